This is an optimization exercise on Yosys and OpenROAD, whose aim is small area and a short achievable clock period, not a production implementation.
RTL that was checked went through simulation tests only; none was proved equivalent to the original.
Order is by start time. A run may have started before the one above it ended, and the first run may already hold edits.
Not every run is shown, and edits may drop behaviour that the tests do not exercise.
No functional check of the RTL was part of runs 3, 5 to 10, 15 to 20, 32, 33, 36, 37 and 48 to 52.
The flow treats the clock pin as an ideal source, which a real chip does not have.
No activity file was given, so power comes from the tool's default toggle rates.

## flow/config.mk

```make
export PLATFORM = sky130hd
export DESIGN_NAME = pe
export DESIGN_NICKNAME = pe
export VERILOG_FILES = /design/flow/design.v
export SDC_FILE = /design/flow/constraint.sdc
export NUM_CORES = 4
export LEC_CHECK = 0
export CAP_MARGIN = 20
export CORE_MARGIN = 2
export CORE_UTILIZATION = 40
export SLEW_MARGIN = 20
```

## flow/constraint.sdc

```tcl
create_clock -name core_clock -period 10.5 [get_ports {clk}]
set_input_delay 2.1000 -clock core_clock [delete_from_list [all_inputs] [get_ports {clk}]]
set_output_delay 2.1000 -clock core_clock [all_outputs]
set_load 0.01 [all_outputs]
```

## flow/design.v

```verilog
module add #(
    parameter HALFWORD_WIDTH = 16  
) (
    input  signed [HALFWORD_WIDTH-1:0] A,   
    input  signed [HALFWORD_WIDTH-1:0] B,   
    output signed [HALFWORD_WIDTH-1:0] out  
);
  assign out = A + B;
endmodule
module signedm #(
    parameter DATA_SIZE      = 8,
    parameter HALFWORD_WIDTH = 16
) (
    input  signed [     DATA_SIZE-1:0] a,
                                       b,
    output signed [HALFWORD_WIDTH-1:0] data_out
);
  assign data_out = a * b;  
endmodule
`timescale 1ns / 1ps
module pe #(
    parameter PERIOD = 25  
) (
    input                               clk,         
    input                               rst,         
    input  signed [     8-1:0] weight,      
                                        inmap,       
    input                               inmap_vld,   
                                        weight_vld,  
    input  signed [     8-1:0] bias,        
    output signed [     8-1:0] outmap,      
    output                              outmap_vld,  
    output signed [16-1:0] outraw    
);
  wire                       in_vld;   
  reg  [               10:0] cnt;      
  wire [16-1:0] vldproduct;
  wire [16-1:0] biased;   
  wire [16-1:0] product;  
  wire [16-1:0] sum;      
  reg  [16-1:0] sum_reg;
  signedm #(
      .HALFWORD_WIDTH (16),
      .DATA_SIZE      (8)
  ) SIGNEDM (
      .a        (inmap),
      .b        (weight),
      .data_out (product)
  );   
  add #(
      .HALFWORD_WIDTH (16)
  ) ADD (
      .A   (vldproduct),
      .B   (sum),
      .out (biased)
  );
  assign in_vld     = inmap_vld & weight_vld;                                   
  assign sum        = (cnt == 0) ? {{5{bias[7]}}, bias, 3'b0} : sum_reg;      
  assign vldproduct = (in_vld == 1'b1) ? product : 16'b0;                       
  assign outraw  = (in_vld == 1'b1) ? biased : 16'b0;                        
  assign outmap_vld = cnt == (PERIOD - 1);
  assign outmap     = (outraw[15]) ? 8'b0 :                                  
                      (outraw[2]) ? {outraw[15], outraw[9:3] + 1'b1} :
                      {outraw[15], outraw[9:3]};   
  always @(posedge rst or posedge clk) begin
    if (rst) cnt <= 0;
    else begin
      if (in_vld) begin
        cnt <= cnt + 1;
        if (cnt == (PERIOD - 1)) begin
          cnt <= 0;
        end
      end
    end
  end
  always @(posedge rst or posedge clk) begin
    if (rst) begin
      sum_reg <= 0;
    end else begin
      if (in_vld) begin
        sum_reg <= outraw;
        if (cnt == (PERIOD - 1)) begin
          sum_reg <= 0;
        end
      end
    end
  end
endmodule
```

## flow/run.sh

```bash
#!/bin/bash
# synth_recipe.tcl (not shown) runs the flow's synth.tcl, then flattens the netlist and writes it again
# the make line also repeats each setting of config.mk as NAME=value (left out here)
make -C /OpenROAD-flow-scripts/flow DESIGN_CONFIG=/design/flow/config.mk WORK_HOME=/design/flow/orfs CLKGATE_MAP_FILE= SYNTH_SCRIPT=/design/flow/synth_recipe.tcl finish
```

==> notes.md, run 1 <==
first-pass GRT wire length: 19600 microns
top post-synthesis cells by area: fa_1 23%, dfrtp_1 14%, ha_1 12%
max incr delay on CP: 0.53 ns
Avg Synthesized Cell Area: 8.37 sq um
Worst EP required: 8.40 ns
initial core utilization: 40.5%
Max Clk Rate: 96.9 MHz
Setup CP Type: input pin to output port
post-DP HPWL: 9720 microns
I/O pins: 53
Hold Path Class: flip-flop to flip-flop
routability cong.: 0.875
number of global-route vias before repair: 4230
Post-synth EDFFs: 0
Synth Register Bits: 27
Synth area leader: fa_1
Synth top cells by count: 96 x inv_1, 77 x nand2_1, 56 x fa_1
final WL: 11700 microns
sequential share of the synthesized area: 14.0%
Tcrit/Tclk final: 98.3%
peak supply drop: 0.120 mV
via count: 4222
PwrDens: 284 nW/um^2
Leak Pwr: 0.00317 uW
status: complete, no violations
syn nets: 708
max reg flops: 16
slowest stage cell, crit path: fa_1
gr ovfl total: 0
register area: 676 sq um
DR WL/cell: 14.0 microns
WP buf/inv: 8
Worst setup EP type: output port
Post-synth top flop: dfrtp_1
FFs w/ async S/R, synth: 100%
Slew @ Worst Pin: 0.889 ns
Core Util, Final: 52.1%
Bufs on Longest Clock Path: 2
die area: 13000 sq um
CP most frequent cell: ha_1
final setup fails: 0
TritonCTS clock tree: done
maximum net fanout on the critical path: 7
post-DR vias/cell: 5.06
cell count after synthesis: 577
Routed Antenna Nets: 0
fin nets: 819
gr usage total: 18.5%
Die Wd: 114 microns
multi-input gate area in the final layout: 3850 sq um
Syn. warnings: 1
number of placement rows: 40
maximum number of pins on one net before global-route repair: 27
Area Growth Syn to Fin: 28.4%
Non-Filler Instances: 834
share of cells above drive strength 1: 14.8%
antenna violations before repair: 0
Clk pin slew, worst setup/hold paths: 0.07 ns
drt pass-1 iters: 4
I/O Buffers: 51
Post-CTS Hold Fix Bufs: 0
Starting DRT DRC Count: 187
Clock Sinks: 27
worst-skew pair later-pin latency: 0.28 ns
# DRC: 0
Core ar.: 11900 sq um
most common cell in the netlist: inv_1
max-slew violation count: 0
Critical Path Source Type: input pin
antenna cells: 0
Fin. Hold Viols: 0
CTS H-Tree Depth: 1
CP top delay family: adder cells
synthesized cell area: 4830 sq um
area share of the largest cell type after synthesis: 23.2%
RSZ-0062 raised after global routing: true
setup_tns: 0 ns
min cycle time layout: 10.32 ns
placed insts: 820
root buffer cell: clkbuf_16
Die Y: 114 microns
Num CTS Buffers: 3
Netlist cell types: 54
clock skew: 0.00591 ns
maximum capacitance violations: 0
Fillers: 1131
Slew HR: 40.8%
Arr. time, crit path: 8.22 ns
## per-layer routing
| layer | up-vias | wire, microns | track usage [%] |
|---|---|---|---|
| met5 | - | 0 | 0 |
| met4 | 0 | 65 | 2.76 |
| met3 | 6 | 420 | 2.76 |
| met2 | 68 | 5720 | 31.2 |
| met1 | 2060 | 5470 | 25.8 |
| li1 | 2088 | - | - |
## final cells by class
| cell class | instances | area share, % |
|---|---|---|
| repair buffers | 117 | 16.8 |
| clock inverters | 1 | 0.141 |
| well taps | 147 | 2.96 |
| inverters | 97 | 5.87 |
| clock buffers | 3 | 1.21 |
| flip-flops and latches | 27 | 10.9 |
| multi-input cells | 442 | 62.1 |
## layout by cell type, fill, tap and decap left out, types with 6 or more instances in the layout
cell / count
inv_1: 94
nand2_1: 77
buf_4: 63
fa_1: 54
and2_1: 45
ha_1: 45
clkdlybuf4s50_1: 38
nor2_1: 32
dfrtp_1: 27
xnor2_1: 24
a21oi_1: 18
o21ai_0: 18
xor2_1: 11
nand3_1: 10
a22o_1: 10
and3_1: 10
a21o_1: 8
dlymetal6s2s_1: 8
nand2b_1: 6
## logic make-up (layout without fill, tap and decap cells)
kind of cell	count (synthesis)	count (layout)	share of synthesized area, %
and+or+nand+nor	211	211	21.7
buffers and inverters	109	218	8.78
adders and majority gates	103	103	35.4
AOI/OAI and AO/OA	85	85	12.0
xor gates and xnor gates	37	38	7.02
DFF	27	27	14.0
muxes	4	4	1.11
other	1	1	0.0776
## worst register-to-register path, delay by kind of cell (launching register included)
kind                       cells  cell delay (ns)
AOI/OAI and AO/OA              6             1.43
xor gates and xnor gates       1             0.25
adders and majority gates      3             0.83
buffers and inverters          2             0.24
DFF                            1             0.43
and+or+nand+nor                4             1.33
## power breakdown
| group | internal [uW] | switching (uW) | leakage (uW) |
|---|---|---|---|
| Clock | 53.0 | 42.1 | 0.0000415 |
| Sequential | 140 | 25.7 | 0.000350 |
| Combinational | 759 | 743 | 0.00278 |
| Total | 952 | 810 | 0.00317 |
## through the flow
| stage | power [uW] | setup WS (ns) | cell area (sq um) | hold WS (ns) |
|---|---|---|---|---|
| finish | 1760 | 0.175 | 6200 | 0.478 |
| global route | 1930 | -0.112 | 6200 | 0.511 |
| floorplan | 1000 | 0.915 | 4830 | 0.447 |
| detailed placement | 1450 | -0.281 | 5910 | 0.467 |
| global placement | 1430 | -0.258 | 5880 | 0.464 |
| CTS | 1660 | 0.000354 | 6060 | 0.480 |
## worst paths after layout
path | start | endpoint | slack, ns | depth (start not counted)
setup reg to reg | cnt[0]$_DFFE_PP0P_ | sum_reg[14]$_DFFE_PP0P_ | 5.86 | 16
setup / recovery | inmap[3] | outraw[15] | 0.18 | 26
hold reg to reg | cnt[10]$_DFFE_PP0P_ | cnt[10]$_DFFE_PP0P_ | 0.48 | 1
max in group asynchronous | rst | cnt[2]$_DFFE_PP0P_ | 7.87 | 3
min in group asynchronous | rst | sum_reg[7]$_DFFE_PP0P_ | 2.15 | 2
hold / removal | cnt[10]$_DFFE_PP0P_ | cnt[10]$_DFFE_PP0P_ | 0.48 | 1
## repair_timing
action	in CTS	in global routing
gates cloned	1	0
gates resized for setup	11	31
endpoints found under the setup margin	8	11
pin swaps	4	14
buffers inserted	3	6
--- run 2: outline of the changes from run 1 ---
flow/design.v: 88 -> 179 lines; modules unchanged: 0
  add: edited, 9 -> 9 lines
  signedm: edited, 10 -> 10 lines
  pe: edited, 68 -> 159 lines, shown in part
==> module add as of run 2 <==
module add #(
    parameter HALFWORD_WIDTH = 16
) (
    input  signed [HALFWORD_WIDTH-1:0] A,
    input  signed [HALFWORD_WIDTH-1:0] B,
    output signed [HALFWORD_WIDTH-1:0] out
);
  assign out = A + B;
endmodule
==> module signedm, changes in run 2 <==
@@ -8,3 +8,3 @@
 );
-  assign data_out = a * b;  
+  assign data_out = a * b;
 endmodule
==> module pe, changes in run 2, first 19 of 224 lines <==
@@ -1,67 +1,158 @@
-module pe #(
-    parameter PERIOD = 25  
-) (
-    input                               clk,         
-    input                               rst,         
-    input  signed [     8-1:0] weight,      
-                                        inmap,       
-    input                               inmap_vld,   
-                                        weight_vld,  
-    input  signed [     8-1:0] bias,        
-    output signed [     8-1:0] outmap,      
-    output                              outmap_vld,  
-    output signed [16-1:0] outraw    
+module pe (
+    input               clk,
+    input               rst,
+    input  signed [7:0] weight,
+    input  signed [7:0] inmap,
==> run 2 against run 1 <==
  * Largest cell class unchanged
  * Highest routed layer unchanged
  * Critical endpoint is now outmap[3]
  * Global-route usage decreased by 0.95 points
  * Still clean on timing, DRC and antenna
  * Final cell count decreased by 41%
  * Register-to-register slack got worse by 0.77 ns
  * Clock power decreased by 45%
  * First-iteration DRC count decreased by 59%
==> notes.md, run 2 <==
gr ovfl total: 0 (unchanged)
Switching Fraction: 48.0% (+2.0 points)
hold path depth: 2 (+1)
Post-synth top flop: dfxtp_1
share of cells above drive strength 1: 6.12% (-8.7 points)
worst-skew pair later-pin latency: 0.25 ns (-0.03 ns)
Clock Sinks: 21 (-22%)
final instance area: 3670 sq um (-41%)
Synth Register Bits: 21 (-22%)
Fillers: 717 (-37%)
Combinational Power Share: 83.2% (-2.0 points)
Tcrit/Tclk final: 95.3% (-3.1 points)
most common cell in the netlist: inv_1
Max Clk Rate: 100 MHz (+3.2%)
Worst Hold Launch: acc[0]$_DFF_P_
min cycle time layout: 10.00 ns (-0.322 ns)
I/O Buffers: 51 (unchanged)
initial core utilization: 41.6% (+1.0 points)
Arr. time, crit path: 7.90 ns (-0.32 ns)
Fin. Hold Viols: 0 (unchanged)
top post-synthesis cells by area: fa_1 22%, dfxtp_1 11%, xnor2_1 9.5%
I/O pins: 53 (unchanged)
Worst EP required: 8.40 ns (about the same)
status: complete, no violations
Routed Antenna Nets: 0 (unchanged)
gr usage total: 17.5% (-0.95 points)
final WL: 6930 microns (-41%)
final setup fails: 0 (unchanged)
Reg2Reg Setup Slack: 5.09 ns (-0.77 ns)
Flop pwr share: 12.4% (+3.0 points)
Post-synth EDFFs: 0 (unchanged)
slowest stage cell, crit path: clkdlybuf4s50_1
peak supply drop: 0.162 mV (+35%)
RSZ-0062 raised after global routing: false
maximum number of pins on one net before global-route repair: 21 (-22%)
most frequent cells in the layout: 51 x clkdlybuf4s50_1, 48 x inv_1, 34 x fa_1, 33 x xnor2_1, 28 x nand2_1
Slew @ Worst Pin: 0.497 ns (-0.392 ns)
Setup CP Type: input pin to output port
Syn. warnings: 1 (unchanged)
routability cong.: 0.866 (-1.1%)
die area: 8340 sq um (-36%)
maximum capacitance violations: 0 (unchanged)
WP buf/inv: 3 (-5)
Slew HR: 66.8% (+26 points)
DR WL/cell: 14.1 microns (+0.82%)
postcts setup bufs: 0 (-3)
synthesized cell area: 3050 sq um (-37%)
drt pass-1 iters: 6 (+2)
Hold Path End: acc[0]$_DFF_P_
CP top delay family: adder cells
root buffer cell: clkbuf_8
sequential share of the synthesized area: 14.6% (+0.62 points)
pre-CTS setup slack: 0.337 ns (+0.618 ns)
area share of the largest cell type after synthesis: 22.3% (-0.89 points)
CTS H-Tree Depth: 1 (unchanged)
Die Wd: 91.3 microns (-20%)
antenna cells: 0 (unchanged)
post-DR vias/cell: 4.98 (-1.7%)
Die Y: 91.3 microns (-20%)
first-pass GRT wire length: 11800 microns (-40%)
clock skew: 0.00189 ns (-0.00402 ns)
maximum net fanout on the critical path: 14 (+7)
fin nets: 471 (-42%)
Worst setup EP type: output port
Core ar.: 7330 sq um (-38%)
cell count after synthesis: 355 (-38%)
Synth top cells by count: 48 x inv_1, 34 x fa_1, 33 x xnor2_1
max reg flops: 16 (unchanged)
capturing point of the worst reg2reg path: acc[14]$_DFF_P_
antenna violations before repair: 0 (unchanged)
via count: 2444 (-42%)
-- run 2: logic make-up after synthesis --
family / after synthesis / synth area share, %
DFF: 21 / 14.6
other: 1 / 0.123
buffers and inverters: 74 / 9.97
adders and majority gates: 50 / 28.9
muxes: 8 / 2.71
and+or+nand+nor: 97 / 17.7
xor gates and xnor gates: 42 / 12.1
AOI/OAI and AO/OA: 62 / 13.9
-- run 2: per-layer routing --
metal	vias to the layer above	GRT usage, %	share of wire [%]
li1	1239	-	-
met1	1124	26.4	52
met2	75	26.5	42
met3	6	2.24	4.7
met4	0	4.55	1.3
met5	-	0	0
-- run 2: cell type report --
type                    count  area (sq um)  area share, %
clock buffers               4          45.0           1.23
multi-input cells         260          2300           62.8
repair buffers             59           571           15.6
flip-flops and latches     21           445           12.1
inverters                  48           180           4.91
well taps                  99           124           3.38
-- run 2: through the flow --
| step | util (%) | instances |
|---|---|---|
| floorplan | - | 355 |
| global placement | 49.4 | 487 |
| detailed placement | 49.4 | 487 |
| CTS | 50.0 | 491 |
| global route | 50.0 | 491 |
| finish | 50.0 | 491 |
-- run 2: repair_timing --
item | CTS | global route
endpoints found under the setup margin | 0 | 1
resized for setup | 0 | 1
hold buffers | 0 | 0
-- run 2: power groups by stage --
| stage | Clock, uW | Combinational [uW] | Sequential, uW |
|---|---|---|---|
| detailed placement | 0 | 990 | 150 |
| global route | 57.9 | 1130 | 154 |
| finish | 52.5 | 996 | 149 |
| CTS | 54.9 | 998 | 149 |
| global placement | 0 | 984 | 150 |
| floorplan | 0 | 730 | 147 |
-- run 2: worst max path at each step --
stage	from	end	slack [ns]	depth (start not counted)
2_1_floorplan	inmap[1]	outraw[14]	1.32	24
3_3_place_gp	inmap_vld	outraw[14]	0.58	23
3_5_place_dp	weight_vld	outraw[14]	0.34	23
4_1_cts	weight_vld	outraw[14]	0.35	23
5_1_grt	inmap_vld	outmap[2]	0.11	17
6_report	weight_vld	outmap[3]	0.50	17
==> inputs of run 3 (changes only) <==
--- a/flow/design.v
+++ b/flow/design.v
@@ -38,5 +38,5 @@
   wire [7:0] xg = inmap & {8{v}};
-  wire one0 = xg[0] ^ 1'b0;
-  wire two0 = (xg[1] & ~xg[0] & ~1'b0) | (~xg[1] & xg[0] & 1'b0);
-  wire neg0 = xg[1] & ~(xg[0] & 1'b0);
+  wire one0 = inmap[0] ^ 1'b0;
+  wire two0 = (inmap[1] & ~inmap[0] & ~1'b0) | (~inmap[1] & inmap[0] & 1'b0);
+  wire neg0 = inmap[1] & ~(inmap[0] & 1'b0);
   wire w0 = ((one0 & weight[0]) | (two0 & 1'b0)) ^ neg0;
@@ -50,5 +50,5 @@
   wire w8 = ~(((one0 & weight[7]) | (two0 & weight[7])) ^ neg0);
-  wire one1 = xg[2] ^ xg[1];
-  wire two1 = (xg[3] & ~xg[2] & ~xg[1]) | (~xg[3] & xg[2] & xg[1]);
-  wire neg1 = xg[3] & ~(xg[2] & xg[1]);
+  wire one1 = inmap[2] ^ inmap[1];
+  wire two1 = (inmap[3] & ~inmap[2] & ~inmap[1]) | (~inmap[3] & inmap[2] & inmap[1]);
+  wire neg1 = inmap[3] & ~(inmap[2] & inmap[1]);
   wire w9 = ((one1 & weight[0]) | (two1 & 1'b0)) ^ neg1;
@@ -62,5 +62,5 @@
   wire w17 = ~(((one1 & weight[7]) | (two1 & weight[7])) ^ neg1);
-  wire one2 = xg[4] ^ xg[3];
-  wire two2 = (xg[5] & ~xg[4] & ~xg[3]) | (~xg[5] & xg[4] & xg[3]);
-  wire neg2 = xg[5] & ~(xg[4] & xg[3]);
+  wire one2 = inmap[4] ^ inmap[3];
+  wire two2 = (inmap[5] & ~inmap[4] & ~inmap[3]) | (~inmap[5] & inmap[4] & inmap[3]);
+  wire neg2 = inmap[5] & ~(inmap[4] & inmap[3]);
   wire w18 = ((one2 & weight[0]) | (two2 & 1'b0)) ^ neg2;
@@ -74,5 +74,5 @@
   wire w26 = ~(((one2 & weight[7]) | (two2 & weight[7])) ^ neg2);
-  wire one3 = xg[6] ^ xg[5];
-  wire two3 = (xg[7] & ~xg[6] & ~xg[5]) | (~xg[7] & xg[6] & xg[5]);
-  wire neg3 = xg[7] & ~(xg[6] & xg[5]);
+  wire one3 = inmap[6] ^ inmap[5];
+  wire two3 = (inmap[7] & ~inmap[6] & ~inmap[5]) | (~inmap[7] & inmap[6] & inmap[5]);
+  wire neg3 = inmap[7] & ~(inmap[6] & inmap[5]);
   wire w27 = ((one3 & weight[0]) | (two3 & 1'b0)) ^ neg3;
@@ -173,3 +173,3 @@
   assign outmap_vld = (n == 5'd24);
-  always @(posedge clk) acc <= t;
+  always @(posedge clk) if (v) acc <= t;
   always @(posedge clk or posedge rst) begin
==> run 3 against run 2 <==
  * Sequential cell count unchanged
  * Critical path type unchanged
  * Still clean
  * Critical path depth increased by 1
  * First-iteration DRC count up 87%
  * Core utilization decreased by 1.2 points
  * Clock skew about the same
  * Die area rose by 2.3%
  * Area after synthesis grew 2.4%
  * Setup slack improved by 0.13 ns
==> notes.md, run 3 <==
maximum net fanout on the critical path: 15 (+1)
Worst EP required: 8.40 ns (about the same)
setup_tns: 0 ns
Non-Filler Instances: 476 (-3.1%)
synthesized cell area: 3120 sq um (+2.4%)
I/O Buffers: 51 (unchanged)
first-pass GRT wire length: 11700 microns (-0.59%)
mux cell area share after synthesis: 4.85% (+2.1 points)
Routed Antenna Nets: 0 (unchanged)
gr ovfl total: 0 (unchanged)
post_cts resized: 0 (unchanged)
area share of the largest cell type after synthesis: 21.8% (-0.52 points)
min cycle time layout: 9.87 ns (-0.135 ns)
Synth Area in Compound Gates: 13.2% (-0.68 points)
Clk pin slew, worst setup/hold paths: 0.08 ns
routability cong.: 0.798 (-7.8%)
Slew @ Worst Pin: 0.608 ns (+0.111 ns)
XOR/XNOR Fraction of Synth Area: 10.1% (-2.0 points)
max reg flops: 16 (unchanged)
Post-Synth Simple-Gate Area: 14.6% (-3.1 points)
via count: 2452 (+0.33%)
CP top delay family: adder cells
maximum number of pins on one net before global-route repair: 19 (-9.5%)
fin nets: 453 (-3.8%)
Max Clk Rate: 101 MHz (+1.4%)
final setup fails: 0 (unchanged)
die area: 8530 sq um (+2.3%)
final instance area: 3730 sq um (+1.7%)
DR WL/cell: 15.1 microns (+7.0%)
most common cell in the netlist: inv_1
adder-cell share of the synthesized area: 28.2% (-0.67 points)
main combinational cell family by area after synthesis: adder cells
Synth top cells by count: 47 x inv_1, 34 x fa_1, 28 x xnor2_1
postcts setup bufs: 0 (unchanged)
top post-synthesis cells by area: fa_1 22%, edfxtp_1 15%, xnor2_1 7.9%
initial core utilization: 40.8% (-0.77 points)
Slew HR: 59.5% (-7.3 points)
Post-synth top flop: edfxtp_1
antenna cells: 0 (unchanged)
post-DR vias/cell: 5.15 (+3.5%)
Core Util, Final: 48.8% (-1.2 points)
Fin. Hold Viols: 0 (unchanged)
register area: 606 sq um (+36%)
Post-CTS Hold Fix Bufs: 0 (unchanged)
Post-synth EDFFs: 16 (+16)
status: complete, no violations
pre-CTS setup slack: 0.666 ns (+0.329 ns)
gr usage total: 17.2% (-0.36 points)
WP buf/inv: 5 (+2)
placed insts: 472 (-3.1%)
I/O pins: 53 (unchanged)
Worst setup EP type: output port
CP Launch Point: inmap[1]
drt pass-1 iters: 4 (-2)
Worst Hold Launch: n[1]$_DFFE_PP0P_
RSZ-0062 raised after global routing: false
Syn. warnings: 1 (unchanged)
Die Wd: 92.3 microns (+1.1%)
clock skew: 0.00213 ns (+0.000237 ns)
multi-input gate area in the final layout: 2220 sq um (-3.6%)
Fillers: 727 (+1.4%)
Setup CP Type: input pin to output port
most frequent cells in the layout: 51 x clkdlybuf4s50_1, 47 x inv_1, 34 x fa_1, 28 x xnor2_1, 26 x nand2_1
Synth Register Bits: 21 (unchanged)
worst-skew pair later-pin latency: 0.26 ns (about the same)
Die Y: 92.3 microns (+1.1%)
sequential share of the synthesized area: 19.4% (+4.8 points)
cell count after synthesis: 336 (-5.4%)
share of cells above drive strength 1: 4.55% (-1.6 points)
CTS H-Tree Depth: 1 (unchanged)
Clock Sinks: 21 (unchanged)
## run 3: worst register-to-register path: stages, from the launching register on
cell and delay (ns):
dfrtp_1 0.42, inv_1 0.09, ha_1 0.20, or4b_1 0.72, nand2_1 0.21, fa_1 0.47, fa_1 0.40, inv_1 0.07
fa_1 0.15, inv_1 0.05, fa_1 0.36, inv_1 0.09, fa_1 0.19, fa_1 0.17, inv_1 0.05, fa_1 0.35
inv_1 0.06, ha_1 0.16, nand3b_1 0.13, a211o_1 0.33, and3_1 0.28, or2_1 0.25
## run 3: layout make-up
cell class / instances / share of cell area (%)
inverters: 49 / 4.93
multi-input cells: 244 / 59.5
repair buffers: 56 / 14.7
well taps: 102 / 3.42
clock inverters: 1 / 0.134
flip-flops and latches: 21 / 16.2
clock buffers: 3 / 1.11
## run 3: layer usage
layer / vias to the layer above / track usage, % / wire length, microns
met4: 0 / 0.746 / 0
met5: - / 0 / 0
met1: 1197 / 23.5 / 3240
li1: 1198 / - / -
met2: 57 / 30.9 / 3690
met3: 0 / 2.03 / 262
## run 3: path summary, 6_finish.rpt
check,end,slack (ns),depth (start not counted)
setup / recovery,outmap[5],0.63,18
hold / removal,n[3]$_DFFE_PP0P_,0.59,2
setup reg to reg,acc[15]$_DFFE_PP_,5.06,21
hold reg to reg,n[3]$_DFFE_PP0P_,0.59,2
max in group asynchronous,n[1]$_DFFE_PP0P_,8.29,2
min in group asynchronous,n[4]$_DFFE_PP0P_,2.04,2
## run 3: kinds of logic (layout without fill, tap and decap cells)
family                     count (synthesis)  after routing
and+or+nand+nor                           83             83
buffers and inverters                     71            109
AOI/OAI and AO/OA                         59             59
adders and majority gates                 50             50
xor gates and xnor gates                  36             36
DFF                                       21             21
muxes                                     15             15
other                                      1              1
Power of run 3 is not shown: the default activity estimate is doubtful for this run.
==> inputs of run 4 (changes only) <==
--- a/flow/design.v
+++ b/flow/design.v
@@ -38,5 +38,5 @@
   wire [7:0] xg = inmap & {8{v}};
-  wire one0 = inmap[0] ^ 1'b0;
-  wire two0 = (inmap[1] & ~inmap[0] & ~1'b0) | (~inmap[1] & inmap[0] & 1'b0);
-  wire neg0 = inmap[1] & ~(inmap[0] & 1'b0);
+  wire one0 = xg[0] ^ 1'b0;
+  wire two0 = (xg[1] & ~xg[0] & ~1'b0) | (~xg[1] & xg[0] & 1'b0);
+  wire neg0 = xg[1] & ~(xg[0] & 1'b0);
   wire w0 = ((one0 & weight[0]) | (two0 & 1'b0)) ^ neg0;
@@ -50,5 +50,5 @@
   wire w8 = ~(((one0 & weight[7]) | (two0 & weight[7])) ^ neg0);
-  wire one1 = inmap[2] ^ inmap[1];
-  wire two1 = (inmap[3] & ~inmap[2] & ~inmap[1]) | (~inmap[3] & inmap[2] & inmap[1]);
-  wire neg1 = inmap[3] & ~(inmap[2] & inmap[1]);
+  wire one1 = xg[2] ^ xg[1];
+  wire two1 = (xg[3] & ~xg[2] & ~xg[1]) | (~xg[3] & xg[2] & xg[1]);
+  wire neg1 = xg[3] & ~(xg[2] & xg[1]);
   wire w9 = ((one1 & weight[0]) | (two1 & 1'b0)) ^ neg1;
@@ -62,5 +62,5 @@
   wire w17 = ~(((one1 & weight[7]) | (two1 & weight[7])) ^ neg1);
-  wire one2 = inmap[4] ^ inmap[3];
-  wire two2 = (inmap[5] & ~inmap[4] & ~inmap[3]) | (~inmap[5] & inmap[4] & inmap[3]);
-  wire neg2 = inmap[5] & ~(inmap[4] & inmap[3]);
+  wire one2 = xg[4] ^ xg[3];
+  wire two2 = (xg[5] & ~xg[4] & ~xg[3]) | (~xg[5] & xg[4] & xg[3]);
+  wire neg2 = xg[5] & ~(xg[4] & xg[3]);
   wire w18 = ((one2 & weight[0]) | (two2 & 1'b0)) ^ neg2;
@@ -74,5 +74,5 @@
   wire w26 = ~(((one2 & weight[7]) | (two2 & weight[7])) ^ neg2);
-  wire one3 = inmap[6] ^ inmap[5];
-  wire two3 = (inmap[7] & ~inmap[6] & ~inmap[5]) | (~inmap[7] & inmap[6] & inmap[5]);
-  wire neg3 = inmap[7] & ~(inmap[6] & inmap[5]);
+  wire one3 = xg[6] ^ xg[5];
+  wire two3 = (xg[7] & ~xg[6] & ~xg[5]) | (~xg[7] & xg[6] & xg[5]);
+  wire neg3 = xg[7] & ~(xg[6] & xg[5]);
   wire w27 = ((one3 & weight[0]) | (two3 & 1'b0)) ^ neg3;
@@ -173,3 +173,3 @@
   assign outmap_vld = (n == 5'd24);
-  always @(posedge clk) if (v) acc <= t;
+  always @(posedge clk) acc <= t;
   always @(posedge clk or posedge rst) begin
==> flow/flow/run.sh (new file) <==
#!/bin/bash
# Own layout flow: the standard ORFS layout, with port buffers of a small, fast buffer
# (buf_2) instead of the default the port buffering picks; every port still gets a buffer.
set -euo pipefail
export BUFFER_PORTS_ARGS="-buffer_cell sky130_fd_sc_hd__buf_2"
bash standard.sh > standard_flow.log 2>&1
==> flow/standard.sh (new file) <==
#!/bin/bash
# synth_recipe.tcl (not shown) runs the flow's synth.tcl, then flattens the netlist and writes it again
# the make line also repeats each setting of config.mk as NAME=value (left out here)
make -C /OpenROAD-flow-scripts/flow DESIGN_CONFIG=/design/flow/config.mk WORK_HOME=/design/flow/orfs CLKGATE_MAP_FILE= SYNTH_SCRIPT=/design/flow/synth_recipe.tcl "${@:-finish}"
removed: flow/run.sh
==> run 4 against run 3 <==
  * Sequential share of layout area shrank 3.0 points
  * Still clean on timing, DRC and antenna
  * Core utilization down 2.8 points
  * Setup slack improved by 0.57 ns
  * Global-route usage is essentially flat
  * Final cell count up 2.1%
==> notes.md, run 4 <==
WHS: 0.526 ns
post_cts resized: 0 (unchanged)
routability cong.: 0.831 (+4.1%)
I/O pins: 53 (unchanged)
final instance area: 3370 sq um (-9.6%)
met3 Usage GRT: 1.33% (-0.71 points)
Fillers: 729 (+0.28%)
placed insts: 482 (+2.1%)
capturing point of the worst reg2reg path: acc[14]$_DFF_P_
multi-input gate area in the final layout: 2300 sq um (+3.6%)
met2 GRT Util: 25.9% (-5.0 points)
top post-synthesis cells by area: fa_1 22%, dfxtp_1 11%, xnor2_1 9.5%
CP Launch Point: inmap[3]
drt pass-1 iters: 4 (unchanged)
busiest layer in global routing: met1
Setup CP Type: input pin to output port
Max Clk Rate: 108 MHz (+6.1%)
postcts setup bufs: 0 (unchanged)
hold path depth: 2 (unchanged)
Clock Sinks: 21 (unchanged)
setup_tns: 0 ns (unchanged)
pre-CTS setup slack: 1.23 ns (+0.568 ns)
DR WL/cell: 14.1 microns (-6.5%)
Syn. warnings: 1 (unchanged)
Non-Filler Instances: 486 (+2.1%)
I/O Buffers: 51 (unchanged)
R2R cell count: 21 (unchanged)
Fin. Hold Viols: 0 (unchanged)
share of cells above drive strength 1: 18.1% (+14 points)
register area: 445 sq um (-26%)
clock skew: 0.00161 ns (-0.000514 ns)
Clk pin slew, worst setup/hold paths: 0.08 ns (about the same)
initial core utilization: 41.6% (+0.77 points)
first-pass GRT wire length: 11600 microns (-1.3%)
Reg2Reg Setup Slack: 5.16 ns (+0.10 ns)
Core Util, Final: 46.0% (-2.8 points)
Slew @ Worst Pin: 0.651 ns (+0.0433 ns)
worst-skew pair later-pin latency: 0.26 ns (about the same)
FFs w/ async S/R, synth: 23.8%
via count: 2431 (-0.86%)
met2 wire length: 2870 microns (-22%)
maximum net fanout on the critical path: 9 (-6)
sequential share of the synthesized area: 14.6% (-4.8 points)
final setup fails: 0 (unchanged)
Met3 Wirelength: 302 microns (+15%)
most frequent cells in the layout: 51 x buf_2, 48 x inv_1, 34 x fa_1, 33 x xnor2_1, 28 x nand2_1
maximum number of pins on one net before global-route repair: 21 (+2)
antenna cells: 0 (unchanged)
Slew HR: 56.6% (-2.9 points)
cell count after synthesis: 355 (+5.7%)
DRT met1 WL: 3650 microns (+13%)
Max Used Layer: met4
Die Wd: 91.3 microns (-1.1%)
Post-synth top flop: dfxtp_1
RSZ-0062 raised after global routing: false
Synth top cells by count: 48 x inv_1, 34 x fa_1, 33 x xnor2_1
CTS H-Tree Depth: 1 (unchanged)
max reg flops: 16 (unchanged)
Post-CTS Hold Fix Bufs: 0 (unchanged)
synthesized cell area: 3050 sq um (-2.3%)
status: complete, no violations
area share of the largest cell type after synthesis: 22.3% (+0.52 points)
Die Y: 91.3 microns (-1.1%)
post-DR vias/cell: 5.00 (-2.9%)
Avg Synthesized Cell Area: 8.59 sq um
min cycle time layout: 9.30 ns (-0.568 ns)
Post-synth EDFFs: 0 (-16)
fin nets: 466 (+2.9%)
CP Capture Point: outmap[6]
Worst setup EP type: output port
gr usage total: 17.2% (+0.043 points)
-- run 4: changes by cell type after synthesis, moves of 3 or more --
cell | before | now
a21oi_1 | 9 | 15
a211o_1 | 1 | 4
dfxtp_1 | 0 | 16
or3b_2 | 0 | 3
mux2i_1 | 14 | 6
xnor2_1 | 28 | 33
o21ai_1 | 3 | 0
nor2b_1 | 7 | 4
and3_1 | 6 | 13
buf_2 | 0 | 3
a22oi_1 | 25 | 22
edfxtp_1 | 16 | 0
-- run 4: cell families (layout without fill, tap and decap cells) --
kind of cell,Yosys count,after routing,share of synthesized area [%]
buffers and inverters,74,106,9.97
adders and majority gates,50,50,28.9
and+or+nand+nor,97,97,17.7
other,1,1,0.123
muxes,8,8,2.71
DFF,21,21,14.6
AOI/OAI and AO/OA,62,62,13.9
xor gates and xnor gates,42,42,12.1
-- run 4: worst min path at each step --
stage | start | endpoint | slack (ns)
5_1_grt | acc[0]$_DFF_P_ | acc[0]$_DFF_P_ | 0.57
4_1_cts | acc[0]$_DFF_P_ | acc[0]$_DFF_P_ | 0.53
3_5_place_dp | acc[0]$_DFF_P_ | acc[0]$_DFF_P_ | 0.52
3_3_place_gp | acc[0]$_DFF_P_ | acc[0]$_DFF_P_ | 0.50
2_1_floorplan | acc[0]$_DFF_P_ | acc[0]$_DFF_P_ | 0.47
6_report | acc[0]$_DFF_P_ | acc[0]$_DFF_P_ | 0.53
-- run 4: critical path: stages --
cell and delay [ns]:
buf_2 0.12, or3b_2 0.45, a21oi_1 0.54, a22oi_1 0.17, xnor2_1 0.19, fa_1 0.53, inv_1 0.05, fa_1 0.38
fa_1 0.40, fa_1 0.40, fa_1 0.39, ha_1 0.36, a211oi_1 0.09, a211o_1 0.32, and3_1 0.25, nor4_1 0.27
buf_2 0.18
-- run 4: cell type report --
class,count,share of cell area [%]
Inverter,48,5.34
Timing Repair Buffer,54,8.23
Sequential cell,21,13.2
Multi-Input combinational cell,260,68.2
Clock inverter,1,0.148
Tap cell,99,3.67
Clock buffer,3,1.22
Power of run 4 is not shown: the default activity estimate is doubtful for this run.
--- run 5: outline of the changes from run 4 ---
flow/design.v: 179 -> 179 lines; modules unchanged: 2
  pe: edited, 159 -> 159 lines, not shown
==> run 5 against run 4 <==
  * Still clean
  * Sequential cell count unchanged
  * Global-route usage rose by 2.4 points
  * Synthesized cell count grew 31%
  * Die area is 18% higher
  * Maximum frequency shrank 3.7%
  * Non-clock buffer count is the same
  * Sequential share of layout area shrank 2.0 points
  * Setup slack got worse by 0.36 ns
  * Critical path type unchanged
  * Critical endpoint is now outmap[5]
==> notes.md, run 5 <==
Clk pin slew, worst setup/hold paths: 0.09 ns (about the same)
CTS H-Tree Depth: 1 (unchanged)
Routed Antenna Nets: 0
Die Wd: 99.4 microns (+8.8%)
slowest stage cell, crit path: fa_1
Max Clk Rate: 104 MHz (-3.7%)
maximum number of pins on one net before global-route repair: 22 (+4.8%)
status: complete, no violations
via count: 3309 (+36%)
CP most frequent cell: fa_1
FFs w/ async S/R, synth: 23.8% (unchanged)
busiest layer in global routing: met2
R2R cell count: 18 (-14%)
DRT met1 WL: 4790 microns (+31%)
met3 Usage GRT: 0.562% (-0.77 points)
register area: 445 sq um (unchanged)
top post-synthesis cells by area: fa_1 14%, ha_1 12%, dfxtp_1 8.8%
Slew HR: 60.7% (+4.1 points)
Post-CTS Hold Fix Bufs: 0 (unchanged)
clock skew: 0.00364 ns (+0.00203 ns)
maximum net fanout on the critical path: 17 (+8)
RSZ-0062 raised after global routing: false
Core Util, Final: 45.4% (-0.60 points)
postcts setup bufs: 0 (unchanged)
max incr delay on CP: 0.50 ns (-0.04 ns)
WP buf/inv: 3 (unchanged)
synthesized cell area: 3640 sq um (+19%)
CP Launch Point: inmap[5]
Avg Synthesized Cell Area: 7.82 sq um (-8.9%)
worst-skew pair later-pin latency: 0.28 ns (+0.02 ns)
max reg flops: 16 (unchanged)
share of cells above drive strength 1: 14.0% (-4.1 points)
Worst setup EP type: output port
Clock Sinks: 21 (unchanged)
Die Y: 99.4 microns (+8.8%)
final instance area: 3980 sq um (+18%)
most frequent cells in the layout: 58 x nand2_1, 51 x buf_2, 38 x inv_1, 35 x ha_1
gr usage total: 19.7% (+2.4 points)
CP top delay family: adder cells
initial core utilization: 41.5% (-0.075 points)
post_cts resized: 0 (unchanged)
Max Used Layer: met4
Reg2Reg Setup Slack: 5.21 ns (+0.05 ns)
pre-CTS setup slack: 0.916 ns (-0.318 ns)
fin nets: 583 (+25%)
cell count after synthesis: 465 (+31%)
Syn. warnings: 1 (unchanged)
capturing point of the worst reg2reg path: acc[15]$_DFF_P_
cell chain of the critical path: buf_2 -> and3_1 -> ha_1 -> a22oi_1 -> xnor2_1 -> fa_1 -> fa_1 -> fa_1 -> fa_1 -> inv_1 -> ha_1 -> a21o_1 -> o21bai_1 -> a221o_1 -> a221oi_2 -> nand4_1 -> a211oi_1 -> buf_2
first-pass GRT wire length: 15900 microns (+38%)
setup_tns: 0 ns (unchanged)
Post-synth EDFFs: 0 (unchanged)
Setup CP Type: input pin to output port
I/O pins: 53 (unchanged)
DR WL/cell: 15.7 microns (+11%)
Fillers: 880 (+21%)
Worst Hold Launch: n[1]$_DFFE_PP0N_
Post-synth top flop: dfxtp_1
final setup fails: 0 (unchanged)
met2 wire length: 4200 microns (+46%)
min cycle time layout: 9.66 ns (+0.357 ns)
post-DR vias/cell: 5.50 (+9.9%)
sequential share of the synthesized area: 12.2% (-2.4 points)
met2 GRT Util: 31.7% (+5.8 points)
Synth top cells by count: 58 x nand2_1, 38 x inv_1, 35 x ha_1
hold path depth: 2 (unchanged)
Fin. Hold Viols: 0 (unchanged)
Met3 Wirelength: 324 microns (+7.3%)
area share of the largest cell type after synthesis: 13.8% (-8.6 points)
I/O Buffers: 51 (unchanged)
drt pass-1 iters: 4 (unchanged)
==> run 5: cell count changes after synthesis, sizes merged, moves of 8 or more <==
cell and delta:
a22oi -13, o221ai +8, nor2 +21, and2 +9, ha +19, fa -9
a21oi +9, nand2 +30, inv -10, a21o +9, clkbuf +10
==> run 5: metrics by stage <==
step                std cells  hold slack [ns]
global route              602            0.623
detailed placement        598            0.590
global placement          598            0.576
finish                    602            0.607
floorplan                 465            0.522
CTS                       602            0.604
==> run 5: logic make-up after synthesis <==
| logic type | after synthesis | share of synthesized area (%) |
|---|---|---|
| AND/OR/NAND/NOR | 161 | 22.0 |
| other | 1 | 0.103 |
| buffers and inverters | 67 | 7.32 |
| AO/OA/AOI/OAI | 106 | 20.1 |
| XOR/XNOR | 38 | 9.35 |
| flip-flops | 21 | 12.2 |
| multiplexers | 11 | 3.06 |
| adder cells (fa/ha/maj) | 60 | 25.8 |
==> run 5: layout make-up <==
class	count	area share [%]
clock buffer	3	1.04
clock inverter	1	0.126
inverter	38	3.58
multi-input combinational	377	73.7
sequential	21	11.2
tap	108	3.40
timing repair buffer	54	6.98
==> run 5: worst reg2reg max path, cell delays in order, from the launching register on <==
cell and delay (ns):
dfrtp_1 0.42, inv_1 0.08, ha_1 0.21, or4b_1 0.69, nand2_1 0.15, nand2_1 0.08
fa_1 0.50, inv_1 0.05, fa_1 0.41, fa_1 0.40, fa_1 0.50, inv_1 0.04
ha_1 0.36, a21oi_1 0.19, o21bai_1 0.08, a221o_1 0.36, a221oi_2 0.38, nand3_1 0.13
nor2b_1 0.15
==> run 5: worst max-delay path by stage <==
stage	to	slack, ns	cells after the start
global route	outmap[5]	0.47	20
finish	outmap[5]	0.84	18
global placement	outmap[5]	1.07	18
detailed placement	outmap[5]	0.92	18
floorplan	outmap[5]	0.89	19
CTS	outmap[5]	0.85	18
Power of run 5 is not shown: the default activity estimate is doubtful for this run.
## Run 6: large edit since run 5, in outline
flow/design.v: 179 -> 251 lines; modules unchanged: 2
  pe: edited, 159 -> 231 lines, shown in part
==> module pe as of run 6, first 28 of 231 lines <==
module pe (
    input               clk,
    input               rst,
    input  signed [7:0] weight,
    input  signed [7:0] inmap,
    input               inmap_vld,
    input               weight_vld,
    input  signed [7:0] bias,
    output signed [7:0] outmap,
    output              outmap_vld,
    output signed [15:0] outraw
);
  wire v = inmap_vld & weight_vld;
  reg  [4:0]  n;     
  reg  [15:0] acc;   
  wire z = (n == 5'd0);
  wire [15:0] base = z ? {{5{bias[7]}}, bias, 3'b0} : acc;
  wire [7:0] xg = inmap & {8{v}};
  wire one0 = xg[0] ^ 1'b0;
  wire two0 = (xg[1] & ~xg[0] & ~1'b0) | (~xg[1] & xg[0] & 1'b0);
  wire neg0 = xg[1] & ~(xg[0] & 1'b0);
  wire w0 = ((one0 & weight[0]) | (two0 & 1'b0)) ^ neg0;
  wire w1 = ((one0 & weight[1]) | (two0 & weight[0])) ^ neg0;
  wire w2 = ((one0 & weight[2]) | (two0 & weight[1])) ^ neg0;
  wire w3 = ((one0 & weight[3]) | (two0 & weight[2])) ^ neg0;
  wire w4 = ((one0 & weight[4]) | (two0 & weight[3])) ^ neg0;
  wire w5 = ((one0 & weight[5]) | (two0 & weight[4])) ^ neg0;
  wire w6 = ((one0 & weight[6]) | (two0 & weight[5])) ^ neg0;
==> run 6 against run 5 <==
  * Final area fell by 11%
  * First-iteration DRC count fell by 24%
  * Routed wire length fell by 19%
  * Register-to-register slack got worse by 1.0 ns
  * Global-route usage fell by 0.46 points
  * Hold slack got worse by 0.092 ns
  * Sequential cell count did not move
  * Clock skew rose by 0.0010 ns
  * Non-clock buffer count rose by 9
  * Maximum frequency fell by 4.9%
  * Sequential share of layout area rose by 1.3 points
  * Core utilization rose by 1.0 points
  * Largest cell class unchanged
  * Highest routed layer unchanged
==> notes.md, run 6 <==
status: complete, no violations
top post-synthesis cells by area: fa_1 22%, ha_1 12%, dfxtp_1 10%
clock skew: 0.00465 ns (+0.00101 ns)
worst-skew pair later-pin latency: 0.28 ns (about the same)
most common cell in the netlist: inv_1
max-slew violation count: 0
Worst Hold Launch: acc[0]$_DFF_P_
routability cong.: 0.867
Syn. warnings: 1 (unchanged)
maximum net fanout on the critical path: 11 (-6)
CP Launch Point: inmap_vld
initial core utilization: 41.1% (-0.47 points)
root buffer cell: clkbuf_8
cell count after synthesis: 369 (-21%)
area share of the largest cell type after synthesis: 22.3% (+8.6 points)
post-DR vias/cell: 5.05 (-8.1%)
CP top delay family: adder cells
Max Clk Rate: 98.5 MHz (-4.9%)
Synth top cells by count: 54 x inv_1, 37 x nand2_1, 35 x fa_1
TritonCTS clock tree: done
Num CTS Buffers: 3
CTS H-Tree Depth: 1 (unchanged)
Die Wd: 92.6 microns (-6.8%)
# DRC: 0
Slew @ Worst Pin: 0.663 ns
Post-CTS Hold Fix Bufs: 0 (unchanged)
number of placement rows: 32
via count: 2592 (-22%)
Setup CP Type: input pin to output port
FFs w/ async S/R, synth: 23.8% (unchanged)
max reg flops: 16 (unchanged)
Avg Synthesized Cell Area: 8.51 sq um (+8.7%)
slowest stage cell, crit path: fa_1
Clock Sinks: 21 (unchanged)
sequential share of the synthesized area: 14.2% (+1.9 points)
antenna cells: 0
R2R cell count: 23 (+5)
first-pass GRT wire length: 13000 microns (-18%)
antenna violations before repair: 0
Die Y: 92.6 microns (-6.8%)
number of global-route vias before repair: 2633
Reg2Reg Setup Slack: 4.18 ns (-1.03 ns)
register area: 445 sq um (unchanged)
Synth area leader: fa_1
RSZ-0062 raised after global routing: false
synthesized cell area: 3140 sq um (-14%)
Area Growth Syn to Fin: 13.2%
most frequent cells in the layout: 54 x inv_1, 51 x buf_2, 37 x nand2_1, 35 x fa_1, 29 x ha_1
post-DP HPWL: 6140 microns
die area: 8570 sq um
capturing point of the worst reg2reg path: acc[15]$_DFF_P_
DR WL/cell: 14.8 microns (-5.3%)
Post-synth top flop: dfxtp_1
Netlist cell types: 42
CP most frequent cell: fa_1
max incr delay on CP: 0.48 ns (-0.02 ns)
Hold Path End: acc[0]$_DFF_P_
most common cell after layout, fill and taps aside: inv_1
setup_tns: 0 ns (unchanged)
min cycle time layout: 10.15 ns (+0.497 ns)
Post-synth EDFFs: 0 (unchanged)
Slew HR: 55.8% (-4.9 points)
final WL: 7620 microns
Routed Antenna Nets: 0 (unchanged)
WP buf/inv: 7 (+4)
Starting DRT DRC Count: 123
hold path depth: 2 (unchanged)
maximum number of pins on one net before global-route repair: 24 (+9.1%)
syn nets: 461
Tcrit/Tclk final: 96.7%
I/O pins: 53 (unchanged)
gr ovfl total: 0
Worst setup EP type: output port
RR Startpoint: n[0]$_DFFE_PP0N_
Core ar.: 7650 sq um
share of cells above drive strength 1: 18.5% (+4.5 points)
Arr. time, crit path: 8.05 ns
Synth Register Bits: 21
maximum capacitance violations: 0
WP depth: 26 (+8)
final setup fails: 0 (unchanged)
Bufs on Longest Clock Path: 2
multi-input gate area in the final layout: 2380 sq um
gr usage total: 19.2% (-0.46 points)
Fin. Hold Viols: 0 (unchanged)
Critical Path Source Type: input pin
Clk pin slew, worst setup/hold paths: 0.10 ns (about the same)
Fillers: 801 (-9.0%)
fin nets: 504 (-14%)
drt pass-1 iters: 4 (unchanged)
I/O Buffers: 51 (unchanged)
Worst EP required: 8.40 ns
Hold Path Class: flip-flop to flip-flop
run 6: changes by cell type after synthesis, moves of 9 or more:
cell,previous run,this run
a22oi_1,9,22
inv_1,38,54
a21o_1,10,1
nor2_1,31,18
a21oi_1,25,8
clkbuf_1,22,10
fa_1,25,35
xor2_1,6,17
and2_1,14,4
nand2_1,58,37
run 6: kinds of logic after synthesis:
family / synth area share, %
and+or+nand+nor: 15.5
buffers and inverters: 10.1
adders and majority gates: 33.9
AOI/OAI and AO/OA: 11.0
xor gates and xnor gates: 12.2
DFF: 14.2
muxes: 2.91
other: 0.119
run 6: cell type report:
cell class                 instances  area share [%]
tap                              102            3.59
timing repair buffer              63            9.72
clock inverter                     1           0.211
multi-input combinational        269            67.1
inverter                          54            5.70
sequential                        21            12.5
clock buffer                       3            1.16
run 6: worst max path at each step:
| stage | end |
|---|---|
| after global placement | outraw[15] |
| after detailed placement | outraw[15] |
| after floorplan | outmap[1] |
| after global routing | outmap[6] |
| final | outmap[1] |
| after CTS | outraw[15] |
run 6: through the flow:
step | instance area, sq um | instances | hold WS (ns) | worst slack, ns | utilization, %
finish | 3550 | 513 | 0.515 | 0.346 | 46.5
global route | 3550 | 513 | 0.563 | 0.00696 | 46.5
CTS | 3530 | 511 | 0.520 | 0.175 | 46.2
detailed placement | 3480 | 507 | 0.505 | 0.149 | 45.5
global placement | 3480 | 507 | 0.493 | 0.289 | 45.5
floorplan | 3140 | 369 | 0.475 | 0.430 | -
run 6: per-layer routing:
metal	up-vias	global-route usage, %	part of all wire, %
met5	-	0	0
met4	0	4.35	1.2
met3	6	1.95	3.0
met2	39	34.3	51
met1	1277	25.0	45
li1	1270	-	-
run 6: repair_timing:
| action | CTS | global route |
|---|---|---|
| gates resized for setup | 0 | 2 |
| endpoints found under the setup margin | 0 | 8 |
| setup buffers | 0 | 2 |
Power of run 6 is not shown: the default activity estimate is doubtful for this run.
==> inputs of run 7 (changes only) <==
--- a/flow/design.v
+++ b/flow/design.v
@@ -194,17 +194,27 @@
   wire cr8 = g7 | (p7 & cr7);
-  wire cr9 = g8 | (p8 & cr8);
-  wire cr10 = g9 | (p9 & cr9);
-  wire cr11 = g10 | (p10 & cr10);
-  wire w36 = g12 | (p12 & g11);
-  wire w37 = p12 & p11;
-  wire w38 = g14 | (p14 & g13);
-  wire w39 = p14 & p13;
-  wire w40 = g13 | (p13 & w36);
-  wire w41 = p13 & w37;
-  wire w42 = w38 | (w39 & w36);
-  wire w43 = w39 & w37;
-  wire cs12 = g11 | (p11 & cr11);
-  wire cs13 = w36 | (w37 & cr11);
-  wire cs14 = w40 | (w41 & cr11);
-  wire cs15 = w42 | (w43 & cr11);
+  wire w36 = g9 | (p9 & g8);
+  wire w37 = p9 & p8;
+  wire w38 = g11 | (p11 & g10);
+  wire w39 = p11 & p10;
+  wire w40 = g13 | (p13 & g12);
+  wire w41 = p13 & p12;
+  wire w42 = g10 | (p10 & w36);
+  wire w43 = p10 & w37;
+  wire w44 = w38 | (w39 & w36);
+  wire w45 = w39 & w37;
+  wire w46 = g14 | (p14 & w40);
+  wire w47 = p14 & w41;
+  wire w48 = g12 | (p12 & w44);
+  wire w49 = p12 & w45;
+  wire w50 = w40 | (w41 & w44);
+  wire w51 = w41 & w45;
+  wire w52 = w46 | (w47 & w44);
+  wire w53 = w47 & w45;
+  wire cs9 = g8 | (p8 & cr8);
+  wire cs10 = w36 | (w37 & cr8);
+  wire cs11 = w42 | (w43 & cr8);
+  wire cs12 = w44 | (w45 & cr8);
+  wire cs13 = w48 | (w49 & cr8);
+  wire cs14 = w50 | (w51 & cr8);
+  wire cs15 = w52 | (w53 & cr8);
   wire tt4 = p4 ^ g3;
@@ -214,5 +224,5 @@
   wire tt8 = p8 ^ cr8;
-  wire tt9 = p9 ^ cr9;
-  wire tt10 = p10 ^ cr10;
-  wire tt11 = p11 ^ cr11;
+  wire tt9 = p9 ^ cs9;
+  wire tt10 = p10 ^ cs10;
+  wire tt11 = p11 ^ cs11;
   wire tt12 = p12 ^ cs12;
@@ -238,3 +248,3 @@
   wire pa9 = p8 & pa8;
-  wire cu9 = cr9 | pa9;
+  wire cu9 = cs9 | pa9;
   wire u9 = p9 ^ cu9;
==> run 7 against run 6 <==
  * Largest cell class unchanged
  * Global-route usage up 0.40 points
  * Critical endpoint is now outraw[15]
  * Clock skew down 0.0023 ns
  * Maximum frequency rose by 6.5%
  * Still clean
  * Non-clock buffer count down 9
  * Routed wire length is 13% higher
  * Synthesized cell count rose by 18%
==> notes.md, run 7 <==
Slew @ Worst Pin: 0.702 ns (+0.0389 ns)
Tcrit/Tclk final: 90.8% (-5.9 points)
post-DP HPWL: 6880 microns (+12%)
antenna violations before repair: 0 (unchanged)
final setup fails: 0 (unchanged)
Setup CP Type: input pin to output port
Die Wd: 96.3 microns (+4.0%)
DR WL/cell: 15.1 microns (+1.6%)
RSZ-0062 raised after global routing: false
synthesized cell area: 3400 sq um (+8.4%)
mux cell area share after synthesis: 2.79% (-0.12 points)
setup_tns: 0 ns (unchanged)
Starting DRT DRC Count: 156 (+27%)
antenna cells: 0 (unchanged)
Non-Filler Instances: 572 (+12%)
status: complete, no violations
placed insts: 568 (+12%)
post-DR vias/cell: 5.17 (+2.3%)
drt pass-1 iters: 5 (+1)
Post-synth EDFFs: 0 (unchanged)
Die Y: 96.3 microns (+4.0%)
Bufs on Longest Clock Path: 2 (unchanged)
most frequent cells in the layout: 64 x nand2_1, 58 x inv_1, 51 x buf_2, 32 x nor2_1, 32 x fa_1
CP top delay family: adder cells
number of global-route vias before repair: 2880 (+9.4%)
Hold Path Class: flip-flop to flip-flop
maximum capacitance violations: 0 (unchanged)
met2 wire length: 4360 microns (+12%)
max reg flops: 16 (unchanged)
Synth top cells by count: 64 x nand2_1, 58 x inv_1, 32 x fa_1, 32 x nor2_1, 31 x xnor2_1
top post-synthesis cells by area: fa_1 19%, ha_1 10%, dfxtp_1 9.4%
Clk pin slew, worst setup/hold paths: 0.09 ns (about the same)
initial core utilization: 41.4% (+0.38 points)
Post-Synth Simple-Gate Area: 21.1% (+5.6 points)
# DRC: 0 (unchanged)
Core Util, Final: 45.5% (-0.92 points)
DRT met1 WL: 3800 microns (+11%)
maximum number of pins on one net before global-route repair: 36 (+50%)
most common cell after layout, fill and taps aside: nand2_1
Core ar.: 8220 sq um (+7.4%)
adder-cell share of the synthesized area: 29.1% (-4.8 points)
Routed Antenna Nets: 0 (unchanged)
root buffer cell: clkbuf_8
sequential share of the synthesized area: 13.1% (-1.1 points)
most common cell in the netlist: nand2_1
I/O Buffers: 51 (unchanged)
WHS: 0.510 ns (-0.00446 ns)
CTS H-Tree Depth: 1 (unchanged)
Worst EP required: 8.40 ns (about the same)
maximum net fanout on the critical path: 16 (+5)
Avg Synthesized Cell Area: 7.83 sq um (-8.0%)
die area: 9270 sq um (+8.1%)
Post-CTS Hold Fix Bufs: 0 (unchanged)
gr usage total: 19.6% (+0.40 points)
clock skew: 0.00240 ns (-0.00226 ns)
gr ovfl total: 0 (unchanged)
TritonCTS clock tree: done
Max Clk Rate: 105 MHz (+6.5%)
Slew HR: 53.0% (-2.8 points)
Num CTS Buffers: 3 (unchanged)
max incr delay on CP: 0.66 ns (+0.18 ns)
fin nets: 556 (+10%)
Met3 Wirelength: 314 microns (+38%)
via count: 2958 (+14%)
Critical Path Source Type: input pin
number of placement rows: 33 (+3.1%)
main combinational cell family by area after synthesis: adder cells
Max Used Layer: met4
XOR/XNOR Fraction of Synth Area: 9.74% (-2.5 points)
first-pass GRT wire length: 14000 microns (+7.7%)
routability cong.: 0.861 (-0.68%)
-- run 7: kinds of logic after synthesis --
kind of cell / after synthesis
DFF: 21
adders and majority gates: 60
buffers and inverters: 84
xor gates and xnor gates: 37
AOI/OAI and AO/OA: 72
other: 1
and+or+nand+nor: 151
muxes: 9
-- run 7: final cells by class --
class	instances	area, sq um	area share (%)
Multi-Input combinational cell	330	2620	70.1
Sequential cell	21	445	11.9
Timing Repair Buffer	54	278	7.42
Inverter	58	218	5.82
Tap cell	105	131	3.51
Clock buffer	3	41.3	1.10
Clock inverter	1	5.00	0.134
-- run 7: final timing paths --
check / slack (ns) / cells past startpoint / end / from
worst max-delay path: 0.96 / 20 / outraw[15] / inmap[5]
worst min-delay path: 0.51 / 2 / acc[0]$_DFF_P_ / acc[0]$_DFF_P_
worst max register to register: 4.95 / 20 / acc[15]$_DFF_P_ / n[0]$_DFFE_PP0N_
worst min register to register: 0.51 / 2 / acc[0]$_DFF_P_ / acc[0]$_DFF_P_
max in group asynchronous: 8.63 / 2 / n[1]$_DFFE_PP0N_ / rst
min in group asynchronous: 1.71 / 2 / n[2]$_DFFE_PP0N_ / rst
-- run 7: layer usage --
layer | vias to the layer above | global-route usage (%)
li1 | 1485 | -
met1 | 1408 | 25.9
met2 | 53 | 34.1
met3 | 12 | 2.51
met4 | 0 | 4.40
met5 | - | 0
-- run 7: through the flow --
step	instance area (sq um)	worst slack (ns)
2_1_floorplan	3400	1.38
3_3_place_gp	3700	1.09
3_5_place_dp	3700	1.01
4_1_cts	3740	0.982
5_1_grt	3740	0.627
6_report	3740	0.965
-- run 7: report_power, final --
group,internal [uW],switching [uW],total [uW],leakage [uW]
Clock,26.6,31.4,58.0,0.0000255
Sequential,133,22.9,156,0.000194
Combinational,424,559,983,0.00156
==> inputs of run 8 (changes only) <==
--- a/flow/design.v
+++ b/flow/design.v
@@ -194,27 +194,9 @@
   wire cr8 = g7 | (p7 & cr7);
-  wire w36 = g9 | (p9 & g8);
-  wire w37 = p9 & p8;
-  wire w38 = g11 | (p11 & g10);
-  wire w39 = p11 & p10;
-  wire w40 = g13 | (p13 & g12);
-  wire w41 = p13 & p12;
-  wire w42 = g10 | (p10 & w36);
-  wire w43 = p10 & w37;
-  wire w44 = w38 | (w39 & w36);
-  wire w45 = w39 & w37;
-  wire w46 = g14 | (p14 & w40);
-  wire w47 = p14 & w41;
-  wire w48 = g12 | (p12 & w44);
-  wire w49 = p12 & w45;
-  wire w50 = w40 | (w41 & w44);
-  wire w51 = w41 & w45;
-  wire w52 = w46 | (w47 & w44);
-  wire w53 = w47 & w45;
-  wire cs9 = g8 | (p8 & cr8);
-  wire cs10 = w36 | (w37 & cr8);
-  wire cs11 = w42 | (w43 & cr8);
-  wire cs12 = w44 | (w45 & cr8);
-  wire cs13 = w48 | (w49 & cr8);
-  wire cs14 = w50 | (w51 & cr8);
-  wire cs15 = w52 | (w53 & cr8);
+  wire cr9 = g8 | (p8 & cr8);
+  wire cr10 = g9 | (p9 & cr9);
+  wire cr11 = g10 | (p10 & cr10);
+  wire cr12 = g11 | (p11 & cr11);
+  wire cr13 = g12 | (p12 & cr12);
+  wire cr14 = g13 | (p13 & cr13);
+  wire cr15 = g14 | (p14 & cr14);
   wire tt4 = p4 ^ g3;
@@ -224,9 +206,9 @@
   wire tt8 = p8 ^ cr8;
-  wire tt9 = p9 ^ cs9;
-  wire tt10 = p10 ^ cs10;
-  wire tt11 = p11 ^ cs11;
-  wire tt12 = p12 ^ cs12;
-  wire tt13 = p13 ^ cs13;
-  wire tt14 = p14 ^ cs14;
-  wire tt15 = s31 ^ cs15;
+  wire tt9 = p9 ^ cr9;
+  wire tt10 = p10 ^ cr10;
+  wire tt11 = p11 ^ cr11;
+  wire tt12 = p12 ^ cr12;
+  wire tt13 = p13 ^ cr13;
+  wire tt14 = p14 ^ cr14;
+  wire tt15 = s31 ^ cr15;
   wire u3 = p3 ^ t[2];
@@ -248,3 +230,3 @@
   wire pa9 = p8 & pa8;
-  wire cu9 = cs9 | pa9;
+  wire cu9 = cr9 | pa9;
   wire u9 = p9 ^ cu9;
==> run 8 against run 7 <==
  * Now fails the layout checks on setup timing
  * Global-route usage decreased by 0.49 points
  * First-iteration DRC count is 42% lower
  * Setup slack got worse by 0.98 ns
  * Hold slack improved by 0.027 ns
  * Register-to-register slack worse by 1.4 ns
  * Sequential cell count is the same
  * Die area fell by 6.5%
  * Final area up 6.3%
  * Routed wire length shrank 8.9%
  * Critical endpoint is now outmap[1]
==> notes.md, run 8 <==
TritonCTS clock tree: done
CP most frequent cell: fa_2
max incr delay on CP: 0.51 ns (-0.15 ns)
via count: 2613 (-12%)
most common cell in the netlist: inv_1
Netlist cell types: 40
setup_tns: -0.0800 ns (-0.0800 ns)
gr usage total: 19.1% (-0.49 points)
Clk pin slew, worst setup/hold paths: 0.09 ns (about the same)
Synth Register Bits: 21
syn nets: 466
most frequent cells in the layout: 52 x inv_1, 49 x buf_2, 33 x nand2_1, 32 x buf_4, 27 x fa_1
drt pass-1 iters: 4 (-1)
Avg Synthesized Cell Area: 8.46 sq um (+8.2%)
Syn. warnings: 1
Non-Filler Instances: 541 (-5.4%)
SO Viols: setup timing
Synth top cells by count: 62 x inv_1, 38 x fa_1, 33 x nand2_1
Critical Path Source Type: input pin
Die Y: 93.1 microns (-3.3%)
share of cells above drive strength 1: 33.5%
cell count after synthesis: 375
Tcrit/Tclk final: 100% (+9.3 points)
min cycle time layout: 10.51 ns
number of global-route vias before repair: 2591 (-10%)
Post-Synth Simple-Gate Area: 16.2% (-4.9 points)
# DRC: 0 (unchanged)
Starting DRT DRC Count: 90 (-42%)
placed cell areas: 3800 sq um (+2.9%)
Worst setup EP type: output port
area share of the largest cell type after synthesis: 24.0%
routability cong.: 0.928 (+7.8%)
post-DR vias/cell: 4.83 (-6.6%)
WHS: 0.537 ns (+0.0268 ns)
Clock Sinks: 21
CTS H-Tree Depth: 1 (unchanged)
root buffer cell: clkbuf_8
die area: 8660 sq um (-6.5%)
worst-skew pair later-pin latency: 0.28 ns
max-slew violation count: 0
max reg flops: 16 (unchanged)
DR WL/cell: 14.5 microns (-3.7%)
Setup CP Type: input pin to output port
I/O pins: 53
Max Clk Rate: 95.1 MHz (-9.3%)
antenna cells: 0 (unchanged)
Area Growth Syn to Fin: 25.3%
RSZ-0062 raised after global routing: true
Die Wd: 93.1 microns (-3.3%)
first-pass GRT wire length: 12900 microns (-7.8%)
Arr. time, crit path: 8.41 ns
sequential share of the synthesized area: 14.0% (+0.95 points)
Reg2Reg Setup Slack: 3.58 ns (-1.37 ns)
Worst EP required: 8.40 ns (about the same)
Fin. Hold Viols: 0
gr ovfl total: 0 (unchanged)
Core ar.: 7730 sq um (-6.0%)
clock skew: 0.00806 ns (+0.00566 ns)
Hold Path Class: flip-flop to flip-flop
Synth area leader: fa_1
synthesized cell area: 3170 sq um (-6.8%)
fin nets: 531 (-4.5%)
adder-cell share of the synthesized area: 33.8% (+4.7 points)
antenna violations before repair: 0 (unchanged)
initial core utilization: 41.1% (-0.36 points)
placed insts: 534 (-6.0%)
Post-synth top flop: dfxtp_1
main combinational cell family by area after synthesis: adder cells
final WL: 7860 microns
pre-CTS setup slack: -0.300 ns (-1.31 ns)
maximum net fanout on the critical path: 7 (-9)
final instance area: 3980 sq um (+6.3%)
FFs w/ async S/R, synth: 23.8%
Post-synth EDFFs: 0 (unchanged)
most common cell after layout, fill and taps aside: inv_1
fin worst setup slack: -0.0140 ns (-0.979 ns)
mux cell area share after synthesis: 3.98% (+1.2 points)
slowest stage cell, crit path: fa_1
post-DP HPWL: 6460 microns (-6.1%)
I/O Buffers: 51 (unchanged)
number of placement rows: 32 (-3.0%)
Bufs on Longest Clock Path: 2 (unchanged)
maximum number of pins on one net before global-route repair: 17 (-53%)
Routed Antenna Nets: 0 (unchanged)
maximum capacitance violations: 0 (unchanged)
status: failed layout checks
XOR/XNOR Fraction of Synth Area: 10.2% (+0.47 points)
Core Util, Final: 51.5% (+5.9 points)
Num CTS Buffers: 3 (unchanged)
top post-synthesis cells by area: fa_1 24%, dfxtp_1 10%, ha_1 9.9%
final setup fails: 7 (+7)
Synth Area in Compound Gates: 10.5%
run 8: changes by cell type after synthesis, sizes merged, moves of 5 or more:
cell | before | now
nand2 | 64 | 34
a22oi | 7 | 18
o221ai | 11 | 0
nor2 | 32 | 22
fa | 32 | 38
nor4 | 6 | 0
nor2b | 5 | 0
xnor2 | 32 | 27
xor2 | 5 | 10
run 8: logic make-up after synthesis:
logic type / Yosys count
other cells: 1
buf+inv: 88
xor+xnor: 37
simple gates: 101
mux: 11
fa+ha+maj: 63
flops: 21
compound gates: 53
run 8: repair_timing:
item                                    4_1_cts  5_1_grt
pin swaps                                    11        6
buffers inserted                              1        2
gates resized for setup                      20        4
endpoints found under the setup margin        8        8
hold buffers                                  0        0
run 8: path summary, 6_finish.rpt:
check,startpoint,endpoint,cells past startpoint
max reg2reg,n[0]$_DFFE_PP0N_,acc[15]$_DFF_P_,29
min reg2reg,acc[0]$_DFF_P_,acc[0]$_DFF_P_,2
max in group asynchronous,rst,n[4]$_DFFE_PP0N_,2
min,acc[0]$_DFF_P_,acc[0]$_DFF_P_,2
min in group asynchronous,rst,n[2]$_DFFE_PP0N_,2
max,inmap[2],outmap[1],33
run 8: area by class of cell:
class / instances / area (sq um)
Clock buffer: 4 / 45.0
Fill cell: 750 / 3750
Inverter: 62 / 233
Multi-Input combinational cell: 266 / 2570
Sequential cell: 21 / 445
Tap cell: 102 / 128
Timing Repair Buffer: 86 / 551
run 8: worst max-delay path: cells and delay by family:
family	cells	cell delay [ns]
buf+inv	11	0.77
fa+ha+maj	14	4.25
compound gates	2	0.21
xor+xnor	2	0.31
simple gates	3	0.62
mux	1	0.16
run 8: routing by layer:
metal	part of all wire [%]	GRT usage, %	vias up	wire length (microns)
met2	49	34.0	48	3850
met5	0	0	-	0
met3	4.3	2.90	6	341
li1	-	-	1314	-
met1	46	25.2	1245	3600
met4	0.90	2.82	0	71
Power of run 8 is not shown: the default activity estimate is doubtful for this run.
==> inputs of run 9 (changes only) <==
--- a/flow/design.v
+++ b/flow/design.v
@@ -190,25 +190,59 @@
   wire g14 = hc7 & s30;
-  wire cr5 = g4 | (p4 & g3);
-  wire cr6 = g5 | (p5 & cr5);
-  wire cr7 = g6 | (p6 & cr6);
-  wire cr8 = g7 | (p7 & cr7);
-  wire cr9 = g8 | (p8 & cr8);
-  wire cr10 = g9 | (p9 & cr9);
-  wire cr11 = g10 | (p10 & cr10);
-  wire cr12 = g11 | (p11 & cr11);
-  wire cr13 = g12 | (p12 & cr12);
-  wire cr14 = g13 | (p13 & cr13);
-  wire cr15 = g14 | (p14 & cr14);
+  wire w36 = g5 | (p5 & g4);
+  wire w37 = p5 & p4;
+  wire w38 = g7 | (p7 & g6);
+  wire w39 = p7 & p6;
+  wire w40 = g9 | (p9 & g8);
+  wire w41 = p9 & p8;
+  wire w42 = g11 | (p11 & g10);
+  wire w43 = p11 & p10;
+  wire w44 = g13 | (p13 & g12);
+  wire w45 = p13 & p12;
+  wire w46 = g6 | (p6 & w36);
+  wire w47 = p6 & w37;
+  wire w48 = w38 | (w39 & w36);
+  wire w49 = w39 & w37;
+  wire w50 = g10 | (p10 & w40);
+  wire w51 = p10 & w41;
+  wire w52 = w42 | (w43 & w40);
+  wire w53 = w43 & w41;
+  wire w54 = g14 | (p14 & w44);
+  wire w55 = p14 & w45;
+  wire w56 = g8 | (p8 & w48);
+  wire w57 = p8 & w49;
+  wire w58 = w40 | (w41 & w48);
+  wire w59 = w41 & w49;
+  wire w60 = w50 | (w51 & w48);
+  wire w61 = w51 & w49;
+  wire w62 = w52 | (w53 & w48);
+  wire w63 = w53 & w49;
+  wire w64 = g12 | (p12 & w62);
+  wire w65 = p12 & w63;
+  wire w66 = w44 | (w45 & w62);
+  wire w67 = w45 & w63;
+  wire w68 = w54 | (w55 & w62);
+  wire w69 = w55 & w63;
+  wire cs5 = g4 | (p4 & g3);
+  wire cs6 = w36 | (w37 & g3);
+  wire cs7 = w46 | (w47 & g3);
+  wire cs8 = w48 | (w49 & g3);
+  wire cs9 = w56 | (w57 & g3);
+  wire cs10 = w58 | (w59 & g3);
+  wire cs11 = w60 | (w61 & g3);
+  wire cs12 = w62 | (w63 & g3);
+  wire cs13 = w64 | (w65 & g3);
+  wire cs14 = w66 | (w67 & g3);
+  wire cs15 = w68 | (w69 & g3);
   wire tt4 = p4 ^ g3;
-  wire tt5 = p5 ^ cr5;
-  wire tt6 = p6 ^ cr6;
-  wire tt7 = p7 ^ cr7;
-  wire tt8 = p8 ^ cr8;
-  wire tt9 = p9 ^ cr9;
-  wire tt10 = p10 ^ cr10;
-  wire tt11 = p11 ^ cr11;
-  wire tt12 = p12 ^ cr12;
-  wire tt13 = p13 ^ cr13;
-  wire tt14 = p14 ^ cr14;
-  wire tt15 = s31 ^ cr15;
+  wire tt5 = p5 ^ cs5;
+  wire tt6 = p6 ^ cs6;
+  wire tt7 = p7 ^ cs7;
+  wire tt8 = p8 ^ cs8;
+  wire tt9 = p9 ^ cs9;
+  wire tt10 = p10 ^ cs10;
+  wire tt11 = p11 ^ cs11;
+  wire tt12 = p12 ^ cs12;
+  wire tt13 = p13 ^ cs13;
+  wire tt14 = p14 ^ cs14;
+  wire tt15 = s31 ^ cs15;
   wire u3 = p3 ^ t[2];
@@ -218,15 +252,15 @@
   wire pa5 = p4 & pa4;
-  wire cu5 = cr5 | pa5;
+  wire cu5 = cs5 | pa5;
   wire u5 = p5 ^ cu5;
   wire pa6 = p5 & pa5;
-  wire cu6 = cr6 | pa6;
+  wire cu6 = cs6 | pa6;
   wire u6 = p6 ^ cu6;
   wire pa7 = p6 & pa6;
-  wire cu7 = cr7 | pa7;
+  wire cu7 = cs7 | pa7;
   wire u7 = p7 ^ cu7;
   wire pa8 = p7 & pa7;
-  wire cu8 = cr8 | pa8;
+  wire cu8 = cs8 | pa8;
   wire u8 = p8 ^ cu8;
   wire pa9 = p8 & pa8;
-  wire cu9 = cr9 | pa9;
+  wire cu9 = cs9 | pa9;
   wire u9 = p9 ^ cu9;
==> run 9 against run 8 <==
  * Now clean on timing, DRC and antenna
  * Via count grew 14%
  * Die area is 8.7% higher
  * Clock skew down 0.0056 ns
  * Final area shrank 4.5%
  * Critical endpoint is now outmap[0]
  * Largest cell class unchanged
  * Highest routed layer unchanged
==> notes.md, run 9 <==
antenna violations before repair: 0 (unchanged)
WP buf/inv: 3 (-8)
placed insts: 562 (+5.2%)
post_cts resized: 0 (-100%)
final WL: 8700 microns (+11%)
R2R cell count: 17 (-41%)
grt met1 use: 28.7% (+3.6 points)
number of global-route vias before repair: 2869 (+11%)
hold path depth: 2 (unchanged)
Routed Antenna Nets: 0 (unchanged)
top post-synthesis cells by area: fa_1 16%, ha_1 10%, dfxtp_1 9.2%
Reg2Reg Setup Slack: 5.43 ns (+1.85 ns)
drt pass-1 iters: 4 (unchanged)
met3 Usage GRT: 1.73% (-1.2 points)
first-pass GRT wire length: 14600 microns (+13%)
maximum number of pins on one net before global-route repair: 40 (+23)
Hold Path Class: flip-flop to flip-flop
most frequent cells in the layout: 62 x nand2_1, 51 x buf_2, 47 x inv_1, 31 x xnor2_1
Die Wd: 97.1 microns (+4.3%)
fin nets: 546 (+2.8%)
Clk pin slew, worst setup/hold paths: 0.10 ns (about the same)
number of placement rows: 33 (+3.1%)
CTS H-Tree Depth: 1 (unchanged)
Bufs on Longest Clock Path: 2 (unchanged)
via count: 2982 (+14%)
routability cong.: 0.858 (-7.5%)
status: complete, no violations
final instance area: 3800 sq um (-4.5%)
Netlist cell types: 56 (+40%)
gr usage total: 18.8% (-0.31 points)
maximum capacitance violations: 0 (unchanged)
final setup fails: 0 (-7)
post-DP HPWL: 6920 microns (+7.2%)
sequential share of the synthesized area: 12.9% (-1.2 points)
Setup CP Type: input pin to output port
CP top delay family: adder cells
most common cell in the netlist: nand2_1
Synth area leader: fa_1
Hold Path End: acc[0]$_DFF_P_
max reg flops: 16 (unchanged)
cell count after synthesis: 430 (+15%)
I/O pins: 53 (unchanged)
# DRC: 0 (unchanged)
pre-CTS setup slack: 1.29 ns (+1.59 ns)
met2 GRT Util: 29.3% (-4.7 points)
syn nets: 514 (+10%)
Critical Path Source Type: input pin
fin worst setup slack: 1.27 ns (+1.28 ns)
I/O Buffers: 51 (unchanged)
Synth Register Bits: 21 (unchanged)
Post-synth top flop: dfxtp_1
most common cell after layout, fill and taps aside: nand2_1
capturing point of the worst reg2reg path: acc[13]$_DFF_P_
Area Growth Syn to Fin: 9.68%
antenna cells: 0 (unchanged)
min cycle time layout: 9.23 ns (-1.28 ns)
clock skew: 0.00241 ns (-0.00565 ns)
setup_tns: 0 ns (+0.0800 ns)
maximum net fanout on the critical path: 16 (+9)
Worst EP required: 8.40 ns (about the same)
Die Y: 97.1 microns (+4.3%)
gr ovfl total: 0 (unchanged)
Avg Synthesized Cell Area: 8.05 sq um (-4.9%)
DR WL/cell: 15.4 microns (+5.8%)
Post-synth EDFFs: 0 (unchanged)
Syn. warnings: 1 (unchanged)
Num CTS Buffers: 3 (unchanged)
slowest stage cell, crit path: fa_1
Fin. Hold Viols: 0 (unchanged)
WHS: 0.518 ns (-0.0190 ns)
RR Startpoint: n[0]$_DFFE_PP0N_
run 9: cell count changes in the layout (fill, tap and decap cells not counted), sizes merged, moves of 5 or more:
cell	before	now
a21o	2	7
a21oi	15	23
a22oi	18	7
and2	4	10
buf	86	54
fa	38	28
inv	62	47
nand2	34	62
o221ai	0	12
xnor2	27	32
run 9: routing by layer:
layer	part of all wire [%]	vias up	wire length, microns
met1	50	1412	4340
met5	0	-	0
li1	-	1496	-
met3	3.6	5	313
met4	0.78	0	68
met2	46	69	3980
run 9: final cells by class:
class                      instances  area (sq um)
clock buffer                       3          41.3
clock inverter                     1          7.51
fill                             855          4500
inverter                          47           176
multi-input combinational        335          2720
sequential                        21           445
tap                              105           131
timing repair buffer              54           278
run 9: worst max-delay path by stage:
stage,start,end,slack (ns),cells past startpoint
5_1_grt,inmap[5],outmap[0],1.00,20
3_3_place_gp,inmap[5],outmap[0],1.37,17
2_1_floorplan,inmap[5],outmap[0],1.39,19
3_5_place_dp,inmap[5],outmap[0],1.29,17
6_report,inmap[5],outmap[0],1.27,17
4_1_cts,inmap[5],outmap[0],1.27,17
run 9: kinds of logic after synthesis:
| group | Yosys count | share of synthesized area (%) |
|---|---|---|
| flops | 21 | 12.9 |
| fa+ha+maj | 56 | 26.3 |
| simple gates | 134 | 18.6 |
| mux | 10 | 3.29 |
| buf+inv | 74 | 8.63 |
| compound gates | 88 | 18.0 |
| other cells | 1 | 0.108 |
| xor+xnor | 46 | 12.2 |
run 9: power by group:
| part | internal, uW | total [uW] | leakage, uW | switching (uW) |
|---|---|---|---|---|
| Sequential | 134 | 156 | 0.000194 | 22.6 |
| Combinational | 460 | 1050 | 0.00158 | 594 |
| Clock | 27.0 | 61.2 | 0.0000217 | 34.2 |
| Total | 620 | 1270 | 0.00180 | 650 |
## Run 10: large edit since run 9, in outline
flow/design.v: 277 -> 254 lines; modules unchanged: 2
  pe: edited, 257 -> 234 lines, shown in part
==> module pe as of run 10, first 28 of 234 lines <==
module pe (
    input               clk,
    input               rst,
    input  signed [7:0] weight,
    input  signed [7:0] inmap,
    input               inmap_vld,
    input               weight_vld,
    input  signed [7:0] bias,
    output signed [7:0] outmap,
    output              outmap_vld,
    output signed [15:0] outraw
);
  wire v = inmap_vld & weight_vld;
  reg  [4:0]  n;     
  reg  [15:0] acc;   
  wire z = (n == 5'd0);
  wire [15:0] base = z ? {{5{bias[7]}}, bias, 3'b0} : acc;
  wire [7:0] xg = inmap & {8{v}};
  wire one0 = xg[0] ^ 1'b0;
  wire two0 = (xg[1] & ~xg[0] & ~1'b0) | (~xg[1] & xg[0] & 1'b0);
  wire neg0 = xg[1] & ~(xg[0] & 1'b0);
  wire w0 = ((one0 & weight[0]) | (two0 & 1'b0)) ^ neg0;
  wire w1 = ((one0 & weight[1]) | (two0 & weight[0])) ^ neg0;
  wire w2 = ((one0 & weight[2]) | (two0 & weight[1])) ^ neg0;
  wire w3 = ((one0 & weight[3]) | (two0 & weight[2])) ^ neg0;
  wire w4 = ((one0 & weight[4]) | (two0 & weight[3])) ^ neg0;
  wire w5 = ((one0 & weight[5]) | (two0 & weight[4])) ^ neg0;
  wire w6 = ((one0 & weight[6]) | (two0 & weight[5])) ^ neg0;
==> run 10 against run 9 <==
  * Hold slack better by 0.078 ns
  * Final area decreased by 1.8%
  * Sequential cell count is the same
  * Clock power is 9.3% lower
  * Non-clock buffer count unchanged
  * Die area shrank 1.9%
  * Critical endpoint is now outmap[2]
  * Highest routed layer unchanged
==> notes.md, run 10 <==
status: complete, no violations
area share of the largest cell type after synthesis: 18.9%
Post-CTS Hold Fix Bufs: 0
multi-input gate area in the final layout: 2600 sq um (-4.4%)
Die Wd: 96.1 microns (-0.96%)
clock skew: 0.00789 ns (+0.00548 ns)
PwrDens: 312 nW/um^2
Num CTS Buffers: 3 (unchanged)
Slew @ Worst Pin: 0.586 ns
fin nets: 559 (+2.4%)
maximum capacitance violations: 0 (unchanged)
Die Y: 96.1 microns (-0.96%)
I/O Buffers: 51 (unchanged)
Avg Synthesized Cell Area: 7.73 sq um (-4.0%)
postcts setup bufs: 0
Slew HR: 60.8%
Post-Synth Simple-Gate Area: 21.3% (+2.7 points)
post_cts resized: 0 (unchanged)
FFs w/ async S/R, synth: 23.8%
max reg flops: 16 (unchanged)
# DRC: 0 (unchanged)
Arr. time, crit path: 7.23 ns
initial core utilization: 41.3%
Starting DRT DRC Count: 139
DR WL/cell: 14.1 microns (-8.5%)
share of cells above drive strength 1: 14.7%
maximum number of pins on one net before global-route repair: 24 (-40%)
Post-synth top flop: dfxtp_1
number of placement rows: 33 (unchanged)
synthesized cell area: 3390 sq um
syn nets: 527 (+2.5%)
die area: 9240 sq um
Synth Area in Compound Gates: 13.1% (-4.9 points)
Netlist cell types: 50 (-11%)
Synth top cells by count: 61 x inv_1, 61 x nand2_1, 36 x nor2_1
antenna cells: 0 (unchanged)
TritonCTS clock tree: done
gr usage total: 18.3% (-0.54 points)
Power Total: 1160 uW
register area: 445 sq um (unchanged)
root buffer cell: clkbuf_8
Clock Sinks: 21
Post-synth EDFFs: 0 (unchanged)
post-DP HPWL: 6630 microns (-4.2%)
peak supply drop: 0.101 mV
first-pass GRT wire length: 13200 microns (-10%)
XOR/XNOR Fraction of Synth Area: 9.51% (-2.7 points)
mux cell area share after synthesis: 3.39% (+0.10 points)
RSZ-0062 raised after global routing: false
Bufs on Longest Clock Path: 2 (unchanged)
Core ar.: 8220 sq um
Fillers: 853 (-0.23%)
Routed Antenna Nets: 0 (unchanged)
Clk pin slew, worst setup/hold paths: 0.09 ns (about the same)
placed insts: 571 (+1.6%)
Leak Pwr: 0.00177 uW
Non-Filler Instances: 575
via count: 2960 (-0.74%)
max-slew violation count: 0
Synth Register Bits: 21 (unchanged)
Synth area leader: fa_1
cell count after synthesis: 439 (+2.1%)
Setup CP Type: input pin to output port
adder-cell share of the synthesized area: 29.2% (+2.9 points)
Tcrit/Tclk final: 88.9%
main combinational cell family by area after synthesis: adder cells
placed cell areas: 3680 sq um
post-DR vias/cell: 5.15
Worst setup EP type: output port
drt pass-1 iters: 4 (unchanged)
Worst EP required: 8.40 ns (about the same)
final setup fails: 0 (unchanged)
antenna violations before repair: 0 (unchanged)
Hold Path Class: flip-flop to flip-flop
most frequent cells in the layout: 61 x inv_1, 61 x nand2_1, 51 x buf_2, 36 x nor2_1, 33 x xnor2_1
I/O pins: 53 (unchanged)
Area Growth Syn to Fin: 9.88%
sequential share of the synthesized area: 13.1% (+0.26 points)
CTS H-Tree Depth: 1 (unchanged)
top post-synthesis cells by area: fa_1 19%, ha_1 10%, dfxtp_1 9.4%
Critical Path Source Type: input pin
number of global-route vias before repair: 2631 (-8.3%)
gr ovfl total: 0 (unchanged)
Fin. Hold Viols: 0 (unchanged)
Max Clk Rate: 107 MHz
worst-skew pair later-pin latency: 0.27 ns
min cycle time layout: 9.33 ns (+0.0958 ns)
final WL: 8090 microns (-7.0%)
final instance area: 3730 sq um (-1.8%)
setup_tns: 0 ns (unchanged)
maximum net fanout on the critical path: 23 (+7)
routability cong.: 0.890 (+3.8%)
Syn. warnings: 1 (unchanged)
## run 10: path summary, 6_finish.rpt
path                                  start          endpoint  slack [ns]  depth (start not counted)
setup / recovery                  inmap_vld         outmap[2]        1.17                         17
hold / removal             n[1]$_DFFE_PP0N_  n[3]$_DFFE_PP0N_        0.60                          2
setup reg to reg           n[0]$_DFFE_PP0N_   acc[15]$_DFF_P_        4.31                         19
hold reg to reg            n[1]$_DFFE_PP0N_  n[3]$_DFFE_PP0N_        0.60                          2
max in group asynchronous               rst  n[2]$_DFFE_PP0N_        8.60                          2
min in group asynchronous               rst  n[3]$_DFFE_PP0N_        1.72                          2
## run 10: worst max-delay path, cell delays in order
cell,delay (ns)
buf_2,0.12
and2_1,0.40
buf_4,0.34
nand2_1,0.11
fa_1,0.46
fa_1,0.42
fa_1,0.40
fa_1,0.40
fa_1,0.41
fa_1,0.39
fa_1,0.42
nor2b_1,0.16
o31a_1,0.22
o211ai_1,0.16
nor3b_2,0.26
nor4_1,0.26
buf_2,0.18
## run 10: layout make-up
type                       count  area share, %
multi-input combinational    330           69.7
sequential                    21           11.9
timing repair buffer          54           7.45
inverter                      61           6.14
tap                          105           3.52
clock buffer                   3           1.11
clock inverter                 1          0.134
## run 10: metal layers
layer	part of all wire [%]	up-vias	global-route usage (%)
li1	-	1484	-
met1	51	1378	27.7
met2	42	92	27.9
met3	6.5	6	1.72
met4	0.98	0	4.17
met5	0	-	0
## run 10: metrics by stage
stage                     setup WS (ns)  utilization, %  hold slack (ns)
after floorplan                    1.35               -            0.537
after global placement             1.28            44.8            0.586
after detailed placement           1.19            44.8            0.589
after CTS                          1.18            45.4            0.602
after global routing              0.829            45.4            0.635
final                              1.17            45.4            0.596
## run 10: power by group
group	switching [uW]	internal, uW	total, uW
logic	542	413	954
clock network	29.0	26.5	55.5
registers	21.0	133	154
==> inputs of run 11 (changes only) <==
==> flow/design.v: back to that of run 2 <==
--- a/flow/config.mk
+++ b/flow/config.mk
@@ -9,3 +9,3 @@
 export CORE_MARGIN = 2
-export CORE_UTILIZATION = 40
+export CORE_UTILIZATION = 60
 export SLEW_MARGIN = 20
==> run 11 against run 10 <==
  * Still clean
  * Clock-buffer cell count is 1 higher
  * Area after synthesis fell by 10%
  * Global-route usage increased by 6.6 points
  * Highest routed layer unchanged
==> notes.md, run 11 <==
clock skew: 0.00520 ns (-0.00268 ns)
Worst Hold Launch: acc[0]$_DFF_P_
Reg2Reg Setup Slack: 5.13 ns (+0.82 ns)
maximum net fanout on the critical path: 14 (-39%)
most common cell in the netlist: inv_1
RSZ-0062 raised after global routing: false
Setup CP Type: input pin to output port
via count: 2442 (-18%)
Bufs on Longest Clock Path: 2 (unchanged)
Area Growth Syn to Fin: 9.03%
drt pass-1 iters: 5 (+1)
number of global-route vias before repair: 2318 (-12%)
most frequent cells in the layout: 51 x buf_2, 48 x inv_1, 34 x fa_1, 33 x xnor2_1, 28 x nand2_1
antenna violations before repair: 0 (unchanged)
share of cells above drive strength 1: 17.6% (+2.9 points)
initial core utilization: 63.3% (+22 points)
area share of the largest cell type after synthesis: 22.3% (+3.5 points)
Hold Path End: acc[0]$_DFF_P_
worst-skew pair later-pin latency: 0.26 ns (about the same)
number of placement rows: 25 (-24%)
hold path depth: 2 (unchanged)
antenna cells: 0 (unchanged)
Synth top cells by count: 48 x inv_1, 34 x fa_1, 33 x xnor2_1
cell count after synthesis: 355 (-19%)
Hold Path Class: flip-flop to flip-flop
setup_tns: 0 ns (unchanged)
RR Startpoint: n[0]$_DFFE_PP0N_
Arr. time, crit path: 7.42 ns (+0.19 ns)
Starting DRT DRC Count: 117 (-16%)
Worst setup EP type: output port
gr usage total: 24.9% (+6.6 points)
min cycle time layout: 9.52 ns (+0.187 ns)
Routed Antenna Nets: 0 (unchanged)
Syn. warnings: 1 (unchanged)
Avg Synthesized Cell Area: 8.59 sq um (+11%)
TritonCTS clock tree: done
I/O pins: 53 (unchanged)
Netlist cell types: 46 (-8.0%)
Die Wd: 75.3 microns (-22%)
postcts setup bufs: 0 (unchanged)
fin nets: 465 (-17%)
post-DP HPWL: 5420 microns (-18%)
final WL: 6590 microns (-19%)
Post-CTS Hold Fix Bufs: 0 (unchanged)
Met3 Wirelength: 308 microns (-41%)
max reg flops: 16 (unchanged)
maximum number of pins on one net before global-route repair: 23 (-4.2%)
Max Clk Rate: 105 MHz (-2.0%)
Tcrit/Tclk final: 90.6% (+1.8 points)
# DRC: 0 (unchanged)
I/O Buffers: 51 (unchanged)
routability cong.: 0.870 (-2.3%)
Fin. Hold Viols: 0 (unchanged)
DR WL/cell: 14.5 microns (+3.4%)
first-pass GRT wire length: 10800 microns (-18%)
CTS H-Tree Depth: 1 (unchanged)
DRT met1 WL: 3330 microns (-19%)
most common cell after layout, fill and taps aside: buf_2
synthesized cell area: 3050 sq um (-10%)
die area: 5670 sq um (-39%)
FFs w/ async S/R, synth: 23.8% (unchanged)
Clk pin slew, worst setup/hold paths: 0.07 ns (-0.02 ns)
Core ar.: 4820 sq um (-41%)
maximum capacitance violations: 0 (unchanged)
max-slew violation count: 0 (unchanged)
status: complete, no violations
final setup fails: 0 (unchanged)
Die Y: 75.3 microns (-22%)
Post-synth EDFFs: 0 (unchanged)
top post-synthesis cells by area: fa_1 22%, dfxtp_1 11%, xnor2_1 9.5%
root buffer cell: clkbuf_8
Max Used Layer: met4
post_cts resized: 0 (unchanged)
R2R cell count: 21 (+2)
Slew @ Worst Pin: 0.677 ns (+0.0910 ns)
Synth area leader: fa_1
met2 wire length: 2880 microns (-15%)
Synth Register Bits: 21 (unchanged)
Critical Path Source Type: input pin
Clock Sinks: 21 (unchanged)
post-DR vias/cell: 5.39 (+4.7%)
gr ovfl total: 0 (unchanged)
Num CTS Buffers: 3 (unchanged)
Worst EP required: 8.40 ns (about the same)
Slew HR: 54.9% (-5.9 points)
Post-synth top flop: dfxtp_1
capturing point of the worst reg2reg path: acc[14]$_DFF_P_
sequential share of the synthesized area: 14.6% (+1.5 points)
syn nets: 433 (-18%)
-- run 11: how the worst max path moves through the flow --
stage	slack, ns	start	endpoint	cells past startpoint
6_report	0.98	inmap_vld	outmap[5]	16
3_5_place_dp	1.06	inmap_vld	outmap[5]	16
4_1_cts	1.04	inmap_vld	outmap[5]	16
2_1_floorplan	1.32	inmap[1]	outraw[14]	24
3_3_place_gp	1.06	weight_vld	outmap[6]	16
5_1_grt	0.71	weight_vld	outmap[4]	16
-- run 11: cells by family (layout without fill, tap and decap cells) --
group                    Yosys count  after routing  synth area share (%)
AND/OR/NAND/NOR                   97             97                  17.7
buffers and inverters             74            105                  9.97
AO/OA/AOI/OAI                     62             62                  13.9
adder cells (fa/ha/maj)           50             50                  28.9
XOR/XNOR                          42             42                  12.1
flip-flops                        21             21                  14.6
multiplexers                       8              8                  2.71
other                              1              1                 0.123
-- run 11: layout make-up --
type                       instances  area [sq um]
multi-input combinational        260          2300
clock buffer                       4          45.0
inverter                          48           180
tap                               67          83.8
fill                             416          1490
sequential                        21           445
timing repair buffer              53           270
-- run 11: layer usage --
metal / vias to the layer above / GRT usage [%]
li1: 1227 / -
met4: 0 / 6.04
met1: 1124 / 37.8
met2: 83 / 39.4
met3: 8 / 1.20
met5: - / 0
-- run 11: metrics by stage --
stage	std cells	hold slack (ns)	area, sq um	setup slack, ns	util (%)
final	453	0.504	3320	0.983	69.0
after global routing	453	0.575	3320	0.710	69.0
after CTS	453	0.509	3320	1.04	69.0
after detailed placement	449	0.497	3280	1.06	68.1
after global placement	449	0.494	3280	1.06	68.1
after floorplan	355	0.475	3050	1.32	-
-- run 11: critical path, cell delays in order --
cell and delay (ns):
buf_2 0.22, and2_1 0.56, nand3b_1 0.59, xnor2_1 0.33, fa_1 0.50, inv_1 0.05
fa_1 0.38, fa_1 0.40, fa_1 0.39, fa_1 0.39, ha_1 0.39, a211oi_1 0.10
a211o_1 0.32, and3_1 0.25, nor4_1 0.26, buf_2 0.18
Power of run 11 is not shown: the default activity estimate is doubtful for this run.
==> inputs of run 12 (changes only) <==
--- a/flow/config.mk
+++ b/flow/config.mk
@@ -7,5 +7,6 @@
 export LEC_CHECK = 0
+export ABC_AREA = 1
 export CAP_MARGIN = 20
 export CORE_MARGIN = 2
-export CORE_UTILIZATION = 60
+export CORE_UTILIZATION = 40
 export SLEW_MARGIN = 20
==> run 12 against run 11 <==
  * Still clean on timing, DRC and antenna
  * Clock-buffer cell count shrank 1
  * First-iteration DRC count shrank 7.7%
  * Final cell count grew 32%
  * Hold slack gained 0.050 ns
  * Critical endpoint is now outraw[14]
  * Highest routed layer unchanged
==> notes.md, run 12 <==
Synth top cells by count: 113 x nand2_1, 90 x inv_1, 34 x fa_1
cell count after synthesis: 449 (+26%)
number of global-route vias before repair: 2625 (+13%)
Syn. warnings: 1 (unchanged)
main combinational cell family by area after synthesis: simple AND/OR/NAND/NOR gates
gr ovfl total: 0 (unchanged)
Post-Synth Simple-Gate Area: 27.3% (+9.5 points)
gr usage total: 18.9% (-6.0 points)
Worst setup EP type: output port
sequential share of the synthesized area: 13.8% (-0.84 points)
Num CTS Buffers: 3 (unchanged)
Post-synth EDFFs: 0 (unchanged)
met2 wire length: 3290 microns (+14%)
XOR/XNOR Fraction of Synth Area: 5.96% (-6.1 points)
Starting DRT DRC Count: 108 (-7.7%)
Clk pin slew, worst setup/hold paths: 0.08 ns (about the same)
antenna violations before repair: 0 (unchanged)
number of placement rows: 32 (+28%)
max reg flops: 16 (unchanged)
Synth area leader: fa_1
RSZ-0062 raised after global routing: false
area share of the largest cell type after synthesis: 21.0% (-1.3 points)
# DRC: 0 (unchanged)
fin nets: 574 (+23%)
Synth Register Bits: 21 (unchanged)
first-pass GRT wire length: 13000 microns (+21%)
TritonCTS clock tree: done
most frequent cells in the layout: 113 x nand2_1, 90 x inv_1, 51 x buf_2, 34 x fa_1, 33 x nor2_1
mux cell area share after synthesis: 1.86% (-0.85 points)
FFs w/ async S/R, synth: 23.8% (unchanged)
I/O pins: 53 (unchanged)
max incr delay on CP: 0.46 ns (-0.13 ns)
Fin. Hold Viols: 0 (unchanged)
Max Clk Rate: 109 MHz (+3.8%)
Worst EP required: 8.40 ns (about the same)
WP buf/inv: 7 (+4)
Core ar.: 7770 sq um (+61%)
die area: 8820 sq um (+56%)
I/O Buffers: 51 (unchanged)
max-slew violation count: 0 (unchanged)
post-DR vias/cell: 4.88 (-9.5%)
Die Y: 93.9 microns (+25%)
syn nets: 527 (+22%)
clock skew: 0.00221 ns (-0.00299 ns)
placed insts: 593 (+32%)
share of cells above drive strength 1: 16.2% (-1.5 points)
adder-cell share of the synthesized area: 27.2% (-1.7 points)
most common cell after layout, fill and taps aside: nand2_1
Non-Filler Instances: 597 (+32%)
status: complete, no violations
Clock Sinks: 21 (unchanged)
CP most frequent cell: fa_1
Arr. time, crit path: 7.07 ns (-0.35 ns)
Area Growth Syn to Fin: 11.8%
pre-CTS setup slack: 1.34 ns (+0.275 ns)
Met3 Wirelength: 445 microns (+44%)
final WL: 7910 microns (+20%)
fin worst setup slack: 1.33 ns (+0.350 ns)
Post-synth top flop: dfxtp_1
postcts setup bufs: 0 (unchanged)
synthesized cell area: 3230 sq um (+6.1%)
most common cell in the netlist: nand2_1
top post-synthesis cells by area: fa_1 21%, nand2_1 13%, inv_1 10%
DR WL/cell: 13.3 microns (-8.9%)
antenna cells: 0 (unchanged)
slowest stage cell, crit path: fa_1
maximum capacitance violations: 0 (unchanged)
routability cong.: 0.873 (+0.31%)
setup_tns: 0 ns (unchanged)
Routed Antenna Nets: 0 (unchanged)
Hold Path Class: flip-flop to flip-flop
Post-CTS Hold Fix Bufs: 0 (unchanged)
Bufs on Longest Clock Path: 2 (unchanged)
post-DP HPWL: 6530 microns (+20%)
Critical Path Source Type: input pin
initial core utilization: 41.6% (-22 points)
CP top delay family: adder cells
Setup CP Type: input pin to output port
CTS H-Tree Depth: 1 (unchanged)
min cycle time layout: 9.17 ns (-0.350 ns)
Max Used Layer: met4
root buffer cell: clkbuf_8
drt pass-1 iters: 4 (-1)
Fillers: 819 (+97%)
maximum number of pins on one net before global-route repair: 28 (+22%)
worst-skew pair later-pin latency: 0.26 ns (about the same)
Die Wd: 93.9 microns (+25%)
DRT met1 WL: 4090 microns (+23%)
Synth Area in Compound Gates: 11.1% (-2.8 points)
maximum net fanout on the critical path: 27 (+13)
via count: 2912 (+19%)
final setup fails: 0 (unchanged)
post_cts resized: 0 (unchanged)
Tcrit/Tclk final: 87.3% (-3.3 points)
Avg Synthesized Cell Area: 7.20 sq um (-16%)
Netlist cell types: 38 (-17%)
run 12: cell type report:
class / instances / area (sq um) / share of cell area [%]
clock buffer: 3 / 41.3 / 1.14
clock inverter: 1 / 5.00 / 0.138
inverter: 97 / 364 / 10.1
multi-input combinational: 322 / 2380 / 65.7
sequential: 21 / 445 / 12.3
tap: 102 / 128 / 3.53
timing repair buffer: 51 / 255 / 7.06
run 12: worst paths after layout:
check | from | to | slack (ns) | depth (start not counted)
hold / removal | acc[0]$_DFF_P_ | acc[0]$_DFF_P_ | 0.55 | 3
setup / recovery | inmap_vld | outraw[14] | 1.33 | 28
max in group asynchronous | rst | n[0]$_DFFE_PP0N_ | 8.61 | 2
min in group asynchronous | rst | n[3]$_DFFE_PP0N_ | 1.72 | 2
hold reg to reg | acc[0]$_DFF_P_ | acc[0]$_DFF_P_ | 0.55 | 3
setup reg to reg | n[0]$_DFFE_PP0N_ | acc[14]$_DFF_P_ | 5.50 | 27
run 12: through the flow:
stage | util [%] | cell area (sq um) | hold WS, ns
after floorplan | - | 3230 | 0.491
after global placement | 46.0 | 3570 | 0.533
after detailed placement | 46.0 | 3570 | 0.539
after CTS | 46.6 | 3620 | 0.559
after global routing | 46.6 | 3620 | 0.621
final | 46.6 | 3620 | 0.553
run 12: layer usage:
layer	vias to the layer above	global-route usage, %
met5	-	0
met4	0	3.74
met3	9	1.77
met2	66	28.8
met1	1357	29.2
li1	1480	-
run 12: cells by family (layout without fill, tap and decap cells):
family,after synthesis,after routing
flops,21,21
other cells,1,1
compound gates,58,58
simple gates,185,185
buf+inv,106,152
xor+xnor,22,22
fa+ha+maj,50,50
mux,6,6
run 12: worst min-delay path, delay by kind of cell, from the launching register on:
kind             cells  cell delay, ns
and+or+nand+nor      3            0.23
DFF                  1            0.30
Power of run 12 is not shown: the default activity estimate is doubtful for this run.
==> inputs of run 13 (changes only) <==
--- a/flow/config.mk
+++ b/flow/config.mk
@@ -7,3 +7,2 @@
 export LEC_CHECK = 0
-export ABC_AREA = 1
 export CAP_MARGIN = 20
@@ -11,2 +10,4 @@
 export CORE_UTILIZATION = 40
+export SETUP_SLACK_MARGIN = 2.0
 export SLEW_MARGIN = 20
+export TNS_END_PERCENT = 0
==> run 13 against run 12 <==
  * Still clean
  * Final cell count decreased by 16%
  * First-iteration DRC count decreased by 8.3%
  * Hold slack got worse by 0.022 ns
  * Sequential cell count unchanged
  * Die area decreased by 5.5%
  * Critical path depth decreased by 9
  * Register-to-register slack got worse by 0.32 ns
  * Sequential share of layout area decreased by 0.70 points
  * Clock-buffer cell count unchanged
  * Non-clock buffer count increased by 15
  * Synthesized cell count decreased by 21%
  * Core utilization increased by 5.7 points
  * Critical path type unchanged
  * Highest routed layer unchanged
==> notes.md, run 13 <==
CTS H-Tree Depth: 1 (unchanged)
Signal inverters: 48 (-51%)
Synth Register Bits: 21 (unchanged)
Hold Path Class: flip-flop to flip-flop
Setup CP Type: input pin to output port
I/O Buffers: 51 (unchanged)
syn nets: 433 (-18%)
Signal buf overhead: 10.8% (+3.8 points)
max-slew violation count: 0 (unchanged)
Synth top cells by count: 48 x inv_1, 34 x fa_1, 33 x xnor2_1
most frequent cells in the layout: 48 x buf_2, 43 x inv_1, 30 x xnor2_1, 27 x nand2_1, 21 x fa_1
routability cong.: 0.820 (-6.1%)
Multi-In Gates: 261 (-19%)
top post-synthesis cells by area: fa_1 22%, dfxtp_1 11%, xnor2_1 9.5%
share of cells above drive strength 1: 33.5% (+17 points)
Hold Path End: acc[0]$_DFF_P_
multi-input gate area in the final layout: 2620 sq um (+10%)
gr ovfl total: 0 (unchanged)
drt pass-1 iters: 4 (unchanged)
Netlist cell types: 46 (+21%)
max reg flops: 16 (unchanged)
maximum capacitance violations: 0 (unchanged)
Syn. warnings: 1 (unchanged)
RSZ-0062 raised after global routing: true
n_taps: 99 (-2.9%)
Tcrit/Tclk final: 82.1% (-5.2 points)
maximum number of pins on one net before global-route repair: 22 (-21%)
status: complete, no violations
Die Y: 91.3 microns (-2.8%)
Biggest Area Class: multi-input gates
via count: 2484 (-15%)
fraction of area in multi-input gates: 68.3% (+2.6 points)
most common cell after layout, fill and taps aside: buf_2
final WL: 7190 microns (-9.1%)
cell count after synthesis: 355 (-21%)
RR Startpoint: n[0]$_DFFE_PP0N_
area share of the largest cell type after synthesis: 22.3% (+1.3 points)
maximum net fanout on the critical path: 17 (-37%)
Core ar.: 7330 sq um (-5.6%)
die area: 8340 sq um (-5.5%)
hold path depth: 2 (-1)
sequential cell count: 21 (unchanged)
fin nets: 479 (-17%)
Max Clk Rate: 116 MHz (+6.4%)
worst-skew pair later-pin latency: 0.26 ns (about the same)
met3 Usage GRT: 1.24% (-0.52 points)
Arr. time, crit path: 6.52 ns (-0.55 ns)
DR WL/cell: 14.4 microns (+8.7%)
first-pass GRT wire length: 12400 microns (-5.2%)
clk tree area frac: 1.21% (-0.073 points)
gr usage total: 18.3% (-0.66 points)
Routed Antenna Nets: 0 (unchanged)
Num CTS Buffers: 3 (unchanged)
initial core utilization: 41.6% (-0.046 points)
grt met1 use: 27.3% (-1.9 points)
Clk pin slew, worst setup/hold paths: 0.08 ns (about the same)
clk_buf instances: 3 (unchanged)
clock skew: 0.00564 ns (+0.00343 ns)
bufs w/o clock: 66 (+29%)
antenna violations before repair: 0 (unchanged)
Worst EP required: 8.40 ns (about the same)
I/O pins: 53 (unchanged)
Post-synth EDFFs: 0 (unchanged)
Fin. Hold Viols: 0 (unchanged)
R2R cell count: 21 (-22%)
Starting DRT DRC Count: 99 (-8.3%)
number of placement rows: 31 (-3.1%)
Seq/total area: 11.6% (-0.70 points)
setup_tns: 0 ns (unchanged)
busiest layer in global routing: met2
Fillers: 690 (-16%)
[run 13: repair_timing]
action                                  4_1_cts  5_1_grt
cloned                                        1        0
endpoints found under the setup margin       15       12
buffers inserted                             12        1
hold buffers                                  0        0
pin swaps                                    23        4
gates resized for setup                      45        3
[run 13: per-layer routing]
layer	share of wire, %	vias to the layer above	wire length [microns]
met2	45	62	3210
li1	-	1261	-
met3	4.9	4	353
met5	0	-	0
met1	49	1157	3540
met4	1.3	0	90
[run 13: critical path: stages]
cell	delay, ns
buf_12	0.13
or3b_4	0.38
a21oi_4	0.24
buf_6	0.14
a22oi_2	0.07
xnor2_2	0.16
fa_1	0.54
inv_1	0.05
fa_2	0.34
fa_2	0.35
fa_2	0.34
fa_2	0.37
ha_4	0.26
a211oi_2	0.21
a211o_1	0.23
a21oi_4	0.06
buf_12	0.15
nor4_4	0.22
buf_2	0.16
[run 13: metrics by stage]
step / worst slack (ns) / instance area, sq um / cells / util, % / hold WS, ns
global route: 1.71 / 3830 / 499 / 52.3 / 0.552
CTS: 1.87 / 3820 / 498 / 52.1 / 0.525
global placement: 1.11 / 3490 / 481 / 47.6 / 0.501
floorplan: 2.01 / 3250 / 355 / - / 0.475
detailed placement: 1.04 / 3490 / 481 / 47.6 / 0.512
finish: 1.88 / 3830 / 499 / 52.3 / 0.531
[run 13: how the worst max path moves through the flow]
| stage | endpoint | from | cells after the start |
|---|---|---|---|
| 3_5_place_dp | outraw[15] | inmap_vld | 16 |
| 4_1_cts | outmap[2] | inmap[1] | 18 |
| 2_1_floorplan | outraw[15] | inmap[1] | 18 |
| 6_report | outmap[5] | inmap[1] | 19 |
| 5_1_grt | outmap[2] | inmap[2] | 19 |
| 3_3_place_gp | outraw[15] | inmap_vld | 16 |
[run 13: logic make-up after synthesis]
family / synth area share (%)
buffers and inverters: 9.97
adder cells (fa/ha/maj): 28.9
other: 0.123
XOR/XNOR: 12.1
AO/OA/AOI/OAI: 13.9
flip-flops: 14.6
AND/OR/NAND/NOR: 17.7
multiplexers: 2.71
Power of run 13 is not shown: the default activity estimate is doubtful for this run.
==> inputs of run 14 (changes only) <==
--- a/flow/config.mk
+++ b/flow/config.mk
@@ -10,3 +10,3 @@
 export CORE_UTILIZATION = 40
-export SETUP_SLACK_MARGIN = 2.0
+export SETUP_SLACK_MARGIN = 1.0
 export SLEW_MARGIN = 20
==> run 14 against run 13 <==
  * Maximum frequency fell by 7.4%
  * Clock skew fell by 0.0040 ns
  * Global-route usage fell by 1.1 points
  * Area after synthesis did not move
  * Highest routed layer unchanged
==> notes.md, run 14 <==
Worst EP required: 8.40 ns (about the same)
RSZ-0062 raised after global routing: true
cell count after synthesis: 355 (unchanged)
routability cong.: 0.831 (+1.4%)
via count: 2443 (-1.7%)
RR Startpoint: n[0]$_DFFE_PP0N_
Synth Register Bits: 21 (unchanged)
grt met1 use: 26.9% (-0.42 points)
Max Clk Rate: 107 MHz (-7.4%)
final instance area: 3380 sq um (-12%)
Netlist cell types: 46 (unchanged)
slowest stage cell, crit path: a21oi_1
Slew HR: 56.3%
placed insts: 482 (+0.21%)
antenna violations before repair: 0 (unchanged)
most frequent cells in the layout: 51 x buf_2, 48 x inv_1, 34 x fa_1, 33 x xnor2_1, 28 x nand2_1
setup_tns: 0 ns (unchanged)
Tcrit/Tclk final: 88.7% (+6.6 points)
worst-skew pair later-pin latency: 0.26 ns (about the same)
Post-synth EDFFs: 0 (unchanged)
number of placement rows: 31 (unchanged)
Core ar.: 7330 sq um (unchanged)
I/O pins: 53 (unchanged)
max reg flops: 16 (unchanged)
met3 Usage GRT: 1.33% (+0.083 points)
gr ovfl total: 0 (unchanged)
Area Growth Syn to Fin: 10.7%
Synth top cells by count: 48 x inv_1, 34 x fa_1, 33 x xnor2_1
DR WL/cell: 14.2 microns (-1.4%)
Post-CTS Hold Fix Bufs: 0 (unchanged)
I/O Buffers: 51 (unchanged)
first-pass GRT wire length: 11600 microns (-6.4%)
fin worst setup slack: 1.19 ns (-0.694 ns)
Core Util, Final: 46.0% (-6.2 points)
CP Launch Point: inmap[3]
maximum number of pins on one net before global-route repair: 21 (-4.5%)
CP most frequent cell: fa_1
Die Y: 91.3 microns (unchanged)
cell chain of the critical path: buf_2 -> or3b_2 -> a21oi_1 -> a22oi_1 -> xnor2_1 -> fa_1 -> inv_1 -> fa_1 -> fa_1 -> fa_1 -> fa_1 -> ha_1 -> a211oi_1 -> a211o_1 -> and3_1 -> nor4_1 -> buf_2
Non-Filler Instances: 486 (-2.6%)
Starting DRT DRC Count: 111 (+12%)
initial core utilization: 41.6% (unchanged)
postcts setup bufs: 0 (-12)
busiest layer in global routing: met1
Fin. Hold Viols: 0 (unchanged)
syn nets: 433 (unchanged)
maximum net fanout on the critical path: 9 (-8)
status: complete, no violations
CTS H-Tree Depth: 1 (unchanged)
max incr delay on CP: 0.55 ns (about the same)
most common cell after layout, fill and taps aside: buf_2
WP buf/inv: 3 (-2)
gr usage total: 17.2% (-1.1 points)
Syn. warnings: 1 (unchanged)
Num CTS Buffers: 3 (unchanged)
CP top delay family: adder cells
maximum capacitance violations: 0 (unchanged)
die area: 8340 sq um (unchanged)
top post-synthesis cells by area: fa_1 22%, dfxtp_1 11%, xnor2_1 9.5%
WHS: 0.526 ns (-0.00502 ns)
share of cells above drive strength 1: 18.3% (-15 points)
clock skew: 0.00161 ns (-0.00403 ns)
Hold Path Class: flip-flop to flip-flop
final WL: 6910 microns (-3.9%)
max-slew violation count: 0 (unchanged)
Routed Antenna Nets: 0 (unchanged)
drt pass-1 iters: 5 (+1)
area share of the largest cell type after synthesis: 22.3% (unchanged)
placed cell areas: 3330 sq um (-4.6%)
Post-synth top flop: dfxtp_1
fin nets: 466 (-2.7%)
run 14: metal layers:
layer	vias up	share of wire [%]
li1	1227	-
met4	0	0.83
met1	1135	53
met3	4	4.9
met2	77	41
met5	-	0
run 14: path summary, 6_finish.rpt:
check                                   end  slack (ns)  depth (start not counted)
max                               outmap[6]        1.19                         17
min                          acc[0]$_DFF_P_        0.53                          2
max reg2reg                 acc[14]$_DFF_P_        5.16                         21
min reg2reg                  acc[0]$_DFF_P_        0.53                          2
max in group asynchronous  n[2]$_DFFE_PP0N_        8.60                          2
min in group asynchronous  n[3]$_DFFE_PP0N_        1.72                          2
run 14: kinds of logic (layout without fill, tap and decap cells):
kind of cell | after synthesis | after routing | synth area share, %
AND/OR/NAND/NOR | 97 | 97 | 17.7
buffers and inverters | 74 | 106 | 9.97
AO/OA/AOI/OAI | 62 | 62 | 13.9
adder cells (fa/ha/maj) | 50 | 50 | 28.9
XOR/XNOR | 42 | 42 | 12.1
flip-flops | 21 | 21 | 14.6
multiplexers | 8 | 8 | 2.71
other | 1 | 1 | 0.123
run 14: layout make-up:
| cell class | instances | area [sq um] |
|---|---|---|
| Fill cell | 729 | 3960 |
| Multi-Input combinational cell | 260 | 2300 |
| Sequential cell | 21 | 445 |
| Timing Repair Buffer | 54 | 278 |
| Inverter | 48 | 180 |
| Tap cell | 99 | 124 |
| Clock buffer | 3 | 41.3 |
| Clock inverter | 1 | 5.00 |
run 14: worst register-to-register path: stages (launching register included):
cell and delay (ns):
dfrtp_1 0.40, inv_1 0.09, ha_1 0.19, or4b_1 0.70, and2_2 0.32, fa_1 0.48
fa_1 0.42, fa_1 0.37, inv_1 0.08, fa_1 0.15, inv_1 0.05, fa_1 0.37
fa_1 0.37, inv_1 0.07, fa_1 0.15, inv_1 0.04, ha_1 0.20, ha_1 0.21
a21o_1 0.18, a31oi_1 0.19, or3_1 0.14, nand2_1 0.05
Power of run 14 is not shown: the default activity estimate is doubtful for this run.
==> inputs of run 15 (changes only) <==
--- a/flow/design.v
+++ b/flow/design.v
@@ -116,57 +116,56 @@
   wire c14 = (c9 & s12) | (c9 & s13) | (s12 & s13);
-  wire s15 = c10 ^ s14 ^ c11;
-  wire c15 = (c10 & s14) | (c10 & c11) | (s14 & c11);
-  wire s16 = base[7] ^ w7 ^ w14;
-  wire c16 = (base[7] & w7) | (base[7] & w14) | (w7 & w14);
-  wire s17 = w21 ^ w28 ^ c12;
-  wire c17 = (w21 & w28) | (w21 & c12) | (w28 & c12);
-  wire s18 = c13 ^ s16 ^ c14;
-  wire c18 = (c13 & s16) | (c13 & c14) | (s16 & c14);
-  wire s19 = s17 ^ s18 ^ c15;
-  wire c19 = (s17 & s18) | (s17 & c15) | (s18 & c15);
-  wire s20 = 1'b1 ^ base[8] ^ w8;
-  wire c20 = (1'b1 & base[8]) | (1'b1 & w8) | (base[8] & w8);
-  wire s21 = w15 ^ w22 ^ w29;
-  wire c21 = (w15 & w22) | (w15 & w29) | (w22 & w29);
-  wire s22 = c16 ^ s20 ^ s21;
-  wire c22 = (c16 & s20) | (c16 & s21) | (s20 & s21);
-  wire s23 = c17 ^ s22 ^ c18;
-  wire c23 = (c17 & s22) | (c17 & c18) | (s22 & c18);
-  wire s24 = 1'b1 ^ base[9] ^ w16;
-  wire c24 = (1'b1 & base[9]) | (1'b1 & w16) | (base[9] & w16);
-  wire s25 = w23 ^ w30 ^ c20;
-  wire c25 = (w23 & w30) | (w23 & c20) | (w30 & c20);
-  wire s26 = c21 ^ s24 ^ c22;
-  wire c26 = (c21 & s24) | (c21 & c22) | (s24 & c22);
-  wire s27 = s25 ^ s26 ^ c23;
-  wire c27 = (s25 & s26) | (s25 & c23) | (s26 & c23);
-  wire s28 = base[10] ^ w17 ^ w24;
-  wire c28 = (base[10] & w17) | (base[10] & w24) | (w17 & w24);
-  wire s29 = w31 ^ c24 ^ s28;
-  wire c29 = (w31 & c24) | (w31 & s28) | (c24 & s28);
-  wire s30 = c25 ^ s29 ^ c26;
-  wire c30 = (c25 & s29) | (c25 & c26) | (s29 & c26);
-  wire s31 = 1'b1 ^ base[11] ^ w25;
-  wire c31 = (1'b1 & base[11]) | (1'b1 & w25) | (base[11] & w25);
-  wire s32 = w32 ^ c28 ^ s31;
-  wire c32 = (w32 & c28) | (w32 & s31) | (c28 & s31);
-  wire s33 = c29 ^ s32 ^ c30;
-  wire c33 = (c29 & s32) | (c29 & c30) | (s32 & c30);
-  wire s34 = base[12] ^ w26 ^ w33;
-  wire c34 = (base[12] & w26) | (base[12] & w33) | (w26 & w33);
-  wire s35 = c31 ^ s34 ^ c32;
-  wire c35 = (c31 & s34) | (c31 & c32) | (s34 & c32);
-  wire s36 = 1'b1 ^ base[13] ^ w34;
-  wire c36 = (1'b1 & base[13]) | (1'b1 & w34) | (base[13] & w34);
-  wire s37 = c34 ^ s36 ^ c35;
-  wire c37 = (c34 & s36) | (c34 & c35) | (s36 & c35);
-  wire s38 = base[14] ^ w35 ^ c36;
-  wire c38 = (base[14] & w35) | (base[14] & c36) | (w35 & c36);
-  wire s39 = 1'b1 ^ base[15] ^ c38;
-  wire c39 = (1'b1 & base[15]) | (1'b1 & c38) | (base[15] & c38);
-  wire [15:0] sx = {s39, s38, s37, s35, s33, s30, s27, s23, s19, s15, s11, s8, s5, s3, s1, s0};
-  wire [15:0] sy = {1'b0, c37, 1'b0, c33, 1'b0, c27, 1'b0, c19, 1'b0, 1'b0, 1'b0, 1'b0, 1'b0, 1'b0, 1'b0, 1'b0};
+  wire hs0 = c10 ^ s14;
+  wire hc0 = c10 & s14;
+  wire s15 = base[7] ^ w7 ^ w14;
+  wire c15 = (base[7] & w7) | (base[7] & w14) | (w7 & w14);
+  wire s16 = w21 ^ w28 ^ c12;
+  wire c16 = (w21 & w28) | (w21 & c12) | (w28 & c12);
+  wire s17 = c13 ^ s15 ^ c14;
+  wire c17 = (c13 & s15) | (c13 & c14) | (s15 & c14);
+  wire hs1 = s16 ^ hc0;
+  wire hc1 = s16 & hc0;
+  wire s18 = 1'b1 ^ base[8] ^ w8;
+  wire c18 = (1'b1 & base[8]) | (1'b1 & w8) | (base[8] & w8);
+  wire s19 = w15 ^ w22 ^ w29;
+  wire c19 = (w15 & w22) | (w15 & w29) | (w22 & w29);
+  wire s20 = c15 ^ s18 ^ s19;
+  wire c20 = (c15 & s18) | (c15 & s19) | (s18 & s19);
+  wire s21 = c16 ^ s20 ^ c17;
+  wire c21 = (c16 & s20) | (c16 & c17) | (s20 & c17);
+  wire s22 = 1'b1 ^ base[9] ^ w16;
+  wire c22 = (1'b1 & base[9]) | (1'b1 & w16) | (base[9] & w16);
+  wire s23 = w23 ^ w30 ^ c18;
+  wire c23 = (w23 & w30) | (w23 & c18) | (w30 & c18);
+  wire s24 = c19 ^ s22 ^ c20;
+  wire c24 = (c19 & s22) | (c19 & c20) | (s22 & c20);
+  wire hs2 = s23 ^ s24;
+  wire hc2 = s23 & s24;
+  wire s25 = base[10] ^ w17 ^ w24;
+  wire c25 = (base[10] & w17) | (base[10] & w24) | (w17 & w24);
+  wire s26 = w31 ^ c22 ^ s25;
+  wire c26 = (w31 & c22) | (w31 & s25) | (c22 & s25);
+  wire s27 = c23 ^ s26 ^ c24;
+  wire c27 = (c23 & s26) | (c23 & c24) | (s26 & c24);
+  wire s28 = 1'b1 ^ base[11] ^ w25;
+  wire c28 = (1'b1 & base[11]) | (1'b1 & w25) | (base[11] & w25);
+  wire s29 = w32 ^ c25 ^ s28;
+  wire c29 = (w32 & c25) | (w32 & s28) | (c25 & s28);
+  wire hs3 = c26 ^ s29;
+  wire hc3 = c26 & s29;
+  wire s30 = base[12] ^ w26 ^ w33;
+  wire c30 = (base[12] & w26) | (base[12] & w33) | (w26 & w33);
+  wire s31 = c28 ^ s30 ^ c29;
+  wire c31 = (c28 & s30) | (c28 & c29) | (s30 & c29);
+  wire s32 = 1'b1 ^ base[13] ^ w34;
+  wire c32 = (1'b1 & base[13]) | (1'b1 & w34) | (base[13] & w34);
+  wire hs4 = c30 ^ s32;
+  wire hc4 = c30 & s32;
+  wire s33 = base[14] ^ w35 ^ c32;
+  wire c33 = (base[14] & w35) | (base[14] & c32) | (w35 & c32);
+  wire top1 = 1'b1 ^ base[15];
+  wire [15:0] sx = {top1, hc4, hs4, hc3, hs3, hc2, c21, hc1, s17, hs0, s11, s8, s5, s3, s1, s0};
+  wire [15:0] sy = {c33, s33, c31, s31, c27, s27, hs2, s21, hs1, c11, 1'b0, 1'b0, 1'b0, 1'b0, 1'b0, 1'b0};
   wire [15:0] t = sx + sy;
+  wire [6:0] r = t[9:3] + t[2];
   assign outraw = t & {16{v}};
-  wire [6:0] r = t[9:3] + t[2];
   assign outmap = {1'b0, r & {7{v & ~t[15]}}};
--- a/flow/config.mk
+++ b/flow/config.mk
@@ -10,4 +10,2 @@
 export CORE_UTILIZATION = 40
-export SETUP_SLACK_MARGIN = 1.0
 export SLEW_MARGIN = 20
-export TNS_END_PERCENT = 0
==> run 15 against run 14 <==
  * Still clean
  * Sequential share of layout area shrank 0.54 points
  * Routed wire length grew 11%
  * Non-clock buffer count shrank 1
  * Maximum frequency shrank 0.84%
==> notes.md, run 15 <==
status: complete, no violations
CP top delay family: adder cells
gr ovfl total: 0 (unchanged)
die area: 8690 sq um (+4.2%)
Synth top cells by count: 44 x inv_1, 38 x nand2_1, 32 x xnor2_1
Tcrit/Tclk final: 89.4% (+0.75 points)
Non-Filler Instances: 518 (+6.6%)
fin nets: 500 (+7.3%)
Core Util, Final: 45.5% (-0.50 points)
Post-synth EDFFs: 0 (unchanged)
maximum capacitance violations: 0 (unchanged)
syn nets: 468 (+8.1%)
Syn. warnings: 1 (unchanged)
drt pass-1 iters: 4 (-1)
I/O Buffers: 51 (unchanged)
initial core utilization: 41.2% (-0.39 points)
main combinational cell family by area after synthesis: adder cells
most frequent cells in the layout: 51 x buf_2, 44 x inv_1, 38 x nand2_1, 32 x xnor2_1, 30 x fa_1
Core ar.: 7730 sq um (+5.4%)
RR Startpoint: n[0]$_DFFE_PP0N_
DR WL/cell: 14.8 microns (+4.3%)
cell count after synthesis: 385 (+8.5%)
worst-skew pair later-pin latency: 0.27 ns (about the same)
placed insts: 514 (+6.6%)
area share of the largest cell type after synthesis: 18.9% (-3.5 points)
top post-synthesis cells by area: fa_1 19%, dfxtp_1 10%, ha_1 9.8%
first-pass GRT wire length: 12200 microns (+5.6%)
setup_tns: 0 ns (unchanged)
WP buf/inv: 3 (unchanged)
mux cell area share after synthesis: 3.30% (+0.59 points)
WP depth: 16 (-1)
capturing point of the worst reg2reg path: acc[14]$_DFF_P_
Post-CTS Hold Fix Bufs: 0 (unchanged)
CP most frequent cell: fa_1
R2R cell count: 19 (-9.5%)
Post-synth top flop: dfxtp_1
gr usage total: 18.0% (+0.79 points)
adder-cell share of the synthesized area: 28.7% (-0.20 points)
slowest stage cell, crit path: or4_1
final WL: 7680 microns (+11%)
XOR/XNOR Fraction of Synth Area: 12.6% (+0.55 points)
Arr. time, crit path: 7.29 ns
most common cell after layout, fill and taps aside: buf_2
postcts setup bufs: 0 (unchanged)
share of cells above drive strength 1: 15.4% (-3.0 points)
clock skew: 0.00794 ns (+0.00633 ns)
maximum number of pins on one net before global-route repair: 19 (-9.5%)
synthesized cell area: 3180 sq um
CP Launch Point: inmap_vld
# DRC: 0
routability cong.: 0.907 (+9.1%)
cell chain of the critical path: buf_2 -> and2_1 -> nand3b_1 -> xnor2_1 -> fa_1 -> inv_1 -> fa_1 -> fa_1 -> fa_1 -> ha_1 -> a21o_1 -> a21oi_1 -> a211oi_1 -> or4_1 -> a21boi_1 -> buf_2
Synth Area in Compound Gates: 15.9% (+2.0 points)
Routed Antenna Nets: 0 (unchanged)
Starting DRT DRC Count: 149 (+34%)
Reg2Reg Setup Slack: 5.62 ns (+0.46 ns)
Worst EP required: 8.40 ns (about the same)
CP Capture Point: outmap[1]
Post-Synth Simple-Gate Area: 16.6% (-1.1 points)
Synth Register Bits: 21 (unchanged)
Area Growth Syn to Fin: 10.5%
via count: 2676 (+9.5%)
max-slew violation count: 0 (unchanged)
antenna violations before repair: 0 (unchanged)
Slew HR: 46.8% (-9.5 points)
maximum net fanout on the critical path: 18 (+9)
CTS H-Tree Depth: 1 (unchanged)
Num CTS Buffers: 3 (unchanged)
Netlist cell types: 48 (+4.3%)
max incr delay on CP: 0.65 ns (+0.10 ns)
number of placement rows: 32 (+3.2%)
-- run 15: cells by family after synthesis --
family	count (synthesis)
xor+xnor	45
buf+inv	70
mux	9
simple gates	105
other cells	1
flops	21
compound gates	79
fa+ha+maj	55
-- run 15: routing by layer --
| layer | vias up | GRT usage (%) | wire (microns) |
|---|---|---|---|
| li1 | 1338 | - | - |
| met1 | 1282 | 24.9 | 3540 |
| met2 | 52 | 31.5 | 3840 |
| met3 | 4 | 1.61 | 250 |
| met4 | 0 | 2.21 | 42 |
| met5 | - | 0 | 0 |
-- run 15: area by class of cell --
| type | count | area, sq um |
|---|---|---|
| clock buffers | 3 | 41.3 |
| inverters | 44 | 165 |
| fillers | 797 | 4210 |
| well taps | 102 | 128 |
| multi-input cells | 294 | 2460 |
| clock inverters | 1 | 5.00 |
| repair buffers | 53 | 270 |
| flip-flops and latches | 21 | 445 |
-- run 15: worst min-delay path, delay by kind of cell, from the launching register on --
kind / cells / cell delay (ns)
simple gates: 1 / 0.08
flops: 1 / 0.31
xor+xnor: 1 / 0.09
-- run 15: how the worst min path moves through the flow --
stage / to / slack [ns] / cells past startpoint
floorplan: acc[0]$_DFF_P_ / 0.47 / 2
global placement: acc[0]$_DFF_P_ / 0.50 / 2
detailed placement: acc[0]$_DFF_P_ / 0.50 / 2
CTS: acc[0]$_DFF_P_ / 0.52 / 2
global route: acc[0]$_DFF_P_ / 0.55 / 2
finish: acc[0]$_DFF_P_ / 0.52 / 2
-- run 15: stage by stage --
stage / cell area (sq um) / hold WS (ns) / setup slack, ns
floorplan: 3180 / 0.475 / 1.57
global placement: 3470 / 0.502 / 1.30
detailed placement: 3470 / 0.503 / 1.15
CTS: 3520 / 0.515 / 1.13
global route: 3520 / 0.550 / 0.880
finish: 3520 / 0.520 / 1.11
Power of run 15 is not shown: the default activity estimate is doubtful for this run.
==> inputs of run 16 (changes only) <==
--- a/flow/design.v
+++ b/flow/design.v
@@ -116,53 +116,54 @@
   wire c14 = (c9 & s12) | (c9 & s13) | (s12 & s13);
-  wire hs0 = c10 ^ s14;
-  wire hc0 = c10 & s14;
-  wire s15 = base[7] ^ w7 ^ w14;
-  wire c15 = (base[7] & w7) | (base[7] & w14) | (w7 & w14);
-  wire s16 = w21 ^ w28 ^ c12;
-  wire c16 = (w21 & w28) | (w21 & c12) | (w28 & c12);
-  wire s17 = c13 ^ s15 ^ c14;
-  wire c17 = (c13 & s15) | (c13 & c14) | (s15 & c14);
-  wire hs1 = s16 ^ hc0;
-  wire hc1 = s16 & hc0;
-  wire s18 = 1'b1 ^ base[8] ^ w8;
-  wire c18 = (1'b1 & base[8]) | (1'b1 & w8) | (base[8] & w8);
-  wire s19 = w15 ^ w22 ^ w29;
-  wire c19 = (w15 & w22) | (w15 & w29) | (w22 & w29);
-  wire s20 = c15 ^ s18 ^ s19;
-  wire c20 = (c15 & s18) | (c15 & s19) | (s18 & s19);
-  wire s21 = c16 ^ s20 ^ c17;
-  wire c21 = (c16 & s20) | (c16 & c17) | (s20 & c17);
-  wire s22 = 1'b1 ^ base[9] ^ w16;
-  wire c22 = (1'b1 & base[9]) | (1'b1 & w16) | (base[9] & w16);
-  wire s23 = w23 ^ w30 ^ c18;
-  wire c23 = (w23 & w30) | (w23 & c18) | (w30 & c18);
-  wire s24 = c19 ^ s22 ^ c20;
-  wire c24 = (c19 & s22) | (c19 & c20) | (s22 & c20);
-  wire hs2 = s23 ^ s24;
-  wire hc2 = s23 & s24;
-  wire s25 = base[10] ^ w17 ^ w24;
-  wire c25 = (base[10] & w17) | (base[10] & w24) | (w17 & w24);
-  wire s26 = w31 ^ c22 ^ s25;
-  wire c26 = (w31 & c22) | (w31 & s25) | (c22 & s25);
-  wire s27 = c23 ^ s26 ^ c24;
-  wire c27 = (c23 & s26) | (c23 & c24) | (s26 & c24);
-  wire s28 = 1'b1 ^ base[11] ^ w25;
-  wire c28 = (1'b1 & base[11]) | (1'b1 & w25) | (base[11] & w25);
-  wire s29 = w32 ^ c25 ^ s28;
-  wire c29 = (w32 & c25) | (w32 & s28) | (c25 & s28);
-  wire hs3 = c26 ^ s29;
-  wire hc3 = c26 & s29;
-  wire s30 = base[12] ^ w26 ^ w33;
-  wire c30 = (base[12] & w26) | (base[12] & w33) | (w26 & w33);
-  wire s31 = c28 ^ s30 ^ c29;
-  wire c31 = (c28 & s30) | (c28 & c29) | (s30 & c29);
-  wire s32 = 1'b1 ^ base[13] ^ w34;
-  wire c32 = (1'b1 & base[13]) | (1'b1 & w34) | (base[13] & w34);
-  wire hs4 = c30 ^ s32;
-  wire hc4 = c30 & s32;
-  wire s33 = base[14] ^ w35 ^ c32;
-  wire c33 = (base[14] & w35) | (base[14] & c32) | (w35 & c32);
-  wire top1 = 1'b1 ^ base[15];
-  wire [15:0] sx = {top1, hc4, hs4, hc3, hs3, hc2, c21, hc1, s17, hs0, s11, s8, s5, s3, s1, s0};
-  wire [15:0] sy = {c33, s33, c31, s31, c27, s27, hs2, s21, hs1, c11, 1'b0, 1'b0, 1'b0, 1'b0, 1'b0, 1'b0};
+  wire s15 = c10 ^ s14 ^ c11;
+  wire c15 = (c10 & s14) | (c10 & c11) | (s14 & c11);
+  wire s16 = base[7] ^ w7 ^ w14;
+  wire c16 = (base[7] & w7) | (base[7] & w14) | (w7 & w14);
+  wire s17 = w21 ^ w28 ^ c12;
+  wire c17 = (w21 & w28) | (w21 & c12) | (w28 & c12);
+  wire s18 = c13 ^ s16 ^ c14;
+  wire c18 = (c13 & s16) | (c13 & c14) | (s16 & c14);
+  wire s19 = s17 ^ s18 ^ c15;
+  wire c19 = (s17 & s18) | (s17 & c15) | (s18 & c15);
+  wire s20 = 1'b1 ^ base[8] ^ w8;
+  wire c20 = (1'b1 & base[8]) | (1'b1 & w8) | (base[8] & w8);
+  wire s21 = w15 ^ w22 ^ w29;
+  wire c21 = (w15 & w22) | (w15 & w29) | (w22 & w29);
+  wire s22 = c16 ^ s20 ^ s21;
+  wire c22 = (c16 & s20) | (c16 & s21) | (s20 & s21);
+  wire s23 = c17 ^ s22 ^ c18;
+  wire c23 = (c17 & s22) | (c17 & c18) | (s22 & c18);
+  wire s24 = 1'b1 ^ base[9] ^ w16;
+  wire c24 = (1'b1 & base[9]) | (1'b1 & w16) | (base[9] & w16);
+  wire s25 = w23 ^ w30 ^ c20;
+  wire c25 = (w23 & w30) | (w23 & c20) | (w30 & c20);
+  wire s26 = c21 ^ s24 ^ c22;
+  wire c26 = (c21 & s24) | (c21 & c22) | (s24 & c22);
+  wire hs0 = s25 ^ s26;
+  wire hc0 = s25 & s26;
+  wire s27 = base[10] ^ w17 ^ w24;
+  wire c27 = (base[10] & w17) | (base[10] & w24) | (w17 & w24);
+  wire s28 = w31 ^ c24 ^ s27;
+  wire c28 = (w31 & c24) | (w31 & s27) | (c24 & s27);
+  wire s29 = c25 ^ s28 ^ c26;
+  wire c29 = (c25 & s28) | (c25 & c26) | (s28 & c26);
+  wire s30 = 1'b1 ^ base[11] ^ w25;
+  wire c30 = (1'b1 & base[11]) | (1'b1 & w25) | (base[11] & w25);
+  wire s31 = w32 ^ c27 ^ s30;
+  wire c31 = (w32 & c27) | (w32 & s30) | (c27 & s30);
+  wire hs1 = c28 ^ s31;
+  wire hc1 = c28 & s31;
+  wire s32 = base[12] ^ w26 ^ w33;
+  wire c32 = (base[12] & w26) | (base[12] & w33) | (w26 & w33);
+  wire s33 = c30 ^ s32 ^ c31;
+  wire c33 = (c30 & s32) | (c30 & c31) | (s32 & c31);
+  wire s34 = 1'b1 ^ base[13] ^ w34;
+  wire c34 = (1'b1 & base[13]) | (1'b1 & w34) | (base[13] & w34);
+  wire hs2 = c32 ^ s34;
+  wire hc2 = c32 & s34;
+  wire s35 = base[14] ^ w35 ^ c34;
+  wire c35 = (base[14] & w35) | (base[14] & c34) | (w35 & c34);
+  wire s36 = 1'b1 ^ base[15] ^ c35;
+  wire c36 = (1'b1 & base[15]) | (1'b1 & c35) | (base[15] & c35);
+  wire [15:0] sx = {s36, hc2, hs2, hc1, hs1, hc0, c23, s23, s19, s15, s11, s8, s5, s3, s1, s0};
+  wire [15:0] sy = {1'b0, s35, c33, s33, c29, s29, hs0, c19, 1'b0, 1'b0, 1'b0, 1'b0, 1'b0, 1'b0, 1'b0, 1'b0};
   wire [15:0] t = sx + sy;
--- a/flow/config.mk
+++ b/flow/config.mk
@@ -7,2 +7,3 @@
 export LEC_CHECK = 0
+export ABC_AREA = 1
 export CAP_MARGIN = 20
==> run 16 against run 15 <==
  * Still clean on timing, DRC and antenna
  * Global-route usage rose by 1.5 points
  * Hold slack improved by 0.036 ns
  * Sequential cell count did not move
  * Final cell count rose by 20%
  * Via count rose by 13%
  * Core utilization barely moved
  * Final area rose by 5.3%
  * Critical endpoint is now outraw[12]
  * Largest cell class unchanged
  * Highest routed layer unchanged
==> notes.md, run 16 <==
status: complete, no violations
Die Wd: 95.1 microns
drt pass-1 iters: 5 (+1)
Die Y: 95.1 microns
post-DR vias/cell: 4.87
CP top delay family: adder cells
slowest stage cell, crit path: fa_1
top post-synthesis cells by area: fa_1 19%, nand2_1 12%, inv_1 11%
Netlist cell types: 36 (-25%)
Post-synth top flop: dfxtp_1
share of cells above drive strength 1: 15.1% (-0.27 points)
first-pass GRT wire length: 13700 microns (+12%)
TritonCTS clock tree: done
Post-synth EDFFs: 0 (unchanged)
Max Clk Rate: 108 MHz
Area Growth Syn to Fin: 11.6%
min cycle time layout: 9.26 ns
final WL: 8170 microns (+6.4%)
fin nets: 598 (+20%)
worst-skew pair later-pin latency: 0.27 ns (about the same)
setup_tns: 0 ns (unchanged)
Post-CTS Hold Fix Bufs: 0 (unchanged)
I/O pins: 53
number of placement rows: 33 (+3.1%)
fin worst setup slack: 1.24 ns (+0.123 ns)
clock skew: 0.00470 ns (-0.00324 ns)
R2R cell count: 26 (+7)
Synth top cells by count: 107 x nand2_1, 99 x inv_1, 33 x nor2_1
CP most frequent cell: fa_1
root buffer cell: clkbuf_8
Worst setup EP type: output port
Reg2Reg Setup Slack: 5.64 ns (+0.02 ns)
Clk pin slew, worst setup/hold paths: 0.08 ns
Starting DRT DRC Count: 182 (+22%)
Avg Synthesized Cell Area: 7.05 sq um
routability cong.: 0.907 (about the same)
most common cell in the netlist: nand2_1
final setup fails: 0
max reg flops: 16
I/O Buffers: 51 (unchanged)
# DRC: 0 (unchanged)
Syn. warnings: 1 (unchanged)
Tcrit/Tclk final: 88.2% (-1.2 points)
register area: 445 sq um (unchanged)
RR Startpoint: n[1]$_DFFE_PP0N_
CTS H-Tree Depth: 1 (unchanged)
Worst EP required: 8.40 ns (about the same)
Core Util, Final: 45.6% (about the same)
FFs w/ async S/R, synth: 23.8%
most common cell after layout, fill and taps aside: nand2_1
RSZ-0062 raised after global routing: false
post-DP HPWL: 6700 microns
maximum number of pins on one net before global-route repair: 29 (+10)
synthesized cell area: 3320 sq um (+4.3%)
syn nets: 552 (+18%)
gr ovfl total: 0 (unchanged)
Routed Antenna Nets: 0 (unchanged)
pre-CTS setup slack: 1.21 ns (+0.0643 ns)
Worst Hold Launch: acc[0]$_DFF_P_
Bufs on Longest Clock Path: 2
Fin. Hold Viols: 0
post_cts resized: 0
Synth Register Bits: 21 (unchanged)
maximum net fanout on the critical path: 28 (+10)
Num CTS Buffers: 3 (unchanged)
antenna violations before repair: 0 (unchanged)
Core ar.: 8130 sq um (+5.3%)
CP Capture Point: outraw[12]
Setup CP Type: input pin to output port
Hold Path Class: flip-flop to flip-flop
Clock Sinks: 21
Arr. time, crit path: 7.16 ns (-0.13 ns)
capturing point of the worst reg2reg path: acc[14]$_DFF_P_
WHS: 0.556 ns (+0.0363 ns)
maximum capacitance violations: 0 (unchanged)
CP Launch Point: inmap_vld
Critical Path Source Type: input pin
antenna cells: 0
number of global-route vias before repair: 3003
DR WL/cell: 13.2 microns (-11%)
area share of the largest cell type after synthesis: 19.3% (+0.42 points)
via count: 3027 (+13%)
die area: 9050 sq um (+4.1%)
cell count after synthesis: 471 (+22%)
gr usage total: 19.5% (+1.5 points)
postcts setup bufs: 0 (unchanged)
max-slew violation count: 0 (unchanged)
max incr delay on CP: 0.43 ns (-0.22 ns)
most frequent cells in the layout: 107 x nand2_1, 99 x inv_1, 51 x buf_2, 33 x nor2_1
initial core utilization: 40.8% (-0.37 points)
WP buf/inv: 8 (+5)
multi-input gate area in the final layout: 2440 sq um (-1.1%)
WP depth: 25 (+9)
sequential share of the synthesized area: 13.4%
Fillers: 843 (+5.8%)
Synth area leader: fa_1
run 16: worst reg2reg max path, delay by kind of cell, from the launching register on:
kind	cells	cell delay (ns)
buffers and inverters	10	0.73
XOR/XNOR	1	0.15
flip-flops	1	0.40
AND/OR/NAND/NOR	6	0.60
adder cells (fa/ha/maj)	9	2.86
run 16: cell type report:
type	instances	share of cell area, %
Clock buffer	4	1.22
Inverter	104	10.5
Multi-Input combinational cell	336	65.8
Sequential cell	21	12.0
Tap cell	105	3.54
Timing Repair Buffer	51	6.89
run 16: worst min-delay path by stage:
stage	to	cells past startpoint
final	acc[0]$_DFF_P_	3
after global routing	acc[0]$_DFF_P_	3
after global placement	acc[0]$_DFF_P_	3
after floorplan	acc[0]$_DFF_P_	3
after CTS	acc[0]$_DFF_P_	3
after detailed placement	acc[0]$_DFF_P_	3
run 16: kinds of logic after synthesis:
family / after synthesis / synth area share (%)
compound gates: 60 / 11.3
xor+xnor: 21 / 5.54
fa+ha+maj: 53 / 27.2
buf+inv: 114 / 13.2
flops: 21 / 13.4
mux: 5 / 1.51
other cells: 1 / 0.113
simple gates: 196 / 27.8
run 16: metrics by stage:
step | instances | instance area (sq um)
after detailed placement | 617 | 3660
after CTS | 621 | 3710
after floorplan | 471 | 3320
final | 621 | 3710
after global placement | 617 | 3660
after global routing | 621 | 3710
run 16: layer usage:
layer  vias to the layer above  routed length (microns)  track usage [%]  part of all wire (%)
met3                         7                      430             2.69                   5.3
met4                         0                       82             3.99                   1.0
li1                       1550                        -                -                     -
met2                        85                     4100             35.4                    50
met1                      1385                     3560             24.5                    44
met5                         -                        0                0                     0
Power of run 16 is not shown: the default activity estimate is doubtful for this run.
--- run 17: outline of the changes from run 16 ---
flow/design.v: 179 -> 223 lines; modules unchanged: 2
  fa: new, 10 lines, not shown
  ha: new, 9 lines
  invb: new, 6 lines
  gate8: new, 8 lines
  pe: edited, 159 -> 170 lines, shown in part
==> module ha as of run 17 <==
module ha (
    input  a,
    input  b,
    output s,
    output co
);
  assign s  = a ^ b;
  assign co = a & b;
endmodule
==> module invb as of run 17 <==
module invb (
    input  [7:0] a,
    output [7:0] y
);
  assign y = ~a;
endmodule
==> module gate8 as of run 17 <==
module gate8 (
    input  [7:0] a,
    input        e0,
    input        e1,
    output [7:0] y
);
  assign y = a & {8{e0 & e1}};
endmodule
==> module pe as of run 17, first 13 of 170 lines <==
module pe (
    input               clk,
    input               rst,
    input  signed [7:0] weight,
    input  signed [7:0] inmap,
    input               inmap_vld,
    input               weight_vld,
    input  signed [7:0] bias,
    output signed [7:0] outmap,
    output              outmap_vld,
    output signed [15:0] outraw
);
  wire v = inmap_vld & weight_vld;
--- a/flow/config.mk
+++ b/flow/config.mk
@@ -7,3 +7,2 @@
 export LEC_CHECK = 0
-export ABC_AREA = 1
 export CAP_MARGIN = 20
@@ -12 +11,3 @@
 export SLEW_MARGIN = 20
+export SYNTH_HIERARCHICAL = 1
+export SYNTH_MINIMUM_KEEP_SIZE = 0
==> run 17 against run 16 <==
  * Still clean
  * Clock-buffer cell count is 1 lower
  * Final cell count is 21% lower
  * Setup slack better by 0.14 ns
  * Critical endpoint unchanged
==> notes.md, run 17 <==
status: complete, no violations
Clock Sinks: 21 (unchanged)
sequential share of the synthesized area: 14.2% (+0.83 points)
top post-synthesis cells by area: fa_1 22%, xnor2_1 11%, dfxtp_1 10%
cell count after synthesis: 357 (-24%)
Clk pin slew, worst setup/hold paths: 0.08 ns (about the same)
Setup CP Type: input pin to output port
root buffer cell: clkbuf_8
met2 wire length: 3710 microns (-9.5%)
setup_tns: 0 ns (unchanged)
max incr delay on CP: 0.42 ns (about the same)
main combinational cell family by area after synthesis: adder cells
Max Clk Rate: 110 MHz (+1.6%)
maximum number of pins on one net before global-route repair: 21 (-28%)
Arr. time, crit path: 7.02 ns (-0.14 ns)
postcts setup bufs: 0 (unchanged)
I/O pins: 53 (unchanged)
Tcrit/Tclk final: 86.9% (-1.4 points)
Post-CTS Hold Fix Bufs: 0 (unchanged)
Critical Path Source Type: input pin
RSZ-0062 raised after global routing: false
maximum net fanout on the critical path: 18 (-36%)
final setup fails: 0 (unchanged)
DR WL/cell: 14.4 microns (+9.2%)
mux cell area share after synthesis: 1.64% (+0.13 points)
Routed Antenna Nets: 0 (unchanged)
Die Y: 92.5 microns (-2.8%)
die area: 8550 sq um (-5.6%)
WP buf/inv: 2 (-6)
most frequent cells in the layout: 51 x buf_2, 44 x nand2_1, 38 x xnor2_1, 34 x fa_1, 26 x a21oi_1
capturing point of the worst reg2reg path: acc[12]$_DFF_P_
Fin. Hold Viols: 0 (unchanged)
Starting DRT DRC Count: 132 (-27%)
Max Used Layer: met4
via count: 2525 (-17%)
Synth area leader: fa_1
Synth Register Bits: 21 (unchanged)
Fillers: 756 (-10%)
area share of the largest cell type after synthesis: 21.8% (+2.5 points)
Post-synth EDFFs: 0 (unchanged)
max-slew violation count: 0 (unchanged)
Synth Area in Compound Gates: 15.3% (+4.0 points)
CP Capture Point: outraw[12]
worst-skew pair later-pin latency: 0.27 ns (about the same)
# DRC: 0 (unchanged)
final WL: 7040 microns (-14%)
most common cell after layout, fill and taps aside: buf_2
drt pass-1 iters: 4 (-1)
max reg flops: 16 (unchanged)
Post-Synth Simple-Gate Area: 18.1% (-9.7 points)
CP most frequent cell: fa_1
post_cts resized: 0 (unchanged)
TritonCTS clock tree: done
WP depth: 18 (-28%)
XOR/XNOR Fraction of Synth Area: 13.2% (+7.6 points)
Worst EP required: 8.40 ns (about the same)
DRT met1 WL: 3070 microns (-14%)
clock skew: 0.00334 ns (-0.00136 ns)
WHS: 0.605 ns (+0.0488 ns)
CTS H-Tree Depth: 1 (unchanged)
Hold Path End: n[3]$_DFFE_PP0P_
Num CTS Buffers: 3 (unchanged)
maximum capacitance violations: 0 (unchanged)
Hold Path Class: flip-flop to flip-flop
Core ar.: 7650 sq um (-6.0%)
gr usage total: 16.6% (-2.9 points)
post-DR vias/cell: 5.15 (+5.7%)
CP top delay family: adder cells
hold path depth: 2 (-1)
FFs w/ async S/R, synth: 23.8% (unchanged)
Area Growth Syn to Fin: 10.2%
==> run 17: cell types whose count changed after synthesis, moves of 6 or more <==
cell,before,now
xor2_1,15,9
o211ai_1,18,1
nand2_1,107,44
inv_1,99,16
a22oi_1,0,21
nand3_1,32,5
nor2_1,33,3
o21ai_0,24,9
a21oi_1,8,26
and2_1,1,10
xnor2_1,6,38
and3_1,0,20
nand2b_1,0,6
clkbuf_1,3,15
==> run 17: per-module statistics from Yosys, one instance, submodules excluded <==
module / flops+latches / area, sq um
gate8: 0 / 50.0
fa: 0 / 20.0
pe: 21 / 2310
ha: 0 / 12.5
==> run 17: per-layer routing <==
| metal | vias to the layer above | GRT usage, % |
|---|---|---|
| met5 | - | 0 |
| met4 | 0 | 2.61 |
| met3 | 5 | 2.12 |
| met2 | 44 | 30.3 |
| met1 | 1200 | 21.2 |
| li1 | 1276 | - |
==> run 17: final cells by class <==
cell class	count	area [sq um]	share of cell area, %
clock buffers	3	41.3	1.20
clock inverters	1	5.00	0.145
well taps	102	128	3.70
inverters	19	71.3	2.07
multi-input cells	293	2500	72.6
repair buffers	51	255	7.40
flip-flops and latches	21	445	12.9
==> run 17: cells by family after synthesis <==
| kind of cell | Yosys count |
|---|---|
| compound gates | 76 |
| xor+xnor | 47 |
| fa+ha+maj | 59 |
| buf+inv | 43 |
| flops | 21 |
| mux | 5 |
| other cells | 1 |
| simple gates | 105 |
==> run 17: metrics by stage <==
step           worst slack [ns]  cell area (sq um)  cells
2_1_floorplan              1.72               3130    357
3_3_place_gp               1.50               3400    486
3_5_place_dp               1.41               3400    486
4_1_cts                    1.40               3450    490
5_1_grt                    1.07               3450    490
6_report                   1.38               3450    490
Power of run 17 is not shown: default switching activity piles up to over one toggle a cycle in this logic, so the estimate is an artifact.
==> inputs of run 18 (changes only) <==
--- a/flow/design.v
+++ b/flow/design.v
@@ -155,59 +155,59 @@
   fa u_fa14 (.a(c9), .b(s12), .ci(s13), .s(s14), .co(c14));
+  wire s15, c15;
+  fa u_fa15 (.a(c10), .b(s14), .ci(c11), .s(s15), .co(c15));
+  wire s16, c16;
+  fa u_fa16 (.a(base[7]), .b(pp0_7), .ci(pp1_5), .s(s16), .co(c16));
+  wire s17, c17;
+  fa u_fa17 (.a(pp2_3), .b(pp3_1), .ci(c12), .s(s17), .co(c17));
+  wire s18, c18;
+  fa u_fa18 (.a(c13), .b(s16), .ci(c14), .s(s18), .co(c18));
+  wire s19, c19;
+  fa u_fa19 (.a(s17), .b(s18), .ci(c15), .s(s19), .co(c19));
+  wire s20, c20;
+  fa u_fa20 (.a(basen8), .b(pp0_8), .ci(pp1_6), .s(s20), .co(c20));
+  wire s21, c21;
+  fa u_fa21 (.a(pp2_4), .b(pp3_2), .ci(c16), .s(s21), .co(c21));
+  wire s22, c22;
+  fa u_fa22 (.a(s20), .b(c17), .ci(s21), .s(s22), .co(c22));
   wire hs0, hc0;
-  ha u_ha0 (.a(c10), .b(s14), .s(hs0), .co(hc0));
-  wire s15, c15;
-  fa u_fa15 (.a(base[7]), .b(pp0_7), .ci(pp1_5), .s(s15), .co(c15));
-  wire s16, c16;
-  fa u_fa16 (.a(pp2_3), .b(pp3_1), .ci(c12), .s(s16), .co(c16));
-  wire s17, c17;
-  fa u_fa17 (.a(c13), .b(s15), .ci(c14), .s(s17), .co(c17));
+  ha u_ha0 (.a(c18), .b(s22), .s(hs0), .co(hc0));
+  wire s23, c23;
+  fa u_fa23 (.a(basen9), .b(base[8]), .ci(pp1_7), .s(s23), .co(c23));
+  wire s24, c24;
+  fa u_fa24 (.a(pp2_5), .b(pp3_3), .ci(c20), .s(s24), .co(c24));
+  wire s25, c25;
+  fa u_fa25 (.a(s23), .b(c21), .ci(s24), .s(s25), .co(c25));
   wire hs1, hc1;
-  ha u_ha1 (.a(s16), .b(hc0), .s(hs1), .co(hc1));
-  wire s18, c18;
-  fa u_fa18 (.a(basen8), .b(pp0_8), .ci(pp1_6), .s(s18), .co(c18));
-  wire s19, c19;
-  fa u_fa19 (.a(pp2_4), .b(pp3_2), .ci(c15), .s(s19), .co(c19));
-  wire s20, c20;
-  fa u_fa20 (.a(s18), .b(c16), .ci(s19), .s(s20), .co(c20));
+  ha u_ha1 (.a(c22), .b(s25), .s(hs1), .co(hc1));
+  wire s26, c26;
+  fa u_fa26 (.a(base[10]), .b(base[9]), .ci(pp1_8), .s(s26), .co(c26));
+  wire s27, c27;
+  fa u_fa27 (.a(pp2_6), .b(pp3_4), .ci(c23), .s(s27), .co(c27));
+  wire s28, c28;
+  fa u_fa28 (.a(s26), .b(c24), .ci(s27), .s(s28), .co(c28));
   wire hs2, hc2;
-  ha u_ha2 (.a(c17), .b(s20), .s(hs2), .co(hc2));
-  wire s21, c21;
-  fa u_fa21 (.a(basen9), .b(base[8]), .ci(pp1_7), .s(s21), .co(c21));
-  wire s22, c22;
-  fa u_fa22 (.a(pp2_5), .b(pp3_3), .ci(c18), .s(s22), .co(c22));
-  wire s23, c23;
-  fa u_fa23 (.a(s21), .b(c19), .ci(s22), .s(s23), .co(c23));
+  ha u_ha2 (.a(c25), .b(s28), .s(hs2), .co(hc2));
+  wire s29, c29;
+  fa u_fa29 (.a(basen11), .b(pp2_7), .ci(pp3_5), .s(s29), .co(c29));
+  wire s30, c30;
+  fa u_fa30 (.a(c26), .b(s29), .ci(c27), .s(s30), .co(c30));
   wire hs3, hc3;
-  ha u_ha3 (.a(c20), .b(s23), .s(hs3), .co(hc3));
-  wire s24, c24;
-  fa u_fa24 (.a(base[10]), .b(base[9]), .ci(pp1_8), .s(s24), .co(c24));
-  wire s25, c25;
-  fa u_fa25 (.a(pp2_6), .b(pp3_4), .ci(c21), .s(s25), .co(c25));
-  wire s26, c26;
-  fa u_fa26 (.a(s24), .b(c22), .ci(s25), .s(s26), .co(c26));
+  ha u_ha3 (.a(c28), .b(s30), .s(hs3), .co(hc3));
+  wire s31, c31;
+  fa u_fa31 (.a(base[12]), .b(base[11]), .ci(pp2_8), .s(s31), .co(c31));
+  wire s32, c32;
+  fa u_fa32 (.a(pp3_6), .b(c29), .ci(s31), .s(s32), .co(c32));
   wire hs4, hc4;
-  ha u_ha4 (.a(c23), .b(s26), .s(hs4), .co(hc4));
-  wire s27, c27;
-  fa u_fa27 (.a(basen11), .b(pp2_7), .ci(pp3_5), .s(s27), .co(c27));
-  wire s28, c28;
-  fa u_fa28 (.a(c24), .b(s27), .ci(c25), .s(s28), .co(c28));
+  ha u_ha4 (.a(s32), .b(c30), .s(hs4), .co(hc4));
+  wire s33, c33;
+  fa u_fa33 (.a(basen13), .b(pp3_7), .ci(c31), .s(s33), .co(c33));
   wire hs5, hc5;
-  ha u_ha5 (.a(c26), .b(s28), .s(hs5), .co(hc5));
-  wire s29, c29;
-  fa u_fa29 (.a(base[12]), .b(base[11]), .ci(pp2_8), .s(s29), .co(c29));
-  wire s30, c30;
-  fa u_fa30 (.a(pp3_6), .b(c27), .ci(s29), .s(s30), .co(c30));
+  ha u_ha5 (.a(c32), .b(s33), .s(hs5), .co(hc5));
+  wire s34, c34;
+  fa u_fa34 (.a(base[14]), .b(base[13]), .ci(pp3_8), .s(s34), .co(c34));
   wire hs6, hc6;
-  ha u_ha6 (.a(s30), .b(c28), .s(hs6), .co(hc6));
-  wire s31, c31;
-  fa u_fa31 (.a(basen13), .b(pp3_7), .ci(c29), .s(s31), .co(c31));
-  wire hs7, hc7;
-  ha u_ha7 (.a(c30), .b(s31), .s(hs7), .co(hc7));
-  wire s32, c32;
-  fa u_fa32 (.a(base[14]), .b(base[13]), .ci(pp3_8), .s(s32), .co(c32));
-  wire hs8, hc8;
-  ha u_ha8 (.a(s32), .b(c31), .s(hs8), .co(hc8));
-  wire w0 = basen15 ^ c32;
-  wire [15:0] sx = {w0, hs8, hs7, hs6, hs5, hc3, hc2, hc1, s17, hs0, s11, s8, s5, s3, s1, s0};
-  wire [15:0] sy = {hc8, hc7, hc6, hc5, hc4, hs4, hs3, hs2, hs1, c11, 1'b0, 1'b0, 1'b0, 1'b0, 1'b0, 1'b0};
+  ha u_ha6 (.a(s34), .b(c33), .s(hs6), .co(hc6));
+  wire w0 = basen15 ^ c34;
+  wire [15:0] sx = {w0, hs6, hs5, hs4, hs3, hc1, hc0, hs0, s19, s15, s11, s8, s5, s3, s1, s0};
+  wire [15:0] sy = {hc6, hc5, hc4, hc3, hc2, hs2, hs1, c19, 1'b0, 1'b0, 1'b0, 1'b0, 1'b0, 1'b0, 1'b0, 1'b0};
   wire [15:0] t = sx + sy;
==> run 18 against run 17 <==
  * Core utilization is 1.3 points higher
  * Synthesized cell count is 5.6% lower
  * Register-to-register slack worse by 0.62 ns
  * Largest cell class unchanged
==> notes.md, run 18 <==
status: complete, no violations
Worst Hold Launch: n[1]$_DFFE_PP0P_
DR WL/cell: 14.4 microns (+0.19%)
FFs w/ async S/R, synth: 23.8% (unchanged)
maximum capacitance violations: 0 (unchanged)
gr usage total: 17.1% (+0.56 points)
area share of the largest cell type after synthesis: 23.8% (+2.0 points)
RSZ-0062 raised after global routing: false
Hold Path End: n[1]$_DFFE_PP0P_
setup_tns: 0 ns (unchanged)
routability cong.: 0.949
Clk pin slew, worst setup/hold paths: 0.09 ns (about the same)
Syn. warnings: 7
worst-skew pair later-pin latency: 0.27 ns (about the same)
Critical Path Source Type: input pin
min cycle time layout: 9.57 ns
Tcrit/Tclk final: 91.1% (+4.3 points)
I/O pins: 53 (unchanged)
Bufs on Longest Clock Path: 2
Starting DRT DRC Count: 209 (+58%)
Routed Antenna Nets: 0 (unchanged)
most common cell in the netlist: nand2_1
max-slew violation count: 0 (unchanged)
Reg2Reg Setup Slack: 4.06 ns
Post-synth top flop: dfxtp_1
Netlist cell types: 47
number of global-route vias before repair: 2349
Worst EP required: 8.40 ns (about the same)
Die Wd: 91.0 microns
Die Y: 91.0 microns (-1.5%)
CP Launch Point: inmap_vld
Max Clk Rate: 104 MHz (-4.7%)
Num CTS Buffers: 3 (unchanged)
syn nets: 422
sequential share of the synthesized area: 14.7% (+0.46 points)
first-pass GRT wire length: 11300 microns
Post-CTS Hold Fix Bufs: 0 (unchanged)
fin nets: 459
top post-synthesis cells by area: fa_1 24%, xnor2_1 11%, dfxtp_1 11%
CP Capture Point: outraw[14]
post_cts resized: 0 (unchanged)
TritonCTS clock tree: done
R2R cell count: 19
final setup fails: 0 (unchanged)
Worst setup EP type: output port
most frequent cells in the layout: 51 x buf_2, 40 x nand2_1, 39 x xnor2_1, 36 x fa_1
final WL: 6800 microns (-3.5%)
die area: 8290 sq um (-3.0%)
initial core utilization: 41.6%
drt pass-1 iters: 4 (unchanged)
Synth area leader: fa_1
via count: 2447 (-3.1%)
hold path depth: 2 (unchanged)
max reg flops: 16 (unchanged)
postcts setup bufs: 0 (unchanged)
antenna cells: 0
root buffer cell: clkbuf_8
number of placement rows: 31
Arr. time, crit path: 7.47 ns (+0.45 ns)
clock skew: 0.0131 ns (+0.00980 ns)
Synth top cells by count: 40 x nand2_1, 39 x xnor2_1, 36 x fa_1
post-DP HPWL: 5740 microns
Avg Synthesized Cell Area: 8.99 sq um
# DRC: 0 (unchanged)
RR Startpoint: n[0]$_DFFE_PP0P_
synthesized cell area: 3030 sq um
Core ar.: 7290 sq um (-4.6%)
post-DR vias/cell: 5.18 (+0.61%)
Slew @ Worst Pin: 0.652 ns
antenna violations before repair: 0
most common cell after layout, fill and taps aside: buf_2
Post-synth EDFFs: 0 (unchanged)
Hold Path Class: flip-flop to flip-flop
gr ovfl total: 0
Slew HR: 56.4%
maximum net fanout on the critical path: 8 (-10)
Clock Sinks: 21 (unchanged)
Setup CP Type: input pin to output port
Area Growth Syn to Fin: 11.8%
CTS H-Tree Depth: 1 (unchanged)
Synth Register Bits: 21 (unchanged)
capturing point of the worst reg2reg path: acc[14]$_DFF_P_
share of cells above drive strength 1: 18.5%
maximum number of pins on one net before global-route repair: 21 (unchanged)
I/O Buffers: 51
Fin. Hold Viols: 0 (unchanged)
cell count after synthesis: 337 (-5.6%)
[run 18: area by class of cell]
type	count	area (sq um)
Fill cell	761	3910
Tap cell	99	124
Inverter	18	67.6
Clock buffer	3	41.3
Timing Repair Buffer	54	278
Multi-Input combinational cell	276	2420
Clock inverter	1	7.51
Sequential cell	21	445
[run 18: per-module statistics from Yosys, one instance, submodules excluded]
module  times used  cell area (sq um)  flip-flops and latches
fa              35               20.0                       0
gate8            1               50.0                       0
ha               7               12.5                       0
pe               1               2190                      21
[run 18: cell families after synthesis]
family          synth area share, %
compound gates                 13.7
xor+xnor                       14.1
fa+ha+maj                      32.5
buf+inv                        5.33
flops                          14.7
mux                            2.02
other cells                   0.124
simple gates                   17.6
[run 18: per-stage QoR]
stage / instance area [sq um] / worst slack (ns) / std cells / utilization (%) / hold WS, ns
floorplan: 3030 / 1.03 / 337 / - / 0.568
global placement: 3340 / 0.993 / 468 / 45.8 / 0.595
detailed placement: 3340 / 0.945 / 468 / 45.8 / 0.605
CTS: 3390 / 0.911 / 472 / 46.4 / 0.618
global route: 3390 / 0.579 / 472 / 46.4 / 0.643
finish: 3390 / 0.931 / 472 / 46.4 / 0.610
[run 18: worst max-delay path: stages]
cell and delay [ns]:
buf_2 0.08, and3_1 0.34, nand2_1 0.11, xnor2_1 0.14
fa_1 0.39, fa_1 0.40, fa_1 0.39, fa_1 0.39
fa_1 0.40, fa_1 0.39, fa_1 0.38, fa_1 0.37
ha_1 0.25, fa_1 0.41, a21o_1 0.17, a21oi_1 0.21
o21bai_1 0.11, mux2i_1 0.18, a21oi_1 0.09, buf_2 0.15
[run 18: routing by layer]
layer,vias to the layer above,GRT usage (%),share of wire (%),routed length [microns]
met5,-,0,0,0
met1,1171,24.2,46,3130
met4,0,4.29,1.0,71
li1,1204,-,-,-
met3,4,1.83,4.7,321
met2,68,28.1,48,3270
Power of run 18 is left out for the same reason.
==> inputs of run 19 (changes only) <==
--- a/flow/design.v
+++ b/flow/design.v
@@ -135,79 +135,79 @@
   fa u_fa4 (.a(base[3]), .b(pp0_3), .ci(pp1_1), .s(s4), .co(c4));
+  wire hs0, hc0;
+  ha u_ha0 (.a(c2), .b(s4), .s(hs0), .co(hc0));
   wire s5, c5;
-  fa u_fa5 (.a(c2), .b(s4), .ci(c3), .s(s5), .co(c5));
+  fa u_fa5 (.a(base[4]), .b(neg2), .ci(pp0_4), .s(s5), .co(c5));
   wire s6, c6;
-  fa u_fa6 (.a(base[4]), .b(neg2), .ci(pp0_4), .s(s6), .co(c6));
+  fa u_fa6 (.a(pp1_2), .b(pp2_0), .ci(c4), .s(s6), .co(c6));
+  wire hs1, hc1;
+  ha u_ha1 (.a(s5), .b(hc0), .s(hs1), .co(hc1));
   wire s7, c7;
-  fa u_fa7 (.a(pp1_2), .b(pp2_0), .ci(c4), .s(s7), .co(c7));
+  fa u_fa7 (.a(base[5]), .b(pp0_5), .ci(pp1_3), .s(s7), .co(c7));
   wire s8, c8;
-  fa u_fa8 (.a(s6), .b(s7), .ci(c5), .s(s8), .co(c8));
+  fa u_fa8 (.a(pp2_1), .b(c5), .ci(s7), .s(s8), .co(c8));
+  wire hs2, hc2;
+  ha u_ha2 (.a(c6), .b(hc1), .s(hs2), .co(hc2));
   wire s9, c9;
-  fa u_fa9 (.a(base[5]), .b(pp0_5), .ci(pp1_3), .s(s9), .co(c9));
+  fa u_fa9 (.a(base[6]), .b(neg3), .ci(pp0_6), .s(s9), .co(c9));
   wire s10, c10;
-  fa u_fa10 (.a(pp2_1), .b(c6), .ci(s9), .s(s10), .co(c10));
+  fa u_fa10 (.a(pp1_4), .b(pp2_2), .ci(pp3_0), .s(s10), .co(c10));
   wire s11, c11;
-  fa u_fa11 (.a(c7), .b(s10), .ci(c8), .s(s11), .co(c11));
+  fa u_fa11 (.a(c7), .b(s9), .ci(s10), .s(s11), .co(c11));
+  wire hs3, hc3;
+  ha u_ha3 (.a(c8), .b(s11), .s(hs3), .co(hc3));
   wire s12, c12;
-  fa u_fa12 (.a(base[6]), .b(neg3), .ci(pp0_6), .s(s12), .co(c12));
+  fa u_fa12 (.a(base[7]), .b(pp0_7), .ci(pp1_5), .s(s12), .co(c12));
   wire s13, c13;
-  fa u_fa13 (.a(pp1_4), .b(pp2_2), .ci(pp3_0), .s(s13), .co(c13));
+  fa u_fa13 (.a(pp2_3), .b(pp3_1), .ci(c9), .s(s13), .co(c13));
   wire s14, c14;
-  fa u_fa14 (.a(c9), .b(s12), .ci(s13), .s(s14), .co(c14));
+  fa u_fa14 (.a(c10), .b(s12), .ci(c11), .s(s14), .co(c14));
+  wire hs4, hc4;
+  ha u_ha4 (.a(s13), .b(hc3), .s(hs4), .co(hc4));
   wire s15, c15;
-  fa u_fa15 (.a(c10), .b(s14), .ci(c11), .s(s15), .co(c15));
+  fa u_fa15 (.a(basen8), .b(pp0_8), .ci(pp1_6), .s(s15), .co(c15));
   wire s16, c16;
-  fa u_fa16 (.a(base[7]), .b(pp0_7), .ci(pp1_5), .s(s16), .co(c16));
+  fa u_fa16 (.a(pp2_4), .b(pp3_2), .ci(c12), .s(s16), .co(c16));
   wire s17, c17;
-  fa u_fa17 (.a(pp2_3), .b(pp3_1), .ci(c12), .s(s17), .co(c17));
+  fa u_fa17 (.a(s15), .b(c13), .ci(s16), .s(s17), .co(c17));
+  wire hs5, hc5;
+  ha u_ha5 (.a(c14), .b(s17), .s(hs5), .co(hc5));
   wire s18, c18;
-  fa u_fa18 (.a(c13), .b(s16), .ci(c14), .s(s18), .co(c18));
+  fa u_fa18 (.a(basen9), .b(base[8]), .ci(pp1_7), .s(s18), .co(c18));
   wire s19, c19;
-  fa u_fa19 (.a(s17), .b(s18), .ci(c15), .s(s19), .co(c19));
+  fa u_fa19 (.a(pp2_5), .b(pp3_3), .ci(c15), .s(s19), .co(c19));
   wire s20, c20;
-  fa u_fa20 (.a(basen8), .b(pp0_8), .ci(pp1_6), .s(s20), .co(c20));
+  fa u_fa20 (.a(s18), .b(c16), .ci(s19), .s(s20), .co(c20));
+  wire hs6, hc6;
+  ha u_ha6 (.a(c17), .b(s20), .s(hs6), .co(hc6));
   wire s21, c21;
-  fa u_fa21 (.a(pp2_4), .b(pp3_2), .ci(c16), .s(s21), .co(c21));
+  fa u_fa21 (.a(base[10]), .b(base[9]), .ci(pp1_8), .s(s21), .co(c21));
   wire s22, c22;
-  fa u_fa22 (.a(s20), .b(c17), .ci(s21), .s(s22), .co(c22));
-  wire hs0, hc0;
-  ha u_ha0 (.a(c18), .b(s22), .s(hs0), .co(hc0));
+  fa u_fa22 (.a(pp2_6), .b(pp3_4), .ci(c18), .s(s22), .co(c22));
   wire s23, c23;
-  fa u_fa23 (.a(basen9), .b(base[8]), .ci(pp1_7), .s(s23), .co(c23));
+  fa u_fa23 (.a(s21), .b(c19), .ci(s22), .s(s23), .co(c23));
+  wire hs7, hc7;
+  ha u_ha7 (.a(c20), .b(s23), .s(hs7), .co(hc7));
   wire s24, c24;
-  fa u_fa24 (.a(pp2_5), .b(pp3_3), .ci(c20), .s(s24), .co(c24));
+  fa u_fa24 (.a(basen11), .b(pp2_7), .ci(pp3_5), .s(s24), .co(c24));
   wire s25, c25;
-  fa u_fa25 (.a(s23), .b(c21), .ci(s24), .s(s25), .co(c25));
-  wire hs1, hc1;
-  ha u_ha1 (.a(c22), .b(s25), .s(hs1), .co(hc1));
+  fa u_fa25 (.a(c21), .b(s24), .ci(c22), .s(s25), .co(c25));
+  wire hs8, hc8;
+  ha u_ha8 (.a(c23), .b(s25), .s(hs8), .co(hc8));
   wire s26, c26;
-  fa u_fa26 (.a(base[10]), .b(base[9]), .ci(pp1_8), .s(s26), .co(c26));
+  fa u_fa26 (.a(base[12]), .b(base[11]), .ci(pp2_8), .s(s26), .co(c26));
   wire s27, c27;
-  fa u_fa27 (.a(pp2_6), .b(pp3_4), .ci(c23), .s(s27), .co(c27));
+  fa u_fa27 (.a(pp3_6), .b(c24), .ci(s26), .s(s27), .co(c27));
+  wire hs9, hc9;
+  ha u_ha9 (.a(s27), .b(c25), .s(hs9), .co(hc9));
   wire s28, c28;
-  fa u_fa28 (.a(s26), .b(c24), .ci(s27), .s(s28), .co(c28));
-  wire hs2, hc2;
-  ha u_ha2 (.a(c25), .b(s28), .s(hs2), .co(hc2));
+  fa u_fa28 (.a(basen13), .b(pp3_7), .ci(c26), .s(s28), .co(c28));
+  wire hs10, hc10;
+  ha u_ha10 (.a(c27), .b(s28), .s(hs10), .co(hc10));
   wire s29, c29;
-  fa u_fa29 (.a(basen11), .b(pp2_7), .ci(pp3_5), .s(s29), .co(c29));
-  wire s30, c30;
-  fa u_fa30 (.a(c26), .b(s29), .ci(c27), .s(s30), .co(c30));
-  wire hs3, hc3;
-  ha u_ha3 (.a(c28), .b(s30), .s(hs3), .co(hc3));
-  wire s31, c31;
-  fa u_fa31 (.a(base[12]), .b(base[11]), .ci(pp2_8), .s(s31), .co(c31));
-  wire s32, c32;
-  fa u_fa32 (.a(pp3_6), .b(c29), .ci(s31), .s(s32), .co(c32));
-  wire hs4, hc4;
-  ha u_ha4 (.a(s32), .b(c30), .s(hs4), .co(hc4));
-  wire s33, c33;
-  fa u_fa33 (.a(basen13), .b(pp3_7), .ci(c31), .s(s33), .co(c33));
-  wire hs5, hc5;
-  ha u_ha5 (.a(c32), .b(s33), .s(hs5), .co(hc5));
-  wire s34, c34;
-  fa u_fa34 (.a(base[14]), .b(base[13]), .ci(pp3_8), .s(s34), .co(c34));
-  wire hs6, hc6;
-  ha u_ha6 (.a(s34), .b(c33), .s(hs6), .co(hc6));
-  wire w0 = basen15 ^ c34;
-  wire [15:0] sx = {w0, hs6, hs5, hs4, hs3, hc1, hc0, hs0, s19, s15, s11, s8, s5, s3, s1, s0};
-  wire [15:0] sy = {hc6, hc5, hc4, hc3, hc2, hs2, hs1, c19, 1'b0, 1'b0, 1'b0, 1'b0, 1'b0, 1'b0, 1'b0, 1'b0};
+  fa u_fa29 (.a(base[14]), .b(base[13]), .ci(pp3_8), .s(s29), .co(c29));
+  wire hs11, hc11;
+  ha u_ha11 (.a(s29), .b(c28), .s(hs11), .co(hc11));
+  wire w0 = basen15 ^ c29;
+  wire [15:0] sx = {w0, hs11, hs10, hs9, hs8, hc6, hc5, hc4, s14, hc2, s8, s6, hs0, s3, s1, s0};
+  wire [15:0] sy = {hc11, hc10, hc9, hc8, hc7, hs7, hs6, hs5, hs4, hs3, hs2, hs1, c3, 1'b0, 1'b0, 1'b0};
   wire [15:0] t = sx + sy;
==> run 19 against run 18 <==
  * Area after synthesis increased by 9.0%
  * Hold slack worse by 0.013 ns
  * Die area rose by 8.6%
  * Setup slack better by 0.81 ns
  * Routed wire length grew 15%
  * Sequential share of layout area fell by 0.90 points
  * Final area rose by 7.3%
  * Largest cell class unchanged
==> notes.md, run 19 <==
maximum number of pins on one net before global-route repair: 21 (unchanged)
grt met1 use: 25.1% (+0.88 points)
final WL: 7810 microns (+15%)
routability cong.: 0.921 (-3.0%)
area share of the largest cell type after synthesis: 18.8% (-5.0 points)
status: complete, no violations
most frequent cells in the layout: 51 x buf_2, 42 x xnor2_1, 40 x nand2_1, 31 x fa_1, 31 x ha_1
worst-skew pair later-pin latency: 0.26 ns (about the same)
Netlist cell types: 58 (+23%)
I/O Buffers: 51 (unchanged)
Max Clk Rate: 114 MHz (+9.2%)
Worst EP required: 8.40 ns (about the same)
min cycle time layout: 8.76 ns (-0.808 ns)
max incr delay on CP: 0.51 ns (+0.10 ns)
top post-synthesis cells by area: fa_1 19%, ha_1 12%, xnor2_1 11%
Post-synth top flop: dfxtp_1
max-slew violation count: 0 (unchanged)
antenna cells: 0 (unchanged)
fin worst setup slack: 1.74 ns (+0.808 ns)
max reg flops: 16 (unchanged)
postcts setup bufs: 0 (unchanged)
clock skew: 0.00532 ns (-0.00782 ns)
FFs w/ async S/R, synth: 23.8% (unchanged)
Routed Antenna Nets: 0 (unchanged)
Starting DRT DRC Count: 94 (-55%)
Tcrit/Tclk final: 83.4% (-7.7 points)
TritonCTS clock tree: done
die area: 9000 sq um (+8.6%)
Clk pin slew, worst setup/hold paths: 0.08 ns (about the same)
Core ar.: 8090 sq um (+11%)
Hold Path End: n[1]$_DFFE_PP0P_
Setup CP Type: input pin to output port
met2 GRT Util: 31.9% (+3.7 points)
share of cells above drive strength 1: 17.5% (-0.99 points)
WP buf/inv: 2 (unchanged)
Die Y: 94.9 microns (+4.2%)
antenna violations before repair: 0 (unchanged)
Post-synth EDFFs: 0 (unchanged)
cell chain of the critical path: buf_2 -> nand2_1 -> o21ai_1 -> a22oi_1 -> xnor2_1 -> fa_1 -> fa_1 -> fa_1 -> ha_1 -> ha_1 -> a21o_1 -> a311oi_1 -> nor2_1 -> a211o_2 -> mux2i_4 -> nor2_1 -> buf_2
Num CTS Buffers: 3 (unchanged)
Arr. time, crit path: 6.66 ns (-0.81 ns)
DR WL/cell: 15.0 microns (+3.9%)
Slew @ Worst Pin: 0.697 ns (+0.0450 ns)
synthesized cell area: 3300 sq um (+9.0%)
drt pass-1 iters: 4 (unchanged)
final setup fails: 0 (unchanged)
capturing point of the worst reg2reg path: acc[15]$_DFF_P_
first-pass GRT wire length: 13000 microns (+15%)
initial core utilization: 40.8% (-0.74 points)
via count: 2687 (+9.8%)
Clock Sinks: 21 (unchanged)
post-DP HPWL: 6410 microns (+12%)
post_cts resized: 0 (unchanged)
CP most frequent cell: fa_1
Die Wd: 94.9 microns (+4.2%)
met2 wire length: 3850 microns (+18%)
post-DR vias/cell: 5.15 (-0.71%)
number of placement rows: 33 (+6.5%)
RSZ-0062 raised after global routing: false
Fillers: 838 (+10%)
Reg2Reg Setup Slack: 5.46 ns (+1.40 ns)
fin nets: 508 (+11%)
Area Growth Syn to Fin: 10.0%
Worst setup EP type: output port
CTS H-Tree Depth: 1 (unchanged)
syn nets: 474 (+12%)
sequential share of the synthesized area: 13.5% (-1.2 points)
pre-CTS setup slack: 1.74 ns (+0.799 ns)
busiest layer in global routing: met2
Synth area leader: fa_1
cell count after synthesis: 384 (+14%)
run 19: cell types whose count changed after synthesis, sizes merged, moves of 2 or more:
cell,previous run,this run
and2,14,18
and3,19,14
fa,36,31
ha,21,31
inv,18,26
mux2i,5,3
nand2b,4,7
nor2,6,18
nor3,6,2
nor3b,0,2
o21ai,11,21
xnor2,40,43
run 19: cell families (layout without fill, tap and decap cells):
group	Yosys count	in the layout	share of synthesized area, %
AOI/OAI and AO/OA	81	81	15.8
adders and majority gates	62	62	30.5
muxes	4	4	1.63
buffers and inverters	48	81	6.02
and+or+nand+nor	116	116	18.7
DFF	21	21	13.5
xor gates and xnor gates	51	51	13.8
other	1	1	0.114
run 19: modules after synthesis (local to each module, per instance):
module  cells inside  area (sq um)
fa                 1          20.0
gate8              8          50.0
ha                 1          12.5
pe               334          2500
run 19: worst max path at each step:
stage                     startpoint         to  slack [ns]  cells past startpoint
after detailed placement    inmap[1]  outmap[0]        1.74                     17
after global placement      inmap[1]  outmap[0]        1.89                     17
after floorplan             inmap[1]  outmap[2]        2.18                     16
after CTS                   inmap[1]  outmap[0]        1.74                     17
after global routing        inmap[1]  outmap[0]        1.42                     17
final                       inmap[1]  outmap[0]        1.74                     17
run 19: final cells by class:
type | count | area (sq um) | share of cell area, %
multi-input combinational | 315 | 2660 | 73.1
inverter | 26 | 97.6 | 2.69
tap | 105 | 131 | 3.61
clock buffer | 3 | 41.3 | 1.14
clock inverter | 1 | 5.00 | 0.138
timing repair buffer | 51 | 255 | 7.02
sequential | 21 | 445 | 12.3
run 19: tightest hold or removal path, cell delays in order (launching register included):
cell     delay [ns]
dfrtp_1        0.40
inv_1          0.07
o21ai_0        0.08
run 19: stage by stage:
stage	area, sq um	instances	hold slack, ns
2_1_floorplan	3300	384	0.551
3_3_place_gp	3590	518	0.577
3_5_place_dp	3590	518	0.581
4_1_cts	3630	522	0.599
5_1_grt	3630	522	0.643
6_report	3630	522	0.597
Power of run 19 is left out for the same reason.
--- run 20: outline of the changes from run 19 ---
flow/design.v: 223 -> 223 lines; modules unchanged: 6
  pe: edited, 170 -> 170 lines, not shown
==> run 20 against run 19 <==
  * Still clean
  * Non-clock buffer count rose by 1
  * Clock skew rose by 0.00051 ns
  * First-iteration DRC count fell by 36%
  * Global-route usage fell by 0.15 points
  * Area after synthesis fell by 3.2%
  * Critical path depth fell by 1
  * Die area fell by 3.1%
  * Final cell count fell by 4.6%
  * Highest routed layer unchanged
  * Maximum frequency fell by 2.3%
  * Clock-buffer cell count did not move
  * Register-to-register slack got worse by 0.72 ns
  * Setup slack got worse by 0.20 ns
==> notes.md, run 20 <==
placed cell areas: 3460 sq um (-3.6%)
Starting DRT DRC Count: 60 (-36%)
final instance area: 3510 sq um (-3.5%)
# DRC: 0
Worst EP required: 8.40 ns (about the same)
number of placement rows: 32 (-3.0%)
antenna violations before repair: 0 (unchanged)
Slew @ Worst Pin: 0.829 ns (+0.132 ns)
Die Y: 93.4 microns (-1.5%)
Setup CP Type: input pin to output port
Hold Path End: acc[7]$_DFF_P_
syn nets: 456 (-3.8%)
worst-skew pair later-pin latency: 0.27 ns (about the same)
via count: 2675 (-0.45%)
met2 GRT Util: 32.9% (+1.1 points)
area share of the largest cell type after synthesis: 20.7% (+1.9 points)
clock skew: 0.00583 ns (+0.000514 ns)
post-DR vias/cell: 5.37 (+4.4%)
min cycle time layout: 8.96 ns (+0.202 ns)
Fillers: 772 (-7.9%)
post-DP HPWL: 6400 microns (-0.17%)
DR WL/cell: 15.5 microns (+3.4%)
Core Util, Final: 45.4%
routability cong.: 0.899 (-2.4%)
final setup fails: 0 (unchanged)
Tcrit/Tclk final: 85.4% (+1.9 points)
TritonCTS clock tree: done
most common cell in the netlist: nand2_1
share of cells above drive strength 1: 15.7% (-1.8 points)
grt met1 use: 23.7% (-1.4 points)
placed insts: 494 (-4.6%)
Synth area leader: fa_1
Arr. time, crit path: 6.86 ns (+0.20 ns)
capturing point of the worst reg2reg path: acc[15]$_DFF_P_
sequential share of the synthesized area: 13.9% (+0.44 points)
antenna cells: 0 (unchanged)
WHS: 0.448 ns (-0.150 ns)
final WL: 7710 microns (-1.4%)
most frequent cells in the layout: 51 x buf_2, 44 x nand2_1, 42 x xnor2_1, 33 x fa_1, 30 x a21oi_1
busiest layer in global routing: met2
I/O Buffers: 51 (unchanged)
initial core utilization: 41.4% (+0.57 points)
Max Clk Rate: 112 MHz (-2.3%)
Routed Antenna Nets: 0 (unchanged)
Netlist cell types: 44 (-24%)
Num CTS Buffers: 3 (unchanged)
Post-synth top flop: dfxtp_1
Die Wd: 93.4 microns (-1.5%)
Area Growth Syn to Fin: 9.62%
Core ar.: 7730 sq um (-4.5%)
Clock Sinks: 21 (unchanged)
max reg flops: 16 (unchanged)
maximum number of pins on one net before global-route repair: 24 (+14%)
cell count after synthesis: 368 (-4.2%)
drt pass-1 iters: 4 (unchanged)
status: complete, no violations
Worst setup EP type: output port
first-pass GRT wire length: 12600 microns (-3.3%)
Syn. warnings: 7
fin worst setup slack: 1.54 ns (-0.202 ns)
Non-Filler Instances: 498 (-4.6%)
pre-CTS setup slack: 1.48 ns (-0.269 ns)
number of global-route vias before repair: 2601
Reg2Reg Setup Slack: 4.74 ns (-0.72 ns)
postcts setup bufs: 0 (unchanged)
Post-synth EDFFs: 0 (unchanged)
fin nets: 485 (-4.5%)
max-slew violation count: 0 (unchanged)
Fin. Hold Viols: 0
FFs w/ async S/R, synth: 23.8% (unchanged)
met2 wire length: 3920 microns (+2.0%)
==> run 20: cell types whose count changed in the layout (fill, tap and decap cells not counted), moves of 4 or more <==
cell,before,now
nand2_1,40,44
inv_1,23,17
a21oi_1,21,30
and2_1,16,2
a21o_1,2,22
ha_1,31,27
o21ai_0,18,8
nor2_1,17,6
==> run 20: how the worst max path moves through the flow <==
stage | from | endpoint | depth (start not counted)
after floorplan | inmap[1] | outmap[2] | 15
after global placement | inmap_vld | outmap[2] | 16
after detailed placement | inmap_vld | outmap[2] | 16
after CTS | inmap_vld | outmap[2] | 16
after global routing | inmap_vld | outmap[2] | 17
final | inmap_vld | outmap[2] | 16
==> run 20: modules after synthesis (local to each module, per instance) <==
module | copies in the design | cells inside | flops+latches
gate8 | 1 | 8 | 0
pe | 1 | 318 | 21
fa | 32 | 1 | 0
ha | 10 | 1 | 0
==> run 20: cell type report <==
cell class | count | area [sq um] | share of cell area, %
timing repair buffer | 52 | 263 | 7.49
multi-input combinational | 299 | 2550 | 72.7
inverter | 20 | 75.1 | 2.14
sequential | 21 | 445 | 12.7
tap | 102 | 128 | 3.64
clock buffer | 3 | 41.3 | 1.18
clock inverter | 1 | 5.00 | 0.143
==> run 20: critical path: stages <==
cell and delay [ns]:
buf_2 0.15, and2_1 0.33, and3_1 0.27, fa_1 0.43, fa_1 0.39, fa_1 0.38
fa_1 0.39, fa_1 0.38, ha_1 0.24, fa_1 0.41, a21o_1 0.20, a22oi_1 0.15
a21oi_1 0.11, xnor2_1 0.64, nor2_1 0.11, buf_2 0.17
==> run 20: logic make-up (layout without fill, tap and decap cells) <==
group | count (synthesis) | in the layout | share of synthesized area [%]
compound gates | 97 | 97 | 19.6
simple gates | 87 | 87 | 13.7
fa+ha+maj | 60 | 60 | 31.2
xor+xnor | 49 | 49 | 13.4
buf+inv | 48 | 76 | 6.38
flops | 21 | 21 | 13.9
mux | 5 | 5 | 1.60
other cells | 1 | 1 | 0.117
Power of run 20 is not shown: the default activity estimate is doubtful for this run.
==> inputs of run 21 (changes only) <==
--- a/flow/design.v
+++ b/flow/design.v
@@ -135,79 +135,79 @@
   fa u_fa4 (.a(base[3]), .b(pp0_3), .ci(pp1_1), .s(s4), .co(c4));
+  wire hs0, hc0;
+  ha u_ha0 (.a(c2), .b(s4), .s(hs0), .co(hc0));
   wire s5, c5;
-  fa u_fa5 (.a(c2), .b(s4), .ci(c3), .s(s5), .co(c5));
+  fa u_fa5 (.a(base[4]), .b(neg2), .ci(pp0_4), .s(s5), .co(c5));
   wire s6, c6;
-  fa u_fa6 (.a(base[4]), .b(neg2), .ci(pp0_4), .s(s6), .co(c6));
+  fa u_fa6 (.a(pp1_2), .b(pp2_0), .ci(c4), .s(s6), .co(c6));
+  wire hs1, hc1;
+  ha u_ha1 (.a(s5), .b(hc0), .s(hs1), .co(hc1));
   wire s7, c7;
-  fa u_fa7 (.a(pp1_2), .b(pp2_0), .ci(c4), .s(s7), .co(c7));
+  fa u_fa7 (.a(base[5]), .b(pp0_5), .ci(pp1_3), .s(s7), .co(c7));
   wire s8, c8;
-  fa u_fa8 (.a(s6), .b(s7), .ci(c5), .s(s8), .co(c8));
+  fa u_fa8 (.a(pp2_1), .b(c5), .ci(s7), .s(s8), .co(c8));
+  wire hs2, hc2;
+  ha u_ha2 (.a(c6), .b(hc1), .s(hs2), .co(hc2));
   wire s9, c9;
-  fa u_fa9 (.a(base[5]), .b(pp0_5), .ci(pp1_3), .s(s9), .co(c9));
+  fa u_fa9 (.a(base[6]), .b(neg3), .ci(pp0_6), .s(s9), .co(c9));
   wire s10, c10;
-  fa u_fa10 (.a(pp2_1), .b(c6), .ci(s9), .s(s10), .co(c10));
-  wire hs0, hc0;
-  ha u_ha0 (.a(c7), .b(s10), .s(hs0), .co(hc0));
+  fa u_fa10 (.a(pp1_4), .b(pp2_2), .ci(pp3_0), .s(s10), .co(c10));
   wire s11, c11;
-  fa u_fa11 (.a(base[6]), .b(neg3), .ci(pp0_6), .s(s11), .co(c11));
+  fa u_fa11 (.a(c7), .b(s9), .ci(s10), .s(s11), .co(c11));
+  wire hs3, hc3;
+  ha u_ha3 (.a(c8), .b(s11), .s(hs3), .co(hc3));
   wire s12, c12;
-  fa u_fa12 (.a(pp1_4), .b(pp2_2), .ci(pp3_0), .s(s12), .co(c12));
+  fa u_fa12 (.a(base[7]), .b(pp0_7), .ci(pp1_5), .s(s12), .co(c12));
   wire s13, c13;
-  fa u_fa13 (.a(c9), .b(s11), .ci(s12), .s(s13), .co(c13));
-  wire hs1, hc1;
-  ha u_ha1 (.a(c10), .b(s13), .s(hs1), .co(hc1));
+  fa u_fa13 (.a(pp2_3), .b(pp3_1), .ci(c9), .s(s13), .co(c13));
   wire s14, c14;
-  fa u_fa14 (.a(base[7]), .b(pp0_7), .ci(pp1_5), .s(s14), .co(c14));
+  fa u_fa14 (.a(c10), .b(s12), .ci(c11), .s(s14), .co(c14));
+  wire hs4, hc4;
+  ha u_ha4 (.a(s13), .b(hc3), .s(hs4), .co(hc4));
   wire s15, c15;
-  fa u_fa15 (.a(pp2_3), .b(pp3_1), .ci(c11), .s(s15), .co(c15));
+  fa u_fa15 (.a(basen8), .b(pp0_8), .ci(pp1_6), .s(s15), .co(c15));
   wire s16, c16;
-  fa u_fa16 (.a(c12), .b(s14), .ci(c13), .s(s16), .co(c16));
-  wire hs2, hc2;
-  ha u_ha2 (.a(s15), .b(hc1), .s(hs2), .co(hc2));
+  fa u_fa16 (.a(pp2_4), .b(pp3_2), .ci(c12), .s(s16), .co(c16));
   wire s17, c17;
-  fa u_fa17 (.a(basen8), .b(pp0_8), .ci(pp1_6), .s(s17), .co(c17));
+  fa u_fa17 (.a(s15), .b(c13), .ci(s16), .s(s17), .co(c17));
+  wire hs5, hc5;
+  ha u_ha5 (.a(c14), .b(s17), .s(hs5), .co(hc5));
   wire s18, c18;
-  fa u_fa18 (.a(pp2_4), .b(pp3_2), .ci(c14), .s(s18), .co(c18));
+  fa u_fa18 (.a(basen9), .b(base[8]), .ci(pp1_7), .s(s18), .co(c18));
   wire s19, c19;
-  fa u_fa19 (.a(s17), .b(c15), .ci(s18), .s(s19), .co(c19));
-  wire hs3, hc3;
-  ha u_ha3 (.a(c16), .b(s19), .s(hs3), .co(hc3));
+  fa u_fa19 (.a(pp2_5), .b(pp3_3), .ci(c15), .s(s19), .co(c19));
   wire s20, c20;
-  fa u_fa20 (.a(basen9), .b(base[8]), .ci(pp1_7), .s(s20), .co(c20));
+  fa u_fa20 (.a(s18), .b(c16), .ci(s19), .s(s20), .co(c20));
+  wire hs6, hc6;
+  ha u_ha6 (.a(c17), .b(s20), .s(hs6), .co(hc6));
   wire s21, c21;
-  fa u_fa21 (.a(pp2_5), .b(pp3_3), .ci(c17), .s(s21), .co(c21));
+  fa u_fa21 (.a(base[10]), .b(base[9]), .ci(pp1_8), .s(s21), .co(c21));
   wire s22, c22;
-  fa u_fa22 (.a(s20), .b(c18), .ci(s21), .s(s22), .co(c22));
-  wire hs4, hc4;
-  ha u_ha4 (.a(c19), .b(s22), .s(hs4), .co(hc4));
+  fa u_fa22 (.a(pp2_6), .b(pp3_4), .ci(c18), .s(s22), .co(c22));
   wire s23, c23;
-  fa u_fa23 (.a(base[10]), .b(base[9]), .ci(pp1_8), .s(s23), .co(c23));
+  fa u_fa23 (.a(s21), .b(c19), .ci(s22), .s(s23), .co(c23));
+  wire hs7, hc7;
+  ha u_ha7 (.a(c20), .b(s23), .s(hs7), .co(hc7));
   wire s24, c24;
-  fa u_fa24 (.a(pp2_6), .b(pp3_4), .ci(c20), .s(s24), .co(c24));
+  fa u_fa24 (.a(basen11), .b(pp2_7), .ci(pp3_5), .s(s24), .co(c24));
   wire s25, c25;
-  fa u_fa25 (.a(s23), .b(c21), .ci(s24), .s(s25), .co(c25));
-  wire hs5, hc5;
-  ha u_ha5 (.a(c22), .b(s25), .s(hs5), .co(hc5));
+  fa u_fa25 (.a(c21), .b(s24), .ci(c22), .s(s25), .co(c25));
+  wire hs8, hc8;
+  ha u_ha8 (.a(c23), .b(s25), .s(hs8), .co(hc8));
   wire s26, c26;
-  fa u_fa26 (.a(basen11), .b(pp2_7), .ci(pp3_5), .s(s26), .co(c26));
+  fa u_fa26 (.a(base[12]), .b(base[11]), .ci(pp2_8), .s(s26), .co(c26));
   wire s27, c27;
-  fa u_fa27 (.a(c23), .b(s26), .ci(c24), .s(s27), .co(c27));
-  wire hs6, hc6;
-  ha u_ha6 (.a(c25), .b(s27), .s(hs6), .co(hc6));
+  fa u_fa27 (.a(pp3_6), .b(c24), .ci(s26), .s(s27), .co(c27));
+  wire hs9, hc9;
+  ha u_ha9 (.a(s27), .b(c25), .s(hs9), .co(hc9));
   wire s28, c28;
-  fa u_fa28 (.a(base[12]), .b(base[11]), .ci(pp2_8), .s(s28), .co(c28));
+  fa u_fa28 (.a(basen13), .b(pp3_7), .ci(c26), .s(s28), .co(c28));
+  wire hs10, hc10;
+  ha u_ha10 (.a(c27), .b(s28), .s(hs10), .co(hc10));
   wire s29, c29;
-  fa u_fa29 (.a(pp3_6), .b(c26), .ci(s28), .s(s29), .co(c29));
-  wire hs7, hc7;
-  ha u_ha7 (.a(s29), .b(c27), .s(hs7), .co(hc7));
-  wire s30, c30;
-  fa u_fa30 (.a(basen13), .b(pp3_7), .ci(c28), .s(s30), .co(c30));
-  wire hs8, hc8;
-  ha u_ha8 (.a(c29), .b(s30), .s(hs8), .co(hc8));
-  wire s31, c31;
-  fa u_fa31 (.a(base[14]), .b(base[13]), .ci(pp3_8), .s(s31), .co(c31));
-  wire hs9, hc9;
-  ha u_ha9 (.a(s31), .b(c30), .s(hs9), .co(hc9));
-  wire w0 = basen15 ^ c31;
-  wire [15:0] sx = {w0, hs9, hs8, hs7, hs6, hc4, hc3, hc2, s16, hc0, hs0, s8, s5, s3, s1, s0};
-  wire [15:0] sy = {hc9, hc8, hc7, hc6, hc5, hs5, hs4, hs3, hs2, hs1, c8, 1'b0, 1'b0, 1'b0, 1'b0, 1'b0};
+  fa u_fa29 (.a(base[14]), .b(base[13]), .ci(pp3_8), .s(s29), .co(c29));
+  wire hs11, hc11;
+  ha u_ha11 (.a(s29), .b(c28), .s(hs11), .co(hc11));
+  wire w0 = basen15 ^ c29;
+  wire [15:0] sx = {w0, hs11, hs10, hs9, hs8, hc6, hc5, hc4, s14, hc2, s8, s6, hs0, s3, s1, s0};
+  wire [15:0] sy = {hc11, hc10, hc9, hc8, hc7, hs7, hs6, hs5, hs4, hs3, hs2, hs1, c3, 1'b0, 1'b0, 1'b0};
   wire [15:0] t = sx + sy;
==> run 21 against run 20 <==
  * Critical path type unchanged
  * Clock skew down 0.0047 ns
  * Hold slack got worse by 0.0041 ns
  * Still clean on timing, DRC and antenna
  * Clock-buffer cell count is 1 higher
  * Final cell count decreased by 1.0%
  * Global-route usage is 0.47 points lower
  * Synthesized cell count is 2.4% lower
  * Critical path depth grew 1
  * Highest routed layer unchanged
==> notes.md, run 21 <==
status: complete, no violations
Clock Sinks: 21 (unchanged)
post-DP HPWL: 6030 microns (-5.7%)
number of placement rows: 32 (unchanged)
share of cells above drive strength 1: 16.9% (+1.2 points)
grt met1 use: 27.4% (+3.7 points)
worst-skew pair later-pin latency: 0.26 ns (about the same)
Slew @ Worst Pin: 0.636 ns (-0.192 ns)
Routed Antenna Nets: 0 (unchanged)
met2 GRT Util: 27.7% (-5.2 points)
Post-Synth Simple-Gate Area: 13.2% (-0.46 points)
clock skew: 0.00115 ns (-0.00468 ns)
via count: 2552 (-4.6%)
Setup CP Type: input pin to output port
Netlist cell types: 47 (+6.8%)
syn nets: 449 (-1.5%)
RSZ-0062 raised after global routing: false
number of global-route vias before repair: 2573 (-1.1%)
postcts setup bufs: 0 (unchanged)
placed insts: 489 (-1.0%)
Arr. time, crit path: 6.75 ns (-0.11 ns)
Synth Register Bits: 21
Die Y: 93.3 microns (-0.17%)
Post-synth EDFFs: 0 (unchanged)
mux cell area share after synthesis: 1.02% (-0.58 points)
adder-cell share of the synthesized area: 31.6% (+0.42 points)
Non-Filler Instances: 493 (-1.0%)
maximum number of pins on one net before global-route repair: 26 (+8.3%)
final WL: 7260 microns (-5.8%)
FFs w/ async S/R, synth: 23.8% (unchanged)
most frequent cells in the layout: 51 x buf_2, 41 x xnor2_1, 31 x fa_1, 31 x ha_1, 26 x nand2_1
TritonCTS clock tree: done
Area Growth Syn to Fin: 10.4%
Num CTS Buffers: 3 (unchanged)
area share of the largest cell type after synthesis: 19.5% (-1.2 points)
Worst setup EP type: output port
capturing point of the worst reg2reg path: acc[15]$_DFF_P_
drt pass-1 iters: 4 (unchanged)
max reg flops: 16 (unchanged)
fin nets: 482 (-0.62%)
most common cell in the netlist: xnor2_1
routability cong.: 0.869 (-3.4%)
Max Clk Rate: 113 MHz (+1.3%)
cell count after synthesis: 359 (-2.4%)
Tcrit/Tclk final: 84.3% (-1.1 points)
I/O Buffers: 51 (unchanged)
CP Launch Point: inmap_vld
Worst EP required: 8.40 ns (about the same)
antenna cells: 0 (unchanged)
main combinational cell family by area after synthesis: adder cells
Starting DRT DRC Count: 94 (+57%)
Post-synth top flop: dfxtp_1
max-slew violation count: 0 (unchanged)
placed cell areas: 3470 sq um (+0.33%)
Reg2Reg Setup Slack: 5.36 ns (+0.62 ns)
sequential share of the synthesized area: 14.0% (+0.049 points)
Fin. Hold Viols: 0 (unchanged)
post-DR vias/cell: 5.18 (-3.6%)
gr usage total: 18.0%
Die Wd: 93.3 microns (-0.17%)
busiest layer in global routing: met2
# DRC: 0 (unchanged)
antenna violations before repair: 0 (unchanged)
min cycle time layout: 8.85 ns (-0.111 ns)
initial core utilization: 41.2% (-0.15 points)
CP Capture Point: outmap[1]
final setup fails: 0 (unchanged)
XOR/XNOR Fraction of Synth Area: 14.3% (+0.83 points)
final instance area: 3520 sq um (+0.36%)
Core ar.: 7730 sq um (unchanged)
DR WL/cell: 14.7 microns (-4.9%)
run 21: area by class of cell:
| class | count | area (sq um) |
|---|---|---|
| inverter | 21 | 78.8 |
| tap | 102 | 128 |
| fill | 752 | 4210 |
| timing repair buffer | 52 | 263 |
| multi-input combinational | 293 | 2560 |
| sequential | 21 | 445 |
| clock buffer | 4 | 45.0 |
run 21: metal layers:
metal,share of wire [%],vias up
li1,-,1296
met1,52,1197
met2,44,53
met3,3.4,6
met4,1.2,0
met5,0,-
run 21: per-stage QoR:
stage | utilization [%] | setup slack [ns] | hold WS [ns]
global route | 45.5 | 1.19 | 0.458
CTS | 45.5 | 1.24 | 0.446
detailed placement | 44.9 | 1.27 | 0.432
global placement | 44.9 | 1.32 | 0.425
floorplan | - | 2.26 | 0.418
finish | 45.5 | 1.65 | 0.444
run 21: critical path: stages:
cell	delay [ns]
buf_2	0.16
nand2_1	0.07
buf_4	0.21
nor2b_2	0.54
a22oi_1	0.28
fa_1	0.51
fa_1	0.51
fa_1	0.43
ha_1	0.29
ha_1	0.39
a21oi_1	0.22
o21ai_0	0.15
nand3_1	0.10
o211ai_1	0.13
xnor2_2	0.39
nor2b_1	0.09
buf_2	0.15
run 21: worst min-delay path by stage:
stage	depth (start not counted)	start	endpoint	slack, ns
floorplan	1	acc[0]$_DFF_P_	acc[0]$_DFF_P_	0.42
global placement	1	acc[2]$_DFF_P_	acc[2]$_DFF_P_	0.42
detailed placement	1	acc[2]$_DFF_P_	acc[2]$_DFF_P_	0.43
CTS	2	acc[4]$_DFF_P_	acc[4]$_DFF_P_	0.45
global route	2	acc[4]$_DFF_P_	acc[4]$_DFF_P_	0.46
finish	2	acc[4]$_DFF_P_	acc[4]$_DFF_P_	0.44
run 21: Yosys stat by module, one instance, submodules excluded:
module / flip-flops and latches / times used / area (sq um) / cells
pe: 21 / 1 / 2390 / 309
gate8: 0 / 1 / 50.0 / 8
fa: 0 / 30 / 20.0 / 1
ha: 0 / 12 / 12.5 / 1
Power of run 21 is not shown: the default activity estimate is doubtful for this run.
==> inputs of run 22 (changes only) <==
--- a/flow/config.mk
+++ b/flow/config.mk
@@ -10,3 +10,3 @@
 export CORE_UTILIZATION = 40
-export SLEW_MARGIN = 20
+export SLEW_MARGIN = 60
 export SYNTH_HIERARCHICAL = 1
==> run 22 against run 21 <==
  * Setup slack improved by 0.12 ns
  * Sequential share of layout area barely moved
  * Non-clock buffer count did not move
  * Sequential cell count did not move
  * Area after synthesis did not move
  * Synthesized cell count did not move
  * Die area did not move
  * Largest cell class unchanged
  * Highest routed layer unchanged
==> notes.md, run 22 <==
TritonCTS clock tree: done
cell chain of the critical path: buf_2 -> nand2_1 -> o21ai_1 -> a22oi_1 -> xnor2_1 -> fa_1 -> fa_1 -> fa_1 -> ha_1 -> ha_1 -> a21o_1 -> a31oi_1 -> o211ai_1 -> xnor2_2 -> nor2b_1 -> buf_2
setup_tns: 0 ns
gr usage total: 17.8% (-0.19 points)
Slew HR: 62.0%
Bufs on Longest Clock Path: 2
number of global-route vias before repair: 2513 (-2.3%)
RSZ-0062 raised after global routing: false
max-slew violation count: 0 (unchanged)
pre-CTS setup slack: 1.75 ns (+0.475 ns)
worst-skew pair later-pin latency: 0.26 ns (about the same)
Tcrit/Tclk final: 83.1% (-1.2 points)
I/O Buffers: 51 (unchanged)
Synth area leader: fa_1
Die Y: 93.3 microns (unchanged)
Max Clk Rate: 115 MHz (+1.4%)
FFs w/ async S/R, synth: 23.8% (unchanged)
WHS: 0.444 ns (+0.000425 ns)
# DRC: 0 (unchanged)
Post-CTS Hold Fix Bufs: 0
WP buf/inv: 2 (-1)
Hold Path Class: flip-flop to flip-flop
top post-synthesis cells by area: fa_1 19%, ha_1 12%, xnor2_1 11%
I/O pins: 53
number of placement rows: 32 (unchanged)
status: complete, no violations
maximum capacitance violations: 0
Core Util, Final: 45.6% (+0.11 points)
Num CTS Buffers: 3 (unchanged)
min cycle time layout: 8.73 ns (-0.122 ns)
Post-synth EDFFs: 0 (unchanged)
post_cts resized: 0
most common cell after layout, fill and taps aside: buf_2
routability cong.: 0.869 (unchanged)
clock skew: 0.00297 ns (+0.00181 ns)
Critical Path Source Type: input pin
Netlist cell types: 47 (unchanged)
Worst setup EP type: output port
slowest stage cell, crit path: fa_1
cell count after synthesis: 359 (unchanged)
max reg flops: 16 (unchanged)
Core ar.: 7730 sq um (unchanged)
Die Wd: 93.3 microns (unchanged)
Worst EP required: 8.40 ns (about the same)
Setup CP Type: input pin to output port
drt pass-1 iters: 6 (+2)
maximum net fanout on the critical path: 20
Area Growth Syn to Fin: 10.7%
CP top delay family: adder cells
initial core utilization: 41.2% (unchanged)
Clock Sinks: 21 (unchanged)
maximum number of pins on one net before global-route repair: 26 (unchanged)
antenna cells: 0 (unchanged)
post-DP HPWL: 5990 microns (-0.73%)
Slew @ Worst Pin: 0.567 ns (-0.0692 ns)
share of cells above drive strength 1: 17.1% (+0.26 points)
gr ovfl total: 0
Starting DRT DRC Count: 83 (-12%)
fin nets: 482 (unchanged)
Fin. Hold Viols: 0 (unchanged)
Syn. warnings: 7
antenna violations before repair: 0 (unchanged)
most frequent cells in the layout: 51 x buf_2, 41 x xnor2_1, 31 x fa_1, 31 x ha_1, 26 x nand2_1
DR WL/cell: 14.7 microns (about the same)
area share of the largest cell type after synthesis: 19.5% (unchanged)
most common cell in the netlist: xnor2_1
root buffer cell: clkbuf_8
Routed Antenna Nets: 0 (unchanged)
fin worst setup slack: 1.77 ns (+0.122 ns)
postcts setup bufs: 0 (unchanged)
synthesized cell area: 3190 sq um
max incr delay on CP: 0.53 ns (about the same)
Arr. time, crit path: 6.63 ns (-0.12 ns)
Synth top cells by count: 41 x xnor2_1, 31 x fa_1, 31 x ha_1
Fillers: 753 (+0.13%)
syn nets: 449 (unchanged)
Avg Synthesized Cell Area: 8.88 sq um
Synth Register Bits: 21 (unchanged)
die area: 8700 sq um
Post-synth top flop: dfxtp_1
Clk pin slew, worst setup/hold paths: 0.07 ns
first-pass GRT wire length: 12500 microns
via count: 2573 (+0.82%)
sequential share of the synthesized area: 14.0% (unchanged)
CP most frequent cell: fa_1
post-DR vias/cell: 5.22 (+0.82%)
CTS H-Tree Depth: 1
final WL: 7260 microns (about the same)
final setup fails: 0 (unchanged)
run 22: cell counts after synthesis:
Identical to the previous run, type by type.
run 22: metrics by stage:
step | cell area (sq um) | instances
after floorplan | 3190 | 359
after global placement | 3470 | 489
after detailed placement | 3480 | 489
after CTS | 3530 | 493
after global routing | 3530 | 493
final | 3530 | 493
run 22: cell families (layout without fill, tap and decap cells):
family	Yosys count	in the layout	synth area share, %
buf+inv	45	77	5.81
mux	3	3	1.02
other cells	1	1	0.118
compound gates	95	95	19.9
flops	21	21	14.0
simple gates	81	81	13.2
fa+ha+maj	62	62	31.6
xor+xnor	51	51	14.3
run 22: per-module statistics from Yosys, one instance, submodules excluded:
| module | cells | area, sq um |
|---|---|---|
| pe | 309 | 2390 |
| fa | 1 | 20.0 |
| ha | 1 | 12.5 |
| gate8 | 8 | 50.0 |
run 22: final timing paths:
check | slack, ns | from | cells past startpoint | to
max in group asynchronous | 8.61 | rst | 2 | n[0]$_DFFE_PP0P_
min in group asynchronous | 1.72 | rst | 2 | n[4]$_DFFE_PP0P_
worst max-delay path | 1.77 | inmap[1] | 16 | outmap[1]
worst min-delay path | 0.44 | acc[4]$_DFF_P_ | 2 | acc[4]$_DFF_P_
worst min register to register | 0.44 | acc[4]$_DFF_P_ | 2 | acc[4]$_DFF_P_
worst max register to register | 5.43 | n[0]$_DFFE_PP0P_ | 17 | acc[15]$_DFF_P_
run 22: metal layers:
metal,vias to the layer above,part of all wire [%],track usage (%)
met5,-,0,0
met4,0,1.4,4.78
met3,7,3.7,1.69
met2,61,43,26.9
met1,1203,51,27.1
li1,1302,-,-
run 22: layout make-up:
cell class	count	area (sq um)	area share (%)
inverter	21	78.8	2.23
sequential	21	445	12.6
tap	102	128	3.62
multi-input combinational	293	2570	72.8
clock buffer	4	45.0	1.28
timing repair buffer	52	263	7.45
Power of run 22 is not shown: the default activity estimate is doubtful for this run.
==> inputs of run 23 (changes only) <==
--- a/flow/config.mk
+++ b/flow/config.mk
@@ -7,6 +7,6 @@
 export LEC_CHECK = 0
-export CAP_MARGIN = 20
+export CAP_MARGIN = 50
 export CORE_MARGIN = 2
 export CORE_UTILIZATION = 40
-export SLEW_MARGIN = 60
+export SLEW_MARGIN = 75
 export SYNTH_HIERARCHICAL = 1
==> run 23 against run 22 <==
  * First-iteration DRC count rose by 4.8%
  * Largest cell class unchanged
  * Hold slack improved by 0.0035 ns
  * Critical endpoint unchanged
  * Highest routed layer unchanged
  * Non-clock buffer count rose by 4
  * Via count fell by 0.43%
==> notes.md, run 23 <==
Post-CTS Hold Fix Bufs: 0 (unchanged)
Die Wd: 93.3 microns (unchanged)
maximum number of pins on one net before global-route repair: 26 (unchanged)
WP buf/inv: 6 (+4)
met3 Usage GRT: 0.886% (-0.81 points)
Setup CP Type: input pin to output port
Bufs on Longest Clock Path: 2 (unchanged)
Routed Antenna Nets: 0 (unchanged)
Clk pin slew, worst setup/hold paths: 0.07 ns (about the same)
drt pass-1 iters: 4 (-2)
maximum net fanout on the critical path: 25 (+25%)
Synth area leader: fa_1
most frequent cells in the layout: 50 x buf_2, 38 x xnor2_1, 31 x fa_1, 31 x ha_1, 26 x nand2_1
routability cong.: 0.869 (unchanged)
met2 GRT Util: 27.9% (+1.1 points)
Num CTS Buffers: 3 (unchanged)
I/O pins: 53 (unchanged)
initial core utilization: 41.2% (unchanged)
Critical Path Source Type: input pin
CP top delay family: adder cells
share of cells above drive strength 1: 20.5% (+3.4 points)
status: complete, no violations
Fillers: 744 (-1.2%)
XOR/XNOR Fraction of Synth Area: 14.3% (unchanged)
Tcrit/Tclk final: 82.8% (-0.33 points)
cell count after synthesis: 359 (unchanged)
met2 wire length: 3230 microns (+2.4%)
busiest layer in global routing: met2
Post-Synth Simple-Gate Area: 13.2% (unchanged)
antenna violations before repair: 0 (unchanged)
max incr delay on CP: 0.51 ns (-0.02 ns)
Netlist cell types: 47 (unchanged)
Core ar.: 7730 sq um (unchanged)
hold path depth: 1 (-1)
Die Y: 93.3 microns (unchanged)
R2R cell count: 19 (+2)
CP most frequent cell: fa_1
worst-skew pair later-pin latency: 0.26 ns (about the same)
post_cts resized: 0 (unchanged)
Post-synth EDFFs: 0 (unchanged)
post-DP HPWL: 6100 microns (+1.9%)
TritonCTS clock tree: done
Fin. Hold Viols: 0 (unchanged)
max-slew violation count: 0 (unchanged)
RR Startpoint: n[0]$_DFFE_PP0P_
Met3 Wirelength: 170 microns (-36%)
Clock Sinks: 21 (unchanged)
Arr. time, crit path: 6.60 ns (-0.03 ns)
synthesized cell area: 3190 sq um (unchanged)
setup_tns: 0 ns (unchanged)
Max Clk Rate: 115 MHz (+0.40%)
max reg flops: 16 (unchanged)
postcts setup bufs: 0 (unchanged)
syn nets: 449 (unchanged)
Worst EP required: 8.40 ns (about the same)
mux cell area share after synthesis: 1.02% (unchanged)
slowest stage cell, crit path: fa_1
main combinational cell family by area after synthesis: adder cells
maximum capacitance violations: 0 (unchanged)
Synth Area in Compound Gates: 19.9% (unchanged)
CP Launch Point: inmap_vld
clock skew: 0.00211 ns (-0.000858 ns)
final setup fails: 0 (unchanged)
min cycle time layout: 8.70 ns (-0.0345 ns)
Area Growth Syn to Fin: 13.9%
Hold Path Class: flip-flop to flip-flop
fin nets: 486 (+0.83%)
number of global-route vias before repair: 2535 (+0.88%)
sequential share of the synthesized area: 14.0% (unchanged)
Post-synth top flop: dfxtp_1
FFs w/ async S/R, synth: 23.8% (unchanged)
==> run 23: final cells by class <==
class	count	area (sq um)	area share [%]
Tap cell	102	128	3.51
Timing Repair Buffer	56	284	7.82
Inverter	21	78.8	2.17
Sequential cell	21	445	12.3
Clock buffer	4	45.0	1.24
Multi-Input combinational cell	293	2650	73.0
==> run 23: logic make-up after synthesis <==
family,after synthesis
muxes,3
adders and majority gates,62
other,1
and+or+nand+nor,81
AOI/OAI and AO/OA,95
DFF,21
xor gates and xnor gates,51
buffers and inverters,45
==> run 23: per-stage QoR <==
step	area (sq um)	setup WS, ns	util (%)	instances
floorplan	3190	2.26	-	359
global placement	3470	1.32	44.9	489
detailed placement	3570	1.82	46.2	493
CTS	3620	1.78	46.8	497
global route	3630	1.41	47.0	497
finish	3630	1.80	47.0	497
==> run 23: per-module statistics from Yosys, one instance, submodules excluded <==
module  cell area [sq um]  flip-flops and latches  cells inside
gate8                50.0                       0             8
pe                   2390                      21           309
fa                   20.0                       0             1
ha                   12.5                       0             1
==> run 23: final timing paths <==
kind,to,slack (ns)
max,outmap[1],1.80
min,acc[0]$_DFF_P_,0.45
max reg2reg,acc[15]$_DFF_P_,5.30
min reg2reg,acc[0]$_DFF_P_,0.45
max in group asynchronous,n[0]$_DFFE_PP0P_,8.61
min in group asynchronous,n[4]$_DFFE_PP0P_,1.72
==> run 23: worst reg2reg max path: stages, from the launching register on <==
cell and delay [ns]:
dfrtp_1 0.42, inv_1 0.08, ha_1 0.18, or4b_4 0.49, nor2b_4 0.18, buf_4 0.19
a22oi_1 0.25, inv_1 0.10, fa_1 0.43, fa_1 0.51, fa_1 0.43, ha_1 0.29
ha_1 0.44, a21oi_1 0.14, o21ai_0 0.25, nand3_1 0.11, o211ai_1 0.10, buf_1 0.21
xnor2_4 0.13, a21o_1 0.17
Power of run 23 is not shown: the default activity estimate is doubtful for this run.
==> inputs of run 24 (changes only) <==
==> flow/design.v: back to that of run 2 <==
--- a/flow/config.mk
+++ b/flow/config.mk
@@ -7,7 +7,5 @@
 export LEC_CHECK = 0
-export CAP_MARGIN = 50
+export CAP_MARGIN = 20
 export CORE_MARGIN = 2
 export CORE_UTILIZATION = 40
-export SLEW_MARGIN = 75
-export SYNTH_HIERARCHICAL = 1
-export SYNTH_MINIMUM_KEEP_SIZE = 0
+export SLEW_MARGIN = 60
==> run 24 against run 23 <==
  * Register-to-register slack worse by 0.14 ns
  * Final cell count decreased by 2.0%
  * Final area fell by 6.6%
  * Hold slack gained 0.077 ns
  * Non-clock buffer count fell by 1
  * First-iteration DRC count increased by 31%
  * Clock skew decreased by 0.00054 ns
  * Via count is 5.7% lower
  * Routed wire length shrank 4.2%
==> notes.md, run 24 <==
worst-skew pair later-pin latency: 0.26 ns (about the same)
Num CTS Buffers: 3 (unchanged)
Netlist cell types: 46 (-2.1%)
Post-synth EDFFs: 0 (unchanged)
XOR/XNOR Fraction of Synth Area: 12.1% (-2.2 points)
maximum net fanout on the critical path: 20 (-20%)
syn nets: 433 (-3.6%)
most frequent cells in the layout: 51 x buf_2, 48 x inv_1, 34 x fa_1, 33 x xnor2_1, 28 x nand2_1
Reg2Reg Setup Slack: 5.16 ns (-0.14 ns)
most common cell after layout, fill and taps aside: buf_2
drt pass-1 iters: 5 (+1)
max-slew violation count: 0 (unchanged)
Setup CP Type: input pin to output port
CP most frequent cell: fa_1
Area Growth Syn to Fin: 11.2%
DRT met1 WL: 3790 microns
gr ovfl total: 0
slowest stage cell, crit path: fa_1
setup_tns: 0 ns (unchanged)
status: complete, no violations
Die Y: 91.3 microns (-2.1%)
register area: 445 sq um (unchanged)
Critical Path Source Type: input pin
main combinational cell family by area after synthesis: adder cells
Hold Path Class: flip-flop to flip-flop
Arr. time, crit path: 7.19 ns (+0.59 ns)
Synth top cells by count: 48 x inv_1, 34 x fa_1, 33 x xnor2_1
Bufs on Longest Clock Path: 2 (unchanged)
maximum number of pins on one net before global-route repair: 21 (-19%)
Post-Synth Simple-Gate Area: 17.7% (+4.5 points)
antenna violations before repair: 0 (unchanged)
Post-synth top flop: dfxtp_1
final setup fails: 0 (unchanged)
Clock Sinks: 21 (unchanged)
FFs w/ async S/R, synth: 23.8% (unchanged)
Routed Antenna Nets: 0 (unchanged)
number of global-route vias before repair: 2312 (-8.8%)
postcts setup bufs: 0 (unchanged)
max incr delay on CP: 0.55 ns (+0.04 ns)
Core Util, Final: 46.3% (-0.73 points)
clock skew: 0.00157 ns (-0.000538 ns)
share of cells above drive strength 1: 19.1% (-1.4 points)
Tcrit/Tclk final: 88.4% (+5.6 points)
multi-input gate area in the final layout: 2310 sq um (-13%)
Worst EP required: 8.40 ns (about the same)
WP buf/inv: 4 (-2)
initial core utilization: 41.6% (+0.35 points)
root buffer cell: clkbuf_8
I/O pins: 53 (unchanged)
max reg flops: 16 (unchanged)
post_cts resized: 0 (unchanged)
Fillers: 762 (+2.4%)
mux cell area share after synthesis: 2.71% (+1.7 points)
Die Wd: 91.3 microns (-2.1%)
TritonCTS clock tree: done
post-DP HPWL: 5850 microns (-4.2%)
Met3 Wirelength: 293 microns (+72%)
Fin. Hold Viols: 0 (unchanged)
Max Clk Rate: 108 MHz (-6.4%)
Synth Area in Compound Gates: 13.9% (-6.0 points)
synthesized cell area: 3050 sq um (-4.3%)
Synth area leader: fa_1
Core ar.: 7330 sq um (-5.1%)
sequential share of the synthesized area: 14.6% (+0.63 points)
fin nets: 467 (-3.9%)
Clk pin slew, worst setup/hold paths: 0.08 ns (about the same)
CP top delay family: adder cells
met2 wire length: 2880 microns (-11%)
cell count after synthesis: 355 (-1.1%)
min cycle time layout: 9.29 ns (+0.590 ns)
maximum capacitance violations: 0 (unchanged)
run 24: cell types whose count changed in the layout (fill, tap and decap cells not counted), moves of 8 or more:
cell	delta
inv_1	+30
a21o_1	-18
ha_1	-15
and3_1	+8
a21oi_1	-11
run 24: final timing paths:
path	cells past startpoint	to	from
max	18	outmap[5]	inmap_vld
min	2	acc[0]$_DFF_P_	acc[0]$_DFF_P_
min in group asynchronous	2	n[3]$_DFFE_PP0N_	rst
min reg2reg	2	acc[0]$_DFF_P_	acc[0]$_DFF_P_
max in group asynchronous	2	n[2]$_DFFE_PP0N_	rst
max reg2reg	21	acc[14]$_DFF_P_	n[1]$_DFFE_PP0N_
run 24: per-stage QoR:
stage | worst slack, ns | instance area [sq um] | hold slack [ns] | cells
4_1_cts | 1.25 | 3390 | 0.532 | 487
2_1_floorplan | 1.32 | 3050 | 0.475 | 355
3_3_place_gp | 1.23 | 3330 | 0.505 | 482
5_1_grt | 0.913 | 3390 | 0.566 | 487
6_report | 1.21 | 3390 | 0.524 | 487
3_5_place_dp | 1.26 | 3340 | 0.518 | 483
run 24: tightest hold or removal path, stage by stage (launching register included):
cell	delay [ns]
dfxtp_1	0.31
nand2_1	0.08
xnor2_1	0.09
run 24: cell type report:
cell class	count	area share, %
inverters	48	5.31
clock inverters	1	0.148
repair buffers	55	8.41
flip-flops and latches	21	13.1
multi-input cells	260	68.1
well taps	99	3.65
clock buffers	3	1.22
run 24: cell families (layout without fill, tap and decap cells):
group / count (synthesis) / count (layout)
simple gates: 97 / 97
buf+inv: 74 / 107
compound gates: 62 / 62
fa+ha+maj: 50 / 50
xor+xnor: 42 / 42
flops: 21 / 21
mux: 8 / 8
other cells: 1 / 1
run 24: routing by layer:
layer / vias up / global-route usage [%]
li1: 1230 / -
met1: 1121 / 26.6
met2: 64 / 25.9
met3: 2 / 1.08
met4: 0 / 3.79
met5: - / 0
Power of run 24 is not shown: the default activity estimate is doubtful for this run.
==> inputs of run 25 (changes only) <==
--- a/flow/config.mk
+++ b/flow/config.mk
@@ -7,5 +7,5 @@
 export LEC_CHECK = 0
-export CAP_MARGIN = 20
+export CAP_MARGIN = 50
 export CORE_MARGIN = 2
 export CORE_UTILIZATION = 40
-export SLEW_MARGIN = 60
+export SLEW_MARGIN = 75
==> run 25 against run 24 <==
  * First-iteration DRC count decreased by 17%
  * Area after synthesis is the same
  * Critical path type unchanged
  * Critical endpoint is now outmap[4]
  * Synthesized cell count did not move
  * Clock skew rose by 0.0028 ns
  * Final cell count increased by 0.21%
  * Still clean
  * Highest routed layer unchanged
  * Hold slack lost 0.0013 ns
  * Maximum frequency rose by 1.3%
  * Non-clock buffer count grew 1
==> notes.md, run 25 <==
post-DR vias/cell: 5.00
maximum capacitance violations: 0 (unchanged)
area share of the largest cell type after synthesis: 22.3%
max-slew violation count: 0 (unchanged)
register area: 445 sq um (unchanged)
Netlist cell types: 46 (unchanged)
Worst setup EP type: output port
worst-skew pair later-pin latency: 0.26 ns (about the same)
Post-synth top flop: dfxtp_1
met2 wire length: 2930 microns (+1.8%)
post-DP HPWL: 5870 microns (+0.35%)
DR WL/cell: 14.4 microns
Syn. warnings: 1
Area Growth Syn to Fin: 12.2%
most common cell after layout, fill and taps aside: buf_2
antenna violations before repair: 0 (unchanged)
via count: 2441
met3 Usage GRT: 1.33% (+0.25 points)
Synth top cells by count: 48 x inv_1, 34 x fa_1, 33 x xnor2_1
maximum net fanout on the critical path: 17 (-15%)
grt met1 use: 26.9% (+0.26 points)
initial core utilization: 41.6% (unchanged)
fin nets: 468 (+0.21%)
Post-synth EDFFs: 0 (unchanged)
Critical Path Source Type: input pin
Clock Sinks: 21 (unchanged)
WHS: 0.523 ns (-0.00127 ns)
DRT met1 WL: 3710 microns (-2.3%)
Max Clk Rate: 109 MHz (+1.3%)
syn nets: 433 (unchanged)
final setup fails: 0 (unchanged)
FFs w/ async S/R, synth: 23.8% (unchanged)
Worst Hold Launch: acc[0]$_DFF_P_
Routed Antenna Nets: 0 (unchanged)
status: complete, no violations
Die Wd: 91.3 microns (unchanged)
top post-synthesis cells by area: fa_1 22%, dfxtp_1 11%, xnor2_1 9.5%
Max Used Layer: met4
Tcrit/Tclk final: 87.3% (-1.1 points)
Core ar.: 7330 sq um (unchanged)
RR Startpoint: n[1]$_DFFE_PP0N_
post_cts resized: 0 (unchanged)
Die Y: 91.3 microns (unchanged)
setup_tns: 0 ns (unchanged)
most common cell in the netlist: inv_1
met2 GRT Util: 26.6% (+0.68 points)
multi-input gate area in the final layout: 2340 sq um (+1.2%)
max reg flops: 16 (unchanged)
Post-CTS Hold Fix Bufs: 0
routability cong.: 0.831
Synth area leader: fa_1
share of cells above drive strength 1: 20.1% (+0.98 points)
gr usage total: 17.5%
maximum number of pins on one net before global-route repair: 21 (unchanged)
sequential share of the synthesized area: 14.6% (unchanged)
die area: 8340 sq um
# DRC: 0
Fin. Hold Viols: 0 (unchanged)
synthesized cell area: 3050 sq um (unchanged)
TritonCTS clock tree: done
antenna cells: 0
CTS H-Tree Depth: 1
most frequent cells in the layout: 53 x buf_2, 48 x inv_1, 34 x fa_1, 33 x xnor2_1, 27 x nand2_1
drt pass-1 iters: 4 (-1)
clock skew: 0.00434 ns (+0.00276 ns)
I/O Buffers: 51
CP Launch Point: inmap[1]
Fillers: 702 (-7.9%)
root buffer cell: clkbuf_8
Setup CP Type: input pin to output port
first-pass GRT wire length: 11800 microns
number of placement rows: 31
Synth Register Bits: 21
final WL: 7030 microns
Avg Synthesized Cell Area: 8.59 sq um
Hold Path Class: flip-flop to flip-flop
Num CTS Buffers: 3 (unchanged)
I/O pins: 53 (unchanged)
number of global-route vias before repair: 2399 (+3.8%)
busiest layer in global routing: met1
gr ovfl total: 0 (unchanged)
min cycle time layout: 9.17 ns (-0.117 ns)
RSZ-0062 raised after global routing: false
postcts setup bufs: 0 (unchanged)
Clk pin slew, worst setup/hold paths: 0.08 ns (about the same)
Bufs on Longest Clock Path: 2 (unchanged)
Starting DRT DRC Count: 95
Worst EP required: 8.40 ns (about the same)
cell count after synthesis: 355 (unchanged)
Met3 Wirelength: 322 microns (+9.9%)
Arr. time, crit path: 7.07 ns (-0.12 ns)
run 25: cell count changes in the layout (fill, tap and decap cells not counted), sizes merged:
| cell | before | now |
|---|---|---|
| buf | 55 | 56 |
run 25: worst paths after layout:
path,end,slack (ns),cells after the start
min,acc[0]$_DFF_P_,0.52,2
max reg2reg,acc[14]$_DFF_P_,5.07,21
min in group asynchronous,n[3]$_DFFE_PP0N_,1.72,2
max,outmap[4],1.33,17
max in group asynchronous,n[2]$_DFFE_PP0N_,8.60,2
min reg2reg,acc[0]$_DFF_P_,0.52,2
run 25: metrics by stage:
stage / utilization [%] / instances / area [sq um] / setup WS [ns]
3_5_place_dp: 45.8 / 484 / 3360 / 1.31
6_report: 46.7 / 488 / 3420 / 1.33
4_1_cts: 46.5 / 488 / 3410 / 1.28
2_1_floorplan: - / 355 / 3050 / 1.32
5_1_grt: 46.7 / 488 / 3420 / 1.09
3_3_place_gp: 45.4 / 482 / 3330 / 1.23
run 25: final cells by class:
cell class              count  area share (%)
clock buffers               3            1.21
flip-flops and latches     21            13.0
well taps                  99            3.62
repair buffers             56            8.41
inverters                  48            5.27
multi-input cells         260            68.3
clock inverters             1           0.146
run 25: logic make-up (layout without fill, tap and decap cells):
logic type / Yosys count / count (layout) / synth area share (%)
AO/OA/AOI/OAI: 62 / 62 / 13.9
XOR/XNOR: 42 / 42 / 12.1
adder cells (fa/ha/maj): 50 / 50 / 28.9
buffers and inverters: 74 / 108 / 9.97
flip-flops: 21 / 21 / 14.6
multiplexers: 8 / 8 / 2.71
other: 1 / 1 / 0.123
AND/OR/NAND/NOR: 97 / 97 / 17.7
run 25: worst max-delay path: stages:
cell      delay [ns]
buf_2           0.22
or3b_2          0.54
a21oi_4         0.27
a22oi_1         0.12
xnor2_1         0.17
fa_1            0.54
inv_1           0.05
fa_1            0.37
fa_1            0.42
fa_1            0.40
fa_1            0.38
ha_1            0.37
a211oi_1        0.10
a211o_1         0.32
and3_1          0.25
nor4_1          0.26
buf_2           0.18
Power of run 25 is not shown: the default activity estimate is doubtful for this run.
==> inputs of run 26 (changes only) <==
--- a/flow/config.mk
+++ b/flow/config.mk
@@ -7,5 +7,6 @@
 export LEC_CHECK = 0
-export CAP_MARGIN = 50
+export CAP_MARGIN = 20
 export CORE_MARGIN = 2
 export CORE_UTILIZATION = 40
-export SLEW_MARGIN = 75
+export GPL_TIMING_DRIVEN = 0
+export SLEW_MARGIN = 20
==> run 26 against run 25 <==
  * Setup slack worse by 0.61 ns
  * Still clean on timing, DRC and antenna
  * Largest cell class unchanged
  * Sequential share of layout area about the same
  * Critical path type unchanged
  * Maximum frequency down 6.2%
  * Highest routed layer unchanged
==> notes.md, run 26 <==
sequential share of the synthesized area: 14.6% (unchanged)
number of global-route vias before repair: 2482 (+3.5%)
Synth Register Bits: 21 (unchanged)
top post-synthesis cells by area: fa_1 22%, dfxtp_1 11%, xnor2_1 9.5%
post-DP HPWL: 5960 microns (+1.6%)
syn nets: 433 (unchanged)
max-slew violation count: 0 (unchanged)
Post-synth EDFFs: 0 (unchanged)
most frequent cells in the layout: 48 x inv_1, 45 x buf_2, 34 x fa_1, 33 x xnor2_1, 28 x nand2_1
Routed Antenna Nets: 0 (unchanged)
CP Launch Point: inmap[1]
I/O Buffers: 42 (-18%)
FFs w/ async S/R, synth: 23.8% (unchanged)
postcts setup bufs: 0 (unchanged)
R2R cell count: 22 (+4.8%)
final instance area: 3430 sq um (+0.22%)
share of cells above drive strength 1: 16.0% (-4.1 points)
cell count after synthesis: 355 (unchanged)
CP most frequent cell: fa_1
post_cts resized: 0 (unchanged)
status: complete, no violations
main combinational cell family by area after synthesis: adder cells
Bufs on Longest Clock Path: 2 (unchanged)
gr ovfl total: 0 (unchanged)
Setup CP Type: input pin to output port
maximum net fanout on the critical path: 10 (-7)
Die Y: 91.3 microns (unchanged)
root buffer cell: clkbuf_8
Worst EP required: 8.40 ns (about the same)
Avg Synthesized Cell Area: 8.59 sq um (unchanged)
first-pass GRT wire length: 12200 microns (+4.0%)
Tcrit/Tclk final: 93.1% (+5.8 points)
Netlist cell types: 46 (unchanged)
max reg flops: 16 (unchanged)
max incr delay on CP: 0.54 ns (about the same)
CP top delay family: adder cells
area share of the largest cell type after synthesis: 22.3% (unchanged)
Starting DRT DRC Count: 115 (+21%)
DR WL/cell: 14.5 microns (+0.39%)
CTS H-Tree Depth: 1 (unchanged)
Fin. Hold Viols: 0 (unchanged)
RSZ-0062 raised after global routing: false
clock skew: 0.00162 ns (-0.00272 ns)
maximum capacitance violations: 0 (unchanged)
setup_tns: 0 ns (unchanged)
most common cell after layout, fill and taps aside: inv_1
WP buf/inv: 9 (+6)
Clock Sinks: 21 (unchanged)
worst-skew pair later-pin latency: 0.25 ns (about the same)
drt pass-1 iters: 5 (+1)
Synth top cells by count: 48 x inv_1, 34 x fa_1, 33 x xnor2_1
Hold Path End: acc[0]$_DFF_P_
Worst Hold Launch: acc[0]$_DFF_P_
Max Clk Rate: 102 MHz (-6.2%)
TritonCTS clock tree: done
synthesized cell area: 3050 sq um (unchanged)
Die Wd: 91.3 microns (unchanged)
via count: 2525 (+3.4%)
Post-synth top flop: dfxtp_1
Area Growth Syn to Fin: 12.4%
Post-Synth Simple-Gate Area: 17.7% (unchanged)
capturing point of the worst reg2reg path: acc[14]$_DFF_P_
routability cong.: 0.845 (+1.6%)
Arr. time, crit path: 7.68 ns (+0.61 ns)
slowest stage cell, crit path: fa_1
antenna violations before repair: 0 (unchanged)
initial core utilization: 41.6% (unchanged)
Synth area leader: fa_1
number of placement rows: 31 (unchanged)
maximum number of pins on one net before global-route repair: 12 (-43%)
mux cell area share after synthesis: 2.71% (unchanged)
[run 26: per-stage QoR]
stage / hold slack (ns) / setup WS, ns / utilization [%] / cells
2_1_floorplan: 0.475 / 1.32 / - / 355
3_3_place_gp: 0.498 / 0.833 / 46.2 / 496
3_5_place_dp: 0.511 / 0.767 / 46.2 / 496
4_1_cts: 0.523 / 0.764 / 46.8 / 500
5_1_grt: 0.553 / 0.326 / 46.8 / 500
6_report: 0.526 / 0.724 / 46.8 / 500
[run 26: worst max path at each step]
stage / end / slack (ns) / cells past startpoint
2_1_floorplan: outraw[14] / 1.32 / 24
3_3_place_gp: outraw[14] / 0.83 / 25
3_5_place_dp: outraw[14] / 0.77 / 25
4_1_cts: outraw[14] / 0.76 / 25
5_1_grt: outraw[14] / 0.33 / 25
6_report: outraw[14] / 0.72 / 25
[run 26: tightest hold or removal path, cell delays in order, from the launching register on]
cell	delay, ns
dfxtp_1	0.30
nand2_1	0.09
xnor2_1	0.09
[run 26: layout make-up]
| cell class | count | area (sq um) |
|---|---|---|
| multi-input cells | 260 | 2300 |
| repair buffers | 42 | 210 |
| fillers | 726 | 3900 |
| clock buffers | 4 | 45.0 |
| well taps | 99 | 124 |
| inverters | 48 | 180 |
| plain buffers | 26 | 124 |
| flip-flops and latches | 21 | 445 |
[run 26: logic make-up after synthesis]
kind of cell	after synthesis
muxes	8
buffers and inverters	74
DFF	21
other	1
AOI/OAI and AO/OA	62
xor gates and xnor gates	42
and+or+nand+nor	97
adders and majority gates	50
[run 26: per-layer routing]
metal / global-route usage [%] / wire length [microns]
met2: 27.3 / 2980
met5: 0 / 0
met3: 0.913 / 506
met1: 28.5 / 3670
met4: 4.29 / 80
Power of run 26 is not shown: the default activity estimate is doubtful for this run.
==> inputs of run 27 (changes only) <==
==> flow/design.v: back to that of run 21 <==
--- a/flow/config.mk
+++ b/flow/config.mk
@@ -12 +12,3 @@
 export SLEW_MARGIN = 20
+export SYNTH_HIERARCHICAL = 1
+export SYNTH_MINIMUM_KEEP_SIZE = 0
==> run 27 against run 26 <==
  * Critical path depth is 6 lower
  * Still clean on timing, DRC and antenna
  * Highest routed layer unchanged
  * Register-to-register slack worse by 0.13 ns
  * Via count is 5.0% higher
  * Clock skew is 0.0023 ns higher
  * Final area is 5.3% higher
  * Area after synthesis is 4.5% higher
  * First-iteration DRC count is 42% lower
  * Routed wire length is 1.9% higher
  * Global-route usage hardly changed
  * Final cell count is 3.0% higher
  * Synthesized cell count is 1.1% higher
  * Core utilization is 0.053 points lower
==> notes.md, run 27 <==
multi-input gate area in the final layout: 2560 sq um (+11%)
share of cells above drive strength 1: 16.5% (+0.50 points)
number of placement rows: 32 (+3.2%)
drt pass-1 iters: 4 (-1)
Worst Hold Launch: acc[2]$_DFF_P_
final WL: 7370 microns
Die Y: 93.3 microns (+2.1%)
worst-skew pair later-pin latency: 0.26 ns (about the same)
post_cts resized: 0 (unchanged)
number of global-route vias before repair: 2636 (+6.2%)
Signal inverters: 21 (-56%)
Tcrit/Tclk final: 85.1% (-8.0 points)
initial core utilization: 41.2% (-0.35 points)
sequential cell count: 21 (unchanged)
CP most frequent cell: fa_1
synthesized cell area: 3190 sq um (+4.5%)
Starting DRT DRC Count: 67 (-42%)
Hold Path End: acc[2]$_DFF_P_
min cycle time layout: 8.94 ns
most frequent cells in the layout: 51 x buf_2, 41 x xnor2_1, 31 x fa_1, 31 x ha_1, 26 x nand2_1
maximum number of pins on one net before global-route repair: 12 (unchanged)
Max Clk Rate: 112 MHz (+9.4%)
postcts setup bufs: 0 (unchanged)
Clock Sinks: 21 (unchanged)
Arr. time, crit path: 6.84 ns (-0.84 ns)
root buffer cell: clkbuf_8
bufs w/o clock: 74 (+8.8%)
cell count after synthesis: 359 (+1.1%)
area share of the largest cell type after synthesis: 19.5% (-2.8 points)
Worst EP required: 8.40 ns (about the same)
Setup CP Type: input pin to output port
status: complete, no violations
clk_buf instances: 4 (unchanged)
slowest stage cell, crit path: fa_1
Netlist cell types: 47 (+2.2%)
I/O Buffers: 50 (+19%)
via count: 2652 (+5.0%)
DR WL/cell: 14.3 microns (-1.1%)
Synth top cells by count: 41 x xnor2_1, 31 x fa_1, 31 x ha_1
routability cong.: 0.866 (+2.5%)
max reg flops: 16 (unchanged)
clock skew: 0.00392 ns (+0.00230 ns)
top post-synthesis cells by area: fa_1 19%, ha_1 12%, xnor2_1 11%
post-DP HPWL: 6120 microns (+2.6%)
RSZ-0062 raised after global routing: false
max-slew violation count: 0 (unchanged)
fraction of area in multi-input gates: 70.8% (+3.7 points)
Multi-In Gates: 293 (+13%)
capturing point of the worst reg2reg path: acc[15]$_DFF_P_
maximum capacitance violations: 0 (unchanged)
FFs w/ async S/R, synth: 23.8% (unchanged)
Synth Register Bits: 21 (unchanged)
first-pass GRT wire length: 12800 microns (+4.6%)
Fin. Hold Viols: 0 (unchanged)
Post-synth top flop: dfxtp_1
n_taps: 102 (+3.0%)
I/O pins: 53
Avg Synthesized Cell Area: 8.88 sq um (+3.3%)
max incr delay on CP: 0.51 ns (-0.03 ns)
register area: 445 sq um (unchanged)
Slew @ Worst Pin: 0.607 ns
Signal buf overhead: 9.88% (+0.13 points)
antenna violations before repair: 0 (unchanged)
Biggest Area Class: multi-input gates
Fillers: 768 (+5.8%)
R2R cell count: 17 (-23%)
Post-synth EDFFs: 0 (unchanged)
Synth area leader: fa_1
Die Wd: 93.3 microns (+2.1%)
Routed Antenna Nets: 0 (unchanged)
Slew HR: 59.3%
## run 27: Yosys stat by module (local to each module, per instance)
module	flip-flops and latches	cells inside	times used
pe	21	309	1
gate8	0	8	1
fa	0	1	30
ha	0	1	12
## run 27: through the flow
stage               hold slack [ns]  worst slack (ns)  util, %  cells  area, sq um
finish                        0.447              1.56     46.7    515         3610
global placement              0.425              1.65     46.1    511         3560
detailed placement            0.431              1.57     46.1    511         3560
floorplan                     0.418              2.26        -    359         3190
CTS                           0.449              1.53     46.7    515         3610
global route                  0.465              1.19     46.7    515         3610
## run 27: how the worst max path moves through the flow
stage | start | cells after the start | to | slack, ns
finish | inmap[1] | 19 | outmap[3] | 1.56
global route | inmap[1] | 17 | outmap[2] | 1.19
CTS | inmap[1] | 19 | outmap[3] | 1.53
detailed placement | inmap[1] | 17 | outmap[3] | 1.57
global placement | inmap_vld | 17 | outmap[4] | 1.65
floorplan | inmap[1] | 15 | outmap[6] | 2.26
## run 27: cells by family (layout without fill, tap and decap cells)
family | after synthesis | in the layout | share of synthesized area (%)
mux | 3 | 3 | 1.02
buf+inv | 45 | 99 | 5.81
xor+xnor | 51 | 51 | 14.3
compound gates | 95 | 95 | 19.9
fa+ha+maj | 62 | 62 | 31.6
other cells | 1 | 1 | 0.118
simple gates | 81 | 81 | 13.2
flops | 21 | 21 | 14.0
## run 27: critical path, delay by kind of cell
| kind | cells | cell delay, ns |
|---|---|---|
| compound gates | 5 | 1.15 |
| xor+xnor | 2 | 0.44 |
| simple gates | 3 | 0.29 |
| fa+ha+maj | 5 | 1.90 |
| buf+inv | 4 | 0.96 |
## run 27: metal layers
| metal | share of wire [%] | up-vias | global-route usage [%] |
|---|---|---|---|
| met5 | 0 | - | 0 |
| met4 | 1.8 | 0 | 5.02 |
| met2 | 44 | 59 | 29.3 |
| li1 | - | 1341 | - |
| met3 | 3.3 | 9 | 1.29 |
| met1 | 51 | 1243 | 26.1 |
Power of run 27 is not shown: the default activity estimate is doubtful for this run.
==> inputs of run 28 (changes only) <==
==> flow/design.v: back to that of run 2 <==
==> flow/flow/run.sh (replaced) <==
#!/bin/bash
# Own layout flow: the standard ORFS layout (standard.sh) with two changes:
#  - port buffers use buf_2 instead of the buffer the port buffering picks by default
#    (every input and output port still gets its own buffer);
#  - before clock-tree synthesis, a timing-driven sizing pass (gate upsizing and pin
#    swaps only, no new buffers) aims at a worst slack somewhat above the placed one.
set -euo pipefail
here=$(cd "$(dirname "$0")" && pwd)
export BUFFER_PORTS_ARGS="-buffer_cell sky130_fd_sc_hd__buf_2"
export PRE_CTS_TCL="$here/pre_cts.tcl"
export SIZE_EXTRA_SLACK="${SIZE_EXTRA_SLACK:-0.35}"
bash standard.sh > standard_flow.log 2>&1
==> flow/flow/pre_cts.tcl (new file) <==
# Timing-driven gate sizing before CTS: upsize gates and swap pins (no buffering) on the
# worst paths until the worst slack is SIZE_EXTRA_SLACK ns above what placement left.
estimate_parasitics -placement
set ws [worst_slack -max]
puts "pre_cts sizing: worst slack $ws, target [expr {$ws + $::env(SIZE_EXTRA_SLACK)}]"
repair_timing -setup -setup_margin [expr {$ws + $::env(SIZE_EXTRA_SLACK)}] \
  -sequence "sizeup,swap" -repair_tns 0 -verbose
puts "pre_cts sizing: worst slack now [worst_slack -max]"
--- a/flow/config.mk
+++ b/flow/config.mk
@@ -10,5 +10,2 @@
 export CORE_UTILIZATION = 40
-export GPL_TIMING_DRIVEN = 0
 export SLEW_MARGIN = 20
-export SYNTH_HIERARCHICAL = 1
-export SYNTH_MINIMUM_KEEP_SIZE = 0
==> run 28 against run 27 <==
  * Clock-buffer cell count down 1
  * Non-clock buffer count down 20
  * Setup slack worse by 0.020 ns
  * Die area down 4.1%
  * Final cell count down 5.6%
  * Register-to-register slack worse by 0.02 ns
  * Critical endpoint is now outmap[4]
==> notes.md, run 28 <==
Post-CTS Hold Fix Bufs: 0
most common cell in the netlist: inv_1
Avg Synthesized Cell Area: 8.59 sq um (-3.2%)
# DRC: 0
final instance area: 3470 sq um (-4.0%)
number of placement rows: 31 (-3.1%)
first-pass GRT wire length: 11800 microns (-8.0%)
Starting DRT DRC Count: 111 (+66%)
maximum number of pins on one net before global-route repair: 21 (+9)
Worst EP required: 8.40 ns (about the same)
Synth top cells by count: 48 x inv_1, 34 x fa_1, 33 x xnor2_1
Non-Filler Instances: 486 (-5.6%)
Synth Register Bits: 21 (unchanged)
max reg flops: 16 (unchanged)
synthesized cell area: 3050 sq um (-4.3%)
Tcrit/Tclk final: 85.3% (+0.19 points)
initial core utilization: 41.6% (+0.35 points)
share of cells above drive strength 1: 22.0% (+5.5 points)
cell count after synthesis: 355 (-1.1%)
DR WL/cell: 14.4 microns (+0.41%)
Reg2Reg Setup Slack: 5.16 ns
placed insts: 482 (-5.7%)
most frequent cells in the layout: 49 x buf_2, 48 x inv_1, 33 x xnor2_1, 31 x fa_1, 27 x nand2_1
Netlist cell types: 46 (-2.1%)
sequential share of the synthesized area: 14.6%
I/O Buffers: 51 (+2.0%)
TritonCTS clock tree: done
adder-cell share of the synthesized area: 28.9% (-2.8 points)
Critical Path Source Type: input pin
fin worst setup slack: 1.54 ns (-0.0197 ns)
worst-skew pair later-pin latency: 0.26 ns (about the same)
final setup fails: 0
antenna cells: 0
post_cts resized: 20 (+20)
number of global-route vias before repair: 2356 (-11%)
drt pass-1 iters: 4 (unchanged)
Arr. time, crit path: 6.86 ns (+0.02 ns)
FFs w/ async S/R, synth: 23.8% (unchanged)
Core Util, Final: 47.3% (+0.58 points)
max-slew violation count: 0 (unchanged)
mux cell area share after synthesis: 2.71% (+1.7 points)
postcts setup bufs: 0 (unchanged)
Hold Path Class: flip-flop to flip-flop
I/O pins: 53 (unchanged)
setup_tns: 0 ns
Die Y: 91.3 microns (-2.1%)
antenna violations before repair: 0 (unchanged)
gr usage total: 17.5%
Post-Synth Simple-Gate Area: 17.7% (+4.5 points)
main combinational cell family by area after synthesis: adder cells
Synth area leader: fa_1
post-DR vias/cell: 5.04
clock skew: 0.00187 ns (-0.00206 ns)
Slew HR: 57.5% (-1.8 points)
XOR/XNOR Fraction of Synth Area: 12.1% (-2.2 points)
via count: 2448 (-7.7%)
final WL: 6980 microns (-5.2%)
min cycle time layout: 8.96 ns (+0.0197 ns)
Routed Antenna Nets: 0 (unchanged)
Worst setup EP type: output port
placed cell areas: 3330 sq um (-6.7%)
Area Growth Syn to Fin: 13.7%
Clk pin slew, worst setup/hold paths: 0.08 ns
Max Clk Rate: 112 MHz (-0.22%)
Fillers: 722 (-6.0%)
top post-synthesis cells by area: fa_1 22%, dfxtp_1 11%, xnor2_1 9.5%
Slew @ Worst Pin: 0.636 ns (+0.0292 ns)
syn nets: 433
Die Wd: 91.3 microns (-2.1%)
die area: 8340 sq um
fin nets: 466
Post-synth top flop: dfxtp_1
most common cell after layout, fill and taps aside: buf_2
post-DP HPWL: 5750 microns (-6.0%)
routability cong.: 0.831 (-4.0%)
area share of the largest cell type after synthesis: 22.3% (+2.8 points)
status: complete, no violations
Num CTS Buffers: 3
pre-CTS setup slack: 1.23 ns (-0.334 ns)
Clock Sinks: 21 (unchanged)
Core ar.: 7330 sq um
Synth Area in Compound Gates: 13.9% (-6.0 points)
gr ovfl total: 0
maximum net fanout on the critical path: 14
maximum capacitance violations: 0 (unchanged)
WHS: 0.526 ns (+0.0785 ns)
RSZ-0062 raised after global routing: false
Syn. warnings: 1
Fin. Hold Viols: 0 (unchanged)
Setup CP Type: input pin to output port
Post-synth EDFFs: 0 (unchanged)
## run 28: cell types whose count changed in the layout (fill, tap and decap cells not counted), moves of 4 or more
cell      delta
nand2b_1     -4
nand3b_1     +4
a21oi_1     -11
ha_1        -17
inv_1       +30
nand3_1      -5
a21o_1      -18
a211o_1      +4
mux2i_1      +5
buf_1        -7
clkbuf_1    -13
a22o_1       -5
xnor2_1      -8
## run 28: final cells by class
cell class                 count  area [sq um]  share of cell area (%)
inverter                      48           180                    5.20
multi-input combinational    260          2390                    68.9
sequential                    21           445                    12.8
timing repair buffer          54           283                    8.16
clock inverter                 1          5.00                   0.144
clock buffer                   3          41.3                    1.19
tap                           99           124                    3.57
## run 28: logic make-up after synthesis
kind of cell             count (synthesis)
AO/OA/AOI/OAI                           62
XOR/XNOR                                42
buffers and inverters                   74
AND/OR/NAND/NOR                         97
flip-flops                              21
other                                    1
multiplexers                             8
adder cells (fa/ha/maj)                 50
## run 28: final timing paths
path	to	from	cells after the start
setup / recovery	outmap[4]	inmap_vld	17
hold / removal	acc[0]$_DFF_P_	acc[0]$_DFF_P_	2
min in group asynchronous	n[3]$_DFFE_PP0N_	rst	2
hold reg to reg	acc[0]$_DFF_P_	acc[0]$_DFF_P_	2
max in group asynchronous	n[2]$_DFFE_PP0N_	rst	2
setup reg to reg	acc[14]$_DFF_P_	n[0]$_DFFE_PP0N_	21
## run 28: critical path, cell delays in order
cell	delay, ns
clkbuf_4	0.18
and3_1	0.21
ha_1	0.18
nand3b_1	0.52
xnor2_1	0.30
fa_1	0.51
inv_1	0.06
fa_1	0.39
fa_2	0.36
fa_1	0.36
inv_1	0.08
fa_1	0.43
nand3b_1	0.22
a211o_1	0.37
and3_4	0.20
nor4_2	0.22
buf_2	0.17
## run 28: metal layers
metal	share of wire (%)	global-route usage (%)	vias to the layer above
met5	0	0	-
met4	0.60	3.79	0
met3	5.0	1.41	2
met2	42	26.2	70
met1	52	27.3	1148
li1	-	-	1228
Power of run 28 is not shown: the default activity estimate is doubtful for this run.
==> inputs of run 29 (changes only) <==
==> flow/design.v: back to that of run 21 <==
--- a/flow/config.mk
+++ b/flow/config.mk
@@ -10,2 +10,4 @@
 export CORE_UTILIZATION = 40
-export SLEW_MARGIN = 20
+export SLEW_MARGIN = 60
+export SYNTH_HIERARCHICAL = 1
+export SYNTH_MINIMUM_KEEP_SIZE = 0
==> run 29 against run 28 <==
  * Still clean
  * First-iteration DRC count fell by 30%
  * Register-to-register slack better by 0.43 ns
  * Global-route usage rose by 0.38 points
  * Sequential cell count unchanged
  * Area after synthesis rose by 4.5%
  * Sequential share of layout area is 0.41 points lower
  * Clock-buffer cell count grew 1
  * Maximum frequency up 6.6%
  * Core utilization decreased by 0.95 points
  * Critical path type unchanged
==> notes.md, run 29 <==
status: complete, no violations
most common cell after layout, fill and taps aside: buf_2
capturing point of the worst reg2reg path: acc[15]$_DFF_P_
Critical Path Source Type: input pin
Synth Area in Compound Gates: 19.9% (+6.0 points)
post-DP HPWL: 5990 microns (+4.1%)
Syn. warnings: 7 (+6)
Routed Antenna Nets: 0 (unchanged)
most common cell in the netlist: xnor2_1
Post-synth EDFFs: 0 (unchanged)
Clock Sinks: 21 (unchanged)
main combinational cell family by area after synthesis: adder cells
Post-CTS Hold Fix Bufs: 0 (unchanged)
Post-synth top flop: dfxtp_1
adder-cell share of the synthesized area: 31.6% (+2.8 points)
FFs w/ async S/R, synth: 23.8% (unchanged)
synthesized cell area: 3190 sq um (+4.5%)
post_cts resized: 14 (-30%)
Slew HR: 61.6% (+4.1 points)
cell chain of the critical path: buf_2 -> nand2_1 -> buf_6 -> nor2_4 -> a22o_1 -> fa_1 -> fa_1 -> fa_1 -> ha_1 -> ha_1 -> a21o_1 -> a31oi_2 -> o211ai_1 -> xnor2_2 -> nor2b_1 -> buf_2
mux cell area share after synthesis: 1.02% (-1.7 points)
Num CTS Buffers: 3 (unchanged)
final WL: 7300 microns (+4.6%)
syn nets: 449 (+3.7%)
WP buf/inv: 3 (-1)
Starting DRT DRC Count: 78 (-30%)
Tcrit/Tclk final: 80.0% (-5.3 points)
first-pass GRT wire length: 12600 microns (+7.2%)
number of global-route vias before repair: 2530 (+7.4%)
Worst EP required: 8.40 ns (about the same)
RR Startpoint: n[0]$_DFFE_PP0P_
Max Clk Rate: 119 MHz (+6.6%)
maximum number of pins on one net before global-route repair: 26 (+24%)
Die Wd: 93.3 microns (+2.1%)
maximum capacitance violations: 0 (unchanged)
drt pass-1 iters: 4 (unchanged)
min cycle time layout: 8.40 ns (-0.552 ns)
Worst setup EP type: output port
Synth Register Bits: 21 (unchanged)
Core ar.: 7730 sq um (+5.4%)
max reg flops: 16 (unchanged)
XOR/XNOR Fraction of Synth Area: 14.3% (+2.2 points)
via count: 2593 (+5.9%)
Hold Path Class: flip-flop to flip-flop
CP Capture Point: outmap[1]
post-DR vias/cell: 5.26 (+4.4%)
Arr. time, crit path: 6.30 ns (-0.56 ns)
Non-Filler Instances: 493 (+1.4%)
DR WL/cell: 14.8 microns (+3.1%)
slowest stage cell, crit path: fa_1
Clk pin slew, worst setup/hold paths: 0.08 ns (about the same)
antenna cells: 0 (unchanged)
Netlist cell types: 47 (+2.2%)
CP Launch Point: inmap_vld
gr ovfl total: 0 (unchanged)
Reg2Reg Setup Slack: 5.59 ns (+0.43 ns)
cell count after synthesis: 359 (+1.1%)
Slew @ Worst Pin: 0.572 ns (-0.0634 ns)
share of cells above drive strength 1: 19.4% (-2.5 points)
top post-synthesis cells by area: fa_1 19%, ha_1 12%, xnor2_1 11%
Fillers: 749 (+3.7%)
area share of the largest cell type after synthesis: 19.5% (-2.8 points)
initial core utilization: 41.2% (-0.35 points)
postcts setup bufs: 0 (unchanged)
number of placement rows: 32 (+3.2%)
maximum net fanout on the critical path: 25 (+11)
clock skew: 0.00283 ns (+0.000965 ns)
Fin. Hold Viols: 0 (unchanged)
placed insts: 489 (+1.5%)
max-slew violation count: 0 (unchanged)
Synth top cells by count: 41 x xnor2_1, 31 x fa_1, 31 x ha_1
==> run 29: cell families after synthesis <==
logic type,count (synthesis)
mux,3
other cells,1
simple gates,81
buf+inv,45
compound gates,95
flops,21
fa+ha+maj,62
xor+xnor,51
==> run 29: worst min-delay path by stage <==
| stage | startpoint | endpoint | slack [ns] | cells after the start |
|---|---|---|---|---|
| finish | acc[4]$_DFF_P_ | acc[4]$_DFF_P_ | 0.44 | 2 |
| global route | acc[4]$_DFF_P_ | acc[4]$_DFF_P_ | 0.46 | 2 |
| CTS | acc[4]$_DFF_P_ | acc[4]$_DFF_P_ | 0.45 | 2 |
| detailed placement | acc[2]$_DFF_P_ | acc[2]$_DFF_P_ | 0.43 | 1 |
| global placement | acc[2]$_DFF_P_ | acc[2]$_DFF_P_ | 0.42 | 1 |
| floorplan | acc[0]$_DFF_P_ | acc[0]$_DFF_P_ | 0.42 | 1 |
==> run 29: per-module statistics from Yosys (local to each module, per instance) <==
module,cells inside,flops+latches,times used
fa,1,0,30
gate8,8,0,1
pe,309,21,1
ha,1,0,12
==> run 29: per-stage QoR <==
step                hold slack (ns)  setup slack [ns]  instance area, sq um  utilization [%]
global placement              0.425              1.32                  3470             44.9
detailed placement            0.432              1.75                  3480             45.1
floorplan                     0.418              2.26                  3190                -
global route                  0.456              1.76                  3580             46.3
CTS                           0.446              2.07                  3580             46.3
finish                        0.443              2.10                  3580             46.3
==> run 29: layout make-up <==
cell class	count	area [sq um]	share of cell area, %
well taps	102	128	3.56
multi-input cells	293	2610	72.9
inverters	21	78.8	2.20
flip-flops and latches	21	445	12.4
repair buffers	52	273	7.62
clock buffers	4	45.0	1.26
==> run 29: per-layer routing <==
| layer | up-vias | wire [microns] | track usage, % |
|---|---|---|---|
| met5 | - | 0 | 0 |
| li1 | 1304 | - | - |
| met4 | 0 | 95 | 4.04 |
| met3 | 6 | 301 | 2.10 |
| met1 | 1217 | 3750 | 27.3 |
| met2 | 66 | 3160 | 26.9 |
Power of run 29 is not shown: the default activity estimate is doubtful for this run.
==> inputs of run 30 (changes only) <==
--- a/flow/flow/run.sh
+++ b/flow/flow/run.sh
@@ -10,3 +10,3 @@
 export PRE_CTS_TCL="$here/pre_cts.tcl"
-export SIZE_EXTRA_SLACK="${SIZE_EXTRA_SLACK:-0.35}"
+export SIZE_EXTRA_SLACK="${SIZE_EXTRA_SLACK:-0.25}"
 bash standard.sh > standard_flow.log 2>&1
==> run 30 against run 29 <==
  * Via count down 0.77%
  * Still clean on timing, DRC and antenna
  * Area after synthesis unchanged
  * Final area down 0.59%
  * Sequential share of layout area up 0.074 points
  * Critical path type unchanged
  * Synthesized cell count unchanged
==> notes.md, run 30 <==
Hold Path Class: flip-flop to flip-flop
die area: 8700 sq um
most common cell in the netlist: xnor2_1
Die Wd: 93.3 microns (unchanged)
fin nets: 482
WP depth: 18
share of cells above drive strength 1: 18.7% (-0.77 points)
Non-Filler Instances: 493 (unchanged)
initial core utilization: 41.2% (unchanged)
Worst setup EP type: output port
max-slew violation count: 0 (unchanged)
maximum capacitance violations: 0 (unchanged)
Fillers: 745 (-0.53%)
top post-synthesis cells by area: fa_1 19%, ha_1 12%, xnor2_1 11%
CP Launch Point: inmap_vld
Slew @ Worst Pin: 0.559 ns (-0.0129 ns)
Core ar.: 7730 sq um (unchanged)
max reg flops: 16 (unchanged)
antenna violations before repair: 0
Clock Sinks: 21 (unchanged)
Arr. time, crit path: 6.38 ns (+0.08 ns)
Num CTS Buffers: 3 (unchanged)
slowest stage cell, crit path: fa_1
Fin. Hold Viols: 0 (unchanged)
first-pass GRT wire length: 12600 microns (-0.11%)
maximum number of pins on one net before global-route repair: 26 (unchanged)
number of placement rows: 32 (unchanged)
placed insts: 489 (unchanged)
min cycle time layout: 8.48 ns (+0.0722 ns)
Post-synth top flop: dfxtp_1
CP most frequent cell: fa_1
Routed Antenna Nets: 0 (unchanged)
R2R cell count: 17
Slew HR: 62.5% (+0.86 points)
gr ovfl total: 0 (unchanged)
Clk pin slew, worst setup/hold paths: 0.08 ns (about the same)
clock skew: 0.00305 ns (+0.000222 ns)
Worst EP required: 8.40 ns (about the same)
Syn. warnings: 7 (unchanged)
DR WL/cell: 14.9 microns (+0.26%)
CP top delay family: adder cells
Post-synth EDFFs: 0 (unchanged)
most common cell after layout, fill and taps aside: buf_2
Synth area leader: fa_1
Avg Synthesized Cell Area: 8.88 sq um
cell count after synthesis: 359 (unchanged)
TritonCTS clock tree: done
status: complete, no violations
setup_tns: 0 ns
RSZ-0062 raised after global routing: false
worst-skew pair later-pin latency: 0.25 ns
cell chain of the critical path: buf_2 -> nand2_1 -> buf_4 -> nor2_4 -> a22oi_2 -> inv_1 -> fa_1 -> fa_1 -> fa_1 -> ha_1 -> ha_2 -> a21oi_1 -> o21ai_0 -> nand3_1 -> o211ai_1 -> xnor2_2 -> nor2b_1 -> buf_2
Synth Register Bits: 21 (unchanged)
drt pass-1 iters: 4 (unchanged)
post-DP HPWL: 5990 microns (unchanged)
final setup fails: 0
most frequent cells in the layout: 50 x buf_2, 41 x xnor2_1, 31 x fa_1, 29 x ha_1, 26 x nand2_1
max incr delay on CP: 0.51 ns
post-DR vias/cell: 5.22 (-0.77%)
routability cong.: 0.869
Synth top cells by count: 41 x xnor2_1, 31 x fa_1, 31 x ha_1
RR Startpoint: n[0]$_DFFE_PP0P_
syn nets: 449 (unchanged)
FFs w/ async S/R, synth: 23.8% (unchanged)
I/O pins: 53
# DRC: 0
synthesized cell area: 3190 sq um (unchanged)
Critical Path Source Type: input pin
hold path depth: 2 (unchanged)
maximum net fanout on the critical path: 25 (unchanged)
Starting DRT DRC Count: 80 (+2.6%)
final WL: 7320 microns (+0.26%)
Netlist cell types: 47 (unchanged)
Setup CP Type: input pin to output port
Max Clk Rate: 118 MHz (-0.85%)
via count: 2573 (-0.77%)
Worst Hold Launch: acc[4]$_DFF_P_
Die Y: 93.3 microns
WP buf/inv: 4 (+1)
number of global-route vias before repair: 2529 (-0.040%)
sequential share of the synthesized area: 14.0%
antenna cells: 0 (unchanged)
area share of the largest cell type after synthesis: 19.5% (unchanged)
I/O Buffers: 51
gr usage total: 17.8%
Tcrit/Tclk final: 80.7% (+0.69 points)
Post-CTS Hold Fix Bufs: 0 (unchanged)
Area Growth Syn to Fin: 11.7%
==> run 30: cell count changes in the layout (fill, tap and decap cells not counted), sizes merged <==
| cell | before | now |
|---|---|---|
| clkbuf | 4 | 5 |
| buf | 52 | 51 |
==> run 30: per-layer routing <==
metal  up-vias  wire, microns  global-route usage [%]
met2        57           3130                    26.7
li1       1303              -                       -
met3         6            285                    2.10
met4         0             90                    4.04
met1      1207           3820                    27.3
met5         -              0                       0
==> run 30: layout make-up <==
cell class / count / area, sq um / share of cell area [%]
clock buffer: 4 / 45.0 / 1.27
inverter: 21 / 78.8 / 2.21
multi-input combinational: 293 / 2600 / 73.0
sequential: 21 / 445 / 12.5
tap: 102 / 128 / 3.59
timing repair buffer: 52 / 265 / 7.45
==> run 30: metrics by stage <==
step | hold WS [ns] | setup WS [ns] | utilization (%) | area, sq um
after floorplan | 0.418 | 2.26 | - | 3190
after global placement | 0.425 | 1.32 | 44.9 | 3470
after detailed placement | 0.432 | 1.75 | 45.1 | 3480
after CTS | 0.446 | 1.99 | 46.1 | 3560
after global routing | 0.456 | 1.65 | 46.1 | 3560
final | 0.443 | 2.02 | 46.1 | 3560
==> run 30: logic make-up after synthesis <==
kind of cell,synth area share [%]
buffers and inverters,5.81
XOR/XNOR,14.3
adder cells (fa/ha/maj),31.6
multiplexers,1.02
flip-flops,14.0
AO/OA/AOI/OAI,19.9
AND/OR/NAND/NOR,13.2
other,0.118
==> run 30: worst paths after layout <==
kind	to	slack (ns)
max in group asynchronous	n[0]$_DFFE_PP0P_	8.61
min reg2reg	acc[4]$_DFF_P_	0.44
max	outmap[1]	2.02
min	acc[4]$_DFF_P_	0.44
max reg2reg	acc[15]$_DFF_P_	5.58
min in group asynchronous	n[4]$_DFFE_PP0P_	1.73
==> run 30: per-module statistics from Yosys (local to each module, per instance) <==
module,copies in the design,flip-flops and latches
pe,1,21
fa,30,0
ha,12,0
gate8,1,0
==> run 30: timing repair <==
item,4_1_cts,5_1_grt
endpoints found under the setup margin,9,0
resized for setup,8,0
setup buffers,0,0
Power of run 30 is not shown: the default activity estimate is doubtful for this run.
==> inputs of run 31 (changes only) <==
--- a/flow/flow/run.sh
+++ b/flow/flow/run.sh
@@ -10,3 +10,3 @@
 export PRE_CTS_TCL="$here/pre_cts.tcl"
-export SIZE_EXTRA_SLACK="${SIZE_EXTRA_SLACK:-0.25}"
+export SIZE_EXTRA_SLACK="${SIZE_EXTRA_SLACK:-0.5}"
 bash standard.sh > standard_flow.log 2>&1
==> run 31 against run 30 <==
  * The flow now stops in final report
  * First-iteration DRC count decreased by 5.0%
  * Global-route usage grew 0.079 points
  * Routed wire length grew 0.14%
  * Area after synthesis is the same
==> notes.md, run 31 <==
status: aborted with a tool error
Failed at: final report
First Err: [ERROR PSM-0069] Check connectivity failed on VDD.
Avg Synthesized Cell Area: 8.88 sq um (unchanged)
gr usage total: 17.9% (+0.079 points)
drt pass-1 iters: 4 (unchanged)
Routed Antenna Nets: 0 (unchanged)
Die Y: 93.3 microns (unchanged)
Post-synth EDFFs: 0 (unchanged)
top post-synthesis cells by area: fa_1 19%, ha_1 12%, xnor2_1 11%
cell count after synthesis: 359 (unchanged)
area share of the largest cell type after synthesis: 19.5% (unchanged)
syn nets: 449 (unchanged)
maximum number of pins on one net before global-route repair: 26 (unchanged)
routability cong.: 0.869 (unchanged)
post-DP HPWL: 5990 microns (unchanged)
number of placement rows: 32 (unchanged)
gr ovfl total: 0 (unchanged)
Post-CTS Hold Fix Bufs: 0 (unchanged)
Num CTS Buffers: 3 (unchanged)
Syn. warnings: 7 (unchanged)
via count: 2577 (+0.16%)
most common cell in the netlist: xnor2_1
Starting DRT DRC Count: 76 (-5.0%)
I/O pins: 53 (unchanged)
first-pass GRT wire length: 12600 microns (+0.44%)
final WL: 7330 microns (+0.14%)
antenna violations before repair: 0 (unchanged)
Post-synth top flop: dfxtp_1
number of global-route vias before repair: 2541 (+0.47%)
Clock Sinks: 21 (unchanged)
initial core utilization: 41.2% (unchanged)
post_cts resized: 25 (+17)
Synth area leader: fa_1
sequential share of the synthesized area: 14.0% (unchanged)
pre-CTS setup slack: 1.75 ns (unchanged)
synthesized cell area: 3190 sq um (unchanged)
Synth top cells by count: 41 x xnor2_1, 31 x fa_1, 31 x ha_1
Netlist cell types: 47 (unchanged)
postcts setup bufs: 0 (unchanged)
Die Wd: 93.3 microns (unchanged)
Synth Register Bits: 21 (unchanged)
FFs w/ async S/R, synth: 23.8% (unchanged)
I/O Buffers: 51 (unchanged)
[run 31: kinds of logic after synthesis]
| kind of cell | synth area share (%) |
|---|---|
| xor+xnor | 14.3 |
| fa+ha+maj | 31.6 |
| other cells | 0.118 |
| mux | 1.02 |
| flops | 14.0 |
| buf+inv | 5.81 |
| compound gates | 19.9 |
| simple gates | 13.2 |
[run 31: per-stage QoR]
stage / hold slack (ns) / instances / area [sq um] / utilization (%)
detailed placement: 0.432 / 489 / 3480 / 45.1
floorplan: 0.418 / 359 / 3190 / -
global placement: 0.425 / 489 / 3470 / 44.9
CTS: 0.446 / 493 / 3650 / 47.2
global route: 0.456 / 493 / 3650 / 47.2
[run 31: per-module statistics from Yosys, one instance, submodules excluded]
module,copies in the design,cell area [sq um],flip-flops and latches
fa,30,20.0,0
ha,12,12.5,0
pe,1,2390,21
gate8,1,50.0,0
[run 31: worst max-delay path by stage]
stage | depth (start not counted) | end | slack, ns | startpoint
after global placement | 17 | outmap[5] | 1.32 | inmap_vld
after CTS | 17 | outmap[6] | 2.21 | inmap_vld
after global routing | 17 | outmap[5] | 1.93 | inmap_vld
after detailed placement | 16 | outmap[1] | 1.75 | inmap[1]
after floorplan | 15 | outmap[6] | 2.26 | inmap[1]
[run 31: metal layers]
| layer | GRT usage [%] | wire [microns] | vias up |
|---|---|---|---|
| li1 | - | - | 1304 |
| met3 | 2.10 | 263 | 7 |
| met2 | 27.0 | 3170 | 57 |
| met5 | 0 | 0 | - |
| met1 | 27.3 | 3800 | 1209 |
| met4 | 4.06 | 96 | 0 |
==> inputs of run 32 (changes only) <==
--- a/flow/design.v
+++ b/flow/design.v
@@ -135,79 +135,79 @@
   fa u_fa4 (.a(base[3]), .b(pp0_3), .ci(pp1_1), .s(s4), .co(c4));
+  wire s5, c5;
+  fa u_fa5 (.a(c2), .b(s4), .ci(c3), .s(s5), .co(c5));
+  wire s6, c6;
+  fa u_fa6 (.a(base[4]), .b(neg2), .ci(pp0_4), .s(s6), .co(c6));
+  wire s7, c7;
+  fa u_fa7 (.a(pp1_2), .b(pp2_0), .ci(c4), .s(s7), .co(c7));
   wire hs0, hc0;
-  ha u_ha0 (.a(c2), .b(s4), .s(hs0), .co(hc0));
-  wire s5, c5;
-  fa u_fa5 (.a(base[4]), .b(neg2), .ci(pp0_4), .s(s5), .co(c5));
-  wire s6, c6;
-  fa u_fa6 (.a(pp1_2), .b(pp2_0), .ci(c4), .s(s6), .co(c6));
+  ha u_ha0 (.a(s6), .b(s7), .s(hs0), .co(hc0));
+  wire s8, c8;
+  fa u_fa8 (.a(base[5]), .b(pp0_5), .ci(pp1_3), .s(s8), .co(c8));
+  wire s9, c9;
+  fa u_fa9 (.a(pp2_1), .b(c6), .ci(s8), .s(s9), .co(c9));
   wire hs1, hc1;
-  ha u_ha1 (.a(s5), .b(hc0), .s(hs1), .co(hc1));
-  wire s7, c7;
-  fa u_fa7 (.a(base[5]), .b(pp0_5), .ci(pp1_3), .s(s7), .co(c7));
-  wire s8, c8;
-  fa u_fa8 (.a(pp2_1), .b(c5), .ci(s7), .s(s8), .co(c8));
+  ha u_ha1 (.a(c7), .b(s9), .s(hs1), .co(hc1));
+  wire s10, c10;
+  fa u_fa10 (.a(base[6]), .b(neg3), .ci(pp0_6), .s(s10), .co(c10));
+  wire s11, c11;
+  fa u_fa11 (.a(pp1_4), .b(pp2_2), .ci(pp3_0), .s(s11), .co(c11));
+  wire s12, c12;
+  fa u_fa12 (.a(c8), .b(s10), .ci(s11), .s(s12), .co(c12));
   wire hs2, hc2;
-  ha u_ha2 (.a(c6), .b(hc1), .s(hs2), .co(hc2));
-  wire s9, c9;
-  fa u_fa9 (.a(base[6]), .b(neg3), .ci(pp0_6), .s(s9), .co(c9));
-  wire s10, c10;
-  fa u_fa10 (.a(pp1_4), .b(pp2_2), .ci(pp3_0), .s(s10), .co(c10));
-  wire s11, c11;
-  fa u_fa11 (.a(c7), .b(s9), .ci(s10), .s(s11), .co(c11));
+  ha u_ha2 (.a(c9), .b(s12), .s(hs2), .co(hc2));
+  wire s13, c13;
+  fa u_fa13 (.a(base[7]), .b(pp0_7), .ci(pp1_5), .s(s13), .co(c13));
+  wire s14, c14;
+  fa u_fa14 (.a(pp2_3), .b(pp3_1), .ci(c10), .s(s14), .co(c14));
+  wire s15, c15;
+  fa u_fa15 (.a(c11), .b(s13), .ci(c12), .s(s15), .co(c15));
   wire hs3, hc3;
-  ha u_ha3 (.a(c8), .b(s11), .s(hs3), .co(hc3));
-  wire s12, c12;
-  fa u_fa12 (.a(base[7]), .b(pp0_7), .ci(pp1_5), .s(s12), .co(c12));
-  wire s13, c13;
-  fa u_fa13 (.a(pp2_3), .b(pp3_1), .ci(c9), .s(s13), .co(c13));
-  wire s14, c14;
-  fa u_fa14 (.a(c10), .b(s12), .ci(c11), .s(s14), .co(c14));
+  ha u_ha3 (.a(s14), .b(hc2), .s(hs3), .co(hc3));
+  wire s16, c16;
+  fa u_fa16 (.a(basen8), .b(pp0_8), .ci(pp1_6), .s(s16), .co(c16));
+  wire s17, c17;
+  fa u_fa17 (.a(pp2_4), .b(pp3_2), .ci(c13), .s(s17), .co(c17));
+  wire s18, c18;
+  fa u_fa18 (.a(s16), .b(c14), .ci(s17), .s(s18), .co(c18));
   wire hs4, hc4;
-  ha u_ha4 (.a(s13), .b(hc3), .s(hs4), .co(hc4));
-  wire s15, c15;
-  fa u_fa15 (.a(basen8), .b(pp0_8), .ci(pp1_6), .s(s15), .co(c15));
-  wire s16, c16;
-  fa u_fa16 (.a(pp2_4), .b(pp3_2), .ci(c12), .s(s16), .co(c16));
-  wire s17, c17;
-  fa u_fa17 (.a(s15), .b(c13), .ci(s16), .s(s17), .co(c17));
+  ha u_ha4 (.a(c15), .b(s18), .s(hs4), .co(hc4));
+  wire s19, c19;
+  fa u_fa19 (.a(basen9), .b(base[8]), .ci(pp1_7), .s(s19), .co(c19));
+  wire s20, c20;
+  fa u_fa20 (.a(pp2_5), .b(pp3_3), .ci(c16), .s(s20), .co(c20));
+  wire s21, c21;
+  fa u_fa21 (.a(s19), .b(c17), .ci(s20), .s(s21), .co(c21));
   wire hs5, hc5;
-  ha u_ha5 (.a(c14), .b(s17), .s(hs5), .co(hc5));
-  wire s18, c18;
-  fa u_fa18 (.a(basen9), .b(base[8]), .ci(pp1_7), .s(s18), .co(c18));
-  wire s19, c19;
-  fa u_fa19 (.a(pp2_5), .b(pp3_3), .ci(c15), .s(s19), .co(c19));
-  wire s20, c20;
-  fa u_fa20 (.a(s18), .b(c16), .ci(s19), .s(s20), .co(c20));
+  ha u_ha5 (.a(c18), .b(s21), .s(hs5), .co(hc5));
+  wire s22, c22;
+  fa u_fa22 (.a(base[10]), .b(base[9]), .ci(pp1_8), .s(s22), .co(c22));
+  wire s23, c23;
+  fa u_fa23 (.a(pp2_6), .b(pp3_4), .ci(c19), .s(s23), .co(c23));
+  wire s24, c24;
+  fa u_fa24 (.a(s22), .b(c20), .ci(s23), .s(s24), .co(c24));
   wire hs6, hc6;
-  ha u_ha6 (.a(c17), .b(s20), .s(hs6), .co(hc6));
-  wire s21, c21;
-  fa u_fa21 (.a(base[10]), .b(base[9]), .ci(pp1_8), .s(s21), .co(c21));
-  wire s22, c22;
-  fa u_fa22 (.a(pp2_6), .b(pp3_4), .ci(c18), .s(s22), .co(c22));
-  wire s23, c23;
-  fa u_fa23 (.a(s21), .b(c19), .ci(s22), .s(s23), .co(c23));
+  ha u_ha6 (.a(c21), .b(s24), .s(hs6), .co(hc6));
+  wire s25, c25;
+  fa u_fa25 (.a(basen11), .b(pp2_7), .ci(pp3_5), .s(s25), .co(c25));
+  wire s26, c26;
+  fa u_fa26 (.a(c22), .b(s25), .ci(c23), .s(s26), .co(c26));
   wire hs7, hc7;
-  ha u_ha7 (.a(c20), .b(s23), .s(hs7), .co(hc7));
-  wire s24, c24;
-  fa u_fa24 (.a(basen11), .b(pp2_7), .ci(pp3_5), .s(s24), .co(c24));
-  wire s25, c25;
-  fa u_fa25 (.a(c21), .b(s24), .ci(c22), .s(s25), .co(c25));
+  ha u_ha7 (.a(c24), .b(s26), .s(hs7), .co(hc7));
+  wire s27, c27;
+  fa u_fa27 (.a(base[12]), .b(base[11]), .ci(pp2_8), .s(s27), .co(c27));
+  wire s28, c28;
+  fa u_fa28 (.a(pp3_6), .b(c25), .ci(s27), .s(s28), .co(c28));
   wire hs8, hc8;
-  ha u_ha8 (.a(c23), .b(s25), .s(hs8), .co(hc8));
-  wire s26, c26;
-  fa u_fa26 (.a(base[12]), .b(base[11]), .ci(pp2_8), .s(s26), .co(c26));
-  wire s27, c27;
-  fa u_fa27 (.a(pp3_6), .b(c24), .ci(s26), .s(s27), .co(c27));
+  ha u_ha8 (.a(s28), .b(c26), .s(hs8), .co(hc8));
+  wire s29, c29;
+  fa u_fa29 (.a(basen13), .b(pp3_7), .ci(c27), .s(s29), .co(c29));
   wire hs9, hc9;
-  ha u_ha9 (.a(s27), .b(c25), .s(hs9), .co(hc9));
-  wire s28, c28;
-  fa u_fa28 (.a(basen13), .b(pp3_7), .ci(c26), .s(s28), .co(c28));
+  ha u_ha9 (.a(c28), .b(s29), .s(hs9), .co(hc9));
+  wire s30, c30;
+  fa u_fa30 (.a(base[14]), .b(base[13]), .ci(pp3_8), .s(s30), .co(c30));
   wire hs10, hc10;
-  ha u_ha10 (.a(c27), .b(s28), .s(hs10), .co(hc10));
-  wire s29, c29;
-  fa u_fa29 (.a(base[14]), .b(base[13]), .ci(pp3_8), .s(s29), .co(c29));
-  wire hs11, hc11;
-  ha u_ha11 (.a(s29), .b(c28), .s(hs11), .co(hc11));
-  wire w0 = basen15 ^ c29;
-  wire [15:0] sx = {w0, hs11, hs10, hs9, hs8, hc6, hc5, hc4, s14, hc2, s8, s6, hs0, s3, s1, s0};
-  wire [15:0] sy = {hc11, hc10, hc9, hc8, hc7, hs7, hs6, hs5, hs4, hs3, hs2, hs1, c3, 1'b0, 1'b0, 1'b0};
+  ha u_ha10 (.a(s30), .b(c29), .s(hs10), .co(hc10));
+  wire w0 = basen15 ^ c30;
+  wire [15:0] sx = {w0, hs10, hs9, hs8, hs7, hc5, hc4, hc3, s15, hc1, hc0, hs0, s5, s3, s1, s0};
+  wire [15:0] sy = {hc10, hc9, hc8, hc7, hc6, hs6, hs5, hs4, hs3, hs2, hs1, c5, 1'b0, 1'b0, 1'b0, 1'b0};
   wire [15:0] t = sx + sy;
--- a/flow/flow/run.sh
+++ b/flow/flow/run.sh
@@ -10,3 +10,3 @@
 export PRE_CTS_TCL="$here/pre_cts.tcl"
-export SIZE_EXTRA_SLACK="${SIZE_EXTRA_SLACK:-0.5}"
+export SIZE_EXTRA_SLACK="${SIZE_EXTRA_SLACK:-0.35}"
 bash standard.sh > standard_flow.log 2>&1
==> run 32 against run 31 <==
  * The run now finishes clean
  * Routed wire length shrank 5.3%
  * Synthesized cell count down 4.7%
  * Global-route usage down 0.88 points
  * Area after synthesis is 1.4% lower
==> notes.md, run 32 <==
Area Growth Syn to Fin: 11.4%
Avg Synthesized Cell Area: 9.19 sq um (+3.5%)
grt met1 use: 24.2% (-3.1 points)
status: complete, no violations
maximum number of pins on one net before global-route repair: 25 (-3.8%)
Syn. warnings: 7 (unchanged)
post_cts resized: 5 (-80%)
Met3 Wirelength: 353 microns (+34%)
R2R cell count: 16
Post-Synth Simple-Gate Area: 12.6% (-0.65 points)
area share of the largest cell type after synthesis: 20.4% (+0.91 points)
initial core utilization: 40.9% (-0.35 points)
cell count after synthesis: 342 (-4.7%)
Synth area leader: fa_1
first-pass GRT wire length: 11900 microns (-6.2%)
DR WL/cell: 14.6 microns
min cycle time layout: 8.67 ns
post-DP HPWL: 5880 microns (-1.7%)
mux cell area share after synthesis: 1.04% (+0.014 points)
via count: 2539 (-1.5%)
most common cell in the netlist: xnor2_1
adder-cell share of the synthesized area: 31.9% (+0.28 points)
maximum net fanout on the critical path: 20
most common cell after layout, fill and taps aside: buf_2
gr usage total: 17.0% (-0.88 points)
drt pass-1 iters: 4 (unchanged)
Die Y: 92.6 microns (-0.66%)
maximum capacitance violations: 0
Max Used Layer: met4
Routed Antenna Nets: 0 (unchanged)
Post-CTS Hold Fix Bufs: 0 (unchanged)
Post-synth EDFFs: 0 (unchanged)
synthesized cell area: 3140 sq um (-1.4%)
Starting DRT DRC Count: 113 (+49%)
Netlist cell types: 42 (-11%)
share of cells above drive strength 1: 19.5%
Synth Area in Compound Gates: 20.0% (+0.039 points)
Clock Sinks: 21 (unchanged)
FFs w/ async S/R, synth: 23.8% (unchanged)
Hold Path End: acc[1]$_DFF_P_
Slew HR: 66.8%
met2 GRT Util: 27.7% (+0.74 points)
Synth top cells by count: 41 x xnor2_1, 32 x fa_1, 29 x ha_1
busiest layer in global routing: met2
syn nets: 431 (-4.0%)
antenna violations before repair: 0 (unchanged)
main combinational cell family by area after synthesis: adder cells
postcts setup bufs: 0 (unchanged)
met2 wire length: 3490 microns (+10%)
sequential share of the synthesized area: 14.2% (+0.19 points)
number of placement rows: 32 (unchanged)
final WL: 6940 microns (-5.3%)
Num CTS Buffers: 3 (unchanged)
gr ovfl total: 0 (unchanged)
DRT met1 WL: 3050 microns (-20%)
Post-synth top flop: dfxtp_1
met3 Usage GRT: 2.85% (+0.75 points)
Synth Register Bits: 21 (unchanged)
setup_tns: 0 ns
top post-synthesis cells by area: fa_1 20%, ha_1 12%, xnor2_1 11%
routability cong.: 0.920 (+5.9%)
worst-skew pair later-pin latency: 0.26 ns
Die Wd: 92.6 microns (-0.66%)
max reg flops: 16
Fin. Hold Viols: 0
Worst setup EP type: output port
I/O Buffers: 51 (unchanged)
I/O pins: 53 (unchanged)
XOR/XNOR Fraction of Synth Area: 14.7% (+0.44 points)
number of global-route vias before repair: 2460 (-3.2%)
RSZ-0062 raised after global routing: false
[run 32: changes by cell type after synthesis, sizes merged, moves of 2 or more]
cell / previous run / this run
ha: 31 / 29
a211oi: 0 / 2
clkbuf: 12 / 10
nand2: 26 / 22
inv: 21 / 18
a21o: 19 / 21
and3: 9 / 11
a21oi: 24 / 17
and4: 2 / 0
o21a: 2 / 0
[run 32: cell families (layout without fill, tap and decap cells)]
| logic type | after synthesis | after routing |
|---|---|---|
| compound gates | 90 | 90 |
| xor+xnor | 51 | 51 |
| fa+ha+maj | 61 | 61 |
| buf+inv | 41 | 74 |
| flops | 21 | 21 |
| mux | 3 | 3 |
| other cells | 1 | 1 |
| simple gates | 74 | 74 |
[run 32: per-stage QoR]
step           setup WS (ns)  hold WS (ns)  std cells  util (%)  area, sq um
2_1_floorplan           2.13         0.418        342         -         3140
3_3_place_gp            1.59         0.429        472      44.5         3420
3_5_place_dp            1.45         0.435        472      44.5         3420
4_1_cts                 1.82         0.454        476      45.4         3490
5_1_grt                 1.59         0.476        477      45.6         3500
6_report                1.83         0.449        477      45.6         3500
[run 32: cell type report]
| class | instances | area, sq um |
|---|---|---|
| Fill cell | 799 | 4190 |
| Multi-Input combinational cell | 280 | 2560 |
| Sequential cell | 21 | 445 |
| Timing Repair Buffer | 52 | 260 |
| Tap cell | 102 | 128 |
| Inverter | 18 | 67.6 |
| Clock buffer | 4 | 45.0 |
[run 32: per-module statistics from Yosys (local to each module, per instance)]
module | cells | times used | flip-flops and latches | area, sq um
pe | 292 | 1 | 21 | 2330
gate8 | 8 | 1 | 0 | 50.0
fa | 1 | 31 | 0 | 20.0
ha | 1 | 11 | 0 | 12.5
[run 32: critical path, delay by kind of cell]
| kind | cells | cell delay [ns] |
|---|---|---|
| compound gates | 4 | 0.96 |
| simple gates | 2 | 0.40 |
| xor+xnor | 2 | 0.27 |
| fa+ha+maj | 6 | 2.36 |
| buf+inv | 2 | 0.50 |
Power of run 32 is not shown: the default activity estimate is doubtful for this run.
==> inputs of run 33 (changes only) <==
==> flow/design.v: back to that of run 19 <==
==> run 33 against run 32 <==
  * Still clean
  * Global-route usage grew 1.4 points
  * Clock skew is 0.0016 ns lower
  * First-iteration DRC count grew 4.4%
  * Sequential cell count unchanged
  * Die area increased by 4.9%
  * Via count up 6.4%
  * Hold slack better by 0.15 ns
  * Clock-buffer cell count shrank 1
  * Critical path depth did not move
  * Critical endpoint is now outmap[0]
  * Largest cell class unchanged
==> notes.md, run 33 <==
number of placement rows: 33 (+3.1%)
DR WL/cell: 15.0 microns (+3.1%)
top post-synthesis cells by area: fa_1 19%, ha_1 12%, xnor2_1 11%
I/O pins: 53 (unchanged)
Clock Sinks: 21 (unchanged)
setup_tns: 0 ns (unchanged)
Netlist cell types: 58 (+38%)
adder-cell share of the synthesized area: 30.5% (-1.4 points)
maximum net fanout on the critical path: 20 (unchanged)
grt met1 use: 24.9% (+0.68 points)
synthesized cell area: 3300 sq um (+5.1%)
most common cell after layout, fill and taps aside: buf_2
die area: 9000 sq um
gr usage total: 18.5% (+1.4 points)
Non-Filler Instances: 523 (+9.6%)
maximum capacitance violations: 0 (unchanged)
R2R cell count: 16 (unchanged)
via count: 2702 (+6.4%)
busiest layer in global routing: met2
Area Growth Syn to Fin: 11.2%
main combinational cell family by area after synthesis: adder cells
Clk pin slew, worst setup/hold paths: 0.08 ns
Synth area leader: fa_1
Worst setup EP type: output port
FFs w/ async S/R, synth: 23.8% (unchanged)
most common cell in the netlist: xnor2_1
routability cong.: 0.921 (about the same)
Post-synth top flop: dfxtp_1
Post-synth EDFFs: 0 (unchanged)
max reg flops: 16 (unchanged)
Fin. Hold Viols: 0 (unchanged)
Slew HR: 66.2% (-0.60 points)
number of global-route vias before repair: 2635 (+7.1%)
sequential share of the synthesized area: 13.5% (-0.69 points)
cell count after synthesis: 384 (+12%)
Fillers: 847 (+6.0%)
DRT met1 WL: 3610 microns (+18%)
Met3 Wirelength: 213 microns (-40%)
met3 Usage GRT: 2.00% (-0.85 points)
placed insts: 519 (+10%)
Synth top cells by count: 42 x xnor2_1, 40 x nand2_1, 31 x fa_1, 31 x ha_1, 23 x inv_1
Synth Area in Compound Gates: 15.8% (-4.2 points)
I/O Buffers: 51 (unchanged)
final WL: 7840 microns (+13%)
Post-Synth Simple-Gate Area: 18.7% (+6.1 points)
min cycle time layout: 8.42 ns (-0.253 ns)
hold path depth: 2
drt pass-1 iters: 5 (+1)
initial core utilization: 40.8% (-0.069 points)
Reg2Reg Setup Slack: 5.45 ns
met2 wire length: 3930 microns (+13%)
capturing point of the worst reg2reg path: acc[15]$_DFF_P_
Die Wd: 94.9 microns (+2.4%)
Max Used Layer: met4
post-DP HPWL: 6380 microns (+8.4%)
Syn. warnings: 7 (unchanged)
worst-skew pair later-pin latency: 0.26 ns (about the same)
maximum number of pins on one net before global-route repair: 21 (-16%)
antenna violations before repair: 0 (unchanged)
Starting DRT DRC Count: 118 (+4.4%)
XOR/XNOR Fraction of Synth Area: 13.8% (-0.94 points)
Avg Synthesized Cell Area: 8.60 sq um (-6.4%)
RSZ-0062 raised after global routing: false
Num CTS Buffers: 3 (unchanged)
met2 GRT Util: 32.1% (+4.4 points)
status: complete, no violations
mux cell area share after synthesis: 1.63% (+0.59 points)
postcts setup bufs: 0 (unchanged)
Hold Path End: n[1]$_DFFE_PP0P_
first-pass GRT wire length: 12800 microns (+8.1%)
syn nets: 474 (+10%)
-- run 33: changes by cell type after synthesis, moves of 6 or more --
cell	delta
nor2_1	+6
inv_1	+8
o21ai_0	+8
nand2_1	+19
and2_1	+9
a21o_1	-19
-- run 33: how the worst max path moves through the flow --
stage	start	endpoint	slack [ns]	depth (start not counted)
floorplan	inmap[1]	outmap[2]	2.18	16
global placement	inmap[1]	outmap[0]	1.89	17
detailed placement	inmap[1]	outmap[0]	1.75	17
CTS	inmap[1]	outmap[0]	2.09	16
global route	weight_vld	outmap[0]	1.83	16
finish	inmap[1]	outmap[0]	2.08	16
-- run 33: metrics by stage --
| step | area [sq um] | hold slack (ns) | utilization (%) | worst slack (ns) |
|---|---|---|---|---|
| 3_3_place_gp | 3590 | 0.577 | 44.3 | 1.89 |
| 2_1_floorplan | 3300 | 0.551 | - | 2.18 |
| 3_5_place_dp | 3590 | 0.581 | 44.4 | 1.75 |
| 4_1_cts | 3670 | 0.599 | 45.4 | 2.09 |
| 6_report | 3670 | 0.596 | 45.4 | 2.08 |
| 5_1_grt | 3670 | 0.643 | 45.4 | 1.83 |
-- run 33: area by class of cell --
type | instances | area, sq um | share of cell area (%)
flip-flops and latches | 21 | 445 | 12.1
clock buffers | 3 | 41.3 | 1.12
well taps | 105 | 131 | 3.58
inverters | 26 | 100 | 2.72
clock inverters | 1 | 5.00 | 0.136
repair buffers | 52 | 267 | 7.25
multi-input cells | 315 | 2690 | 73.1
-- run 33: critical path: stages --
cell and delay, ns:
buf_6 0.18, ha_2 0.36, a22oi_2 0.22, xnor2_1 0.11
fa_1 0.38, fa_1 0.51, fa_1 0.42, ha_1 0.29
ha_1 0.36, a21o_1 0.18, a311oi_1 0.27, nor2_1 0.08
a211o_2 0.31, mux2i_4 0.30, nor2_1 0.08, buf_2 0.15
-- run 33: repair_timing --
| action | 4_1_cts | 5_1_grt |
|---|---|---|
| endpoints found under the setup margin | 12 | 0 |
| resized for setup | 11 | 0 |
| hold buffers | 0 | 0 |
Power of run 33 is left out: the tool's default activity adds up to more than one toggle a clock period on the data nets, which glitch-free logic cannot reach.
==> inputs of run 34 (changes only) <==
--- a/flow/design.v
+++ b/flow/design.v
@@ -69,3 +69,3 @@
   wire z = (n == 5'd0);
-  wire [15:0] base = z ? {{5{bias[7]}}, bias, 3'b0} : acc;
+  wire [15:0] base = (v & z) ? {{5{bias[7]}}, bias, 3'b0} : (v ? acc : 16'd0);
   wire [7:0] wg;
@@ -214,6 +214,6 @@
   wire [6:0] r = t[9:3] + t[2];
-  assign outraw = t & {16{v}};
-  assign outmap = {1'b0, r & {7{v & ~t[15]}}};
+  assign outraw = t;
+  assign outmap = {1'b0, r & {7{~t[15]}}};
   assign outmap_vld = (n == 5'd24);
-  always @(posedge clk) acc <= t;
+  always @(posedge clk) acc <= t | (acc & {16{~v}});
   always @(posedge clk or posedge rst) begin
--- a/flow/config.mk
+++ b/flow/config.mk
@@ -9,3 +9,3 @@
 export CORE_MARGIN = 2
-export CORE_UTILIZATION = 40
+export CORE_UTILIZATION = 55
 export SLEW_MARGIN = 60
==> run 34 against run 33 <==
  * Area after synthesis shrank 3.5%
  * Critical path depth is the same
  * Final cell count shrank 11%
  * Final area shrank 3.9%
  * Global-route usage grew 5.7 points
  * Clock-buffer cell count is the same
  * Sequential share of layout area grew 0.50 points
  * Maximum frequency grew 0.11%
  * Routed wire length shrank 8.5%
  * Still clean
  * Largest cell class unchanged
  * Register-to-register slack gained 0.16 ns
  * Clock skew grew 0.0020 ns
  * Setup slack gained 0.0093 ns
==> notes.md, run 34 <==
met2 GRT Util: 37.4% (+5.3 points)
cell chain of the critical path: buf_4 -> nand2_1 -> o21ai_2 -> a22oi_1 -> xnor2_1 -> fa_1 -> fa_1 -> fa_1 -> ha_1 -> ha_1 -> a21o_1 -> a31oi_2 -> o211ai_1 -> xnor2_2 -> nor2_1 -> buf_2
die area: 6420 sq um (-29%)
FFs w/ async S/R, synth: 23.8% (unchanged)
I/O pins: 53 (unchanged)
Die Wd: 80.1 microns (-16%)
min cycle time layout: 8.41 ns (-0.00931 ns)
maximum capacitance violations: 0 (unchanged)
Post-synth EDFFs: 0 (unchanged)
Max Used Layer: met4
Area Growth Syn to Fin: 10.8%
setup_tns: 0 ns (unchanged)
met2 wire length: 3110 microns (-21%)
slowest stage cell, crit path: fa_1
first-pass GRT wire length: 12100 microns (-5.4%)
syn nets: 449 (-5.3%)
Clk pin slew, worst setup/hold paths: 0.08 ns (about the same)
Syn. warnings: 7 (unchanged)
Worst setup EP type: output port
routability cong.: 0.860 (-6.6%)
Tcrit/Tclk final: 80.1%
Avg Synthesized Cell Area: 8.88 sq um (+3.2%)
Synth area leader: fa_1
worst-skew pair later-pin latency: 0.26 ns (about the same)
maximum net fanout on the critical path: 20 (unchanged)
adder-cell share of the synthesized area: 31.6% (+1.1 points)
drt pass-1 iters: 4 (-1)
antenna violations before repair: 0 (unchanged)
final WL: 7180 microns (-8.5%)
most common cell after layout, fill and taps aside: buf_2
number of placement rows: 27 (-18%)
CP most frequent cell: fa_1
maximum number of pins on one net before global-route repair: 26 (+24%)
Post-Synth Simple-Gate Area: 13.2% (-5.5 points)
sequential share of the synthesized area: 14.0% (+0.49 points)
main combinational cell family by area after synthesis: adder cells
Starting DRT DRC Count: 81 (-31%)
I/O Buffers: 51 (unchanged)
number of global-route vias before repair: 2506 (-4.9%)
Netlist cell types: 47 (-19%)
Slew HR: 64.8% (-1.5 points)
Clock Sinks: 21 (unchanged)
Critical Path Source Type: input pin
Fin. Hold Viols: 0 (unchanged)
via count: 2566 (-5.0%)
mux cell area share after synthesis: 1.02% (-0.61 points)
Num CTS Buffers: 3 (unchanged)
Met3 Wirelength: 297 microns (+39%)
max reg flops: 16 (unchanged)
busiest layer in global routing: met2
max incr delay on CP: 0.52 ns (about the same)
top post-synthesis cells by area: fa_1 19%, ha_1 12%, xnor2_1 11%
DRT met1 WL: 3710 microns (+2.9%)
antenna cells: 0
Setup CP Type: input pin to output port
RSZ-0062 raised after global routing: false
status: complete, no violations
synthesized cell area: 3190 sq um (-3.5%)
cell count after synthesis: 359 (-6.5%)
DR WL/cell: 15.5 microns (+3.4%)
Synth Area in Compound Gates: 19.9% (+4.2 points)
post-DP HPWL: 5970 microns (-6.4%)
postcts setup bufs: 0 (unchanged)
initial core utilization: 57.5% (+17 points)
grt met1 use: 36.7% (+12 points)
XOR/XNOR Fraction of Synth Area: 14.3% (+0.50 points)
most common cell in the netlist: xnor2_1
Synth top cells by count: 41 x xnor2_1, 31 x fa_1, 31 x ha_1
Post-synth top flop: dfxtp_1
gr usage total: 24.1% (+5.7 points)
met3 Usage GRT: 2.36% (+0.36 points)
-- run 34: layout make-up --
class / instances / area [sq um]
clock inverter: 1 / 7.51
fill: 488 / 2010
tap: 72 / 90.1
multi-input combinational: 293 / 2600
clock buffer: 3 / 41.3
timing repair buffer: 52 / 269
sequential: 21 / 445
inverter: 21 / 78.8
-- run 34: final timing paths --
kind                                       start               end  slack [ns]  cells past startpoint
worst min register to register    acc[4]$_DFF_P_    acc[4]$_DFF_P_        0.45                      2
worst max register to register  n[0]$_DFFE_PP0P_   acc[15]$_DFF_P_        5.61                     17
worst min-delay path              acc[4]$_DFF_P_    acc[4]$_DFF_P_        0.45                      2
worst max-delay path                    inmap[1]         outmap[3]        2.09                     16
min in group asynchronous                    rst  n[0]$_DFFE_PP0P_        1.72                      2
max in group asynchronous                    rst  n[3]$_DFFE_PP0P_        8.61                      2
-- run 34: metrics by stage --
step           area [sq um]  std cells  worst slack [ns]  hold slack, ns  util, %
2_1_floorplan          3190        359              2.26           0.418        -
3_3_place_gp           3430        459              1.50           0.427     62.0
3_5_place_dp           3440        459              1.73           0.433     62.0
4_1_cts                3530        463              2.08           0.448     63.7
5_1_grt                3530        463              1.79           0.465     63.7
6_report               3530        463              2.09           0.450     63.7
-- run 34: cell families after synthesis --
family / after synthesis
AO/OA/AOI/OAI: 95
AND/OR/NAND/NOR: 81
flip-flops: 21
buffers and inverters: 45
other: 1
multiplexers: 3
XOR/XNOR: 51
adder cells (fa/ha/maj): 62
-- run 34: worst max-delay path: cells and delay by family --
kind | cells | cell delay [ns]
AOI/OAI and AO/OA | 5 | 1.04
xor gates and xnor gates | 2 | 0.57
adders and majority gates | 5 | 1.97
buffers and inverters | 2 | 0.40
and+or+nand+nor | 2 | 0.20
-- run 34: what timing repair did --
action	CTS	global route
gates resized for setup	12	0
hold buffers	0	0
endpoints found under the setup margin	12	0
Power of run 34 is not shown: the default activity estimate is doubtful for this run.
==> inputs of run 35 (changes only) <==
--- a/flow/config.mk
+++ b/flow/config.mk
@@ -9,3 +9,4 @@
 export CORE_MARGIN = 2
-export CORE_UTILIZATION = 55
+export CORE_UTILIZATION = 40
+export CTS_BUF_LIST = sky130_fd_sc_hd__clkbuf_4
 export SLEW_MARGIN = 60
==> run 35 against run 34 <==
  * Synthesized cell count did not move
  * Clock-buffer cell count is 1 higher
  * Global-route usage down 6.4 points
  * Area after synthesis is the same
  * Sequential share of layout area decreased by 0.13 points
  * First-iteration DRC count is 1.2% lower
  * Hold slack worse by 0.00065 ns
  * Clock skew increased by 0.0030 ns
  * Final area up 1.0%
  * Sequential cell count stayed put
  * Register-to-register slack lost 0.03 ns
  * Core utilization shrank 18 points
==> notes.md, run 35 <==
RSZ-0062 raised after global routing: false
sequential share of the synthesized area: 14.0% (unchanged)
capturing point of the worst reg2reg path: acc[15]$_DFF_P_
CP Launch Point: inmap_vld
FFs w/ async S/R, synth: 23.8% (unchanged)
Post-synth top flop: dfxtp_1
placed cell areas: 3480 sq um (+1.3%)
top post-synthesis cells by area: fa_1 19%, ha_1 12%, xnor2_1 11%
worst-skew pair later-pin latency: 0.30 ns (+0.04 ns)
RR Startpoint: n[0]$_DFFE_PP0P_
drt pass-1 iters: 4 (unchanged)
Worst setup EP type: output port
status: complete, no violations
post_cts resized: 14 (+2)
pre-CTS setup slack: 1.75 ns (+0.0134 ns)
I/O Buffers: 51 (unchanged)
final instance area: 3570 sq um (+1.0%)
number of placement rows: 32 (+19%)
most common cell after layout, fill and taps aside: buf_2
Fillers: 751 (+54%)
met2 GRT Util: 26.9% (-11 points)
Post-CTS Hold Fix Bufs: 0 (unchanged)
busiest layer in global routing: met1
CP Capture Point: outmap[1]
Clock Sinks: 21 (unchanged)
hold path depth: 2 (unchanged)
placed insts: 489 (+6.5%)
antenna cells: 0 (unchanged)
min cycle time layout: 8.40 ns (-0.00964 ns)
final WL: 7290 microns (+1.6%)
fin worst setup slack: 2.10 ns (+0.00964 ns)
cell chain of the critical path: buf_2 -> nand2_1 -> buf_6 -> nor2_4 -> a22o_1 -> fa_1 -> fa_1 -> fa_1 -> ha_1 -> ha_1 -> a21o_1 -> a31oi_2 -> o211ai_1 -> xnor2_2 -> nor2b_1 -> buf_2
max reg flops: 16 (unchanged)
postcts setup bufs: 0 (unchanged)
Syn. warnings: 7 (unchanged)
first-pass GRT wire length: 12600 microns (+3.7%)
routability cong.: 0.869 (+0.99%)
grt met1 use: 27.3% (-9.4 points)
Non-Filler Instances: 493 (+6.5%)
I/O pins: 53 (unchanged)
Netlist cell types: 47 (unchanged)
maximum number of pins on one net before global-route repair: 26 (unchanged)
WP buf/inv: 3 (+1)
Fin. Hold Viols: 0 (unchanged)
max incr delay on CP: 0.53 ns (about the same)
setup_tns: 0 ns (unchanged)
CP most frequent cell: fa_1
Starting DRT DRC Count: 80 (-1.2%)
CP top delay family: adder cells
Avg Synthesized Cell Area: 8.88 sq um (unchanged)
via count: 2570 (+0.16%)
met3 Usage GRT: 1.85% (-0.51 points)
Area Growth Syn to Fin: 11.9%
Num CTS Buffers: 3 (unchanged)
Reg2Reg Setup Slack: 5.58 ns (-0.03 ns)
initial core utilization: 41.2% (-16 points)
Core Util, Final: 46.1% (-18 points)
Critical Path Source Type: input pin
DR WL/cell: 14.8 microns (-4.6%)
R2R cell count: 17 (unchanged)
Die Wd: 93.3 microns (+16%)
Tcrit/Tclk final: 80.0% (-0.092 points)
cell count after synthesis: 359 (unchanged)
Clk pin slew, worst setup/hold paths: 0.12 ns (+0.04 ns)
WHS: 0.449 ns (-0.000646 ns)
post-DP HPWL: 5990 microns (+0.30%)
maximum net fanout on the critical path: 25 (+25%)
Synth area leader: fa_1
synthesized cell area: 3190 sq um (unchanged)
syn nets: 449 (unchanged)
Post-synth EDFFs: 0 (unchanged)
run 35: cells by family after synthesis:
logic type                 count (synthesis)  synth area share, %
DFF                                       21                 14.0
buffers and inverters                     45                 5.81
AOI/OAI and AO/OA                         95                 19.9
xor gates and xnor gates                  51                 14.3
other                                      1                0.118
adders and majority gates                 62                 31.6
and+or+nand+nor                           81                 13.2
muxes                                      3                 1.02
run 35: routing by layer:
metal	wire, microns	vias up
met5	0	-
met3	289	6
li1	-	1304
met2	3140	62
met4	95	0
met1	3770	1198
run 35: per-module statistics from Yosys (local to each module, per instance):
module / cells / copies in the design / cell area, sq um / flip-flops and latches
fa: 1 / 30 / 20.0 / 0
gate8: 8 / 1 / 50.0 / 0
ha: 1 / 12 / 12.5 / 0
pe: 309 / 1 / 2390 / 21
run 35: layout make-up:
cell class / instances / area, sq um / share of cell area (%)
Timing Repair Buffer: 52 / 273 / 7.65
Tap cell: 102 / 128 / 3.58
Clock buffer: 4 / 30.0 / 0.842
Sequential cell: 21 / 445 / 12.5
Inverter: 21 / 78.8 / 2.21
Multi-Input combinational cell: 293 / 2610 / 73.2
run 35: worst register-to-register path, delay by kind of cell, from the launching register on:
kind	cells	cell delay, ns
buffers and inverters	2	0.18
adder cells (fa/ha/maj)	6	2.26
AO/OA/AOI/OAI	3	0.73
XOR/XNOR	1	0.21
flip-flops	1	0.44
AND/OR/NAND/NOR	5	1.00
run 35: how the worst min path moves through the flow:
| stage | startpoint | to |
|---|---|---|
| floorplan | acc[0]$_DFF_P_ | acc[0]$_DFF_P_ |
| global placement | acc[2]$_DFF_P_ | acc[2]$_DFF_P_ |
| detailed placement | acc[2]$_DFF_P_ | acc[2]$_DFF_P_ |
| CTS | acc[4]$_DFF_P_ | acc[4]$_DFF_P_ |
| global route | acc[4]$_DFF_P_ | acc[4]$_DFF_P_ |
| finish | acc[4]$_DFF_P_ | acc[4]$_DFF_P_ |
Power of run 35 is not shown: the default activity estimate is doubtful for this run.
==> inputs of run 36 (changes only) <==
--- a/flow/design.v
+++ b/flow/design.v
@@ -126,3 +126,3 @@
   wire s0, c0;
-  fa u_fa0 (.a(base[0]), .b(neg0), .ci(pp0_0), .s(s0), .co(c0));
+  fa u_fa0 (.a(neg0), .b(base[0]), .ci(pp0_0), .s(s0), .co(c0));
   wire s1, c1;
@@ -130,3 +130,3 @@
   wire s2, c2;
-  fa u_fa2 (.a(base[2]), .b(neg1), .ci(pp0_2), .s(s2), .co(c2));
+  fa u_fa2 (.a(neg1), .b(base[2]), .ci(pp0_2), .s(s2), .co(c2));
   wire s3, c3;
@@ -138,3 +138,3 @@
   wire s5, c5;
-  fa u_fa5 (.a(base[4]), .b(neg2), .ci(pp0_4), .s(s5), .co(c5));
+  fa u_fa5 (.a(neg2), .b(base[4]), .ci(pp0_4), .s(s5), .co(c5));
   wire s6, c6;
@@ -150,3 +150,3 @@
   wire s9, c9;
-  fa u_fa9 (.a(base[6]), .b(neg3), .ci(pp0_6), .s(s9), .co(c9));
+  fa u_fa9 (.a(neg3), .b(base[6]), .ci(pp0_6), .s(s9), .co(c9));
   wire s10, c10;
--- a/flow/config.mk
+++ b/flow/config.mk
@@ -10,3 +10,2 @@
 export CORE_UTILIZATION = 40
-export CTS_BUF_LIST = sky130_fd_sc_hd__clkbuf_4
 export SLEW_MARGIN = 60
==> run 36 against run 35 <==
  * Core utilization grew 0.18 points
  * Highest routed layer unchanged
  * Critical path type unchanged
  * Die area unchanged
  * Sequential cell count stayed put
  * Maximum frequency shrank 0.85%
  * Non-clock buffer count grew 1
  * Area after synthesis unchanged
  * Setup slack worse by 0.072 ns
  * Still clean
==> notes.md, run 36 <==
status: complete, no violations
number of global-route vias before repair: 2665
Arr. time, crit path: 6.37 ns
first-pass GRT wire length: 12900 microns (+2.7%)
fin nets: 483
Fin. Hold Viols: 0 (unchanged)
maximum net fanout on the critical path: 25 (unchanged)
Core ar.: 7730 sq um
FFs w/ async S/R, synth: 23.8% (unchanged)
max-slew violation count: 0
Non-Filler Instances: 494 (+0.20%)
Starting DRT DRC Count: 97 (+21%)
Slew HR: 66.2%
Worst setup EP type: output port
TritonCTS clock tree: done
most common cell in the netlist: xnor2_1
area share of the largest cell type after synthesis: 19.5%
Syn. warnings: 7 (unchanged)
antenna cells: 0 (unchanged)
Met3 Wirelength: 297 microns (+2.8%)
antenna violations before repair: 0
Post-synth EDFFs: 0 (unchanged)
Die Y: 93.3 microns
gr usage total: 18.6%
via count: 2598 (+1.1%)
fin worst setup slack: 2.03 ns (-0.0717 ns)
sequential share of the synthesized area: 14.0% (unchanged)
Area Growth Syn to Fin: 12.3%
most frequent cells in the layout: 50 x buf_2, 40 x xnor2_1, 31 x fa_1, 29 x ha_1, 26 x nand2_1
Post-synth top flop: dfxtp_1
syn nets: 449 (unchanged)
initial core utilization: 41.2% (unchanged)
# DRC: 0
placed insts: 490 (+0.20%)
I/O pins: 53 (unchanged)
final instance area: 3580 sq um (+0.39%)
final WL: 7360 microns (+0.89%)
maximum capacitance violations: 0
Netlist cell types: 47 (unchanged)
CP Launch Point: inmap_vld
cell count after synthesis: 359 (unchanged)
min cycle time layout: 8.47 ns (+0.0717 ns)
post-DR vias/cell: 5.26
Routed Antenna Nets: 0
Clock Sinks: 21 (unchanged)
DR WL/cell: 14.9 microns (+0.69%)
Setup CP Type: input pin to output port
synthesized cell area: 3190 sq um (unchanged)
I/O Buffers: 51 (unchanged)
clock skew: 0.00128 ns
maximum number of pins on one net before global-route repair: 26 (unchanged)
post-DP HPWL: 6040 microns (+0.88%)
DRT met1 WL: 3860 microns (+2.5%)
final setup fails: 0
RR Startpoint: n[0]$_DFFE_PP0P_
most common cell after layout, fill and taps aside: buf_2
Synth top cells by count: 41 x xnor2_1, 31 x fa_1, 31 x ha_1
top post-synthesis cells by area: fa_1 19%, ha_1 12%, xnor2_1 11%
die area: 8700 sq um
Worst Hold Launch: acc[4]$_DFF_P_
Max Used Layer: met4
max reg flops: 16 (unchanged)
Core Util, Final: 46.3% (+0.18 points)
Clk pin slew, worst setup/hold paths: 0.08 ns (-0.04 ns)
pre-CTS setup slack: 1.68 ns (-0.0618 ns)
RSZ-0062 raised after global routing: false
Synth Register Bits: 21
Synth area leader: fa_1
Tcrit/Tclk final: 80.6% (+0.68 points)
drt pass-1 iters: 4 (unchanged)
share of cells above drive strength 1: 19.1%
Avg Synthesized Cell Area: 8.88 sq um (unchanged)
setup_tns: 0 ns (unchanged)
Die Wd: 93.3 microns (unchanged)
number of placement rows: 32 (unchanged)
met2 wire length: 3080 microns (-2.0%)
Max Clk Rate: 118 MHz
placed cell areas: 3480 sq um (unchanged)
Slew @ Worst Pin: 0.503 ns
worst-skew pair later-pin latency: 0.26 ns (-0.04 ns)
Critical Path Source Type: input pin
Num CTS Buffers: 3 (unchanged)
Worst EP required: 8.40 ns
post_cts resized: 11 (-3)
Post-CTS Hold Fix Bufs: 0 (unchanged)
routability cong.: 0.860 (-0.98%)
WHS: 0.446 ns (-0.00362 ns)
postcts setup bufs: 0 (unchanged)
Hold Path Class: flip-flop to flip-flop
gr ovfl total: 0
## run 36: logic make-up after synthesis
kind of cell / count (synthesis) / share of synthesized area [%]
flops: 21 / 14.0
other cells: 1 / 0.118
mux: 3 / 1.02
simple gates: 81 / 13.2
buf+inv: 45 / 5.81
fa+ha+maj: 62 / 31.6
compound gates: 95 / 19.9
xor+xnor: 51 / 14.3
## run 36: final cells by class
cell class	count	area [sq um]
timing repair buffer	53	277
fill	768	4150
inverter	21	81.3
multi-input combinational	293	2600
tap	102	128
clock buffer	4	45.0
sequential	21	445
## run 36: final timing paths
kind / endpoint / slack [ns] / cells after the start
setup / recovery: outmap[5] / 2.03 / 19
hold / removal: acc[4]$_DFF_P_ / 0.45 / 2
setup reg to reg: acc[15]$_DFF_P_ / 5.46 / 18
hold reg to reg: acc[4]$_DFF_P_ / 0.45 / 2
max in group asynchronous: n[3]$_DFFE_PP0P_ / 8.61 / 2
min in group asynchronous: n[1]$_DFFE_PP0P_ / 1.72 / 2
## run 36: per-module statistics from Yosys, one instance, submodules excluded
module	times used	cell area, sq um	flops+latches	cells inside
ha	12	12.5	0	1
pe	1	2390	21	309
fa	30	20.0	0	1
gate8	1	50.0	0	8
## run 36: layer usage
layer / vias up / GRT usage, %
met4: 0 / 5.88
met2: 64 / 27.7
met5: - / 0
met3: 12 / 1.85
met1: 1222 / 28.3
li1: 1300 / -
## run 36: critical path, stage by stage
cell and delay (ns):
buf_2 0.15, nand2_1 0.09, buf_6 0.22, nor2b_4 0.09, buf_4 0.18, a22oi_2 0.21
inv_1 0.09, fa_1 0.43, fa_1 0.52, fa_1 0.42, ha_1 0.29, ha_2 0.34
a21oi_1 0.18, o21ai_0 0.13, nand3_1 0.10, o211ai_1 0.14, xnor2_2 0.43, nor2_1 0.09
buf_2 0.15
Power of run 36 is not shown: the default activity estimate is doubtful for this run.
==> inputs of run 37 (changes only) <==
--- a/flow/design.v
+++ b/flow/design.v
@@ -120,17 +120,17 @@
   wire pp3_8 = ~(((one3 & wg[7]) | (two3 & wg[7])) ^ neg3);
-  wire basen8 = ~base[8];
-  wire basen9 = ~base[9];
-  wire basen11 = ~base[11];
-  wire basen13 = ~base[13];
+  wire basen8 = ~pp0_8;
+  wire basen9 = ~pp1_7;
+  wire basen11 = ~pp2_7;
+  wire basen13 = ~pp3_7;
   wire basen15 = ~base[15];
   wire s0, c0;
-  fa u_fa0 (.a(neg0), .b(base[0]), .ci(pp0_0), .s(s0), .co(c0));
+  fa u_fa0 (.a(neg0), .b(pp0_0), .ci(base[0]), .s(s0), .co(c0));
   wire s1, c1;
-  fa u_fa1 (.a(base[1]), .b(pp0_1), .ci(c0), .s(s1), .co(c1));
+  fa u_fa1 (.a(pp0_1), .b(base[1]), .ci(c0), .s(s1), .co(c1));
   wire s2, c2;
-  fa u_fa2 (.a(neg1), .b(base[2]), .ci(pp0_2), .s(s2), .co(c2));
+  fa u_fa2 (.a(neg1), .b(pp0_2), .ci(pp1_0), .s(s2), .co(c2));
   wire s3, c3;
-  fa u_fa3 (.a(pp1_0), .b(s2), .ci(c1), .s(s3), .co(c3));
+  fa u_fa3 (.a(base[2]), .b(s2), .ci(c1), .s(s3), .co(c3));
   wire s4, c4;
-  fa u_fa4 (.a(base[3]), .b(pp0_3), .ci(pp1_1), .s(s4), .co(c4));
+  fa u_fa4 (.a(pp0_3), .b(pp1_1), .ci(base[3]), .s(s4), .co(c4));
   wire hs0, hc0;
@@ -138,17 +138,17 @@
   wire s5, c5;
-  fa u_fa5 (.a(neg2), .b(base[4]), .ci(pp0_4), .s(s5), .co(c5));
+  fa u_fa5 (.a(neg2), .b(pp0_4), .ci(pp1_2), .s(s5), .co(c5));
   wire s6, c6;
-  fa u_fa6 (.a(pp1_2), .b(pp2_0), .ci(c4), .s(s6), .co(c6));
+  fa u_fa6 (.a(pp2_0), .b(base[4]), .ci(s5), .s(s6), .co(c6));
   wire hs1, hc1;
-  ha u_ha1 (.a(s5), .b(hc0), .s(hs1), .co(hc1));
+  ha u_ha1 (.a(c4), .b(hc0), .s(hs1), .co(hc1));
   wire s7, c7;
-  fa u_fa7 (.a(base[5]), .b(pp0_5), .ci(pp1_3), .s(s7), .co(c7));
+  fa u_fa7 (.a(pp0_5), .b(pp1_3), .ci(pp2_1), .s(s7), .co(c7));
   wire s8, c8;
-  fa u_fa8 (.a(pp2_1), .b(c5), .ci(s7), .s(s8), .co(c8));
+  fa u_fa8 (.a(base[5]), .b(c5), .ci(s7), .s(s8), .co(c8));
   wire hs2, hc2;
-  ha u_ha2 (.a(c6), .b(hc1), .s(hs2), .co(hc2));
+  ha u_ha2 (.a(c6), .b(s8), .s(hs2), .co(hc2));
   wire s9, c9;
-  fa u_fa9 (.a(neg3), .b(base[6]), .ci(pp0_6), .s(s9), .co(c9));
+  fa u_fa9 (.a(neg3), .b(pp0_6), .ci(pp1_4), .s(s9), .co(c9));
   wire s10, c10;
-  fa u_fa10 (.a(pp1_4), .b(pp2_2), .ci(pp3_0), .s(s10), .co(c10));
+  fa u_fa10 (.a(pp2_2), .b(pp3_0), .ci(base[6]), .s(s10), .co(c10));
   wire s11, c11;
@@ -158,13 +158,13 @@
   wire s12, c12;
-  fa u_fa12 (.a(base[7]), .b(pp0_7), .ci(pp1_5), .s(s12), .co(c12));
+  fa u_fa12 (.a(pp0_7), .b(pp1_5), .ci(pp2_3), .s(s12), .co(c12));
   wire s13, c13;
-  fa u_fa13 (.a(pp2_3), .b(pp3_1), .ci(c9), .s(s13), .co(c13));
+  fa u_fa13 (.a(pp3_1), .b(base[7]), .ci(c9), .s(s13), .co(c13));
   wire s14, c14;
-  fa u_fa14 (.a(c10), .b(s12), .ci(c11), .s(s14), .co(c14));
+  fa u_fa14 (.a(s12), .b(c10), .ci(s13), .s(s14), .co(c14));
   wire hs4, hc4;
-  ha u_ha4 (.a(s13), .b(hc3), .s(hs4), .co(hc4));
+  ha u_ha4 (.a(c11), .b(s14), .s(hs4), .co(hc4));
   wire s15, c15;
-  fa u_fa15 (.a(basen8), .b(pp0_8), .ci(pp1_6), .s(s15), .co(c15));
+  fa u_fa15 (.a(basen8), .b(pp1_6), .ci(pp2_4), .s(s15), .co(c15));
   wire s16, c16;
-  fa u_fa16 (.a(pp2_4), .b(pp3_2), .ci(c12), .s(s16), .co(c16));
+  fa u_fa16 (.a(pp3_2), .b(base[8]), .ci(c12), .s(s16), .co(c16));
   wire s17, c17;
@@ -174,5 +174,5 @@
   wire s18, c18;
-  fa u_fa18 (.a(basen9), .b(base[8]), .ci(pp1_7), .s(s18), .co(c18));
+  fa u_fa18 (.a(basen9), .b(pp2_5), .ci(pp3_3), .s(s18), .co(c18));
   wire s19, c19;
-  fa u_fa19 (.a(pp2_5), .b(pp3_3), .ci(c15), .s(s19), .co(c19));
+  fa u_fa19 (.a(pp0_8), .b(base[9]), .ci(c15), .s(s19), .co(c19));
   wire s20, c20;
@@ -182,5 +182,5 @@
   wire s21, c21;
-  fa u_fa21 (.a(base[10]), .b(base[9]), .ci(pp1_8), .s(s21), .co(c21));
+  fa u_fa21 (.a(pp1_8), .b(pp2_6), .ci(pp3_4), .s(s21), .co(c21));
   wire s22, c22;
-  fa u_fa22 (.a(pp2_6), .b(pp3_4), .ci(c18), .s(s22), .co(c22));
+  fa u_fa22 (.a(pp1_7), .b(base[10]), .ci(c18), .s(s22), .co(c22));
   wire s23, c23;
@@ -190,3 +190,3 @@
   wire s24, c24;
-  fa u_fa24 (.a(basen11), .b(pp2_7), .ci(pp3_5), .s(s24), .co(c24));
+  fa u_fa24 (.a(basen11), .b(pp3_5), .ci(base[11]), .s(s24), .co(c24));
   wire s25, c25;
@@ -196,5 +196,5 @@
   wire s26, c26;
-  fa u_fa26 (.a(base[12]), .b(base[11]), .ci(pp2_8), .s(s26), .co(c26));
+  fa u_fa26 (.a(pp2_8), .b(pp3_6), .ci(pp2_7), .s(s26), .co(c26));
   wire s27, c27;
-  fa u_fa27 (.a(pp3_6), .b(c24), .ci(s26), .s(s27), .co(c27));
+  fa u_fa27 (.a(base[12]), .b(s26), .ci(c24), .s(s27), .co(c27));
   wire hs9, hc9;
@@ -202,7 +202,7 @@
   wire s28, c28;
-  fa u_fa28 (.a(basen13), .b(pp3_7), .ci(c26), .s(s28), .co(c28));
+  fa u_fa28 (.a(basen13), .b(base[13]), .ci(c26), .s(s28), .co(c28));
   wire hs10, hc10;
-  ha u_ha10 (.a(c27), .b(s28), .s(hs10), .co(hc10));
+  ha u_ha10 (.a(s28), .b(c27), .s(hs10), .co(hc10));
   wire s29, c29;
-  fa u_fa29 (.a(base[14]), .b(base[13]), .ci(pp3_8), .s(s29), .co(c29));
+  fa u_fa29 (.a(pp3_8), .b(pp3_7), .ci(base[14]), .s(s29), .co(c29));
   wire hs11, hc11;
@@ -210,3 +210,3 @@
   wire w0 = basen15 ^ c29;
-  wire [15:0] sx = {w0, hs11, hs10, hs9, hs8, hc6, hc5, hc4, s14, hc2, s8, s6, hs0, s3, s1, s0};
+  wire [15:0] sx = {w0, hs11, hs10, hs9, hs8, hc6, hc5, hc4, hc3, hc2, hc1, s6, hs0, s3, s1, s0};
   wire [15:0] sy = {hc11, hc10, hc9, hc8, hc7, hs7, hs6, hs5, hs4, hs3, hs2, hs1, c3, 1'b0, 1'b0, 1'b0};
==> run 37 against run 36 <==
  * Global-route usage shrank 0.86 points
  * Non-clock buffer count shrank 1
  * Clock-buffer cell count is the same
  * Core utilization shrank 0.43 points
  * Sequential cell count is the same
  * Critical path type unchanged
  * Still clean on timing, DRC and antenna
==> notes.md, run 37 <==
status: complete, no violations
fin nets: 481 (-0.41%)
RSZ-0062 raised after global routing: false
DR WL/cell: 14.6 microns (-2.2%)
Area Growth Syn to Fin: 11.3%
Die Wd: 93.0 microns (-0.27%)
synthesized cell area: 3170 sq um (-0.55%)
min cycle time layout: 8.53 ns (+0.0668 ns)
share of cells above drive strength 1: 17.9% (-1.2 points)
antenna cells: 0 (unchanged)
Worst setup EP type: output port
Post-synth top flop: dfxtp_1
Routed Antenna Nets: 0 (unchanged)
slowest stage cell, crit path: fa_1
Synth area leader: fa_1
CP most frequent cell: fa_1
maximum capacitance violations: 0 (unchanged)
Worst Hold Launch: acc[0]$_DFF_P_
first-pass GRT wire length: 12400 microns (-4.1%)
setup_tns: 0 ns (unchanged)
routability cong.: 0.862 (+0.17%)
antenna violations before repair: 0 (unchanged)
maximum number of pins on one net before global-route repair: 26 (unchanged)
FFs w/ async S/R, synth: 23.8% (unchanged)
cell chain of the critical path: buf_6 -> ha_2 -> a22o_1 -> xnor2_2 -> inv_1 -> fa_1 -> fa_1 -> fa_1 -> ha_1 -> ha_2 -> a21oi_2 -> o21ai_0 -> nand3_1 -> o211ai_1 -> xnor2_2 -> nor2_1 -> buf_2
CP top delay family: adder cells
# DRC: 0 (unchanged)
Clk pin slew, worst setup/hold paths: 0.08 ns (about the same)
via count: 2618 (+0.77%)
most common cell after layout, fill and taps aside: buf_2
final WL: 7170 microns (-2.6%)
Post-synth EDFFs: 0 (unchanged)
Core Util, Final: 45.9% (-0.43 points)
Hold Path Class: flip-flop to flip-flop
number of global-route vias before repair: 2561 (-3.9%)
die area: 8650 sq um (-0.54%)
Max Clk Rate: 117 MHz (-0.78%)
most frequent cells in the layout: 50 x buf_2, 34 x nand2_1, 33 x xnor2_1, 31 x fa_1, 29 x ha_1
Setup CP Type: input pin to output port
gr usage total: 17.7% (-0.86 points)
max reg flops: 16 (unchanged)
Clock Sinks: 21 (unchanged)
Slew HR: 64.6% (-1.6 points)
Critical Path Source Type: input pin
WHS: 0.447 ns (+0.000790 ns)
Synth top cells by count: 34 x nand2_1, 34 x xnor2_1, 31 x fa_1, 31 x ha_1
Syn. warnings: 7 (unchanged)
maximum net fanout on the critical path: 20 (-20%)
syn nets: 449 (unchanged)
top post-synthesis cells by area: fa_1 20%, ha_1 12%, dfxtp_1 10%
sequential share of the synthesized area: 14.1% (+0.077 points)
Tcrit/Tclk final: 81.3% (+0.64 points)
cell count after synthesis: 359 (unchanged)
initial core utilization: 41.2% (about the same)
I/O Buffers: 51 (unchanged)
post-DP HPWL: 5890 microns (-2.5%)
Fin. Hold Viols: 0 (unchanged)
Arr. time, crit path: 6.43 ns (+0.06 ns)
clock skew: 0.00243 ns (+0.00116 ns)
Core ar.: 7690 sq um (-0.52%)
RR Startpoint: n[0]$_DFFE_PP0P_
Worst EP required: 8.40 ns (about the same)
max-slew violation count: 0 (unchanged)
max incr delay on CP: 0.52 ns (about the same)
Avg Synthesized Cell Area: 8.83 sq um (-0.55%)
gr ovfl total: 0 (unchanged)
area share of the largest cell type after synthesis: 19.6% (+0.11 points)
CP Launch Point: inmap[1]
WP buf/inv: 3 (-2)
final setup fails: 0 (unchanged)
TritonCTS clock tree: done
number of placement rows: 32 (unchanged)
Synth Register Bits: 21 (unchanged)
Die Y: 93.0 microns (-0.27%)
drt pass-1 iters: 5 (+1)
I/O pins: 53 (unchanged)
Starting DRT DRC Count: 78 (-20%)
Num CTS Buffers: 3 (unchanged)
post-DR vias/cell: 5.32 (+1.2%)
Post-CTS Hold Fix Bufs: 0 (unchanged)
Slew @ Worst Pin: 0.527 ns (+0.0240 ns)
Netlist cell types: 47 (unchanged)
worst-skew pair later-pin latency: 0.26 ns (about the same)
==> run 37: kinds of logic after synthesis <==
kind of cell	count (synthesis)	synth area share [%]
compound gates	88	19.1
xor+xnor	44	12.4
fa+ha+maj	62	31.8
buf+inv	39	5.13
flops	21	14.1
mux	3	0.987
other cells	1	0.118
simple gates	101	16.3
==> run 37: layout make-up <==
class / count / area, sq um
sequential: 21 / 445
timing repair buffer: 52 / 269
fill: 793 / 4160
clock buffer: 4 / 45.0
multi-input combinational: 299 / 2590
tap: 102 / 128
inverter: 14 / 52.6
==> run 37: modules after synthesis, one instance, submodules excluded <==
module | cells | flops+latches | times used | cell area [sq um]
fa | 1 | 0 | 30 | 20.0
gate8 | 8 | 0 | 1 | 50.0
ha | 1 | 0 | 12 | 12.5
pe | 309 | 21 | 1 | 2370
==> run 37: what timing repair did <==
item,CTS,global route
buffers inserted,0,0
setup endpoints to repair,10,0
resized for setup,8,0
==> run 37: layer usage <==
layer | GRT usage (%) | up-vias | wire [microns]
met5 | 0 | - | 0
met4 | 5.64 | 0 | 111
met3 | 1.21 | 8 | 421
met2 | 27.8 | 87 | 3120
met1 | 26.1 | 1223 | 3510
li1 | - | 1300 | -
==> run 37: worst paths after layout <==
check	end	slack [ns]	cells after the start
max in group asynchronous	n[3]$_DFFE_PP0P_	8.59	2
worst min register to register	acc[0]$_DFF_P_	0.45	1
worst min-delay path	acc[0]$_DFF_P_	0.45	1
worst max register to register	acc[15]$_DFF_P_	5.90	16
worst max-delay path	outmap[5]	1.97	17
min in group asynchronous	n[0]$_DFFE_PP0P_	1.73	2
==> run 37: metrics by stage <==
step	setup WS [ns]	cells	cell area [sq um]
detailed placement	1.67	488	3460
global route	1.68	492	3530
CTS	1.96	492	3530
floorplan	2.13	359	3170
global placement	1.71	488	3450
finish	1.97	492	3530
Power of run 37 is not shown: the default activity estimate is doubtful for this run.
==> inputs of run 38 (changes only) <==
==> flow/design.v: back to that of run 21 <==
--- a/flow/flow/pre_cts.tcl
+++ b/flow/flow/pre_cts.tcl
@@ -6,3 +6,3 @@
 repair_timing -setup -setup_margin [expr {$ws + $::env(SIZE_EXTRA_SLACK)}] \
-  -sequence "sizeup,swap" -repair_tns 0 -verbose
+  -sequence "sizeup,swap,clone" -repair_tns 0 -verbose
 puts "pre_cts sizing: worst slack now [worst_slack -max]"
==> run 38 against run 37 <==
  * Sequential cell count unchanged
  * Area after synthesis up 0.55%
  * Largest cell class unchanged
  * Critical path type unchanged
  * Still clean on timing, DRC and antenna
  * Final cell count up 0.81%
==> notes.md, run 38 <==
status: complete, no violations
drt pass-1 iters: 4 (-1)
Hold Path End: acc[4]$_DFF_P_
clock skew: 0.00219 ns (-0.000246 ns)
Clk pin slew, worst setup/hold paths: 0.07 ns (about the same)
antenna violations before repair: 0 (unchanged)
Arr. time, crit path: 6.27 ns (-0.16 ns)
post-DR vias/cell: 5.26 (-1.2%)
Synth Register Bits: 21 (unchanged)
CP Capture Point: outmap[1]
first-pass GRT wire length: 12900 microns (+4.2%)
area share of the largest cell type after synthesis: 19.5% (-0.11 points)
maximum number of pins on one net before global-route repair: 28 (+7.7%)
Slew HR: 62.3% (-2.4 points)
Die Y: 93.3 microns (+0.27%)
Critical Path Source Type: input pin
Post-synth EDFFs: 0 (unchanged)
gr usage total: 18.4% (+0.64 points)
CP Launch Point: inmap[1]
FFs w/ async S/R, synth: 23.8% (unchanged)
I/O Buffers: 51 (unchanged)
Syn. warnings: 7 (unchanged)
fin nets: 485 (+0.83%)
WHS: 0.443 ns (-0.00318 ns)
final setup fails: 0 (unchanged)
Clock Sinks: 21 (unchanged)
# DRC: 0 (unchanged)
RR Startpoint: n[0]$_DFFE_PP0P_
max-slew violation count: 0 (unchanged)
capturing point of the worst reg2reg path: acc[15]$_DFF_P_
Netlist cell types: 47 (unchanged)
initial core utilization: 41.2% (about the same)
Num CTS Buffers: 3 (unchanged)
worst-skew pair later-pin latency: 0.25 ns (about the same)
cell count after synthesis: 359 (unchanged)
Avg Synthesized Cell Area: 8.88 sq um (+0.55%)
Reg2Reg Setup Slack: 5.55 ns (-0.35 ns)
sequential share of the synthesized area: 14.0% (-0.077 points)
synthesized cell area: 3190 sq um (+0.55%)
post-DP HPWL: 5990 microns (+1.7%)
Setup CP Type: input pin to output port
most common cell in the netlist: xnor2_1
die area: 8700 sq um (+0.54%)
Worst EP required: 8.40 ns (about the same)
most common cell after layout, fill and taps aside: buf_2
via count: 2608 (-0.38%)
Synth area leader: fa_1
Slew @ Worst Pin: 0.562 ns (+0.0355 ns)
Worst setup EP type: output port
setup_tns: 0 ns (unchanged)
hold path depth: 2 (+1)
TritonCTS clock tree: done
maximum net fanout on the critical path: 20 (unchanged)
Starting DRT DRC Count: 92 (+18%)
Die Wd: 93.3 microns (+0.27%)
share of cells above drive strength 1: 21.1% (+3.1 points)
Post-synth top flop: dfxtp_1
Synth top cells by count: 41 x xnor2_1, 31 x fa_1, 31 x ha_1
top post-synthesis cells by area: fa_1 19%, ha_1 12%, xnor2_1 11%
Core ar.: 7730 sq um (+0.52%)
max reg flops: 16 (unchanged)
routability cong.: 0.869 (+0.81%)
DR WL/cell: 15.3 microns (+4.8%)
gr ovfl total: 0 (unchanged)
most frequent cells in the layout: 50 x buf_2, 40 x xnor2_1, 31 x fa_1, 28 x ha_1, 26 x nand2_1
maximum capacitance violations: 0 (unchanged)
I/O pins: 53 (unchanged)
number of placement rows: 32 (unchanged)
Fillers: 746 (-5.9%)
Max Clk Rate: 119 MHz (+1.9%)
Area Growth Syn to Fin: 14.1%
Routed Antenna Nets: 0 (unchanged)
antenna cells: 0 (unchanged)
Fin. Hold Viols: 0 (unchanged)
min cycle time layout: 8.37 ns (-0.161 ns)
syn nets: 449 (unchanged)
R2R cell count: 17 (+1)
Worst Hold Launch: acc[4]$_DFF_P_
number of global-route vias before repair: 2569 (+0.31%)
postcts setup bufs: 0 (unchanged)
Hold Path Class: flip-flop to flip-flop
RSZ-0062 raised after global routing: false
Tcrit/Tclk final: 79.8% (-1.5 points)
final WL: 7570 microns (+5.7%)
## run 38: cell type report
cell class	count	area [sq um]	share of cell area, %
Timing Repair Buffer	52	282	7.74
Tap cell	102	128	3.51
Inverter	21	78.8	2.17
Clock buffer	4	45.0	1.24
Multi-Input combinational cell	296	2660	73.1
Sequential cell	21	445	12.2
## run 38: per-layer routing
metal / wire length, microns / share of wire, % / vias up / track usage (%)
li1: - / - / 1311 / -
met1: 3820 / 50 / 1222 / 27.5
met2: 3340 / 44 / 69 / 28.3
met3: 318 / 4.2 / 6 / 2.26
met4: 95 / 1.3 / 0 / 4.17
met5: 0 / 0 / - / 0
## run 38: what timing repair did
action	4_1_cts	5_1_grt
gates resized for setup	24	0
endpoints found under the setup margin	12	0
hold buffers	0	0
endpoints found under the hold margin	0	0
## run 38: critical path, stage by stage
cell and delay, ns:
buf_6 0.15, ha_2 0.18, nand2b_1 0.20, inv_2 0.23
xnor2_1 0.15, fa_1 0.39, fa_1 0.52, fa_1 0.43
ha_1 0.29, ha_1 0.40, nand2_1 0.10, nor2_1 0.12
nand3_1 0.09, o211ai_1 0.42, xnor2_2 0.21, nor2b_1 0.14
buf_2 0.14
## run 38: cell families after synthesis
logic type | synth area share (%)
buffers and inverters | 5.81
flip-flops | 14.0
AO/OA/AOI/OAI | 19.9
adder cells (fa/ha/maj) | 31.6
other | 0.118
XOR/XNOR | 14.3
multiplexers | 1.02
AND/OR/NAND/NOR | 13.2
## run 38: per-module statistics from Yosys (local to each module, per instance)
module,flip-flops and latches,copies in the design
gate8,0,1
ha,0,12
pe,21,1
fa,0,30
## run 38: metrics by stage
step                cell area, sq um  util [%]  cells  setup WS [ns]
detailed placement              3480      45.1    489           1.75
global placement                3470      44.9    489           1.32
global route                    3640      47.1    496           1.84
finish                          3640      47.1    496           2.13
floorplan                       3190         -    359           2.26
CTS                             3640      47.1    496           2.08
Power of run 38 is not shown: the default activity estimate is doubtful for this run.
==> inputs of run 39 (changes only) <==
--- a/flow/flow/run.sh
+++ b/flow/flow/run.sh
@@ -8,3 +8,3 @@
 here=$(cd "$(dirname "$0")" && pwd)
-export BUFFER_PORTS_ARGS="-buffer_cell sky130_fd_sc_hd__buf_2"
+export BUFFER_PORTS_ARGS="-buffer_cell sky130_fd_sc_hd__buf_1"
 export PRE_CTS_TCL="$here/pre_cts.tcl"
--- a/flow/flow/pre_cts.tcl
+++ b/flow/flow/pre_cts.tcl
@@ -6,3 +6,3 @@
 repair_timing -setup -setup_margin [expr {$ws + $::env(SIZE_EXTRA_SLACK)}] \
-  -sequence "sizeup,swap,clone" -repair_tns 0 -verbose
+  -sequence "sizeup,swap" -repair_tns 0 -verbose
 puts "pre_cts sizing: worst slack now [worst_slack -max]"
==> run 39 against run 38 <==
  * Via count shrank 1.3%
  * Non-clock buffer count unchanged
  * First-iteration DRC count shrank 1.1%
  * Final area is 3.4% lower
  * Critical endpoint is now outmap[4]
  * Routed wire length is 4.6% lower
  * Area after synthesis unchanged
  * Clock-buffer cell count is the same
  * Sequential share of layout area rose by 0.44 points
  * Global-route usage shrank 0.65 points
  * Clock skew increased by 0.0028 ns
==> notes.md, run 39 <==
final setup fails: 0 (unchanged)
Hold Path Class: flip-flop to flip-flop
most common cell in the netlist: xnor2_1
cell chain of the critical path: clkbuf_2 -> and3_1 -> a22oi_1 -> xnor2_1 -> fa_1 -> fa_1 -> fa_1 -> ha_1 -> ha_1 -> a21o_1 -> a31oi_2 -> o211ai_1 -> xnor2_2 -> nor2_1 -> buf_1
Netlist cell types: 47 (unchanged)
Synth Area in Compound Gates: 19.9% (unchanged)
DR WL/cell: 14.7 microns (-4.0%)
maximum net fanout on the critical path: 10 (-50%)
Worst EP required: 8.40 ns (about the same)
R2R cell count: 18 (+1)
Clock Sinks: 21 (unchanged)
Die Y: 93.3 microns (unchanged)
# DRC: 0 (unchanged)
status: complete, no violations
slowest stage cell, crit path: fa_1
max-slew violation count: 0 (unchanged)
Fin. Hold Viols: 0 (unchanged)
drt pass-1 iters: 4 (unchanged)
main combinational cell family by area after synthesis: adder cells
Post-CTS Hold Fix Bufs: 0 (unchanged)
most frequent cells in the layout: 47 x buf_1, 40 x xnor2_1, 31 x fa_1, 30 x ha_1, 25 x nand2_1
min cycle time layout: 8.45 ns (+0.0741 ns)
first-pass GRT wire length: 12400 microns (-3.9%)
mux cell area share after synthesis: 1.02% (unchanged)
Max Clk Rate: 118 MHz (-0.88%)
Post-Synth Simple-Gate Area: 13.2% (unchanged)
clock skew: 0.00502 ns (+0.00283 ns)
syn nets: 449 (unchanged)
synthesized cell area: 3190 sq um (unchanged)
postcts setup bufs: 0 (unchanged)
CP most frequent cell: fa_1
WP depth: 15 (-2)
number of placement rows: 32 (unchanged)
antenna cells: 0 (unchanged)
routability cong.: 0.858 (-1.2%)
sequential share of the synthesized area: 14.0% (unchanged)
Arr. time, crit path: 6.35 ns (+0.08 ns)
Synth Register Bits: 21 (unchanged)
TritonCTS clock tree: done
capturing point of the worst reg2reg path: acc[15]$_DFF_P_
RR Startpoint: n[0]$_DFFE_PP0P_
Routed Antenna Nets: 0 (unchanged)
share of cells above drive strength 1: 6.39% (-15 points)
Core ar.: 7730 sq um (unchanged)
Avg Synthesized Cell Area: 8.88 sq um (unchanged)
max incr delay on CP: 0.52 ns (about the same)
Die Wd: 93.3 microns (unchanged)
die area: 8700 sq um (unchanged)
Syn. warnings: 7 (unchanged)
CP Capture Point: outmap[4]
RSZ-0062 raised after global routing: false
final WL: 7230 microns (-4.6%)
Synth top cells by count: 41 x xnor2_1, 31 x fa_1, 31 x ha_1
adder-cell share of the synthesized area: 31.6% (unchanged)
fin nets: 482 (-0.62%)
FFs w/ async S/R, synth: 23.8% (unchanged)
initial core utilization: 41.2% (unchanged)
Starting DRT DRC Count: 91 (-1.1%)
antenna violations before repair: 0 (unchanged)
DRT met1 WL: 3830 microns (+0.26%)
Num CTS Buffers: 3 (unchanged)
Post-synth EDFFs: 0 (unchanged)
maximum number of pins on one net before global-route repair: 26 (-7.1%)
met2 wire length: 3100 microns (-7.1%)
Clk pin slew, worst setup/hold paths: 0.07 ns (about the same)
XOR/XNOR Fraction of Synth Area: 14.3% (unchanged)
CP Launch Point: inmap_vld
Core Util, Final: 45.5% (-1.6 points)
Met3 Wirelength: 235 microns (-26%)
Max Used Layer: met4
Tcrit/Tclk final: 80.5% (+0.71 points)
[run 39: area by class of cell]
| cell class | instances | area, sq um |
|---|---|---|
| fillers | 759 | 4220 |
| multi-input cells | 293 | 2610 |
| flip-flops and latches | 21 | 445 |
| repair buffers | 52 | 206 |
| well taps | 102 | 128 |
| inverters | 21 | 81.3 |
| clock buffers | 4 | 45.0 |
[run 39: worst min-delay path by stage]
stage / from / endpoint / slack, ns / cells after the start
floorplan: acc[0]$_DFF_P_ / acc[0]$_DFF_P_ / 0.42 / 1
global placement: acc[2]$_DFF_P_ / acc[2]$_DFF_P_ / 0.42 / 1
detailed placement: acc[2]$_DFF_P_ / acc[2]$_DFF_P_ / 0.43 / 1
CTS: acc[4]$_DFF_P_ / acc[4]$_DFF_P_ / 0.45 / 2
global route: acc[4]$_DFF_P_ / acc[4]$_DFF_P_ / 0.47 / 2
finish: acc[2]$_DFF_P_ / acc[2]$_DFF_P_ / 0.45 / 1
[run 39: metrics by stage]
step | hold slack, ns | setup slack (ns) | instances | cell area [sq um]
3_3_place_gp | 0.424 | 1.42 | 489 | 3410
4_1_cts | 0.448 | 2.00 | 493 | 3500
5_1_grt | 0.471 | 1.72 | 493 | 3510
2_1_floorplan | 0.418 | 2.26 | 359 | 3190
6_report | 0.446 | 2.05 | 493 | 3510
3_5_place_dp | 0.434 | 1.64 | 489 | 3410
[run 39: routing by layer]
metal,vias up,track usage [%]
met5,-,0
met4,0,4.53
met3,4,1.05
met2,53,26.2
met1,1218,28.0
li1,1299,-
[run 39: cells by family after synthesis]
group,after synthesis
adder cells (fa/ha/maj),62
AO/OA/AOI/OAI,95
flip-flops,21
AND/OR/NAND/NOR,81
multiplexers,3
XOR/XNOR,51
other,1
buffers and inverters,45
[run 39: what timing repair did]
| item | 4_1_cts | 5_1_grt |
|---|---|---|
| resized for setup | 12 | 0 |
| endpoints found under the setup margin | 11 | 0 |
| hold endpoints to repair | 0 | 0 |
Power of run 39 is not shown: the default activity estimate is doubtful for this run.
==> inputs of run 40 (changes only) <==
--- a/flow/flow/run.sh
+++ b/flow/flow/run.sh
@@ -10,3 +10,3 @@
 export PRE_CTS_TCL="$here/pre_cts.tcl"
-export SIZE_EXTRA_SLACK="${SIZE_EXTRA_SLACK:-0.35}"
+export SIZE_EXTRA_SLACK="${SIZE_EXTRA_SLACK:-0.45}"
 bash standard.sh > standard_flow.log 2>&1
==> run 40 against run 39 <==
  * Global-route usage about the same
  * Critical endpoint is now outmap[6]
  * Critical path depth is 3 higher
  * Area after synthesis stayed put
  * Final area grew 0.61%
  * Sequential cell count unchanged
  * Clock-buffer cell count is the same
  * Final cell count unchanged
  * Setup slack gained 0.073 ns
  * Synthesized cell count unchanged
  * Via count shrank 0.89%
  * Die area did not move
  * Clock skew barely moved
  * Still clean
==> notes.md, run 40 <==
status: complete, no violations
WHS: 0.446 ns (+0.0000250 ns)
max-slew violation count: 0 (unchanged)
hold path depth: 1 (unchanged)
clock skew: 0.00490 ns (-0.000119 ns)
Synth top cells by count: 41 x xnor2_1, 31 x fa_1, 31 x ha_1
first-pass GRT wire length: 12400 microns (+0.11%)
synthesized cell area: 3190 sq um (unchanged)
Max Used Layer: met4
RR Startpoint: n[0]$_DFFE_PP0P_
Die Wd: 93.3 microns (unchanged)
routability cong.: 0.858 (unchanged)
Avg Synthesized Cell Area: 8.88 sq um (unchanged)
Worst EP required: 8.40 ns (about the same)
Worst Hold Launch: acc[2]$_DFF_P_
sequential share of the synthesized area: 14.0% (unchanged)
DR WL/cell: 14.6 microns (-0.46%)
RSZ-0062 raised after global routing: false
Fin. Hold Viols: 0 (unchanged)
die area: 8700 sq um (unchanged)
Starting DRT DRC Count: 77 (-15%)
Hold Path Class: flip-flop to flip-flop
Clk pin slew, worst setup/hold paths: 0.07 ns (about the same)
initial core utilization: 41.2% (unchanged)
Post-synth EDFFs: 0 (unchanged)
Synth Register Bits: 21 (unchanged)
Die Y: 93.3 microns (unchanged)
Core Util, Final: 45.7% (+0.28 points)
Syn. warnings: 7 (unchanged)
Clock Sinks: 21 (unchanged)
Core ar.: 7730 sq um (unchanged)
maximum net fanout on the critical path: 25 (+15)
met2 wire length: 3090 microns (-0.26%)
drt pass-1 iters: 4 (unchanged)
# DRC: 0 (unchanged)
min cycle time layout: 8.38 ns (-0.0733 ns)
Max Clk Rate: 119 MHz (+0.88%)
TritonCTS clock tree: done
Met3 Wirelength: 255 microns (+8.5%)
most common cell in the netlist: xnor2_1
max reg flops: 16
fin nets: 482 (unchanged)
cell chain of the critical path: clkbuf_2 -> nand2_8 -> nor2b_1 -> buf_4 -> a22oi_2 -> inv_1 -> fa_1 -> fa_1 -> fa_1 -> ha_1 -> ha_2 -> a21oi_1 -> o21ai_0 -> nand3_1 -> o211ai_1 -> xnor2_2 -> a21oi_1 -> buf_1
top post-synthesis cells by area: fa_1 19%, ha_1 12%, xnor2_1 11%
slowest stage cell, crit path: fa_1
maximum number of pins on one net before global-route repair: 26 (unchanged)
final setup fails: 0 (unchanged)
max incr delay on CP: 0.51 ns (about the same)
antenna cells: 0 (unchanged)
Tcrit/Tclk final: 79.8% (-0.70 points)
antenna violations before repair: 0 (unchanged)
met3 Usage GRT: 1.05% (unchanged)
final WL: 7200 microns (-0.46%)
CP most frequent cell: fa_1
DRT met1 WL: 3790 microns (-1.2%)
post_cts resized: 24 (+12)
grt met1 use: 28.0% (unchanged)
placed cell areas: 3410 sq um (unchanged)
Arr. time, crit path: 6.28 ns (-0.07 ns)
Netlist cell types: 47 (unchanged)
met2 GRT Util: 26.3% (+0.060 points)
share of cells above drive strength 1: 9.21% (+2.8 points)
Hold Path End: acc[2]$_DFF_P_
final instance area: 3530 sq um (+0.61%)
FFs w/ async S/R, synth: 23.8% (unchanged)
busiest layer in global routing: met1
Num CTS Buffers: 3 (unchanged)
capturing point of the worst reg2reg path: acc[15]$_DFF_P_
R2R cell count: 18 (unchanged)
syn nets: 449 (unchanged)
Routed Antenna Nets: 0 (unchanged)
==> run 40: cell types whose count changed in the layout (fill, tap and decap cells not counted) <==
| cell | before | now |
|---|---|---|
| buf_4 | 2 | 1 |
| clkbuf_2 | 3 | 4 |
| and3_1 | 9 | 2 |
| ha_2 | 1 | 3 |
| nand2b_2 | 0 | 1 |
| buf_6 | 0 | 1 |
| and3_2 | 0 | 7 |
| ha_1 | 30 | 28 |
| nand2b_1 | 5 | 4 |
| buf_1 | 47 | 46 |
==> run 40: through the flow <==
stage,setup WS (ns),cells
after floorplan,2.26,359
after global placement,1.42,489
after detailed placement,1.64,489
after CTS,2.07,493
after global routing,1.78,493
final,2.12,493
==> run 40: kinds of logic (layout without fill, tap and decap cells) <==
group	count (synthesis)	count (layout)	synth area share [%]
muxes	3	3	1.02
adders and majority gates	62	62	31.6
AOI/OAI and AO/OA	95	95	19.9
and+or+nand+nor	81	81	13.2
other	1	1	0.118
xor gates and xnor gates	51	51	14.3
buffers and inverters	45	77	5.81
DFF	21	21	14.0
==> run 40: how the worst max path moves through the flow <==
stage / startpoint / endpoint / slack [ns] / cells after the start
6_report: inmap_vld / outmap[6] / 2.12 / 18
5_1_grt: weight_vld / outmap[6] / 1.78 / 18
4_1_cts: weight_vld / outmap[4] / 2.07 / 16
2_1_floorplan: inmap[1] / outmap[6] / 2.26 / 15
3_5_place_dp: inmap_vld / outmap[4] / 1.64 / 15
3_3_place_gp: inmap[1] / outmap[2] / 1.42 / 16
==> run 40: cell type report <==
cell class | instances | area, sq um
inverter | 21 | 81.3
tap | 102 | 128
timing repair buffer | 52 | 211
sequential | 21 | 445
multi-input combinational | 293 | 2620
fill | 762 | 4190
clock buffer | 4 | 45.0
==> run 40: modules after synthesis, one instance, submodules excluded <==
module | area [sq um] | cells inside | times used
fa | 20.0 | 1 | 30
gate8 | 50.0 | 8 | 1
ha | 12.5 | 1 | 12
pe | 2390 | 309 | 1
Power of run 40 is not shown: the default activity estimate is doubtful for this run.
==> inputs of run 41 (changes only) <==
--- a/flow/config.mk
+++ b/flow/config.mk
@@ -10,3 +10,3 @@
 export CORE_UTILIZATION = 40
-export SLEW_MARGIN = 60
+export SLEW_MARGIN = 40
 export SYNTH_HIERARCHICAL = 1
==> run 41 against run 40 <==
  * Synthesized cell count unchanged
  * Highest routed layer unchanged
  * Die area unchanged
  * Setup slack worse by 0.28 ns
  * Register-to-register slack worse by 0.16 ns
  * Critical path depth down 2
==> notes.md, run 41 <==
Clock Sinks: 21 (unchanged)
Die Wd: 93.3 microns (unchanged)
Routed Antenna Nets: 0 (unchanged)
Fillers: 759 (-0.39%)
number of global-route vias before repair: 2538
Post-synth top flop: dfxtp_1
busiest layer in global routing: met1
Die Y: 93.3 microns (unchanged)
met2 GRT Util: 26.1% (-0.18 points)
cell count after synthesis: 359
Hold Path End: acc[2]$_DFF_P_
Worst setup EP type: output port
post-DP HPWL: 5900 microns
min cycle time layout: 8.65 ns (+0.279 ns)
die area: 8700 sq um (unchanged)
Synth top cells by count: 41 x xnor2_1, 31 x fa_1, 31 x ha_1
worst-skew pair later-pin latency: 0.26 ns
Num CTS Buffers: 3 (unchanged)
maximum capacitance violations: 0
Critical Path Source Type: input pin
most frequent cells in the layout: 50 x buf_1, 41 x xnor2_1, 31 x fa_1, 31 x ha_1, 25 x nand2_1
RSZ-0062 raised after global routing: false
Post-synth EDFFs: 0 (unchanged)
gr ovfl total: 0
Core ar.: 7730 sq um (unchanged)
Setup CP Type: input pin to output port
setup_tns: 0 ns
Synth Register Bits: 21 (unchanged)
capturing point of the worst reg2reg path: acc[15]$_DFF_P_
area share of the largest cell type after synthesis: 19.5%
antenna violations before repair: 0 (unchanged)
Tcrit/Tclk final: 82.4% (+2.7 points)
placed insts: 489 (unchanged)
maximum number of pins on one net before global-route repair: 26 (unchanged)
Worst EP required: 8.40 ns (about the same)
final setup fails: 0 (unchanged)
Reg2Reg Setup Slack: 5.38 ns
gr usage total: 17.5%
antenna cells: 0 (unchanged)
clock skew: 0.00127 ns (-0.00363 ns)
hold path depth: 1 (unchanged)
RR Startpoint: n[0]$_DFFE_PP0P_
I/O pins: 53
Syn. warnings: 7 (unchanged)
max-slew violation count: 0 (unchanged)
FFs w/ async S/R, synth: 23.8% (unchanged)
Hold Path Class: flip-flop to flip-flop
Fin. Hold Viols: 0 (unchanged)
routability cong.: 0.858 (unchanged)
grt met1 use: 27.2% (-0.75 points)
most common cell in the netlist: xnor2_1
status: complete, no violations
final WL: 7130 microns (-0.96%)
top post-synthesis cells by area: fa_1 19%, ha_1 12%, xnor2_1 11%
Non-Filler Instances: 493 (unchanged)
Netlist cell types: 47 (unchanged)
maximum net fanout on the critical path: 20 (-20%)
# DRC: 0 (unchanged)
post-DR vias/cell: 5.21
I/O Buffers: 51
sequential share of the synthesized area: 14.0% (unchanged)
postcts setup bufs: 0
R2R cell count: 18 (unchanged)
initial core utilization: 41.2% (unchanged)
Starting DRT DRC Count: 84 (+9.1%)
share of cells above drive strength 1: 4.35% (-4.9 points)
first-pass GRT wire length: 12200 microns (-1.6%)
via count: 2567
Max Clk Rate: 116 MHz (-3.2%)
CP Capture Point: outmap[3]
CP Launch Point: inmap[1]
most common cell after layout, fill and taps aside: buf_1
Core Util, Final: 44.9% (-0.83 points)
drt pass-1 iters: 4 (unchanged)
fin nets: 482 (unchanged)
Synth area leader: fa_1
met3 Usage GRT: 1.53% (+0.48 points)
number of placement rows: 32
Arr. time, crit path: 6.55 ns (+0.27 ns)
Slew HR: 58.8%
syn nets: 449 (unchanged)
Worst Hold Launch: acc[2]$_DFF_P_
Area Growth Syn to Fin: 8.87%
TritonCTS clock tree: done
Clk pin slew, worst setup/hold paths: 0.08 ns (about the same)
DR WL/cell: 14.5 microns (-0.96%)
max reg flops: 16 (unchanged)
Slew @ Worst Pin: 0.614 ns
synthesized cell area: 3190 sq um (unchanged)
Avg Synthesized Cell Area: 8.88 sq um (unchanged)
[run 41: cell type report]
class / instances / area (sq um) / share of cell area, %
multi-input combinational: 293 / 2570 / 74.1
tap: 102 / 128 / 3.68
clock buffer: 4 / 45.0 / 1.30
inverter: 21 / 78.8 / 2.27
timing repair buffer: 52 / 200 / 5.77
sequential: 21 / 445 / 12.8
[run 41: worst max-delay path, stage by stage]
cell      delay [ns]
buf_2           0.36
ha_1            0.21
nand2b_1        0.21
inv_2           0.16
xnor2_1         0.26
fa_1            0.46
fa_1            0.39
fa_1            0.40
ha_1            0.31
ha_1            0.32
a21o_1          0.17
a31oi_1         0.37
o211ai_1        0.21
xnor2_2         0.39
nor2_1          0.09
buf_1           0.14
[run 41: metrics by stage]
stage	hold slack, ns	instance area, sq um	worst slack [ns]
floorplan	0.418	3190	2.26
global placement	0.424	3410	1.42
detailed placement	0.431	3410	1.35
CTS	0.448	3470	1.80
global route	0.472	3470	1.38
finish	0.447	3470	1.85
[run 41: layer usage]
metal	vias up	part of all wire (%)	wire length, microns
met4	0	0.90	64
met2	72	43	3050
met3	6	4.7	332
li1	1297	-	-
met1	1192	52	3680
met5	-	0	0
[run 41: cell families (layout without fill, tap and decap cells)]
logic type               after synthesis  in the layout  synth area share, %
AO/OA/AOI/OAI                         95             95                 19.9
buffers and inverters                 45             77                 5.81
AND/OR/NAND/NOR                       81             81                 13.2
adder cells (fa/ha/maj)               62             62                 31.6
multiplexers                           3              3                 1.02
flip-flops                            21             21                 14.0
other                                  1              1                0.118
XOR/XNOR                              51             51                 14.3
[run 41: modules after synthesis (local to each module, per instance)]
module,copies in the design,area (sq um)
pe,1,2390
gate8,1,50.0
fa,30,20.0
ha,12,12.5
[run 41: repair_timing]
| action | CTS | global route |
|---|---|---|
| gates resized for setup | 4 | 0 |
| endpoints found under the setup margin | 14 | 0 |
| hold buffers | 0 | 0 |
Power of run 41 is not shown: the default activity estimate is doubtful for this run.
==> inputs of run 42 (changes only) <==
--- a/flow/flow/run.sh
+++ b/flow/flow/run.sh
@@ -10,3 +10,3 @@
 export PRE_CTS_TCL="$here/pre_cts.tcl"
-export SIZE_EXTRA_SLACK="${SIZE_EXTRA_SLACK:-0.45}"
+export SIZE_EXTRA_SLACK="${SIZE_EXTRA_SLACK:-0.55}"
 bash standard.sh > standard_flow.log 2>&1
--- a/flow/config.mk
+++ b/flow/config.mk
@@ -10,3 +10,3 @@
 export CORE_UTILIZATION = 40
-export SLEW_MARGIN = 40
+export SLEW_MARGIN = 60
 export SYNTH_HIERARCHICAL = 1
==> run 42 against run 41 <==
  * The run now fails in final report
  * First-iteration DRC count up 15%
  * Global-route usage rose by 0.30 points
  * Routed wire length rose by 0.90%
  * Synthesized cell count stayed put
==> notes.md, run 42 <==
routability cong.: 0.858 (unchanged)
top post-synthesis cells by area: fa_1 19%, ha_1 12%, xnor2_1 11%
Synth top cells by count: 41 x xnor2_1, 31 x fa_1, 31 x ha_1
syn nets: 449 (unchanged)
grt met1 use: 28.0% (+0.75 points)
Failed at: final report
first-pass GRT wire length: 12400 microns (+1.5%)
Avg Synthesized Cell Area: 8.88 sq um (unchanged)
initial core utilization: 41.2% (unchanged)
most common cell in the netlist: xnor2_1
Num CTS Buffers: 3 (unchanged)
number of placement rows: 32 (unchanged)
postcts setup bufs: 0 (unchanged)
Synth Register Bits: 21 (unchanged)
drt pass-1 iters: 4 (unchanged)
Syn. warnings: 7 (unchanged)
met3 Usage GRT: 1.05% (-0.48 points)
busiest layer in global routing: met1
final WL: 7190 microns (+0.90%)
I/O pins: 53 (unchanged)
gr ovfl total: 0 (unchanged)
Post-synth EDFFs: 0 (unchanged)
FFs w/ async S/R, synth: 23.8% (unchanged)
Clock Sinks: 21 (unchanged)
area share of the largest cell type after synthesis: 19.5% (unchanged)
met2 GRT Util: 26.3% (+0.26 points)
antenna violations before repair: 0 (unchanged)
Netlist cell types: 47 (unchanged)
Routed Antenna Nets: 0 (unchanged)
Die Wd: 93.3 microns (unchanged)
via count: 2566 (-0.039%)
post-DP HPWL: 6000 microns (+1.7%)
cell count after synthesis: 359 (unchanged)
First Err: [ERROR PSM-0069] Check connectivity failed on VDD.
Post-synth top flop: dfxtp_1
number of global-route vias before repair: 2524 (-0.55%)
gr usage total: 17.8% (+0.30 points)
Starting DRT DRC Count: 97 (+15%)
I/O Buffers: 51 (unchanged)
Synth area leader: fa_1
synthesized cell area: 3190 sq um (unchanged)
status: aborted with a tool error
sequential share of the synthesized area: 14.0% (unchanged)
Die Y: 93.3 microns (unchanged)
maximum number of pins on one net before global-route repair: 26 (unchanged)
run 42: cell counts after synthesis:
Identical to the previous run, type by type.
run 42: per-stage QoR:
step                      cell area [sq um]  hold WS, ns  cells  setup slack, ns  utilization (%)
after floorplan                        3190        0.418    359             2.26                -
after global placement                 3410        0.424    489             1.42             44.1
after detailed placement               3410        0.434    489             1.64             44.2
after CTS                              3590        0.448    493             2.20             46.5
after global routing                   3600        0.471    493             1.91             46.6
run 42: how the worst min path moves through the flow:
| stage | start | endpoint | depth (start not counted) |
|---|---|---|---|
| 5_1_grt | acc[4]$_DFF_P_ | acc[4]$_DFF_P_ | 2 |
| 3_5_place_dp | acc[2]$_DFF_P_ | acc[2]$_DFF_P_ | 1 |
| 4_1_cts | acc[4]$_DFF_P_ | acc[4]$_DFF_P_ | 2 |
| 2_1_floorplan | acc[0]$_DFF_P_ | acc[0]$_DFF_P_ | 1 |
| 3_3_place_gp | acc[2]$_DFF_P_ | acc[2]$_DFF_P_ | 1 |
run 42: per-module statistics from Yosys, one instance, submodules excluded:
module	flops+latches	copies in the design	area, sq um	cells
ha	0	12	12.5	1
gate8	0	1	50.0	8
pe	21	1	2390	309
fa	0	30	20.0	1
run 42: repair_timing:
item                       in CTS  in global routing
gates resized for setup        39                  0
setup endpoints to repair      15                  0
hold buffers                    0                  0
run 42: logic make-up after synthesis:
| group | share of synthesized area [%] |
|---|---|
| AO/OA/AOI/OAI | 19.9 |
| XOR/XNOR | 14.3 |
| adder cells (fa/ha/maj) | 31.6 |
| buffers and inverters | 5.81 |
| flip-flops | 14.0 |
| multiplexers | 1.02 |
| other | 0.118 |
| AND/OR/NAND/NOR | 13.2 |
run 42: per-layer routing:
layer	part of all wire, %	wire (microns)
met5	0	0
met4	0.89	64
met3	3.4	247
met2	43	3070
met1	53	3800
==> inputs of run 43 (changes only) <==
==> flow/flow/run.sh (replaced) <==
#!/bin/bash
# Own layout flow: the standard ORFS layout (standard.sh, which also runs the standard
# synthesis) with two changes:
#  - port buffers are buf_1 instead of the buffer the port buffering picks by default
#    (every input and output port still gets its own buffer; the sizing may upsize it);
#  - before clock-tree synthesis, pre_cts.tcl runs a timing-driven sizing pass (gate
#    upsizing and pin swaps only) aiming at a worst slack SIZE_EXTRA_SLACK ns above the
#    placed one.
# The final report's power-grid check has failed now and then on a placement; if the run
# fails, it is redone from scratch with a slightly smaller sizing target. Each attempt's
# output is in standard_flow_<target>.log; ORFS's own logs are under orfs/logs.
set -uo pipefail
here=$(cd "$(dirname "$0")" && pwd)
export BUFFER_PORTS_ARGS="-buffer_cell sky130_fd_sc_hd__buf_1"
export PRE_CTS_TCL="$here/pre_cts.tcl"
for x in 0.45 0.40 0.35 0.30; do
  rm -rf orfs out/final.def
  if SIZE_EXTRA_SLACK=$x bash standard.sh > "standard_flow_$x.log" 2>&1 && [[ -f out/final.def ]]; then
    echo "layout done with sizing target +$x ns"
    exit 0
  fi
  echo "layout with sizing target +$x ns failed; see standard_flow_$x.log"
done
exit 1
==> run 43 against run 42 <==
  * Now clean on timing, DRC and antenna
  * Via count down 0.58%
  * Routed wire length hardly changed
  * Global-route usage about the same
==> notes.md, run 43 <==
maximum net fanout on the critical path: 25
Netlist cell types: 47 (unchanged)
Synth area leader: fa_1
Worst setup EP type: output port
WHS: 0.446 ns
routability cong.: 0.858 (unchanged)
Arr. time, crit path: 6.28 ns
met2 wire length: 3090 microns (+0.62%)
max incr delay on CP: 0.51 ns
top post-synthesis cells by area: fa_1 19%, ha_1 12%, xnor2_1 11%
Synth top cells by count: 41 x xnor2_1, 31 x fa_1, 31 x ha_1
most common cell in the netlist: xnor2_1
DRT met1 WL: 3790 microns (-0.45%)
I/O pins: 53 (unchanged)
Syn. warnings: 7 (unchanged)
worst-skew pair later-pin latency: 0.26 ns
Num CTS Buffers: 3 (unchanged)
min cycle time layout: 8.38 ns
Tcrit/Tclk final: 79.8%
fin worst setup slack: 2.12 ns
Fin. Hold Viols: 0
final WL: 7200 microns (about the same)
slowest stage cell, crit path: fa_1
number of global-route vias before repair: 2515 (-0.36%)
number of placement rows: 32 (unchanged)
Max Clk Rate: 119 MHz
cell count after synthesis: 359 (unchanged)
most frequent cells in the layout: 46 x buf_1, 40 x xnor2_1, 31 x fa_1, 28 x ha_1, 25 x nand2_1
DR WL/cell: 14.6 microns
max-slew violation count: 0
FFs w/ async S/R, synth: 23.8% (unchanged)
Critical Path Source Type: input pin
Clock Sinks: 21 (unchanged)
Worst EP required: 8.40 ns
CP top delay family: adder cells
gr usage total: 17.8% (-0.045 points)
share of cells above drive strength 1: 9.21%
TritonCTS clock tree: done
Starting DRT DRC Count: 77 (-21%)
maximum number of pins on one net before global-route repair: 26 (unchanged)
Core Util, Final: 45.7%
post-DR vias/cell: 5.17
most common cell after layout, fill and taps aside: buf_1
syn nets: 449 (unchanged)
Die Wd: 93.3 microns (unchanged)
met2 GRT Util: 26.3% (-0.076 points)
Die Y: 93.3 microns (unchanged)
initial core utilization: 41.2% (unchanged)
antenna violations before repair: 0 (unchanged)
Post-synth top flop: dfxtp_1
met3 Usage GRT: 1.05% (-0.0017 points)
Fillers: 762
Slew @ Worst Pin: 0.521 ns
gr ovfl total: 0 (unchanged)
Met3 Wirelength: 255 microns (+3.2%)
Routed Antenna Nets: 0 (unchanged)
# DRC: 0
CP most frequent cell: fa_1
area share of the largest cell type after synthesis: 19.5% (unchanged)
Post-synth EDFFs: 0 (unchanged)
die area: 8700 sq um
cell chain of the critical path: clkbuf_2 -> nand2_8 -> nor2b_1 -> buf_4 -> a22oi_2 -> inv_1 -> fa_1 -> fa_1 -> fa_1 -> ha_1 -> ha_2 -> a21oi_1 -> o21ai_0 -> nand3_1 -> o211ai_1 -> xnor2_2 -> a21oi_1 -> buf_1
sequential share of the synthesized area: 14.0% (unchanged)
synthesized cell area: 3190 sq um (unchanged)
status: complete, no violations
final instance area: 3530 sq um
drt pass-1 iters: 4 (unchanged)
pre-CTS setup slack: 1.64 ns (unchanged)
final setup fails: 0
clock skew: 0.00490 ns
post-DP HPWL: 6000 microns (unchanged)
maximum capacitance violations: 0
setup_tns: 0 ns
Setup CP Type: input pin to output port
RSZ-0062 raised after global routing: false
fin nets: 482
antenna cells: 0
Post-CTS Hold Fix Bufs: 0 (unchanged)
Hold Path Class: flip-flop to flip-flop
Core ar.: 7730 sq um
Non-Filler Instances: 493
Area Growth Syn to Fin: 10.9%
Synth Register Bits: 21 (unchanged)
Max Used Layer: met4
placed cell areas: 3410 sq um (unchanged)
grt met1 use: 28.0% (unchanged)
Avg Synthesized Cell Area: 8.88 sq um (unchanged)
Slew HR: 65.0%
placed insts: 489 (unchanged)
max reg flops: 16
I/O Buffers: 51 (unchanged)
Clk pin slew, worst setup/hold paths: 0.07 ns
first-pass GRT wire length: 12400 microns (about the same)
busiest layer in global routing: met1
via count: 2551 (-0.58%)
WP buf/inv: 4
run 43: cell counts after synthesis:
Identical to the previous run, type by type.
run 43: repair_timing:
| action | CTS | global route |
|---|---|---|
| setup endpoints to repair | 14 | 0 |
| gates resized for setup | 24 | 0 |
| buffers inserted | 0 | 0 |
run 43: path summary, 6_finish.rpt:
kind,from,endpoint,slack [ns],depth (start not counted)
max,inmap_vld,outmap[6],2.12,18
min,acc[2]$_DFF_P_,acc[2]$_DFF_P_,0.45,1
max reg2reg,n[0]$_DFFE_PP0P_,acc[15]$_DFF_P_,5.54,18
min reg2reg,acc[2]$_DFF_P_,acc[2]$_DFF_P_,0.45,1
max in group asynchronous,rst,n[0]$_DFFE_PP0P_,8.62,2
min in group asynchronous,rst,n[2]$_DFFE_PP0P_,1.70,2
run 43: layout make-up:
cell class / instances / area [sq um] / area share [%]
inverters: 21 / 81.3 / 2.30
flip-flops and latches: 21 / 445 / 12.6
multi-input cells: 293 / 2620 / 74.2
well taps: 102 / 128 / 3.61
clock buffers: 4 / 45.0 / 1.27
repair buffers: 52 / 211 / 5.98
run 43: worst reg2reg max path, cell delays in order, from the launching register on:
cell and delay (ns):
dfrtp_1 0.42, inv_1 0.07, ha_1 0.17, or4b_4 0.48, nor2b_1 0.15, buf_4 0.19, a22oi_2 0.22, inv_1 0.09
fa_1 0.41, fa_1 0.51, fa_1 0.42, ha_1 0.29, ha_2 0.41, a21oi_1 0.10, o21ai_0 0.25, nand3_1 0.11
o211ai_1 0.17, xnor2_2 0.21, a21o_1 0.19
run 43: kinds of logic (layout without fill, tap and decap cells):
kind of cell / Yosys count / after routing / share of synthesized area, %
adder cells (fa/ha/maj): 62 / 62 / 31.6
XOR/XNOR: 51 / 51 / 14.3
AND/OR/NAND/NOR: 81 / 81 / 13.2
multiplexers: 3 / 3 / 1.02
other: 1 / 1 / 0.118
buffers and inverters: 45 / 77 / 5.81
AO/OA/AOI/OAI: 95 / 95 / 19.9
flip-flops: 21 / 21 / 14.0
Power of run 43 is not shown: the default activity estimate is doubtful for this run.
==> inputs of run 44 (changes only) <==
--- a/flow/config.mk
+++ b/flow/config.mk
@@ -7,2 +7,3 @@
 export LEC_CHECK = 0
+export ABC_AREA = 1
 export CAP_MARGIN = 20
==> run 44 against run 43 <==
  * Non-clock buffer count shrank 1
  * Global-route usage is 0.13 points higher
  * Die area up 9.8%
  * Still clean
==> notes.md, run 44 <==
status: complete, no violations
antenna cells: 0 (unchanged)
syn nets: 558 (+24%)
Tcrit/Tclk final: 78.4% (-1.4 points)
Setup CP Type: input pin to output port
I/O Buffers: 51 (unchanged)
antenna violations before repair: 0 (unchanged)
capturing point of the worst reg2reg path: acc[10]$_DFF_P_
hold path depth: 2 (+1)
Clock Sinks: 21 (unchanged)
most common cell in the netlist: inv_1
Core ar.: 8640 sq um (+12%)
Post-synth top flop: dfxtp_1
Worst EP required: 8.40 ns (about the same)
max reg flops: 16 (unchanged)
final WL: 8280 microns (+15%)
top post-synthesis cells by area: fa_1 18%, ha_1 11%, dfxtp_1 9.1%
Die Wd: 97.7 microns (+4.8%)
sequential share of the synthesized area: 12.7% (-1.3 points)
DRT met1 WL: 4180 microns (+10%)
Worst Hold Launch: acc[0]$_DFF_P_
setup_tns: 0 ns (unchanged)
Netlist cell types: 36 (-23%)
post-DP HPWL: 7050 microns (+17%)
first-pass GRT wire length: 14300 microns (+15%)
Arr. time, crit path: 6.13 ns (-0.15 ns)
Starting DRT DRC Count: 123 (+60%)
area share of the largest cell type after synthesis: 17.7% (-1.8 points)
multi-input gate area in the final layout: 2710 sq um (+3.4%)
Synth top cells by count: 82 x inv_1, 74 x nand2_1, 34 x nor2_1
min cycle time layout: 8.23 ns (-0.145 ns)
post_cts resized: 9 (-63%)
Avg Synthesized Cell Area: 7.51 sq um (-15%)
TritonCTS clock tree: done
# DRC: 0 (unchanged)
synthesized cell area: 3510 sq um (+10%)
Met3 Wirelength: 330 microns (+29%)
Critical Path Source Type: input pin
met2 GRT Util: 28.9% (+2.7 points)
drt pass-1 iters: 4 (unchanged)
Synth Register Bits: 21 (unchanged)
gr ovfl total: 0 (unchanged)
most frequent cells in the layout: 80 x inv_1, 73 x nand2_1, 50 x buf_1, 34 x nor2_1, 32 x xor2_1
Die Y: 97.7 microns (+4.8%)
die area: 9550 sq um (+9.8%)
max-slew violation count: 0 (unchanged)
DR WL/cell: 13.3 microns (-8.8%)
cell count after synthesis: 468 (+30%)
Num CTS Buffers: 3 (unchanged)
Hold Path End: acc[0]$_DFF_P_
Worst setup EP type: output port
via count: 3061 (+20%)
Fillers: 927 (+22%)
I/O pins: 53 (unchanged)
fin nets: 605 (+26%)
CP Capture Point: outmap[6]
RR Startpoint: n[0]$_DFFE_PP0P_
Hold Path Class: flip-flop to flip-flop
worst-skew pair later-pin latency: 0.27 ns (about the same)
FFs w/ async S/R, synth: 23.8% (unchanged)
most common cell after layout, fill and taps aside: inv_1
number of global-route vias before repair: 3009 (+20%)
Routed Antenna Nets: 0 (unchanged)
CP Launch Point: inmap[1]
routability cong.: 0.935 (+9.0%)
initial core utilization: 40.7% (-0.54 points)
met3 Usage GRT: 1.79% (+0.74 points)
met2 wire length: 3680 microns (+19%)
Max Clk Rate: 122 MHz (+1.8%)
Clk pin slew, worst setup/hold paths: 0.09 ns (+0.02 ns)
maximum net fanout on the critical path: 12 (-52%)
postcts setup bufs: 0 (unchanged)
Reg2Reg Setup Slack: 6.12 ns (+0.58 ns)
number of placement rows: 34 (+6.3%)
gr usage total: 17.9% (+0.13 points)
Area Growth Syn to Fin: 9.93%
RSZ-0062 raised after global routing: false
busiest layer in global routing: met2
maximum capacitance violations: 0 (unchanged)
maximum number of pins on one net before global-route repair: 26 (unchanged)
clock skew: 0.00396 ns (-0.000943 ns)
Fin. Hold Viols: 0 (unchanged)
register area: 445 sq um (unchanged)
Synth area leader: fa_1
Post-synth EDFFs: 0 (unchanged)
Max Used Layer: met4
Post-CTS Hold Fix Bufs: 0 (unchanged)
grt met1 use: 26.4% (-1.6 points)
post-DR vias/cell: 4.92 (-4.9%)
share of cells above drive strength 1: 9.53% (+0.33 points)
Syn. warnings: 7 (unchanged)
final setup fails: 0 (unchanged)
R2R cell count: 19 (+1)
## run 44: changes by cell type after synthesis, moves of 9 or more
cell,before,now
a21o_1,19,1
inv_1,18,82
clkbuf_1,12,2
nand3_1,7,20
nor2_1,11,34
xnor2_1,41,8
nand2_1,26,74
o22ai_1,0,29
o21ai_0,10,23
a21oi_1,24,12
a22oi_1,23,0
and3_1,9,0
xor2_1,9,32
## run 44: modules after synthesis (local to each module, per instance)
module  cells inside  area, sq um  times used
pe               409         2700           1
gate8             17         66.3           1
ha                 1         12.5          12
fa                 1         20.0          30
## run 44: kinds of logic (layout without fill, tap and decap cells)
group	Yosys count	after routing	share of synthesized area, %
AOI/OAI and AO/OA	81	81	13.5
xor gates and xnor gates	40	40	9.97
adders and majority gates	62	62	28.7
buffers and inverters	96	142	10.9
DFF	21	21	12.7
other	1	1	0.107
and+or+nand+nor	167	167	24.1
## run 44: final cells by class
class | instances | share of cell area (%)
Clock buffer | 3 | 1.07
Clock inverter | 1 | 0.130
Inverter | 87 | 8.58
Multi-Input combinational cell | 351 | 70.2
Sequential cell | 21 | 11.5
Tap cell | 108 | 3.50
Timing Repair Buffer | 51 | 4.99
## run 44: worst max-delay path, stage by stage
cell	delay, ns
buf_2	0.26
ha_1	0.31
inv_2	0.14
o22ai_1	0.12
xor2_1	0.18
fa_1	0.54
fa_1	0.41
fa_1	0.39
ha_1	0.31
ha_1	0.36
nand2_1	0.12
nor2_1	0.16
nand2_1	0.09
nand3_1	0.07
nand2_1	0.05
nand2_1	0.12
inv_2	0.05
nand2_1	0.06
nand2_1	0.07
nor2_4	0.07
buf_1	0.15
## run 44: through the flow
step	cells	worst slack, ns	instance area [sq um]	hold WS (ns)	util (%)
floorplan	468	2.83	3510	0.440	-
finish	622	2.27	3860	0.472	44.7
global placement	618	1.67	3780	0.450	43.8
detailed placement	618	1.78	3780	0.459	43.8
CTS	622	2.20	3860	0.472	44.7
global route	622	1.82	3860	0.512	44.7
Power of run 44 is not shown: the default activity estimate is doubtful for this run.
==> inputs of run 45 (changes only) <==
--- a/flow/config.mk
+++ b/flow/config.mk
@@ -7,6 +7,5 @@
 export LEC_CHECK = 0
-export ABC_AREA = 1
 export CAP_MARGIN = 20
 export CORE_MARGIN = 2
-export CORE_UTILIZATION = 40
+export CORE_UTILIZATION = 50
 export SLEW_MARGIN = 60
==> run 45 against run 44 <==
  * Still clean
  * Non-clock buffer count is 2 higher
  * Area after synthesis shrank 9.3%
  * Register-to-register slack worse by 0.47 ns
  * Hold slack worse by 0.026 ns
  * Critical path depth is 3 lower
  * Sequential cell count unchanged
  * Sequential share of layout area up 1.0 points
  * Final cell count down 25%
  * Final area down 8.0%
  * Critical endpoint unchanged
  * Highest routed layer unchanged
==> notes.md, run 45 <==
Post-synth EDFFs: 0 (unchanged)
WP depth: 18 (-14%)
Worst setup EP type: output port
RR Startpoint: n[0]$_DFFE_PP0P_
max incr delay on CP: 0.44 ns (-0.10 ns)
register area: 445 sq um (unchanged)
fin worst setup slack: 2.21 ns (-0.0592 ns)
Area Growth Syn to Fin: 11.6%
maximum net fanout on the critical path: 25 (+13)
pre-CTS setup slack: 1.78 ns (+0.00898 ns)
placed insts: 465 (-25%)
CP Launch Point: inmap_vld
worst-skew pair later-pin latency: 0.27 ns (about the same)
number of placement rows: 29 (-15%)
WP buf/inv: 5 (+1)
I/O Buffers: 51 (unchanged)
capturing point of the worst reg2reg path: acc[15]$_DFF_P_
Die Wd: 83.8 microns (-14%)
Num CTS Buffers: 3 (unchanged)
syn nets: 449 (-20%)
routability cong.: 0.778 (-17%)
min cycle time layout: 8.29 ns (+0.0592 ns)
adder-cell share of the synthesized area: 31.6% (+3.0 points)
cell count after synthesis: 359 (-23%)
Synth area leader: fa_1
Fin. Hold Viols: 0 (unchanged)
postcts setup bufs: 0 (unchanged)
clock skew: 0.00677 ns (+0.00281 ns)
Worst EP required: 8.40 ns (about the same)
multi-input gate area in the final layout: 2650 sq um (-2.4%)
TritonCTS clock tree: done
Synth Area in Compound Gates: 19.9% (+6.4 points)
maximum capacitance violations: 0 (unchanged)
# DRC: 0 (unchanged)
I/O pins: 53 (unchanged)
R2R cell count: 17 (-2)
most frequent cells in the layout: 46 x buf_1, 39 x xnor2_1, 30 x fa_1, 27 x ha_1, 25 x nand2_1
post-DR vias/cell: 5.48 (+11%)
placed cell areas: 3390 sq um (-10%)
final WL: 7400 microns (-11%)
CP Capture Point: outmap[6]
number of global-route vias before repair: 2381 (-21%)
Fillers: 603 (-35%)
Netlist cell types: 47 (+31%)
Reg2Reg Setup Slack: 5.65 ns (-0.47 ns)
maximum number of pins on one net before global-route repair: 26 (unchanged)
mux cell area share after synthesis: 1.02% (+1.0 points)
share of cells above drive strength 1: 9.69% (+0.16 points)
setup_tns: 0 ns (unchanged)
status: complete, no violations
area share of the largest cell type after synthesis: 19.5% (+1.8 points)
initial core utilization: 51.1% (+10 points)
Post-synth top flop: dfxtp_1
Setup CP Type: input pin to output port
gr usage total: 21.5% (+3.6 points)
XOR/XNOR Fraction of Synth Area: 14.3% (+4.3 points)
CP top delay family: adder cells
Synth Register Bits: 21 (unchanged)
first-pass GRT wire length: 12200 microns (-15%)
Starting DRT DRC Count: 78 (-37%)
max-slew violation count: 0 (unchanged)
via count: 2571 (-16%)
Syn. warnings: 7 (unchanged)
Avg Synthesized Cell Area: 8.88 sq um (+18%)
gr ovfl total: 0 (unchanged)
FFs w/ async S/R, synth: 23.8% (unchanged)
Post-CTS Hold Fix Bufs: 0 (unchanged)
slowest stage cell, crit path: fa_1
fin nets: 483 (-20%)
Critical Path Source Type: input pin
Arr. time, crit path: 6.19 ns (+0.06 ns)
run 45: changes by cell type in the layout (fill, tap and decap cells not counted), sizes merged, moves of 9 or more:
cell | previous run | this run
nand2 | 86 | 26
xnor2 | 8 | 42
o21ai | 28 | 13
nand3 | 25 | 7
inv | 87 | 21
and3 | 0 | 9
nor2 | 47 | 12
a21o | 1 | 19
a22oi | 0 | 24
o22ai | 29 | 0
xor2 | 32 | 9
a21oi | 12 | 24
run 45: layout make-up:
cell class                      instances  share of cell area [%]
Tap cell                               77                    2.71
Timing Repair Buffer                   53                    6.62
Clock buffer                            3                    1.16
Sequential cell                        21                    12.5
Clock inverter                          1                   0.211
Inverter                               21                    2.29
Multi-Input combinational cell        293                    74.5
run 45: layer usage:
layer	up-vias	GRT usage [%]	share of wire, %
li1	1297	-	-
met1	1215	34.7	53
met2	52	31.6	43
met3	7	1.19	3.1
met4	0	4.55	1.2
met5	-	0	0
run 45: worst min-delay path: cells and delay by family, from the launching register on:
family           cells  cell delay, ns
DFF                  1            0.32
and+or+nand+nor      2            0.09
run 45: kinds of logic after synthesis:
kind of cell	count (synthesis)
buffers and inverters	45
multiplexers	3
other	1
XOR/XNOR	51
AO/OA/AOI/OAI	95
flip-flops	21
adder cells (fa/ha/maj)	62
AND/OR/NAND/NOR	81
run 45: per-module statistics from Yosys, one instance, submodules excluded:
module	copies in the design	cells inside	area [sq um]
ha	12	1	12.5
gate8	1	8	50.0
pe	1	309	2390
fa	30	1	20.0
run 45: worst min path at each step:
stage                     endpoint  slack [ns]  cells past startpoint
floorplan           acc[0]$_DFF_P_        0.42                      1
global placement    acc[2]$_DFF_P_        0.43                      1
detailed placement  acc[4]$_DFF_P_        0.44                      2
CTS                 acc[4]$_DFF_P_        0.45                      2
global route        acc[0]$_DFF_P_        0.47                      1
finish              acc[4]$_DFF_P_        0.45                      2
Power of run 45 is not shown: the default activity estimate is doubtful for this run.
==> inputs of run 46 (changes only) <==
--- a/flow/flow/run.sh
+++ b/flow/flow/run.sh
@@ -15,3 +15,3 @@
 export PRE_CTS_TCL="$here/pre_cts.tcl"
-for x in 0.45 0.40 0.35 0.30; do
+for x in 0.55 0.45 0.40 0.35; do
   rm -rf orfs out/final.def
--- a/flow/config.mk
+++ b/flow/config.mk
@@ -9,3 +9,3 @@
 export CORE_MARGIN = 2
-export CORE_UTILIZATION = 50
+export CORE_UTILIZATION = 40
 export SLEW_MARGIN = 60
==> run 46 against run 45 <==
  * Still clean on timing, DRC and antenna
  * First-iteration DRC count down 1.3%
  * Hold slack worse by 0.0010 ns
  * Sequential cell count unchanged
  * Sequential share of layout area up 0.080 points
  * Register-to-register slack worse by 0.11 ns
  * Die area up 24%
  * Non-clock buffer count down 1
==> notes.md, run 46 <==
status: complete, no violations
most common cell after layout, fill and taps aside: buf_1
I/O Buffers: 51 (unchanged)
RSZ-0062 raised after global routing: false
via count: 2551 (-0.78%)
antenna cells: 0
Tcrit/Tclk final: 79.8%
Post-CTS Hold Fix Bufs: 0 (unchanged)
post-DR vias/cell: 5.17 (-5.6%)
most common cell in the netlist: xnor2_1
syn nets: 449 (unchanged)
Reg2Reg Setup Slack: 5.54 ns (-0.11 ns)
Post-synth top flop: dfxtp_1
maximum number of pins on one net before global-route repair: 26 (unchanged)
routability cong.: 0.858 (+10%)
Die Y: 93.3 microns
Netlist cell types: 47 (unchanged)
Synth Register Bits: 21 (unchanged)
die area: 8700 sq um
maximum net fanout on the critical path: 25 (unchanged)
hold path depth: 1 (-1)
CP most frequent cell: fa_1
R2R cell count: 18 (+1)
gr ovfl total: 0 (unchanged)
Fin. Hold Viols: 0 (unchanged)
share of cells above drive strength 1: 9.21% (-0.49 points)
maximum capacitance violations: 0 (unchanged)
I/O pins: 53 (unchanged)
RR Startpoint: n[0]$_DFFE_PP0P_
slowest stage cell, crit path: fa_1
sequential share of the synthesized area: 14.0%
cell count after synthesis: 359 (unchanged)
drt pass-1 iters: 4
gr usage total: 17.8% (-3.7 points)
area share of the largest cell type after synthesis: 19.5% (unchanged)
Worst setup EP type: output port
most frequent cells in the layout: 46 x buf_1, 40 x xnor2_1, 31 x fa_1, 28 x ha_1, 25 x nand2_1
DR WL/cell: 14.6 microns
Worst Hold Launch: acc[2]$_DFF_P_
Avg Synthesized Cell Area: 8.88 sq um (unchanged)
post-DP HPWL: 6000 microns
top post-synthesis cells by area: fa_1 19%, ha_1 12%, xnor2_1 11%
Arr. time, crit path: 6.28 ns (+0.09 ns)
Clk pin slew, worst setup/hold paths: 0.07 ns
Setup CP Type: input pin to output port
clock skew: 0.00490 ns (-0.00187 ns)
Synth top cells by count: 41 x xnor2_1, 31 x fa_1, 31 x ha_1
Fillers: 762 (+26%)
post_cts resized: 24
antenna violations before repair: 0
Starting DRT DRC Count: 77 (-1.3%)
number of placement rows: 32 (+10%)
max-slew violation count: 0 (unchanged)
Worst EP required: 8.40 ns (about the same)
final WL: 7200 microns (-2.7%)
initial core utilization: 41.2% (-9.8 points)
worst-skew pair later-pin latency: 0.26 ns (about the same)
Hold Path Class: flip-flop to flip-flop
synthesized cell area: 3190 sq um
Num CTS Buffers: 3 (unchanged)
Slew HR: 65.0%
Syn. warnings: 7 (unchanged)
Max Clk Rate: 119 MHz
Synth area leader: fa_1
FFs w/ async S/R, synth: 23.8% (unchanged)
Clock Sinks: 21
TritonCTS clock tree: done
Routed Antenna Nets: 0
Die Wd: 93.3 microns (+11%)
Area Growth Syn to Fin: 10.9%
number of global-route vias before repair: 2515 (+5.6%)
Core ar.: 7730 sq um
Slew @ Worst Pin: 0.521 ns
postcts setup bufs: 0 (unchanged)
Hold Path End: acc[2]$_DFF_P_
setup_tns: 0 ns (unchanged)
Critical Path Source Type: input pin
Post-synth EDFFs: 0 (unchanged)
CP top delay family: adder cells
min cycle time layout: 8.38 ns (+0.0854 ns)
fin nets: 482 (-0.21%)
# DRC: 0 (unchanged)
max reg flops: 16
cell chain of the critical path: clkbuf_2 -> nand2_8 -> nor2b_1 -> buf_4 -> a22oi_2 -> inv_1 -> fa_1 -> fa_1 -> fa_1 -> ha_1 -> ha_2 -> a21oi_1 -> o21ai_0 -> nand3_1 -> o211ai_1 -> xnor2_2 -> a21oi_1 -> buf_1
first-pass GRT wire length: 12400 microns (+1.4%)
max incr delay on CP: 0.51 ns (+0.07 ns)
WP buf/inv: 4 (-1)
final setup fails: 0
capturing point of the worst reg2reg path: acc[15]$_DFF_P_
## run 46: cells by family after synthesis
kind of cell	after synthesis	share of synthesized area, %
AOI/OAI and AO/OA	95	19.9
and+or+nand+nor	81	13.2
adders and majority gates	62	31.6
xor gates and xnor gates	51	14.3
buffers and inverters	45	5.81
DFF	21	14.0
muxes	3	1.02
other	1	0.118
## run 46: final cells by class
type                       count  area (sq um)  area share [%]
sequential                    21           445            12.6
multi-input combinational    293          2620            74.2
inverter                      21          81.3            2.30
tap                          102           128            3.61
timing repair buffer          52           211            5.98
clock buffer                   4          45.0            1.27
## run 46: how the worst max path moves through the flow
| stage | end | start | slack (ns) | depth (start not counted) |
|---|---|---|---|---|
| floorplan | outmap[6] | inmap[1] | 2.26 | 15 |
| global placement | outmap[2] | inmap[1] | 1.42 | 16 |
| detailed placement | outmap[4] | inmap_vld | 1.64 | 15 |
| CTS | outmap[4] | weight_vld | 2.07 | 16 |
| global route | outmap[6] | weight_vld | 1.78 | 18 |
| finish | outmap[6] | inmap_vld | 2.12 | 18 |
## run 46: per-layer routing
metal	global-route usage (%)	routed length, microns	up-vias	share of wire (%)
li1	-	-	1300	-
met3	1.05	255	4	3.5
met1	28.0	3790	1194	53
met2	26.3	3090	53	43
met4	4.53	60	0	0.83
met5	0	0	-	0
## run 46: worst reg2reg max path: cells and delay by family (launching register included)
family,cells,cell delay [ns]
flops,1,0.42
buf+inv,3,0.35
compound gates,5,0.93
xor+xnor,1,0.21
simple gates,3,0.74
fa+ha+maj,6,2.21
## run 46: modules after synthesis, one instance, submodules excluded
module / flip-flops and latches / cells
pe: 21 / 309
fa: 0 / 1
gate8: 0 / 8
ha: 0 / 1
## run 46: through the flow
step	setup slack (ns)	area (sq um)	hold WS (ns)	util, %	instances
after floorplan	2.26	3190	0.418	-	359
after CTS	2.07	3520	0.448	45.6	493
after global routing	1.78	3530	0.471	45.7	493
after detailed placement	1.64	3410	0.434	44.2	489
after global placement	1.42	3410	0.424	44.1	489
final	2.12	3530	0.446	45.7	493
Power of run 46 is not shown: the default activity estimate is doubtful for this run.
==> inputs of run 47 (changes only) <==
--- a/flow/flow/run.sh
+++ b/flow/flow/run.sh
@@ -15,3 +15,3 @@
 export PRE_CTS_TCL="$here/pre_cts.tcl"
-for x in 0.55 0.45 0.40 0.35; do
+for x in 0.65 0.45 0.40 0.35; do
   rm -rf orfs out/final.def
==> run 47 against run 46 <==
  * Still clean on timing, DRC and antenna
  * Final area unchanged
  * Area after synthesis unchanged
  * Register-to-register slack about the same
  * Critical path depth unchanged
  * Final cell count is the same
  * Global-route usage unchanged
  * Non-clock buffer count unchanged
  * Routed wire length unchanged
  * Clock skew is the same
  * First-iteration DRC count unchanged
  * Die area unchanged
==> notes.md, run 47 <==
Setup CP Type: input pin to output port
max incr delay on CP: 0.51 ns (about the same)
maximum number of pins on one net before global-route repair: 26 (unchanged)
Die Y: 93.3 microns (unchanged)
Post-CTS Hold Fix Bufs: 0 (unchanged)
antenna cells: 0 (unchanged)
clock skew: 0.00490 ns (unchanged)
post-DP HPWL: 6000 microns (unchanged)
slowest stage cell, crit path: fa_1
Die Wd: 93.3 microns (unchanged)
Netlist cell types: 47 (unchanged)
worst-skew pair later-pin latency: 0.26 ns (about the same)
I/O pins: 53 (unchanged)
Slew HR: 65.0% (unchanged)
max-slew violation count: 0 (unchanged)
fin worst setup slack: 2.12 ns (unchanged)
cell count after synthesis: 359 (unchanged)
Slew @ Worst Pin: 0.521 ns (unchanged)
Arr. time, crit path: 6.28 ns (about the same)
Area Growth Syn to Fin: 10.9% (unchanged)
top post-synthesis cells by area: fa_1 19%, ha_1 12%, xnor2_1 11%
drt pass-1 iters: 4 (unchanged)
max reg flops: 16 (unchanged)
gr ovfl total: 0 (unchanged)
sequential share of the synthesized area: 14.0% (unchanged)
most common cell after layout, fill and taps aside: buf_1
placed insts: 489 (unchanged)
Num CTS Buffers: 3 (unchanged)
initial core utilization: 41.2% (unchanged)
Avg Synthesized Cell Area: 8.88 sq um (unchanged)
Tcrit/Tclk final: 79.8% (unchanged)
DR WL/cell: 14.6 microns (unchanged)
cell chain of the critical path: clkbuf_2 -> nand2_8 -> nor2b_1 -> buf_4 -> a22oi_2 -> inv_1 -> fa_1 -> fa_1 -> fa_1 -> ha_1 -> ha_2 -> a21oi_1 -> o21ai_0 -> nand3_1 -> o211ai_1 -> xnor2_2 -> a21oi_1 -> buf_1
Critical Path Source Type: input pin
gr usage total: 17.8% (unchanged)
CP most frequent cell: fa_1
Synth top cells by count: 41 x xnor2_1, 31 x fa_1, 31 x ha_1
Starting DRT DRC Count: 77 (unchanged)
number of placement rows: 32 (unchanged)
placed cell areas: 3410 sq um (unchanged)
setup_tns: 0 ns (unchanged)
Non-Filler Instances: 493 (unchanged)
WHS: 0.446 ns (unchanged)
TritonCTS clock tree: done
RSZ-0062 raised after global routing: false
Worst setup EP type: output port
syn nets: 449 (unchanged)
Core ar.: 7730 sq um (unchanged)
Max Used Layer: met4
status: complete, no violations
final WL: 7200 microns (unchanged)
fin nets: 482 (unchanged)
first-pass GRT wire length: 12400 microns (unchanged)
via count: 2551 (unchanged)
Hold Path Class: flip-flop to flip-flop
Synth Register Bits: 21 (unchanged)
met2 wire length: 3090 microns (unchanged)
Worst EP required: 8.40 ns (about the same)
maximum net fanout on the critical path: 25 (unchanged)
Clock Sinks: 21 (unchanged)
Core Util, Final: 45.7% (unchanged)
synthesized cell area: 3190 sq um (unchanged)
pre-CTS setup slack: 1.64 ns (unchanged)
antenna violations before repair: 0 (unchanged)
Post-synth EDFFs: 0 (unchanged)
Routed Antenna Nets: 0 (unchanged)
final instance area: 3530 sq um (unchanged)
Syn. warnings: 7 (unchanged)
Met3 Wirelength: 255 microns (unchanged)
I/O Buffers: 51 (unchanged)
min cycle time layout: 8.38 ns (unchanged)
Post-synth top flop: dfxtp_1
most common cell in the netlist: xnor2_1
share of cells above drive strength 1: 9.21% (unchanged)
FFs w/ async S/R, synth: 23.8% (unchanged)
area share of the largest cell type after synthesis: 19.5% (unchanged)
routability cong.: 0.858 (unchanged)
Max Clk Rate: 119 MHz (unchanged)
# DRC: 0 (unchanged)
Clk pin slew, worst setup/hold paths: 0.07 ns (about the same)
maximum capacitance violations: 0 (unchanged)
most frequent cells in the layout: 46 x buf_1, 40 x xnor2_1, 31 x fa_1, 28 x ha_1, 25 x nand2_1
Synth area leader: fa_1
Fin. Hold Viols: 0 (unchanged)
DRT met1 WL: 3790 microns (unchanged)
post-DR vias/cell: 5.17 (unchanged)
die area: 8700 sq um (unchanged)
number of global-route vias before repair: 2515 (unchanged)
final setup fails: 0 (unchanged)
run 47: layout make-up:
| cell class | instances | area (sq um) |
|---|---|---|
| Timing Repair Buffer | 52 | 211 |
| Clock buffer | 4 | 45.0 |
| Fill cell | 762 | 4190 |
| Tap cell | 102 | 128 |
| Multi-Input combinational cell | 293 | 2620 |
| Sequential cell | 21 | 445 |
| Inverter | 21 | 81.3 |
run 47: worst paths after layout:
check	slack, ns	cells after the start	end	startpoint
max reg2reg	5.54	18	acc[15]$_DFF_P_	n[0]$_DFFE_PP0P_
min in group asynchronous	1.70	2	n[2]$_DFFE_PP0P_	rst
min reg2reg	0.45	1	acc[2]$_DFF_P_	acc[2]$_DFF_P_
min	0.45	1	acc[2]$_DFF_P_	acc[2]$_DFF_P_
max in group asynchronous	8.62	2	n[0]$_DFFE_PP0P_	rst
max	2.12	18	outmap[6]	inmap_vld
run 47: kinds of logic after synthesis:
group | share of synthesized area [%]
simple gates | 13.2
fa+ha+maj | 31.6
compound gates | 19.9
other cells | 0.118
buf+inv | 5.81
mux | 1.02
xor+xnor | 14.3
flops | 14.0
run 47: critical path: cells and delay by family:
kind | cells | cell delay, ns
fa+ha+maj | 5 | 2.04
compound gates | 5 | 0.90
buf+inv | 4 | 0.63
simple gates | 3 | 0.38
xor+xnor | 1 | 0.21
run 47: repair_timing:
action / 4_1_cts / 5_1_grt
buffers inserted: 0 / 0
setup endpoints to repair: 14 / 0
resized for setup: 24 / 0
run 47: metal layers:
layer	track usage [%]	vias to the layer above
li1	-	1300
met1	28.0	1194
met2	26.3	53
met3	1.05	4
met4	4.53	0
met5	0	-
run 47: Yosys stat by module (local to each module, per instance):
module / flops+latches / area (sq um)
ha: 0 / 12.5
gate8: 0 / 50.0
pe: 21 / 2390
fa: 0 / 20.0
Power of run 47 is not shown: the default activity estimate is doubtful for this run.
--- run 48: outline of the changes from run 47 ---
flow/design.v: 223 -> 241 lines; modules unchanged: 6
  nandg8: new, 8 lines
  bsel4: new, 10 lines
  pe: edited, 170 -> 170 lines, not shown
==> module nandg8 as of run 48 <==
module nandg8 (
    input  [7:0] a,
    input        e0,
    input        e1,
    output [7:0] y
);
  assign y = ~(a & {8{e0 & e1}});
endmodule
==> module bsel4 as of run 48 <==
module bsel4 (
    input        e0,
    input        e1,
    input        z,
    input  [3:0] b,
    input  [3:0] a,
    output [3:0] y
);
  assign y = (e0 & e1) ? (z ? b : a) : 4'd0;
endmodule
--- a/flow/flow/run.sh
+++ b/flow/flow/run.sh
@@ -15,3 +15,3 @@
 export PRE_CTS_TCL="$here/pre_cts.tcl"
-for x in 0.65 0.45 0.40 0.35; do
+for x in 0.45 0.40 0.35 0.30; do
   rm -rf orfs out/final.def
==> run 48 against run 47 <==
  * Still clean on timing, DRC and antenna
  * Setup slack worse by 0.22 ns
  * Register-to-register slack worse by 0.10 ns
  * Non-clock buffer count rose by 1
  * Synthesized cell count is 2.5% higher
  * Maximum frequency is 2.5% lower
==> notes.md, run 48 <==
status: complete, no violations
Avg Synthesized Cell Area: 8.96 sq um (+0.89%)
Die Y: 94.8 microns (+1.6%)
synthesized cell area: 3300 sq um (+3.4%)
cell count after synthesis: 368 (+2.5%)
final instance area: 3660 sq um (+3.5%)
WP buf/inv: 3 (-1)
Arr. time, crit path: 6.49 ns (+0.21 ns)
Post-synth top flop: dfxtp_1
DR WL/cell: 14.8 microns (+1.6%)
most common cell after layout, fill and taps aside: buf_1
Critical Path Source Type: input pin
first-pass GRT wire length: 12800 microns (+3.2%)
I/O Buffers: 51 (unchanged)
Tcrit/Tclk final: 81.8% (+2.1 points)
via count: 2711 (+6.3%)
max incr delay on CP: 0.54 ns (+0.03 ns)
post-DP HPWL: 6150 microns (+2.4%)
antenna violations before repair: 0 (unchanged)
Starting DRT DRC Count: 94 (+22%)
Slew HR: 64.5% (-0.56 points)
Slew @ Worst Pin: 0.529 ns (+0.00841 ns)
sequential share of the synthesized area: 13.5% (-0.46 points)
placed cell areas: 3540 sq um (+3.7%)
Die Wd: 94.8 microns (+1.6%)
die area: 8980 sq um (+3.3%)
min cycle time layout: 8.59 ns (+0.218 ns)
Synth Register Bits: 21 (unchanged)
Clock Sinks: 21 (unchanged)
Core ar.: 8090 sq um (+4.7%)
maximum net fanout on the critical path: 11 (-56%)
Netlist cell types: 52 (+11%)
share of cells above drive strength 1: 8.93% (-0.27 points)
post-DR vias/cell: 5.34 (+3.1%)
Clk pin slew, worst setup/hold paths: 0.09 ns (+0.02 ns)
area share of the largest cell type after synthesis: 18.2% (-1.3 points)
cell chain of the critical path: buf_2 -> nand2_1 -> nor4_4 -> a22oi_2 -> fa_1 -> fa_1 -> fa_1 -> ha_1 -> ha_2 -> inv_1 -> nor3_1 -> a311oi_2 -> o311ai_2 -> or4b_1 -> a21oi_1 -> clkbuf_2
antenna cells: 0 (unchanged)
worst-skew pair later-pin latency: 0.27 ns (about the same)
placed insts: 504 (+3.1%)
max-slew violation count: 0 (unchanged)
number of placement rows: 33 (+3.1%)
Post-synth EDFFs: 0 (unchanged)
drt pass-1 iters: 5 (+1)
Syn. warnings: 7 (unchanged)
clock skew: 0.00777 ns (+0.00287 ns)
# DRC: 0 (unchanged)
pre-CTS setup slack: 1.47 ns (-0.172 ns)
Worst EP required: 8.40 ns (about the same)
number of global-route vias before repair: 2640 (+5.0%)
gr usage total: 18.1% (+0.30 points)
Hold Path Class: flip-flop to flip-flop
fin nets: 495 (+2.7%)
most frequent cells in the layout: 46 x buf_1, 41 x xnor2_1, 30 x fa_1, 30 x ha_1, 25 x a21oi_1
Worst setup EP type: output port
Non-Filler Instances: 508 (+3.0%)
syn nets: 459 (+2.2%)
Fin. Hold Viols: 0 (unchanged)
most common cell in the netlist: xnor2_1
RSZ-0062 raised after global routing: false
gr ovfl total: 0 (unchanged)
fin worst setup slack: 1.91 ns (-0.218 ns)
Synth area leader: fa_1
slowest stage cell, crit path: or4b_1
initial core utilization: 40.7% (-0.52 points)
Setup CP Type: input pin to output port
CP most frequent cell: fa_1
max reg flops: 16 (unchanged)
Area Growth Syn to Fin: 10.9% (about the same)
final setup fails: 0 (unchanged)
Num CTS Buffers: 3 (unchanged)
==> run 48: metrics by stage <==
| stage | util [%] | hold WS [ns] |
|---|---|---|
| 5_1_grt | 45.2 | 0.479 |
| 4_1_cts | 45.2 | 0.452 |
| 3_5_place_dp | 43.7 | 0.431 |
| 2_1_floorplan | - | 0.418 |
| 6_report | 45.2 | 0.447 |
| 3_3_place_gp | 43.6 | 0.425 |
==> run 48: per-layer routing <==
layer / wire [microns] / global-route usage [%] / vias to the layer above
met1: 3780 / 26.7 / 1282
met2: 3360 / 28.6 / 53
met3: 278 / 1.60 / 9
met5: 0 / 0 / -
li1: - / - / 1367
met4: 119 / 3.99 / 0
==> run 48: kinds of logic after synthesis <==
| family | share of synthesized area (%) |
|---|---|
| buffers and inverters | 5.24 |
| flip-flops | 13.5 |
| AO/OA/AOI/OAI | 22.2 |
| other | 0.114 |
| adder cells (fa/ha/maj) | 30.8 |
| multiplexers | 0.683 |
| AND/OR/NAND/NOR | 13.8 |
| XOR/XNOR | 13.7 |
==> run 48: layout make-up <==
| cell class | instances | area (sq um) |
|---|---|---|
| flip-flops and latches | 21 | 445 |
| clock inverters | 1 | 5.00 |
| clock buffers | 3 | 41.3 |
| fillers | 817 | 4440 |
| repair buffers | 53 | 215 |
| well taps | 105 | 131 |
| inverters | 21 | 81.3 |
| multi-input cells | 304 | 2740 |
==> run 48: worst paths after layout <==
check | slack [ns] | from | endpoint | cells after the start
setup / recovery | 1.91 | inmap_vld | outmap[6] | 16
hold / removal | 0.45 | acc[0]$_DFF_P_ | acc[0]$_DFF_P_ | 1
setup reg to reg | 5.44 | n[0]$_DFFE_PP0P_ | acc[15]$_DFF_P_ | 17
hold reg to reg | 0.45 | acc[0]$_DFF_P_ | acc[0]$_DFF_P_ | 1
max in group asynchronous | 8.63 | rst | n[3]$_DFFE_PP0P_ | 2
min in group asynchronous | 1.69 | rst | n[2]$_DFFE_PP0P_ | 2
==> run 48: timing repair <==
item	in CTS	in global routing
hold buffers	0	0
setup endpoints to repair	11	0
resized for setup	21	0
Power of run 48 is not shown: the default activity estimate is doubtful for this run.
--- run 49: outline of the changes from run 48 ---
flow/design.v: 241 -> 241 lines; modules unchanged: 8
  pe: edited, 170 -> 170 lines, not shown
==> run 49 against run 48 <==
  * Still clean on timing, DRC and antenna
  * Synthesized cell count fell by 7.3%
  * Final cell count fell by 6.3%
  * Core utilization fell by 0.63 points
  * Clock-buffer cell count did not move
  * Final area fell by 6.3%
  * Global-route usage fell by 1.2 points
  * Clock skew rose by 0.0034 ns
  * First-iteration DRC count rose by 12%
  * Highest routed layer unchanged
==> notes.md, run 49 <==
Slew @ Worst Pin: 0.551 ns (+0.0220 ns)
antenna cells: 0 (unchanged)
RSZ-0062 raised after global routing: false
Clock Sinks: 21 (unchanged)
WP buf/inv: 2 (-1)
max reg flops: 16 (unchanged)
DRT met1 WL: 3240 microns (-14%)
syn nets: 430 (-6.3%)
WHS: 0.452 ns (+0.00487 ns)
most common cell in the netlist: xnor2_1
via count: 2530 (-6.7%)
Clk pin slew, worst setup/hold paths: 0.08 ns (about the same)
fin nets: 464 (-6.3%)
max incr delay on CP: 0.52 ns (-0.02 ns)
max-slew violation count: 0 (unchanged)
Arr. time, crit path: 6.74 ns (+0.25 ns)
adder-cell share of the synthesized area: 31.9% (+1.1 points)
most common cell after layout, fill and taps aside: buf_1
mux cell area share after synthesis: 1.03% (+0.35 points)
XOR/XNOR Fraction of Synth Area: 14.7% (+0.93 points)
Starting DRT DRC Count: 105 (+12%)
Die Wd: 92.7 microns (-2.2%)
Worst EP required: 8.40 ns (about the same)
cell count after synthesis: 341 (-7.3%)
post-DP HPWL: 5970 microns (-3.0%)
number of global-route vias before repair: 2346 (-11%)
met2 wire length: 3500 microns (+4.2%)
CP Launch Point: inmap[1]
initial core utilization: 40.9% (+0.19 points)
DR WL/cell: 14.9 microns (+0.40%)
antenna violations before repair: 0 (unchanged)
Slew HR: 63.0% (-1.5 points)
Hold Path Class: flip-flop to flip-flop
main combinational cell family by area after synthesis: adder cells
Fin. Hold Viols: 0 (unchanged)
Worst setup EP type: output port
first-pass GRT wire length: 11600 microns (-9.4%)
area share of the largest cell type after synthesis: 20.4% (+2.1 points)
status: complete, no violations
# DRC: 0 (unchanged)
synthesized cell area: 3150 sq um (-4.6%)
placed cell areas: 3360 sq um (-5.1%)
number of placement rows: 32 (-3.0%)
Post-synth EDFFs: 0 (unchanged)
Max Clk Rate: 113 MHz
share of cells above drive strength 1: 5.88% (-3.1 points)
final instance area: 3420 sq um (-6.3%)
Synth Register Bits: 21 (unchanged)
Met3 Wirelength: 316 microns (+14%)
final setup fails: 0 (unchanged)
Critical Path Source Type: input pin
Area Growth Syn to Fin: 8.87%
drt pass-1 iters: 4 (-1)
Post-synth top flop: dfxtp_1
I/O Buffers: 51 (unchanged)
Avg Synthesized Cell Area: 9.22 sq um (+3.0%)
Netlist cell types: 42 (-19%)
Tcrit/Tclk final: 84.2% (+2.4 points)
Post-Synth Simple-Gate Area: 12.6% (-1.1 points)
Max Used Layer: met4
cell chain of the critical path: buf_2 -> ha_1 -> a22oi_1 -> xnor2_1 -> fa_1 -> fa_1 -> fa_1 -> ha_1 -> ha_1 -> and2_1 -> a221oi_1 -> a211oi_1 -> nor3_1 -> xnor2_2 -> nor2b_1 -> buf_1
clock skew: 0.0111 ns (+0.00335 ns)
slowest stage cell, crit path: fa_1
maximum net fanout on the critical path: 20 (+9)
most frequent cells in the layout: 47 x buf_1, 41 x xnor2_1, 32 x fa_1, 29 x ha_1, 23 x a22oi_1
post-DR vias/cell: 5.32 (-0.40%)
Worst Hold Launch: acc[0]$_DFF_P_
worst-skew pair later-pin latency: 0.27 ns (about the same)
Synth Area in Compound Gates: 20.0% (-2.2 points)
Core ar.: 7690 sq um (-5.0%)
Setup CP Type: input pin to output port
## run 49: cell count changes in the layout (fill, tap and decap cells not counted), moves of 3 or more
| cell | change |
|---|---|
| a21oi_1 | -8 |
| nand2_1 | -5 |
| o21a_1 | -4 |
| buf_4 | -3 |
| inv_1 | -3 |
| nand4_1 | -3 |
| o21ai_0 | +3 |
## run 49: path summary, 6_finish.rpt
kind	endpoint	slack (ns)	depth (start not counted)
max reg2reg	acc[15]$_DFF_P_	5.55	17
max	outmap[0]	1.66	16
max in group asynchronous	n[0]$_DFFE_PP0N_	8.64	2
min in group asynchronous	n[3]$_DFFE_PP0N_	1.69	2
min reg2reg	acc[0]$_DFF_P_	0.45	1
min	acc[0]$_DFF_P_	0.45	1
## run 49: Yosys stat by module, one instance, submodules excluded
module,cells,area (sq um),flops+latches
fa,1,20.0,0
pe,291,2340,21
ha,1,12.5,0
gate8,8,50.0,0
## run 49: area by class of cell
type | instances | area [sq um]
Inverter | 18 | 67.6
Tap cell | 102 | 128
Clock inverter | 1 | 5.00
Timing Repair Buffer | 52 | 201
Fill cell | 796 | 4260
Clock buffer | 3 | 41.3
Multi-Input combinational cell | 279 | 2540
Sequential cell | 21 | 445
## run 49: metal layers
metal  up-vias  global-route usage, %
met1      1234                   23.6
met5         -                      0
met3         5                   2.44
met2        48                   28.8
li1       1243                      -
met4         0                   1.47
## run 49: timing repair
| item | in CTS | in global routing |
|---|---|---|
| gates resized for setup | 4 | 0 |
| setup endpoints to repair | 12 | 0 |
| hold buffers | 0 | 0 |
## run 49: metrics by stage
step | std cells | utilization, % | setup slack [ns]
after floorplan | 341 | - | 2.14
after global placement | 471 | 43.7 | 1.20
after detailed placement | 471 | 43.7 | 1.20
after CTS | 475 | 44.5 | 1.65
after global routing | 476 | 44.5 | 1.34
final | 476 | 44.5 | 1.66
Power of run 49 is not shown: the default activity estimate is doubtful for this run.
==> inputs of run 50 (changes only) <==
--- a/flow/design.v
+++ b/flow/design.v
@@ -87,3 +87,3 @@
   wire z = (n == 5'd0);
-  wire [15:0] base = (v & z) ? {{5{bias[7]}}, bias, 3'b0} : (v ? acc : 16'd0);
+  wire [15:0] base = z ? {{5{bias[7]}}, bias, 3'b0} : acc;
   wire [7:0] wg;
@@ -153,85 +153,85 @@
   fa u_fa4 (.a(base[3]), .b(pp0_3), .ci(pp1_1), .s(s4), .co(c4));
+  wire hs0, hc0;
+  ha u_ha0 (.a(c2), .b(s4), .s(hs0), .co(hc0));
   wire s5, c5;
-  fa u_fa5 (.a(c2), .b(s4), .ci(c3), .s(s5), .co(c5));
+  fa u_fa5 (.a(base[4]), .b(neg2), .ci(pp0_4), .s(s5), .co(c5));
   wire s6, c6;
-  fa u_fa6 (.a(base[4]), .b(neg2), .ci(pp0_4), .s(s6), .co(c6));
+  fa u_fa6 (.a(pp1_2), .b(pp2_0), .ci(c4), .s(s6), .co(c6));
+  wire hs1, hc1;
+  ha u_ha1 (.a(s5), .b(hc0), .s(hs1), .co(hc1));
   wire s7, c7;
-  fa u_fa7 (.a(pp1_2), .b(pp2_0), .ci(c4), .s(s7), .co(c7));
-  wire hs0, hc0;
-  ha u_ha0 (.a(s6), .b(s7), .s(hs0), .co(hc0));
+  fa u_fa7 (.a(base[5]), .b(pp0_5), .ci(pp1_3), .s(s7), .co(c7));
   wire s8, c8;
-  fa u_fa8 (.a(base[5]), .b(pp0_5), .ci(pp1_3), .s(s8), .co(c8));
+  fa u_fa8 (.a(pp2_1), .b(c5), .ci(s7), .s(s8), .co(c8));
+  wire hs2, hc2;
+  ha u_ha2 (.a(c6), .b(hc1), .s(hs2), .co(hc2));
   wire s9, c9;
-  fa u_fa9 (.a(pp2_1), .b(c6), .ci(s8), .s(s9), .co(c9));
-  wire hs1, hc1;
-  ha u_ha1 (.a(c7), .b(s9), .s(hs1), .co(hc1));
+  fa u_fa9 (.a(base[6]), .b(neg3), .ci(pp0_6), .s(s9), .co(c9));
   wire s10, c10;
-  fa u_fa10 (.a(base[6]), .b(neg3), .ci(pp0_6), .s(s10), .co(c10));
+  fa u_fa10 (.a(pp1_4), .b(pp2_2), .ci(pp3_0), .s(s10), .co(c10));
   wire s11, c11;
-  fa u_fa11 (.a(pp1_4), .b(pp2_2), .ci(pp3_0), .s(s11), .co(c11));
+  fa u_fa11 (.a(c7), .b(s9), .ci(s10), .s(s11), .co(c11));
+  wire hs3, hc3;
+  ha u_ha3 (.a(c8), .b(s11), .s(hs3), .co(hc3));
   wire s12, c12;
-  fa u_fa12 (.a(c8), .b(s10), .ci(s11), .s(s12), .co(c12));
-  wire hs2, hc2;
-  ha u_ha2 (.a(c9), .b(s12), .s(hs2), .co(hc2));
+  fa u_fa12 (.a(base[7]), .b(pp0_7), .ci(pp1_5), .s(s12), .co(c12));
   wire s13, c13;
-  fa u_fa13 (.a(base[7]), .b(pp0_7), .ci(pp1_5), .s(s13), .co(c13));
+  fa u_fa13 (.a(pp2_3), .b(pp3_1), .ci(c9), .s(s13), .co(c13));
   wire s14, c14;
-  fa u_fa14 (.a(pp2_3), .b(pp3_1), .ci(c10), .s(s14), .co(c14));
+  fa u_fa14 (.a(c10), .b(s12), .ci(c11), .s(s14), .co(c14));
+  wire hs4, hc4;
+  ha u_ha4 (.a(s13), .b(hc3), .s(hs4), .co(hc4));
   wire s15, c15;
-  fa u_fa15 (.a(c11), .b(s13), .ci(c12), .s(s15), .co(c15));
-  wire hs3, hc3;
-  ha u_ha3 (.a(s14), .b(hc2), .s(hs3), .co(hc3));
+  fa u_fa15 (.a(basen8), .b(pp0_8), .ci(pp1_6), .s(s15), .co(c15));
   wire s16, c16;
-  fa u_fa16 (.a(basen8), .b(pp0_8), .ci(pp1_6), .s(s16), .co(c16));
+  fa u_fa16 (.a(pp2_4), .b(pp3_2), .ci(c12), .s(s16), .co(c16));
   wire s17, c17;
-  fa u_fa17 (.a(pp2_4), .b(pp3_2), .ci(c13), .s(s17), .co(c17));
+  fa u_fa17 (.a(s15), .b(c13), .ci(s16), .s(s17), .co(c17));
+  wire hs5, hc5;
+  ha u_ha5 (.a(c14), .b(s17), .s(hs5), .co(hc5));
   wire s18, c18;
-  fa u_fa18 (.a(s16), .b(c14), .ci(s17), .s(s18), .co(c18));
-  wire hs4, hc4;
-  ha u_ha4 (.a(c15), .b(s18), .s(hs4), .co(hc4));
+  fa u_fa18 (.a(basen9), .b(base[8]), .ci(pp1_7), .s(s18), .co(c18));
   wire s19, c19;
-  fa u_fa19 (.a(basen9), .b(base[8]), .ci(pp1_7), .s(s19), .co(c19));
+  fa u_fa19 (.a(pp2_5), .b(pp3_3), .ci(c15), .s(s19), .co(c19));
   wire s20, c20;
-  fa u_fa20 (.a(pp2_5), .b(pp3_3), .ci(c16), .s(s20), .co(c20));
+  fa u_fa20 (.a(s18), .b(c16), .ci(s19), .s(s20), .co(c20));
+  wire hs6, hc6;
+  ha u_ha6 (.a(c17), .b(s20), .s(hs6), .co(hc6));
   wire s21, c21;
-  fa u_fa21 (.a(s19), .b(c17), .ci(s20), .s(s21), .co(c21));
-  wire hs5, hc5;
-  ha u_ha5 (.a(c18), .b(s21), .s(hs5), .co(hc5));
+  fa u_fa21 (.a(base[10]), .b(base[9]), .ci(pp1_8), .s(s21), .co(c21));
   wire s22, c22;
-  fa u_fa22 (.a(base[10]), .b(base[9]), .ci(pp1_8), .s(s22), .co(c22));
+  fa u_fa22 (.a(pp2_6), .b(pp3_4), .ci(c18), .s(s22), .co(c22));
   wire s23, c23;
-  fa u_fa23 (.a(pp2_6), .b(pp3_4), .ci(c19), .s(s23), .co(c23));
+  fa u_fa23 (.a(s21), .b(c19), .ci(s22), .s(s23), .co(c23));
+  wire hs7, hc7;
+  ha u_ha7 (.a(c20), .b(s23), .s(hs7), .co(hc7));
   wire s24, c24;
-  fa u_fa24 (.a(s22), .b(c20), .ci(s23), .s(s24), .co(c24));
-  wire hs6, hc6;
-  ha u_ha6 (.a(c21), .b(s24), .s(hs6), .co(hc6));
+  fa u_fa24 (.a(basen11), .b(pp2_7), .ci(pp3_5), .s(s24), .co(c24));
   wire s25, c25;
-  fa u_fa25 (.a(basen11), .b(pp2_7), .ci(pp3_5), .s(s25), .co(c25));
+  fa u_fa25 (.a(c21), .b(s24), .ci(c22), .s(s25), .co(c25));
+  wire hs8, hc8;
+  ha u_ha8 (.a(c23), .b(s25), .s(hs8), .co(hc8));
   wire s26, c26;
-  fa u_fa26 (.a(c22), .b(s25), .ci(c23), .s(s26), .co(c26));
-  wire hs7, hc7;
-  ha u_ha7 (.a(c24), .b(s26), .s(hs7), .co(hc7));
+  fa u_fa26 (.a(base[12]), .b(base[11]), .ci(pp2_8), .s(s26), .co(c26));
   wire s27, c27;
-  fa u_fa27 (.a(base[12]), .b(base[11]), .ci(pp2_8), .s(s27), .co(c27));
+  fa u_fa27 (.a(pp3_6), .b(c24), .ci(s26), .s(s27), .co(c27));
+  wire hs9, hc9;
+  ha u_ha9 (.a(s27), .b(c25), .s(hs9), .co(hc9));
   wire s28, c28;
-  fa u_fa28 (.a(pp3_6), .b(c25), .ci(s27), .s(s28), .co(c28));
-  wire hs8, hc8;
-  ha u_ha8 (.a(s28), .b(c26), .s(hs8), .co(hc8));
+  fa u_fa28 (.a(basen13), .b(pp3_7), .ci(c26), .s(s28), .co(c28));
+  wire hs10, hc10;
+  ha u_ha10 (.a(c27), .b(s28), .s(hs10), .co(hc10));
   wire s29, c29;
-  fa u_fa29 (.a(basen13), .b(pp3_7), .ci(c27), .s(s29), .co(c29));
-  wire hs9, hc9;
-  ha u_ha9 (.a(c28), .b(s29), .s(hs9), .co(hc9));
-  wire s30, c30;
-  fa u_fa30 (.a(base[14]), .b(base[13]), .ci(pp3_8), .s(s30), .co(c30));
-  wire hs10, hc10;
-  ha u_ha10 (.a(s30), .b(c29), .s(hs10), .co(hc10));
-  wire w0 = basen15 ^ c30;
-  wire [15:0] sx = {w0, hs10, hs9, hs8, hs7, hc5, hc4, hc3, s15, hc1, hc0, hs0, s5, s3, s1, s0};
-  wire [15:0] sy = {hc10, hc9, hc8, hc7, hc6, hs6, hs5, hs4, hs3, hs2, hs1, c5, 1'b0, 1'b0, 1'b0, 1'b0};
+  fa u_fa29 (.a(base[14]), .b(base[13]), .ci(pp3_8), .s(s29), .co(c29));
+  wire hs11, hc11;
+  ha u_ha11 (.a(s29), .b(c28), .s(hs11), .co(hc11));
+  wire w0 = basen15 ^ c29;
+  wire [15:0] sx = {w0, hs11, hs10, hs9, hs8, hc6, hc5, hc4, s14, hc2, s8, s6, hs0, s3, s1, s0};
+  wire [15:0] sy = {hc11, hc10, hc9, hc8, hc7, hs7, hs6, hs5, hs4, hs3, hs2, hs1, c3, 1'b0, 1'b0, 1'b0};
   wire [15:0] t = sx + sy;
   wire [6:0] r = t[9:3] + t[2];
-  assign outraw = t;
-  assign outmap = {1'b0, r & {7{~t[15]}}};
+  assign outraw = t & {16{v}};
+  assign outmap = {1'b0, r & {7{v & ~t[15]}}};
   assign outmap_vld = (n == 5'd24);
-  always @(posedge clk) acc <= t | (acc & {16{~v}});
+  always @(posedge clk) acc <= t;
   always @(posedge clk or posedge rst) begin
==> run 50 against run 49 <==
  * Still clean
  * Global-route usage grew 1.9 points
  * Sequential share of layout area shrank 1.0 points
  * Via count grew 7.4%
  * Register-to-register slack gained 0.03 ns
  * Maximum frequency grew 7.1%
  * Hold slack gained 0.14 ns
==> notes.md, run 50 <==
Die Wd: 94.9 microns (+2.4%)
Post-Synth Simple-Gate Area: 18.8% (+6.1 points)
most common cell after layout, fill and taps aside: buf_1
I/O Buffers: 51 (unchanged)
area share of the largest cell type after synthesis: 18.8% (-1.6 points)
Avg Synthesized Cell Area: 8.63 sq um (-6.4%)
Synth Area in Compound Gates: 15.7% (-4.2 points)
antenna cells: 0 (unchanged)
most common cell in the netlist: xnor2_1
Slew HR: 61.6% (-1.4 points)
cell count after synthesis: 383 (+12%)
die area: 9010 sq um
fin nets: 508 (+9.5%)
Starting DRT DRC Count: 107 (+1.9%)
drt pass-1 iters: 4 (unchanged)
number of global-route vias before repair: 2635 (+12%)
Synth area leader: fa_1
syn nets: 473 (+10%)
Area Growth Syn to Fin: 12.3%
final setup fails: 0 (unchanged)
Critical Path Source Type: input pin
Fin. Hold Viols: 0 (unchanged)
Core Util, Final: 45.9% (+1.3 points)
main combinational cell family by area after synthesis: adder cells
Setup CP Type: input pin to output port
CP most frequent cell: fa_1
max reg flops: 16 (unchanged)
Clock Sinks: 21 (unchanged)
cell chain of the critical path: clkbuf_4 -> and3_4 -> nand2_1 -> mux2_2 -> fa_1 -> fa_1 -> fa_1 -> ha_1 -> ha_1 -> a21o_1 -> a311oi_1 -> nor2_1 -> a211o_2 -> mux2i_4 -> nor2_1 -> buf_1
Clk pin slew, worst setup/hold paths: 0.09 ns (about the same)
Max Clk Rate: 121 MHz (+7.1%)
CP top delay family: adder cells
number of placement rows: 33 (+3.1%)
antenna violations before repair: 0 (unchanged)
post-DR vias/cell: 5.21 (-2.0%)
mux cell area share after synthesis: 1.63% (+0.59 points)
Tcrit/Tclk final: 78.6% (-5.6 points)
final WL: 7900 microns
final instance area: 3710 sq um (+8.4%)
synthesized cell area: 3310 sq um (+5.1%)
Netlist cell types: 58 (+38%)
RSZ-0062 raised after global routing: false
post-DP HPWL: 6460 microns (+8.2%)
Worst EP required: 8.40 ns (about the same)
worst-skew pair later-pin latency: 0.27 ns (about the same)
maximum net fanout on the critical path: 14 (-30%)
adder-cell share of the synthesized area: 30.5% (-1.4 points)
slowest stage cell, crit path: fa_1
Synth Register Bits: 21 (unchanged)
max-slew violation count: 0 (unchanged)
Hold Path Class: flip-flop to flip-flop
max incr delay on CP: 0.51 ns (about the same)
Fillers: 821 (+3.1%)
Core ar.: 8090 sq um (+5.3%)
via count: 2718 (+7.4%)
WP buf/inv: 2 (unchanged)
first-pass GRT wire length: 13200 microns (+13%)
DR WL/cell: 15.1 microns (+1.6%)
clock skew: 0.00444 ns (-0.00668 ns)
status: complete, no violations
share of cells above drive strength 1: 11.8% (+5.9 points)
Slew @ Worst Pin: 0.571 ns (+0.0202 ns)
Worst setup EP type: output port
# DRC: 0 (unchanged)
Routed Antenna Nets: 0
initial core utilization: 40.8% (-0.071 points)
Post-CTS Hold Fix Bufs: 0 (unchanged)
XOR/XNOR Fraction of Synth Area: 13.7% (-0.94 points)
placed cell areas: 3540 sq um (+5.2%)
Post-synth top flop: dfxtp_1
most frequent cells in the layout: 46 x buf_1, 41 x xnor2_1, 38 x nand2_1, 31 x fa_1, 26 x ha_1
## run 50: routing by layer
| layer | track usage (%) | wire length [microns] | vias to the layer above |
|---|---|---|---|
| met5 | 0 | 0 | - |
| met4 | 2.29 | 63 | 0 |
| met3 | 2.23 | 286 | 6 |
| met2 | 31.6 | 3920 | 52 |
| met1 | 26.5 | 3620 | 1291 |
| li1 | - | - | 1369 |
## run 50: cell families after synthesis
group           Yosys count
simple gates            115
fa+ha+maj                62
buf+inv                  48
compound gates           81
flops                    21
other cells               1
mux                       4
xor+xnor                 51
## run 50: tightest hold or removal path, cell delays in order (launching register included)
cell	delay, ns
dfrtp_1	0.40
inv_1	0.08
o21ai_0	0.08
## run 50: area by class of cell
class | count | area [sq um] | area share, %
Multi-Input combinational cell | 314 | 2770 | 74.6
Sequential cell | 21 | 445 | 12.0
Timing Repair Buffer | 52 | 216 | 5.83
Tap cell | 105 | 131 | 3.54
Inverter | 26 | 103 | 2.76
Clock buffer | 3 | 41.3 | 1.11
Clock inverter | 1 | 5.00 | 0.135
## run 50: worst paths after layout
path                       slack [ns]  depth (start not counted)        startpoint                to
max                              2.25                         16         inmap_vld         outmap[3]
min                              0.60                          2  n[1]$_DFFE_PP0P_  n[1]$_DFFE_PP0P_
max reg2reg                      5.58                         16  n[0]$_DFFE_PP0P_   acc[15]$_DFF_P_
min reg2reg                      0.60                          2  n[1]$_DFFE_PP0P_  n[1]$_DFFE_PP0P_
max in group asynchronous        8.62                          2               rst  n[4]$_DFFE_PP0P_
min in group asynchronous        1.69                          2               rst  n[0]$_DFFE_PP0P_
## run 50: metrics by stage
stage                     setup WS (ns)  instances  hold WS, ns
after floorplan                    2.18        383        0.551
after CTS                          2.22        522        0.594
after detailed placement           1.77        518        0.580
after global placement             1.50        517        0.575
after global routing               1.99        522        0.650
final                              2.25        522        0.595
## run 50: timing repair
action | in CTS | in global routing
setup endpoints to repair | 14 | 0
gates resized for setup | 38 | 0
setup buffers | 0 | 0
hold endpoints to repair | 0 | 0
Power of run 50 is left out: the tool's default activity adds up to more than one toggle a clock period on the data nets, which glitch-free logic cannot reach.
==> inputs of run 51 (changes only) <==
==> flow/design.v: back to that of run 37 <==
==> run 51 against run 50 <==
  * Final area shrank 3.4%
  * Critical endpoint is now outmap[1]
  * First-iteration DRC count down 36%
  * Synthesized cell count down 6.3%
==> notes.md, run 51 <==
status: complete, no violations
antenna violations before repair: 0 (unchanged)
cell count after synthesis: 359 (-6.3%)
Max Clk Rate: 120 MHz (-1.0%)
most frequent cells in the layout: 46 x buf_1, 33 x nand2_1, 32 x xnor2_1, 31 x fa_1, 26 x ha_1
clock skew: 0.00931 ns (+0.00487 ns)
slowest stage cell, crit path: fa_1
fin worst setup slack: 2.16 ns (-0.0863 ns)
Post-Synth Simple-Gate Area: 16.3% (-2.4 points)
mux cell area share after synthesis: 0.987% (-0.64 points)
Routed Antenna Nets: 0 (unchanged)
share of cells above drive strength 1: 10.0% (-1.8 points)
most common cell after layout, fill and taps aside: buf_1
worst-skew pair later-pin latency: 0.26 ns (about the same)
Setup CP Type: input pin to output port
via count: 2566 (-5.6%)
number of global-route vias before repair: 2580 (-2.1%)
I/O Buffers: 51 (unchanged)
Worst setup EP type: output port
max incr delay on CP: 0.51 ns (about the same)
final instance area: 3590 sq um (-3.4%)
Fin. Hold Viols: 0 (unchanged)
Die Wd: 93.0 microns (-2.0%)
post-DP HPWL: 5790 microns (-10%)
Synth area leader: fa_1
DR WL/cell: 14.4 microns (-4.8%)
post-DR vias/cell: 5.22 (+0.16%)
initial core utilization: 41.2% (+0.38 points)
max-slew violation count: 0 (unchanged)
max reg flops: 16 (unchanged)
Avg Synthesized Cell Area: 8.83 sq um (+2.3%)
# DRC: 0 (unchanged)
synthesized cell area: 3170 sq um (-4.1%)
capturing point of the worst reg2reg path: acc[15]$_DFF_P_
pre-CTS setup slack: 1.77 ns (-0.00238 ns)
cell chain of the critical path: buf_1 -> nand2_1 -> o21ai_2 -> a22o_1 -> xnor2_2 -> inv_1 -> fa_1 -> fa_1 -> fa_1 -> ha_1 -> ha_4 -> nand2_1 -> nor2_1 -> nand3_1 -> o211ai_1 -> xnor2_2 -> nor2b_1 -> buf_1
maximum net fanout on the critical path: 9 (-5)
final setup fails: 0 (unchanged)
placed cell areas: 3390 sq um (-4.2%)
Reg2Reg Setup Slack: 5.84 ns (+0.26 ns)
drt pass-1 iters: 4 (unchanged)
XOR/XNOR Fraction of Synth Area: 12.4% (-1.3 points)
Tcrit/Tclk final: 79.4% (+0.82 points)
Post-synth top flop: dfxtp_1
Area Growth Syn to Fin: 13.1%
CP most frequent cell: fa_1
Clock Sinks: 21 (unchanged)
first-pass GRT wire length: 12500 microns (-4.8%)
Core ar.: 7690 sq um (-5.0%)
postcts setup bufs: 0 (unchanged)
area share of the largest cell type after synthesis: 19.6% (+0.81 points)
syn nets: 449 (-5.1%)
Worst Hold Launch: acc[1]$_DFF_P_
Critical Path Source Type: input pin
Clk pin slew, worst setup/hold paths: 0.08 ns (about the same)
number of placement rows: 32 (-3.0%)
main combinational cell family by area after synthesis: adder cells
Worst EP required: 8.40 ns (about the same)
Starting DRT DRC Count: 69 (-36%)
Slew @ Worst Pin: 0.514 ns (-0.0577 ns)
Synth Area in Compound Gates: 19.1% (+3.4 points)
placed insts: 488 (-5.8%)
Netlist cell types: 47 (-19%)
antenna cells: 0 (unchanged)
die area: 8650 sq um (-4.0%)
Synth Register Bits: 21 (unchanged)
RR Startpoint: n[0]$_DFFE_PP0P_
adder-cell share of the synthesized area: 31.8% (+1.3 points)
Non-Filler Instances: 492 (-5.7%)
final WL: 7080 microns (-10%)
RSZ-0062 raised after global routing: false
-- run 51: cell types whose count changed after synthesis, moves of 5 or more --
| cell | change |
|---|---|
| nor2_1 | -5 |
| inv_1 | -12 |
| a22o_1 | +9 |
| a21oi_1 | -11 |
| clkbuf_1 | +5 |
| and2_1 | -12 |
| nand3_1 | +11 |
| a21o_1 | +17 |
| xnor2_1 | -8 |
-- run 51: worst max-delay path, delay by kind of cell --
family	cells	cell delay, ns
AO/OA/AOI/OAI	3	0.82
XOR/XNOR	2	0.35
adder cells (fa/ha/maj)	5	2.01
buffers and inverters	3	0.42
AND/OR/NAND/NOR	5	0.53
-- run 51: worst max path at each step --
stage,endpoint,cells after the start,startpoint
final,outmap[1],18,inmap[2]
after global routing,outmap[0],18,inmap[2]
after CTS,outmap[6],18,inmap[2]
after detailed placement,outmap[5],17,inmap[1]
after global placement,outmap[2],17,inmap[1]
after floorplan,outmap[6],18,inmap[1]
-- run 51: what timing repair did --
item | in CTS | in global routing
hold buffers | 0 | 0
gates resized for setup | 38 | 0
setup endpoints to repair | 15 | 0
-- run 51: per-layer routing --
metal  share of wire [%]  track usage (%)
met1                  52             26.4
met2                  43             28.7
met3                 3.7             1.61
met4                0.92             4.66
met5                   0                0
-- run 51: Yosys stat by module (local to each module, per instance) --
module | cells | flip-flops and latches | copies in the design | cell area (sq um)
fa | 1 | 0 | 30 | 20.0
gate8 | 8 | 0 | 1 | 50.0
pe | 309 | 21 | 1 | 2370
ha | 1 | 0 | 12 | 12.5
-- run 51: through the flow --
step                      util, %  hold slack, ns
final                        46.6           0.449
after global routing         46.6           0.474
after CTS                    46.5           0.452
after detailed placement     44.1           0.431
after global placement       44.0           0.425
after floorplan                 -           0.418
-- run 51: layout make-up --
cell class              count  area [sq um]  area share (%)
multi-input cells         299          2690            75.1
flip-flops and latches     21           445            12.4
repair buffers             52           216            6.04
well taps                 102           128            3.56
inverters                  14          57.6            1.61
clock buffers               3          41.3            1.15
clock inverters             1          5.00           0.140
Power of run 51 is not shown: the default activity estimate is doubtful for this run.
--- run 52: outline of the changes from run 51 ---
flow/design.v: 223 -> 241 lines; modules unchanged: 6
  nandg8: new, 8 lines
  bsel4: new, 10 lines
  pe: edited, 170 -> 170 lines, not shown
==> module nandg8 as of run 52 <==
module nandg8 (
    input  [7:0] a,
    input        e0,
    input        e1,
    output [7:0] y
);
  assign y = ~(a & {8{e0 & e1}});
endmodule
==> module bsel4 as of run 52 <==
module bsel4 (
    input        e0,
    input        e1,
    input        z,
    input  [3:0] b,
    input  [3:0] a,
    output [3:0] y
);
  assign y = (e0 & e1) ? (z ? b : a) : 4'd0;
endmodule
==> run 52 against run 51 <==
  * Non-clock buffer count is 1 higher
  * Largest cell class unchanged
  * Final area is 1.5% lower
  * Hold slack gained 0.0042 ns
  * Critical path depth down 2
  * Setup slack worse by 0.058 ns
  * Area after synthesis rose by 0.63%
  * First-iteration DRC count rose by 26%
  * Sequential share of layout area is 0.19 points higher
  * Core utilization shrank 0.94 points
  * Synthesized cell count shrank 0.28%
  * Highest routed layer unchanged
  * Routed wire length up 5.0%
==> notes.md, run 52 <==
most common cell after layout, fill and taps aside: buf_1
Worst EP required: 8.40 ns (about the same)
status: complete, no violations
area share of the largest cell type after synthesis: 19.5% (-0.12 points)
Fin. Hold Viols: 0 (unchanged)
antenna cells: 0 (unchanged)
clock skew: 0.00291 ns (-0.00641 ns)
met2 GRT Util: 26.7% (-2.0 points)
RSZ-0062 raised after global routing: false
die area: 8700 sq um (+0.61%)
Synth area leader: fa_1
first-pass GRT wire length: 12700 microns (+1.4%)
busiest layer in global routing: met1
final setup fails: 0 (unchanged)
Reg2Reg Setup Slack: 5.49 ns (-0.35 ns)
antenna violations before repair: 0 (unchanged)
I/O Buffers: 51 (unchanged)
grt met1 use: 28.5% (+2.1 points)
Clock Sinks: 21 (unchanged)
# DRC: 0 (unchanged)
Met3 Wirelength: 298 microns (+13%)
Worst setup EP type: output port
met2 wire length: 3110 microns (+2.2%)
Die Wd: 93.3 microns (+0.31%)
post-DP HPWL: 6100 microns (+5.4%)
max-slew violation count: 0 (unchanged)
Critical Path Source Type: input pin
Avg Synthesized Cell Area: 8.91 sq um (+0.91%)
Netlist cell types: 47 (unchanged)
capturing point of the worst reg2reg path: acc[15]$_DFF_P_
Slew @ Worst Pin: 0.550 ns (+0.0365 ns)
RR Startpoint: n[0]$_DFFE_PP0P_
via count: 2590 (+0.94%)
number of placement rows: 32 (unchanged)
syn nets: 448 (-0.22%)
synthesized cell area: 3190 sq um (+0.63%)
Max Clk Rate: 119 MHz (-0.69%)
CP Launch Point: weight[3]
Clk pin slew, worst setup/hold paths: 0.08 ns (about the same)
met3 Usage GRT: 1.69% (+0.081 points)
Starting DRT DRC Count: 87 (+26%)
DRT met1 WL: 3910 microns (+5.5%)
final WL: 7440 microns (+5.0%)
maximum net fanout on the critical path: 9 (unchanged)
share of cells above drive strength 1: 7.93% (-2.1 points)
initial core utilization: 41.3% (+0.045 points)
Setup CP Type: input pin to output port
slowest stage cell, crit path: fa_1
CP Capture Point: outmap[3]
WP buf/inv: 3 (unchanged)
Core ar.: 7730 sq um (+0.52%)
cell count after synthesis: 358 (-0.28%)
worst-skew pair later-pin latency: 0.27 ns (about the same)
number of global-route vias before repair: 2540 (-1.6%)
CP top delay family: adder cells
WP depth: 16 (-2)
DR WL/cell: 15.1 microns (+4.8%)
post-DR vias/cell: 5.25 (+0.73%)
cell chain of the critical path: clkbuf_2 -> ha_1 -> nand2b_1 -> inv_2 -> xnor2_1 -> fa_1 -> fa_1 -> fa_1 -> ha_1 -> ha_1 -> a21o_1 -> a31oi_2 -> o211ai_1 -> xnor2_2 -> nor2_1 -> buf_1
Synth Register Bits: 21 (unchanged)
Area Growth Syn to Fin: 10.7%
Post-CTS Hold Fix Bufs: 0 (unchanged)
max incr delay on CP: 0.49 ns (-0.02 ns)
Post-synth top flop: dfxtp_1
postcts setup bufs: 0 (unchanged)
Tcrit/Tclk final: 80.0% (+0.55 points)
max reg flops: 16 (unchanged)
drt pass-1 iters: 4 (unchanged)
gr ovfl total: 0
most frequent cells in the layout: 46 x buf_1, 41 x xnor2_1, 31 x fa_1, 29 x ha_1, 24 x a21oi_1
Max Used Layer: met4
## run 52: changes by cell type after synthesis, moves of 7 or more
cell / delta
inv_1: +7
o21ai_0: -7
xnor2_1: +7
clkbuf_1: -7
nand2_1: -10
a21oi_1: +14
nand3_1: -7
## run 52: area by class of cell
type / count / area, sq um
flip-flops and latches: 21 / 445
clock buffers: 3 / 41.3
clock inverters: 1 / 5.00
inverters: 21 / 81.3
well taps: 102 / 128
repair buffers: 53 / 228
multi-input cells: 292 / 2600
fillers: 783 / 4200
## run 52: worst min-delay path by stage
stage | from | end | slack [ns]
finish | acc[1]$_DFF_P_ | acc[1]$_DFF_P_ | 0.45
global route | acc[1]$_DFF_P_ | acc[1]$_DFF_P_ | 0.48
CTS | acc[2]$_DFF_P_ | acc[2]$_DFF_P_ | 0.46
detailed placement | acc[2]$_DFF_P_ | acc[2]$_DFF_P_ | 0.44
global placement | acc[2]$_DFF_P_ | acc[2]$_DFF_P_ | 0.44
floorplan | acc[0]$_DFF_P_ | acc[0]$_DFF_P_ | 0.42
## run 52: cells by family after synthesis
family	count (synthesis)	synth area share, %
buffers and inverters	45	5.81
AOI/OAI and AO/OA	95	19.9
adders and majority gates	62	31.6
DFF	21	14.0
other	1	0.118
xor gates and xnor gates	51	14.2
muxes	3	1.02
and+or+nand+nor	80	13.3
## run 52: what timing repair did
item / CTS / global route
resized for setup: 22 / 0
hold endpoints to repair: 0 / 0
endpoints found under the setup margin: 13 / 0
## run 52: per-stage QoR
stage / hold WS (ns) / utilization, % / worst slack (ns) / instances / cell area, sq um
3_5_place_dp: 0.435 / 44.3 / 1.72 / 489 / 3420
6_report: 0.453 / 45.7 / 2.10 / 493 / 3530
5_1_grt: 0.475 / 45.7 / 1.76 / 493 / 3530
2_1_floorplan: 0.418 / - / 2.26 / 358 / 3190
4_1_cts: 0.456 / 45.7 / 2.09 / 493 / 3530
3_3_place_gp: 0.436 / 44.2 / 1.57 / 489 / 3420
Power of run 52 is not shown: the default activity estimate is doubtful for this run.
==> inputs of run 53 (changes only) <==
--- a/flow/design.v
+++ b/flow/design.v
@@ -41,20 +41,2 @@
   assign y = a & {8{e0 & e1}};
-endmodule
-module nandg8 (
-    input  [7:0] a,
-    input        e0,
-    input        e1,
-    output [7:0] y
-);
-  assign y = ~(a & {8{e0 & e1}});
-endmodule
-module bsel4 (
-    input        e0,
-    input        e1,
-    input        z,
-    input  [3:0] b,
-    input  [3:0] a,
-    output [3:0] y
-);
-  assign y = (e0 & e1) ? (z ? b : a) : 4'd0;
 endmodule
@@ -89,6 +71,6 @@
   wire [7:0] wg;
-  gate8 u_gw (.a(inmap), .e0(inmap_vld), .e1(weight_vld), .y(wg));
-  wire one0 = weight[0] ^ 1'b0;
-  wire two0 = (weight[1] & ~weight[0] & ~1'b0) | (~weight[1] & weight[0] & 1'b0);
-  wire neg0 = weight[1] & ~(weight[0] & 1'b0);
+  gate8 u_gw (.a(weight), .e0(inmap_vld), .e1(weight_vld), .y(wg));
+  wire one0 = inmap[0] ^ 1'b0;
+  wire two0 = (inmap[1] & ~inmap[0] & ~1'b0) | (~inmap[1] & inmap[0] & 1'b0);
+  wire neg0 = inmap[1] & ~(inmap[0] & 1'b0);
   wire pp0_0 = ((one0 & wg[0]) | (two0 & 1'b0)) ^ neg0;
@@ -102,5 +84,5 @@
   wire pp0_8 = ~(((one0 & wg[7]) | (two0 & wg[7])) ^ neg0);
-  wire one1 = weight[2] ^ weight[1];
-  wire two1 = (weight[3] & ~weight[2] & ~weight[1]) | (~weight[3] & weight[2] & weight[1]);
-  wire neg1 = weight[3] & ~(weight[2] & weight[1]);
+  wire one1 = inmap[2] ^ inmap[1];
+  wire two1 = (inmap[3] & ~inmap[2] & ~inmap[1]) | (~inmap[3] & inmap[2] & inmap[1]);
+  wire neg1 = inmap[3] & ~(inmap[2] & inmap[1]);
   wire pp1_0 = ((one1 & wg[0]) | (two1 & 1'b0)) ^ neg1;
@@ -114,5 +96,5 @@
   wire pp1_8 = ~(((one1 & wg[7]) | (two1 & wg[7])) ^ neg1);
-  wire one2 = weight[4] ^ weight[3];
-  wire two2 = (weight[5] & ~weight[4] & ~weight[3]) | (~weight[5] & weight[4] & weight[3]);
-  wire neg2 = weight[5] & ~(weight[4] & weight[3]);
+  wire one2 = inmap[4] ^ inmap[3];
+  wire two2 = (inmap[5] & ~inmap[4] & ~inmap[3]) | (~inmap[5] & inmap[4] & inmap[3]);
+  wire neg2 = inmap[5] & ~(inmap[4] & inmap[3]);
   wire pp2_0 = ((one2 & wg[0]) | (two2 & 1'b0)) ^ neg2;
@@ -126,5 +108,5 @@
   wire pp2_8 = ~(((one2 & wg[7]) | (two2 & wg[7])) ^ neg2);
-  wire one3 = weight[6] ^ weight[5];
-  wire two3 = (weight[7] & ~weight[6] & ~weight[5]) | (~weight[7] & weight[6] & weight[5]);
-  wire neg3 = weight[7] & ~(weight[6] & weight[5]);
+  wire one3 = inmap[6] ^ inmap[5];
+  wire two3 = (inmap[7] & ~inmap[6] & ~inmap[5]) | (~inmap[7] & inmap[6] & inmap[5]);
+  wire neg3 = inmap[7] & ~(inmap[6] & inmap[5]);
   wire pp3_0 = ((one3 & wg[0]) | (two3 & 1'b0)) ^ neg3;
--- a/flow/config.mk
+++ b/flow/config.mk
@@ -10,2 +10,3 @@
 export CORE_UTILIZATION = 40
+export PLACE_DENSITY = 0.8
 export SLEW_MARGIN = 60
==> run 53 against run 52 <==
  * Synthesized cell count up 0.28%
  * Area after synthesis barely moved
  * Sequential share of layout area is 0.13 points higher
  * First-iteration DRC count rose by 150%
  * Clock-buffer cell count unchanged
  * Final area is 1.0% lower
  * Global-route usage fell by 0.16 points
==> notes.md, run 53 <==
status: complete, no violations
number of global-route vias before repair: 2695 (+6.1%)
Avg Synthesized Cell Area: 8.88 sq um (-0.36%)
I/O Buffers: 51 (unchanged)
max incr delay on CP: 0.52 ns (+0.03 ns)
slowest stage cell, crit path: fa_1
gr ovfl total: 0 (unchanged)
Fin. Hold Viols: 0 (unchanged)
R2R cell count: 16
fin nets: 483
Num CTS Buffers: 3
WP buf/inv: 4 (+1)
Hold Path End: acc[2]$_DFF_P_
Starting DRT DRC Count: 215 (+150%)
TritonCTS clock tree: done
most frequent cells in the layout: 49 x buf_1, 41 x xnor2_1, 31 x fa_1, 31 x ha_1, 25 x nand2_1
max reg flops: 16 (unchanged)
drt pass-1 iters: 4 (unchanged)
multi-input gate area in the final layout: 2590 sq um (-0.58%)
share of cells above drive strength 1: 6.12% (-1.8 points)
RR Startpoint: n[0]$_DFFE_PP0P_
synthesized cell area: 3190 sq um (about the same)
most common cell in the netlist: xnor2_1
Worst EP required: 8.40 ns (about the same)
maximum capacitance violations: 0
Synth Register Bits: 21 (unchanged)
# DRC: 0 (unchanged)
postcts setup bufs: 0 (unchanged)
clock skew: 0.00748 ns (+0.00457 ns)
final WL: 7420 microns (-0.20%)
cell chain of the critical path: buf_1 -> nand2_2 -> buf_4 -> nor2b_4 -> buf_4 -> a22o_1 -> fa_1 -> fa_1 -> fa_1 -> ha_1 -> ha_1 -> a21o_1 -> a31oi_2 -> o211ai_1 -> xnor2_2 -> nor2_1 -> buf_1
max-slew violation count: 0 (unchanged)
Area Growth Syn to Fin: 9.70%
Reg2Reg Setup Slack: 5.42 ns (-0.07 ns)
most common cell after layout, fill and taps aside: buf_1
Die Wd: 93.3 microns (about the same)
initial core utilization: 41.2% (about the same)
Clk pin slew, worst setup/hold paths: 0.08 ns (about the same)
min cycle time layout: 8.77 ns
antenna violations before repair: 0 (unchanged)
Post-synth top flop: dfxtp_1
Synth top cells by count: 41 x xnor2_1, 31 x fa_1, 31 x ha_1
Worst Hold Launch: acc[2]$_DFF_P_
Worst setup EP type: output port
capturing point of the worst reg2reg path: acc[15]$_DFF_P_
DR WL/cell: 15.0 microns (-0.40%)
Netlist cell types: 47 (unchanged)
number of placement rows: 32 (unchanged)
CP top delay family: adder cells
Setup CP Type: input pin to output port
antenna cells: 0 (unchanged)
Critical Path Source Type: input pin
Synth area leader: fa_1
CP most frequent cell: fa_1
first-pass GRT wire length: 12800 microns (+0.98%)
Syn. warnings: 7
area share of the largest cell type after synthesis: 19.5% (about the same)
final setup fails: 0 (unchanged)
worst-skew pair later-pin latency: 0.27 ns (about the same)
sequential share of the synthesized area: 14.0%
post-DR vias/cell: 5.49 (+4.5%)
cell count after synthesis: 359 (+0.28%)
Tcrit/Tclk final: 83.5% (+3.6 points)
I/O pins: 53
Arr. time, crit path: 6.67 ns
Routed Antenna Nets: 0
via count: 2712 (+4.7%)
Slew @ Worst Pin: 0.516 ns (-0.0345 ns)
gr usage total: 18.2%
hold path depth: 1
post-DP HPWL: 6110 microns (+0.13%)
CP Launch Point: inmap_vld
register area: 445 sq um (unchanged)
Hold Path Class: flip-flop to flip-flop
maximum net fanout on the critical path: 15 (+6)
top post-synthesis cells by area: fa_1 19%, ha_1 12%, xnor2_1 11%
FFs w/ async S/R, synth: 23.8%
Clock Sinks: 21 (unchanged)
Max Clk Rate: 114 MHz (-4.3%)
Die Y: 93.3 microns
RSZ-0062 raised after global routing: false
setup_tns: 0 ns
Slew HR: 65.4%
die area: 8700 sq um (about the same)
syn nets: 449 (+0.22%)
Post-synth EDFFs: 0
Core ar.: 7730 sq um (unchanged)
maximum number of pins on one net before global-route repair: 21
Fillers: 743 (-5.1%)
routability cong.: 0.865
[run 53: cell count changes after synthesis]
| cell | before | now |
|---|---|---|
| nor2_1 | 10 | 11 |
| nand3b_1 | 3 | 2 |
| nand2_1 | 24 | 26 |
| nand2b_1 | 6 | 5 |
[run 53: timing repair]
action                     4_1_cts  5_1_grt
gates resized for setup          6        0
setup endpoints to repair       13        0
hold buffers                     0        0
[run 53: metal layers]
layer  global-route usage, %  wire length, microns
met5                       0                     0
met4                    5.15                   121
met1                    25.5                  3460
met3                   0.886                   374
met2                    30.5                  3470
[run 53: layout make-up]
class | count | share of cell area (%)
multi-input cells | 293 | 74.1
flip-flops and latches | 21 | 12.7
clock buffers | 3 | 1.18
repair buffers | 53 | 5.98
clock inverters | 1 | 0.143
well taps | 102 | 3.65
inverters | 21 | 2.25
[run 53: metrics by stage]
step | instances | hold slack (ns) | utilization, % | area, sq um | setup WS (ns)
final | 494 | 0.447 | 45.2 | 3500 | 1.73
after global routing | 494 | 0.463 | 45.2 | 3500 | 1.40
after CTS | 494 | 0.452 | 45.1 | 3490 | 1.72
after detailed placement | 490 | 0.433 | 44.2 | 3420 | 1.29
after global placement | 490 | 0.425 | 44.2 | 3410 | 1.49
after floorplan | 359 | 0.418 | - | 3190 | 2.26
[run 53: how the worst max path moves through the flow]
stage                            to  slack (ns)  depth (start not counted)
after detailed placement  outmap[2]        1.29                         17
after floorplan           outmap[6]        2.26                         15
after CTS                 outmap[2]        1.72                         17
after global placement    outmap[5]        1.49                         16
final                     outmap[2]        1.73                         17
after global routing      outmap[2]        1.40                         17
[run 53: cells by family after synthesis]
family / after synthesis / share of synthesized area (%)
AND/OR/NAND/NOR: 81 / 13.2
buffers and inverters: 45 / 5.81
other: 1 / 0.118
multiplexers: 3 / 1.02
AO/OA/AOI/OAI: 95 / 19.9
XOR/XNOR: 51 / 14.3
adder cells (fa/ha/maj): 62 / 31.6
flip-flops: 21 / 14.0
Power of run 53 is not shown: the default activity estimate is doubtful for this run.
==> inputs of run 54 (changes only) <==
--- a/flow/config.mk
+++ b/flow/config.mk
@@ -10,3 +10,3 @@
 export CORE_UTILIZATION = 40
-export PLACE_DENSITY = 0.8
+export PLACE_DENSITY = 0.9
 export SLEW_MARGIN = 60
==> run 54 against run 53 <==
  * Setup slack gained 0.39 ns
  * Clock-buffer cell count is the same
  * Sequential share of layout area shrank 0.21 points
  * Routed wire length grew 2.7%
  * Core utilization grew 0.76 points
  * Critical endpoint is now outmap[5]
  * First-iteration DRC count grew 3.3%
  * Critical path type unchanged
  * Final cell count shrank 0.20%
  * Non-clock buffer count shrank 1
  * Area after synthesis is the same
  * Register-to-register slack gained 0.10 ns
  * Maximum frequency grew 4.7%
  * Die area is the same
==> notes.md, run 54 <==
XOR/XNOR Fraction of Synth Area: 14.3% (unchanged)
final setup fails: 0 (unchanged)
Worst Hold Launch: acc[0]$_DFF_P_
mux cell area share after synthesis: 1.02% (unchanged)
Worst setup EP type: output port
Num CTS Buffers: 3 (unchanged)
status: complete, no violations
Post-Synth Simple-Gate Area: 13.2% (unchanged)
WHS: 0.449 ns (+0.00183 ns)
Area Growth Syn to Fin: 11.5%
# DRC: 0 (unchanged)
Synth top cells by count: 41 x xnor2_1, 31 x fa_1, 31 x ha_1
post-DP HPWL: 6180 microns (+1.2%)
cell count after synthesis: 359 (unchanged)
Synth Register Bits: 21 (unchanged)
max-slew violation count: 0 (unchanged)
FFs w/ async S/R, synth: 23.8% (unchanged)
RR Startpoint: n[0]$_DFFE_PP0P_
Clock Sinks: 21 (unchanged)
placed insts: 489 (-0.20%)
postcts setup bufs: 0 (unchanged)
antenna cells: 0 (unchanged)
final WL: 7620 microns (+2.7%)
routability cong.: 0.945 (+9.3%)
Non-Filler Instances: 493 (-0.20%)
number of global-route vias before repair: 2702 (+0.26%)
sequential share of the synthesized area: 14.0% (unchanged)
Tcrit/Tclk final: 79.8% (-3.7 points)
Synth Area in Compound Gates: 19.9% (unchanged)
gr usage total: 18.2% (+0.056 points)
Starting DRT DRC Count: 222 (+3.3%)
Core ar.: 7730 sq um (unchanged)
Setup CP Type: input pin to output port
post-DR vias/cell: 5.45 (-0.68%)
Arr. time, crit path: 6.28 ns (-0.39 ns)
max reg flops: 16 (unchanged)
Avg Synthesized Cell Area: 8.88 sq um (unchanged)
capturing point of the worst reg2reg path: acc[15]$_DFF_P_
Worst EP required: 8.40 ns (about the same)
maximum net fanout on the critical path: 25 (+10)
Post-synth EDFFs: 0 (unchanged)
fin nets: 482 (-0.21%)
most frequent cells in the layout: 46 x buf_1, 40 x xnor2_1, 31 x fa_1, 28 x ha_1, 25 x nand2_1
hold path depth: 1 (unchanged)
main combinational cell family by area after synthesis: adder cells
share of cells above drive strength 1: 8.95% (+2.8 points)
min cycle time layout: 8.38 ns (-0.394 ns)
antenna violations before repair: 0 (unchanged)
Max Clk Rate: 119 MHz (+4.7%)
Fin. Hold Viols: 0 (unchanged)
via count: 2688 (-0.88%)
DR WL/cell: 15.5 microns (+2.9%)
initial core utilization: 41.2% (unchanged)
maximum number of pins on one net before global-route repair: 26 (+24%)
Post-CTS Hold Fix Bufs: 0 (unchanged)
die area: 8700 sq um (unchanged)
Fillers: 707 (-4.8%)
Hold Path End: acc[0]$_DFF_P_
Core Util, Final: 46.0% (+0.76 points)
worst-skew pair later-pin latency: 0.27 ns (about the same)
placed cell areas: 3410 sq um (-0.15%)
number of placement rows: 32 (unchanged)
drt pass-1 iters: 4 (unchanged)
most common cell after layout, fill and taps aside: buf_1
Netlist cell types: 47 (unchanged)
syn nets: 449 (unchanged)
Hold Path Class: flip-flop to flip-flop
top post-synthesis cells by area: fa_1 19%, ha_1 12%, xnor2_1 11%
Clk pin slew, worst setup/hold paths: 0.08 ns (about the same)
final instance area: 3550 sq um (+1.7%)
Slew HR: 65.0% (-0.32 points)
[run 54: cell counts after synthesis]
Identical to the previous run, type by type.
[run 54: what timing repair did]
action | in CTS | in global routing
setup endpoints to repair | 14 | 0
hold endpoints to repair | 0 | 0
resized for setup | 28 | 0
[run 54: cell type report]
class / instances / area, sq um / area share [%]
Clock buffer: 3 / 41.3 / 1.16
Clock inverter: 1 / 5.00 / 0.141
Inverter: 21 / 83.8 / 2.36
Multi-Input combinational cell: 293 / 2640 / 74.2
Sequential cell: 21 / 445 / 12.5
Tap cell: 102 / 128 / 3.59
Timing Repair Buffer: 52 / 215 / 6.05
[run 54: critical path: stages]
cell and delay, ns:
clkbuf_2 0.17, nand2_8 0.20, nor2b_1 0.08, buf_6 0.16, a22o_1 0.23, fa_1 0.47
fa_1 0.52, fa_1 0.43, ha_1 0.29, ha_1 0.36, a21o_1 0.22, a31oi_4 0.22
o211ai_1 0.16, xnor2_2 0.41, nor2_1 0.11, buf_1 0.14
[run 54: worst max-delay path by stage]
| stage | startpoint | end | cells after the start |
|---|---|---|---|
| CTS | weight_vld | outmap[5] | 16 |
| global placement | inmap[1] | outmap[5] | 16 |
| global route | weight_vld | outmap[5] | 15 |
| detailed placement | inmap_vld | outmap[5] | 15 |
| floorplan | inmap[1] | outmap[6] | 15 |
| finish | weight_vld | outmap[5] | 16 |
[run 54: cell families (layout without fill, tap and decap cells)]
group                      after synthesis  in the layout
AOI/OAI and AO/OA                       95             95
xor gates and xnor gates                51             51
adders and majority gates               62             62
buffers and inverters                   45             77
DFF                                     21             21
muxes                                    3              3
other                                    1              1
and+or+nand+nor                         81             81
[run 54: metal layers]
metal | up-vias | GRT usage, % | wire length, microns
li1 | 1308 | - | -
met4 | 0 | 5.64 | 129
met5 | - | 0 | 0
met3 | 12 | 1.13 | 309
met1 | 1278 | 24.0 | 3380
met2 | 90 | 32.0 | 3800
Power of run 54 is not shown: the default activity estimate is doubtful for this run.
==> inputs of run 55 (changes only) <==
--- a/flow/config.mk
+++ b/flow/config.mk
@@ -10,4 +10,3 @@
 export CORE_UTILIZATION = 40
-export PLACE_DENSITY = 0.9
-export SLEW_MARGIN = 60
+export SLEW_MARGIN = 70
 export SYNTH_HIERARCHICAL = 1
==> run 55 against run 54 <==
  * Sequential cell count unchanged
  * Final cell count grew 0.20%
  * Final area up 1.5%
  * Still clean
  * Sequential share of layout area decreased by 0.19 points
  * Non-clock buffer count rose by 1
  * Global-route usage is 0.42 points lower
  * Largest cell class unchanged
==> notes.md, run 55 <==
status: complete, no violations
number of placement rows: 32 (unchanged)
Fin. Hold Viols: 0 (unchanged)
max reg flops: 16 (unchanged)
Die Wd: 93.3 microns
synthesized cell area: 3190 sq um
Arr. time, crit path: 6.27 ns (about the same)
worst-skew pair later-pin latency: 0.26 ns (about the same)
clock skew: 0.00338 ns
Die Y: 93.3 microns
R2R cell count: 19
Worst Hold Launch: acc[2]$_DFF_P_
Post-synth EDFFs: 0 (unchanged)
I/O Buffers: 51
drt pass-1 iters: 4 (unchanged)
post-DR vias/cell: 5.23 (-4.1%)
Avg Synthesized Cell Area: 8.88 sq um (unchanged)
Synth Register Bits: 21 (unchanged)
Clock Sinks: 21 (unchanged)
top post-synthesis cells by area: fa_1 19%, ha_1 12%, xnor2_1 11%
share of cells above drive strength 1: 10.7% (+1.8 points)
multi-input gate area in the final layout: 2680 sq um (+1.7%)
Worst EP required: 8.40 ns (about the same)
Tcrit/Tclk final: 79.7% (about the same)
Core ar.: 7730 sq um (unchanged)
most common cell after layout, fill and taps aside: buf_1
Post-synth top flop: dfxtp_1
Synth Area in Compound Gates: 19.9% (unchanged)
antenna cells: 0 (unchanged)
maximum net fanout on the critical path: 20 (-20%)
max-slew violation count: 0 (unchanged)
area share of the largest cell type after synthesis: 19.5%
Reg2Reg Setup Slack: 5.52 ns
first-pass GRT wire length: 12400 microns
final WL: 7240 microns (-5.0%)
antenna violations before repair: 0 (unchanged)
routability cong.: 0.858 (-9.2%)
I/O pins: 53
# DRC: 0 (unchanged)
Post-Synth Simple-Gate Area: 13.2% (unchanged)
final setup fails: 0 (unchanged)
post-DP HPWL: 5930 microns (-4.1%)
Netlist cell types: 47 (unchanged)
maximum capacitance violations: 0
Fillers: 739 (+4.5%)
setup_tns: 0 ns
initial core utilization: 41.2% (unchanged)
number of global-route vias before repair: 2534 (-6.2%)
fin nets: 483 (+0.21%)
Hold Path End: acc[2]$_DFF_P_
Area Growth Syn to Fin: 13.3%
Num CTS Buffers: 3 (unchanged)
maximum number of pins on one net before global-route repair: 26 (unchanged)
Setup CP Type: input pin to output port
Syn. warnings: 7
gr usage total: 17.8% (-0.42 points)
most frequent cells in the layout: 45 x buf_1, 39 x xnor2_1, 31 x fa_1, 28 x ha_1, 25 x nand2_1
Critical Path Source Type: input pin
Max Clk Rate: 119 MHz (about the same)
gr ovfl total: 0
Clk pin slew, worst setup/hold paths: 0.08 ns (about the same)
syn nets: 449 (unchanged)
Hold Path Class: flip-flop to flip-flop
Starting DRT DRC Count: 114 (-49%)
TritonCTS clock tree: done
RSZ-0062 raised after global routing: false
die area: 8700 sq um (unchanged)
Synth area leader: fa_1
FFs w/ async S/R, synth: 23.8% (unchanged)
XOR/XNOR Fraction of Synth Area: 14.3% (unchanged)
via count: 2582 (-3.9%)
main combinational cell family by area after synthesis: adder cells
RR Startpoint: n[0]$_DFFE_PP0P_
DR WL/cell: 14.7 microns (-5.2%)
register area: 445 sq um (unchanged)
sequential share of the synthesized area: 14.0% (unchanged)
cell count after synthesis: 359 (unchanged)
min cycle time layout: 8.37 ns (-0.00495 ns)
adder-cell share of the synthesized area: 31.6%
mux cell area share after synthesis: 1.02% (unchanged)
hold path depth: 1 (unchanged)
Worst setup EP type: output port
most common cell in the netlist: xnor2_1
capturing point of the worst reg2reg path: acc[15]$_DFF_P_
Synth top cells by count: 41 x xnor2_1, 31 x fa_1, 31 x ha_1
Routed Antenna Nets: 0
-- run 55: cell counts after synthesis --
No cell type changed its count.
-- run 55: how the worst max path moves through the flow --
stage,start,to,slack (ns),cells after the start
after floorplan,inmap[1],outmap[6],2.26,15
after global placement,inmap[1],outmap[2],1.42,16
after detailed placement,inmap_vld,outmap[0],1.85,18
after CTS,inmap[1],outmap[6],2.16,16
after global routing,weight_vld,outmap[6],1.85,19
final,inmap[1],outmap[6],2.13,17
-- run 55: stage by stage --
stage / hold slack [ns] / setup slack, ns / area (sq um) / cells / utilization, %
3_3_place_gp: 0.424 / 1.42 / 3410 / 489 / 44.1
3_5_place_dp: 0.434 / 1.85 / 3450 / 489 / 44.6
4_1_cts: 0.448 / 2.16 / 3590 / 493 / 46.4
6_report: 0.448 / 2.13 / 3610 / 494 / 46.7
2_1_floorplan: 0.418 / 2.26 / 3190 / 359 / -
5_1_grt: 0.472 / 1.85 / 3610 / 494 / 46.7
-- run 55: critical path: stages --
cell      delay, ns
buf_6          0.18
ha_2           0.36
a22oi_1        0.25
xnor2_1        0.14
fa_1           0.42
fa_1           0.51
fa_1           0.42
ha_1           0.29
ha_2           0.42
a21oi_1        0.11
o21ai_0        0.24
nand3_1        0.10
o211ai_1       0.10
clkbuf_2       0.19
xnor2_4        0.12
a21oi_1        0.14
buf_1          0.16
-- run 55: modules after synthesis (local to each module, per instance) --
module | flops+latches | cells inside
gate8 | 0 | 8
ha | 0 | 1
fa | 0 | 1
pe | 21 | 309
-- run 55: layout make-up --
type	instances	area share, %
multi-input combinational	293	74.3
sequential	21	12.3
timing repair buffer	53	6.27
tap	102	3.54
inverter	21	2.32
clock buffer	4	1.25
-- run 55: per-layer routing --
layer / part of all wire [%] / GRT usage (%)
met4: 0.83 / 4.53
met3: 4.7 / 1.69
met5: 0 / 0
met1: 51 / 27.5
met2: 44 / 26.6
-- run 55: repair_timing --
item	CTS	global route
hold buffers	0	0
resized for setup	32	0
endpoints found under the setup margin	13	0
buffers inserted	0	0
Power of run 55 is not shown: the default activity estimate is doubtful for this run.
==> inputs of run 56 (changes only) <==
--- a/flow/config.mk
+++ b/flow/config.mk
@@ -10,3 +10,3 @@
 export CORE_UTILIZATION = 40
-export SLEW_MARGIN = 70
+export SLEW_MARGIN = 80
 export SYNTH_HIERARCHICAL = 1
==> run 56 against run 55 <==
  * Synthesized cell count stayed put
  * Routed wire length is 3.5% higher
  * Non-clock buffer count is 7 higher
  * First-iteration DRC count is 11% lower
  * Clock skew is 0.00064 ns lower
  * Maximum frequency is 1.7% lower
  * Final cell count is 1.4% higher
  * Sequential share of layout area is 0.56 points lower
  * Sequential cell count stayed put
==> notes.md, run 56 <==
status: complete, no violations
Worst setup EP type: output port
Synth area leader: fa_1
placed cell areas: 3580 sq um (+3.9%)
final setup fails: 0 (unchanged)
# DRC: 0 (unchanged)
synthesized cell area: 3190 sq um (unchanged)
maximum net fanout on the critical path: 25 (+25%)
I/O pins: 53 (unchanged)
antenna violations before repair: 0 (unchanged)
number of global-route vias before repair: 2577 (+1.7%)
maximum number of pins on one net before global-route repair: 26 (unchanged)
clock skew: 0.00275 ns (-0.000638 ns)
most common cell in the netlist: xnor2_1
number of placement rows: 32 (unchanged)
Critical Path Source Type: input pin
Avg Synthesized Cell Area: 8.88 sq um (unchanged)
Post-synth EDFFs: 0 (unchanged)
syn nets: 449 (unchanged)
TritonCTS clock tree: done
Setup CP Type: input pin to output port
final WL: 7490 microns (+3.5%)
CP top delay family: adder cells
Starting DRT DRC Count: 102 (-11%)
Hold Path Class: flip-flop to flip-flop
RR Startpoint: n[0]$_DFFE_PP0P_
Num CTS Buffers: 3 (unchanged)
I/O Buffers: 51 (unchanged)
WP buf/inv: 6 (+3)
top post-synthesis cells by area: fa_1 19%, ha_1 12%, xnor2_1 11%
routability cong.: 0.858 (unchanged)
first-pass GRT wire length: 12700 microns (+2.3%)
Worst EP required: 8.40 ns (about the same)
setup_tns: 0 ns (unchanged)
Worst Hold Launch: acc[2]$_DFF_P_
fin nets: 490 (+1.4%)
max-slew violation count: 0 (unchanged)
pre-CTS setup slack: 1.73 ns (-0.124 ns)
die area: 8700 sq um (unchanged)
WHS: 0.449 ns (+0.00132 ns)
placed insts: 495 (+1.2%)
Fillers: 739 (unchanged)
Die Wd: 93.3 microns (unchanged)
Arr. time, crit path: 6.42 ns (+0.15 ns)
CP Launch Point: inmap_vld
Routed Antenna Nets: 0 (unchanged)
Post-synth top flop: dfxtp_1
CP most frequent cell: fa_1
Syn. warnings: 7 (unchanged)
DR WL/cell: 15.0 microns (+2.0%)
sequential share of the synthesized area: 14.0% (unchanged)
most frequent cells in the layout: 47 x buf_1, 33 x xnor2_1, 31 x fa_1, 26 x ha_1, 25 x nand2_1
Fin. Hold Viols: 0 (unchanged)
area share of the largest cell type after synthesis: 19.5% (unchanged)
cell chain of the critical path: clkbuf_4 -> nand2_8 -> nor2b_2 -> buf_6 -> a22oi_1 -> clkdlybuf4s25_1 -> fa_1 -> fa_1 -> fa_1 -> ha_1 -> ha_4 -> nand2_1 -> nor2_1 -> nand3_1 -> o211ai_1 -> buf_2 -> xnor2_4 -> buf_2 -> a21oi_1 -> clkbuf_2
Netlist cell types: 47 (unchanged)
cell count after synthesis: 359 (unchanged)
min cycle time layout: 8.52 ns (+0.147 ns)
Max Clk Rate: 117 MHz (-1.7%)
Core ar.: 7730 sq um (unchanged)
Core Util, Final: 48.9% (+2.2 points)
Non-Filler Instances: 501 (+1.4%)
Die Y: 93.3 microns (unchanged)
Clock Sinks: 21 (unchanged)
initial core utilization: 41.2% (unchanged)
gr ovfl total: 0 (unchanged)
multi-input gate area in the final layout: 2810 sq um (+4.7%)
most common cell after layout, fill and taps aside: buf_1
gr usage total: 18.2% (+0.39 points)
fin worst setup slack: 1.98 ns (-0.147 ns)
drt pass-1 iters: 4 (unchanged)
==> run 56: cell counts after synthesis <==
Identical to the previous run, type by type.
==> run 56: final cells by class <==
cell class              count  area share [%]
well taps                 102            3.38
inverters                  21            2.25
repair buffers             60            7.12
clock buffers               3            1.09
multi-input cells         293            74.2
clock inverters             1           0.132
flip-flops and latches     21            11.8
==> run 56: final timing paths <==
path	to	cells after the start
setup / recovery	outmap[6]	20
setup reg to reg	acc[14]$_DFF_P_	17
min in group asynchronous	n[2]$_DFFE_PP0P_	2
hold / removal	acc[2]$_DFF_P_	1
max in group asynchronous	n[3]$_DFFE_PP0P_	2
hold reg to reg	acc[2]$_DFF_P_	1
==> run 56: kinds of logic (layout without fill, tap and decap cells) <==
family          after synthesis  count (layout)  share of synthesized area, %
compound gates               95              95                          19.9
xor+xnor                     51              51                          14.3
fa+ha+maj                    62              62                          31.6
buf+inv                      45              85                          5.81
flops                        21              21                          14.0
mux                           3               3                          1.02
other cells                   1               1                         0.118
simple gates                 81              81                          13.2
==> run 56: worst register-to-register path, cell delays in order, from the launching register on <==
cell	delay (ns)
dfrtp_1	0.42
inv_1	0.07
ha_1	0.17
or4b_4	0.49
nor2_4	0.20
a22oi_1	0.15
clkdlybuf4s25_1	0.30
fa_1	0.45
fa_1	0.52
fa_1	0.42
ha_1	0.32
ha_4	0.26
a21oi_1	0.13
o21ai_1	0.09
a21o_1	0.18
a221oi_1	0.29
xnor2_1	0.13
a21o_1	0.16
==> run 56: timing repair <==
item	CTS	global route
setup endpoints to repair	12	0
setup buffers	0	0
gates resized for setup	22	0
==> run 56: per-module statistics from Yosys, one instance, submodules excluded <==
module,cells,flip-flops and latches
pe,309,21
gate8,8,0
fa,1,0
ha,1,0
==> run 56: routing by layer <==
layer	track usage [%]	share of wire, %	vias up
li1	-	-	1315
met1	27.9	51	1267
met2	28.2	44	70
met3	0.886	3.6	9
met4	4.17	1.3	0
met5	0	0	-
Power of run 56 is not shown: the default activity estimate is doubtful for this run.
==> inputs of run 57 (changes only) <==
--- a/flow/config.mk
+++ b/flow/config.mk
@@ -7,6 +7,6 @@
 export LEC_CHECK = 0
-export CAP_MARGIN = 20
+export CAP_MARGIN = 0
 export CORE_MARGIN = 2
 export CORE_UTILIZATION = 40
-export SLEW_MARGIN = 80
+export SLEW_MARGIN = 60
 export SYNTH_HIERARCHICAL = 1
==> run 57 against run 56 <==
  * Still clean
  * Sequential share of layout area grew 0.82 points
  * Synthesized cell count is the same
  * Clock-buffer cell count grew 1
  * Area after synthesis is the same
  * Hold slack lost 0.0032 ns
  * Setup slack gained 0.14 ns
  * Critical path depth shrank 2
  * Maximum frequency grew 1.7%
  * Critical endpoint unchanged
  * Largest cell class unchanged
==> notes.md, run 57 <==
initial core utilization: 41.2% (unchanged)
Starting DRT DRC Count: 77 (-25%)
DRT met1 WL: 3790 microns (-1.4%)
first-pass GRT wire length: 12400 microns (-2.3%)
final WL: 7200 microns (-4.0%)
Worst setup EP type: output port
Synth Area in Compound Gates: 19.9% (unchanged)
Hold Path Class: flip-flop to flip-flop
gr ovfl total: 0 (unchanged)
Multi-In Gates: 293 (unchanged)
Syn. warnings: 7 (unchanged)
clock skew: 0.00490 ns (+0.00215 ns)
I/O Buffers: 51 (unchanged)
min cycle time layout: 8.38 ns (-0.145 ns)
maximum number of pins on one net before global-route repair: 26 (unchanged)
fraction of area in multi-input gates: 74.2% (about the same)
busiest layer in global routing: met1
mux cell area share after synthesis: 1.02% (unchanged)
Post-synth top flop: dfxtp_1
number of global-route vias before repair: 2515 (-2.4%)
max-slew violation count: 0 (unchanged)
adder-cell share of the synthesized area: 31.6% (unchanged)
# DRC: 0 (unchanged)
Die Wd: 93.3 microns (unchanged)
met2 wire length: 3090 microns (-5.8%)
antenna violations before repair: 0 (unchanged)
fin nets: 482 (-1.6%)
n_taps: 102 (unchanged)
Signal inverters: 21 (unchanged)
Fillers: 762 (+3.1%)
cell count after synthesis: 359 (unchanged)
Worst EP required: 8.40 ns (about the same)
top post-synthesis cells by area: fa_1 19%, ha_1 12%, xnor2_1 11%
Netlist cell types: 47 (unchanged)
Avg Synthesized Cell Area: 8.88 sq um (unchanged)
drt pass-1 iters: 4 (unchanged)
Seq/total area: 12.6% (+0.82 points)
DR WL/cell: 14.6 microns (-2.4%)
routability cong.: 0.858 (unchanged)
sequential share of the synthesized area: 14.0% (unchanged)
Post-Synth Simple-Gate Area: 13.2% (unchanged)
Setup CP Type: input pin to output port
setup_tns: 0 ns (unchanged)
Critical Path Source Type: input pin
Met3 Wirelength: 255 microns (-6.3%)
maximum net fanout on the critical path: 25 (unchanged)
Num CTS Buffers: 3 (unchanged)
status: complete, no violations
sequential cell count: 21 (unchanged)
met2 GRT Util: 26.3% (-2.0 points)
bufs w/o clock: 52 (-13%)
most common cell after layout, fill and taps aside: buf_1
main combinational cell family by area after synthesis: adder cells
met3 Usage GRT: 1.05% (+0.16 points)
Max Clk Rate: 119 MHz (+1.7%)
syn nets: 449 (unchanged)
Max Used Layer: met4
Die Y: 93.3 microns (unchanged)
Routed Antenna Nets: 0 (unchanged)
Fin. Hold Viols: 0 (unchanged)
multi-input gate area in the final layout: 2620 sq um (-6.6%)
most common cell in the netlist: xnor2_1
most frequent cells in the layout: 46 x buf_1, 40 x xnor2_1, 31 x fa_1, 28 x ha_1, 25 x nand2_1
Signal buf overhead: 5.98% (-1.1 points)
number of placement rows: 32 (unchanged)
Synth area leader: fa_1
Biggest Area Class: multi-input gates
die area: 8700 sq um (unchanged)
Post-synth EDFFs: 0 (unchanged)
synthesized cell area: 3190 sq um (unchanged)
Core ar.: 7730 sq um (unchanged)
run 57: cell types whose count changed in the layout (fill, tap and decap cells not counted), sizes merged:
cell	change
clkdlybuf4s25	-1
clkbuf	+1
inv	+1
clkinv	-2
buf	-7
run 57: path summary, 6_finish.rpt:
| check | end | from | cells after the start | slack (ns) |
|---|---|---|---|---|
| max | outmap[6] | inmap_vld | 18 | 2.12 |
| min in group asynchronous | n[2]$_DFFE_PP0P_ | rst | 2 | 1.70 |
| min reg2reg | acc[2]$_DFF_P_ | acc[2]$_DFF_P_ | 1 | 0.45 |
| max in group asynchronous | n[0]$_DFFE_PP0P_ | rst | 2 | 8.62 |
| max reg2reg | acc[15]$_DFF_P_ | n[0]$_DFFE_PP0P_ | 18 | 5.54 |
| min | acc[2]$_DFF_P_ | acc[2]$_DFF_P_ | 1 | 0.45 |
run 57: metrics by stage:
step	setup slack [ns]	cells	area, sq um	util (%)
3_3_place_gp	1.42	489	3410	44.1
4_1_cts	2.07	493	3520	45.6
2_1_floorplan	2.26	359	3190	-
6_report	2.12	493	3530	45.7
3_5_place_dp	1.64	489	3410	44.2
5_1_grt	1.78	493	3530	45.7
run 57: repair_timing:
item,in CTS,in global routing
setup buffers,0,0
resized for setup,24,0
endpoints found under the setup margin,14,0
run 57: worst max-delay path, stage by stage:
cell and delay (ns):
clkbuf_2 0.19, nand2_8 0.20, nor2b_1 0.07, buf_4 0.19
a22oi_2 0.22, inv_1 0.09, fa_1 0.41, fa_1 0.51
fa_1 0.42, ha_1 0.29, ha_2 0.41, a21oi_1 0.10
o21ai_0 0.25, nand3_1 0.11, o211ai_1 0.17, xnor2_2 0.21
a21oi_1 0.16, buf_1 0.16
run 57: cells by family after synthesis:
group,Yosys count
AO/OA/AOI/OAI,95
XOR/XNOR,51
other,1
adder cells (fa/ha/maj),62
flip-flops,21
buffers and inverters,45
AND/OR/NAND/NOR,81
multiplexers,3
Power of run 57 is not shown: the default activity estimate is doubtful for this run.
==> inputs of run 58 (changes only) <==
--- a/flow/config.mk
+++ b/flow/config.mk
@@ -7,3 +7,3 @@
 export LEC_CHECK = 0
-export CAP_MARGIN = 0
+export CAP_MARGIN = 40
 export CORE_MARGIN = 2
==> run 58 against run 57 <==
  * Still clean
  * Routed wire length stayed put
  * First-iteration DRC count stayed put
  * Maximum frequency stayed put
  * Critical path type unchanged
==> notes.md, run 58 <==
status: complete, no violations
gr ovfl total: 0 (unchanged)
first-pass GRT wire length: 12400 microns (unchanged)
Syn. warnings: 7 (unchanged)
Fin. Hold Viols: 0 (unchanged)
DR WL/cell: 14.6 microns (unchanged)
Post-CTS Hold Fix Bufs: 0
maximum net fanout on the critical path: 25 (unchanged)
Area Growth Syn to Fin: 10.9%
Critical Path Source Type: input pin
Synth Register Bits: 21
max-slew violation count: 0 (unchanged)
antenna cells: 0
Netlist cell types: 47 (unchanged)
fin nets: 482 (unchanged)
post-DP HPWL: 6000 microns
max reg flops: 16
synthesized cell area: 3190 sq um (unchanged)
# DRC: 0 (unchanged)
min cycle time layout: 8.38 ns (unchanged)
Synth area leader: fa_1
adder-cell share of the synthesized area: 31.6% (unchanged)
final setup fails: 0
syn nets: 449 (unchanged)
post_cts resized: 24 (unchanged)
Clock Sinks: 21
cell count after synthesis: 359 (unchanged)
FFs w/ async S/R, synth: 23.8%
main combinational cell family by area after synthesis: adder cells
die area: 8700 sq um (unchanged)
sequential share of the synthesized area: 14.0% (unchanged)
register area: 445 sq um
Post-synth top flop: dfxtp_1
top post-synthesis cells by area: fa_1 19%, ha_1 12%, xnor2_1 11%
most common cell after layout, fill and taps aside: buf_1
mux cell area share after synthesis: 1.02% (unchanged)
Die Wd: 93.3 microns (unchanged)
Worst EP required: 8.40 ns (about the same)
most common cell in the netlist: xnor2_1
drt pass-1 iters: 4 (unchanged)
maximum number of pins on one net before global-route repair: 26 (unchanged)
Routed Antenna Nets: 0 (unchanged)
maximum capacitance violations: 0
number of placement rows: 32 (unchanged)
RSZ-0062 raised after global routing: false
clock skew: 0.00490 ns (unchanged)
Slew HR: 65.0%
Tcrit/Tclk final: 79.8%
area share of the largest cell type after synthesis: 19.5%
I/O Buffers: 51 (unchanged)
most frequent cells in the layout: 46 x buf_1, 40 x xnor2_1, 31 x fa_1, 28 x ha_1, 25 x nand2_1
Max Clk Rate: 119 MHz (unchanged)
Num CTS Buffers: 3 (unchanged)
Avg Synthesized Cell Area: 8.88 sq um (unchanged)
I/O pins: 53
Clk pin slew, worst setup/hold paths: 0.07 ns
Setup CP Type: input pin to output port
multi-input gate area in the final layout: 2620 sq um (unchanged)
TritonCTS clock tree: done
Fillers: 762 (unchanged)
antenna violations before repair: 0 (unchanged)
Post-Synth Simple-Gate Area: 13.2% (unchanged)
gr usage total: 17.8%
Hold Path Class: flip-flop to flip-flop
postcts setup bufs: 0 (unchanged)
initial core utilization: 41.2% (unchanged)
XOR/XNOR Fraction of Synth Area: 14.3%
Starting DRT DRC Count: 77 (unchanged)
Worst setup EP type: output port
Synth Area in Compound Gates: 19.9% (unchanged)
via count: 2551
number of global-route vias before repair: 2515 (unchanged)
Post-synth EDFFs: 0 (unchanged)
share of cells above drive strength 1: 9.21%
Synth top cells by count: 41 x xnor2_1, 31 x fa_1, 31 x ha_1
final WL: 7200 microns (unchanged)
Die Y: 93.3 microns (unchanged)
worst-skew pair later-pin latency: 0.26 ns
routability cong.: 0.858 (unchanged)
setup_tns: 0 ns (unchanged)
Core ar.: 7730 sq um (unchanged)
post-DR vias/cell: 5.17
Slew @ Worst Pin: 0.521 ns
Arr. time, crit path: 6.28 ns
## run 58: cell counts in the layout (fill, tap and decap cells not counted)
Identical to the previous run, type by type.
## run 58: cell type report
| cell class | count | share of cell area, % |
|---|---|---|
| well taps | 102 | 3.61 |
| inverters | 21 | 2.30 |
| repair buffers | 52 | 5.98 |
| clock buffers | 4 | 1.27 |
| flip-flops and latches | 21 | 12.6 |
| multi-input cells | 293 | 74.2 |
## run 58: Yosys stat by module (local to each module, per instance)
module,cell area (sq um),cells,flops+latches
pe,2390,309,21
gate8,50.0,8,0
fa,20.0,1,0
ha,12.5,1,0
## run 58: stage by stage
step                      worst slack (ns)  hold WS, ns  std cells  util [%]  cell area (sq um)
after floorplan                       2.26        0.418        359         -               3190
after global placement                1.42        0.424        489      44.1               3410
after detailed placement              1.64        0.434        489      44.2               3410
after CTS                             2.07        0.448        493      45.6               3520
after global routing                  1.78        0.471        493      45.7               3530
final                                 2.12        0.446        493      45.7               3530
## run 58: final timing paths
check,start,end,slack (ns),cells after the start
min reg2reg,acc[2]$_DFF_P_,acc[2]$_DFF_P_,0.45,1
min,acc[2]$_DFF_P_,acc[2]$_DFF_P_,0.45,1
min in group asynchronous,rst,n[2]$_DFFE_PP0P_,1.70,2
max reg2reg,n[0]$_DFFE_PP0P_,acc[15]$_DFF_P_,5.54,18
max in group asynchronous,rst,n[0]$_DFFE_PP0P_,8.62,2
max,inmap_vld,outmap[6],2.12,18
## run 58: critical path, cell delays in order
cell,delay [ns]
clkbuf_2,0.19
nand2_8,0.20
nor2b_1,0.07
buf_4,0.19
a22oi_2,0.22
inv_1,0.09
fa_1,0.41
fa_1,0.51
fa_1,0.42
ha_1,0.29
ha_2,0.41
a21oi_1,0.10
o21ai_0,0.25
nand3_1,0.11
o211ai_1,0.17
xnor2_2,0.21
a21oi_1,0.16
buf_1,0.16
## run 58: per-layer routing
layer  GRT usage (%)  wire length, microns
met4            4.53                    60
met2            26.3                  3090
met5               0                     0
met1            28.0                  3790
met3            1.05                   255
Power of run 58 is not shown: the default activity estimate is doubtful for this run.
==> inputs of run 59 (changes only) <==
--- a/flow/config.mk
+++ b/flow/config.mk
@@ -7,5 +7,8 @@
 export LEC_CHECK = 0
-export CAP_MARGIN = 40
+export CAP_MARGIN = 20
 export CORE_MARGIN = 2
 export CORE_UTILIZATION = 40
+export CTS_BUF_LIST = sky130_fd_sc_hd__clkbuf_8 sky130_fd_sc_hd__clkbuf_4
+export CTS_CLUSTER_DIAMETER = 200
+export CTS_CLUSTER_SIZE = 30
 export SLEW_MARGIN = 60
==> run 59 against run 58 <==
  * Still clean on timing, DRC and antenna
  * Hold slack about the same
  * Routed wire length about the same
  * Maximum frequency about the same
  * Global-route usage about the same
  * Setup slack better by 0.0019 ns
  * Synthesized cell count unchanged
  * Final cell count unchanged
  * Sequential share of layout area about the same
  * Area after synthesis unchanged
  * Register-to-register slack about the same
  * First-iteration DRC count up 3.9%
  * Final area up 0.11%
  * Critical path type unchanged
==> notes.md, run 59 <==
Starting DRT DRC Count: 80 (+3.9%)
RR Startpoint: n[0]$_DFFE_PP0P_
final setup fails: 0 (unchanged)
number of global-route vias before repair: 2519 (+0.16%)
gr ovfl total: 0 (unchanged)
antenna cells: 0 (unchanged)
busiest layer in global routing: met1
Worst Hold Launch: acc[2]$_DFF_P_
I/O Buffers: 51 (unchanged)
# DRC: 0 (unchanged)
TritonCTS clock tree: done
most common cell in the netlist: xnor2_1
CP most frequent cell: fa_1
Avg Synthesized Cell Area: 8.88 sq um (unchanged)
Non-Filler Instances: 493 (unchanged)
adder-cell share of the synthesized area: 31.6% (unchanged)
die area: 8700 sq um (unchanged)
sequential share of the synthesized area: 14.0% (unchanged)
I/O pins: 53 (unchanged)
max reg flops: 16 (unchanged)
Routed Antenna Nets: 0 (unchanged)
Syn. warnings: 7 (unchanged)
mux cell area share after synthesis: 1.02% (unchanged)
Critical Path Source Type: input pin
post-DP HPWL: 6000 microns (unchanged)
clock skew: 0.00614 ns (+0.00124 ns)
Synth top cells by count: 41 x xnor2_1, 31 x fa_1, 31 x ha_1
Reg2Reg Setup Slack: 5.55 ns (about the same)
Setup CP Type: input pin to output port
status: complete, no violations
Slew HR: 65.1% (+0.092 points)
Post-synth EDFFs: 0 (unchanged)
drt pass-1 iters: 4 (unchanged)
Synth Register Bits: 21 (unchanged)
top post-synthesis cells by area: fa_1 19%, ha_1 12%, xnor2_1 11%
number of placement rows: 32 (unchanged)
Netlist cell types: 47 (unchanged)
Worst setup EP type: output port
Tcrit/Tclk final: 79.7% (about the same)
synthesized cell area: 3190 sq um (unchanged)
Synth area leader: fa_1
fin nets: 482 (unchanged)
main combinational cell family by area after synthesis: adder cells
most frequent cells in the layout: 46 x buf_1, 40 x xnor2_1, 31 x fa_1, 28 x ha_1, 25 x nand2_1
Post-synth top flop: dfxtp_1
Core ar.: 7730 sq um (unchanged)
RSZ-0062 raised after global routing: false
maximum number of pins on one net before global-route repair: 26 (unchanged)
Fin. Hold Viols: 0 (unchanged)
placed insts: 489 (unchanged)
min cycle time layout: 8.37 ns (-0.00191 ns)
initial core utilization: 41.2% (unchanged)
final instance area: 3540 sq um (+0.11%)
Max Clk Rate: 119 MHz (about the same)
maximum net fanout on the critical path: 25 (unchanged)
cell chain of the critical path: clkbuf_2 -> nand2_8 -> nor2b_1 -> buf_4 -> a22oi_2 -> inv_1 -> fa_1 -> fa_1 -> fa_1 -> ha_1 -> ha_2 -> a21oi_1 -> o21ai_0 -> nand3_1 -> o211ai_1 -> xnor2_2 -> a21oi_1 -> buf_1
first-pass GRT wire length: 12400 microns (+0.16%)
Die Y: 93.3 microns (unchanged)
share of cells above drive strength 1: 9.46% (+0.26 points)
met2 GRT Util: 26.3% (unchanged)
Synth Area in Compound Gates: 19.9% (unchanged)
max incr delay on CP: 0.51 ns (about the same)
Clk pin slew, worst setup/hold paths: 0.07 ns (about the same)
area share of the largest cell type after synthesis: 19.5% (unchanged)
XOR/XNOR Fraction of Synth Area: 14.3% (unchanged)
Slew @ Worst Pin: 0.520 ns (-0.00137 ns)
Area Growth Syn to Fin: 11.0%
DR WL/cell: 14.6 microns (about the same)
Worst EP required: 8.40 ns (about the same)
syn nets: 449 (unchanged)
postcts setup bufs: 0 (unchanged)
==> run 59: cell counts after synthesis <==
No cell type changed its count.
==> run 59: worst max-delay path: cells and delay by family <==
| family | cells | cell delay [ns] |
|---|---|---|
| adder cells (fa/ha/maj) | 5 | 2.04 |
| AND/OR/NAND/NOR | 3 | 0.38 |
| AO/OA/AOI/OAI | 5 | 0.89 |
| XOR/XNOR | 1 | 0.20 |
| buffers and inverters | 4 | 0.63 |
==> run 59: per-stage QoR <==
stage	utilization [%]	hold slack [ns]	setup slack (ns)
2_1_floorplan	-	0.418	2.26
3_3_place_gp	44.1	0.424	1.42
3_5_place_dp	44.2	0.434	1.64
4_1_cts	45.7	0.448	2.07
5_1_grt	45.8	0.471	1.78
6_report	45.8	0.446	2.13
==> run 59: what timing repair did <==
item                       in CTS  in global routing
hold buffers                    0                  0
setup endpoints to repair      14                  0
resized for setup              24                  0
==> run 59: layout make-up <==
type / count / area, sq um
clock buffer: 4 / 48.8
timing repair buffer: 52 / 211
inverter: 21 / 81.3
tap: 102 / 128
sequential: 21 / 445
multi-input combinational: 293 / 2620
fill: 762 / 4190
==> run 59: final timing paths <==
kind / endpoint / cells past startpoint
hold / removal: acc[2]$_DFF_P_ / 1
min in group asynchronous: n[2]$_DFFE_PP0P_ / 2
setup reg to reg: acc[15]$_DFF_P_ / 18
max in group asynchronous: n[0]$_DFFE_PP0P_ / 2
setup / recovery: outmap[6] / 18
hold reg to reg: acc[2]$_DFF_P_ / 1
==> run 59: cell families (layout without fill, tap and decap cells) <==
logic type,Yosys count,in the layout
AOI/OAI and AO/OA,95,95
DFF,21,21
muxes,3,3
other,1,1
and+or+nand+nor,81,81
adders and majority gates,62,62
buffers and inverters,45,77
xor gates and xnor gates,51,51
==> run 59: metal layers <==
metal,share of wire [%],up-vias
li1,-,1300
met1,53,1194
met2,43,55
met3,3.6,4
met4,0.83,0
met5,0,-
Power of run 59 is not shown: the default activity estimate is doubtful for this run.
==> inputs of run 60 (changes only) <==
--- a/flow/config.mk
+++ b/flow/config.mk
@@ -10,3 +10,2 @@
 export CORE_UTILIZATION = 40
-export CTS_BUF_LIST = sky130_fd_sc_hd__clkbuf_8 sky130_fd_sc_hd__clkbuf_4
 export CTS_CLUSTER_DIAMETER = 200
==> run 60 against run 59 <==
  * Clock-buffer cell count did not move
  * Final cell count unchanged
  * Area after synthesis stayed put
  * Via count about the same
  * Maximum frequency is essentially flat
  * Synthesized cell count unchanged
  * Final area fell by 0.11%
  * Largest cell class unchanged
==> notes.md, run 60 <==
Hold Path Class: flip-flop to flip-flop
capturing point of the worst reg2reg path: acc[15]$_DFF_P_
die area: 8700 sq um (unchanged)
TritonCTS clock tree: done
area share of the largest cell type after synthesis: 19.5% (unchanged)
Tcrit/Tclk final: 79.8% (about the same)
final WL: 7200 microns
share of cells above drive strength 1: 9.21% (-0.26 points)
Arr. time, crit path: 6.28 ns
routability cong.: 0.858
cell count after synthesis: 359
Post-CTS Hold Fix Bufs: 0 (unchanged)
Synth Register Bits: 21 (unchanged)
Hold Path End: acc[2]$_DFF_P_
Syn. warnings: 7 (unchanged)
Clock Sinks: 21
maximum net fanout on the critical path: 25 (unchanged)
post-DP HPWL: 6000 microns (unchanged)
number of global-route vias before repair: 2515 (-0.16%)
RR Startpoint: n[0]$_DFFE_PP0P_
post-DR vias/cell: 5.17
final instance area: 3530 sq um (-0.11%)
most common cell in the netlist: xnor2_1
Routed Antenna Nets: 0 (unchanged)
max-slew violation count: 0
maximum capacitance violations: 0
number of placement rows: 32 (unchanged)
Post-synth EDFFs: 0 (unchanged)
Starting DRT DRC Count: 77 (-3.8%)
gr usage total: 17.8%
fin nets: 482 (unchanged)
I/O pins: 53 (unchanged)
Core ar.: 7730 sq um (unchanged)
fin worst setup slack: 2.12 ns (-0.00191 ns)
# DRC: 0 (unchanged)
syn nets: 449 (unchanged)
clock skew: 0.00490 ns (-0.00124 ns)
gr ovfl total: 0 (unchanged)
via count: 2551
Setup CP Type: input pin to output port
Num CTS Buffers: 3
Clk pin slew, worst setup/hold paths: 0.07 ns (about the same)
DR WL/cell: 14.6 microns (about the same)
Fillers: 762 (unchanged)
hold path depth: 1 (unchanged)
top post-synthesis cells by area: fa_1 19%, ha_1 12%, xnor2_1 11%
drt pass-1 iters: 4 (unchanged)
FFs w/ async S/R, synth: 23.8%
sequential share of the synthesized area: 14.0% (unchanged)
max reg flops: 16 (unchanged)
Worst setup EP type: output port
most frequent cells in the layout: 46 x buf_1, 40 x xnor2_1, 31 x fa_1, 28 x ha_1, 25 x nand2_1
min cycle time layout: 8.38 ns (+0.00191 ns)
maximum number of pins on one net before global-route repair: 26 (unchanged)
placed cell areas: 3410 sq um
most common cell after layout, fill and taps aside: buf_1
RSZ-0062 raised after global routing: false
Reg2Reg Setup Slack: 5.54 ns (about the same)
antenna cells: 0 (unchanged)
first-pass GRT wire length: 12400 microns (-0.16%)
Die Y: 93.3 microns (unchanged)
Fin. Hold Viols: 0 (unchanged)
worst-skew pair later-pin latency: 0.26 ns
final setup fails: 0 (unchanged)
Area Growth Syn to Fin: 10.9%
Slew HR: 65.0% (-0.092 points)
placed insts: 489 (unchanged)
setup_tns: 0 ns
Post-synth top flop: dfxtp_1
Worst Hold Launch: acc[2]$_DFF_P_
Max Clk Rate: 119 MHz (about the same)
CP Launch Point: inmap_vld
I/O Buffers: 51 (unchanged)
Synth area leader: fa_1
Worst EP required: 8.40 ns (about the same)
Slew @ Worst Pin: 0.521 ns (+0.00137 ns)
CP Capture Point: outmap[6]
status: complete, no violations
antenna violations before repair: 0
Die Wd: 93.3 microns
pre-CTS setup slack: 1.64 ns (unchanged)
Non-Filler Instances: 493 (unchanged)
Avg Synthesized Cell Area: 8.88 sq um (unchanged)
initial core utilization: 41.2% (unchanged)
Netlist cell types: 47 (unchanged)
Synth top cells by count: 41 x xnor2_1, 31 x fa_1, 31 x ha_1
synthesized cell area: 3190 sq um (unchanged)
R2R cell count: 18 (unchanged)
Critical Path Source Type: input pin
[run 60: logic make-up after synthesis]
kind of cell / synth area share (%)
XOR/XNOR: 14.3
flip-flops: 14.0
AND/OR/NAND/NOR: 13.2
other: 0.118
adder cells (fa/ha/maj): 31.6
AO/OA/AOI/OAI: 19.9
buffers and inverters: 5.81
multiplexers: 1.02
[run 60: area by class of cell]
cell class              count  area [sq um]  share of cell area (%)
clock buffers               4          45.0                    1.27
inverters                  21          81.3                    2.30
multi-input cells         293          2620                    74.2
flip-flops and latches     21           445                    12.6
well taps                 102           128                    3.61
repair buffers             52           211                    5.98
[run 60: metrics by stage]
stage / utilization (%) / hold WS, ns
finish: 45.7 / 0.446
global route: 45.7 / 0.471
floorplan: - / 0.418
CTS: 45.6 / 0.448
detailed placement: 44.2 / 0.434
global placement: 44.1 / 0.424
[run 60: layer usage]
metal | GRT usage, % | up-vias | part of all wire, %
met1 | 28.0 | 1194 | 53
met3 | 1.05 | 4 | 3.5
li1 | - | 1300 | -
met2 | 26.3 | 53 | 43
met4 | 4.53 | 0 | 0.83
met5 | 0 | - | 0
[run 60: per-module statistics from Yosys (local to each module, per instance)]
module / copies in the design / flops+latches / cells inside
pe: 1 / 21 / 309
gate8: 1 / 0 / 8
fa: 30 / 0 / 1
ha: 12 / 0 / 1
[run 60: worst max-delay path: stages]
cell	delay, ns
clkbuf_2	0.19
nand2_8	0.20
nor2b_1	0.07
buf_4	0.19
a22oi_2	0.22
inv_1	0.09
fa_1	0.41
fa_1	0.51
fa_1	0.42
ha_1	0.29
ha_2	0.41
a21oi_1	0.10
o21ai_0	0.25
nand3_1	0.11
o211ai_1	0.17
xnor2_2	0.21
a21oi_1	0.16
buf_1	0.16
[run 60: what timing repair did]
action                     in CTS  in global routing
buffers inserted                0                  0
resized for setup              24                  0
setup endpoints to repair      14                  0
Power of run 60 is not shown: the default activity estimate is doubtful for this run.
==> inputs of run 61 (changes only) <==
--- a/flow/flow/run.sh
+++ b/flow/flow/run.sh
@@ -15,2 +15,3 @@
 export PRE_CTS_TCL="$here/pre_cts.tcl"
+export SETUP_SLACK_MARGIN=2.15 SETUP_MOVE_SEQUENCE=sizeup,swap TNS_END_PERCENT=0
 for x in 0.45 0.40 0.35 0.30; do
--- a/flow/config.mk
+++ b/flow/config.mk
@@ -10,4 +10,2 @@
 export CORE_UTILIZATION = 40
-export CTS_CLUSTER_DIAMETER = 200
-export CTS_CLUSTER_SIZE = 30
 export SLEW_MARGIN = 60
==> run 61 against run 60 <==
  * Still clean
  * Core utilization increased by 2.8 points
  * Sequential cell count unchanged
  * Synthesized cell count unchanged
  * Non-clock buffer count unchanged
  * Critical path depth fell by 2
  * Via count rose by 1.4%
  * Final cell count is the same
  * Maximum frequency up 2.9%
  * Final area up 6.1%
  * Area after synthesis did not move
  * Die area unchanged
  * Setup slack improved by 0.24 ns
==> notes.md, run 61 <==
Post-synth EDFFs: 0 (unchanged)
Synth Register Bits: 21 (unchanged)
area share of the largest cell type after synthesis: 19.5% (unchanged)
Max Clk Rate: 123 MHz (+2.9%)
setup_tns: 0 ns (unchanged)
post-DP HPWL: 6000 microns (unchanged)
final WL: 7330 microns (+1.9%)
maximum net fanout on the critical path: 9 (-64%)
# DRC: 0 (unchanged)
Hold Path End: acc[2]$_DFF_P_
Slew HR: 64.4% (-0.61 points)
Arr. time, crit path: 6.04 ns (-0.24 ns)
Num CTS Buffers: 3 (unchanged)
Tcrit/Tclk final: 77.5% (-2.3 points)
WP depth: 16 (-2)
Die Y: 93.3 microns (unchanged)
via count: 2586 (+1.4%)
post-DR vias/cell: 5.25 (+1.4%)
DR WL/cell: 14.9 microns (+1.9%)
most common cell after layout, fill and taps aside: buf_1
max reg flops: 16 (unchanged)
Starting DRT DRC Count: 113 (+47%)
number of global-route vias before repair: 2524 (+0.36%)
gr usage total: 17.8% (+0.051 points)
most frequent cells in the layout: 42 x buf_1, 39 x xnor2_1, 28 x fa_1, 25 x nand2_1
Synth top cells by count: 41 x xnor2_1, 31 x fa_1, 31 x ha_1
Post-synth top flop: dfxtp_1
Worst setup EP type: output port
cell chain of the critical path: clkbuf_2 -> ha_4 -> nand2b_2 -> inv_4 -> xnor2_1 -> fa_1 -> fa_1 -> fa_1 -> ha_4 -> ha_4 -> a21o_1 -> a31oi_4 -> o211ai_1 -> xnor2_2 -> nor2b_1 -> buf_2
I/O Buffers: 51 (unchanged)
Synth area leader: fa_1
Routed Antenna Nets: 0 (unchanged)
Slew @ Worst Pin: 0.530 ns (+0.00908 ns)
drt pass-1 iters: 4 (unchanged)
maximum number of pins on one net before global-route repair: 26 (unchanged)
I/O pins: 53 (unchanged)
final setup fails: 0 (unchanged)
Critical Path Source Type: input pin
max-slew violation count: 0 (unchanged)
Worst EP required: 8.40 ns (about the same)
gr ovfl total: 0 (unchanged)
routability cong.: 0.858 (unchanged)
RSZ-0062 raised after global routing: true
syn nets: 449 (unchanged)
Fillers: 736 (-3.4%)
FFs w/ async S/R, synth: 23.8% (unchanged)
postcts setup bufs: 0 (unchanged)
Area Growth Syn to Fin: 17.6%
hold path depth: 1 (unchanged)
Syn. warnings: 7 (unchanged)
antenna violations before repair: 0 (unchanged)
R2R cell count: 18 (unchanged)
RR Startpoint: n[0]$_DFFE_PP0P_
slowest stage cell, crit path: fa_1
initial core utilization: 41.2% (unchanged)
top post-synthesis cells by area: fa_1 19%, ha_1 12%, xnor2_1 11%
capturing point of the worst reg2reg path: acc[15]$_DFF_P_
Setup CP Type: input pin to output port
Fin. Hold Viols: 0 (unchanged)
status: complete, no violations
sequential share of the synthesized area: 14.0% (unchanged)
die area: 8700 sq um (unchanged)
most common cell in the netlist: xnor2_1
WP buf/inv: 3 (-1)
Avg Synthesized Cell Area: 8.88 sq um (unchanged)
CP top delay family: adder cells
TritonCTS clock tree: done
Clk pin slew, worst setup/hold paths: 0.07 ns (about the same)
WHS: 0.446 ns (+0.000155 ns)
share of cells above drive strength 1: 16.1% (+6.9 points)
worst-skew pair later-pin latency: 0.26 ns (about the same)
==> run 61: cells by family (layout without fill, tap and decap cells) <==
family / Yosys count / count (layout) / synth area share, %
other: 1 / 1 / 0.118
muxes: 3 / 3 / 1.02
xor gates and xnor gates: 51 / 51 / 14.3
adders and majority gates: 62 / 62 / 31.6
buffers and inverters: 45 / 77 / 5.81
AOI/OAI and AO/OA: 95 / 95 / 19.9
DFF: 21 / 21 / 14.0
and+or+nand+nor: 81 / 81 / 13.2
==> run 61: routing by layer <==
metal	routed length (microns)	track usage [%]	up-vias
li1	-	-	1298
met1	3880	28.1	1231
met2	3180	26.3	53
met3	209	1.05	4
met4	60	4.53	0
met5	0	0	-
==> run 61: how the worst max path moves through the flow <==
stage,startpoint,endpoint,slack (ns)
after floorplan,inmap[1],outmap[6],2.26
after global placement,inmap[1],outmap[2],1.42
after detailed placement,inmap_vld,outmap[4],1.64
after CTS,inmap[5],outmap[4],2.17
after global routing,inmap[4],outmap[0],2.12
final,inmap[3],outmap[0],2.36
==> run 61: per-stage QoR <==
step | utilization (%) | cell area [sq um] | cells
global route | 48.5 | 3750 | 493
floorplan | - | 3190 | 359
CTS | 45.8 | 3540 | 493
global placement | 44.1 | 3410 | 489
finish | 48.5 | 3750 | 493
detailed placement | 44.2 | 3410 | 489
==> run 61: layout make-up <==
| class | count | area [sq um] | share of cell area (%) |
|---|---|---|---|
| multi-input combinational | 293 | 2820 | 75.2 |
| inverter | 21 | 83.8 | 2.24 |
| sequential | 21 | 445 | 11.9 |
| tap | 102 | 128 | 3.41 |
| clock buffer | 4 | 45.0 | 1.20 |
| timing repair buffer | 52 | 229 | 6.11 |
==> run 61: modules after synthesis, one instance, submodules excluded <==
module	cell area [sq um]	flops+latches	times used
pe	2390	21	1
fa	20.0	0	30
ha	12.5	0	12
gate8	50.0	0	1
==> run 61: timing repair <==
item | CTS | global route
hold buffers | 0 | 0
setup endpoints to repair | 14 | 10
resized for setup | 28 | 41
pin swaps | 4 | 13
endpoints found under the hold margin | 0 | 0
Power of run 61 is not shown: the default activity estimate is doubtful for this run.
==> inputs of run 62 (changes only) <==
--- a/flow/flow/run.sh
+++ b/flow/flow/run.sh
@@ -15,3 +15,3 @@
 export PRE_CTS_TCL="$here/pre_cts.tcl"
-export SETUP_SLACK_MARGIN=2.15 SETUP_MOVE_SEQUENCE=sizeup,swap TNS_END_PERCENT=0
+export SETUP_SLACK_MARGIN=2.3 SETUP_MOVE_SEQUENCE=sizeup,swap TNS_END_PERCENT=0
 for x in 0.45 0.40 0.35 0.30; do
==> run 62 against run 61 <==
  * Critical path type unchanged
  * Clock skew about the same
  * Register-to-register slack improved by 0.06 ns
  * Still clean
  * Non-clock buffer count unchanged
  * Critical endpoint is now outmap[2]
==> notes.md, run 62 <==
final WL: 7440 microns (+1.6%)
I/O Buffers: 51 (unchanged)
max incr delay on CP: 0.46 ns
maximum capacitance violations: 0
Clock Sinks: 21
cell chain of the critical path: clkbuf_4 -> nand2_8 -> nor2b_4 -> buf_12 -> a22oi_2 -> inv_2 -> fa_2 -> fa_1 -> fa_1 -> ha_1 -> ha_1 -> a21oi_1 -> o21ai_1 -> nand3_1 -> o211ai_1 -> xnor2_2 -> nor2_1 -> buf_1
R2R cell count: 17 (-1)
Worst EP required: 8.40 ns (about the same)
Slew HR: 66.7% (+2.3 points)
min cycle time layout: 8.11 ns
Synth Register Bits: 21 (unchanged)
postcts setup bufs: 0 (unchanged)
share of cells above drive strength 1: 17.1% (+1.0 points)
gr ovfl total: 0 (unchanged)
cell count after synthesis: 359
RSZ-0062 raised after global routing: true
capturing point of the worst reg2reg path: acc[14]$_DFF_P_
worst-skew pair later-pin latency: 0.26 ns (about the same)
Worst setup EP type: output port
Setup CP Type: input pin to output port
CP Launch Point: weight_vld
Max Clk Rate: 123 MHz (+0.33%)
Die Wd: 93.3 microns
Post-synth top flop: dfxtp_1
number of placement rows: 32
Synth area leader: fa_1
status: complete, no violations
I/O pins: 53 (unchanged)
slowest stage cell, crit path: fa_1
area share of the largest cell type after synthesis: 19.5% (unchanged)
DR WL/cell: 15.1 microns (+1.6%)
Avg Synthesized Cell Area: 8.88 sq um (unchanged)
Clk pin slew, worst setup/hold paths: 0.08 ns (about the same)
Routed Antenna Nets: 0 (unchanged)
most frequent cells in the layout: 40 x xnor2_1, 40 x buf_1, 28 x fa_1, 25 x nand2_1, 22 x ha_1
clock skew: 0.00266 ns
Die Y: 93.3 microns (unchanged)
maximum number of pins on one net before global-route repair: 26 (unchanged)
Synth top cells by count: 41 x xnor2_1, 31 x fa_1, 31 x ha_1
hold path depth: 2 (+1)
post-DP HPWL: 6090 microns (+1.4%)
WHS: 0.446 ns (-0.0000340 ns)
antenna violations before repair: 0 (unchanged)
first-pass GRT wire length: 13100 microns
Syn. warnings: 7 (unchanged)
Post-synth EDFFs: 0 (unchanged)
Tcrit/Tclk final: 77.2% (-0.25 points)
Slew @ Worst Pin: 0.496 ns (-0.0345 ns)
setup_tns: 0 ns (unchanged)
max reg flops: 16 (unchanged)
final setup fails: 0 (unchanged)
max-slew violation count: 0 (unchanged)
post-DR vias/cell: 5.23 (-0.27%)
die area: 8700 sq um (unchanged)
synthesized cell area: 3190 sq um
syn nets: 449 (unchanged)
Fin. Hold Viols: 0 (unchanged)
drt pass-1 iters: 4 (unchanged)
RR Startpoint: n[0]$_DFFE_PP0P_
Area Growth Syn to Fin: 18.0%
fin nets: 482
Starting DRT DRC Count: 102 (-9.7%)
top post-synthesis cells by area: fa_1 19%, ha_1 12%, xnor2_1 11%
Arr. time, crit path: 6.01 ns (-0.03 ns)
gr usage total: 18.8% (+0.95 points)
via count: 2579 (-0.27%)
Num CTS Buffers: 3 (unchanged)
Reg2Reg Setup Slack: 5.73 ns
maximum net fanout on the critical path: 25 (+16)
number of global-route vias before repair: 2638 (+4.5%)
FFs w/ async S/R, synth: 23.8% (unchanged)
CP Capture Point: outmap[2]
initial core utilization: 41.2% (unchanged)
Hold Path Class: flip-flop to flip-flop
Post-CTS Hold Fix Bufs: 0 (unchanged)
TritonCTS clock tree: done
# DRC: 0 (unchanged)
Worst Hold Launch: acc[4]$_DFF_P_
Hold Path End: acc[4]$_DFF_P_
antenna cells: 0
sequential share of the synthesized area: 14.0% (unchanged)
Critical Path Source Type: input pin
Core ar.: 7730 sq um
Netlist cell types: 47
most common cell in the netlist: xnor2_1
routability cong.: 0.914 (+6.5%)
==> run 62: cell counts after synthesis <==
Identical to the previous run, type by type.
==> run 62: kinds of logic after synthesis <==
logic type	count (synthesis)	share of synthesized area, %
other	1	0.118
muxes	3	1.02
AOI/OAI and AO/OA	95	19.9
and+or+nand+nor	81	13.2
adders and majority gates	62	31.6
DFF	21	14.0
xor gates and xnor gates	51	14.3
buffers and inverters	45	5.81
==> run 62: worst max-delay path, delay by kind of cell <==
kind | cells | cell delay, ns
adder cells (fa/ha/maj) | 5 | 1.81
AO/OA/AOI/OAI | 4 | 0.65
buffers and inverters | 4 | 0.55
AND/OR/NAND/NOR | 4 | 0.44
XOR/XNOR | 1 | 0.43
==> run 62: repair_timing <==
item	CTS	global route
pin swaps	7	10
resized for setup	49	25
endpoints found under the setup margin	13	11
gates cloned	0	0
==> run 62: Yosys stat by module, one instance, submodules excluded <==
module	area (sq um)	flops+latches	times used
ha	12.5	0	12
gate8	50.0	0	1
fa	20.0	0	30
pe	2390	21	1
==> run 62: routing by layer <==
layer | track usage (%) | vias to the layer above | share of wire [%]
met5 | 0 | - | 0
met4 | 4.53 | 0 | 1.6
met3 | 1.13 | 10 | 3.8
met2 | 29.1 | 68 | 44
met1 | 28.5 | 1205 | 50
li1 | - | 1296 | -
==> run 62: cell type report <==
type / count / area (sq um)
Clock buffer: 3 / 41.3
Inverter: 21 / 83.8
Timing Repair Buffer: 52 / 245
Clock inverter: 1 / 5.00
Fill cell: 760 / 3970
Multi-Input combinational cell: 293 / 2810
Tap cell: 102 / 128
Sequential cell: 21 / 445
==> run 62: through the flow <==
stage          setup WS, ns  instances  util (%)  area (sq um)
2_1_floorplan          2.32        359         -          3190
3_3_place_gp           1.51        489      44.1          3410
3_5_place_dp           1.60        489      44.2          3410
4_1_cts                2.30        493      47.1          3640
5_1_grt                2.20        493      48.7          3760
6_report               2.39        493      48.7          3760
Power of run 62 is not shown: the default activity estimate is doubtful for this run.

static timing again, ports no longer ideal:
The flow's constraints put no driver on any port. The routed layouts listed below were extracted and timed again, unchanged, in two steps.
Step 1 assumes that a clkbuf_16 drives the clock port and a buf_2 every other input.
Step 2 adds t to the input delays and takes it off the output delays; t is the mean of the earliest and latest rising clock arrival at the registers after step 1. Input paths then give back, and output paths get back, about the clock's delay inside the block.
Slacks: ideal / step 1 / step 2; pairs: ideal / step 1.
| run | t, ns | slack for setup (ns) | worst setup path at the end | worst register clock-pin slew, ns | worst slew at a driven data input, ns |
|---|---|---|---|---|---|
| run 1 | 0.305 | 0.175 / 0.151 / 0.151 | input to output | 0.08 / 0.08 | 0.04 |
| run 2 | 0.280 | 0.497 / 0.476 / 0.476 | input to output | 0.08 / 0.08 | 0.04 |
| run 3 | 0.286 | 0.632 / 0.608 / 0.608 | input to output | 0.08 / 0.08 | 0.04 |
| run 4 | 0.284 | 1.200 / 1.181 / 1.181 | input to output | 0.08 / 0.08 | 0.03 |
| run 5 | 0.299 | 0.843 / 0.822 / 0.822 | input to output | 0.09 / 0.09 | 0.03 |
| run 6 | 0.305 | 0.346 / 0.327 / 0.327 | input to output | 0.10 / 0.10 | 0.05 |
| run 7 | 0.295 | 0.965 / 0.946 / 0.946 | input to output | 0.09 / 0.09 | 0.03 |
| run 8 | 0.305 | -0.014 / -0.047 / -0.047 | input to output | 0.10 / 0.10 | 0.04 |
| run 9 | 0.305 | 1.267 / 1.246 / 1.246 | input to output | 0.10 / 0.10 | 0.03 |
| run 10 | 0.290 | 1.171 / 1.148 / 1.148 | input to output | 0.09 / 0.09 | 0.03 |
| run 11 | 0.280 | 0.983 / 0.963 / 0.963 | input to output | 0.08 / 0.08 | 0.03 |
| run 12 | 0.289 | 1.333 / 1.311 / 1.311 | input to output | 0.08 / 0.08 | 0.03 |
| run 13 | 0.286 | 1.884 / 1.839 / 1.839 | input to output | 0.08 / 0.08 | 0.06 |
| run 14 | 0.284 | 1.191 / 1.172 / 1.172 | input to output | 0.08 / 0.08 | 0.03 |
| run 15 | 0.289 | 1.113 / 1.083 / 1.083 | input to output | 0.09 / 0.09 | 0.04 |
| run 16 | 0.300 | 1.236 / 1.215 / 1.215 | input to output | 0.08 / 0.08 | 0.03 |
| run 17 | 0.293 | 1.381 / 1.359 / 1.359 | input to output | 0.08 / 0.08 | 0.03 |
| run 18 | 0.288 | 0.931 / 0.898 / 0.898 | input to output | 0.09 / 0.09 | 0.03 |
| run 19 | 0.288 | 1.738 / 1.710 / 1.710 | input to output | 0.08 / 0.08 | 0.04 |
| run 20 | 0.297 | 1.536 / 1.517 / 1.517 | input to output | 0.08 / 0.08 | 0.03 |
| run 21 | 0.280 | 1.648 / 1.628 / 1.628 | input to output | 0.07 / 0.07 | 0.03 |
| run 22 | 0.283 | 1.769 / 1.747 / 1.747 | input to output | 0.07 / 0.07 | 0.03 |
| run 23 | 0.283 | 1.804 / 1.783 / 1.783 | input to output | 0.07 / 0.07 | 0.03 |
| run 24 | 0.284 | 1.214 / 1.191 / 1.191 | input to output | 0.08 / 0.08 | 0.03 |
| run 25 | 0.288 | 1.331 / 1.313 / 1.313 | input to output | 0.08 / 0.08 | 0.03 |
| run 26 | 0.276 | 0.724 / 0.703 / 0.703 | input to output | 0.07 / 0.07 | 0.04 |
| run 27 | 0.284 | 1.564 / 1.538 / 1.538 | input to output | 0.08 / 0.08 | 0.03 |
| run 28 | 0.284 | 1.544 / 1.516 / 1.516 | input to output | 0.08 / 0.08 | 0.03 |
| run 29 | 0.278 | 2.096 / 2.078 / 2.078 | input to output | 0.08 / 0.08 | 0.04 |
| run 30 | 0.278 | 2.024 / 2.006 / 2.006 | input to output | 0.08 / 0.08 | 0.03 |
| run 32 | 0.283 | 1.832 / 1.810 / 1.810 | input to output | 0.08 / 0.08 | 0.03 |
| run 33 | 0.291 | 2.085 / 2.047 / 2.047 | input to output | 0.08 / 0.08 | 0.04 |
| run 34 | 0.283 | 2.094 / 2.062 / 2.062 | input to output | 0.08 / 0.08 | 0.04 |
| run 35 | 0.316 | 2.104 / 2.086 / 2.086 | input to output | 0.12 / 0.12 | 0.04 |
| run 36 | 0.292 | 2.032 / 2.012 / 2.012 | input to output | 0.08 / 0.08 | 0.03 |
| run 37 | 0.287 | 1.965 / 1.927 / 1.927 | input to output | 0.08 / 0.08 | 0.04 |
| run 38 | 0.277 | 2.126 / 2.092 / 2.092 | input to output | 0.07 / 0.07 | 0.04 |
| run 39 | 0.281 | 2.052 / 2.030 / 2.030 | input to output | 0.08 / 0.08 | 0.03 |
| run 40 | 0.281 | 2.125 / 2.105 / 2.105 | input to output | 0.08 / 0.08 | 0.04 |
| run 41 | 0.282 | 1.846 / 1.825 / 1.825 | input to output | 0.08 / 0.08 | 0.03 |
| run 43 | 0.281 | 2.125 / 2.105 / 2.105 | input to output | 0.08 / 0.08 | 0.04 |
| run 44 | 0.292 | 2.270 / 2.248 / 2.248 | input to output | 0.09 / 0.09 | 0.03 |
| run 45 | 0.292 | 2.210 / 2.188 / 2.188 | input to output | 0.08 / 0.08 | 0.04 |
| run 46 | 0.281 | 2.125 / 2.105 / 2.105 | input to output | 0.08 / 0.08 | 0.04 |
| run 47 | 0.281 | 2.125 / 2.105 / 2.105 | input to output | 0.08 / 0.08 | 0.04 |
| run 48 | 0.295 | 1.907 / 1.879 / 1.879 | input to output | 0.09 / 0.09 | 0.03 |
| run 49 | 0.289 | 1.656 / 1.634 / 1.634 | input to output | 0.08 / 0.08 | 0.04 |
| run 50 | 0.293 | 2.246 / 2.224 / 2.224 | input to output | 0.09 / 0.09 | 0.04 |
| run 51 | 0.284 | 2.160 / 2.125 / 2.125 | input to output | 0.08 / 0.08 | 0.04 |
| run 52 | 0.292 | 2.102 / 2.071 / 2.071 | input to output | 0.08 / 0.08 | 0.04 |
| run 53 | 0.292 | 1.728 / 1.707 / 1.707 | input to output | 0.08 / 0.08 | 0.04 |
| run 54 | 0.288 | 2.122 / 2.100 / 2.100 | input to output | 0.08 / 0.08 | 0.04 |
| run 55 | 0.282 | 2.127 / 2.090 / 2.090 | input to output | 0.08 / 0.08 | 0.04 |
| run 56 | 0.286 | 1.980 / 1.957 / 1.957 | input to output | 0.08 / 0.08 | 0.03 |
| run 57 | 0.281 | 2.125 / 2.105 / 2.105 | input to output | 0.08 / 0.08 | 0.04 |
| run 58 | 0.281 | 2.125 / 2.105 / 2.105 | input to output | 0.08 / 0.08 | 0.04 |
| run 59 | 0.282 | 2.127 / 2.106 / 2.106 | input to output | 0.08 / 0.08 | 0.04 |
| run 60 | 0.281 | 2.125 / 2.105 / 2.105 | input to output | 0.08 / 0.08 | 0.04 |
| run 61 | 0.280 | 2.364 / 2.328 / 2.328 | input to output | 0.08 / 0.08 | 0.05 |
| run 62 | 0.288 | 2.390 / 2.370 / 2.370 | input to output | 0.08 / 0.08 | 0.06 |
The setup slack of run 13, which loses most, moves by -0.045 ns with the drivers and by -0.045 ns with both steps.
